Background: an optimization exercise with open tools, aiming at small area. Do not read the settings as production practice.
At most, simulation tests tie the RTL to the original design; equivalence was not proved.
Runs are listed by start time; runs that overlapped did not see each other's results, and the first one shown may already differ from the original design.
Some runs may be left out. An edit can pass the tests and still lose a function that they never use.
Only the layout flow was run in runs 2, 3, 8, 11, 12, 18, 20, 21, 23 and 24; the RTL was not checked for function there.
The flow treats the clock pin as an ideal source, which a real chip does not have.
Power and IR drop assume default switching activity.

--- flow/config.mk ---
export PLATFORM = sky130hd
export DESIGN_NAME = main
export DESIGN_NICKNAME = main
export VERILOG_FILES = /design/flow/design.v
export SDC_FILE = /design/flow/constraint.sdc
export NUM_CORES = 4
export LEC_CHECK = 0
export CAP_MARGIN = 20
export CORE_MARGIN = 2
export CORE_UTILIZATION = 40
export SLEW_MARGIN = 20
--- flow/constraint.sdc ---
create_clock -name core_clock -period 10.0 [get_ports {clk}]
set_input_delay 2.0000 -clock core_clock [delete_from_list [all_inputs] [get_ports {clk}]]
set_output_delay 2.0000 -clock core_clock [all_outputs]
set_load 0.01 [all_outputs]
--- flow/run.sh ---
#!/bin/bash
# synth_recipe.tcl (not shown) runs the flow's synth.tcl, then flattens the netlist and writes it again
# the make line also repeats each setting of config.mk as NAME=value (left out here)
make -C /OpenROAD-flow-scripts/flow DESIGN_CONFIG=/design/flow/config.mk WORK_HOME=/design/flow/orfs CLKGATE_MAP_FILE= SYNTH_SCRIPT=/design/flow/synth_recipe.tcl finish
--- flow/design.v ---
`timescale 1ns / 1ps
module DigitToSeg(clk, Digit, Segments );
input clk;
input [3:0] Digit;
output [6:0] Segments;
reg [6:0] Segments;
always @(posedge clk) begin
	if (Digit == 0) begin
	Segments <= 7'b1000000;
	end if (Digit == 1) begin
	Segments <= 7'b1111001;
	end if (Digit == 2) begin
	Segments <= 7'b0100100;
	end if (Digit == 3) begin
	Segments <= 7'b0110000;
	end if (Digit == 4) begin
	Segments <= 7'b0011001;
	end if (Digit == 5) begin
	Segments <= 7'b0010010;
	end if (Digit == 6) begin
	Segments <= 7'b0000010;
	end if (Digit == 7) begin
	Segments <= 7'b1111000;
	end if (Digit == 8) begin
	Segments <= 7'b0000000;
	end if (Digit == 9) begin
	Segments <= 7'b0011000;
	end
end
endmodule
`timescale 1ns / 1ps
module SevenSegment2digit(clk, number, ten, one );
input [6:0] number;
input clk;
output [6:0] ten;
output [6:0] one;
wire [6:0] ten;
wire [6:0] one;
reg [3:0] tens;
reg [3:0] ones;
reg [3:0] t;
reg [3:0] o;
DigitToSeg left(clk, tens, ten);
DigitToSeg right(clk, ones, one);
	always @(posedge clk) begin
	t = tens;
	if (number < 10) begin
	t = 0;
	end if ((number > 9) && (number < 20)) begin
	t = 1;
	end if ((number > 19) && (number < 30)) begin
	t = 2;
	end if ((number > 29) && (number < 40)) begin
	t = 3;
	end if ((number > 39) && (number < 50)) begin
	t = 4;
	end if ((number > 49) && (number < 60)) begin
	t = 5;
	end if ((number > 59) && (number < 70)) begin
	t = 6;
	end if ((number > 69) && (number < 80)) begin
	t = 7;
	end if ((number > 79) && (number < 90)) begin
	t = 8;
	end if ((number > 89) && (number < 100)) begin
	t = 9;
	end
	o = (number - (t * 10));
	tens <= t;
	ones <= o;
	end
endmodule
`timescale 1ns / 1ps
module Countdown(clk, reset, stop, from, current, win, lose );
parameter CLOCK = 50000000;
input clk;
input reset;
input stop;
input [6:0] from;
output [6:0] current;
output win;
output lose;
reg [25:0] counter;
reg [6:0] current;
reg [6:0] cur;
reg win;
reg lose;
reg pause;
wire clk;
always @ (posedge clk) begin
cur = current;
if (reset) begin
cur = from;
counter = 0;
pause <= 0;
lose <= 0;
win <= 0;
end
if ((stop) && (pause == 0)) begin
pause <= 1;
	if (cur == 0) begin
	win <= 1;
	lose <= 0;
	end
	if (cur != 0) begin
	lose <= 1;
	win <= 0;
	end
end
	if ((counter < CLOCK) && (pause == 0)) begin
	counter = counter + 1;
	end
	if ((counter >= CLOCK) && (pause == 0)) begin
		if (cur == 0) begin
		lose <= 1;
		pause <= 1;
		end
		if (cur > 0) begin
		cur = cur - 1;
		end
	counter = 0;
	end
current <= cur;
end 
endmodule
`timescale 1ns / 1ps
module main(clk, reset, multiply, stop, Led, seg, an, sw, dp );    
parameter CLOCK = 5000;
parameter DISP_BITS = 10;
input reset;
input multiply;
input stop;	
input clk;
input [7:0] sw;
output [7:0] Led;
output [6:0] seg;
output [3:0] an;
output dp;
reg [DISP_BITS-1:0] counter;
reg [6:0] From;
reg pause;
reg dp;
reg [7:0] Led;
reg [3:0] an;
reg [6:0] seg;
wire [6:0] tens;
wire [6:0] ones;
wire [6:0] Number;
wire win;
wire lose;
wire clk;
localparam [DISP_BITS-1:0] DISP_ONE = 1;
localparam [DISP_BITS-1:0] DISP_HALF = 1 << (DISP_BITS-1);
SevenSegment2digit A1(clk, Number, tens, ones);
Countdown #(.CLOCK(CLOCK)) C1(clk, reset, stop, From, Number, win, lose);
always @(posedge clk) begin
Led = 0;
counter = counter + 1;
	if (stop) begin
	pause <= 1;
	end
	if (reset) begin
	From <= 10;
	pause <= 0;
	dp <= 1;
	counter = 0;
	an <= 4'b1111;
	seg <= 7'b1111111;
	end
	if ((8'b10000000 & sw) == 8'b10000000) begin
	Led = Led + 1;
	end if ((8'b01000000 & sw) == 8'b01000000) begin
	Led = Led + 1;
	end if ((8'b00100000 & sw) == 8'b00100000) begin
	Led = Led + 1;
	end if ((8'b00010000 & sw) == 8'b00010000) begin
	Led = Led + 1;
	end if ((8'b00001000 & sw) == 8'b00001000) begin
	Led = Led + 1;
	end if ((8'b00000100 & sw) == 8'b00000100) begin
	Led = Led + 1;
	end if ((8'b00000010 & sw) == 8'b00000010) begin
	Led = Led + 1;
	end if ((8'b00000001 & sw) == 8'b00000001) begin
	Led = Led + 1;
	end
	if (multiply) begin
	Led = Led * 2;
	end
	if ((counter == DISP_ONE) && (tens != 7'b1000000) && (!pause)) begin
	an <= 4'b0111;
	seg <= tens;
	end
	if ((counter == DISP_HALF) && (!pause)) begin
	an <= 4'b1011;
	seg <= ones;
	end
	if (pause || lose) begin
		if (win) begin
		an <= 4'b1100;
		seg <= 7'b1000001;
		end
		if (lose) begin
		an <= 4'b1101;
		seg <= 7'b1000111;
		end
	end
end
endmodule
==> flow_summary.html, run 1 <==
<table>
<tr><th>Metric</th><th>Value</th></tr>
<tr><th colspan="2">Status</th></tr>
<tr><td>Outcome</td><td>timing/DRC/antenna clean</td></tr>
<tr><th colspan="2">Timing</th></tr>
<tr><td>Final worst-path cycle share</td><td>60.9%</td></tr>
<tr><td>Upper clock frequency limit</td><td>0.164 GHz</td></tr>
<tr><td>Number of max-slew violations in the final report</td><td>0</td></tr>
<tr><td>Final min period</td><td>6.09 ns</td></tr>
<tr><td>Final hold violation count</td><td>0</td></tr>
<tr><td>Tightest Pin Transition</td><td>0.713 ns</td></tr>
<tr><td>Largest clock skew in the final design</td><td>0.00596 ns</td></tr>
<tr><td>Post-Route Setup TNS</td><td>0 ns</td></tr>
<tr><td>RSZ-0062 raised after global routing</td><td>no</td></tr>
<tr><td>Worst setup slack after layout</td><td>around 4 ns</td></tr>
<tr><td>Finish-stage setup viols</td><td>0</td></tr>
<tr><td>Worst max-slew margin expressed relative to the limit</td><td>52.5%</td></tr>
<tr><th colspan="2">Global routing</th></tr>
<tr><td>Via count of the first global-routing pass</td><td>3,670</td></tr>
<tr><td>Number of antenna violations at the first check in global routing</td><td>0</td></tr>
<tr><td>Maximum number of pins on one net before global-route repair</td><td>50</td></tr>
<tr><td>Total routing resource utilization after global routing</td><td>16.4%</td></tr>
<tr><td>Wire length of the first global-routing pass</td><td>17.0 mm</td></tr>
<tr><td>Total congestion overflow</td><td>0</td></tr>
<tr><th colspan="2">Logic synthesis</th></tr>
<tr><td>Average size of a mapped cell</td><td>8.59 µm²</td></tr>
<tr><td>Top post-synthesis cells by area</td><td>dfxtp_1 38%, xnor2_1 4.6%, nor2_1 4.4%</td></tr>
<tr><td>Total of warnings raised by yosys</td><td>4</td></tr>
<tr><td>Part of the Yosys area used for sequential elements</td><td>38.1%</td></tr>
<tr><td>Number of unique standard cell types used by synthesis</td><td>76</td></tr>
<tr><td>Combined area of all synthesized cells</td><td>0.00462 mm²</td></tr>
<tr><td>Number of flops mapped to enable cells by yosys</td><td>0</td></tr>
<tr><td>Async SR Flop Fraction</td><td>0%</td></tr>
<tr><td>Cell count after synthesis</td><td>538</td></tr>
<tr><td>Share of the synthesized area in the top cell type</td><td>38.1%</td></tr>
<tr><td>Dominant cell type by area after synthesis</td><td>dfxtp_1</td></tr>
<tr><td>Main synth FF type</td><td>dfxtp_1</td></tr>
<tr><td>Total of flip-flops plus latches after synthesis</td><td>88</td></tr>
<tr><th colspan="2">Power</th></tr>
<tr><td>Leakage</td><td>2.04 nW</td></tr>
<tr><td>Sequential Power Share</td><td>around 45%</td></tr>
<tr><td>Combinational power share</td><td>around 17%</td></tr>
<tr><td>Switching part of the total</td><td>~28%</td></tr>
<tr><td>Total chip power</td><td>0.000842 W</td></tr>
<tr><td>Pwr dens</td><td>160 mW/mm²</td></tr>
<tr><td>Sw power</td><td>0.000232 W</td></tr>
<tr><td>Clk network pwr share</td><td>38.1%</td></tr>
<tr><td>Worst vdd ir</td><td>0.121 mV</td></tr>
<tr><td>Internal Power</td><td>0.000609 W</td></tr>
<tr><th colspan="2">Setup path</th></tr>
<tr><td>Source of the critical timing path</td><td>sw[6]</td></tr>
<tr><td>Crit Path Category</td><td>input port to flop</td></tr>
<tr><td>Number of logic stages on the critical path including buffering</td><td>20</td></tr>
<tr><td>WP data required</td><td>between 10 and 15 ns</td></tr>
<tr><td>Crit. End Element</td><td>flop</td></tr>
<tr><td>Standard cell with the maximum stage delay on the critical path</td><td>clkdlybuf4s50_1</td></tr>
<tr><td>FF-to-FF setup slack</td><td>around 6.7 ns</td></tr>
<tr><td>Largest fanout on the critical path</td><td>6</td></tr>
<tr><td>Ordered list of cells on the worst path</td><td>clkdlybuf4s50_1, inv_1, ha_1, xor2_1, ha_1, nor2b_1, a31oi_1, ha_1, and2_1, or2_2, ha_1, nand2b_1, o31a_1, ha_1, nand2_1, xnor2_1, nand3_1, nor2_1, mux2_2, a21oi_1</td></tr>
<tr><td>Cell family with the largest share of critical-path delay</td><td>adder cells</td></tr>
<tr><td>CP max stage delay</td><td>0.48 ns</td></tr>
<tr><td>Last element of the critical path</td><td>Led[4]$_DFF_P_</td></tr>
<tr><td>Worst flop-to-flop path endpoint</td><td>A1.ones[3]$_DFF_P_</td></tr>
<tr><td>Number of buffer and inverter instances along the worst setup path</td><td>2</td></tr>
<tr><td>Worst flop-to-flop path startpoint</td><td>C1.current[4]$_DFF_P_</td></tr>
<tr><td>CP startpoint kind</td><td>input port</td></tr>
<tr><td>Most prevalent standard cell on the critical path</td><td>ha_1</td></tr>
<tr><td>CP Data Arrival Time</td><td>6.37 ns</td></tr>
<tr><td>R2r worst-path depth</td><td>12</td></tr>
<tr><th colspan="2">Finish</th></tr>
<tr><td>Final core area utilization</td><td>between 40% and 50%</td></tr>
<tr><td>Final instance area</td><td>0.00525 mm²</td></tr>
<tr><td>Fill cells</td><td>between 1,000 and 1,500</td></tr>
<tr><td>Multi-input gate area in the final layout</td><td>0.00262 mm²</td></tr>
<tr><td>Area Growth Syn to Fin</td><td>13.7%</td></tr>
<tr><td>Share of post-route cells with drive strength above 1</td><td>8.06%</td></tr>
<tr><td>Number of nets in the final layout</td><td>577</td></tr>
<tr><td>Number of diodes added for antenna fixing</td><td>0</td></tr>
<tr><td>Area used by sequential logic in the layout</td><td>roughly 0.0018 mm²</td></tr>
<tr><th colspan="2">Drt</th></tr>
<tr><td>Drt pass-1 iters</td><td>4</td></tr>
<tr><td>Wire per inst</td><td>around 14 µm</td></tr>
<tr><td>Post-detailed-route via-to-cell ratio</td><td>5.42</td></tr>
<tr><td>Wire length reported by the detailed router</td><td>about 9.7 mm</td></tr>
<tr><td>M1 wire length</td><td>4.64 mm</td></tr>
<tr><td>Antenna Violating Nets Remaining</td><td>0</td></tr>
<tr><td>Via count</td><td>between 3,000 and 4,000</td></tr>
<tr><td>DR WL met3</td><td>348 µm</td></tr>
<tr><td>DRC violations left</td><td>0</td></tr>
<tr><td>First-iteration detailed-routing DRC count</td><td>between 200 and 300</td></tr>
<tr><td>Top sig layer</td><td>met4</td></tr>
<tr><td>Detail Route met2 WL</td><td>4.55 mm</td></tr>
<tr><th colspan="2">Clock tree</th></tr>
<tr><td>Later-pin clock latency in the skew report</td><td>0.35 ns</td></tr>
<tr><td>CTS tree</td><td>yes</td></tr>
<tr><td>Clock sinks</td><td>a little under 90</td></tr>
<tr><td>Clock slew seen by the registers of the worst setup and hold paths</td><td>approximately 0.070 ns</td></tr>
<tr><td># resized after CTS</td><td>0</td></tr>
<tr><td>Number of hold buffers added after cts</td><td>0</td></tr>
<tr><td>Root buffer cell</td><td>clkbuf_16</td></tr>
<tr><td>Number of buffers inserted during clock tree synthesis</td><td>9</td></tr>
<tr><td>Largest buffer count on any clock path</td><td>2</td></tr>
<tr><td>Buffers inserted by post-CTS timing repair</td><td>0</td></tr>
<tr><td>Number of levels the H-tree was split into</td><td>3</td></tr>
<tr><th colspan="2">Placed design</th></tr>
<tr><td>Placed wire-length estimate</td><td>6.85 mm</td></tr>
<tr><td>Placer's final routability congestion estimate</td><td>~0.85</td></tr>
<tr><td>Area post-placement</td><td>0.00497 mm²</td></tr>
<tr><td>Post-Place Setup Slack</td><td>3.59 ns</td></tr>
<tr><td>Total of buffers placed on input and output ports</td><td>30</td></tr>
<tr><th colspan="2">Floorplan</th></tr>
<tr><td>Initial core utilization</td><td>40.8%</td></tr>
<tr><td>Die footprint</td><td>~0.012 mm²</td></tr>
<tr><td>Die Wd</td><td>approximately 110 µm</td></tr>
<tr><td>Placeable core region</td><td>around 0.011 mm²</td></tr>
<tr><td>Row cnt</td><td>39</td></tr>
<tr><td>Top-level I/O count</td><td>32</td></tr>
<tr><td>Vertical die dimension</td><td>111 µm</td></tr>
<tr><th colspan="2">Min path</th></tr>
<tr><td>Min-Delay Path Class</td><td>flop to flop</td></tr>
<tr><td>Startpoint of the most critical hold path</td><td>C1.current[0]$_DFF_P_</td></tr>
<tr><th colspan="2">Job</th></tr>
<tr><td>Count of maximum capacitance violations</td><td>0</td></tr>
</table>
## power groups by stage
stage / combinational (W) / sequential (W) / clock [W]
after floorplan: 0.0000881 / 0.000390 / 0
after global placement: 0.000136 / 0.000387 / 0
after detailed placement: 0.000141 / 0.000387 / 0
after CTS: 0.000142 / 0.000379 / 0.000330
after global routing: 0.000158 / 0.000380 / 0.000345
final: 0.000142 / 0.000379 / 0.000320
## layout make-up
class,instances,share of cell area [%]
tap,143,3.41
sequential,88,33.6
multi-input combinational,394,49.9
inverter,29,2.07
clock buffer,9,4.29
timing repair buffer,31,5.77
clock inverter,7,1.05
## cells in the mapped netlist (9+ instances only)
library cell  number
inv_1             28
clkbuf_1          16
a21oi_1           20
xnor2_1           24
xor2_1            12
o21ai_0           30
mux2i_1           11
dfxtp_1           88
nand3_1           21
nor2b_1            9
ha_1              11
nor2_1            54
nand4_1           10
and2_1            17
nor3_1            10
nand2_1           44
## flip-flops by register name (all words and copies together), names as in the netlist
signal             count
C1.counter            26
counter               10
Led                    8
A1.left.Segments       7
A1.right.Segments      7
C1.current             7
seg                    7
A1.ones                4
A1.tens                4
an                     4
C1.lose                1
C1.pause               1
C1.win                 1
pause                  1
## layout by cell type, fill, tap and decap left out, types with 6 or more instances in the layout
master           count
and2_1              17
o21ai_0             30
xor2_1              12
nor4_1               7
clkdlybuf4s50_1     29
mux2i_1             11
clkbuf_16            9
nand2_1             44
nor2_2               7
nand3_1             21
nor3_1              10
nor2b_1              9
ha_1                11
xnor2_1             24
nand4_1             10
a21oi_1             20
or3_1                6
inv_1               28
dfxtp_1             88
nor2_1              54
## how the worst min path moves through the flow
stage | endpoint | slack [ns] | cells past startpoint
finish | A1.ones[0]$_DFF_P_ | 0.42 | 0
global route | A1.ones[0]$_DFF_P_ | 0.44 | 0
CTS | A1.ones[0]$_DFF_P_ | 0.43 | 0
detailed placement | A1.ones[0]$_DFF_P_ | 0.42 | 0
global placement | A1.ones[0]$_DFF_P_ | 0.42 | 0
floorplan | A1.ones[0]$_DFF_P_ | 0.37 | 0
## logic make-up after synthesis
kind of cell	Yosys count	synth area share, %
multiplexers	15	3.60
XOR/XNOR	38	7.85
AO/OA/AOI/OAI	113	17.6
flip-flops	88	38.1
adder cells (fa/ha/maj)	12	3.41
other	2	0.163
AND/OR/NAND/NOR	213	24.0
buffers and inverters	57	5.28
## per-layer routing
metal	vias to the layer above	track usage (%)
li1	1930	-
met1	1794	20.2
met2	57	27.0
met3	15	4.46
met4	0	7.00
met5	-	0
## metrics by stage
stage,hold slack (ns),cells
global placement,0.423,685
detailed placement,0.420,685
floorplan,0.375,539
finish,0.425,701
global route,0.436,701
CTS,0.427,701
==> inputs of run 2 (changes only) <==
==> flow/design.v (replaced) <==
module DigitToSeg(D, seg, an);
input [3:0] D;
output reg [6:0] seg;
output reg [3:0] an;
always @(*) begin
	an = 4'b1011;
	case (D)
	4'd0: seg = 7'b1000000;
	4'd1: seg = 7'b1111001;
	4'd2: seg = 7'b0100100;
	4'd3: seg = 7'b0110000;
	4'd4: seg = 7'b0011001;
	4'd5: seg = 7'b0010010;
	4'd6: seg = 7'b0000010;
	4'd7: seg = 7'b1111000;
	4'd8: seg = 7'b0000000;
	4'd9: seg = 7'b0011000;
	4'd10: begin seg = 7'b1111001; an = 4'b0111; end
	4'd12: begin seg = 7'b1000001; an = 4'b1100; end
	4'd13: begin seg = 7'b1000111; an = 4'b1101; end
	default: begin seg = 7'b1111111; an = 4'b1111; end
	endcase
end
endmodule
module SevenSegment2digit(sw, count);
input [7:0] sw;
output [3:0] count;
assign count = sw[0] + sw[1] + sw[2] + sw[3] + sw[4] + sw[5] + sw[6] + sw[7];
endmodule
module Countdown(m, digit);
input [5:0] m;
output reg [3:0] digit;
always @(*) begin
	if (m < 6'd5)       digit = 4'd0;
	else if (m < 6'd10) digit = 4'd9;
	else if (m < 6'd15) digit = 4'd8;
	else if (m < 6'd20) digit = 4'd7;
	else if (m < 6'd24) digit = 4'd6;
	else if (m < 6'd29) digit = 4'd5;
	else if (m < 6'd34) digit = 4'd4;
	else if (m < 6'd39) digit = 4'd3;
	else if (m < 6'd44) digit = 4'd2;
	else if (m < 6'd49) digit = 4'd1;
	else                digit = 4'd0;
end
endmodule
module main(clk, reset, multiply, stop, Led, seg, an, sw, dp );
input reset;
input multiply;
input stop;
input clk;
input [7:0] sw;
output [7:0] Led;
output [6:0] seg;
output [3:0] an;
output dp;
reg [15:0] K;
reg        c0;
reg        win;
reg        lose;
reg        t1, t2;       
reg  [3:0] D;            
reg  [4:0] L;            
wire run = ~win & ~lose;
wire [5:0] m = K[15:10];
wire is10 = K < 16'd5000;
wire cur0 = K >= 16'd50000;
wire timeout = K == 16'd54999;
wire ten_ev = (K[9:0] == {9'd0, c0}) & t2;
wire one_ev = K[9:0] == (10'd511 + {9'd0, c0});
wire [3:0] pc;
wire [3:0] digit;
Countdown CD(.m(m), .digit(digit));
SevenSegment2digit P(.sw(sw), .count(pc));
DigitToSeg S(.D(D), .seg(seg), .an(an));
always @(posedge clk) begin
	t1 <= is10;
	t2 <= t1;
	L <= multiply ? {pc, 1'b0} : {1'b0, pc};
	if (reset) begin
		K <= {15'd0, run};
		c0 <= run;
		win <= 1'b0;
		lose <= stop & run;
	end else if (run) begin
		K <= K + 16'd1;
		if (timeout | (stop & ~cur0))
			lose <= 1'b1;
		else if (stop)
			win <= 1'b1;
	end
	if (lose)
		D <= 4'd13;
	else if (win)
		D <= 4'd12;
	else if (reset)
		D <= 4'd15;
	else if (ten_ev)
		D <= 4'd10;
	else if (one_ev)
		D <= digit;
end
assign Led = {3'b000, L};
assign dp = 1'b1;
endmodule
==> flow_summary.html, run 2 <==
<table>
<tr><th>Metric</th><th>Value</th></tr>
<tr><th colspan="2">Status</th></tr>
<tr><td>Outcome</td><td>timing/DRC/antenna clean</td></tr>
<tr><th colspan="2">Setup path</th></tr>
<tr><td>CP Data Arrival Time</td><td>4.75 ns</td></tr>
<tr><td>Number of buffer and inverter instances along the worst setup path</td><td>4</td></tr>
<tr><td>CP max stage delay</td><td>0.50 ns</td></tr>
<tr><td>Worst flop-to-flop path endpoint</td><td>K[12]$_SDFFE_PP0P_</td></tr>
<tr><td>Most prevalent standard cell on the critical path</td><td>fa_1</td></tr>
<tr><td>Cell family with the largest share of critical-path delay</td><td>adder cells</td></tr>
<tr><td>WP data required</td><td>roughly 10 ns</td></tr>
<tr><td>FF-to-FF setup slack</td><td>8.08 ns</td></tr>
<tr><td>Standard cell with the maximum stage delay on the critical path</td><td>fa_1</td></tr>
<tr><td>CP startpoint kind</td><td>input port</td></tr>
<tr><td>R2r worst-path depth</td><td>5</td></tr>
<tr><td>Ordered list of cells on the worst path</td><td>clkdlybuf4s50_1, ha_1, inv_1, fa_1, fa_1, inv_1, fa_1, inv_1, fa_1, o21ai_0</td></tr>
<tr><td>Crit Path Category</td><td>input port to flop</td></tr>
<tr><td>Largest fanout on the critical path</td><td>2</td></tr>
<tr><td>Worst flop-to-flop path startpoint</td><td>lose$_SDFFCE_PN1P_</td></tr>
<tr><td>Crit. End Element</td><td>flop</td></tr>
<tr><th colspan="2">Power</th></tr>
<tr><td>Clk network pwr share</td><td>32.8%</td></tr>
<tr><td>Worst vdd ir</td><td>between 0.1 and 0.15 mV</td></tr>
<tr><td>Combinational power share</td><td>22.8%</td></tr>
<tr><td>Leakage</td><td>roughly 0.96 nW</td></tr>
<tr><td>Switching part of the total</td><td>27.6%</td></tr>
<tr><td>Internal Power</td><td>0.000224 W</td></tr>
<tr><td>Sequential Power Share</td><td>44.3%</td></tr>
<tr><td>Pwr dens</td><td>132 mW/mm²</td></tr>
<tr><td>Sw power</td><td>0.0000854 W</td></tr>
<tr><th colspan="2">Clock tree</th></tr>
<tr><td>Root buffer cell</td><td>clkbuf_8</td></tr>
<tr><td>Clock sinks</td><td>30</td></tr>
<tr><td># resized after CTS</td><td>0</td></tr>
<tr><td>Later-pin clock latency in the skew report</td><td>~0.28 ns</td></tr>
<tr><td>Clock slew seen by the registers of the worst setup and hold paths</td><td>0.06 ns</td></tr>
<tr><td>Number of buffers inserted during clock tree synthesis</td><td>5</td></tr>
<tr><td>Number of levels the H-tree was split into</td><td>2</td></tr>
<tr><td>Buffers inserted by post-CTS timing repair</td><td>0</td></tr>
<tr><td>CTS tree</td><td>yes</td></tr>
<tr><td>Number of hold buffers added after cts</td><td>0</td></tr>
<tr><td>Largest buffer count on any clock path</td><td>2</td></tr>
<tr><th colspan="2">Timing</th></tr>
<tr><td>Final hold violation count</td><td>0</td></tr>
<tr><td>Finish-stage setup viols</td><td>0</td></tr>
<tr><td>Worst setup slack after layout</td><td>about 5.5 ns</td></tr>
<tr><td>RSZ-0062 raised after global routing</td><td>no</td></tr>
<tr><td>Final worst-path cycle share</td><td>45.4%</td></tr>
<tr><td>Post-Route Setup TNS</td><td>0 ns</td></tr>
<tr><td>Final min period</td><td>4.54 ns</td></tr>
<tr><td>Worst max-slew margin expressed relative to the limit</td><td>around 44%</td></tr>
<tr><td>Tightest Pin Transition</td><td>around 0.83 ns</td></tr>
<tr><td>Number of max-slew violations in the final report</td><td>0</td></tr>
<tr><td>Largest clock skew in the final design</td><td>0.00453 ns</td></tr>
<tr><td>Upper clock frequency limit</td><td>approximately 0.22 GHz</td></tr>
<tr><th colspan="2">Logic synthesis</th></tr>
<tr><td>Part of the Yosys area used for sequential elements</td><td>31.6%</td></tr>
<tr><td>Top post-synthesis cells by area</td><td>dfxtp_1 27%, ha_1 5.6%, nand2_1 4.9%</td></tr>
<tr><td>Average size of a mapped cell</td><td>slightly above 8 µm²</td></tr>
<tr><td>Total of warnings raised by yosys</td><td>3</td></tr>
<tr><td>Most frequently used cell type in the post-synthesis netlist</td><td>dfxtp_1</td></tr>
<tr><td>Number of unique standard cell types used by synthesis</td><td>52</td></tr>
<tr><td>Async SR Flop Fraction</td><td>0%</td></tr>
<tr><td>Total of flip-flops plus latches after synthesis</td><td>30</td></tr>
<tr><td>Number of flops mapped to enable cells by yosys</td><td>3</td></tr>
<tr><td>Commonest cells post-synth</td><td>27 x dfxtp_1, 26 x nand2_1, 19 x inv_1, 19 x o21ai_0, 18 x nor2_1</td></tr>
<tr><td>Dominant cell type by area after synthesis</td><td>dfxtp_1</td></tr>
<tr><td>Share of the synthesized area in the top cell type</td><td>27.1%</td></tr>
<tr><td>Main synth FF type</td><td>dfxtp_1</td></tr>
<tr><td>Cell count after synthesis</td><td>241</td></tr>
<tr><td>Combined area of all synthesized cells</td><td>0.00199 mm²</td></tr>
<tr><th colspan="2">Global routing</th></tr>
<tr><td>Number of antenna violations at the first check in global routing</td><td>0</td></tr>
<tr><td>Via count of the first global-routing pass</td><td>1,473</td></tr>
<tr><td>Total congestion overflow</td><td>0</td></tr>
<tr><td>Maximum number of pins on one net before global-route repair</td><td>24</td></tr>
<tr><td>Wire length of the first global-routing pass</td><td>6.62 mm</td></tr>
<tr><td>Total routing resource utilization after global routing</td><td>between 10% and 20%</td></tr>
<tr><th colspan="2">Drt</th></tr>
<tr><td>Antenna Violating Nets Remaining</td><td>0</td></tr>
<tr><td>DRC violations left</td><td>0</td></tr>
<tr><td>Wire per inst</td><td>about 12 µm</td></tr>
<tr><td>Via count</td><td>1,654</td></tr>
<tr><td>First-iteration detailed-routing DRC count</td><td>slightly above 70</td></tr>
<tr><td>Wire length reported by the detailed router</td><td>3.89 mm</td></tr>
<tr><td>Post-detailed-route via-to-cell ratio</td><td>5.09</td></tr>
<tr><td>Drt pass-1 iters</td><td>4</td></tr>
<tr><th colspan="2">Finish</th></tr>
<tr><td>Final instance area</td><td>0.00236 mm²</td></tr>
<tr><td>Number of flip-flops under the largest register name</td><td>16</td></tr>
<tr><td>Share of post-route cells with drive strength above 1</td><td>5.43%</td></tr>
<tr><td>Number of diodes added for antenna fixing</td><td>0</td></tr>
<tr><td>Commonest non-fill, non-tap cells in the layout</td><td>27 x dfxtp_1, 27 x clkdlybuf4s50_1, 26 x nand2_1, 19 x inv_1, 19 x o21ai_0</td></tr>
<tr><td>Number of nets in the final layout</td><td>282</td></tr>
<tr><td>Area Growth Syn to Fin</td><td>18.1%</td></tr>
<tr><th colspan="2">Floorplan</th></tr>
<tr><td>Die footprint</td><td>around 0.0056 mm²</td></tr>
<tr><td>Initial core utilization</td><td>41.9%</td></tr>
<tr><td>Row cnt</td><td>25</td></tr>
<tr><td>Vertical die dimension</td><td>74.6 µm</td></tr>
<tr><td>Die Wd</td><td>74.6 µm</td></tr>
<tr><td>Top-level I/O count</td><td>32</td></tr>
<tr><td>Placeable core region</td><td>0.00475 mm²</td></tr>
<tr><th colspan="2">Min path</th></tr>
<tr><td>Worst-case hold path end point</td><td>t2$_DFF_P_</td></tr>
<tr><td>Min-Delay Path Class</td><td>flop to flop</td></tr>
<tr><td>Startpoint of the most critical hold path</td><td>t1$_DFF_P_</td></tr>
<tr><td>Instance count along the most critical hold path</td><td>0</td></tr>
<tr><th colspan="2">Job</th></tr>
<tr><td>Count of maximum capacitance violations</td><td>0</td></tr>
<tr><th colspan="2">Placed design</th></tr>
<tr><td>Placed wire-length estimate</td><td>roughly 2.9 mm</td></tr>
<tr><td>Post-Place Setup Slack</td><td>5.15 ns</td></tr>
<tr><td>Area post-placement</td><td>0.00226 mm²</td></tr>
<tr><td>Total of buffers placed on input and output ports</td><td>27</td></tr>
<tr><td>Placer's final routability congestion estimate</td><td>roughly 0.78</td></tr>
</table>
## run 2: cell count changes after synthesis, sizes merged, moves of 6 or more
| cell | change |
|---|---|
| nand2 | -18 |
| a211oi | -6 |
| nand3 | -13 |
| nor2 | -43 |
| nor3 | -9 |
| dfxtp | -61 |
| a21oi | -15 |
| inv | -9 |
| o21ai | -11 |
| or3 | -6 |
| xnor2 | -18 |
| mux2i | -8 |
| and2 | -18 |
## run 2: area by class of cell
type	count	area [µm²]
Timing Repair Buffer	27	270
Fill cell	504	2400
Sequential cell	30	631
Clock buffer	6	82.6
Inverter	19	71.3
Multi-Input combinational cell	174	1200
Clock inverter	2	12.5
Tap cell	67	83.8
## run 2: kinds of logic after synthesis
group	count (synthesis)	share of synthesized area, %
buffers and inverters	39	8.34
XOR/XNOR	17	7.47
AND/OR/NAND/NOR	92	26.3
multiplexers	3	1.51
other	2	0.377
adder cells (fa/ha/maj)	13	9.66
flip-flops	30	31.6
AO/OA/AOI/OAI	45	14.7
## run 2: through the flow
step	cells	hold WS, ns	total power (W)	util, %
CTS	325	0.329	0.000314	49.6
floorplan	243	0.310	0.000180	-
finish	325	0.328	0.000310	49.6
global placement	317	0.311	0.000211	47.6
detailed placement	317	0.314	0.000212	47.6
global route	325	0.333	0.000330	49.6
## run 2: worst max path at each step
stage / startpoint / to / slack (ns) / cells past startpoint
finish: sw[0] / L[1]$_DFF_P_ / 5.46 / 10
global route: sw[0] / L[2]$_DFF_P_ / 5.37 / 10
CTS: sw[0] / L[1]$_DFF_P_ / 5.45 / 10
detailed placement: sw[0] / L[1]$_DFF_P_ / 5.15 / 10
global placement: sw[0] / L[1]$_DFF_P_ / 5.20 / 10
floorplan: sw[0] / L[1]$_DFF_P_ / 5.68 / 9
## run 2: power groups by stage
| stage | clock [W] | combinational, W | sequential, W |
|---|---|---|---|
| floorplan | 0 | 0.0000401 | 0.000140 |
| global placement | 0 | 0.0000705 | 0.000140 |
| detailed placement | 0 | 0.0000719 | 0.000140 |
| CTS | 0.000104 | 0.0000721 | 0.000138 |
| global route | 0.000111 | 0.0000799 | 0.000139 |
| finish | 0.000102 | 0.0000708 | 0.000137 |
## run 2: per-layer routing
metal	routed length, µm	up-vias	share of wire, %	track usage (%)
met5	0	-	0	0
met4	57	0	1.5	5.36
met3	139	5	3.6	4.42
met2	1770	31	46	23.8
met1	1910	760	49	21.0
li1	-	858	-	-
==> inputs of run 3 (changes only) <==
--- a/flow/config.mk
+++ b/flow/config.mk
@@ -5,6 +5,7 @@
 export SDC_FILE = /design/flow/constraint.sdc
 export NUM_CORES = 4
 export LEC_CHECK = 0
+export ABC_AREA = 1
 export CAP_MARGIN = 20
 export CORE_MARGIN = 2
 export CORE_UTILIZATION = 40
==> flow_summary.html, run 3 <==
<table>
<tr><th>Metric</th><th>Value</th></tr>
<tr><th colspan="2">Global routing</th></tr>
<tr><td>Via count of the first global-routing pass</td><td>approximately 1,700</td></tr>
<tr><td>Number of antenna violations at the first check in global routing</td><td>0</td></tr>
<tr><td>Maximum number of pins on one net before global-route repair</td><td>15</td></tr>
<tr><td>Met2 Use GR</td><td>27.6%</td></tr>
<tr><td>Met1 layer usage reported by global route</td><td>23.8%</td></tr>
<tr><td>Global route hottest layer</td><td>met2</td></tr>
<tr><td>Total congestion overflow</td><td>0</td></tr>
<tr><td>Wire length of the first global-routing pass</td><td>between 7 and 8 mm</td></tr>
<tr><td>M3 GR Usage</td><td>between 4 and 5%</td></tr>
<tr><td>Total routing resource utilization after global routing</td><td>between 10% and 20%</td></tr>
<tr><th colspan="2">Power</th></tr>
<tr><td>Sequential Power Share</td><td>44.2%</td></tr>
<tr><td>Internal Power</td><td>0.000219 W</td></tr>
<tr><td>Sw power</td><td>0.0000909 W</td></tr>
<tr><td>Clk network pwr share</td><td>29.3%</td></tr>
<tr><td>Pwr dens</td><td>roughly 130 mW/mm²</td></tr>
<tr><td>Switching part of the total</td><td>29.3%</td></tr>
<tr><td>Combinational power share</td><td>26.5%</td></tr>
<tr><td>Worst vdd ir</td><td>between 0.07 and 0.08 mV</td></tr>
<tr><td>Leakage</td><td>0.959 nW</td></tr>
<tr><th colspan="2">Logic synthesis</th></tr>
<tr><td>Share of the synthesized area in the top cell type</td><td>27.3%</td></tr>
<tr><td>Number of unique standard cell types used by synthesis</td><td>35</td></tr>
<tr><td>Top post-synthesis cells by area</td><td>dfxtp_1 27%, nand2_1 9.3%, inv_1 8.2%</td></tr>
<tr><td>Commonest cells post-synth</td><td>49 x nand2_1, 43 x inv_1, 27 x dfxtp_1, 27 x nor2_1, 25 x o21ai_0</td></tr>
<tr><td>Total of flip-flops plus latches after synthesis</td><td>30</td></tr>
<tr><td>Part of the Yosys area used for sequential elements</td><td>a little under a third</td></tr>
<tr><td>Dominant cell type by area after synthesis</td><td>dfxtp_1</td></tr>
<tr><td>Main synth FF type</td><td>dfxtp_1</td></tr>
<tr><td>Cell count after synthesis</td><td>281</td></tr>
<tr><td>Total of warnings raised by yosys</td><td>3</td></tr>
<tr><td>Async SR Flop Fraction</td><td>0%</td></tr>
<tr><td>Average size of a mapped cell</td><td>7.04 µm²</td></tr>
<tr><td>Number of flops mapped to enable cells by yosys</td><td>3</td></tr>
<tr><td>Combined area of all synthesized cells</td><td>between 0.0015 and 0.002 mm²</td></tr>
<tr><td>Most frequently used cell type in the post-synthesis netlist</td><td>nand2_1</td></tr>
<tr><th colspan="2">Setup path</th></tr>
<tr><td>CP startpoint kind</td><td>input port</td></tr>
<tr><td>Worst flop-to-flop path startpoint</td><td>K[0]$_DFFE_PP_</td></tr>
<tr><td>Largest fanout on the critical path</td><td>2</td></tr>
<tr><td>CP Data Arrival Time</td><td>~4.8 ns</td></tr>
<tr><td>Source of the critical timing path</td><td>sw[0]</td></tr>
<tr><td>WP data required</td><td>about 10 ns</td></tr>
<tr><td>R2r worst-path depth</td><td>8</td></tr>
<tr><td>Last element of the critical path</td><td>L[2]$_DFF_P_</td></tr>
<tr><td>Worst flop-to-flop path endpoint</td><td>K[14]$_SDFFE_PP0P_</td></tr>
<tr><td>CP max stage delay</td><td>0.49 ns</td></tr>
<tr><td>Most prevalent standard cell on the critical path</td><td>fa_1</td></tr>
<tr><td>Crit Path Category</td><td>input port to flop</td></tr>
<tr><td>Ordered list of cells on the worst path</td><td>clkdlybuf4s50_1, ha_1, inv_1, fa_1, fa_1, inv_1, fa_1, inv_1, fa_1, o21ai_0</td></tr>
<tr><td>Standard cell with the maximum stage delay on the critical path</td><td>fa_1</td></tr>
<tr><td>FF-to-FF setup slack</td><td>8.21 ns</td></tr>
<tr><td>Crit. End Element</td><td>flop</td></tr>
<tr><th colspan="2">Clock tree</th></tr>
<tr><td>CTS tree</td><td>yes</td></tr>
<tr><td>Clock sinks</td><td>30</td></tr>
<tr><td>Buffers inserted by post-CTS timing repair</td><td>0</td></tr>
<tr><td>Largest buffer count on any clock path</td><td>2</td></tr>
<tr><td>Number of hold buffers added after cts</td><td>0</td></tr>
<tr><td># resized after CTS</td><td>0</td></tr>
<tr><td>Number of buffers inserted during clock tree synthesis</td><td>5</td></tr>
<tr><td>Clock slew seen by the registers of the worst setup and hold paths</td><td>0.06 ns</td></tr>
<tr><td>Number of levels the H-tree was split into</td><td>2</td></tr>
<tr><td>Later-pin clock latency in the skew report</td><td>0.28 ns</td></tr>
<tr><td>Root buffer cell</td><td>clkbuf_8</td></tr>
<tr><th colspan="2">Finish</th></tr>
<tr><td>Area Growth Syn to Fin</td><td>19.2%</td></tr>
<tr><td>Share of post-route cells with drive strength above 1</td><td>7.82%</td></tr>
<tr><td>Number of diodes added for antenna fixing</td><td>0</td></tr>
<tr><td>Leading cell type in the layout, fill and taps excluded</td><td>nand2_1</td></tr>
<tr><td>Fill cells</td><td>489</td></tr>
<tr><td>Final instance area</td><td>0.00236 mm²</td></tr>
<tr><td>Commonest non-fill, non-tap cells in the layout</td><td>49 x nand2_1, 43 x inv_1, 27 x dfxtp_1, 27 x nor2_1, 27 x clkdlybuf4s50_1</td></tr>
<tr><td>Number of nets in the final layout</td><td>between 300 and 400</td></tr>
<tr><td>Number of flip-flops under the largest register name</td><td>16</td></tr>
<tr><th colspan="2">Floorplan</th></tr>
<tr><td>Initial core utilization</td><td>41.6%</td></tr>
<tr><td>Vertical die dimension</td><td>74.3 µm</td></tr>
<tr><td>Die Wd</td><td>74.3 µm</td></tr>
<tr><td>Row cnt</td><td>25</td></tr>
<tr><td>Placeable core region</td><td>0.00475 mm²</td></tr>
<tr><td>Die footprint</td><td>0.00552 mm²</td></tr>
<tr><td>Top-level I/O count</td><td>32</td></tr>
<tr><th colspan="2">Timing</th></tr>
<tr><td>Largest clock skew in the final design</td><td>0.00526 ns</td></tr>
<tr><td>RSZ-0062 raised after global routing</td><td>no</td></tr>
<tr><td>Finish-stage setup viols</td><td>0</td></tr>
<tr><td>Number of max-slew violations in the final report</td><td>0</td></tr>
<tr><td>Final min period</td><td>approximately 4.6 ns</td></tr>
<tr><td>Final hold violation count</td><td>0</td></tr>
<tr><td>Upper clock frequency limit</td><td>0.220 GHz</td></tr>
<tr><td>Post-Route Setup TNS</td><td>0 ns</td></tr>
<tr><td>Final worst-path cycle share</td><td>45.5%</td></tr>
<tr><th colspan="2">Drt</th></tr>
<tr><td>First-iteration detailed-routing DRC count</td><td>83</td></tr>
<tr><td>Post-detailed-route via-to-cell ratio</td><td>a little under 5</td></tr>
<tr><td>DRC violations left</td><td>0</td></tr>
<tr><td>Wire length reported by the detailed router</td><td>4.42 mm</td></tr>
<tr><td>Drt pass-1 iters</td><td>4</td></tr>
<tr><td>Antenna Violating Nets Remaining</td><td>0</td></tr>
<tr><td>Wire per inst</td><td>11.8 µm</td></tr>
<tr><td>Via count</td><td>1,835</td></tr>
<tr><th colspan="2">Placed design</th></tr>
<tr><td>Total of buffers placed on input and output ports</td><td>27</td></tr>
<tr><td>Placed wire-length estimate</td><td>3.36 mm</td></tr>
<tr><td>Area post-placement</td><td>~0.0023 mm²</td></tr>
<tr><td>Placer's final routability congestion estimate</td><td>between 0.8 and 0.9</td></tr>
<tr><th colspan="2">Min path</th></tr>
<tr><td>Startpoint of the most critical hold path</td><td>t1$_DFF_P_</td></tr>
<tr><td>Min-Delay Path Class</td><td>flop to flop</td></tr>
<tr><th colspan="2">Status</th></tr>
<tr><td>Outcome</td><td>timing/DRC/antenna clean</td></tr>
<tr><th colspan="2">Job</th></tr>
<tr><td>Count of maximum capacitance violations</td><td>0</td></tr>
</table>
run 3: changes by cell type after synthesis, moves of 9 or more:
cell      change
inv_1        +24
nand2_1      +23
nand3_1      +11
xor2_1       -10
clkbuf_1      -9
nor2_1        +9
run 3: worst min path at each step:
stage	to	slack (ns)	cells after the start
4_1_cts	t2$_DFF_P_	0.33	0
3_3_place_gp	t2$_DFF_P_	0.31	0
6_report	t2$_DFF_P_	0.33	0
2_1_floorplan	t2$_DFF_P_	0.31	0
3_5_place_dp	t2$_DFF_P_	0.31	0
5_1_grt	t2$_DFF_P_	0.35	0
run 3: layout make-up:
| cell class | instances | area [µm²] | area share [%] |
|---|---|---|---|
| clock inverter | 2 | 8.76 | 0.371 |
| sequential | 30 | 631 | 26.7 |
| multi-input combinational | 196 | 1120 | 47.5 |
| tap | 67 | 83.8 | 3.55 |
| inverter | 46 | 173 | 7.32 |
| clock buffer | 6 | 72.6 | 3.08 |
| timing repair buffer | 27 | 270 | 11.5 |
run 3: power by group through the flow:
| stage | Combinational (W) | Sequential, W | Clock, W |
|---|---|---|---|
| 5_1_grt | 0.0000945 | 0.000138 | 0.000100 |
| 2_1_floorplan | 0.0000471 | 0.000140 | 0 |
| 6_report | 0.0000821 | 0.000137 | 0.0000910 |
| 3_5_place_dp | 0.0000824 | 0.000140 | 0 |
| 3_3_place_gp | 0.0000821 | 0.000140 | 0 |
| 4_1_cts | 0.0000830 | 0.000137 | 0.0000944 |
run 3: logic make-up (layout without fill, tap and decap cells):
kind of cell | count (synthesis) | after routing | synth area share [%]
adder cells (fa/ha/maj) | 13 | 13 | 9.74
other | 2 | 4 | 0.380
buffers and inverters | 57 | 81 | 11.9
AO/OA/AOI/OAI | 52 | 52 | 14.7
AND/OR/NAND/NOR | 125 | 125 | 30.6
XOR/XNOR | 2 | 2 | 0.886
flip-flops | 30 | 30 | 31.9
run 3: stage by stage:
step	std cells	utilization, %	total power (W)	hold WS, ns	setup slack (ns)
floorplan	283	-	0.000187	0.310	5.68
global placement	366	47.9	0.000222	0.311	5.21
detailed placement	366	47.9	0.000222	0.314	5.15
CTS	374	49.6	0.000315	0.329	5.44
global route	374	49.6	0.000333	0.351	5.27
finish	374	49.6	0.000310	0.329	5.45
run 3: critical path: cells and delay by family:
family | cells | cell delay, ns
fa+ha+maj | 5 | 2.00
compound gates | 1 | 0.16
buf+inv | 4 | 0.61
run 3: per-layer routing:
metal  share of wire [%]  vias up
li1                    -      965
met1                  49      818
met4                 2.0        0
met5                   0        -
met3                 5.5        8
met2                  44       44
==> inputs of run 4 (changes only) <==
--- a/flow/design.v
+++ b/flow/design.v
@@ -54,37 +54,49 @@
 output [6:0] seg;
 output [3:0] an;
 output dp;
-reg [15:0] K;
+reg [15:0] k;
 reg        c0;
+reg        f10;
 reg        win;
 reg        lose;
 reg        t1, t2;       
 reg  [3:0] D;            
 reg  [4:0] L;            
 wire run = ~win & ~lose;
-wire [5:0] m = K[15:10];
-wire is10 = K < 16'd5000;
-wire cur0 = K >= 16'd50000;
-wire timeout = K == 16'd54999;
-wire ten_ev = (K[9:0] == {9'd0, c0}) & t2;
-wire one_ev = K[9:0] == (10'd511 + {9'd0, c0});
+wire [5:0] m = k[15:10];
+wire odd_ok = k[0] ^ c0;
+wire at4999  = odd_ok & (k[15:1] == 15'd2499);
+wire at54999 = odd_ok & (k[15:1] == 15'd27499);
+wire cur0 = (k >= 16'd50000) | (c0 & (k == 16'd49999));
+wire ten_ev = (k[9:0] == 10'd0) & t2;
+wire one_ev = k[9:0] == 10'd511;
+wire [16:0] cy;
+wire [15:0] kn;
+assign cy[0] = 1'b1;
+genvar i;
+generate for (i = 0; i < 16; i = i + 1) begin : inc
+	assign cy[i+1] = cy[i] & k[i];
+	assign kn[i] = ~reset & (k[i] ^ cy[i]);
+end endgenerate
 wire [3:0] pc;
 wire [3:0] digit;
 Countdown CD(.m(m), .digit(digit));
 SevenSegment2digit P(.sw(sw), .count(pc));
 DigitToSeg S(.D(D), .seg(seg), .an(an));
 always @(posedge clk) begin
-	t1 <= is10;
+	k <= kn;
+	t1 <= f10;
 	t2 <= t1;
 	L <= multiply ? {pc, 1'b0} : {1'b0, pc};
 	if (reset) begin
-		K <= {15'd0, run};
 		c0 <= run;
+		f10 <= 1'b1;
 		win <= 1'b0;
 		lose <= stop & run;
 	end else if (run) begin
-		K <= K + 16'd1;
-		if (timeout | (stop & ~cur0))
+		if (at4999)
+			f10 <= 1'b0;
+		if (at54999 | (stop & ~cur0))
 			lose <= 1'b1;
 		else if (stop)
 			win <= 1'b1;
==> flow/flow/run.sh (new file) <==
#!/bin/bash
# Own layout flow: the standard ORFS flow with
#  - synthesis that maps the logic with a stronger area-oriented ABC script and
#    without the half/full-adder cell mapping (registers are mapped exactly as in
#    the standard synthesis: only the abc call and the adder mapping differ),
#  - the smallest buffer for the port buffers.
# Each step's output goes to a log file in the work folder.
set -euo pipefail
W=$PWD
F=$W/flow

# synthesis script: synth_recipe.tcl, sourcing a copy of ORFS's synth.tcl whose
# abc call uses flow/area.abc
sed 's#log_cmd abc {\*}$abc_args#set abc_args [lreplace $abc_args 1 1 '"$F"'/area.abc]; log_cmd abc {*}$abc_args#' \
  "$FLOW_HOME/scripts/synth.tcl" > "$W/own_synth_body.tcl"
grep -q "$F/area.abc" "$W/own_synth_body.tcl"
sed "s#source \$::env(SCRIPTS_DIR)/synth.tcl#source $W/own_synth_body.tcl#" "$W/synth_recipe.tcl" > "$W/own_synth.tcl"
grep -q own_synth_body "$W/own_synth.tcl"

bash standard.sh SYNTH_SCRIPT="$W/own_synth.tcl" ADDER_MAP_FILE= synth > "$W/synth.log" 2>&1
bash standard.sh BUFFER_PORTS_ARGS="-buffer_cell sky130_fd_sc_hd__buf_1" finish > "$W/layout.log" 2>&1
test -s out/final.def
==> flow/flow/area.abc (new file) <==
strash;balance -l;resub -K 6 -l;rewrite -l;resub -K 6 -N 2 -l;refactor -l;resub -K 8 -l;balance -l;resub -K 8 -N 2 -l;rewrite -l;resub -K 10 -l;rewrite -z -l;resub -K 10 -N 2 -l;balance -l;resub -K 12 -l;refactor -z -l;resub -K 12 -N 2 -l;rewrite -z -l;balance -l;dch -f;amap;mfs2;strash;balance -l;resub -K 6 -l;rewrite -l;resub -K 6 -N 2 -l;refactor -l;resub -K 8 -l;balance -l;resub -K 8 -N 2 -l;rewrite -l;resub -K 10 -l;rewrite -z -l;resub -K 10 -N 2 -l;balance -l;resub -K 12 -l;refactor -z -l;resub -K 12 -N 2 -l;rewrite -z -l;balance -l;dch -f;amap;mfs2;strash;dch -f;amap
==> flow/standard.sh (new file) <==
#!/bin/bash
# synth_recipe.tcl (not shown) runs the flow's synth.tcl, then flattens the netlist and writes it again
# the make line also repeats each setting of config.mk as NAME=value (left out here)
make -C /OpenROAD-flow-scripts/flow DESIGN_CONFIG=/design/flow/config.mk WORK_HOME=/design/flow/orfs CLKGATE_MAP_FILE= SYNTH_SCRIPT=/design/flow/synth_recipe.tcl "${@:-finish}"
--- a/flow/config.mk
+++ b/flow/config.mk
@@ -5,7 +5,6 @@
 export SDC_FILE = /design/flow/constraint.sdc
 export NUM_CORES = 4
 export LEC_CHECK = 0
-export ABC_AREA = 1
 export CAP_MARGIN = 20
 export CORE_MARGIN = 2
 export CORE_UTILIZATION = 40
removed: flow/run.sh
==> flow_summary.html, run 4 <==
<table>
<tr><th>Metric</th><th>Value</th></tr>
<tr><th colspan="2">Floorplan</th></tr>
<tr><td>Die footprint</td><td>0.00447 mm²</td></tr>
<tr><td>Die Wd</td><td>between 60 and 70 µm</td></tr>
<tr><td>Vertical die dimension</td><td>about 67 µm</td></tr>
<tr><td>Row cnt</td><td>22</td></tr>
<tr><td>Placeable core region</td><td>0.00374 mm²</td></tr>
<tr><td>Initial core utilization</td><td>42.2%</td></tr>
<tr><td>Top-level I/O count</td><td>32</td></tr>
<tr><th colspan="2">Global routing</th></tr>
<tr><td>Number of antenna violations at the first check in global routing</td><td>0</td></tr>
<tr><td>Wire length of the first global-routing pass</td><td>5.69 mm</td></tr>
<tr><td>Via count of the first global-routing pass</td><td>1,339</td></tr>
<tr><td>Total congestion overflow</td><td>0</td></tr>
<tr><td>Total routing resource utilization after global routing</td><td>16.6%</td></tr>
<tr><td>Maximum number of pins on one net before global-route repair</td><td>21</td></tr>
<tr><th colspan="2">Finish</th></tr>
<tr><td>Area Growth Syn to Fin</td><td>14.4%</td></tr>
<tr><td>Number of diodes added for antenna fixing</td><td>0</td></tr>
<tr><td>Number of nets in the final layout</td><td>268</td></tr>
<tr><td>Final instance area</td><td>0.00181 mm²</td></tr>
<tr><td>Area used by sequential logic in the layout</td><td>641 µm²</td></tr>
<tr><td>Fill cells</td><td>392</td></tr>
<tr><td>Leading cell type in the layout, fill and taps excluded</td><td>nor2_1</td></tr>
<tr><td>Commonest non-fill, non-tap cells in the layout</td><td>48 x nor2_1, 32 x clkinv_1, 29 x dfxtp_1, 27 x buf_1, 20 x a21oi_1</td></tr>
<tr><td>Final core area utilization</td><td>48.3%</td></tr>
<tr><td>Post-route insts no fill</td><td>between 300 and 400</td></tr>
<tr><td>Number of flip-flops under the largest register name</td><td>16</td></tr>
<tr><td>Share of post-route cells with drive strength above 1</td><td>2.72%</td></tr>
<tr><td>Multi-input gate area in the final layout</td><td>about 800 µm²</td></tr>
<tr><th colspan="2">Drt</th></tr>
<tr><td>Via count</td><td>1,530</td></tr>
<tr><td>Top sig layer</td><td>met4</td></tr>
<tr><td>Detail Route met2 WL</td><td>1.37 mm</td></tr>
<tr><td>DR WL met3</td><td>137 µm</td></tr>
<tr><td>Wire length reported by the detailed router</td><td>3.29 mm</td></tr>
<tr><td>M1 wire length</td><td>1.73 mm</td></tr>
<tr><td>DRC violations left</td><td>0</td></tr>
<tr><td>Wire per inst</td><td>10.8 µm</td></tr>
<tr><td>First-iteration detailed-routing DRC count</td><td>61</td></tr>
<tr><td>Drt pass-1 iters</td><td>6</td></tr>
<tr><td>Post-detailed-route via-to-cell ratio</td><td>5.02</td></tr>
<tr><td>Antenna Violating Nets Remaining</td><td>0</td></tr>
<tr><th colspan="2">Job</th></tr>
<tr><td>Count of maximum capacitance violations</td><td>0</td></tr>
<tr><th colspan="2">Logic synthesis</th></tr>
<tr><td>Average size of a mapped cell</td><td>7.09 µm²</td></tr>
<tr><td>Combined area of all synthesized cells</td><td>between 0.0015 and 0.002 mm²</td></tr>
<tr><td>Total of flip-flops plus latches after synthesis</td><td>31</td></tr>
<tr><td>Cell count after synthesis</td><td>between 200 and 250</td></tr>
<tr><td>Total of warnings raised by yosys</td><td>3</td></tr>
<tr><td>Most frequently used cell type in the post-synthesis netlist</td><td>nor2_1</td></tr>
<tr><td>Share of the synthesized area in the top cell type</td><td>36.7%</td></tr>
<tr><td>Top post-synthesis cells by area</td><td>dfxtp_1 37%, nor2_1 11%, clkinv_1 7.6%</td></tr>
<tr><td>Number of unique standard cell types used by synthesis</td><td>32</td></tr>
<tr><td>Number of flops mapped to enable cells by yosys</td><td>2</td></tr>
<tr><td>Dominant cell type by area after synthesis</td><td>dfxtp_1</td></tr>
<tr><td>Part of the Yosys area used for sequential elements</td><td>around two fifths</td></tr>
<tr><td>Main synth FF type</td><td>dfxtp_1</td></tr>
<tr><td>Async SR Flop Fraction</td><td>0%</td></tr>
<tr><td>Commonest cells post-synth</td><td>48 x nor2_1, 32 x clkinv_1, 29 x dfxtp_1, 20 x a21oi_1, 18 x nand2_1</td></tr>
<tr><th colspan="2">Timing</th></tr>
<tr><td>Tightest Pin Transition</td><td>0.623 ns</td></tr>
<tr><td>Final min period</td><td>4.05 ns</td></tr>
<tr><td>Finish-stage setup viols</td><td>0</td></tr>
<tr><td>Post-Route Setup TNS</td><td>0 ns</td></tr>
<tr><td>Upper clock frequency limit</td><td>0.247 GHz</td></tr>
<tr><td>Final worst-path cycle share</td><td>40.5%</td></tr>
<tr><td>Worst max-slew margin expressed relative to the limit</td><td>57.9%</td></tr>
<tr><td>RSZ-0062 raised after global routing</td><td>no</td></tr>
<tr><td>Largest clock skew in the final design</td><td>0.00451 ns</td></tr>
<tr><td>Number of max-slew violations in the final report</td><td>0</td></tr>
<tr><td>Final hold violation count</td><td>0</td></tr>
<tr><th colspan="2">Clock tree</th></tr>
<tr><td>Largest buffer count on any clock path</td><td>2</td></tr>
<tr><td># resized after CTS</td><td>0</td></tr>
<tr><td>Number of levels the H-tree was split into</td><td>2</td></tr>
<tr><td>Clock sinks</td><td>31</td></tr>
<tr><td>CTS tree</td><td>yes</td></tr>
<tr><td>Buffers inserted by post-CTS timing repair</td><td>0</td></tr>
<tr><td>Later-pin clock latency in the skew report</td><td>~0.28 ns</td></tr>
<tr><td>Clock slew seen by the registers of the worst setup and hold paths</td><td>0.06 ns</td></tr>
<tr><td>Number of hold buffers added after cts</td><td>0</td></tr>
<tr><td>Root buffer cell</td><td>clkbuf_8</td></tr>
<tr><td>Number of buffers inserted during clock tree synthesis</td><td>5</td></tr>
<tr><th colspan="2">Placed design</th></tr>
<tr><td>Area post-placement</td><td>between 0.0015 and 0.002 mm²</td></tr>
<tr><td>Placer's final routability congestion estimate</td><td>0.916</td></tr>
<tr><td>Total of buffers placed on input and output ports</td><td>27</td></tr>
<tr><td>Number of placed instances with taps included</td><td>297</td></tr>
<tr><td>Placed wire-length estimate</td><td>2.55 mm</td></tr>
<tr><th colspan="2">Setup path</th></tr>
<tr><td>Ordered list of cells on the worst path</td><td>buf_1, o21ai_0, nor2_1, a21oi_1, nand2_1, o21a_1, a21oi_1, nor2_1, a21oi_1, nor2_1, a21oi_1, a21oi_1, a21oi_1, a21oi_1, o32a_1</td></tr>
<tr><td>Most prevalent standard cell on the critical path</td><td>a21oi_1</td></tr>
<tr><td>CP startpoint kind</td><td>input port</td></tr>
<tr><td>Largest fanout on the critical path</td><td>4</td></tr>
<tr><td>FF-to-FF setup slack</td><td>around 7.2 ns</td></tr>
<tr><td>Crit. End Element</td><td>flop</td></tr>
<tr><td>Standard cell with the maximum stage delay on the critical path</td><td>o21ai_0</td></tr>
<tr><td>CP Data Arrival Time</td><td>4.21 ns</td></tr>
<tr><td>Crit Path Category</td><td>input port to flop</td></tr>
<tr><td>WP data required</td><td>10.16 ns</td></tr>
<tr><td>CP max stage delay</td><td>between 0.2 and 0.3 ns</td></tr>
<tr><th colspan="2">Status</th></tr>
<tr><td>Outcome</td><td>timing/DRC/antenna clean</td></tr>
<tr><th colspan="2">Power</th></tr>
<tr><td>Pwr dens</td><td>~150 mW/mm²</td></tr>
<tr><td>Worst vdd ir</td><td>0.0725 mV</td></tr>
<tr><td>Leakage</td><td>roughly 0.64 nW</td></tr>
<tr><th colspan="2">Min path</th></tr>
<tr><td>Min-Delay Path Class</td><td>flop to flop</td></tr>
</table>
-- run 4: worst max-delay path: cells and delay by family --
family	cells	cell delay, ns
compound gates	10	1.82
simple gates	4	0.30
buf+inv	1	0.08
-- run 4: kinds of logic (layout without fill, tap and decap cells) --
| family | Yosys count | after routing | synth area share (%) |
|---|---|---|---|
| DFF | 31 | 31 | 40.5 |
| and+or+nand+nor | 94 | 94 | 25.8 |
| other | 2 | 4 | 0.475 |
| buffers and inverters | 36 | 68 | 9.49 |
| AOI/OAI and AO/OA | 60 | 60 | 23.7 |
-- run 4: layout make-up --
type | instances | share of cell area (%)
repair buffers | 28 | 6.02
clock inverters | 1 | 0.277
multi-input cells | 158 | 44.1
well taps | 48 | 3.32
clock buffers | 7 | 4.22
flip-flops and latches | 31 | 35.4
inverters | 32 | 6.64
-- run 4: where the power goes --
part           internal, W  leakage (nW)  switching, W  total [W]
clock network    0.0000486        0.0422     0.0000410  0.0000896
registers         0.000131         0.256    0.00000344   0.000134
logic            0.0000145         0.341     0.0000257  0.0000402
-- run 4: metal layers --
metal	vias to the layer above	global-route usage, %
li1	841	-
met1	656	22.0
met2	26	25.1
met3	7	4.56
met4	0	6.89
met5	-	0
-- run 4: stage by stage --
| step | worst slack, ns | total power [W] | hold WS (ns) |
|---|---|---|---|
| final | 5.95 | 0.000264 | 0.331 |
| after global routing | 5.50 | 0.000279 | 0.344 |
| after CTS | 5.95 | 0.000267 | 0.336 |
| after detailed placement | 5.66 | 0.000177 | 0.322 |
| after global placement | 5.77 | 0.000177 | 0.313 |
| after floorplan | 6.00 | 0.000165 | 0.310 |
-- run 4: worst paths after layout --
path	startpoint	endpoint	cells past startpoint
setup / recovery	sw[1]	L[2]$_DFF_P_	15
hold / removal	t1$_DFF_P_	t2$_DFF_P_	0
setup reg to reg	k[0]$_DFF_P_	D[1]$_SDFFE_PN0P_	13
hold reg to reg	t1$_DFF_P_	t2$_DFF_P_	0
==> inputs of run 5 (changes only) <==
==> flow/flow/run.sh (replaced) <==
#!/bin/bash
# Own layout flow: the standard ORFS flow (standard.sh) with three changes.
#  1. Synthesis maps the logic with a stronger area-oriented ABC script
#     (flow/area.abc) and without the half/full-adder cell mapping. Everything
#     else in synthesis, registers included, is the standard synthesis.
#  2. Port buffers use the smallest buffer, sky130_fd_sc_hd__buf_1.
#  3. Clock tree: before CTS, flow/pre_cts.tcl buffers the clock with one
#     clock buffer per group of registers (OWN_CLK_GROUPS groups by position,
#     OWN_CLKBUF cells); CTS then leaves the buffered net as it is, and ORFS's
#     CTS step goes on as usual (placement legalisation, timing repair).
# Each step's full output goes to a log file of its own in the work folder.
set -euo pipefail
W=$PWD
F=$W/flow
export OWN_CLKBUF=${OWN_CLKBUF:-sky130_fd_sc_hd__clkbuf_16}
export OWN_CLK_GROUPS=${OWN_CLK_GROUPS:-1}

sed 's#log_cmd abc {\*}$abc_args#set abc_args [lreplace $abc_args 1 1 '"$F"'/area.abc]; log_cmd abc {*}$abc_args#' \
  "$FLOW_HOME/scripts/synth.tcl" > "$W/own_synth_body.tcl"
grep -q "$F/area.abc" "$W/own_synth_body.tcl"
sed "s#source \$::env(SCRIPTS_DIR)/synth.tcl#source $W/own_synth_body.tcl#" "$W/synth_recipe.tcl" > "$W/own_synth.tcl"
grep -q own_synth_body "$W/own_synth.tcl"

bash standard.sh SYNTH_SCRIPT="$W/own_synth.tcl" ADDER_MAP_FILE= synth > "$W/synth.log" 2>&1
bash standard.sh BUFFER_PORTS_ARGS="-buffer_cell sky130_fd_sc_hd__buf_1" PRE_CTS_TCL="$F/pre_cts.tcl" finish > "$W/layout.log" 2>&1
test -s out/final.def
==> flow/flow/pre_cts.tcl (new file) <==
# Clock buffering: the registers are split into OWN_CLK_GROUPS groups by
# position (sorted by x, equal counts); one clock buffer per group, placed at
# the group's centre, drives that group's clock pins.
set block [ord::get_db_block]
set dbu [[ord::get_db_tech] getDbUnitsPerMicron]
set regs {}
foreach inst [$block getInsts] {
  if { [[$inst getMaster] isSequential] } {
    set bb [$inst getBBox]
    lappend regs [list [expr {([$bb xMin] + [$bb xMax]) / 2}] [expr {([$bb yMin] + [$bb yMax]) / 2}] [$inst getName]]
  }
}
set regs [lsort -integer -index 0 $regs]
set n [llength $regs]
set g $::env(OWN_CLK_GROUPS)
for {set i 0} {$i < $g} {incr i} {
  set lo [expr {$i * $n / $g}]
  set hi [expr {($i + 1) * $n / $g - 1}]
  set xs 0; set ys 0; set pins {}
  foreach r [lrange $regs $lo $hi] {
    set xs [expr {$xs + [lindex $r 0]}]
    set ys [expr {$ys + [lindex $r 1]}]
    lappend pins [get_pins [lindex $r 2]/CLK]
  }
  set k [expr {$hi - $lo + 1}]
  set cx [expr {double($xs) / $k / $dbu}]
  set cy [expr {double($ys) / $k / $dbu}]
  puts "clock buffer $i at $cx $cy for $k registers"
  insert_buffer -buffer_cell $::env(OWN_CLKBUF) -net clk -load_pins $pins -location [list $cx $cy] -buffer_name clkbuf_$i -net_name clknet_$i
}
==> flow_summary.html, run 5 <==
<table>
<tr><th>Metric</th><th>Value</th></tr>
<tr><th colspan="2">Drt</th></tr>
<tr><td>Drt pass-1 iters</td><td>4</td></tr>
<tr><td>Wire per inst</td><td>around 11 µm</td></tr>
<tr><td>Antenna Violating Nets Remaining</td><td>0</td></tr>
<tr><td>Wire length reported by the detailed router</td><td>about 3.3 mm</td></tr>
<tr><td>Post-detailed-route via-to-cell ratio</td><td>5.01</td></tr>
<tr><td>Via count</td><td>~1,500</td></tr>
<tr><td>First-iteration detailed-routing DRC count</td><td>61</td></tr>
<tr><td>DRC violations left</td><td>0</td></tr>
<tr><th colspan="2">Logic synthesis</th></tr>
<tr><td>Most frequently used cell type in the post-synthesis netlist</td><td>nor2_1</td></tr>
<tr><td>Share of the synthesized area in the top cell type</td><td>36.7%</td></tr>
<tr><td>Average size of a mapped cell</td><td>7.09 µm²</td></tr>
<tr><td>Total of flip-flops plus latches after synthesis</td><td>31</td></tr>
<tr><td>Total of warnings raised by yosys</td><td>3</td></tr>
<tr><td>Cell count after synthesis</td><td>223</td></tr>
<tr><td>Main synth FF type</td><td>dfxtp_1</td></tr>
<tr><td>Part of the Yosys area used for sequential elements</td><td>40.5%</td></tr>
<tr><td>Number of unique standard cell types used by synthesis</td><td>32</td></tr>
<tr><td>Top post-synthesis cells by area</td><td>dfxtp_1 37%, nor2_1 11%, clkinv_1 7.6%</td></tr>
<tr><td>Combined area of all synthesized cells</td><td>0.00158 mm²</td></tr>
<tr><td>Async SR Flop Fraction</td><td>0%</td></tr>
<tr><td>Number of flops mapped to enable cells by yosys</td><td>2</td></tr>
<tr><td>Commonest cells post-synth</td><td>48 x nor2_1, 32 x clkinv_1, 29 x dfxtp_1, 20 x a21oi_1, 18 x nand2_1</td></tr>
<tr><td>Dominant cell type by area after synthesis</td><td>dfxtp_1</td></tr>
<tr><th colspan="2">Global routing</th></tr>
<tr><td>Maximum number of pins on one net before global-route repair</td><td>32</td></tr>
<tr><td>Total routing resource utilization after global routing</td><td>15.2%</td></tr>
<tr><td>Via count of the first global-routing pass</td><td>between 1,000 and 1,500</td></tr>
<tr><td>Number of antenna violations at the first check in global routing</td><td>0</td></tr>
<tr><td>Wire length of the first global-routing pass</td><td>5.62 mm</td></tr>
<tr><td>Total congestion overflow</td><td>0</td></tr>
<tr><th colspan="2">Setup path</th></tr>
<tr><td>WP data required</td><td>roughly 10 ns</td></tr>
<tr><td>Standard cell with the maximum stage delay on the critical path</td><td>o21ai_0</td></tr>
<tr><td>FF-to-FF setup slack</td><td>between 7 and 8 ns</td></tr>
<tr><td>Largest fanout on the critical path</td><td>4</td></tr>
<tr><td>Source of the critical timing path</td><td>sw[1]</td></tr>
<tr><td>CP startpoint kind</td><td>input port</td></tr>
<tr><td>Most prevalent standard cell on the critical path</td><td>a21oi_1</td></tr>
<tr><td>CP Data Arrival Time</td><td>roughly 4.2 ns</td></tr>
<tr><td>R2r worst-path depth</td><td>13</td></tr>
<tr><td>Number of buffer and inverter instances along the worst setup path</td><td>1</td></tr>
<tr><td>Cell family with the largest share of critical-path delay</td><td>compound AO/OA/AOI/OAI gates</td></tr>
<tr><td>Worst flop-to-flop path endpoint</td><td>D[1]$_SDFFE_PN0P_</td></tr>
<tr><td>Crit Path Category</td><td>input port to flop</td></tr>
<tr><td>Crit. End Element</td><td>flop</td></tr>
<tr><td>Worst flop-to-flop path startpoint</td><td>k[0]$_DFF_P_</td></tr>
<tr><td>Ordered list of cells on the worst path</td><td>buf_1, o21ai_0, nor2_1, a21oi_1, nand2_1, o21a_1, a21oi_1, nor2_1, a21oi_1, nor2_1, a21oi_1, a21oi_1, a21oi_1, a21oi_1, o32a_1</td></tr>
<tr><td>CP max stage delay</td><td>0.27 ns</td></tr>
<tr><th colspan="2">Power</th></tr>
<tr><td>Clk network pwr share</td><td>between 20% and 30%</td></tr>
<tr><td>Internal Power</td><td>0.000164 W</td></tr>
<tr><td>Leakage</td><td>0.610 nW</td></tr>
<tr><td>Pwr dens</td><td>between 100 and 150 mW/mm²</td></tr>
<tr><td>Worst vdd ir</td><td>0.0768 mV</td></tr>
<tr><td>Combinational power share</td><td>between 15 and 20%</td></tr>
<tr><td>Switching part of the total</td><td>26.5%</td></tr>
<tr><td>Sequential Power Share</td><td>60.1%</td></tr>
<tr><td>Sw power</td><td>slightly below 0.00006 W</td></tr>
<tr><th colspan="2">Timing</th></tr>
<tr><td>RSZ-0062 raised after global routing</td><td>no</td></tr>
<tr><td>Largest clock skew in the final design</td><td>0.00146 ns</td></tr>
<tr><td>Tightest Pin Transition</td><td>approximately 0.63 ns</td></tr>
<tr><td>Post-Route Setup TNS</td><td>0 ns</td></tr>
<tr><td>Hold WS</td><td>0.343 ns</td></tr>
<tr><td>Upper clock frequency limit</td><td>0.241 GHz</td></tr>
<tr><td>Final hold violation count</td><td>0</td></tr>
<tr><td>Final min period</td><td>4.14 ns</td></tr>
<tr><td>Final worst-path cycle share</td><td>between 40% and 50%</td></tr>
<tr><td>Number of max-slew violations in the final report</td><td>0</td></tr>
<tr><td>Worst max-slew margin expressed relative to the limit</td><td>57.4%</td></tr>
<tr><td>Finish-stage setup viols</td><td>0</td></tr>
<tr><th colspan="2">Placed design</th></tr>
<tr><td>Placed wire-length estimate</td><td>2.55 mm</td></tr>
<tr><td>Total of buffers placed on input and output ports</td><td>27</td></tr>
<tr><td>Placer's final routability congestion estimate</td><td>0.916</td></tr>
<tr><th colspan="2">Floorplan</th></tr>
<tr><td>Vertical die dimension</td><td>66.9 µm</td></tr>
<tr><td>Die footprint</td><td>approximately 0.0045 mm²</td></tr>
<tr><td>Top-level I/O count</td><td>32</td></tr>
<tr><td>Initial core utilization</td><td>between 40% and 50%</td></tr>
<tr><td>Placeable core region</td><td>around 0.0037 mm²</td></tr>
<tr><td>Row cnt</td><td>22</td></tr>
<tr><td>Die Wd</td><td>between 60 and 70 µm</td></tr>
<tr><th colspan="2">Status</th></tr>
<tr><td>Outcome</td><td>timing/DRC/antenna clean</td></tr>
<tr><th colspan="2">Clock tree</th></tr>
<tr><td>Buffers inserted by post-CTS timing repair</td><td>0</td></tr>
<tr><td># resized after CTS</td><td>0</td></tr>
<tr><td>Number of hold buffers added after cts</td><td>0</td></tr>
<tr><td>Clock slew seen by the registers of the worst setup and hold paths</td><td>0.11 ns</td></tr>
<tr><td>Later-pin clock latency in the skew report</td><td>approximately 0.17 ns</td></tr>
<tr><th colspan="2">Finish</th></tr>
<tr><td>Share of post-route cells with drive strength above 1</td><td>0.800%</td></tr>
<tr><td>Final core area utilization</td><td>46.8%</td></tr>
<tr><td>Commonest non-fill, non-tap cells in the layout</td><td>48 x nor2_1, 32 x clkinv_1, 29 x dfxtp_1, 27 x buf_1, 20 x a21oi_1</td></tr>
<tr><td>Number of nets in the final layout</td><td>about 260</td></tr>
<tr><td>Number of diodes added for antenna fixing</td><td>0</td></tr>
<tr><td>Leading cell type in the layout, fill and taps excluded</td><td>nor2_1</td></tr>
<tr><td>Number of flip-flops under the largest register name</td><td>16</td></tr>
<tr><td>Area Growth Syn to Fin</td><td>10.8%</td></tr>
<tr><th colspan="2">Min path</th></tr>
<tr><td>Worst-case hold path end point</td><td>t2$_DFF_P_</td></tr>
<tr><td>Startpoint of the most critical hold path</td><td>t1$_DFF_P_</td></tr>
<tr><td>Min-Delay Path Class</td><td>flop to flop</td></tr>
<tr><td>Instance count along the most critical hold path</td><td>0</td></tr>
<tr><th colspan="2">Job</th></tr>
<tr><td>Count of maximum capacitance violations</td><td>0</td></tr>
</table>
==> run 5: worst register-to-register path: stages, from the launching register on <==
cell       delay (ns)
dfxtp_1          0.37
clkinv_1         0.12
nor2_1           0.19
nand2_1          0.12
nor2_1           0.21
nand2_1          0.10
nor2_1           0.19
nand2_1          0.13
nor2_1           0.20
clkinv_1         0.15
nor2_1           0.26
clkinv_1         0.16
a2111oi_0        0.45
nor2_1           0.07
==> run 5: per-stage QoR <==
step / area, µm² / power, W / cells / setup slack [ns]
final: 1750 / 0.000223 / 298 / 5.86
after global routing: 1750 / 0.000237 / 298 / 5.41
after CTS: 1750 / 0.000215 / 298 / 5.65
after detailed placement: 1730 / 0.000177 / 297 / 5.66
after global placement: 1730 / 0.000177 / 297 / 5.77
after floorplan: 1590 / 0.000165 / 225 / 6.00
==> run 5: cell families after synthesis <==
| logic type | Yosys count | share of synthesized area [%] |
|---|---|---|
| AO/OA/AOI/OAI | 60 | 23.7 |
| buffers and inverters | 36 | 9.49 |
| flip-flops | 31 | 40.5 |
| other | 2 | 0.475 |
| AND/OR/NAND/NOR | 94 | 25.8 |
==> run 5: area by class of cell, without the clock buffers <==
| type | instances | area (µm²) |
|---|---|---|
| well taps | 48 | 60.1 |
| repair buffers | 28 | 109 |
| flip-flops and latches | 31 | 641 |
| inverters | 32 | 120 |
| fillers | 395 | 1990 |
| multi-input cells | 158 | 798 |
==> run 5: worst max-delay path by stage <==
stage | to | slack [ns] | cells past startpoint
after floorplan | L[2]$_DFF_P_ | 6.00 | 14
after global placement | L[2]$_DFF_P_ | 5.77 | 15
after detailed placement | L[2]$_DFF_P_ | 5.66 | 15
after CTS | L[2]$_DFF_P_ | 5.65 | 15
after global routing | L[2]$_DFF_P_ | 5.41 | 15
final | L[2]$_DFF_P_ | 5.86 | 15
==> run 5: power groups by stage <==
stage	logic, W	clock network, W	registers, W
after floorplan	0.0000277	0	0.000138
after global placement	0.0000403	0	0.000137
after global routing	0.0000465	0.0000559	0.000135
final	0.0000402	0.0000487	0.000134
after CTS	0.0000405	0.0000370	0.000137
after detailed placement	0.0000403	0	0.000137
==> run 5: routing by layer <==
layer / share of wire (%) / vias up / track usage (%)
met2: 41 / 25 / 25.6
met4: 0.71 / 0 / 1.02
li1: - / 827 / -
met3: 3.3 / 2 / 0.676
met5: 0 / - / 0
met1: 55 / 640 / 22.3
==> inputs of run 6 (changes only) <==
==> flow/flow/run.sh (replaced) <==
#!/bin/bash
# Own layout flow: the standard ORFS flow (standard.sh) with these changes.
#  1. Synthesis: ORFS's synthesis with the abc call's script replaced and without
#     the half/full-adder cell mapping. It is run once for each flow/abc_*.abc and
#     the netlist with the smallest cell area (buffers aside) is kept. Registers are
#     mapped before abc, exactly as in the standard synthesis; the flow checks that
#     the kept netlist has the standard synthesis's registers (names and cell
#     types) and falls back to the standard synthesis if not.
#  2. Port buffers use the smallest buffer, sky130_fd_sc_hd__buf_1.
#  3. Tie cells are not duplicated per load (SKIP_REPAIR_TIE_FANOUT).
#  4. Clock: before CTS, flow/pre_cts.tcl buffers the clock with one clock buffer
#     per group of registers (OWN_CLK_GROUPS groups by position, OWN_CLKBUF
#     cells); CTS then leaves the buffered net as it is and ORFS's CTS step goes
#     on as usual (legalisation, timing repair).
# Each tool run's full output goes to a log file of its own in the work folder.
set -euo pipefail
W=$PWD
F=$W/flow
export OWN_CLKBUF=${OWN_CLKBUF:-sky130_fd_sc_hd__clkbuf_16}
export OWN_CLK_GROUPS=${OWN_CLK_GROUPS:-1}
R=orfs/results/sky130hd/main/base

regs() {  # register cell types (drive strength dropped) and names of a netlist
  grep -oE 'sky130_fd_sc_hd__[a-z0-9]*df[a-z0-9]*_[0-9]+ +[^ ]+' "$1" | sed -E 's/_[0-9]+ +/ /' | sort
}
area() {  # cell area without buffers from a synth_stat.txt
  awk '/sky130_fd_sc_hd__/ && $3 !~ /__(buf|clkbuf)_/ {s += $2} END {printf "%.3f\n", s}' "$1"
}

# standard synthesis, for its registers
bash standard.sh WORK_HOME="$W/try_std" synth > "$W/synth_std.log" 2>&1
regs "$W/try_std/results/sky130hd/main/base/1_2_yosys.v" > "$W/regs_std.txt"

best=""
best_area=""
for s in "$F"/abc_*.abc; do
  n=$(basename "$s" .abc)
  sed 's#log_cmd abc {\*}$abc_args#set abc_args [lreplace $abc_args 1 1 '"$s"']; log_cmd abc {*}$abc_args#' \
    "$FLOW_HOME/scripts/synth.tcl" > "$W/synth_body_$n.tcl"
  grep -q "$s" "$W/synth_body_$n.tcl" || continue
  sed "s#source \$::env(SCRIPTS_DIR)/synth.tcl#source $W/synth_body_$n.tcl#" "$W/synth_recipe.tcl" > "$W/synth_$n.tcl"
  grep -q "synth_body_$n" "$W/synth_$n.tcl" || continue
  if bash standard.sh WORK_HOME="$W/try_$n" SYNTH_SCRIPT="$W/synth_$n.tcl" ADDER_MAP_FILE= synth > "$W/synth_$n.log" 2>&1; then
    regs "$W/try_$n/results/sky130hd/main/base/1_2_yosys.v" > "$W/regs_$n.txt"
    if cmp -s "$W/regs_std.txt" "$W/regs_$n.txt"; then
      a=$(area "$W/try_$n/reports/sky130hd/main/base/synth_stat.txt")
      echo "$n $a" >> "$W/synth_areas.txt"
      if [[ -z "$best" ]] || awk -v a="$a" -v b="$best_area" 'BEGIN {exit !(a < b)}'; then
        best=$n
        best_area=$a
      fi
    fi
  fi
done
echo "chosen: ${best:-standard}" >> "$W/synth_areas.txt"

if [[ -n "$best" ]]; then
  bash standard.sh SYNTH_SCRIPT="$W/synth_$best.tcl" ADDER_MAP_FILE= synth > "$W/synth.log" 2>&1
else
  bash standard.sh synth > "$W/synth.log" 2>&1
fi
regs "$R/1_2_yosys.v" > "$W/regs_final.txt"
cmp "$W/regs_std.txt" "$W/regs_final.txt"

bash standard.sh BUFFER_PORTS_ARGS="-buffer_cell sky130_fd_sc_hd__buf_1" SKIP_REPAIR_TIE_FANOUT=1 \
  PRE_CTS_TCL="$F/pre_cts.tcl" finish > "$W/layout.log" 2>&1
test -s out/final.def
==> flow/flow/abc_a2.abc (new file) <==
strash;ifraig;dc2;dch -f;amap;mfs2;strash;dch -f;amap
==> flow/flow/abc_a7.abc (new file) <==
strash;balance -l;resub -K 6 -l;rewrite -l;resub -K 6 -N 2 -l;refactor -l;resub -K 8 -l;balance -l;resub -K 8 -N 2 -l;rewrite -l;resub -K 10 -l;rewrite -z -l;resub -K 10 -N 2 -l;balance -l;resub -K 12 -l;refactor -z -l;resub -K 12 -N 2 -l;rewrite -z -l;balance -l;dch -f;amap;mfs2;strash;balance -l;resub -K 6 -l;rewrite -l;resub -K 6 -N 2 -l;refactor -l;resub -K 8 -l;balance -l;resub -K 8 -N 2 -l;rewrite -l;resub -K 10 -l;rewrite -z -l;resub -K 10 -N 2 -l;balance -l;resub -K 12 -l;refactor -z -l;resub -K 12 -N 2 -l;rewrite -z -l;balance -l;dch -f;amap;mfs2;strash;dch -f;amap
==> flow/flow/abc_b1.abc (new file) <==
strash;&get -n;&deepsyn -T 15;&put;dch -f;amap;mfs2;strash;dch -f;amap
==> flow/flow/abc_b2.abc (new file) <==
strash;balance -l;resub -K 6 -l;rewrite -l;resub -K 6 -N 2 -l;refactor -l;resub -K 8 -l;balance -l;resub -K 8 -N 2 -l;rewrite -l;resub -K 10 -l;rewrite -z -l;resub -K 10 -N 2 -l;balance -l;resub -K 12 -l;refactor -z -l;resub -K 12 -N 2 -l;rewrite -z -l;balance -l;balance -l;resub -K 6 -l;rewrite -l;resub -K 6 -N 2 -l;refactor -l;resub -K 8 -l;balance -l;resub -K 8 -N 2 -l;rewrite -l;resub -K 10 -l;rewrite -z -l;resub -K 10 -N 2 -l;balance -l;resub -K 12 -l;refactor -z -l;resub -K 12 -N 2 -l;rewrite -z -l;balance -l;dch -f;amap;mfs2;strash;balance -l;resub -K 6 -l;rewrite -l;resub -K 6 -N 2 -l;refactor -l;resub -K 8 -l;balance -l;resub -K 8 -N 2 -l;rewrite -l;resub -K 10 -l;rewrite -z -l;resub -K 10 -N 2 -l;balance -l;resub -K 12 -l;refactor -z -l;resub -K 12 -N 2 -l;rewrite -z -l;balance -l;dch -f;amap;mfs2;strash;dch -f;amap
==> flow/flow/abc_s3.abc (new file) <==
strash;ifraig;dc2;dch -f;map -a;mfs2;strash;dch -f;map -a;mfs2;strash;dch -f;map -a
--- a/flow/config.mk
+++ b/flow/config.mk
@@ -8,4 +8,5 @@
 export CAP_MARGIN = 20
 export CORE_MARGIN = 2
 export CORE_UTILIZATION = 40
+export GPL_TIMING_DRIVEN = 0
 export SLEW_MARGIN = 20
removed: flow/flow/area.abc
==> flow_summary.html, run 6 <==
<table>
<tr><th>Metric</th><th>Value</th></tr>
<tr><th colspan="2">Placed design</th></tr>
<tr><td>Total of buffers placed on input and output ports</td><td>27</td></tr>
<tr><td>Placed wire-length estimate</td><td>approximately 2.5 mm</td></tr>
<tr><td>Number of placed instances with taps included</td><td>295</td></tr>
<tr><td>Placer's final routability congestion estimate</td><td>0.798</td></tr>
<tr><th colspan="2">Logic synthesis</th></tr>
<tr><td>Combined area of all synthesized cells</td><td>0.00157 mm²</td></tr>
<tr><td>Total of flip-flops plus latches after synthesis</td><td>31</td></tr>
<tr><td>Cell count after synthesis</td><td>220</td></tr>
<tr><td>Average size of a mapped cell</td><td>7.13 µm²</td></tr>
<tr><td>Dominant cell type by area after synthesis</td><td>dfxtp_1</td></tr>
<tr><td>Commonest cells post-synth</td><td>43 x nor2_1, 29 x dfxtp_1, 28 x clkinv_1, 22 x nand2_1, 19 x a21oi_1</td></tr>
<tr><td>Main combinational cell family by area after synthesis</td><td>simple AND/OR/NAND/NOR gates</td></tr>
<tr><td>Main synth FF type</td><td>dfxtp_1</td></tr>
<tr><td>Number of unique standard cell types used by synthesis</td><td>31</td></tr>
<tr><td>Most frequently used cell type in the post-synthesis netlist</td><td>nor2_1</td></tr>
<tr><td>Share of the synthesized area in the top cell type</td><td>37.0%</td></tr>
<tr><td>Synthesized-area fraction occupied by and/or/nand/nor cells</td><td>approximately 27%</td></tr>
<tr><td>Multiplexer share of the synthesized area</td><td>0%</td></tr>
<tr><td>Parity-gate share of the synthesized area counting xor and xnor cells</td><td>0%</td></tr>
<tr><td>Compound-cell area share of the yosys netlist</td><td>23.1%</td></tr>
<tr><td>Number of flops mapped to enable cells by yosys</td><td>2</td></tr>
<tr><td>Async SR Flop Fraction</td><td>0%</td></tr>
<tr><td>Top post-synthesis cells by area</td><td>dfxtp_1 37%, nor2_1 10%, clkinv_1 6.7%</td></tr>
<tr><td>Total of warnings raised by yosys</td><td>3</td></tr>
<tr><td>Part of the Yosys area used for sequential elements</td><td>40.8%</td></tr>
<tr><td>Synthesized-area fraction occupied by adder cells</td><td>0%</td></tr>
<tr><th colspan="2">Clock tree</th></tr>
<tr><td>Number of hold buffers added after cts</td><td>0</td></tr>
<tr><td>Clock slew seen by the registers of the worst setup and hold paths</td><td>~0.11 ns</td></tr>
<tr><td>Later-pin clock latency in the skew report</td><td>approximately 0.17 ns</td></tr>
<tr><td># resized after CTS</td><td>0</td></tr>
<tr><td>Buffers inserted by post-CTS timing repair</td><td>0</td></tr>
<tr><th colspan="2">Finish</th></tr>
<tr><td>Fill cells</td><td>412</td></tr>
<tr><td>Number of nets in the final layout</td><td>roughly 260</td></tr>
<tr><td>Share of post-route cells with drive strength above 1</td><td>under 10%</td></tr>
<tr><td>Area Growth Syn to Fin</td><td>11.9%</td></tr>
<tr><td>Number of flip-flops under the largest register name</td><td>16</td></tr>
<tr><td>Commonest non-fill, non-tap cells in the layout</td><td>43 x nor2_1, 29 x dfxtp_1, 28 x clkinv_1, 27 x buf_1, 22 x nand2_1</td></tr>
<tr><td>Number of diodes added for antenna fixing</td><td>0</td></tr>
<tr><td>Leading cell type in the layout, fill and taps excluded</td><td>nor2_1</td></tr>
<tr><td>Post-route insts no fill</td><td>just under 300</td></tr>
<tr><th colspan="2">Global routing</th></tr>
<tr><td>Maximum number of pins on one net before global-route repair</td><td>32</td></tr>
<tr><td>Number of antenna violations at the first check in global routing</td><td>0</td></tr>
<tr><td>Total routing resource utilization after global routing</td><td>15.5%</td></tr>
<tr><td>Total congestion overflow</td><td>0</td></tr>
<tr><td>Via count of the first global-routing pass</td><td>1,325</td></tr>
<tr><td>Wire length of the first global-routing pass</td><td>5.64 mm</td></tr>
<tr><th colspan="2">Setup path</th></tr>
<tr><td>CP Data Arrival Time</td><td>4.23 ns</td></tr>
<tr><td>Most prevalent standard cell on the critical path</td><td>a21oi_1</td></tr>
<tr><td>Standard cell with the maximum stage delay on the critical path</td><td>a21oi_1</td></tr>
<tr><td>Worst flop-to-flop path endpoint</td><td>D[0]$_SDFFE_PP1P_</td></tr>
<tr><td>Largest fanout on the critical path</td><td>4</td></tr>
<tr><td>Crit Path Category</td><td>input port to flop</td></tr>
<tr><td>Worst flop-to-flop path startpoint</td><td>k[0]$_DFF_P_</td></tr>
<tr><td>WP data required</td><td>10.07 ns</td></tr>
<tr><td>Ordered list of cells on the worst path</td><td>buf_1, o21ai_0, nor2_1, a21oi_1, nand2_1, o21a_1, a21oi_1, nor2_1, a21oi_1, nor2_1, a21oi_1, a21oi_1, a21oi_1, a21oi_1, o32a_1</td></tr>
<tr><td>CP startpoint kind</td><td>input port</td></tr>
<tr><td>FF-to-FF setup slack</td><td>7.31 ns</td></tr>
<tr><td>CP max stage delay</td><td>0.27 ns</td></tr>
<tr><td>R2r worst-path depth</td><td>13</td></tr>
<tr><td>Crit. End Element</td><td>flop</td></tr>
<tr><th colspan="2">Drt</th></tr>
<tr><td>Wire per inst</td><td>10.8 µm</td></tr>
<tr><td>Wire length reported by the detailed router</td><td>3.19 mm</td></tr>
<tr><td>Antenna Violating Nets Remaining</td><td>0</td></tr>
<tr><td>Via count</td><td>1,487</td></tr>
<tr><td>Post-detailed-route via-to-cell ratio</td><td>between 5 and 6</td></tr>
<tr><td>First-iteration detailed-routing DRC count</td><td>73</td></tr>
<tr><td>DRC violations left</td><td>0</td></tr>
<tr><td>Drt pass-1 iters</td><td>4</td></tr>
<tr><th colspan="2">Min path</th></tr>
<tr><td>Startpoint of the most critical hold path</td><td>t1$_DFF_P_</td></tr>
<tr><td>Worst-case hold path end point</td><td>t2$_DFF_P_</td></tr>
<tr><td>Instance count along the most critical hold path</td><td>0</td></tr>
<tr><td>Min-Delay Path Class</td><td>flop to flop</td></tr>
<tr><th colspan="2">Status</th></tr>
<tr><td>Outcome</td><td>timing/DRC/antenna clean</td></tr>
<tr><th colspan="2">Floorplan</th></tr>
<tr><td>Row cnt</td><td>22</td></tr>
<tr><td>Die Wd</td><td>between 60 and 70 µm</td></tr>
<tr><td>Vertical die dimension</td><td>66.6 µm</td></tr>
<tr><td>Top-level I/O count</td><td>32</td></tr>
<tr><td>Die footprint</td><td>0.00444 mm²</td></tr>
<tr><td>Initial core utilization</td><td>between 40% and 50%</td></tr>
<tr><td>Placeable core region</td><td>about 0.0037 mm²</td></tr>
<tr><th colspan="2">Timing</th></tr>
<tr><td>Upper clock frequency limit</td><td>0.240 GHz</td></tr>
<tr><td>Final worst-path cycle share</td><td>about two fifths</td></tr>
<tr><td>Number of max-slew violations in the final report</td><td>0</td></tr>
<tr><td>Largest clock skew in the final design</td><td>0.00380 ns</td></tr>
<tr><td>Finish-stage setup viols</td><td>0</td></tr>
<tr><td>Post-Route Setup TNS</td><td>0 ns</td></tr>
<tr><td>Tightest Pin Transition</td><td>0.939 ns</td></tr>
<tr><td>Final min period</td><td>4.16 ns</td></tr>
<tr><td>Worst max-slew margin expressed relative to the limit</td><td>37.4%</td></tr>
<tr><td>RSZ-0062 raised after global routing</td><td>no</td></tr>
<tr><td>Final hold violation count</td><td>0</td></tr>
<tr><th colspan="2">Power</th></tr>
<tr><td>Pwr dens</td><td>128 mW/mm²</td></tr>
<tr><td>Leakage</td><td>slightly above 0.6 nW</td></tr>
<tr><td>Worst vdd ir</td><td>0.0779 mV</td></tr>
<tr><th colspan="2">Job</th></tr>
<tr><td>Count of maximum capacitance violations</td><td>0</td></tr>
</table>
-- run 6: changes by cell type in the layout (fill, tap and decap cells not counted), sizes merged, moves of 2 or more --
cell / change
a31oi: +3
buf: +3
clkinv: -4
conb: -2
nand2: +4
nand3: +5
nor2: -5
o21ai: -2
-- run 6: routing by layer --
layer	GRT usage, %	wire (µm)
met4	1.53	36
met2	27.3	1420
met5	0	0
met3	0.676	97
met1	21.8	1630
-- run 6: logic make-up after synthesis --
kind of cell    after synthesis
flops                        31
other cells                   2
compound gates               58
simple gates                 97
buf+inv                      32
-- run 6: area by class of cell, without the clock buffers --
| cell class | count | area [µm²] | share of cell area [%] |
|---|---|---|---|
| repair buffers | 27 | 101 | 5.77 |
| multi-input cells | 157 | 793 | 45.2 |
| flip-flops and latches | 31 | 641 | 36.5 |
| well taps | 48 | 60.1 | 3.42 |
| inverters | 28 | 105 | 5.99 |
| plain buffers | 4 | 30.0 | 1.71 |
-- run 6: worst max-delay path by stage --
stage	from	endpoint	slack, ns	cells past startpoint
after global routing	sw[1]	L[2]$_DFF_P_	5.41	15
after floorplan	sw[1]	L[2]$_DFF_P_	6.00	14
after global placement	sw[1]	L[2]$_DFF_P_	5.68	15
after detailed placement	sw[1]	L[2]$_DFF_P_	5.64	15
after CTS	sw[1]	L[2]$_DFF_P_	5.63	15
final	sw[1]	L[2]$_DFF_P_	5.84	15
-- run 6: critical path, delay by kind of cell --
kind | cells | cell delay, ns
AND/OR/NAND/NOR | 4 | 0.31
AO/OA/AOI/OAI | 10 | 1.84
buffers and inverters | 1 | 0.08
-- run 6: stage by stage --
stage	hold slack, ns	total power [W]	instance area [µm²]	worst slack (ns)	util (%)
finish	0.346	0.000224	1760	5.84	47.2
global route	0.362	0.000239	1760	5.41	47.2
CTS	0.322	0.000216	1760	5.63	47.2
detailed placement	0.316	0.000178	1730	5.64	46.6
global placement	0.312	0.000178	1730	5.68	46.6
floorplan	0.310	0.000166	1570	6.00	-
-- run 6: power by group --
part           switching (W)  total (W)  internal [W]
clock network      0.0000301  0.0000487     0.0000186
logic              0.0000254  0.0000405     0.0000151
registers         0.00000394   0.000135      0.000131
total              0.0000594   0.000224      0.000165
==> inputs of run 7 (changes only) <==
--- a/flow/config.mk
+++ b/flow/config.mk
@@ -8,5 +8,4 @@
 export CAP_MARGIN = 20
 export CORE_MARGIN = 2
 export CORE_UTILIZATION = 40
-export GPL_TIMING_DRIVEN = 0
 export SLEW_MARGIN = 20
==> flow_summary.html, run 7 <==
<table>
<tr><th>Metric</th><th>Value</th></tr>
<tr><th colspan="2">Drt</th></tr>
<tr><td>Wire length reported by the detailed router</td><td>3.18 mm</td></tr>
<tr><td>DRC violations left</td><td>0</td></tr>
<tr><td>Wire per inst</td><td>10.8 µm</td></tr>
<tr><td>Post-detailed-route via-to-cell ratio</td><td>5.06</td></tr>
<tr><td>Antenna Violating Nets Remaining</td><td>0</td></tr>
<tr><td>First-iteration detailed-routing DRC count</td><td>108</td></tr>
<tr><td>Drt pass-1 iters</td><td>4</td></tr>
<tr><td>Via count</td><td>around 1,500</td></tr>
<tr><th colspan="2">Logic synthesis</th></tr>
<tr><td>Part of the Yosys area used for sequential elements</td><td>40.8%</td></tr>
<tr><td>Number of flops mapped to enable cells by yosys</td><td>2</td></tr>
<tr><td>Dominant cell type by area after synthesis</td><td>dfxtp_1</td></tr>
<tr><td>Main synth FF type</td><td>dfxtp_1</td></tr>
<tr><td>Average size of a mapped cell</td><td>7.13 µm²</td></tr>
<tr><td>Total of flip-flops plus latches after synthesis</td><td>31</td></tr>
<tr><td>Top post-synthesis cells by area</td><td>dfxtp_1 37%, nor2_1 10%, clkinv_1 6.7%</td></tr>
<tr><td>Total of warnings raised by yosys</td><td>3</td></tr>
<tr><td>Number of unique standard cell types used by synthesis</td><td>31</td></tr>
<tr><td>Cell count after synthesis</td><td>between 200 and 250</td></tr>
<tr><td>Async SR Flop Fraction</td><td>0%</td></tr>
<tr><td>Most frequently used cell type in the post-synthesis netlist</td><td>nor2_1</td></tr>
<tr><td>Commonest cells post-synth</td><td>43 x nor2_1, 29 x dfxtp_1, 28 x clkinv_1, 22 x nand2_1, 19 x a21oi_1</td></tr>
<tr><td>Share of the synthesized area in the top cell type</td><td>37.0%</td></tr>
<tr><td>Combined area of all synthesized cells</td><td>0.00157 mm²</td></tr>
<tr><th colspan="2">Min path</th></tr>
<tr><td>Min-Delay Path Class</td><td>flop to flop</td></tr>
<tr><td>Instance count along the most critical hold path</td><td>0</td></tr>
<tr><td>Worst-case hold path end point</td><td>t2$_DFF_P_</td></tr>
<tr><td>Startpoint of the most critical hold path</td><td>t1$_DFF_P_</td></tr>
<tr><th colspan="2">Timing</th></tr>
<tr><td>Post-Route Setup TNS</td><td>0 ns</td></tr>
<tr><td>Worst max-slew margin expressed relative to the limit</td><td>roughly 61%</td></tr>
<tr><td>Finish-stage setup viols</td><td>0</td></tr>
<tr><td>Final min period</td><td>4.14 ns</td></tr>
<tr><td>Largest clock skew in the final design</td><td>roughly 0.0086 ns</td></tr>
<tr><td>Final worst-path cycle share</td><td>41.4%</td></tr>
<tr><td>RSZ-0062 raised after global routing</td><td>no</td></tr>
<tr><td>Number of max-slew violations in the final report</td><td>0</td></tr>
<tr><td>Final hold violation count</td><td>0</td></tr>
<tr><td>Tightest Pin Transition</td><td>0.572 ns</td></tr>
<tr><td>Upper clock frequency limit</td><td>~0.24 GHz</td></tr>
<tr><th colspan="2">Finish</th></tr>
<tr><td>Fill cells</td><td>386</td></tr>
<tr><td>Leading cell type in the layout, fill and taps excluded</td><td>nor2_1</td></tr>
<tr><td>Commonest non-fill, non-tap cells in the layout</td><td>43 x nor2_1, 29 x dfxtp_1, 28 x clkinv_1, 27 x buf_1, 22 x nand2_1</td></tr>
<tr><td>Number of nets in the final layout</td><td>259</td></tr>
<tr><td>Number of flip-flops under the largest register name</td><td>16</td></tr>
<tr><td>Area Growth Syn to Fin</td><td>10.4%</td></tr>
<tr><td>Number of diodes added for antenna fixing</td><td>0</td></tr>
<tr><td>Final core area utilization</td><td>between 40% and 50%</td></tr>
<tr><td>Share of post-route cells with drive strength above 1</td><td>0.816%</td></tr>
<tr><th colspan="2">Floorplan</th></tr>
<tr><td>Placeable core region</td><td>0.00372 mm²</td></tr>
<tr><td>Row cnt</td><td>22</td></tr>
<tr><td>Die Wd</td><td>66.6 µm</td></tr>
<tr><td>Top-level I/O count</td><td>32</td></tr>
<tr><td>Vertical die dimension</td><td>roughly 67 µm</td></tr>
<tr><td>Initial core utilization</td><td>42.2%</td></tr>
<tr><td>Die footprint</td><td>between 0.004 and 0.005 mm²</td></tr>
<tr><th colspan="2">Status</th></tr>
<tr><td>Outcome</td><td>timing/DRC/antenna clean</td></tr>
<tr><th colspan="2">Setup path</th></tr>
<tr><td>R2r worst-path depth</td><td>13</td></tr>
<tr><td>WP data required</td><td>10.08 ns</td></tr>
<tr><td>Worst flop-to-flop path startpoint</td><td>k[0]$_DFF_P_</td></tr>
<tr><td>CP Data Arrival Time</td><td>4.21 ns</td></tr>
<tr><td>Largest fanout on the critical path</td><td>4</td></tr>
<tr><td>Source of the critical timing path</td><td>sw[1]</td></tr>
<tr><td>Worst flop-to-flop path endpoint</td><td>D[0]$_SDFFE_PP1P_</td></tr>
<tr><td>FF-to-FF setup slack</td><td>approximately 7.4 ns</td></tr>
<tr><td>Crit Path Category</td><td>input port to flop</td></tr>
<tr><td>Crit. End Element</td><td>flop</td></tr>
<tr><td>CP startpoint kind</td><td>input port</td></tr>
<tr><th colspan="2">Placed design</th></tr>
<tr><td>Placer's final routability congestion estimate</td><td>0.786</td></tr>
<tr><td>Total of buffers placed on input and output ports</td><td>27</td></tr>
<tr><td>Placed wire-length estimate</td><td>about 2.5 mm</td></tr>
<tr><th colspan="2">Global routing</th></tr>
<tr><td>Maximum number of pins on one net before global-route repair</td><td>32</td></tr>
<tr><td>Via count of the first global-routing pass</td><td>about 1,300</td></tr>
<tr><td>Number of antenna violations at the first check in global routing</td><td>0</td></tr>
<tr><td>Total routing resource utilization after global routing</td><td>14.7%</td></tr>
<tr><td>Total congestion overflow</td><td>0</td></tr>
<tr><td>Wire length of the first global-routing pass</td><td>5.39 mm</td></tr>
<tr><th colspan="2">Power</th></tr>
<tr><td>Leakage</td><td>between 0.6 and 0.7 nW</td></tr>
<tr><td>Worst vdd ir</td><td>0.0799 mV</td></tr>
<tr><td>Pwr dens</td><td>129 mW/mm²</td></tr>
<tr><th colspan="2">Clock tree</th></tr>
<tr><td>Number of hold buffers added after cts</td><td>0</td></tr>
<tr><td>Buffers inserted by post-CTS timing repair</td><td>0</td></tr>
<tr><td>Clock slew seen by the registers of the worst setup and hold paths</td><td>0.11 ns</td></tr>
<tr><td>Later-pin clock latency in the skew report</td><td>0.18 ns</td></tr>
<tr><td># resized after CTS</td><td>0</td></tr>
<tr><th colspan="2">Job</th></tr>
<tr><td>Count of maximum capacitance violations</td><td>0</td></tr>
</table>
run 7: through the flow:
step                      cells  total power, W  instance area (µm²)  worst slack [ns]  hold slack, ns
after detailed placement    292        0.000178                 1710              5.69           0.327
after global placement      292        0.000178                 1710              5.73           0.312
final                       293        0.000224                 1730              5.86           0.347
after CTS                   293        0.000215                 1730              5.67           0.324
after global routing        293        0.000237                 1730              5.47           0.356
after floorplan             220        0.000166                 1570              6.00           0.310
run 7: worst max-delay path by stage:
| stage | cells after the start | to | slack [ns] |
|---|---|---|---|
| after floorplan | 14 | L[2]$_DFF_P_ | 6.00 |
| after global placement | 15 | L[2]$_DFF_P_ | 5.73 |
| after detailed placement | 15 | L[2]$_DFF_P_ | 5.69 |
| after CTS | 15 | L[2]$_DFF_P_ | 5.67 |
| after global routing | 15 | L[2]$_DFF_P_ | 5.47 |
| final | 15 | L[2]$_DFF_P_ | 5.86 |
run 7: per-layer routing:
| layer | vias up | track usage, % | share of wire [%] |
|---|---|---|---|
| met3 | 2 | 0.845 | 2.9 |
| met4 | 0 | 1.28 | 1.1 |
| met5 | - | 0 | 0 |
| li1 | 822 | - | - |
| met1 | 637 | 20.1 | 52 |
| met2 | 23 | 26.1 | 44 |
run 7: final cells by class, without the clock buffers:
type	count	area (µm²)	share of cell area, %
Sequential cell	31	641	37.0
Timing Repair Buffer	28	109	6.28
Tap cell	48	60.1	3.47
Inverter	28	105	6.07
Multi-Input combinational cell	157	793	45.8
run 7: cells by family (layout without fill, tap and decap cells):
| logic type | after synthesis | after routing | synth area share (%) |
|---|---|---|---|
| AOI/OAI and AO/OA | 58 | 58 | 23.1 |
| buffers and inverters | 32 | 57 | 8.61 |
| DFF | 31 | 31 | 40.8 |
| other | 2 | 2 | 0.479 |
| and+or+nand+nor | 97 | 97 | 27.0 |
run 7: critical path: stages:
cell and delay [ns]:
buf_1 0.08, o21ai_0 0.26, nor2_1 0.07, a21oi_1 0.16, nand2_1 0.11, o21a_1 0.12
a21oi_1 0.22, nor2_1 0.06, a21oi_1 0.15, nor2_1 0.07, a21oi_1 0.19, a21oi_1 0.13
a21oi_1 0.27, a21oi_1 0.13, o32a_1 0.18
run 7: where the power goes:
part | internal [W] | total [W] | switching, W
combinational | 0.0000144 | 0.0000399 | 0.0000255
sequential | 0.000131 | 0.000135 | 0.00000383
clock | 0.0000187 | 0.0000497 | 0.0000311
total | 0.000164 | 0.000224 | 0.0000603
==> inputs of run 8 (changes only) <==
==> flow/design.v (replaced) <==
module DigitToSeg(k, gdl, gdw, rh, tf, seg, an);
input [15:0] k;
input gdl, gdw;
input [1:0] rh;
input tf;
output reg [6:0] seg;
output reg [3:0] an;
wire [6:0] h = k[15:9];
wire z = k[9:0] == 10'd0;
wire [5:0] j = (h - 7'd1) >> 1;
wire [3:0] d;
Countdown CD(.m(j), .digit(d));
always @(*) begin
	if (gdl | (h == 7'd0 & ~z & ~tf & rh[1])) begin
		seg = 7'b1000111; an = 4'b1101;
	end else if (gdw | (h == 7'd0 & ~z & ~tf & rh[0])) begin
		seg = 7'b1000001; an = 4'b1100;
	end else if (h == 7'd0 & (z | ~tf)) begin
		seg = 7'b1111111; an = 4'b1111;
	end else if (h == 7'd0 | (~k[9] & ~z & (k[15:10] <= 6'd4))) begin
		seg = 7'b1111001; an = 4'b0111;
	end else begin
		an = 4'b1011;
		case (d)
		4'd0: seg = 7'b1000000;
		4'd1: seg = 7'b1111001;
		4'd2: seg = 7'b0100100;
		4'd3: seg = 7'b0110000;
		4'd4: seg = 7'b0011001;
		4'd5: seg = 7'b0010010;
		4'd6: seg = 7'b0000010;
		4'd7: seg = 7'b1111000;
		4'd8: seg = 7'b0000000;
		default: seg = 7'b0011000;
		endcase
	end
end
endmodule
module SevenSegment2digit(sw, count);
input [7:0] sw;
output [3:0] count;
assign count = sw[0] + sw[1] + sw[2] + sw[3] + sw[4] + sw[5] + sw[6] + sw[7];
endmodule
module Countdown(m, digit);
input [5:0] m;
output reg [3:0] digit;
always @(*) begin
	if (m < 6'd5)       digit = 4'd0;
	else if (m < 6'd10) digit = 4'd9;
	else if (m < 6'd15) digit = 4'd8;
	else if (m < 6'd20) digit = 4'd7;
	else if (m < 6'd24) digit = 4'd6;
	else if (m < 6'd29) digit = 4'd5;
	else if (m < 6'd34) digit = 4'd4;
	else if (m < 6'd39) digit = 4'd3;
	else if (m < 6'd44) digit = 4'd2;
	else if (m < 6'd49) digit = 4'd1;
	else                digit = 4'd0;
end
endmodule
module main(clk, reset, multiply, stop, Led, seg, an, sw, dp );
input reset;
input multiply;
input stop;
input clk;
input [7:0] sw;
output [7:0] Led;
output [6:0] seg;
output [3:0] an;
output dp;
reg [15:0] k;
reg        c0;
reg        f10;
reg        t1;           
reg        tf;           
reg        win;
reg        lose;
reg        gdl, gdw;     
reg  [1:0] rh;           
reg  [4:0] L;
wire run = ~win & ~lose;
wire odd_ok = k[0] ^ c0;
wire at4999  = odd_ok & (k[15:1] == 15'd2499);
wire at54999 = odd_ok & (k[15:1] == 15'd27499);
wire cur0 = (k >= 16'd50000) | (c0 & (k == 16'd49999));
wire [16:0] cy;
wire [15:0] kn;
assign cy[0] = 1'b1;
genvar i;
generate for (i = 0; i < 16; i = i + 1) begin : inc
	assign cy[i+1] = cy[i] & k[i];
	assign kn[i] = ~reset & (k[i] ^ cy[i]);
end endgenerate
wire [3:0] pc;
SevenSegment2digit P(.sw(sw), .count(pc));
DigitToSeg S(.k(k), .gdl(gdl), .gdw(gdw), .rh(rh), .tf(tf), .seg(seg), .an(an));
always @(posedge clk) begin
	k <= kn;
	t1 <= f10;
	gdl <= lose;
	gdw <= win;
	L <= multiply ? {pc, 1'b0} : {1'b0, pc};
	if (reset) begin
		tf <= t1;
		rh <= {lose, win};
		c0 <= run;
		f10 <= 1'b1;
		win <= 1'b0;
		lose <= stop & run;
	end else if (run) begin
		if (at4999)
			f10 <= 1'b0;
		if (at54999 | (stop & ~cur0))
			lose <= 1'b1;
		else if (stop)
			win <= 1'b1;
	end
end
assign Led = {3'b000, L};
assign dp = 1'b1;
endmodule
==> flow/flow/run.sh (replaced) <==
#!/bin/bash
# Own layout flow: the standard ORFS flow (standard.sh) with these changes.
#  1. Synthesis: ORFS's synthesis with the script of its abc call replaced, in
#     three adder variants: no half/full-adder cell mapping, full adders only,
#     and ORFS's default. Each variant runs with each flow/abc_*.abc and the
#     netlist with the smallest cell area (buffers aside) is kept. Registers are
#     mapped before abc, as in the standard synthesis; the flow checks that the
#     kept netlist has the standard synthesis's registers (names and cell types)
#     and falls back to the standard synthesis if none does.
#  2. Port buffers use the smallest buffer, sky130_fd_sc_hd__buf_1.
#  3. Tie cells are not duplicated per load (SKIP_REPAIR_TIE_FANOUT).
#  4. Clock: before CTS, flow/pre_cts.tcl buffers the clock with one clock buffer
#     per group of registers (OWN_CLK_GROUPS groups by position, OWN_CLKBUF
#     cells); CTS then leaves the buffered net as it is and ORFS's CTS step goes
#     on as usual (legalisation, timing repair).
# Each tool run's full output goes to a log file of its own in the work folder.
set -euo pipefail
W=$PWD
F=$W/flow
export OWN_CLKBUF=${OWN_CLKBUF:-sky130_fd_sc_hd__clkbuf_16}
export OWN_CLK_GROUPS=${OWN_CLK_GROUPS:-1}
R=orfs/results/sky130hd/main/base
TR=results/sky130hd/main/base

regs() {  # register cell types (drive strength dropped) and names of a netlist
  grep -oE 'sky130_fd_sc_hd__[a-z0-9]*df[a-z0-9]*_[0-9]+ +[^ ]+' "$1" | sed -E 's/_[0-9]+ +/ /' | sort
}
area() {  # cell area without buffers from a synth_stat.txt
  awk '/sky130_fd_sc_hd__/ && $3 !~ /__(buf|clkbuf)_/ {s += $2} END {printf "%.3f\n", s}' "$1"
}

# standard synthesis, for its registers
bash standard.sh WORK_HOME="$W/try_std" synth > "$W/synth_std.log" 2>&1
regs "$W/try_std/$TR/1_2_yosys.v" > "$W/regs_std.txt"
test -s "$W/regs_std.txt"

# synthesis scripts: variant x abc script
names=()
for v in noadd fa both; do
  for s in "$F"/abc_*.abc; do
    n=${v}_$(basename "$s" .abc)
    sed 's#log_cmd abc {\*}$abc_args#set abc_args [lreplace $abc_args 1 1 '"$s"']; log_cmd abc {*}$abc_args#' \
      "$FLOW_HOME/scripts/synth.tcl" > "$W/synth_body_$n.tcl"
    grep -q "$s" "$W/synth_body_$n.tcl" || continue
    if [[ $v == fa ]]; then
      sed -i 's#extract_fa {\*}\[dont_use_extract_fa_args\]#extract_fa -fa#' "$W/synth_body_$n.tcl"
      grep -q "extract_fa -fa" "$W/synth_body_$n.tcl" || continue
    fi
    sed "s#source \$::env(SCRIPTS_DIR)/synth.tcl#source $W/synth_body_$n.tcl#" "$W/synth_recipe.tcl" > "$W/synth_$n.tcl"
    grep -q "synth_body_$n" "$W/synth_$n.tcl" || continue
    names+=("$n")
  done
done
adder_arg() { if [[ $1 == noadd_* ]]; then echo "ADDER_MAP_FILE="; else echo "OWN_VARIANT=$1"; fi; }

run_try() {
  local n=$1
  bash standard.sh WORK_HOME="$W/try_$n" SYNTH_SCRIPT="$W/synth_$n.tcl" "$(adder_arg "$n")" synth \
    > "$W/synth_$n.log" 2>&1 || return 0
  regs "$W/try_$n/$TR/1_2_yosys.v" > "$W/regs_$n.txt"
  if cmp -s "$W/regs_std.txt" "$W/regs_$n.txt"; then
    echo "$n $(area "$W/try_$n/reports/sky130hd/main/base/synth_stat.txt")" > "$W/area_$n.txt"
  fi
}
i=0
for n in "${names[@]}"; do
  run_try "$n" &
  i=$((i + 1))
  if (( i % ${NUM_CORES:-4} == 0 )); then wait; fi
done
wait

best=""
best_area=""
for n in "${names[@]}"; do
  [[ -s "$W/area_$n.txt" ]] || continue
  a=$(awk '{print $2}' "$W/area_$n.txt")
  echo "$n $a" >> "$W/synth_areas.txt"
  if [[ -z "$best" ]] || awk -v a="$a" -v b="$best_area" 'BEGIN {exit !(a < b)}'; then
    best=$n
    best_area=$a
  fi
done
echo "chosen: ${best:-standard}" >> "$W/synth_areas.txt"

if [[ -n "$best" ]]; then
  bash standard.sh SYNTH_SCRIPT="$W/synth_$best.tcl" "$(adder_arg "$best")" synth > "$W/synth.log" 2>&1
else
  bash standard.sh synth > "$W/synth.log" 2>&1
fi
regs "$R/1_2_yosys.v" > "$W/regs_final.txt"
cmp "$W/regs_std.txt" "$W/regs_final.txt"

bash standard.sh BUFFER_PORTS_ARGS="-buffer_cell sky130_fd_sc_hd__buf_1" SKIP_REPAIR_TIE_FANOUT=1 \
  PRE_CTS_TCL="$F/pre_cts.tcl" finish > "$W/layout.log" 2>&1
test -s out/final.def
==> flow/flow/abc_n3.abc (new file) <==
strash;balance -l;resub -K 6 -l;rewrite -l;resub -K 6 -N 2 -l;refactor -l;resub -K 8 -l;balance -l;resub -K 8 -N 2 -l;rewrite -l;resub -K 10 -l;rewrite -z -l;resub -K 10 -N 2 -l;balance -l;resub -K 12 -l;refactor -z -l;resub -K 12 -N 2 -l;rewrite -z -l;balance -l;dch -f;amap;mfs2;strash;balance -l;resub -K 6 -l;rewrite -l;resub -K 6 -N 2 -l;refactor -l;resub -K 8 -l;balance -l;resub -K 8 -N 2 -l;rewrite -l;resub -K 10 -l;rewrite -z -l;resub -K 10 -N 2 -l;balance -l;resub -K 12 -l;refactor -z -l;resub -K 12 -N 2 -l;rewrite -z -l;balance -l;&get -n;&dch -f;&nf -R 1000 -p;&put
==> flow_summary.html, run 8 <==
<table>
<tr><th>Metric</th><th>Value</th></tr>
<tr><th colspan="2">Clock tree</th></tr>
<tr><td>Later-pin clock latency in the skew report</td><td>0.17 ns</td></tr>
<tr><td>Number of hold buffers added after cts</td><td>0</td></tr>
<tr><td>Buffers inserted by post-CTS timing repair</td><td>0</td></tr>
<tr><td>Clock slew seen by the registers of the worst setup and hold paths</td><td>0.11 ns</td></tr>
<tr><td># resized after CTS</td><td>0</td></tr>
<tr><th colspan="2">Setup path</th></tr>
<tr><td>CP Data Arrival Time</td><td>2.86 ns</td></tr>
<tr><td>Worst flop-to-flop path endpoint</td><td>k[15]$_DFF_P_</td></tr>
<tr><td>R2r worst-path depth</td><td>18</td></tr>
<tr><td>Largest fanout on the critical path</td><td>6</td></tr>
<tr><td>Crit. End Element</td><td>primary output</td></tr>
<tr><td>CP startpoint kind</td><td>flop</td></tr>
<tr><td>Standard cell with the maximum stage delay on the critical path</td><td>dfxtp_1</td></tr>
<tr><td>Crit Path Category</td><td>flop to primary output</td></tr>
<tr><td>WP data required</td><td>8.00 ns</td></tr>
<tr><td>CP max stage delay</td><td>between 0.4 and 0.5 ns</td></tr>
<tr><td>FF-to-FF setup slack</td><td>6.89 ns</td></tr>
<tr><td>Worst flop-to-flop path startpoint</td><td>k[0]$_DFF_P_</td></tr>
<tr><td>Ordered list of cells on the worst path</td><td>clkinv_1, nor2_1, clkinv_1, nand2_1, a21oi_1, o21ai_0, nor3_1, o22a_1, a31oi_1, clkinv_1, o211ai_1, o21ai_0, nor2_1, buf_1</td></tr>
<tr><td>Number of buffer and inverter instances along the worst setup path</td><td>4</td></tr>
<tr><td>Number of logic stages on the critical path including buffering</td><td>14</td></tr>
<tr><td>Last element of the critical path</td><td>seg[3]</td></tr>
<tr><td>Most prevalent standard cell on the critical path</td><td>clkinv_1</td></tr>
<tr><td>Source of the critical timing path</td><td>k[9]$_DFF_P_</td></tr>
<tr><td>Cell family with the largest share of critical-path delay</td><td>compound AO/OA/AOI/OAI gates</td></tr>
<tr><th colspan="2">Floorplan</th></tr>
<tr><td>Die footprint</td><td>0.00441 mm²</td></tr>
<tr><td>Initial core utilization</td><td>42.2%</td></tr>
<tr><td>Row cnt</td><td>22</td></tr>
<tr><td>Vertical die dimension</td><td>between 60 and 70 µm</td></tr>
<tr><td>Top-level I/O count</td><td>32</td></tr>
<tr><td>Die Wd</td><td>66.4 µm</td></tr>
<tr><td>Placeable core region</td><td>0.00369 mm²</td></tr>
<tr><th colspan="2">Logic synthesis</th></tr>
<tr><td>Total of warnings raised by yosys</td><td>3</td></tr>
<tr><td>Total of flip-flops plus latches after synthesis</td><td>31</td></tr>
<tr><td>Top post-synthesis cells by area</td><td>dfxtp_1 33%, edfxtp_1 9.6%, nor2_1 9.4%</td></tr>
<tr><td>Main synth FF type</td><td>dfxtp_1</td></tr>
<tr><td>Share of the synthesized area in the top cell type</td><td>33.4%</td></tr>
<tr><td>Commonest cells post-synth</td><td>39 x nor2_1, 28 x clkinv_1, 26 x dfxtp_1, 22 x nand2_1, 20 x a21oi_1</td></tr>
<tr><td>Number of flops mapped to enable cells by yosys</td><td>5</td></tr>
<tr><td>Average size of a mapped cell</td><td>around 7.4 µm²</td></tr>
<tr><td>Dominant cell type by area after synthesis</td><td>dfxtp_1</td></tr>
<tr><td>Cell count after synthesis</td><td>211</td></tr>
<tr><td>Most frequently used cell type in the post-synthesis netlist</td><td>nor2_1</td></tr>
<tr><td>Part of the Yosys area used for sequential elements</td><td>43.1%</td></tr>
<tr><td>Async SR Flop Fraction</td><td>0%</td></tr>
<tr><td>Number of unique standard cell types used by synthesis</td><td>29</td></tr>
<tr><td>Combined area of all synthesized cells</td><td>0.00156 mm²</td></tr>
<tr><th colspan="2">Drt</th></tr>
<tr><td>Wire per inst</td><td>10.7 µm</td></tr>
<tr><td>Wire length reported by the detailed router</td><td>3.05 mm</td></tr>
<tr><td>Drt pass-1 iters</td><td>4</td></tr>
<tr><td>First-iteration detailed-routing DRC count</td><td>55</td></tr>
<tr><td>Antenna Violating Nets Remaining</td><td>0</td></tr>
<tr><td>Post-detailed-route via-to-cell ratio</td><td>4.99</td></tr>
<tr><td>Detail Route met2 WL</td><td>1.42 mm</td></tr>
<tr><td>DRC violations left</td><td>0</td></tr>
<tr><td>M1 wire length</td><td>1.51 mm</td></tr>
<tr><td>Top sig layer</td><td>met4</td></tr>
<tr><td>DR WL met3</td><td>89 µm</td></tr>
<tr><td>Via count</td><td>1,416</td></tr>
<tr><th colspan="2">Timing</th></tr>
<tr><td>Largest clock skew in the final design</td><td>0.00790 ns</td></tr>
<tr><td>Final hold violation count</td><td>0</td></tr>
<tr><td>Finish-stage setup viols</td><td>0</td></tr>
<tr><td>Upper clock frequency limit</td><td>just over 0.2 GHz</td></tr>
<tr><td>Post-Route Setup TNS</td><td>0 ns</td></tr>
<tr><td>Worst setup slack after layout</td><td>between 5 and 6 ns</td></tr>
<tr><td>Number of max-slew violations in the final report</td><td>0</td></tr>
<tr><td>RSZ-0062 raised after global routing</td><td>no</td></tr>
<tr><td>Final min period</td><td>4.86 ns</td></tr>
<tr><td>Final worst-path cycle share</td><td>48.6%</td></tr>
<tr><th colspan="2">Global routing</th></tr>
<tr><td>Wire length of the first global-routing pass</td><td>5.53 mm</td></tr>
<tr><td>Total routing resource utilization after global routing</td><td>15.3%</td></tr>
<tr><td>Total congestion overflow</td><td>0</td></tr>
<tr><td>Number of antenna violations at the first check in global routing</td><td>0</td></tr>
<tr><td>Via count of the first global-routing pass</td><td>1,258</td></tr>
<tr><td>Maximum number of pins on one net before global-route repair</td><td>32</td></tr>
<tr><th colspan="2">Finish</th></tr>
<tr><td>Final core area utilization</td><td>46.6%</td></tr>
<tr><td>Commonest non-fill, non-tap cells in the layout</td><td>39 x nor2_1, 28 x clkinv_1, 27 x buf_1, 26 x dfxtp_1, 22 x nand2_1</td></tr>
<tr><td>Number of nets in the final layout</td><td>250</td></tr>
<tr><td>Area used by sequential logic in the layout</td><td>around 670 µm²</td></tr>
<tr><td>Area Growth Syn to Fin</td><td>10.5%</td></tr>
<tr><td>Multi-input gate area in the final layout</td><td>751 µm²</td></tr>
<tr><td>Fill cells</td><td>405</td></tr>
<tr><td>Share of post-route cells with drive strength above 1</td><td>less than 1%</td></tr>
<tr><td>Number of flip-flops under the largest register name</td><td>16</td></tr>
<tr><td>Leading cell type in the layout, fill and taps excluded</td><td>nor2_1</td></tr>
<tr><td>Number of diodes added for antenna fixing</td><td>0</td></tr>
<tr><th colspan="2">Job</th></tr>
<tr><td>Count of maximum capacitance violations</td><td>0</td></tr>
<tr><th colspan="2">Power</th></tr>
<tr><td>Total chip power</td><td>0.000219 W</td></tr>
<tr><td>Worst vdd ir</td><td>0.0700 mV</td></tr>
<tr><td>Pwr dens</td><td>~130 mW/mm²</td></tr>
<tr><td>Leakage</td><td>0.577 nW</td></tr>
<tr><th colspan="2">Status</th></tr>
<tr><td>Outcome</td><td>timing/DRC/antenna clean</td></tr>
<tr><th colspan="2">Placed design</th></tr>
<tr><td>Placer's final routability congestion estimate</td><td>about 0.86</td></tr>
<tr><td>Placed wire-length estimate</td><td>2.45 mm</td></tr>
<tr><td>Post-Place Setup Slack</td><td>5.37 ns</td></tr>
<tr><td>Total of buffers placed on input and output ports</td><td>27</td></tr>
<tr><th colspan="2">Min path</th></tr>
<tr><td>Instance count along the most critical hold path</td><td>0</td></tr>
<tr><td>Min-Delay Path Class</td><td>flop to flop</td></tr>
</table>
==> run 8: cell types whose count changed after synthesis, sizes merged, moves of 3 or more <==
cell | previous run | this run
a211oi | 6 | 9
dfxtp | 29 | 26
edfxtp | 2 | 5
nor2 | 43 | 39
nor3 | 14 | 8
==> run 8: logic make-up after synthesis <==
group	count (synthesis)	synth area share [%]
flip-flops	31	43.1
other	2	0.482
AO/OA/AOI/OAI	60	24.0
buffers and inverters	32	8.68
AND/OR/NAND/NOR	86	23.8
==> run 8: metrics by stage <==
stage | cell area [µm²] | hold WS (ns) | cells
after global placement | 1700 | 0.350 | 283
after detailed placement | 1700 | 0.350 | 283
after CTS | 1720 | 0.351 | 284
after floorplan | 1560 | 0.338 | 211
final | 1720 | 0.363 | 284
after global routing | 1720 | 0.382 | 284
==> run 8: worst min path at each step <==
stage                     startpoint    endpoint  slack [ns]
finish              f10$_SDFFE_PP1P_  t1$_DFF_P_        0.36
global route        f10$_SDFFE_PP1P_  t1$_DFF_P_        0.38
CTS                 f10$_SDFFE_PP1P_  t1$_DFF_P_        0.35
detailed placement  f10$_SDFFE_PP1P_  t1$_DFF_P_        0.35
global placement    f10$_SDFFE_PP1P_  t1$_DFF_P_        0.35
floorplan           f10$_SDFFE_PP1P_  t1$_DFF_P_        0.34
==> run 8: per-layer routing <==
metal  GRT usage (%)  vias to the layer above
met4            1.79                        0
met3           0.681                        2
met1            20.7                      611
li1                -                      781
met2            27.5                       22
met5               0                        -
==> run 8: layout make-up, without the clock buffers <==
cell class	instances	share of cell area (%)
sequential	31	39.0
inverter	28	6.11
tap	48	3.49
timing repair buffer	28	6.33
multi-input combinational	148	43.6
==> run 8: worst reg2reg max path, cell delays in order (launching register included) <==
cell and delay (ns):
dfxtp_1 0.41, and2_0 0.23, nand2_1 0.10, nor2_1 0.19
clkinv_1 0.11, nor2_1 0.20, nand2_1 0.10, nor2_1 0.21
nand2_1 0.11, nor2_1 0.24, clkinv_1 0.13, nor2_1 0.19
nand2_1 0.12, nor2_1 0.17, nand2_1 0.12, nor2_1 0.17
nor2_1 0.06, a21oi_1 0.11, nor2_1 0.04
==> run 8: report_power, final <==
| part | total (W) | switching [W] | internal, W |
|---|---|---|---|
| clock network | 0.0000492 | 0.0000306 | 0.0000187 |
| logic | 0.0000344 | 0.0000224 | 0.0000121 |
| registers | 0.000135 | 0.00000257 | 0.000133 |
==> inputs of run 9 (changes only) <==
==> flow/design.v (replaced) <==
module DigitToSeg(D, seg, an);
input [3:0] D;
output reg [6:0] seg;
output reg [3:0] an;
always @(*) begin
	case (D)
	4'd0: begin seg = 7'b1000000; an = 4'b1011; end
	4'd1: begin seg = 7'b1111001; an = 4'b1011; end
	4'd2: begin seg = 7'b0010010; an = 4'b1011; end
	4'd3: begin seg = 7'b0110000; an = 4'b1011; end
	4'd4: begin seg = 7'b1000111; an = 4'b1101; end
	4'd5: begin seg = 7'b1111000; an = 4'b1011; end
	4'd6: begin seg = 7'b0000010; an = 4'b1011; end
	4'd7: begin seg = 7'b0100100; an = 4'b1011; end
	4'd8: begin seg = 7'b0000000; an = 4'b1011; end
	4'd9: begin seg = 7'b0011000; an = 4'b1011; end
	4'd10: begin seg = 7'b1111001; an = 4'b0111; end
	4'd11: begin seg = 7'b1111111; an = 4'b1111; end
	4'd12: begin seg = 7'b1000001; an = 4'b1100; end
	4'd13: begin seg = 7'b0011001; an = 4'b1011; end
	4'd14: begin seg = 7'b1111111; an = 4'b1111; end
	4'd15: begin seg = 7'b1111111; an = 4'b1111; end
	endcase
end
endmodule
module SevenSegment2digit(sw, count);
input [7:0] sw;
output [3:0] count;
assign count = sw[0] + sw[1] + sw[2] + sw[3] + sw[4] + sw[5] + sw[6] + sw[7];
endmodule
module Countdown(m, digit);
input [5:0] m;
output reg [3:0] digit;
always @(*) begin
	if (m < 6'd5) digit = 4'd0;
	else if (m < 6'd10) digit = 4'd9;
	else if (m < 6'd15) digit = 4'd8;
	else if (m < 6'd20) digit = 4'd5;
	else if (m < 6'd24) digit = 4'd6;
	else if (m < 6'd29) digit = 4'd2;
	else if (m < 6'd34) digit = 4'd13;
	else if (m < 6'd39) digit = 4'd3;
	else if (m < 6'd44) digit = 4'd7;
	else if (m < 6'd49) digit = 4'd1;
	else digit = 4'd0;
end
endmodule
module main(clk, reset, multiply, stop, Led, seg, an, sw, dp );
input reset;
input multiply;
input stop;
input clk;
input [7:0] sw;
output [7:0] Led;
output [6:0] seg;
output [3:0] an;
output dp;
reg [15:0] k;
reg        c0;
reg        f10;
reg        win;
reg        lose;
reg        t1, t2;       
reg  [3:0] D;            
reg  [4:0] L;            
wire run = ~win & ~lose;
wire [5:0] m = k[15:10];
wire odd_ok = k[0] ^ c0;
wire at4999  = odd_ok & (k[15:1] == 15'd2499);
wire at54999 = odd_ok & (k[15:1] == 15'd27499);
wire cur0 = (k >= 16'd50000) | (c0 & (k == 16'd49999));
wire ten_ev = (k[9:0] == 10'd0) & t2;
wire one_ev = k[9:0] == 10'd511;
wire [16:0] cy;
wire [15:0] kn;
assign cy[0] = 1'b1;
genvar i;
generate for (i = 0; i < 16; i = i + 1) begin : inc
	assign cy[i+1] = cy[i] & k[i];
	assign kn[i] = ~reset & (k[i] ^ cy[i]);
end endgenerate
wire [3:0] pc;
wire [3:0] digit;
Countdown CD(.m(m), .digit(digit));
SevenSegment2digit P(.sw(sw), .count(pc));
DigitToSeg S(.D(D), .seg(seg), .an(an));
always @(posedge clk) begin
	k <= kn;
	t1 <= f10;
	t2 <= t1;
	L <= multiply ? {pc, 1'b0} : {1'b0, pc};
	if (reset) begin
		c0 <= run;
		f10 <= 1'b1;
		win <= 1'b0;
		lose <= stop & run;
	end else if (run) begin
		if (at4999)
			f10 <= 1'b0;
		if (at54999 | (stop & ~cur0))
			lose <= 1'b1;
		else if (stop)
			win <= 1'b1;
	end
	if (lose)
		D <= 4'd4;
	else if (win)
		D <= 4'd12;
	else if (reset)
		D <= 4'd14;
	else if (ten_ev)
		D <= 4'd10;
	else if (one_ev)
		D <= digit;
end
assign Led = {3'b000, L};
assign dp = 1'b1;
endmodule
==> flow_summary.html, run 9 <==
<table>
<tr><th>Metric</th><th>Value</th></tr>
<tr><th colspan="2">Status</th></tr>
<tr><td>Outcome</td><td>timing/DRC/antenna clean</td></tr>
<tr><th colspan="2">Global routing</th></tr>
<tr><td>Via count of the first global-routing pass</td><td>1,268</td></tr>
<tr><td>Wire length of the first global-routing pass</td><td>5.33 mm</td></tr>
<tr><td>Number of antenna violations at the first check in global routing</td><td>0</td></tr>
<tr><td>Total congestion overflow</td><td>0</td></tr>
<tr><td>Total routing resource utilization after global routing</td><td>around 15%</td></tr>
<tr><td>Maximum number of pins on one net before global-route repair</td><td>32</td></tr>
<tr><th colspan="2">Logic synthesis</th></tr>
<tr><td>Main synth FF type</td><td>dfxtp_1</td></tr>
<tr><td>Part of the Yosys area used for sequential elements</td><td>41.2%</td></tr>
<tr><td>Cell count after synthesis</td><td>210</td></tr>
<tr><td>Most frequently used cell type in the post-synthesis netlist</td><td>nor2_1</td></tr>
<tr><td>Share of the synthesized area in the top cell type</td><td>37.4%</td></tr>
<tr><td>Total of warnings raised by yosys</td><td>3</td></tr>
<tr><td>Total of flip-flops plus latches after synthesis</td><td>31</td></tr>
<tr><td>Commonest cells post-synth</td><td>44 x nor2_1, 34 x clkinv_1, 29 x dfxtp_1, 18 x nand2_1</td></tr>
<tr><td>Number of flops mapped to enable cells by yosys</td><td>2</td></tr>
<tr><td>Async SR Flop Fraction</td><td>0%</td></tr>
<tr><td>Combined area of all synthesized cells</td><td>between 0.0015 and 0.002 mm²</td></tr>
<tr><td>Dominant cell type by area after synthesis</td><td>dfxtp_1</td></tr>
<tr><td>Average size of a mapped cell</td><td>7.40 µm²</td></tr>
<tr><td>Top post-synthesis cells by area</td><td>dfxtp_1 37%, nor2_1 11%, clkinv_1 8.2%</td></tr>
<tr><td>Number of unique standard cell types used by synthesis</td><td>29</td></tr>
<tr><th colspan="2">Drt</th></tr>
<tr><td>Drt pass-1 iters</td><td>4</td></tr>
<tr><td>Via count</td><td>1,419</td></tr>
<tr><td>Wire per inst</td><td>10.7 µm</td></tr>
<tr><td>First-iteration detailed-routing DRC count</td><td>34</td></tr>
<tr><td>Antenna Violating Nets Remaining</td><td>0</td></tr>
<tr><td>Post-detailed-route via-to-cell ratio</td><td>~5</td></tr>
<tr><td>Wire length reported by the detailed router</td><td>3.00 mm</td></tr>
<tr><td>DRC violations left</td><td>0</td></tr>
<tr><th colspan="2">Setup path</th></tr>
<tr><td>WP data required</td><td>around 10 ns</td></tr>
<tr><td>Crit. End Element</td><td>flop</td></tr>
<tr><td>Largest fanout on the critical path</td><td>2</td></tr>
<tr><td>CP Data Arrival Time</td><td>4.37 ns</td></tr>
<tr><td>CP startpoint kind</td><td>input port</td></tr>
<tr><td>Crit Path Category</td><td>input port to flop</td></tr>
<tr><th colspan="2">Timing</th></tr>
<tr><td>Number of max-slew violations in the final report</td><td>0</td></tr>
<tr><td>Worst max-slew margin expressed relative to the limit</td><td>between 40 and 50%</td></tr>
<tr><td>Upper clock frequency limit</td><td>0.235 GHz</td></tr>
<tr><td>Final min period</td><td>4.26 ns</td></tr>
<tr><td>Final hold violation count</td><td>0</td></tr>
<tr><td>RSZ-0062 raised after global routing</td><td>no</td></tr>
<tr><td>Tightest Pin Transition</td><td>approximately 0.75 ns</td></tr>
<tr><td>Finish-stage setup viols</td><td>0</td></tr>
<tr><td>Largest clock skew in the final design</td><td>0.00580 ns</td></tr>
<tr><td>Final worst-path cycle share</td><td>42.6%</td></tr>
<tr><td>Post-Route Setup TNS</td><td>0 ns</td></tr>
<tr><th colspan="2">Finish</th></tr>
<tr><td>Multi-input gate area in the final layout</td><td>756 µm²</td></tr>
<tr><td>Fill cells</td><td>around 390</td></tr>
<tr><td>Area Growth Syn to Fin</td><td>10.1%</td></tr>
<tr><td>Leading cell type in the layout, fill and taps excluded</td><td>nor2_1</td></tr>
<tr><td>Share of post-route cells with drive strength above 1</td><td>0.427%</td></tr>
<tr><td>Number of flip-flops under the largest register name</td><td>16</td></tr>
<tr><td>Commonest non-fill, non-tap cells in the layout</td><td>44 x nor2_1, 34 x clkinv_1, 29 x dfxtp_1, 27 x buf_1, 18 x nand2_1</td></tr>
<tr><td>Number of diodes added for antenna fixing</td><td>0</td></tr>
<tr><td>Number of nets in the final layout</td><td>252</td></tr>
<tr><td>Area used by sequential logic in the layout</td><td>641 µm²</td></tr>
<tr><th colspan="2">Floorplan</th></tr>
<tr><td>Top-level I/O count</td><td>32</td></tr>
<tr><td>Initial core utilization</td><td>42.1%</td></tr>
<tr><td>Placeable core region</td><td>0.00369 mm²</td></tr>
<tr><td>Vertical die dimension</td><td>about 66 µm</td></tr>
<tr><td>Row cnt</td><td>22</td></tr>
<tr><td>Die footprint</td><td>0.00440 mm²</td></tr>
<tr><td>Die Wd</td><td>66.3 µm</td></tr>
<tr><th colspan="2">Clock tree</th></tr>
<tr><td>Number of hold buffers added after cts</td><td>0</td></tr>
<tr><td># resized after CTS</td><td>0</td></tr>
<tr><td>Later-pin clock latency in the skew report</td><td>0.17 ns</td></tr>
<tr><td>Clock slew seen by the registers of the worst setup and hold paths</td><td>0.11 ns</td></tr>
<tr><td>Buffers inserted by post-CTS timing repair</td><td>0</td></tr>
<tr><th colspan="2">Power</th></tr>
<tr><td>Worst vdd ir</td><td>0.0829 mV</td></tr>
<tr><td>Leakage</td><td>0.572 nW</td></tr>
<tr><td>Pwr dens</td><td>136 mW/mm²</td></tr>
<tr><td>Total chip power</td><td>0.000232 W</td></tr>
<tr><th colspan="2">Placed design</th></tr>
<tr><td>Total of buffers placed on input and output ports</td><td>27</td></tr>
<tr><td>Placed wire-length estimate</td><td>approximately 2.4 mm</td></tr>
<tr><td>Placer's final routability congestion estimate</td><td>approximately 0.76</td></tr>
<tr><th colspan="2">Job</th></tr>
<tr><td>Count of maximum capacitance violations</td><td>0</td></tr>
<tr><th colspan="2">Min path</th></tr>
<tr><td>Min-Delay Path Class</td><td>flop to flop</td></tr>
</table>
[run 9: report_power, final]
part           leakage (nW)  internal [W]  switching, W
registers             0.256      0.000132    0.00000418
clock network        0.0123     0.0000186     0.0000304
logic                 0.304     0.0000170     0.0000295
total                 0.572      0.000168     0.0000641
[run 9: layout make-up, without the clock buffers]
type,count,area share [%]
tap,48,3.51
timing repair buffer,27,5.93
inverter,34,7.46
sequential,31,37.5
multi-input combinational,141,44.2
[run 9: cell families after synthesis]
| family | synth area share [%] |
|---|---|
| simple gates | 25.1 |
| compound gates | 17.9 |
| buf+inv | 10.1 |
| flops | 41.2 |
| fa+ha+maj | 5.15 |
| other cells | 0.483 |
[run 9: critical path: stages]
cell and delay, ns:
buf_1 0.08, o21ai_0 0.21, fa_1 0.47, fa_1 0.50, clkinv_1 0.07, fa_1 0.36
clkinv_1 0.07, fa_1 0.43, o22ai_1 0.17
[run 9: through the flow]
step / std cells / hold slack (ns) / worst slack (ns) / cell area, µm² / utilization (%)
finish: 282 / 0.344 / 5.74 / 1710 / 46.4
global route: 282 / 0.352 / 5.59 / 1710 / 46.4
CTS: 282 / 0.322 / 5.55 / 1710 / 46.4
detailed placement: 281 / 0.322 / 5.55 / 1690 / 45.7
global placement: 281 / 0.311 / 5.63 / 1690 / 45.7
floorplan: 210 / 0.310 / 5.76 / 1550 / -
[run 9: per-layer routing]
| layer | global-route usage (%) | up-vias | share of wire, % |
|---|---|---|---|
| li1 | - | 757 | - |
| met1 | 19.7 | 640 | 49 |
| met2 | 26.8 | 20 | 48 |
| met3 | 0.681 | 2 | 2.7 |
| met4 | 1.28 | 0 | 0.70 |
| met5 | 0 | - | 0 |
[run 9: path summary, 6_finish.rpt]
kind | from | end | slack [ns] | depth (start not counted)
worst max-delay path | sw[1] | L[1]$_DFF_P_ | 5.74 | 9
worst min-delay path | t1$_DFF_P_ | t2$_DFF_P_ | 0.34 | 0
worst max register to register | k[0]$_DFF_P_ | k[15]$_DFF_P_ | 7.30 | 14
worst min register to register | t1$_DFF_P_ | t2$_DFF_P_ | 0.34 | 0
==> inputs of run 10 (changes only) <==
--- a/flow/flow/run.sh
+++ b/flow/flow/run.sh
@@ -17,8 +17,8 @@
 set -euo pipefail
 W=$PWD
 F=$W/flow
-export OWN_CLKBUF=${OWN_CLKBUF:-sky130_fd_sc_hd__clkbuf_16}
-export OWN_CLK_GROUPS=${OWN_CLK_GROUPS:-1}
+export OWN_CLKBUF=${OWN_CLKBUF:-sky130_fd_sc_hd__clkbuf_4}
+export OWN_CLK_GROUPS=${OWN_CLK_GROUPS:-3}
 R=orfs/results/sky130hd/main/base
 TR=results/sky130hd/main/base
 
==> flow_summary.html, run 10 <==
<table>
<tr><th>Metric</th><th>Value</th></tr>
<tr><th colspan="2">Setup path</th></tr>
<tr><td>Last element of the critical path</td><td>L[1]$_DFF_P_</td></tr>
<tr><td>WP data required</td><td>around 10 ns</td></tr>
<tr><td>CP max stage delay</td><td>0.50 ns</td></tr>
<tr><td>Source of the critical timing path</td><td>sw[1]</td></tr>
<tr><td>Standard cell with the maximum stage delay on the critical path</td><td>fa_1</td></tr>
<tr><td>Ordered list of cells on the worst path</td><td>buf_1, o21ai_0, fa_1, fa_1, clkinv_1, fa_1, clkinv_1, fa_1, o22ai_1</td></tr>
<tr><td>CP Data Arrival Time</td><td>4.36 ns</td></tr>
<tr><td>Worst flop-to-flop path startpoint</td><td>k[0]$_DFF_P_</td></tr>
<tr><td>FF-to-FF setup slack</td><td>roughly 7.3 ns</td></tr>
<tr><td>Crit. End Element</td><td>flop</td></tr>
<tr><td>CP startpoint kind</td><td>input port</td></tr>
<tr><td>Crit Path Category</td><td>input port to flop</td></tr>
<tr><td>Largest fanout on the critical path</td><td>2</td></tr>
<tr><td>R2r worst-path depth</td><td>14</td></tr>
<tr><td>Worst flop-to-flop path endpoint</td><td>k[15]$_DFF_P_</td></tr>
<tr><td>Most prevalent standard cell on the critical path</td><td>fa_1</td></tr>
<tr><th colspan="2">Placed design</th></tr>
<tr><td>Post-Place Setup Slack</td><td>5.55 ns</td></tr>
<tr><td>Total of buffers placed on input and output ports</td><td>27</td></tr>
<tr><td>Placer's final routability congestion estimate</td><td>0.764</td></tr>
<tr><td>Placed wire-length estimate</td><td>2.40 mm</td></tr>
<tr><td>Area post-placement</td><td>0.00169 mm²</td></tr>
<tr><th colspan="2">Logic synthesis</th></tr>
<tr><td>Average size of a mapped cell</td><td>7.40 µm²</td></tr>
<tr><td>Share of the synthesized area in the top cell type</td><td>37.4%</td></tr>
<tr><td>Number of flops mapped to enable cells by yosys</td><td>2</td></tr>
<tr><td>Cell count after synthesis</td><td>210</td></tr>
<tr><td>Number of unique standard cell types used by synthesis</td><td>29</td></tr>
<tr><td>Total of flip-flops plus latches after synthesis</td><td>31</td></tr>
<tr><td>Top post-synthesis cells by area</td><td>dfxtp_1 37%, nor2_1 11%, clkinv_1 8.2%</td></tr>
<tr><td>Dominant cell type by area after synthesis</td><td>dfxtp_1</td></tr>
<tr><td>Part of the Yosys area used for sequential elements</td><td>41.2%</td></tr>
<tr><td>Async SR Flop Fraction</td><td>0%</td></tr>
<tr><td>Main synth FF type</td><td>dfxtp_1</td></tr>
<tr><td>Combined area of all synthesized cells</td><td>0.00155 mm²</td></tr>
<tr><td>Commonest cells post-synth</td><td>44 x nor2_1, 34 x clkinv_1, 29 x dfxtp_1, 18 x nand2_1</td></tr>
<tr><td>Total of warnings raised by yosys</td><td>3</td></tr>
<tr><td>Most frequently used cell type in the post-synthesis netlist</td><td>nor2_1</td></tr>
<tr><th colspan="2">Timing</th></tr>
<tr><td>Post-Route Setup TNS</td><td>0 ns</td></tr>
<tr><td>Worst max-slew margin expressed relative to the limit</td><td>47.8%</td></tr>
<tr><td>RSZ-0062 raised after global routing</td><td>no</td></tr>
<tr><td>Upper clock frequency limit</td><td>0.235 GHz</td></tr>
<tr><td>Final min period</td><td>4.26 ns</td></tr>
<tr><td>Largest clock skew in the final design</td><td>0.0125 ns</td></tr>
<tr><td>Hold WS</td><td>0.341 ns</td></tr>
<tr><td>Number of max-slew violations in the final report</td><td>0</td></tr>
<tr><td>Worst setup slack after layout</td><td>5.74 ns</td></tr>
<tr><td>Final worst-path cycle share</td><td>~43%</td></tr>
<tr><td>Final hold violation count</td><td>0</td></tr>
<tr><td>Finish-stage setup viols</td><td>0</td></tr>
<tr><td>Tightest Pin Transition</td><td>0.783 ns</td></tr>
<tr><th colspan="2">Drt</th></tr>
<tr><td>Post-detailed-route via-to-cell ratio</td><td>5.01</td></tr>
<tr><td>First-iteration detailed-routing DRC count</td><td>41</td></tr>
<tr><td>Via count</td><td>approximately 1,400</td></tr>
<tr><td>Wire length reported by the detailed router</td><td>3.01 mm</td></tr>
<tr><td>Drt pass-1 iters</td><td>4</td></tr>
<tr><td>Antenna Violating Nets Remaining</td><td>0</td></tr>
<tr><td>Wire per inst</td><td>about 11 µm</td></tr>
<tr><td>DRC violations left</td><td>0</td></tr>
<tr><th colspan="2">Finish</th></tr>
<tr><td>Number of flip-flops under the largest register name</td><td>16</td></tr>
<tr><td>Commonest non-fill, non-tap cells in the layout</td><td>44 x nor2_1, 34 x clkinv_1, 29 x dfxtp_1, 27 x buf_1, 18 x nand2_1</td></tr>
<tr><td>Number of nets in the final layout</td><td>254</td></tr>
<tr><td>Multi-input gate area in the final layout</td><td>~760 µm²</td></tr>
<tr><td>Final instance area</td><td>0.00171 mm²</td></tr>
<tr><td>Leading cell type in the layout, fill and taps excluded</td><td>nor2_1</td></tr>
<tr><td>Number of diodes added for antenna fixing</td><td>0</td></tr>
<tr><td>Fill cells</td><td>398</td></tr>
<tr><td>Area used by sequential logic in the layout</td><td>641 µm²</td></tr>
<tr><td>Share of post-route cells with drive strength above 1</td><td>1.27%</td></tr>
<tr><td>Area Growth Syn to Fin</td><td>9.90%</td></tr>
<tr><th colspan="2">Floorplan</th></tr>
<tr><td>Die Wd</td><td>66.3 µm</td></tr>
<tr><td>Top-level I/O count</td><td>32</td></tr>
<tr><td>Row cnt</td><td>22</td></tr>
<tr><td>Vertical die dimension</td><td>66.3 µm</td></tr>
<tr><td>Initial core utilization</td><td>42.1%</td></tr>
<tr><td>Placeable core region</td><td>between 0.003 and 0.004 mm²</td></tr>
<tr><td>Die footprint</td><td>0.00440 mm²</td></tr>
<tr><th colspan="2">Clock tree</th></tr>
<tr><td>Clock slew seen by the registers of the worst setup and hold paths</td><td>roughly 0.1 ns</td></tr>
<tr><td>Buffers inserted by post-CTS timing repair</td><td>0</td></tr>
<tr><td>Number of hold buffers added after cts</td><td>0</td></tr>
<tr><td>Later-pin clock latency in the skew report</td><td>0.17 ns</td></tr>
<tr><td># resized after CTS</td><td>0</td></tr>
<tr><th colspan="2">Global routing</th></tr>
<tr><td>Total congestion overflow</td><td>0</td></tr>
<tr><td>Maximum number of pins on one net before global-route repair</td><td>17</td></tr>
<tr><td>Total routing resource utilization after global routing</td><td>14.7%</td></tr>
<tr><td>Number of antenna violations at the first check in global routing</td><td>0</td></tr>
<tr><td>Via count of the first global-routing pass</td><td>1,277</td></tr>
<tr><td>Wire length of the first global-routing pass</td><td>5.38 mm</td></tr>
<tr><th colspan="2">Power</th></tr>
<tr><td>Worst vdd ir</td><td>0.0671 mV</td></tr>
<tr><td>Pwr dens</td><td>about 130 mW/mm²</td></tr>
<tr><td>Leakage</td><td>~0.57 nW</td></tr>
<tr><th colspan="2">Min path</th></tr>
<tr><td>Instance count along the most critical hold path</td><td>0</td></tr>
<tr><td>Min-Delay Path Class</td><td>flop to flop</td></tr>
<tr><th colspan="2">Job</th></tr>
<tr><td>Count of maximum capacitance violations</td><td>0</td></tr>
<tr><th colspan="2">Status</th></tr>
<tr><td>Outcome</td><td>timing/DRC/antenna clean</td></tr>
</table>
==> run 10: changes by cell type in the layout (fill, tap and decap cells not counted), sizes merged <==
cell,previous run,this run
clkbuf,1,3
==> run 10: cells by family after synthesis <==
group / after synthesis / share of synthesized area (%)
AND/OR/NAND/NOR: 90 / 25.1
AO/OA/AOI/OAI: 45 / 17.9
buffers and inverters: 38 / 10.1
flip-flops: 31 / 41.2
adder cells (fa/ha/maj): 4 / 5.15
other: 2 / 0.483
==> run 10: worst min-delay path by stage <==
stage                    start         end  slack, ns
floorplan           t1$_DFF_P_  t2$_DFF_P_       0.31
global placement    t1$_DFF_P_  t2$_DFF_P_       0.31
detailed placement  t1$_DFF_P_  t2$_DFF_P_       0.32
CTS                 t1$_DFF_P_  t2$_DFF_P_       0.32
global route        t1$_DFF_P_  t2$_DFF_P_       0.35
finish              t1$_DFF_P_  t2$_DFF_P_       0.34
==> run 10: where the power goes <==
| group | switching [W] | leakage, nW | internal (W) |
|---|---|---|---|
| logic | 0.0000295 | 0.304 | 0.0000170 |
| registers | 0.00000417 | 0.256 | 0.000132 |
| clock network | 0.0000312 | 0.0138 | 0.0000144 |
==> run 10: critical path: cells and delay by family <==
kind	cells	cell delay, ns
compound gates	2	0.38
fa+ha+maj	4	1.76
buf+inv	3	0.22
==> run 10: final cells by class, without the clock buffers <==
type / instances / area share [%]
Sequential cell: 31 / 37.5
Timing Repair Buffer: 27 / 5.93
Inverter: 34 / 7.47
Multi-Input combinational cell: 141 / 44.2
Tap cell: 48 / 3.52
==> run 10: stage by stage <==
step / util [%] / cells / power (W)
after floorplan: - / 210 / 0.000172
after global placement: 45.7 / 281 / 0.000185
after detailed placement: 45.7 / 281 / 0.000186
after CTS: 46.3 / 284 / 0.000219
after global routing: 46.3 / 284 / 0.000243
final: 46.3 / 284 / 0.000228
==> run 10: routing by layer <==
metal	share of wire, %	track usage [%]
met1	48	19.4
met2	48	27.0
met3	4.1	1.02
met4	0.66	1.28
met5	0	0
==> inputs of run 11 (changes only) <==
--- a/flow/design.v
+++ b/flow/design.v
@@ -26,7 +26,19 @@
 module SevenSegment2digit(sw, count);
 input [7:0] sw;
 output [3:0] count;
-assign count = sw[0] + sw[1] + sw[2] + sw[3] + sw[4] + sw[5] + sw[6] + sw[7];
+wire s1 = sw[0] ^ sw[1] ^ sw[2];
+wire c1 = (sw[0] & sw[1]) | (sw[2] & (sw[0] ^ sw[1]));
+wire s2 = sw[3] ^ sw[4] ^ sw[5];
+wire c2 = (sw[3] & sw[4]) | (sw[5] & (sw[3] ^ sw[4]));
+wire s3 = sw[6] ^ sw[7];
+wire c3 = sw[6] & sw[7];
+wire s4 = s1 ^ s2 ^ s3;
+wire c4 = (s1 & s2) | (s3 & (s1 ^ s2));
+wire s5 = c1 ^ c2 ^ c3;
+wire c5 = (c1 & c2) | (c3 & (c1 ^ c2));
+wire s6 = s5 ^ c4;
+wire c6 = s5 & c4;
+assign count = {c5 & c6, c5 ^ c6, s6, s4};
 endmodule
 module Countdown(m, digit);
 input [5:0] m;
--- a/flow/flow/run.sh
+++ b/flow/flow/run.sh
@@ -17,8 +17,8 @@
 set -euo pipefail
 W=$PWD
 F=$W/flow
-export OWN_CLKBUF=${OWN_CLKBUF:-sky130_fd_sc_hd__clkbuf_4}
-export OWN_CLK_GROUPS=${OWN_CLK_GROUPS:-3}
+export OWN_CLKBUF=${OWN_CLKBUF:-sky130_fd_sc_hd__clkbuf_16}
+export OWN_CLK_GROUPS=${OWN_CLK_GROUPS:-1}
 R=orfs/results/sky130hd/main/base
 TR=results/sky130hd/main/base
 
==> flow_summary.html, run 11 <==
<table>
<tr><th>Metric</th><th>Value</th></tr>
<tr><th colspan="2">Status</th></tr>
<tr><td>Outcome</td><td>timing/DRC/antenna clean</td></tr>
<tr><th colspan="2">Placed design</th></tr>
<tr><td>Area post-placement</td><td>0.00168 mm²</td></tr>
<tr><td>Placer's final routability congestion estimate</td><td>0.801</td></tr>
<tr><td>Placed wire-length estimate</td><td>around 2.4 mm</td></tr>
<tr><td>Total of buffers placed on input and output ports</td><td>27</td></tr>
<tr><th colspan="2">Logic synthesis</th></tr>
<tr><td>Total of warnings raised by yosys</td><td>3</td></tr>
<tr><td>Async SR Flop Fraction</td><td>0%</td></tr>
<tr><td>Dominant cell type by area after synthesis</td><td>dfxtp_1</td></tr>
<tr><td>Main synth FF type</td><td>dfxtp_1</td></tr>
<tr><td>Share of the synthesized area in the top cell type</td><td>between 30% and 40%</td></tr>
<tr><td>Cell count after synthesis</td><td>202</td></tr>
<tr><td>Top post-synthesis cells by area</td><td>dfxtp_1 37%, nor2_1 10%, clkinv_1 7.0%</td></tr>
<tr><td>Commonest cells post-synth</td><td>42 x nor2_1, 29 x clkinv_1, 29 x dfxtp_1, 12 x a21oi_1, 12 x nand2_1</td></tr>
<tr><td>Average size of a mapped cell</td><td>7.68 µm²</td></tr>
<tr><td>Number of flops mapped to enable cells by yosys</td><td>2</td></tr>
<tr><td>Most frequently used cell type in the post-synthesis netlist</td><td>nor2_1</td></tr>
<tr><td>Total of flip-flops plus latches after synthesis</td><td>31</td></tr>
<tr><td>Combined area of all synthesized cells</td><td>about 0.0016 mm²</td></tr>
<tr><td>Number of unique standard cell types used by synthesis</td><td>33</td></tr>
<tr><td>Part of the Yosys area used for sequential elements</td><td>41.3%</td></tr>
<tr><th colspan="2">Setup path</th></tr>
<tr><td>CP Data Arrival Time</td><td>~3.8 ns</td></tr>
<tr><td>Largest fanout on the critical path</td><td>5</td></tr>
<tr><td>Worst flop-to-flop path startpoint</td><td>k[0]$_DFF_P_</td></tr>
<tr><td>Worst flop-to-flop path endpoint</td><td>D[2]$_SDFFE_PP1P_</td></tr>
<tr><td>CP max stage delay</td><td>0.54 ns</td></tr>
<tr><td>FF-to-FF setup slack</td><td>7.48 ns</td></tr>
<tr><td>Ordered list of cells on the worst path</td><td>buf_1, clkinv_1, fa_1, clkinv_1, fa_1, and2_0, o32a_1</td></tr>
<tr><td>R2r worst-path depth</td><td>11</td></tr>
<tr><td>CP startpoint kind</td><td>input port</td></tr>
<tr><td>Standard cell with the maximum stage delay on the critical path</td><td>fa_1</td></tr>
<tr><td>WP data required</td><td>10.08 ns</td></tr>
<tr><td>Crit. End Element</td><td>flop</td></tr>
<tr><td>Crit Path Category</td><td>input port to flop</td></tr>
<tr><th colspan="2">Finish</th></tr>
<tr><td>Final core area utilization</td><td>46.3%</td></tr>
<tr><td>Leading cell type in the layout, fill and taps excluded</td><td>nor2_1</td></tr>
<tr><td>Area used by sequential logic in the layout</td><td>641 µm²</td></tr>
<tr><td>Final instance area</td><td>~0.0017 mm²</td></tr>
<tr><td>Fill cells</td><td>391</td></tr>
<tr><td>Number of nets in the final layout</td><td>between 200 and 250</td></tr>
<tr><td>Number of diodes added for antenna fixing</td><td>0</td></tr>
<tr><td>Commonest non-fill, non-tap cells in the layout</td><td>42 x nor2_1, 29 x dfxtp_1, 29 x clkinv_1, 27 x buf_1</td></tr>
<tr><td>Multi-input gate area in the final layout</td><td>772 µm²</td></tr>
<tr><td>Share of post-route cells with drive strength above 1</td><td>0.442%</td></tr>
<tr><td>Area Growth Syn to Fin</td><td>10.1%</td></tr>
<tr><td>Number of flip-flops under the largest register name</td><td>16</td></tr>
<tr><th colspan="2">Min path</th></tr>
<tr><td>Worst-case hold path end point</td><td>t2$_DFF_P_</td></tr>
<tr><td>Instance count along the most critical hold path</td><td>0</td></tr>
<tr><td>Startpoint of the most critical hold path</td><td>t1$_DFF_P_</td></tr>
<tr><td>Min-Delay Path Class</td><td>flop to flop</td></tr>
<tr><th colspan="2">Drt</th></tr>
<tr><td>Post-detailed-route via-to-cell ratio</td><td>5.01</td></tr>
<tr><td>Via count</td><td>between 1,000 and 1,500</td></tr>
<tr><td>DRC violations left</td><td>0</td></tr>
<tr><td>Drt pass-1 iters</td><td>4</td></tr>
<tr><td>Wire per inst</td><td>10.9 µm</td></tr>
<tr><td>Antenna Violating Nets Remaining</td><td>0</td></tr>
<tr><td>Wire length reported by the detailed router</td><td>2.98 mm</td></tr>
<tr><td>First-iteration detailed-routing DRC count</td><td>76</td></tr>
<tr><th colspan="2">Power</th></tr>
<tr><td>Pwr dens</td><td>136 mW/mm²</td></tr>
<tr><td>Clk network pwr share</td><td>22.2%</td></tr>
<tr><td>Sequential Power Share</td><td>approximately three fifths</td></tr>
<tr><td>Leakage</td><td>0.574 nW</td></tr>
<tr><td>Internal Power</td><td>roughly 0.00017 W</td></tr>
<tr><td>Sw power</td><td>0.0000645 W</td></tr>
<tr><td>Combinational power share</td><td>18.8%</td></tr>
<tr><td>Switching part of the total</td><td>27.8%</td></tr>
<tr><td>Worst vdd ir</td><td>0.0814 mV</td></tr>
<tr><th colspan="2">Timing</th></tr>
<tr><td>Finish-stage setup viols</td><td>0</td></tr>
<tr><td>Final worst-path cycle share</td><td>36.8%</td></tr>
<tr><td>Tightest Pin Transition</td><td>approximately 0.80 ns</td></tr>
<tr><td>Hold WS</td><td>0.340 ns</td></tr>
<tr><td>Largest clock skew in the final design</td><td>0.00208 ns</td></tr>
<tr><td>Upper clock frequency limit</td><td>0.272 GHz</td></tr>
<tr><td>Worst max-slew margin expressed relative to the limit</td><td>approximately 47%</td></tr>
<tr><td>RSZ-0062 raised after global routing</td><td>no</td></tr>
<tr><td>Final hold violation count</td><td>0</td></tr>
<tr><td>Post-Route Setup TNS</td><td>0 ns</td></tr>
<tr><td>Number of max-slew violations in the final report</td><td>0</td></tr>
<tr><td>Final min period</td><td>3.68 ns</td></tr>
<tr><th colspan="2">Job</th></tr>
<tr><td>Count of maximum capacitance violations</td><td>0</td></tr>
<tr><th colspan="2">Global routing</th></tr>
<tr><td>Total routing resource utilization after global routing</td><td>between 10% and 20%</td></tr>
<tr><td>Number of antenna violations at the first check in global routing</td><td>0</td></tr>
<tr><td>Via count of the first global-routing pass</td><td>between 1,000 and 1,500</td></tr>
<tr><td>Total congestion overflow</td><td>0</td></tr>
<tr><td>Wire length of the first global-routing pass</td><td>5.00 mm</td></tr>
<tr><td>Maximum number of pins on one net before global-route repair</td><td>32</td></tr>
<tr><th colspan="2">Floorplan</th></tr>
<tr><td>Placeable core region</td><td>0.00369 mm²</td></tr>
<tr><td>Initial core utilization</td><td>between 40% and 50%</td></tr>
<tr><td>Vertical die dimension</td><td>66.3 µm</td></tr>
<tr><td>Top-level I/O count</td><td>32</td></tr>
<tr><td>Row cnt</td><td>22</td></tr>
<tr><td>Die footprint</td><td>roughly 0.0044 mm²</td></tr>
<tr><td>Die Wd</td><td>66.3 µm</td></tr>
<tr><th colspan="2">Clock tree</th></tr>
<tr><td>Buffers inserted by post-CTS timing repair</td><td>0</td></tr>
<tr><td>Number of hold buffers added after cts</td><td>0</td></tr>
<tr><td>Later-pin clock latency in the skew report</td><td>0.17 ns</td></tr>
<tr><td># resized after CTS</td><td>0</td></tr>
<tr><td>Clock slew seen by the registers of the worst setup and hold paths</td><td>0.12 ns</td></tr>
</table>
[run 11: cell count changes in the layout (fill, tap and decap cells not counted), moves of 3 or more]
cell,delta
clkbuf_4,-3
clkinv_1,-5
nand2_1,-6
nor3_1,-3
[run 11: power groups by stage]
| stage | sequential [W] | combinational, W | clock [W] |
|---|---|---|---|
| finish | 0.000137 | 0.0000435 | 0.0000514 |
| global route | 0.000138 | 0.0000497 | 0.0000565 |
| CTS | 0.000140 | 0.0000440 | 0.0000370 |
| detailed placement | 0.000140 | 0.0000438 | 0 |
| global placement | 0.000140 | 0.0000437 | 0 |
| floorplan | 0.000141 | 0.0000291 | 0 |
[run 11: how the worst max path moves through the flow]
stage	startpoint	endpoint	slack, ns	cells after the start
after floorplan	sw[0]	L[2]$_DFF_P_	6.27	6
after global placement	sw[0]	L[2]$_DFF_P_	6.13	7
after detailed placement	sw[0]	L[2]$_DFF_P_	6.10	7
after CTS	sw[0]	L[2]$_DFF_P_	6.10	7
after global routing	sw[0]	L[2]$_DFF_P_	6.21	8
final	sw[0]	L[2]$_DFF_P_	6.32	7
[run 11: kinds of logic (layout without fill, tap and decap cells)]
| group | count (synthesis) | in the layout | synth area share [%] |
|---|---|---|---|
| and+or+nand+nor | 87 | 87 | 25.3 |
| AOI/OAI and AO/OA | 45 | 45 | 18.8 |
| buffers and inverters | 33 | 57 | 8.95 |
| DFF | 31 | 31 | 41.3 |
| adders and majority gates | 4 | 4 | 5.16 |
| other | 2 | 2 | 0.484 |
[run 11: critical path: cells and delay by family]
family	cells	cell delay (ns)
adders and majority gates	2	0.97
AOI/OAI and AO/OA	1	0.35
buffers and inverters	3	0.23
and+or+nand+nor	1	0.21
[run 11: through the flow]
step / total power (W) / worst slack (ns) / cells
5_1_grt: 0.000244 / 6.21 / 274
3_5_place_dp: 0.000184 / 6.10 / 273
3_3_place_gp: 0.000184 / 6.13 / 273
2_1_floorplan: 0.000170 / 6.27 / 202
4_1_cts: 0.000221 / 6.10 / 274
6_report: 0.000232 / 6.32 / 274
[run 11: area by class of cell, without the clock buffers]
| cell class | instances | share of cell area [%] |
|---|---|---|
| flip-flops and latches | 31 | 37.5 |
| repair buffers | 27 | 5.93 |
| multi-input cells | 138 | 45.2 |
| inverters | 29 | 6.37 |
| well taps | 48 | 3.52 |
[run 11: routing by layer]
layer	GRT usage, %	share of wire (%)	wire [µm]
met5	0	0	0
met3	1.02	3.6	107
met1	18.0	50	1500
met4	1.79	0.54	16
met2	25.3	45	1350
==> inputs of run 12 (changes only) <==
--- a/flow/flow/run.sh
+++ b/flow/flow/run.sh
@@ -1,9 +1,10 @@
 #!/bin/bash
 # Own layout flow: the standard ORFS flow (standard.sh) with these changes.
 #  1. Synthesis: ORFS's synthesis with the script of its abc call replaced, in
-#     three adder variants: no half/full-adder cell mapping, full adders only,
-#     and ORFS's default. Each variant runs with each flow/abc_*.abc and the
-#     netlist with the smallest cell area (buffers aside) is kept. Registers are
+#     two adder variants: no half/full-adder cell mapping, and full adders
+#     only. Each variant runs with each flow/abc_*.abc and the run whose netlist
+#     has the smallest cell area (buffers aside) is kept as the layout's
+#     synthesis (its results are copied, not re-run). Registers are
 #     mapped before abc, as in the standard synthesis; the flow checks that the
 #     kept netlist has the standard synthesis's registers (names and cell types)
 #     and falls back to the standard synthesis if none does.
@@ -17,8 +18,8 @@
 set -euo pipefail
 W=$PWD
 F=$W/flow
-export OWN_CLKBUF=${OWN_CLKBUF:-sky130_fd_sc_hd__clkbuf_16}
-export OWN_CLK_GROUPS=${OWN_CLK_GROUPS:-1}
+export OWN_CLKBUF=${OWN_CLKBUF:-sky130_fd_sc_hd__clkbuf_4}
+export OWN_CLK_GROUPS=${OWN_CLK_GROUPS:-3}
 R=orfs/results/sky130hd/main/base
 TR=results/sky130hd/main/base
 
@@ -36,7 +37,7 @@
 
 # synthesis scripts: variant x abc script
 names=()
-for v in noadd fa both; do
+for v in noadd fa; do
   for s in "$F"/abc_*.abc; do
     n=${v}_$(basename "$s" .abc)
     sed 's#log_cmd abc {\*}$abc_args#set abc_args [lreplace $abc_args 1 1 '"$s"']; log_cmd abc {*}$abc_args#' \
@@ -83,11 +84,15 @@
 done
 echo "chosen: ${best:-standard}" >> "$W/synth_areas.txt"
 
+mkdir -p orfs
 if [[ -n "$best" ]]; then
-  bash standard.sh SYNTH_SCRIPT="$W/synth_$best.tcl" "$(adder_arg "$best")" synth > "$W/synth.log" 2>&1
+  cp -a "$W/try_$best/." orfs/
 else
-  bash standard.sh synth > "$W/synth.log" 2>&1
+  cp -a "$W/try_std/." orfs/
 fi
+md5sum "$R/1_2_yosys.v" > "$W/synth_netlist.md5"
+bash standard.sh synth > "$W/synth.log" 2>&1
+md5sum -c "$W/synth_netlist.md5" >> "$W/synth.log" 2>&1
 regs "$R/1_2_yosys.v" > "$W/regs_final.txt"
 cmp "$W/regs_std.txt" "$W/regs_final.txt"
 
removed: flow/flow/abc_a2.abc
removed: flow/flow/abc_s3.abc
==> flow_summary.html, run 12 <==
<table>
<tr><th>Metric</th><th>Value</th></tr>
<tr><th colspan="2">Power</th></tr>
<tr><td>Sw power</td><td>roughly 0.000064 W</td></tr>
<tr><td>Switching part of the total</td><td>28.1%</td></tr>
<tr><td>Internal Power</td><td>0.000163 W</td></tr>
<tr><td>Leakage</td><td>0.576 nW</td></tr>
<tr><td>Sequential Power Share</td><td>60.3%</td></tr>
<tr><td>Worst vdd ir</td><td>0.110 mV</td></tr>
<tr><td>Clk network pwr share</td><td>20.4%</td></tr>
<tr><td>Pwr dens</td><td>about 130 mW/mm²</td></tr>
<tr><td>Combinational power share</td><td>between 10% and 20%</td></tr>
<tr><th colspan="2">Placed design</th></tr>
<tr><td>Placed wire-length estimate</td><td>2.39 mm</td></tr>
<tr><td>Total of buffers placed on input and output ports</td><td>27</td></tr>
<tr><td>Placer's final routability congestion estimate</td><td>0.801</td></tr>
<tr><td>Area post-placement</td><td>0.00168 mm²</td></tr>
<tr><td>Post-Place Setup Slack</td><td>6.10 ns</td></tr>
<tr><th colspan="2">Global routing</th></tr>
<tr><td>Number of antenna violations at the first check in global routing</td><td>0</td></tr>
<tr><td>Total congestion overflow</td><td>0</td></tr>
<tr><td>Via count of the first global-routing pass</td><td>1,163</td></tr>
<tr><td>Wire length of the first global-routing pass</td><td>5.04 mm</td></tr>
<tr><td>Maximum number of pins on one net before global-route repair</td><td>18</td></tr>
<tr><td>Total routing resource utilization after global routing</td><td>14.0%</td></tr>
<tr><th colspan="2">Logic synthesis</th></tr>
<tr><td>Most frequently used cell type in the post-synthesis netlist</td><td>nor2_1</td></tr>
<tr><td>Share of the synthesized area in the top cell type</td><td>37.4%</td></tr>
<tr><td>Cell count after synthesis</td><td>202</td></tr>
<tr><td>Top post-synthesis cells by area</td><td>dfxtp_1 37%, nor2_1 10%, clkinv_1 7.0%</td></tr>
<tr><td>Commonest cells post-synth</td><td>42 x nor2_1, 29 x clkinv_1, 29 x dfxtp_1, 12 x a21oi_1, 12 x nand2_1</td></tr>
<tr><td>Number of flops mapped to enable cells by yosys</td><td>2</td></tr>
<tr><td>Dominant cell type by area after synthesis</td><td>dfxtp_1</td></tr>
<tr><td>Synthesized-area fraction occupied by and/or/nand/nor cells</td><td>25.3%</td></tr>
<tr><td>Part of the Yosys area used for sequential elements</td><td>41.3%</td></tr>
<tr><td>Synthesized-area fraction occupied by adder cells</td><td>5.16%</td></tr>
<tr><td>Parity-gate share of the synthesized area counting xor and xnor cells</td><td>0%</td></tr>
<tr><td>Total of warnings raised by yosys</td><td>3</td></tr>
<tr><td>Main synth FF type</td><td>dfxtp_1</td></tr>
<tr><td>Average size of a mapped cell</td><td>7.68 µm²</td></tr>
<tr><td>Combined area of all synthesized cells</td><td>0.00155 mm²</td></tr>
<tr><td>Number of unique standard cell types used by synthesis</td><td>33</td></tr>
<tr><td>Compound-cell area share of the yosys netlist</td><td>about a fifth</td></tr>
<tr><td>Total of flip-flops plus latches after synthesis</td><td>31</td></tr>
<tr><td>Async SR Flop Fraction</td><td>0%</td></tr>
<tr><td>Multiplexer share of the synthesized area</td><td>0%</td></tr>
<tr><td>Main combinational cell family by area after synthesis</td><td>simple AND/OR/NAND/NOR gates</td></tr>
<tr><th colspan="2">Setup path</th></tr>
<tr><td>CP startpoint kind</td><td>input port</td></tr>
<tr><td>WP data required</td><td>~10 ns</td></tr>
<tr><td>FF-to-FF setup slack</td><td>7.49 ns</td></tr>
<tr><td>Largest fanout on the critical path</td><td>5</td></tr>
<tr><td>CP Data Arrival Time</td><td>3.76 ns</td></tr>
<tr><td>Crit Path Category</td><td>input port to flop</td></tr>
<tr><td>Crit. End Element</td><td>flop</td></tr>
<tr><th colspan="2">Clock tree</th></tr>
<tr><td>Later-pin clock latency in the skew report</td><td>0.17 ns</td></tr>
<tr><td>Buffers inserted by post-CTS timing repair</td><td>0</td></tr>
<tr><td>Clock slew seen by the registers of the worst setup and hold paths</td><td>0.10 ns</td></tr>
<tr><td># resized after CTS</td><td>0</td></tr>
<tr><td>Number of hold buffers added after cts</td><td>0</td></tr>
<tr><th colspan="2">Timing</th></tr>
<tr><td>Largest clock skew in the final design</td><td>0.0106 ns</td></tr>
<tr><td>Final hold violation count</td><td>0</td></tr>
<tr><td>Worst setup slack after layout</td><td>6.31 ns</td></tr>
<tr><td>Final min period</td><td>3.69 ns</td></tr>
<tr><td>Upper clock frequency limit</td><td>0.271 GHz</td></tr>
<tr><td>Post-Route Setup TNS</td><td>0 ns</td></tr>
<tr><td>Final worst-path cycle share</td><td>36.9%</td></tr>
<tr><td>Finish-stage setup viols</td><td>0</td></tr>
<tr><td>RSZ-0062 raised after global routing</td><td>no</td></tr>
<tr><td>Number of max-slew violations in the final report</td><td>0</td></tr>
<tr><td>Tightest Pin Transition</td><td>0.820 ns</td></tr>
<tr><td>Worst max-slew margin expressed relative to the limit</td><td>roughly 45%</td></tr>
<tr><th colspan="2">Drt</th></tr>
<tr><td>Detail Route met2 WL</td><td>1.43 mm</td></tr>
<tr><td>First-iteration detailed-routing DRC count</td><td>82</td></tr>
<tr><td>DRC violations left</td><td>0</td></tr>
<tr><td>Top sig layer</td><td>met4</td></tr>
<tr><td>Wire per inst</td><td>11.0 µm</td></tr>
<tr><td>M1 wire length</td><td>roughly 1.4 mm</td></tr>
<tr><td>Antenna Violating Nets Remaining</td><td>0</td></tr>
<tr><td>Post-detailed-route via-to-cell ratio</td><td>5.03</td></tr>
<tr><td>Wire length reported by the detailed router</td><td>3.03 mm</td></tr>
<tr><td>DR WL met3</td><td>126 µm</td></tr>
<tr><td>Via count</td><td>1,389</td></tr>
<tr><td>Drt pass-1 iters</td><td>4</td></tr>
<tr><th colspan="2">Finish</th></tr>
<tr><td>Number of diodes added for antenna fixing</td><td>0</td></tr>
<tr><td>Area Growth Syn to Fin</td><td>9.92%</td></tr>
<tr><td>Final instance area</td><td>0.00171 mm²</td></tr>
<tr><td>Number of flip-flops under the largest register name</td><td>16</td></tr>
<tr><td>Commonest non-fill, non-tap cells in the layout</td><td>42 x nor2_1, 29 x dfxtp_1, 29 x clkinv_1, 27 x buf_1</td></tr>
<tr><td>Share of post-route cells with drive strength above 1</td><td>roughly 1.3%</td></tr>
<tr><td>Leading cell type in the layout, fill and taps excluded</td><td>nor2_1</td></tr>
<tr><td>Number of nets in the final layout</td><td>246</td></tr>
<tr><th colspan="2">Floorplan</th></tr>
<tr><td>Die Wd</td><td>~66 µm</td></tr>
<tr><td>Initial core utilization</td><td>42.1%</td></tr>
<tr><td>Die footprint</td><td>roughly 0.0044 mm²</td></tr>
<tr><td>Vertical die dimension</td><td>66.3 µm</td></tr>
<tr><td>Row cnt</td><td>22</td></tr>
<tr><td>Top-level I/O count</td><td>32</td></tr>
<tr><td>Placeable core region</td><td>between 0.003 and 0.004 mm²</td></tr>
<tr><th colspan="2">Min path</th></tr>
<tr><td>Min-Delay Path Class</td><td>flop to flop</td></tr>
<tr><th colspan="2">Status</th></tr>
<tr><td>Outcome</td><td>timing/DRC/antenna clean</td></tr>
<tr><th colspan="2">Job</th></tr>
<tr><td>Count of maximum capacitance violations</td><td>0</td></tr>
</table>
-- run 12: final cells by class, without the clock buffers --
class	instances	area (µm²)
tap	48	60.1
inverter	29	109
timing repair buffer	27	101
fill	394	1980
multi-input combinational	138	772
sequential	31	641
-- run 12: layer usage --
layer | up-vias | track usage (%)
li1 | 744 | -
met1 | 621 | 17.6
met2 | 22 | 25.9
met5 | - | 0
met3 | 2 | 1.53
met4 | 0 | 2.04
-- run 12: power by group through the flow --
| stage | Clock (W) | Combinational, W | Sequential (W) |
|---|---|---|---|
| 6_report | 0.0000463 | 0.0000437 | 0.000137 |
| 2_1_floorplan | 0 | 0.0000291 | 0.000141 |
| 3_3_place_gp | 0 | 0.0000437 | 0.000140 |
| 5_1_grt | 0.0000524 | 0.0000497 | 0.000138 |
| 3_5_place_dp | 0 | 0.0000438 | 0.000140 |
| 4_1_cts | 0.0000331 | 0.0000440 | 0.000140 |
-- run 12: per-stage QoR --
stage / power (W) / utilization [%] / hold WS [ns] / cells
3_3_place_gp: 0.000184 / 45.6 / 0.310 / 273
2_1_floorplan: 0.000170 / - / 0.310 / 202
5_1_grt: 0.000240 / 46.2 / 0.360 / 276
4_1_cts: 0.000217 / 46.2 / 0.312 / 276
3_5_place_dp: 0.000184 / 45.6 / 0.312 / 273
6_report: 0.000227 / 46.2 / 0.337 / 276
-- run 12: cells by family (layout without fill, tap and decap cells) --
kind of cell               count (synthesis)  count (layout)
and+or+nand+nor                           87              87
AOI/OAI and AO/OA                         45              45
buffers and inverters                     33              59
DFF                                       31              31
adders and majority gates                  4               4
other                                      2               2
-- run 12: worst max-delay path: stages --
cell and delay (ns):
buf_1 0.07, clkinv_1 0.08, fa_1 0.54, clkinv_1 0.08
fa_1 0.43, and2_0 0.21, o32a_1 0.35
-- run 12: final timing paths --
check / from / end / cells after the start
setup / recovery: sw[0] / L[2]$_DFF_P_ / 7
hold / removal: t1$_DFF_P_ / t2$_DFF_P_ / 0
setup reg to reg: k[0]$_DFF_P_ / D[2]$_SDFFE_PP1P_ / 11
hold reg to reg: t1$_DFF_P_ / t2$_DFF_P_ / 0
==> inputs of run 13 (changes only) <==
--- a/flow/design.v
+++ b/flow/design.v
@@ -4,20 +4,20 @@
 output reg [3:0] an;
 always @(*) begin
 	case (D)
-	4'd0: begin seg = 7'b1000000; an = 4'b1011; end
+	4'd0: begin seg = 7'b1000001; an = 4'b1100; end
 	4'd1: begin seg = 7'b1111001; an = 4'b1011; end
-	4'd2: begin seg = 7'b0010010; an = 4'b1011; end
+	4'd2: begin seg = 7'b0011001; an = 4'b1011; end
 	4'd3: begin seg = 7'b0110000; an = 4'b1011; end
-	4'd4: begin seg = 7'b1000111; an = 4'b1101; end
+	4'd4: begin seg = 7'b1000000; an = 4'b1011; end
 	4'd5: begin seg = 7'b1111000; an = 4'b1011; end
 	4'd6: begin seg = 7'b0000010; an = 4'b1011; end
 	4'd7: begin seg = 7'b0100100; an = 4'b1011; end
 	4'd8: begin seg = 7'b0000000; an = 4'b1011; end
-	4'd9: begin seg = 7'b0011000; an = 4'b1011; end
+	4'd9: begin seg = 7'b1000111; an = 4'b1101; end
 	4'd10: begin seg = 7'b1111001; an = 4'b0111; end
-	4'd11: begin seg = 7'b1111111; an = 4'b1111; end
-	4'd12: begin seg = 7'b1000001; an = 4'b1100; end
-	4'd13: begin seg = 7'b0011001; an = 4'b1011; end
+	4'd11: begin seg = 7'b0010010; an = 4'b1011; end
+	4'd12: begin seg = 7'b0011000; an = 4'b1011; end
+	4'd13: begin seg = 7'b1111111; an = 4'b1111; end
 	4'd14: begin seg = 7'b1111111; an = 4'b1111; end
 	4'd15: begin seg = 7'b1111111; an = 4'b1111; end
 	endcase
@@ -44,17 +44,17 @@
 input [5:0] m;
 output reg [3:0] digit;
 always @(*) begin
-	if (m < 6'd5) digit = 4'd0;
-	else if (m < 6'd10) digit = 4'd9;
+	if (m < 6'd5) digit = 4'd4;
+	else if (m < 6'd10) digit = 4'd12;
 	else if (m < 6'd15) digit = 4'd8;
 	else if (m < 6'd20) digit = 4'd5;
 	else if (m < 6'd24) digit = 4'd6;
-	else if (m < 6'd29) digit = 4'd2;
-	else if (m < 6'd34) digit = 4'd13;
+	else if (m < 6'd29) digit = 4'd11;
+	else if (m < 6'd34) digit = 4'd2;
 	else if (m < 6'd39) digit = 4'd3;
 	else if (m < 6'd44) digit = 4'd7;
 	else if (m < 6'd49) digit = 4'd1;
-	else digit = 4'd0;
+	else digit = 4'd4;
 end
 endmodule
 module main(clk, reset, multiply, stop, Led, seg, an, sw, dp );
@@ -115,9 +115,9 @@
 			win <= 1'b1;
 	end
 	if (lose)
-		D <= 4'd4;
+		D <= 4'd9;
 	else if (win)
-		D <= 4'd12;
+		D <= 4'd0;
 	else if (reset)
 		D <= 4'd14;
 	else if (ten_ev)
--- a/flow/flow/run.sh
+++ b/flow/flow/run.sh
@@ -92,7 +92,7 @@
 fi
 md5sum "$R/1_2_yosys.v" > "$W/synth_netlist.md5"
 bash standard.sh synth > "$W/synth.log" 2>&1
-md5sum -c "$W/synth_netlist.md5" >> "$W/synth.log" 2>&1
+md5sum -c "$W/synth_netlist.md5" >> "$W/synth.log" 2>&1 || true
 regs "$R/1_2_yosys.v" > "$W/regs_final.txt"
 cmp "$W/regs_std.txt" "$W/regs_final.txt"
 
==> flow/flow/abc_p1.abc (new file) <==
strash;&get -n;&deepsyn -T 15;&put;dch -f;amap;mfs2;strash;dch -f;&get -n;&nf -R 1000 -p -F 10 -A 10;&put
==> flow/flow/abc_p5.abc (new file) <==
strash;&get -n;&deepsyn -T 15 -S 7;&put;dch -f;amap;mfs2;strash;dch -f;amap
==> flow_summary.html, run 13 <==
<table>
<tr><th>Metric</th><th>Value</th></tr>
<tr><th colspan="2">Logic synthesis</th></tr>
<tr><td>Share of the synthesized area in the top cell type</td><td>38.3%</td></tr>
<tr><td>Total of warnings raised by yosys</td><td>3</td></tr>
<tr><td>Cell count after synthesis</td><td>193</td></tr>
<tr><td>Main synth FF type</td><td>dfxtp_1</td></tr>
<tr><td>Combined area of all synthesized cells</td><td>0.00152 mm²</td></tr>
<tr><td>Dominant cell type by area after synthesis</td><td>dfxtp_1</td></tr>
<tr><td>Total of flip-flops plus latches after synthesis</td><td>31</td></tr>
<tr><td>Async SR Flop Fraction</td><td>0%</td></tr>
<tr><td>Average size of a mapped cell</td><td>around 7.9 µm²</td></tr>
<tr><td>Commonest cells post-synth</td><td>29 x dfxtp_1, 29 x nor2_1, 28 x clkinv_1, 16 x nor3_1, 15 x o21ai_0</td></tr>
<tr><td>Number of flops mapped to enable cells by yosys</td><td>2</td></tr>
<tr><td>Top post-synthesis cells by area</td><td>dfxtp_1 38%, nor2_1 7.2%, clkinv_1 6.9%</td></tr>
<tr><td>Number of unique standard cell types used by synthesis</td><td>31</td></tr>
<tr><td>Part of the Yosys area used for sequential elements</td><td>42.2%</td></tr>
<tr><th colspan="2">Global routing</th></tr>
<tr><td>Wire length of the first global-routing pass</td><td>around 5.6 mm</td></tr>
<tr><td>Total routing resource utilization after global routing</td><td>between 10% and 20%</td></tr>
<tr><td>Maximum number of pins on one net before global-route repair</td><td>19</td></tr>
<tr><td>Number of antenna violations at the first check in global routing</td><td>0</td></tr>
<tr><td>Via count of the first global-routing pass</td><td>1,275</td></tr>
<tr><td>Total congestion overflow</td><td>0</td></tr>
<tr><th colspan="2">Placed design</th></tr>
<tr><td>Placer's final routability congestion estimate</td><td>0.841</td></tr>
<tr><td>Placed wire-length estimate</td><td>2.41 mm</td></tr>
<tr><td>Total of buffers placed on input and output ports</td><td>27</td></tr>
<tr><th colspan="2">Floorplan</th></tr>
<tr><td>Initial core utilization</td><td>41.5%</td></tr>
<tr><td>Placeable core region</td><td>0.00366 mm²</td></tr>
<tr><td>Vertical die dimension</td><td>about 66 µm</td></tr>
<tr><td>Die footprint</td><td>0.00430 mm²</td></tr>
<tr><td>Die Wd</td><td>65.6 µm</td></tr>
<tr><td>Top-level I/O count</td><td>32</td></tr>
<tr><td>Row cnt</td><td>22</td></tr>
<tr><th colspan="2">Drt</th></tr>
<tr><td>First-iteration detailed-routing DRC count</td><td>33</td></tr>
<tr><td>Drt pass-1 iters</td><td>4</td></tr>
<tr><td>Wire per inst</td><td>approximately 11 µm</td></tr>
<tr><td>Wire length reported by the detailed router</td><td>around 3.1 mm</td></tr>
<tr><td>DRC violations left</td><td>0</td></tr>
<tr><td>Antenna Violating Nets Remaining</td><td>0</td></tr>
<tr><td>Via count</td><td>1,354</td></tr>
<tr><td>Post-detailed-route via-to-cell ratio</td><td>5.07</td></tr>
<tr><th colspan="2">Power</th></tr>
<tr><td>Total chip power</td><td>0.000230 W</td></tr>
<tr><td>Combinational power share</td><td>20.8%</td></tr>
<tr><td>Sequential Power Share</td><td>59.6%</td></tr>
<tr><td>Worst vdd ir</td><td>0.0621 mV</td></tr>
<tr><td>Switching part of the total</td><td>around 28%</td></tr>
<tr><td>Internal Power</td><td>between 0.00015 and 0.0002 W</td></tr>
<tr><td>Leakage</td><td>0.540 nW</td></tr>
<tr><td>Sw power</td><td>~0.000065 W</td></tr>
<tr><td>Pwr dens</td><td>138 mW/mm²</td></tr>
<tr><td>Clk network pwr share</td><td>19.6%</td></tr>
<tr><th colspan="2">Timing</th></tr>
<tr><td>Tightest Pin Transition</td><td>roughly 0.88 ns</td></tr>
<tr><td>Upper clock frequency limit</td><td>0.244 GHz</td></tr>
<tr><td>Post-Route Setup TNS</td><td>0 ns</td></tr>
<tr><td>Number of max-slew violations in the final report</td><td>0</td></tr>
<tr><td>Final hold violation count</td><td>0</td></tr>
<tr><td>Largest clock skew in the final design</td><td>a little over 0.009 ns</td></tr>
<tr><td>Worst max-slew margin expressed relative to the limit</td><td>40.6%</td></tr>
<tr><td>RSZ-0062 raised after global routing</td><td>no</td></tr>
<tr><td>Final worst-path cycle share</td><td>41.0%</td></tr>
<tr><td>Finish-stage setup viols</td><td>0</td></tr>
<tr><td>Final min period</td><td>between 4 and 5 ns</td></tr>
<tr><th colspan="2">Finish</th></tr>
<tr><td>Number of nets in the final layout</td><td>237</td></tr>
<tr><td>Number of flip-flops under the largest register name</td><td>16</td></tr>
<tr><td>Number of diodes added for antenna fixing</td><td>0</td></tr>
<tr><td>Area Growth Syn to Fin</td><td>10.1%</td></tr>
<tr><td>Commonest non-fill, non-tap cells in the layout</td><td>29 x dfxtp_1, 29 x nor2_1, 28 x clkinv_1, 27 x buf_1, 16 x nor3_1</td></tr>
<tr><td>Fill cells</td><td>398</td></tr>
<tr><td>Share of post-route cells with drive strength above 1</td><td>under 10%</td></tr>
<tr><td>Multi-input gate area in the final layout</td><td>742 µm²</td></tr>
<tr><td>Area used by sequential logic in the layout</td><td>641 µm²</td></tr>
<tr><th colspan="2">Setup path</th></tr>
<tr><td>WP data required</td><td>8.00 ns</td></tr>
<tr><td>CP Data Arrival Time</td><td>2.10 ns</td></tr>
<tr><td>Crit. End Element</td><td>primary output</td></tr>
<tr><td>Largest fanout on the critical path</td><td>7</td></tr>
<tr><td>CP startpoint kind</td><td>flop</td></tr>
<tr><td>Crit Path Category</td><td>flop to primary output</td></tr>
<tr><th colspan="2">Clock tree</th></tr>
<tr><td>Clock slew seen by the registers of the worst setup and hold paths</td><td>about 0.11 ns</td></tr>
<tr><td>Buffers inserted by post-CTS timing repair</td><td>0</td></tr>
<tr><td># resized after CTS</td><td>0</td></tr>
<tr><td>Later-pin clock latency in the skew report</td><td>0.17 ns</td></tr>
<tr><td>Number of hold buffers added after cts</td><td>0</td></tr>
<tr><th colspan="2">Min path</th></tr>
<tr><td>Min-Delay Path Class</td><td>flop to flop</td></tr>
<tr><th colspan="2">Status</th></tr>
<tr><td>Outcome</td><td>timing/DRC/antenna clean</td></tr>
<tr><th colspan="2">Job</th></tr>
<tr><td>Count of maximum capacitance violations</td><td>0</td></tr>
</table>
[run 13: changes by cell type after synthesis, sizes merged, moves of 2 or more]
| cell | before | now |
|---|---|---|
| o21ai | 11 | 15 |
| a21oi | 12 | 7 |
| a22oi | 0 | 2 |
| nor3 | 10 | 16 |
| nor4 | 3 | 0 |
| and2 | 1 | 3 |
| a211oi | 8 | 4 |
| nor2 | 42 | 29 |
| nand3 | 5 | 7 |
| o22ai | 1 | 4 |
| nor2b | 3 | 0 |
[run 13: area by class of cell, without the clock buffers]
| cell class | count | area share (%) |
|---|---|---|
| inverters | 28 | 6.29 |
| multi-input cells | 130 | 44.4 |
| flip-flops and latches | 31 | 38.3 |
| well taps | 48 | 3.59 |
| repair buffers | 27 | 6.06 |
[run 13: final timing paths]
kind	slack [ns]	cells past startpoint	endpoint	start
min reg2reg	0.34	0	t2$_DFF_P_	t1$_DFF_P_
max	5.90	9	seg[6]	D[3]$_SDFFE_PP1P_
max reg2reg	7.69	13	k[15]$_DFF_P_	k[0]$_DFF_P_
min	0.34	0	t2$_DFF_P_	t1$_DFF_P_
[run 13: power groups by stage]
stage / combinational, W / sequential, W / clock (W)
final: 0.0000478 / 0.000137 / 0.0000451
after global routing: 0.0000558 / 0.000138 / 0.0000526
after CTS: 0.0000485 / 0.000140 / 0.0000331
after detailed placement: 0.0000484 / 0.000140 / 0
after global placement: 0.0000478 / 0.000140 / 0
after floorplan: 0.0000312 / 0.000141 / 0
[run 13: worst max-delay path, cell delays in order, from the launching register on]
cell      delay [ns]
dfxtp_1         0.46
clkinv_1        0.18
o21ai_0         0.27
o22ai_1         0.13
a21oi_1         0.18
nand3_1         0.11
or2_0           0.23
o21ai_0         0.10
or2_0           0.13
buf_1           0.15
[run 13: per-stage QoR]
| stage | instances | utilization [%] | worst slack [ns] | hold WS [ns] | cell area, µm² |
|---|---|---|---|---|---|
| after floorplan | 193 | - | 5.98 | 0.310 | 1520 |
| after global placement | 264 | 45.0 | 6.19 | 0.315 | 1650 |
| after detailed placement | 264 | 45.0 | 6.13 | 0.313 | 1650 |
| after CTS | 267 | 45.7 | 6.13 | 0.313 | 1670 |
| after global routing | 267 | 45.7 | 5.63 | 0.357 | 1670 |
| final | 267 | 45.7 | 5.90 | 0.338 | 1670 |
[run 13: per-layer routing]
layer,share of wire (%),global-route usage [%],wire length (µm)
met5,0,0,0
met4,0.79,1.30,24
met3,4.6,1.37,141
met2,46,28.3,1410
met1,49,20.0,1480
[run 13: cell families (layout without fill, tap and decap cells)]
logic type               Yosys count  after routing  share of synthesized area (%)
buffers and inverters             32             58                           8.90
adder cells (fa/ha/maj)            4              4                           5.28
AND/OR/NAND/NOR                   80             80                           24.5
flip-flops                        31             31                           42.2
other                              2              2                          0.495
AO/OA/AOI/OAI                     44             44                           18.6
==> inputs of run 14 (changes only) <==
==> flow/flow/abc_ds2.abc (new file) <==
strash;&get -n;&deepsyn -T 15 -S 2;&put;dch -f;amap;mfs2;strash;dch -f;amap
==> flow/flow/abc_ds3.abc (new file) <==
strash;&get -n;&deepsyn -T 15 -S 3;&put;dch -f;amap;mfs2;strash;dch -f;amap
==> flow_summary.html, run 14 <==
<table>
<tr><th>Metric</th><th>Value</th></tr>
<tr><th colspan="2">Placed design</th></tr>
<tr><td>Placed wire-length estimate</td><td>2.41 mm</td></tr>
<tr><td>Total of buffers placed on input and output ports</td><td>27</td></tr>
<tr><td>Number of placed instances with taps included</td><td>around 260</td></tr>
<tr><td>Placer's final routability congestion estimate</td><td>0.841</td></tr>
<tr><th colspan="2">Drt</th></tr>
<tr><td>Drt pass-1 iters</td><td>4</td></tr>
<tr><td>Wire length reported by the detailed router</td><td>a little over 3 mm</td></tr>
<tr><td>Post-detailed-route via-to-cell ratio</td><td>5.07</td></tr>
<tr><td>Via count</td><td>1,354</td></tr>
<tr><td>Wire per inst</td><td>roughly 11 µm</td></tr>
<tr><td>DRC violations left</td><td>0</td></tr>
<tr><td>First-iteration detailed-routing DRC count</td><td>33</td></tr>
<tr><td>Antenna Violating Nets Remaining</td><td>0</td></tr>
<tr><th colspan="2">Setup path</th></tr>
<tr><td>Standard cell with the maximum stage delay on the critical path</td><td>dfxtp_1</td></tr>
<tr><td>Number of buffer and inverter instances along the worst setup path</td><td>2</td></tr>
<tr><td>WP data required</td><td>8.00 ns</td></tr>
<tr><td>Crit. End Element</td><td>primary output</td></tr>
<tr><td>CP max stage delay</td><td>0.46 ns</td></tr>
<tr><td>Worst flop-to-flop path startpoint</td><td>k[0]$_DFF_P_</td></tr>
<tr><td>Source of the critical timing path</td><td>D[3]$_SDFFE_PP1P_</td></tr>
<tr><td>Crit Path Category</td><td>flop to primary output</td></tr>
<tr><td>Largest fanout on the critical path</td><td>7</td></tr>
<tr><td>Ordered list of cells on the worst path</td><td>clkinv_1, o21ai_0, o22ai_1, a21oi_1, nand3_1, or2_0, o21ai_0, or2_0, buf_1</td></tr>
<tr><td>CP startpoint kind</td><td>flop</td></tr>
<tr><td>CP Data Arrival Time</td><td>about 2.1 ns</td></tr>
<tr><td>Cell family with the largest share of critical-path delay</td><td>compound AO/OA/AOI/OAI gates</td></tr>
<tr><th colspan="2">Logic synthesis</th></tr>
<tr><td>Number of flops mapped to enable cells by yosys</td><td>2</td></tr>
<tr><td>Total of flip-flops plus latches after synthesis</td><td>31</td></tr>
<tr><td>Combined area of all synthesized cells</td><td>0.00152 mm²</td></tr>
<tr><td>Number of unique standard cell types used by synthesis</td><td>31</td></tr>
<tr><td>Async SR Flop Fraction</td><td>0%</td></tr>
<tr><td>Commonest cells post-synth</td><td>29 x dfxtp_1, 29 x nor2_1, 28 x clkinv_1, 16 x nor3_1, 15 x o21ai_0</td></tr>
<tr><td>Dominant cell type by area after synthesis</td><td>dfxtp_1</td></tr>
<tr><td>Average size of a mapped cell</td><td>7.86 µm²</td></tr>
<tr><td>Part of the Yosys area used for sequential elements</td><td>42.2%</td></tr>
<tr><td>Share of the synthesized area in the top cell type</td><td>38.3%</td></tr>
<tr><td>Total of warnings raised by yosys</td><td>3</td></tr>
<tr><td>Main synth FF type</td><td>dfxtp_1</td></tr>
<tr><td>Top post-synthesis cells by area</td><td>dfxtp_1 38%, nor2_1 7.2%, clkinv_1 6.9%</td></tr>
<tr><td>Cell count after synthesis</td><td>193</td></tr>
<tr><th colspan="2">Clock tree</th></tr>
<tr><td>Later-pin clock latency in the skew report</td><td>0.17 ns</td></tr>
<tr><td># resized after CTS</td><td>0</td></tr>
<tr><td>Number of hold buffers added after cts</td><td>0</td></tr>
<tr><td>Buffers inserted by post-CTS timing repair</td><td>0</td></tr>
<tr><td>Clock slew seen by the registers of the worst setup and hold paths</td><td>0.11 ns</td></tr>
<tr><th colspan="2">Timing</th></tr>
<tr><td>Post-Route Setup TNS</td><td>0 ns</td></tr>
<tr><td>Finish-stage setup viols</td><td>0</td></tr>
<tr><td>Number of max-slew violations in the final report</td><td>0</td></tr>
<tr><td>Worst max-slew margin expressed relative to the limit</td><td>approximately two fifths</td></tr>
<tr><td>Largest clock skew in the final design</td><td>roughly 0.009 ns</td></tr>
<tr><td>Final hold violation count</td><td>0</td></tr>
<tr><td>Tightest Pin Transition</td><td>0.880 ns</td></tr>
<tr><td>Upper clock frequency limit</td><td>0.244 GHz</td></tr>
<tr><td>Final worst-path cycle share</td><td>41.0%</td></tr>
<tr><td>Final min period</td><td>between 4 and 5 ns</td></tr>
<tr><td>RSZ-0062 raised after global routing</td><td>no</td></tr>
<tr><td>Hold WS</td><td>0.338 ns</td></tr>
<tr><th colspan="2">Global routing</th></tr>
<tr><td>Total routing resource utilization after global routing</td><td>between 10% and 20%</td></tr>
<tr><td>Number of antenna violations at the first check in global routing</td><td>0</td></tr>
<tr><td>Wire length of the first global-routing pass</td><td>roughly 5.6 mm</td></tr>
<tr><td>Maximum number of pins on one net before global-route repair</td><td>19</td></tr>
<tr><td>Total congestion overflow</td><td>0</td></tr>
<tr><td>Via count of the first global-routing pass</td><td>1,275</td></tr>
<tr><th colspan="2">Floorplan</th></tr>
<tr><td>Die Wd</td><td>65.6 µm</td></tr>
<tr><td>Top-level I/O count</td><td>32</td></tr>
<tr><td>Vertical die dimension</td><td>65.6 µm</td></tr>
<tr><td>Die footprint</td><td>0.00430 mm²</td></tr>
<tr><td>Row cnt</td><td>22</td></tr>
<tr><td>Placeable core region</td><td>0.00366 mm²</td></tr>
<tr><td>Initial core utilization</td><td>41.5%</td></tr>
<tr><th colspan="2">Power</th></tr>
<tr><td>Total chip power</td><td>0.000230 W</td></tr>
<tr><td>Worst vdd ir</td><td>0.0621 mV</td></tr>
<tr><td>Pwr dens</td><td>138 mW/mm²</td></tr>
<tr><td>Leakage</td><td>about 0.54 nW</td></tr>
<tr><th colspan="2">Finish</th></tr>
<tr><td>Number of flip-flops under the largest register name</td><td>16</td></tr>
<tr><td>Commonest non-fill, non-tap cells in the layout</td><td>29 x dfxtp_1, 29 x nor2_1, 28 x clkinv_1, 27 x buf_1, 16 x nor3_1</td></tr>
<tr><td>Area Growth Syn to Fin</td><td>10.1%</td></tr>
<tr><td>Number of nets in the final layout</td><td>237</td></tr>
<tr><td>Share of post-route cells with drive strength above 1</td><td>about 1.4%</td></tr>
<tr><td>Number of diodes added for antenna fixing</td><td>0</td></tr>
<tr><td>Post-route insts no fill</td><td>267</td></tr>
<tr><th colspan="2">Status</th></tr>
<tr><td>Outcome</td><td>timing/DRC/antenna clean</td></tr>
<tr><th colspan="2">Min path</th></tr>
<tr><td>Min-Delay Path Class</td><td>flop to flop</td></tr>
<tr><td>Startpoint of the most critical hold path</td><td>t1$_DFF_P_</td></tr>
<tr><th colspan="2">Job</th></tr>
<tr><td>Count of maximum capacitance violations</td><td>0</td></tr>
</table>
[run 14: kinds of logic (layout without fill, tap and decap cells)]
logic type,count (synthesis),count (layout),synth area share (%)
AOI/OAI and AO/OA,44,44,18.6
adders and majority gates,4,4,5.28
other,2,2,0.495
and+or+nand+nor,80,80,24.5
DFF,31,31,42.2
buffers and inverters,32,58,8.90
[run 14: layer usage]
layer	share of wire (%)	GRT usage, %
met3	4.6	1.37
met4	0.79	1.30
met5	0	0
met1	49	20.0
met2	46	28.3
[run 14: final timing paths]
path | to | depth (start not counted) | slack (ns)
max | seg[6] | 9 | 5.90
min | t2$_DFF_P_ | 0 | 0.34
max reg2reg | k[15]$_DFF_P_ | 13 | 7.69
min reg2reg | t2$_DFF_P_ | 0 | 0.34
[run 14: layout make-up, without the clock buffers]
type	instances	area [µm²]
Fill cell	398	1990
Inverter	28	105
Multi-Input combinational cell	130	742
Sequential cell	31	641
Tap cell	48	60.1
Timing Repair Buffer	27	101
[run 14: per-stage QoR]
stage               utilization (%)  instance area (µm²)  setup slack (ns)
global placement               45.0                 1650              6.19
floorplan                         -                 1520              5.98
global route                   45.7                 1670              5.63
finish                         45.7                 1670              5.90
CTS                            45.7                 1670              6.13
detailed placement             45.0                 1650              6.13
[run 14: where the power goes]
| group | internal, W | total [W] | switching [W] |
|---|---|---|---|
| Clock | 0.0000144 | 0.0000451 | 0.0000307 |
| Sequential | 0.000133 | 0.000137 | 0.00000453 |
| Combinational | 0.0000176 | 0.0000478 | 0.0000302 |
| Total | 0.000165 | 0.000230 | 0.0000654 |
[run 14: worst register-to-register path: cells and delay by family, from the launching register on]
| kind | cells | cell delay [ns] |
|---|---|---|
| AOI/OAI and AO/OA | 1 | 0.20 |
| and+or+nand+nor | 10 | 1.43 |
| buffers and inverters | 2 | 0.20 |
| DFF | 1 | 0.42 |
==> inputs of run 15 (changes only) <==
--- a/flow/design.v
+++ b/flow/design.v
@@ -1,27 +1,18 @@
 module DigitToSeg(D, seg, an);
 input [3:0] D;
-output reg [6:0] seg;
-output reg [3:0] an;
-always @(*) begin
-	case (D)
-	4'd0: begin seg = 7'b1000001; an = 4'b1100; end
-	4'd1: begin seg = 7'b1111001; an = 4'b1011; end
-	4'd2: begin seg = 7'b0011001; an = 4'b1011; end
-	4'd3: begin seg = 7'b0110000; an = 4'b1011; end
-	4'd4: begin seg = 7'b1000000; an = 4'b1011; end
-	4'd5: begin seg = 7'b1111000; an = 4'b1011; end
-	4'd6: begin seg = 7'b0000010; an = 4'b1011; end
-	4'd7: begin seg = 7'b0100100; an = 4'b1011; end
-	4'd8: begin seg = 7'b0000000; an = 4'b1011; end
-	4'd9: begin seg = 7'b1000111; an = 4'b1101; end
-	4'd10: begin seg = 7'b1111001; an = 4'b0111; end
-	4'd11: begin seg = 7'b0010010; an = 4'b1011; end
-	4'd12: begin seg = 7'b0011000; an = 4'b1011; end
-	4'd13: begin seg = 7'b1111111; an = 4'b1111; end
-	4'd14: begin seg = 7'b1111111; an = 4'b1111; end
-	4'd15: begin seg = 7'b1111111; an = 4'b1111; end
-	endcase
-end
+output [6:0] seg;
+output [3:0] an;
+assign seg[0] = (D == 4'd0) | (D == 4'd1) | (D == 4'd2) | (D == 4'd9) | (D == 4'd10) | (D == 4'd13) | (D == 4'd14) | (D == 4'd15);
+assign seg[1] = (D == 4'd6) | (D == 4'd9) | (D == 4'd11) | (D == 4'd13) | (D == 4'd14) | (D == 4'd15);
+assign seg[2] = (D == 4'd7) | (D == 4'd9) | (D == 4'd13) | (D == 4'd14) | (D == 4'd15);
+assign seg[3] = (D == 4'd1) | (D == 4'd2) | (D == 4'd5) | (D == 4'd10) | (D == 4'd12) | (D == 4'd13) | (D == 4'd14) | (D == 4'd15);
+assign seg[4] = (D == 4'd1) | (D == 4'd2) | (D == 4'd3) | (D == 4'd5) | (D == 4'd10) | (D == 4'd11) | (D == 4'd12) | (D == 4'd13) | (D == 4'd14) | (D == 4'd15);
+assign seg[5] = (D == 4'd1) | (D == 4'd3) | (D == 4'd5) | (D == 4'd7) | (D == 4'd10) | (D == 4'd13) | (D == 4'd14) | (D == 4'd15);
+assign seg[6] = (D == 4'd0) | (D == 4'd1) | (D == 4'd4) | (D == 4'd5) | (D == 4'd9) | (D == 4'd10) | (D == 4'd13) | (D == 4'd14) | (D == 4'd15);
+assign an[0] = (D == 4'd1) | (D == 4'd2) | (D == 4'd3) | (D == 4'd4) | (D == 4'd5) | (D == 4'd6) | (D == 4'd7) | (D == 4'd8) | (D == 4'd9) | (D == 4'd10) | (D == 4'd11) | (D == 4'd12) | (D == 4'd13) | (D == 4'd14) | (D == 4'd15);
+assign an[1] = (D == 4'd1) | (D == 4'd2) | (D == 4'd3) | (D == 4'd4) | (D == 4'd5) | (D == 4'd6) | (D == 4'd7) | (D == 4'd8) | (D == 4'd10) | (D == 4'd11) | (D == 4'd12) | (D == 4'd13) | (D == 4'd14) | (D == 4'd15);
+assign an[2] = (D == 4'd0) | (D == 4'd9) | (D == 4'd10) | (D == 4'd13) | (D == 4'd14) | (D == 4'd15);
+assign an[3] = (D == 4'd0) | (D == 4'd1) | (D == 4'd2) | (D == 4'd3) | (D == 4'd4) | (D == 4'd5) | (D == 4'd6) | (D == 4'd7) | (D == 4'd8) | (D == 4'd9) | (D == 4'd11) | (D == 4'd12) | (D == 4'd13) | (D == 4'd14) | (D == 4'd15);
 endmodule
 module SevenSegment2digit(sw, count);
 input [7:0] sw;
==> flow_summary.html, run 15 <==
<table>
<tr><th>Metric</th><th>Value</th></tr>
<tr><th colspan="2">Logic synthesis</th></tr>
<tr><td>Async SR Flop Fraction</td><td>0%</td></tr>
<tr><td>Most frequently used cell type in the post-synthesis netlist</td><td>nor2_1</td></tr>
<tr><td>Dominant cell type by area after synthesis</td><td>dfxtp_1</td></tr>
<tr><td>Share of the synthesized area in the top cell type</td><td>37.9%</td></tr>
<tr><td>Commonest cells post-synth</td><td>32 x nor2_1, 29 x dfxtp_1, 28 x clkinv_1, 17 x o21ai_0, 16 x nand2_1</td></tr>
<tr><td>Top post-synthesis cells by area</td><td>dfxtp_1 38%, nor2_1 7.8%, clkinv_1 6.9%</td></tr>
<tr><td>Total of flip-flops plus latches after synthesis</td><td>31</td></tr>
<tr><td>Number of unique standard cell types used by synthesis</td><td>31</td></tr>
<tr><td>Average size of a mapped cell</td><td>7.74 µm²</td></tr>
<tr><td>Combined area of all synthesized cells</td><td>about 0.0015 mm²</td></tr>
<tr><td>Cell count after synthesis</td><td>198</td></tr>
<tr><td>Number of flops mapped to enable cells by yosys</td><td>2</td></tr>
<tr><td>Total of warnings raised by yosys</td><td>2</td></tr>
<tr><td>Main synth FF type</td><td>dfxtp_1</td></tr>
<tr><td>Part of the Yosys area used for sequential elements</td><td>41.8%</td></tr>
<tr><th colspan="2">Timing</th></tr>
<tr><td>Worst max-slew margin expressed relative to the limit</td><td>59.0%</td></tr>
<tr><td>Final hold violation count</td><td>0</td></tr>
<tr><td>Final worst-path cycle share</td><td>37.4%</td></tr>
<tr><td>Tightest Pin Transition</td><td>0.616 ns</td></tr>
<tr><td>Largest clock skew in the final design</td><td>between 0.01 and 0.015 ns</td></tr>
<tr><td>Post-Route Setup TNS</td><td>0 ns</td></tr>
<tr><td>RSZ-0062 raised after global routing</td><td>no</td></tr>
<tr><td>Upper clock frequency limit</td><td>0.268 GHz</td></tr>
<tr><td>Number of max-slew violations in the final report</td><td>0</td></tr>
<tr><td>Final min period</td><td>3.74 ns</td></tr>
<tr><td>Finish-stage setup viols</td><td>0</td></tr>
<tr><th colspan="2">Finish</th></tr>
<tr><td>Area Growth Syn to Fin</td><td>10.0%</td></tr>
<tr><td>Final core area utilization</td><td>46.1%</td></tr>
<tr><td>Share of post-route cells with drive strength above 1</td><td>about 1.3%</td></tr>
<tr><td>Number of nets in the final layout</td><td>242</td></tr>
<tr><td>Number of flip-flops under the largest register name</td><td>16</td></tr>
<tr><td>Number of diodes added for antenna fixing</td><td>0</td></tr>
<tr><td>Post-route insts no fill</td><td>roughly 270</td></tr>
<tr><td>Leading cell type in the layout, fill and taps excluded</td><td>nor2_1</td></tr>
<tr><td>Commonest non-fill, non-tap cells in the layout</td><td>32 x nor2_1, 29 x dfxtp_1, 28 x clkinv_1, 27 x buf_1, 17 x o21ai_0</td></tr>
<tr><th colspan="2">Drt</th></tr>
<tr><td>Antenna Violating Nets Remaining</td><td>0</td></tr>
<tr><td>Wire length reported by the detailed router</td><td>3.10 mm</td></tr>
<tr><td>Via count</td><td>1,381</td></tr>
<tr><td>First-iteration detailed-routing DRC count</td><td>62</td></tr>
<tr><td>Post-detailed-route via-to-cell ratio</td><td>5.08</td></tr>
<tr><td>DRC violations left</td><td>0</td></tr>
<tr><td>Wire per inst</td><td>11.4 µm</td></tr>
<tr><td>Drt pass-1 iters</td><td>4</td></tr>
<tr><th colspan="2">Job</th></tr>
<tr><td>Count of maximum capacitance violations</td><td>0</td></tr>
<tr><th colspan="2">Floorplan</th></tr>
<tr><td>Top-level I/O count</td><td>32</td></tr>
<tr><td>Die footprint</td><td>between 0.004 and 0.005 mm²</td></tr>
<tr><td>Vertical die dimension</td><td>about 66 µm</td></tr>
<tr><td>Initial core utilization</td><td>between 40% and 50%</td></tr>
<tr><td>Row cnt</td><td>22</td></tr>
<tr><td>Die Wd</td><td>65.9 µm</td></tr>
<tr><td>Placeable core region</td><td>0.00366 mm²</td></tr>
<tr><th colspan="2">Placed design</th></tr>
<tr><td>Placer's final routability congestion estimate</td><td>0.851</td></tr>
<tr><td>Placed wire-length estimate</td><td>2.46 mm</td></tr>
<tr><td>Total of buffers placed on input and output ports</td><td>27</td></tr>
<tr><td>Number of placed instances with taps included</td><td>269</td></tr>
<tr><th colspan="2">Setup path</th></tr>
<tr><td>Ordered list of cells on the worst path</td><td>clkinv_1, nor2_1, a21o_1, nor2_1, o21ai_0, clkinv_1, nand2_1, buf_1</td></tr>
<tr><td>WP data required</td><td>8.00 ns</td></tr>
<tr><td>Crit Path Category</td><td>flop to primary output</td></tr>
<tr><td>CP max stage delay</td><td>0.49 ns</td></tr>
<tr><td>CP startpoint kind</td><td>flop</td></tr>
<tr><td>Largest fanout on the critical path</td><td>8</td></tr>
<tr><td>CP Data Arrival Time</td><td>1.74 ns</td></tr>
<tr><td>Crit. End Element</td><td>primary output</td></tr>
<tr><td>Standard cell with the maximum stage delay on the critical path</td><td>dfxtp_1</td></tr>
<tr><th colspan="2">Global routing</th></tr>
<tr><td>Total congestion overflow</td><td>0</td></tr>
<tr><td>Via count of the first global-routing pass</td><td>1,283</td></tr>
<tr><td>Wire length of the first global-routing pass</td><td>5.58 mm</td></tr>
<tr><td>Total routing resource utilization after global routing</td><td>between 10% and 20%</td></tr>
<tr><td>Number of antenna violations at the first check in global routing</td><td>0</td></tr>
<tr><td>Maximum number of pins on one net before global-route repair</td><td>14</td></tr>
<tr><th colspan="2">Min path</th></tr>
<tr><td>Min-Delay Path Class</td><td>flop to flop</td></tr>
<tr><th colspan="2">Power</th></tr>
<tr><td>Leakage</td><td>0.568 nW</td></tr>
<tr><td>Worst vdd ir</td><td>0.0735 mV</td></tr>
<tr><td>Pwr dens</td><td>about 140 mW/mm²</td></tr>
<tr><th colspan="2">Clock tree</th></tr>
<tr><td>Clock slew seen by the registers of the worst setup and hold paths</td><td>0.11 ns</td></tr>
<tr><td># resized after CTS</td><td>0</td></tr>
<tr><td>Later-pin clock latency in the skew report</td><td>roughly 0.17 ns</td></tr>
<tr><td>Buffers inserted by post-CTS timing repair</td><td>0</td></tr>
<tr><td>Number of hold buffers added after cts</td><td>0</td></tr>
<tr><th colspan="2">Status</th></tr>
<tr><td>Outcome</td><td>timing/DRC/antenna clean</td></tr>
</table>
[run 15: cell count changes in the layout (fill, tap and decap cells not counted), moves of 2 or more]
cell / previous run / this run
a21oi_1: 7 / 10
a211oi_1: 4 / 9
o22ai_1: 4 / 2
a31oi_1: 2 / 4
a22oi_1: 2 / 0
nor2b_1: 0 / 2
or2_0: 5 / 3
nor2_1: 29 / 32
nor3_1: 16 / 10
nand2_1: 12 / 16
nand3_1: 7 / 5
o21ai_0: 15 / 17
[run 15: metrics by stage]
| step | setup WS, ns | hold slack [ns] | area (µm²) | total power [W] |
|---|---|---|---|---|
| after CTS | 6.40 | 0.314 | 1690 | 0.000224 |
| after floorplan | 6.60 | 0.310 | 1530 | 0.000174 |
| after global routing | 5.99 | 0.357 | 1690 | 0.000249 |
| final | 6.26 | 0.334 | 1690 | 0.000232 |
| after global placement | 6.43 | 0.311 | 1660 | 0.000190 |
| after detailed placement | 6.40 | 0.314 | 1660 | 0.000191 |
[run 15: final cells by class, without the clock buffers]
class                   count  area, µm²
fillers                   379       1970
multi-input cells         135        757
flip-flops and latches     31        641
inverters                  28        105
repair buffers             27        101
well taps                  48       60.1
[run 15: cells by family after synthesis]
group | Yosys count | share of synthesized area [%]
compound gates | 52 | 21.1
fa+ha+maj | 4 | 5.22
buf+inv | 32 | 8.82
flops | 31 | 41.8
other cells | 2 | 0.490
simple gates | 77 | 22.6
[run 15: final timing paths]
check | to | cells after the start | start | slack, ns
max | an[1] | 8 | D[3]$_SDFFE_PP1P_ | 6.26
min | t2$_DFF_P_ | 0 | t1$_DFF_P_ | 0.33
max reg2reg | k[15]$_DFF_P_ | 13 | k[0]$_DFF_P_ | 7.32
min reg2reg | t2$_DFF_P_ | 0 | t1$_DFF_P_ | 0.33
[run 15: power by group]
group | switching, W | internal, W | total (W)
Clock | 0.0000300 | 0.0000144 | 0.0000444
Sequential | 0.00000461 | 0.000132 | 0.000137
Combinational | 0.0000318 | 0.0000188 | 0.0000506
Total | 0.0000664 | 0.000166 | 0.000232
[run 15: metal layers]
| layer | track usage, % | wire length [µm] | vias up |
|---|---|---|---|
| met3 | 1.02 | 124 | 5 |
| met5 | 0 | 0 | - |
| met2 | 27.9 | 1460 | 26 |
| met1 | 20.9 | 1490 | 613 |
| met4 | 1.56 | 29 | 0 |
| li1 | - | - | 737 |
[run 15: worst max-delay path, delay by kind of cell, from the launching register on]
| kind | cells | cell delay, ns |
|---|---|---|
| AO/OA/AOI/OAI | 2 | 0.35 |
| buffers and inverters | 3 | 0.44 |
| flip-flops | 1 | 0.49 |
| AND/OR/NAND/NOR | 3 | 0.29 |
==> inputs of run 16 (changes only) <==
--- a/flow/flow/run.sh
+++ b/flow/flow/run.sh
@@ -9,7 +9,9 @@
 #     kept netlist has the standard synthesis's registers (names and cell types)
 #     and falls back to the standard synthesis if none does.
 #  2. Port buffers use the smallest buffer, sky130_fd_sc_hd__buf_1.
-#  3. Tie cells are not duplicated per load (SKIP_REPAIR_TIE_FANOUT).
+#  3. Tie cells: synthesis's two tie cells (constant 1 and constant 0) are merged
+#     into one sky130_fd_sc_hd__conb_1 (flow/merge_ties.py), and they are not
+#     duplicated per load (SKIP_REPAIR_TIE_FANOUT).
 #  4. Clock: before CTS, flow/pre_cts.tcl buffers the clock with one clock buffer
 #     per group of registers (OWN_CLK_GROUPS groups by position, OWN_CLKBUF
 #     cells); CTS then leaves the buffered net as it is and ORFS's CTS step goes
@@ -90,6 +92,8 @@
 else
   cp -a "$W/try_std/." orfs/
 fi
+# one tie cell for both constants (its netlist change makes make rebuild 1_synth.odb)
+python3 "$F/merge_ties.py" "$R/1_2_yosys.v" > "$W/merge_ties.log" 2>&1 || true
 md5sum "$R/1_2_yosys.v" > "$W/synth_netlist.md5"
 bash standard.sh synth > "$W/synth.log" 2>&1
 md5sum -c "$W/synth_netlist.md5" >> "$W/synth.log" 2>&1 || true
==> flow/flow/merge_ties.py (new file) <==
#!/usr/bin/env python3
"""Merge the synthesis netlist's two tie cells (one driving constant 1 from HI,
one driving constant 0 from LO) into one sky130_fd_sc_hd__conb_1, which has
both outputs. Leaves the netlist as it is unless it has exactly one of each."""
import re, sys
path = sys.argv[1]
text = open(path).read()
cell = r"  sky130_fd_sc_hd__conb_1 (\S+) \(\n    \.%s\(([^()]*)\)\n  \);\n"
hi = list(re.finditer(cell % 'HI', text))
lo = list(re.finditer(cell % 'LO', text))
if len(hi) != 1 or len(lo) != 1:
    print("tie merge: %d HI-only and %d LO-only tie cells, netlist unchanged" % (len(hi), len(lo)))
    sys.exit(0)
h, l = hi[0], lo[0]
merged = "  sky130_fd_sc_hd__conb_1 %s (\n    .HI(%s),\n    .LO(%s)\n  );\n" % (h.group(1), h.group(2), l.group(2))
spans = sorted([(h.start(), h.end(), merged), (l.start(), l.end(), "")], reverse=True)
for a, b, rep in spans:
    text = text[:a] + rep + text[b:]
open(path, 'w').write(text)
print("tie merge: %s and %s merged into %s" % (h.group(1), l.group(1), h.group(1)))
==> flow_summary.html, run 16 <==
<table>
<tr><th>Metric</th><th>Value</th></tr>
<tr><th colspan="2">Setup path</th></tr>
<tr><td>Worst flop-to-flop path endpoint</td><td>k[15]$_DFF_P_</td></tr>
<tr><td>R2r worst-path depth</td><td>13</td></tr>
<tr><td>FF-to-FF setup slack</td><td>7.41 ns</td></tr>
<tr><td>Worst flop-to-flop path startpoint</td><td>k[0]$_DFF_P_</td></tr>
<tr><td>CP Data Arrival Time</td><td>1.72 ns</td></tr>
<tr><td>Crit. End Element</td><td>primary output</td></tr>
<tr><td>CP startpoint kind</td><td>flop</td></tr>
<tr><td>Crit Path Category</td><td>flop to primary output</td></tr>
<tr><td>Largest fanout on the critical path</td><td>8</td></tr>
<tr><td>WP data required</td><td>8.00 ns</td></tr>
<tr><th colspan="2">Power</th></tr>
<tr><td>Sequential Power Share</td><td>58.8%</td></tr>
<tr><td>Combinational power share</td><td>21.5%</td></tr>
<tr><td>Clk network pwr share</td><td>19.7%</td></tr>
<tr><td>Leakage</td><td>0.564 nW</td></tr>
<tr><td>Internal Power</td><td>0.000165 W</td></tr>
<tr><td>Switching part of the total</td><td>between 20% and 30%</td></tr>
<tr><td>Worst vdd ir</td><td>0.0651 mV</td></tr>
<tr><td>Sw power</td><td>0.0000676 W</td></tr>
<tr><td>Pwr dens</td><td>138 mW/mm²</td></tr>
<tr><th colspan="2">Placed design</th></tr>
<tr><td>Placed wire-length estimate</td><td>2.43 mm</td></tr>
<tr><td>Total of buffers placed on input and output ports</td><td>27</td></tr>
<tr><td>Post-Place Setup Slack</td><td>between 6 and 7 ns</td></tr>
<tr><td>Number of placed instances with taps included</td><td>approximately 270</td></tr>
<tr><td>Area post-placement</td><td>0.00166 mm²</td></tr>
<tr><td>Placer's final routability congestion estimate</td><td>about 0.88</td></tr>
<tr><th colspan="2">Min path</th></tr>
<tr><td>Instance count along the most critical hold path</td><td>0</td></tr>
<tr><td>Worst-case hold path end point</td><td>t2$_DFF_P_</td></tr>
<tr><td>Startpoint of the most critical hold path</td><td>t1$_DFF_P_</td></tr>
<tr><td>Min-Delay Path Class</td><td>flop to flop</td></tr>
<tr><th colspan="2">Floorplan</th></tr>
<tr><td>Top-level I/O count</td><td>32</td></tr>
<tr><td>Placeable core region</td><td>0.00366 mm²</td></tr>
<tr><td>Die footprint</td><td>roughly 0.0043 mm²</td></tr>
<tr><td>Initial core utilization</td><td>a little over two fifths</td></tr>
<tr><td>Row cnt</td><td>22</td></tr>
<tr><td>Vertical die dimension</td><td>about 66 µm</td></tr>
<tr><td>Die Wd</td><td>65.8 µm</td></tr>
<tr><th colspan="2">Clock tree</th></tr>
<tr><td>Number of hold buffers added after cts</td><td>0</td></tr>
<tr><td>Later-pin clock latency in the skew report</td><td>0.17 ns</td></tr>
<tr><td>Clock slew seen by the registers of the worst setup and hold paths</td><td>between 0.1 and 0.15 ns</td></tr>
<tr><td>Buffers inserted by post-CTS timing repair</td><td>0</td></tr>
<tr><td># resized after CTS</td><td>0</td></tr>
<tr><th colspan="2">Drt</th></tr>
<tr><td>DR WL met3</td><td>132 µm</td></tr>
<tr><td>M1 wire length</td><td>1.46 mm</td></tr>
<tr><td>Detail Route met2 WL</td><td>1.51 mm</td></tr>
<tr><td>Via count</td><td>~1,400</td></tr>
<tr><td>First-iteration detailed-routing DRC count</td><td>46</td></tr>
<tr><td>Wire per inst</td><td>11.5 µm</td></tr>
<tr><td>Antenna Violating Nets Remaining</td><td>0</td></tr>
<tr><td>Top sig layer</td><td>met4</td></tr>
<tr><td>Post-detailed-route via-to-cell ratio</td><td>between 5 and 6</td></tr>
<tr><td>Wire length reported by the detailed router</td><td>around 3.1 mm</td></tr>
<tr><td>DRC violations left</td><td>0</td></tr>
<tr><td>Drt pass-1 iters</td><td>4</td></tr>
<tr><th colspan="2">Global routing</th></tr>
<tr><td>Total congestion overflow</td><td>0</td></tr>
<tr><td>Wire length of the first global-routing pass</td><td>5.23 mm</td></tr>
<tr><td>Total routing resource utilization after global routing</td><td>14.6%</td></tr>
<tr><td>Maximum number of pins on one net before global-route repair</td><td>14</td></tr>
<tr><td>Number of antenna violations at the first check in global routing</td><td>0</td></tr>
<tr><td>Via count of the first global-routing pass</td><td>between 1,000 and 1,500</td></tr>
<tr><th colspan="2">Timing</th></tr>
<tr><td>Worst max-slew margin expressed relative to the limit</td><td>58.1%</td></tr>
<tr><td>Worst setup slack after layout</td><td>6.28 ns</td></tr>
<tr><td>RSZ-0062 raised after global routing</td><td>no</td></tr>
<tr><td>Upper clock frequency limit</td><td>around 0.27 GHz</td></tr>
<tr><td>Final hold violation count</td><td>0</td></tr>
<tr><td>Largest clock skew in the final design</td><td>0.0143 ns</td></tr>
<tr><td>Tightest Pin Transition</td><td>0.628 ns</td></tr>
<tr><td>Final min period</td><td>3.72 ns</td></tr>
<tr><td>Final worst-path cycle share</td><td>37.2%</td></tr>
<tr><td>Number of max-slew violations in the final report</td><td>0</td></tr>
<tr><td>Finish-stage setup viols</td><td>0</td></tr>
<tr><td>Post-Route Setup TNS</td><td>0 ns</td></tr>
<tr><th colspan="2">Finish</th></tr>
<tr><td>Fill cells</td><td>between 300 and 400</td></tr>
<tr><td>Final core area utilization</td><td>between 40% and 50%</td></tr>
<tr><td>Number of flip-flops under the largest register name</td><td>16</td></tr>
<tr><td>Commonest non-fill, non-tap cells in the layout</td><td>32 x nor2_1, 29 x dfxtp_1, 28 x clkinv_1, 27 x buf_1, 17 x o21ai_0</td></tr>
<tr><td>Number of diodes added for antenna fixing</td><td>0</td></tr>
<tr><td>Share of post-route cells with drive strength above 1</td><td>1.35%</td></tr>
<tr><td>Area Growth Syn to Fin</td><td>10.1%</td></tr>
<tr><td>Post-route insts no fill</td><td>271</td></tr>
<tr><td>Number of nets in the final layout</td><td>242</td></tr>
<tr><td>Final instance area</td><td>0.00168 mm²</td></tr>
<tr><td>Leading cell type in the layout, fill and taps excluded</td><td>nor2_1</td></tr>
<tr><th colspan="2">Logic synthesis</th></tr>
<tr><td>Combined area of all synthesized cells</td><td>0.00153 mm²</td></tr>
<tr><td>Cell count after synthesis</td><td>197</td></tr>
<tr><td>Average size of a mapped cell</td><td>7.76 µm²</td></tr>
<tr><td>Total of warnings raised by yosys</td><td>2</td></tr>
<tr><th colspan="2">Job</th></tr>
<tr><td>Count of maximum capacitance violations</td><td>0</td></tr>
<tr><th colspan="2">Status</th></tr>
<tr><td>Outcome</td><td>timing/DRC/antenna clean</td></tr>
</table>
==> run 16: final cells by class, without the clock buffers <==
type	instances	area [µm²]	share of cell area [%]
Tap cell	48	60.1	3.57
Inverter	28	105	6.25
Sequential cell	31	641	38.1
Multi-Input combinational cell	134	753	44.8
Timing Repair Buffer	27	101	6.02
==> run 16: power by group through the flow <==
stage               combinational, W  clock (W)  sequential (W)
floorplan                  0.0000329          0        0.000141
detailed placement         0.0000503          0        0.000140
finish                     0.0000501  0.0000459        0.000137
global placement           0.0000500          0        0.000140
global route               0.0000569  0.0000524        0.000138
CTS                        0.0000507  0.0000331        0.000140
==> run 16: worst max-delay path by stage <==
stage / depth (start not counted) / slack (ns) / end / from
after floorplan: 7 / 6.60 / L[3]$_DFF_P_ / sw[3]
after global placement: 8 / 6.43 / L[3]$_DFF_P_ / sw[3]
after detailed placement: 3 / 6.39 / lose$_SDFFCE_PN1P_ / reset
after CTS: 8 / 6.38 / L[2]$_DFF_P_ / sw[0]
after global routing: 8 / 6.03 / an[1] / D[3]$_SDFFE_PP1P_
final: 8 / 6.28 / an[1] / D[3]$_SDFFE_PP1P_
==> run 16: per-layer routing <==
layer  track usage [%]  vias to the layer above
li1                  -                      732
met1              19.0                      613
met2              27.5                       29
met3              1.02                        2
met4              1.04                        0
met5                 0                        -
==> run 16: stage by stage <==
stage / hold slack [ns] / total power (W)
CTS: 0.314 / 0.000224
global route: 0.342 / 0.000248
floorplan: 0.310 / 0.000174
detailed placement: 0.314 / 0.000190
finish: 0.336 / 0.000233
global placement: 0.311 / 0.000190
==> run 16: worst max-delay path: stages, from the launching register on <==
cell and delay [ns]:
dfxtp_1 0.48, clkinv_1 0.18, nor2_1 0.16, a21o_1 0.12, nor2_1 0.05, o21ai_0 0.22
clkinv_1 0.11, nand2_1 0.07, buf_1 0.14
==> inputs of run 17 (changes only) <==
==> flow/design.v: back to that of run 13 <==
==> flow_summary.html, run 17 <==
<table>
<tr><th>Metric</th><th>Value</th></tr>
<tr><th colspan="2">Status</th></tr>
<tr><td>Outcome</td><td>timing/DRC/antenna clean</td></tr>
<tr><th colspan="2">Drt</th></tr>
<tr><td>Detail Route met2 WL</td><td>1.33 mm</td></tr>
<tr><td>Antenna Violating Nets Remaining</td><td>0</td></tr>
<tr><td>Post-detailed-route via-to-cell ratio</td><td>5.18</td></tr>
<tr><td>Drt pass-1 iters</td><td>4</td></tr>
<tr><td>DRC violations left</td><td>0</td></tr>
<tr><td>Wire per inst</td><td>11.3 µm</td></tr>
<tr><td>First-iteration detailed-routing DRC count</td><td>48</td></tr>
<tr><td>Wire length reported by the detailed router</td><td>approximately 3 mm</td></tr>
<tr><td>M1 wire length</td><td>1.46 mm</td></tr>
<tr><td>Via count</td><td>1,379</td></tr>
<tr><td>DR WL met3</td><td>170 µm</td></tr>
<tr><td>Top sig layer</td><td>met4</td></tr>
<tr><th colspan="2">Min path</th></tr>
<tr><td>Min-Delay Path Class</td><td>flop to flop</td></tr>
<tr><th colspan="2">Global routing</th></tr>
<tr><td>Total congestion overflow</td><td>0</td></tr>
<tr><td>Number of antenna violations at the first check in global routing</td><td>0</td></tr>
<tr><td>Wire length of the first global-routing pass</td><td>5.31 mm</td></tr>
<tr><td>Maximum number of pins on one net before global-route repair</td><td>19</td></tr>
<tr><td>Via count of the first global-routing pass</td><td>roughly 1,300</td></tr>
<tr><td>Total routing resource utilization after global routing</td><td>14.9%</td></tr>
<tr><th colspan="2">Floorplan</th></tr>
<tr><td>Initial core utilization</td><td>41.4%</td></tr>
<tr><td>Vertical die dimension</td><td>65.5 µm</td></tr>
<tr><td>Die footprint</td><td>0.00429 mm²</td></tr>
<tr><td>Row cnt</td><td>22</td></tr>
<tr><td>Placeable core region</td><td>0.00366 mm²</td></tr>
<tr><td>Top-level I/O count</td><td>32</td></tr>
<tr><td>Die Wd</td><td>about 66 µm</td></tr>
<tr><th colspan="2">Setup path</th></tr>
<tr><td>CP startpoint kind</td><td>flop</td></tr>
<tr><td>Cell family with the largest share of critical-path delay</td><td>compound AO/OA/AOI/OAI gates</td></tr>
<tr><td>Number of buffer and inverter instances along the worst setup path</td><td>2</td></tr>
<tr><td>CP Data Arrival Time</td><td>2.14 ns</td></tr>
<tr><td>CP max stage delay</td><td>0.46 ns</td></tr>
<tr><td>Ordered list of cells on the worst path</td><td>clkinv_1, o21ai_0, o22ai_1, a21oi_1, nand3_1, or2_0, o21ai_0, or2_0, buf_1</td></tr>
<tr><td>Standard cell with the maximum stage delay on the critical path</td><td>dfxtp_1</td></tr>
<tr><td>Crit. End Element</td><td>primary output</td></tr>
<tr><td>Largest fanout on the critical path</td><td>7</td></tr>
<tr><td>WP data required</td><td>8.00 ns</td></tr>
<tr><td>Crit Path Category</td><td>flop to primary output</td></tr>
<tr><th colspan="2">Finish</th></tr>
<tr><td>Commonest non-fill, non-tap cells in the layout</td><td>29 x dfxtp_1, 29 x nor2_1, 28 x clkinv_1, 27 x buf_1, 16 x nor3_1</td></tr>
<tr><td>Number of diodes added for antenna fixing</td><td>0</td></tr>
<tr><td>Share of post-route cells with drive strength above 1</td><td>1.38%</td></tr>
<tr><td>Fill cells</td><td>392</td></tr>
<tr><td>Number of flip-flops under the largest register name</td><td>16</td></tr>
<tr><td>Number of nets in the final layout</td><td>237</td></tr>
<tr><td>Area Growth Syn to Fin</td><td>10.2%</td></tr>
<tr><td>Multi-input gate area in the final layout</td><td>about 740 µm²</td></tr>
<tr><td>Area used by sequential logic in the layout</td><td>641 µm²</td></tr>
<tr><td>Final core area utilization</td><td>between 40 and 50%</td></tr>
<tr><th colspan="2">Logic synthesis</th></tr>
<tr><td>Cell count after synthesis</td><td>around 190</td></tr>
<tr><td>Average size of a mapped cell</td><td>a little under 8 µm²</td></tr>
<tr><td>Total of warnings raised by yosys</td><td>3</td></tr>
<tr><td>Combined area of all synthesized cells</td><td>roughly 0.0015 mm²</td></tr>
<tr><th colspan="2">Job</th></tr>
<tr><td>Count of maximum capacitance violations</td><td>0</td></tr>
<tr><th colspan="2">Timing</th></tr>
<tr><td>Final hold violation count</td><td>0</td></tr>
<tr><td>RSZ-0062 raised after global routing</td><td>no</td></tr>
<tr><td>Finish-stage setup viols</td><td>0</td></tr>
<tr><td>Largest clock skew in the final design</td><td>0.00553 ns</td></tr>
<tr><td>Worst max-slew margin expressed relative to the limit</td><td>~43%</td></tr>
<tr><td>Tightest Pin Transition</td><td>0.848 ns</td></tr>
<tr><td>Final min period</td><td>approximately 4.1 ns</td></tr>
<tr><td>Upper clock frequency limit</td><td>0.242 GHz</td></tr>
<tr><td>Final worst-path cycle share</td><td>41.4%</td></tr>
<tr><td>Post-Route Setup TNS</td><td>0 ns</td></tr>
<tr><td>Number of max-slew violations in the final report</td><td>0</td></tr>
<tr><th colspan="2">Clock tree</th></tr>
<tr><td>Number of hold buffers added after cts</td><td>0</td></tr>
<tr><td># resized after CTS</td><td>0</td></tr>
<tr><td>Buffers inserted by post-CTS timing repair</td><td>0</td></tr>
<tr><td>Clock slew seen by the registers of the worst setup and hold paths</td><td>around 0.11 ns</td></tr>
<tr><td>Later-pin clock latency in the skew report</td><td>approximately 0.17 ns</td></tr>
<tr><th colspan="2">Placed design</th></tr>
<tr><td>Total of buffers placed on input and output ports</td><td>27</td></tr>
<tr><td>Placed wire-length estimate</td><td>around 2.4 mm</td></tr>
<tr><td>Placer's final routability congestion estimate</td><td>0.865</td></tr>
<tr><th colspan="2">Power</th></tr>
<tr><td>Leakage</td><td>0.537 nW</td></tr>
<tr><td>Worst vdd ir</td><td>0.0689 mV</td></tr>
<tr><td>Pwr dens</td><td>~140 mW/mm²</td></tr>
</table>
==> run 17: changes by cell type in the layout (fill, tap and decap cells not counted), moves of 2 or more <==
cell	before	now
a22oi_1	0	2
nor2_1	32	29
nor2b_1	2	0
nor3_1	10	16
a21oi_1	10	7
o21ai_0	17	15
nand3_1	5	7
a31oi_1	4	2
or2_0	3	5
nand2_1	16	12
o22ai_1	2	4
a211oi_1	9	4
==> run 17: routing by layer <==
layer,vias up,track usage [%]
li1,725,-
met1,603,19.3
met2,44,27.4
met3,7,1.37
met4,0,1.82
met5,-,0
==> run 17: through the flow <==
stage                     setup WS, ns  area, µm²  instances  hold WS (ns)  power, W
after floorplan                   5.98       1510        192         0.310  0.000172
after global placement            6.20       1650        263         0.310  0.000188
after detailed placement          6.10       1650        263         0.312  0.000189
after CTS                         6.09       1670        266         0.312  0.000222
after global routing              5.64       1670        266         0.379  0.000247
final                             5.86       1670        266         0.332  0.000230
==> run 17: final timing paths <==
kind / depth (start not counted) / end / start / slack [ns]
hold / removal: 0 / t2$_DFF_P_ / t1$_DFF_P_ / 0.33
setup / recovery: 9 / seg[6] / D[3]$_SDFFE_PP1P_ / 5.86
hold reg to reg: 0 / t2$_DFF_P_ / t1$_DFF_P_ / 0.33
setup reg to reg: 13 / k[15]$_DFF_P_ / k[0]$_DFF_P_ / 7.70
==> run 17: area by class of cell, without the clock buffers <==
type / instances / share of cell area (%)
tap: 48 / 3.60
multi-input combinational: 129 / 44.3
inverter: 28 / 6.30
timing repair buffer: 27 / 6.08
sequential: 31 / 38.4
==> run 17: report_power, final <==
| group | internal (W) | leakage (nW) | switching, W |
|---|---|---|---|
| combinational | 0.0000178 | 0.266 | 0.0000306 |
| sequential | 0.000132 | 0.257 | 0.00000426 |
| clock | 0.0000144 | 0.0138 | 0.0000307 |
==> inputs of run 18 (changes only) <==
--- a/flow/design.v
+++ b/flow/design.v
@@ -9,12 +9,12 @@
 	4'd2: begin seg = 7'b0011001; an = 4'b1011; end
 	4'd3: begin seg = 7'b0110000; an = 4'b1011; end
 	4'd4: begin seg = 7'b1000000; an = 4'b1011; end
-	4'd5: begin seg = 7'b1111000; an = 4'b1011; end
+	4'd5: begin seg = 7'b1111001; an = 4'b0111; end
 	4'd6: begin seg = 7'b0000010; an = 4'b1011; end
 	4'd7: begin seg = 7'b0100100; an = 4'b1011; end
 	4'd8: begin seg = 7'b0000000; an = 4'b1011; end
 	4'd9: begin seg = 7'b1000111; an = 4'b1101; end
-	4'd10: begin seg = 7'b1111001; an = 4'b0111; end
+	4'd10: begin seg = 7'b1111000; an = 4'b1011; end
 	4'd11: begin seg = 7'b0010010; an = 4'b1011; end
 	4'd12: begin seg = 7'b0011000; an = 4'b1011; end
 	4'd13: begin seg = 7'b1111111; an = 4'b1111; end
@@ -47,7 +47,7 @@
 	if (m < 6'd5) digit = 4'd4;
 	else if (m < 6'd10) digit = 4'd12;
 	else if (m < 6'd15) digit = 4'd8;
-	else if (m < 6'd20) digit = 4'd5;
+	else if (m < 6'd20) digit = 4'd10;
 	else if (m < 6'd24) digit = 4'd6;
 	else if (m < 6'd29) digit = 4'd11;
 	else if (m < 6'd34) digit = 4'd2;
@@ -121,7 +121,7 @@
 	else if (reset)
 		D <= 4'd14;
 	else if (ten_ev)
-		D <= 4'd10;
+		D <= 4'd5;
 	else if (one_ev)
 		D <= digit;
 end
==> flow_summary.html, run 18 <==
<table>
<tr><th>Metric</th><th>Value</th></tr>
<tr><th colspan="2">Status</th></tr>
<tr><td>Outcome</td><td>timing/DRC/antenna clean</td></tr>
<tr><th colspan="2">Drt</th></tr>
<tr><td>Wire per inst</td><td>10.9 µm</td></tr>
<tr><td>Wire length reported by the detailed router</td><td>3.16 mm</td></tr>
<tr><td>Post-detailed-route via-to-cell ratio</td><td>slightly above 5</td></tr>
<tr><td>Drt pass-1 iters</td><td>4</td></tr>
<tr><td>Via count</td><td>1,487</td></tr>
<tr><td>First-iteration detailed-routing DRC count</td><td>37</td></tr>
<tr><td>DRC violations left</td><td>0</td></tr>
<tr><td>Antenna Violating Nets Remaining</td><td>0</td></tr>
<tr><th colspan="2">Floorplan</th></tr>
<tr><td>Vertical die dimension</td><td>66.1 µm</td></tr>
<tr><td>Placeable core region</td><td>~0.0037 mm²</td></tr>
<tr><td>Row cnt</td><td>22</td></tr>
<tr><td>Top-level I/O count</td><td>32</td></tr>
<tr><td>Die Wd</td><td>66.1 µm</td></tr>
<tr><td>Initial core utilization</td><td>41.8%</td></tr>
<tr><td>Die footprint</td><td>0.00437 mm²</td></tr>
<tr><th colspan="2">Global routing</th></tr>
<tr><td>Number of antenna violations at the first check in global routing</td><td>0</td></tr>
<tr><td>Maximum number of pins on one net before global-route repair</td><td>21</td></tr>
<tr><td>Via count of the first global-routing pass</td><td>1,376</td></tr>
<tr><td>Met1 layer usage reported by global route</td><td>a little over a fifth</td></tr>
<tr><td>Total congestion overflow</td><td>0</td></tr>
<tr><td>Total routing resource utilization after global routing</td><td>15.5%</td></tr>
<tr><td>Global route hottest layer</td><td>met2</td></tr>
<tr><td>M3 GR Usage</td><td>1.36%</td></tr>
<tr><td>Wire length of the first global-routing pass</td><td>5.75 mm</td></tr>
<tr><td>Met2 Use GR</td><td>27.8%</td></tr>
<tr><th colspan="2">Min path</th></tr>
<tr><td>Min-Delay Path Class</td><td>flop to flop</td></tr>
<tr><th colspan="2">Timing</th></tr>
<tr><td>RSZ-0062 raised after global routing</td><td>no</td></tr>
<tr><td>Number of max-slew violations in the final report</td><td>0</td></tr>
<tr><td>Finish-stage setup viols</td><td>0</td></tr>
<tr><td>Upper clock frequency limit</td><td>0.270 GHz</td></tr>
<tr><td>Worst setup slack after layout</td><td>between 6 and 7 ns</td></tr>
<tr><td>Post-Route Setup TNS</td><td>0 ns</td></tr>
<tr><td>Tightest Pin Transition</td><td>0.473 ns</td></tr>
<tr><td>Worst max-slew margin expressed relative to the limit</td><td>67.7%</td></tr>
<tr><td>Final min period</td><td>3.71 ns</td></tr>
<tr><td>Largest clock skew in the final design</td><td>0.00618 ns</td></tr>
<tr><td>Final worst-path cycle share</td><td>37.1%</td></tr>
<tr><td>Final hold violation count</td><td>0</td></tr>
<tr><th colspan="2">Setup path</th></tr>
<tr><td>Crit. End Element</td><td>primary output</td></tr>
<tr><td>Last element of the critical path</td><td>an[1]</td></tr>
<tr><td>Largest fanout on the critical path</td><td>7</td></tr>
<tr><td>Cell family with the largest share of critical-path delay</td><td>compound AO/OA/AOI/OAI gates</td></tr>
<tr><td>Worst flop-to-flop path endpoint</td><td>D[3]$_SDFFE_PP1P_</td></tr>
<tr><td>Standard cell with the maximum stage delay on the critical path</td><td>dfxtp_1</td></tr>
<tr><td>Most prevalent standard cell on the critical path</td><td>nand2_1</td></tr>
<tr><td>Crit Path Category</td><td>flop to primary output</td></tr>
<tr><td>FF-to-FF setup slack</td><td>about 7.2 ns</td></tr>
<tr><td>Ordered list of cells on the worst path</td><td>clkinv_1, o21ai_0, nand2_1, o32ai_1, o21a_1, nand2_1, buf_1</td></tr>
<tr><td>Number of logic stages on the critical path including buffering</td><td>7</td></tr>
<tr><td>R2r worst-path depth</td><td>13</td></tr>
<tr><td>CP Data Arrival Time</td><td>1.71 ns</td></tr>
<tr><td>CP startpoint kind</td><td>flop</td></tr>
<tr><td>Worst flop-to-flop path startpoint</td><td>k[0]$_DFF_P_</td></tr>
<tr><td>WP data required</td><td>8.00 ns</td></tr>
<tr><td>Source of the critical timing path</td><td>D[3]$_SDFFE_PP1P_</td></tr>
<tr><td>CP max stage delay</td><td>0.37 ns</td></tr>
<tr><td>Number of buffer and inverter instances along the worst setup path</td><td>2</td></tr>
<tr><th colspan="2">Clock tree</th></tr>
<tr><td>Clock slew seen by the registers of the worst setup and hold paths</td><td>0.11 ns</td></tr>
<tr><td>Later-pin clock latency in the skew report</td><td>0.17 ns</td></tr>
<tr><td># resized after CTS</td><td>0</td></tr>
<tr><td>Number of hold buffers added after cts</td><td>0</td></tr>
<tr><td>Buffers inserted by post-CTS timing repair</td><td>0</td></tr>
<tr><th colspan="2">Power</th></tr>
<tr><td>Combinational power share</td><td>20.5%</td></tr>
<tr><td>Pwr dens</td><td>134 mW/mm²</td></tr>
<tr><td>Total chip power</td><td>0.000228 W</td></tr>
<tr><td>Leakage</td><td>0.572 nW</td></tr>
<tr><td>Switching part of the total</td><td>28.5%</td></tr>
<tr><td>Sequential Power Share</td><td>59.5%</td></tr>
<tr><td>Worst vdd ir</td><td>0.0843 mV</td></tr>
<tr><td>Internal Power</td><td>0.000163 W</td></tr>
<tr><td>Sw power</td><td>0.0000649 W</td></tr>
<tr><td>Clk network pwr share</td><td>20.0%</td></tr>
<tr><th colspan="2">Logic synthesis</th></tr>
<tr><td>Total of warnings raised by yosys</td><td>3</td></tr>
<tr><td>Cell count after synthesis</td><td>between 200 and 250</td></tr>
<tr><td>Combined area of all synthesized cells</td><td>0.00154 mm²</td></tr>
<tr><td>Average size of a mapped cell</td><td>slightly above 7 µm²</td></tr>
<tr><th colspan="2">Finish</th></tr>
<tr><td>Share of post-route cells with drive strength above 1</td><td>1.65%</td></tr>
<tr><td>Number of nets in the final layout</td><td>258</td></tr>
<tr><td>Final instance area</td><td>0.00170 mm²</td></tr>
<tr><td>Multi-input gate area in the final layout</td><td>766 µm²</td></tr>
<tr><td>Leading cell type in the layout, fill and taps excluded</td><td>nor2_1</td></tr>
<tr><td>Number of flip-flops under the largest register name</td><td>16</td></tr>
<tr><td>Fill cells</td><td>about 400</td></tr>
<tr><td>Commonest non-fill, non-tap cells in the layout</td><td>52 x nor2_1, 29 x dfxtp_1, 28 x clkinv_1, 27 x buf_1, 21 x nand2_1</td></tr>
<tr><td>Area Growth Syn to Fin</td><td>10.5%</td></tr>
<tr><td>Number of diodes added for antenna fixing</td><td>0</td></tr>
<tr><td>Area used by sequential logic in the layout</td><td>roughly 640 µm²</td></tr>
<tr><th colspan="2">Job</th></tr>
<tr><td>Count of maximum capacitance violations</td><td>0</td></tr>
<tr><th colspan="2">Placed design</th></tr>
<tr><td>Post-Place Setup Slack</td><td>6.36 ns</td></tr>
<tr><td>Placer's final routability congestion estimate</td><td>0.912</td></tr>
<tr><td>Area post-placement</td><td>0.00168 mm²</td></tr>
<tr><td>Total of buffers placed on input and output ports</td><td>27</td></tr>
<tr><td>Placed wire-length estimate</td><td>2.43 mm</td></tr>
</table>
==> run 18: cell types whose count changed in the layout (fill, tap and decap cells not counted), moves of 3 or more <==
| cell | delta |
|---|---|
| nand3_1 | -3 |
| nor3_1 | -3 |
| nand2_1 | +9 |
| o21a_1 | +3 |
| nor2b_1 | +3 |
| a21o_1 | +3 |
| or2_0 | -4 |
| fa_1 | -4 |
| nor4_1 | +4 |
| nor2_1 | +23 |
==> run 18: worst register-to-register path: stages, from the launching register on <==
cell	delay [ns]
dfxtp_1	0.43
clkinv_1	0.12
nor2_1	0.19
nand2_1	0.12
nor2_1	0.21
nand2_1	0.11
nor2_1	0.20
nand2_1	0.14
nor3_1	0.44
clkinv_1	0.17
nand2_1	0.16
nor2_1	0.06
a311oi_1	0.22
o21ai_0	0.11
==> run 18: metal layers <==
metal / vias to the layer above / part of all wire, %
met5: - / 0
met2: 26 / 44
met3: 2 / 4.4
met4: 0 / 0.73
li1: 787 / -
met1: 672 / 51
==> run 18: final cells by class, without the clock buffers <==
| class | instances | share of cell area, % |
|---|---|---|
| Inverter | 28 | 6.17 |
| Multi-Input combinational cell | 153 | 45.0 |
| Sequential cell | 31 | 37.6 |
| Tap cell | 48 | 3.53 |
| Timing Repair Buffer | 28 | 6.39 |
==> run 18: worst min path at each step <==
| stage | startpoint | endpoint | slack (ns) | depth (start not counted) |
|---|---|---|---|---|
| 3_5_place_dp | t1$_DFF_P_ | t2$_DFF_P_ | 0.31 | 0 |
| 2_1_floorplan | t1$_DFF_P_ | t2$_DFF_P_ | 0.31 | 0 |
| 4_1_cts | t1$_DFF_P_ | t2$_DFF_P_ | 0.31 | 0 |
| 5_1_grt | t1$_DFF_P_ | t2$_DFF_P_ | 0.35 | 0 |
| 3_3_place_gp | t1$_DFF_P_ | t2$_DFF_P_ | 0.31 | 0 |
| 6_report | t1$_DFF_P_ | t2$_DFF_P_ | 0.34 | 0 |
==> run 18: per-stage QoR <==
step	hold slack (ns)	utilization [%]	instances
2_1_floorplan	0.310	-	216
3_5_place_dp	0.314	45.6	288
6_report	0.339	46.2	291
4_1_cts	0.314	46.2	291
3_3_place_gp	0.312	45.6	288
5_1_grt	0.346	46.2	291
==> run 18: power groups by stage <==
stage	Sequential (W)	Combinational (W)	Clock (W)
floorplan	0.000139	0.0000319	0
global placement	0.000139	0.0000466	0
detailed placement	0.000138	0.0000470	0
CTS	0.000138	0.0000471	0.0000331
global route	0.000136	0.0000534	0.0000513
finish	0.000135	0.0000467	0.0000454
==> inputs of run 19 (changes only) <==
--- a/flow/design.v
+++ b/flow/design.v
@@ -9,14 +9,14 @@
 	4'd2: begin seg = 7'b0011001; an = 4'b1011; end
 	4'd3: begin seg = 7'b0110000; an = 4'b1011; end
 	4'd4: begin seg = 7'b1000000; an = 4'b1011; end
-	4'd5: begin seg = 7'b1111001; an = 4'b0111; end
+	4'd5: begin seg = 7'b1111000; an = 4'b1011; end
 	4'd6: begin seg = 7'b0000010; an = 4'b1011; end
 	4'd7: begin seg = 7'b0100100; an = 4'b1011; end
 	4'd8: begin seg = 7'b0000000; an = 4'b1011; end
-	4'd9: begin seg = 7'b1000111; an = 4'b1101; end
-	4'd10: begin seg = 7'b1111000; an = 4'b1011; end
+	4'd9: begin seg = 7'b0011000; an = 4'b1011; end
+	4'd10: begin seg = 7'b1111001; an = 4'b0111; end
 	4'd11: begin seg = 7'b0010010; an = 4'b1011; end
-	4'd12: begin seg = 7'b0011000; an = 4'b1011; end
+	4'd12: begin seg = 7'b1000111; an = 4'b1101; end
 	4'd13: begin seg = 7'b1111111; an = 4'b1111; end
 	4'd14: begin seg = 7'b1111111; an = 4'b1111; end
 	4'd15: begin seg = 7'b1111111; an = 4'b1111; end
@@ -45,9 +45,9 @@
 output reg [3:0] digit;
 always @(*) begin
 	if (m < 6'd5) digit = 4'd4;
-	else if (m < 6'd10) digit = 4'd12;
+	else if (m < 6'd10) digit = 4'd9;
 	else if (m < 6'd15) digit = 4'd8;
-	else if (m < 6'd20) digit = 4'd10;
+	else if (m < 6'd20) digit = 4'd5;
 	else if (m < 6'd24) digit = 4'd6;
 	else if (m < 6'd29) digit = 4'd11;
 	else if (m < 6'd34) digit = 4'd2;
@@ -115,13 +115,13 @@
 			win <= 1'b1;
 	end
 	if (lose)
-		D <= 4'd9;
+		D <= 4'd12;
 	else if (win)
 		D <= 4'd0;
 	else if (reset)
 		D <= 4'd14;
 	else if (ten_ev)
-		D <= 4'd5;
+		D <= 4'd10;
 	else if (one_ev)
 		D <= digit;
 end
==> flow_summary.html, run 19 <==
<table>
<tr><th>Metric</th><th>Value</th></tr>
<tr><th colspan="2">Setup path</th></tr>
<tr><td>CP startpoint kind</td><td>flop</td></tr>
<tr><td>Largest fanout on the critical path</td><td>3</td></tr>
<tr><td>Standard cell with the maximum stage delay on the critical path</td><td>dfxtp_1</td></tr>
<tr><td>Crit. End Element</td><td>primary output</td></tr>
<tr><td>Crit Path Category</td><td>flop to primary output</td></tr>
<tr><td>WP data required</td><td>around 8 ns</td></tr>
<tr><td>CP max stage delay</td><td>0.37 ns</td></tr>
<tr><td>Ordered list of cells on the worst path</td><td>clkinv_1, nand2_1, clkinv_1, nor3_1, o21bai_1, nand2_1, buf_1</td></tr>
<tr><td>CP Data Arrival Time</td><td>roughly 1.5 ns</td></tr>
<tr><th colspan="2">Power</th></tr>
<tr><td>Clk network pwr share</td><td>20.3%</td></tr>
<tr><td>Worst vdd ir</td><td>0.0665 mV</td></tr>
<tr><td>Combinational power share</td><td>18.6%</td></tr>
<tr><td>Internal Power</td><td>~0.00016 W</td></tr>
<tr><td>Switching part of the total</td><td>27.1%</td></tr>
<tr><td>Pwr dens</td><td>133 mW/mm²</td></tr>
<tr><td>Sequential Power Share</td><td>61.1%</td></tr>
<tr><td>Leakage</td><td>0.562 nW</td></tr>
<tr><td>Sw power</td><td>approximately 0.000060 W</td></tr>
<tr><th colspan="2">Clock tree</th></tr>
<tr><td>Number of hold buffers added after cts</td><td>0</td></tr>
<tr><td>Later-pin clock latency in the skew report</td><td>0.17 ns</td></tr>
<tr><td># resized after CTS</td><td>0</td></tr>
<tr><td>Buffers inserted by post-CTS timing repair</td><td>0</td></tr>
<tr><td>Clock slew seen by the registers of the worst setup and hold paths</td><td>0.11 ns</td></tr>
<tr><th colspan="2">Logic synthesis</th></tr>
<tr><td>Combined area of all synthesized cells</td><td>0.00151 mm²</td></tr>
<tr><td>Average size of a mapped cell</td><td>roughly 7.7 µm²</td></tr>
<tr><td>Cell count after synthesis</td><td>197</td></tr>
<tr><td>Total of warnings raised by yosys</td><td>3</td></tr>
<tr><th colspan="2">Finish</th></tr>
<tr><td>Share of post-route cells with drive strength above 1</td><td>1.35%</td></tr>
<tr><td>Number of nets in the final layout</td><td>~240</td></tr>
<tr><td>Post-route insts no fill</td><td>271</td></tr>
<tr><td>Area Growth Syn to Fin</td><td>10.2%</td></tr>
<tr><td>Commonest non-fill, non-tap cells in the layout</td><td>34 x nor2_1, 29 x dfxtp_1, 28 x clkinv_1, 27 x buf_1, 20 x nand2_1</td></tr>
<tr><td>Final instance area</td><td>0.00167 mm²</td></tr>
<tr><td>Leading cell type in the layout, fill and taps excluded</td><td>nor2_1</td></tr>
<tr><td>Number of flip-flops under the largest register name</td><td>16</td></tr>
<tr><td>Final core area utilization</td><td>45.8%</td></tr>
<tr><td>Number of diodes added for antenna fixing</td><td>0</td></tr>
<tr><th colspan="2">Placed design</th></tr>
<tr><td>Number of placed instances with taps included</td><td>about 270</td></tr>
<tr><td>Placed wire-length estimate</td><td>2.34 mm</td></tr>
<tr><td>Total of buffers placed on input and output ports</td><td>27</td></tr>
<tr><td>Area post-placement</td><td>roughly 0.0016 mm²</td></tr>
<tr><td>Post-Place Setup Slack</td><td>6.41 ns</td></tr>
<tr><td>Placer's final routability congestion estimate</td><td>0.787</td></tr>
<tr><th colspan="2">Drt</th></tr>
<tr><td>DRC violations left</td><td>0</td></tr>
<tr><td>First-iteration detailed-routing DRC count</td><td>65</td></tr>
<tr><td>Wire length reported by the detailed router</td><td>2.96 mm</td></tr>
<tr><td>Via count</td><td>1,383</td></tr>
<tr><td>Drt pass-1 iters</td><td>4</td></tr>
<tr><td>Post-detailed-route via-to-cell ratio</td><td>roughly 5.1</td></tr>
<tr><td>Antenna Violating Nets Remaining</td><td>0</td></tr>
<tr><td>Wire per inst</td><td>10.9 µm</td></tr>
<tr><th colspan="2">Floorplan</th></tr>
<tr><td>Row cnt</td><td>22</td></tr>
<tr><td>Initial core utilization</td><td>41.6%</td></tr>
<tr><td>Vertical die dimension</td><td>65.5 µm</td></tr>
<tr><td>Placeable core region</td><td>0.00363 mm²</td></tr>
<tr><td>Top-level I/O count</td><td>32</td></tr>
<tr><td>Die footprint</td><td>0.00429 mm²</td></tr>
<tr><td>Die Wd</td><td>65.5 µm</td></tr>
<tr><th colspan="2">Global routing</th></tr>
<tr><td>Number of antenna violations at the first check in global routing</td><td>0</td></tr>
<tr><td>Via count of the first global-routing pass</td><td>1,295</td></tr>
<tr><td>Wire length of the first global-routing pass</td><td>5.60 mm</td></tr>
<tr><td>Maximum number of pins on one net before global-route repair</td><td>17</td></tr>
<tr><td>Total routing resource utilization after global routing</td><td>15.6%</td></tr>
<tr><td>Total congestion overflow</td><td>0</td></tr>
<tr><th colspan="2">Timing</th></tr>
<tr><td>Final hold violation count</td><td>0</td></tr>
<tr><td>Finish-stage setup viols</td><td>0</td></tr>
<tr><td>Worst setup slack after layout</td><td>6.49 ns</td></tr>
<tr><td>Final min period</td><td>3.51 ns</td></tr>
<tr><td>RSZ-0062 raised after global routing</td><td>no</td></tr>
<tr><td>Final worst-path cycle share</td><td>around a third</td></tr>
<tr><td>Largest clock skew in the final design</td><td>0.0117 ns</td></tr>
<tr><td>Upper clock frequency limit</td><td>0.285 GHz</td></tr>
<tr><td>Number of max-slew violations in the final report</td><td>0</td></tr>
<tr><td>Post-Route Setup TNS</td><td>0 ns</td></tr>
<tr><td>Tightest Pin Transition</td><td>0.691 ns</td></tr>
<tr><td>Worst max-slew margin expressed relative to the limit</td><td>53.9%</td></tr>
<tr><th colspan="2">Status</th></tr>
<tr><td>Outcome</td><td>timing/DRC/antenna clean</td></tr>
<tr><th colspan="2">Job</th></tr>
<tr><td>Count of maximum capacitance violations</td><td>0</td></tr>
<tr><th colspan="2">Min path</th></tr>
<tr><td>Min-Delay Path Class</td><td>flop to flop</td></tr>
</table>
==> run 19: path summary, 6_finish.rpt <==
| path | start | to | slack (ns) | depth (start not counted) |
|---|---|---|---|---|
| max | D[0]$_SDFFE_PP0P_ | an[1] | 6.49 | 7 |
| min | t1$_DFF_P_ | t2$_DFF_P_ | 0.34 | 0 |
| max reg2reg | k[0]$_DFF_P_ | D[0]$_SDFFE_PP0P_ | 7.47 | 13 |
| min reg2reg | t1$_DFF_P_ | t2$_DFF_P_ | 0.34 | 0 |
==> run 19: area by class of cell, without the clock buffers <==
| class | count | area [µm²] |
|---|---|---|
| tap | 48 | 60.1 |
| multi-input combinational | 134 | 736 |
| sequential | 31 | 641 |
| inverter | 28 | 105 |
| timing repair buffer | 27 | 101 |
| fill | 387 | 1970 |
==> run 19: power by group through the flow <==
stage               combinational (W)  clock (W)  sequential, W
floorplan                   0.0000272          0       0.000140
global placement            0.0000419          0       0.000139
detailed placement          0.0000419          0       0.000139
CTS                         0.0000419  0.0000331       0.000139
global route                0.0000489  0.0000521       0.000137
finish                      0.0000414  0.0000450       0.000136
==> run 19: stage by stage <==
| stage | power, W | hold slack (ns) |
|---|---|---|
| after floorplan | 0.000167 | 0.310 |
| after global placement | 0.000180 | 0.310 |
| after CTS | 0.000214 | 0.317 |
| final | 0.000222 | 0.337 |
| after detailed placement | 0.000180 | 0.317 |
| after global routing | 0.000238 | 0.345 |
==> run 19: critical path, delay by kind of cell (launching register included) <==
| family | cells | cell delay [ns] |
|---|---|---|
| simple gates | 3 | 0.49 |
| flops | 1 | 0.37 |
| buf+inv | 3 | 0.34 |
| compound gates | 1 | 0.13 |
==> run 19: metal layers <==
layer | part of all wire, % | vias to the layer above | global-route usage (%)
met1 | 48 | 609 | 21.2
li1 | - | 730 | -
met5 | 0 | - | 0
met3 | 6.1 | 2 | 1.71
met4 | 0.71 | 0 | 1.30
met2 | 46 | 42 | 27.8
==> inputs of run 20 (changes only) <==
--- a/flow/design.v
+++ b/flow/design.v
@@ -67,12 +67,17 @@
 output [6:0] seg;
 output [3:0] an;
 output dp;
-reg [15:0] k;
+reg [15:0] kq;             
+wire [15:0] k = ~kq;
 reg        c0;
 reg        f10;
 reg        win;
-reg        lose;
-reg        t1, t2;       
+reg        loseq;
+wire       lose = ~loseq;
+reg        t1q;           
+wire       t1 = ~t1q;
+reg        t2q;           
+wire       t2 = ~t2q;
 reg  [3:0] D;            
 reg  [4:0] L;            
 wire run = ~win & ~lose;
@@ -97,20 +102,20 @@
 SevenSegment2digit P(.sw(sw), .count(pc));
 DigitToSeg S(.D(D), .seg(seg), .an(an));
 always @(posedge clk) begin
-	k <= kn;
-	t1 <= f10;
-	t2 <= t1;
+	kq <= ~kn;
+	t1q <= ~(f10);
+	t2q <= ~(t1);
 	L <= multiply ? {pc, 1'b0} : {1'b0, pc};
 	if (reset) begin
 		c0 <= run;
 		f10 <= 1'b1;
 		win <= 1'b0;
-		lose <= stop & run;
+		loseq <= ~(stop & run);
 	end else if (run) begin
 		if (at4999)
 			f10 <= 1'b0;
 		if (at54999 | (stop & ~cur0))
-			lose <= 1'b1;
+			loseq <= ~(1'b1);
 		else if (stop)
 			win <= 1'b1;
 	end
==> flow_summary.html, run 20 <==
<table>
<tr><th>Metric</th><th>Value</th></tr>
<tr><th colspan="2">Timing</th></tr>
<tr><td>Final worst-path cycle share</td><td>38.5%</td></tr>
<tr><td>Upper clock frequency limit</td><td>0.260 GHz</td></tr>
<tr><td>Finish-stage setup viols</td><td>0</td></tr>
<tr><td>Post-Route Setup TNS</td><td>0 ns</td></tr>
<tr><td>RSZ-0062 raised after global routing</td><td>no</td></tr>
<tr><td>Number of max-slew violations in the final report</td><td>0</td></tr>
<tr><td>Largest clock skew in the final design</td><td>0.00449 ns</td></tr>
<tr><td>Worst setup slack after layout</td><td>6.15 ns</td></tr>
<tr><td>Worst max-slew margin expressed relative to the limit</td><td>60.5%</td></tr>
<tr><td>Final min period</td><td>approximately 3.8 ns</td></tr>
<tr><td>Final hold violation count</td><td>0</td></tr>
<tr><td>Tightest Pin Transition</td><td>0.593 ns</td></tr>
<tr><th colspan="2">Clock tree</th></tr>
<tr><td>Later-pin clock latency in the skew report</td><td>0.16 ns</td></tr>
<tr><td>Buffers inserted by post-CTS timing repair</td><td>0</td></tr>
<tr><td># resized after CTS</td><td>0</td></tr>
<tr><td>Clock slew seen by the registers of the worst setup and hold paths</td><td>0.10 ns</td></tr>
<tr><td>Number of hold buffers added after cts</td><td>0</td></tr>
<tr><th colspan="2">Setup path</th></tr>
<tr><td>Largest fanout on the critical path</td><td>4</td></tr>
<tr><td>CP startpoint kind</td><td>input port</td></tr>
<tr><td>FF-to-FF setup slack</td><td>7.05 ns</td></tr>
<tr><td>Crit. End Element</td><td>flop</td></tr>
<tr><td>Worst flop-to-flop path startpoint</td><td>kq[1]$_DFF_P_</td></tr>
<tr><td>Source of the critical timing path</td><td>sw[0]</td></tr>
<tr><td>Crit Path Category</td><td>input port to flop</td></tr>
<tr><td>WP data required</td><td>between 10 and 15 ns</td></tr>
<tr><td>CP Data Arrival Time</td><td>3.92 ns</td></tr>
<tr><th colspan="2">Finish</th></tr>
<tr><td>Post-route insts no fill</td><td>278</td></tr>
<tr><td>Number of flip-flops under the largest register name</td><td>16</td></tr>
<tr><td>Fill cells</td><td>375</td></tr>
<tr><td>Final instance area</td><td>between 0.0015 and 0.002 mm²</td></tr>
<tr><td>Area Growth Syn to Fin</td><td>10.1%</td></tr>
<tr><td>Share of post-route cells with drive strength above 1</td><td>1.30%</td></tr>
<tr><td>Leading cell type in the layout, fill and taps excluded</td><td>nor2_1</td></tr>
<tr><td>Number of diodes added for antenna fixing</td><td>0</td></tr>
<tr><td>Commonest non-fill, non-tap cells in the layout</td><td>38 x nor2_1, 29 x dfxtp_1, 27 x buf_1, 25 x clkinv_1, 25 x nand2_1</td></tr>
<tr><td>Number of nets in the final layout</td><td>approximately 250</td></tr>
<tr><td>Final core area utilization</td><td>45.8%</td></tr>
<tr><th colspan="2">Placed design</th></tr>
<tr><td>Post-Place Setup Slack</td><td>between 5 and 6 ns</td></tr>
<tr><td>Placed wire-length estimate</td><td>between 2 and 2.5 mm</td></tr>
<tr><td>Total of buffers placed on input and output ports</td><td>27</td></tr>
<tr><td>Placer's final routability congestion estimate</td><td>0.791</td></tr>
<tr><td>Area post-placement</td><td>0.00165 mm²</td></tr>
<tr><td>Number of placed instances with taps included</td><td>275</td></tr>
<tr><th colspan="2">Drt</th></tr>
<tr><td>Antenna Violating Nets Remaining</td><td>0</td></tr>
<tr><td>Detail Route met2 WL</td><td>1.45 mm</td></tr>
<tr><td>First-iteration detailed-routing DRC count</td><td>about 100</td></tr>
<tr><td>Top sig layer</td><td>met4</td></tr>
<tr><td>Wire per inst</td><td>11.4 µm</td></tr>
<tr><td>DRC violations left</td><td>0</td></tr>
<tr><td>M1 wire length</td><td>1.55 mm</td></tr>
<tr><td>Wire length reported by the detailed router</td><td>between 3 and 4 mm</td></tr>
<tr><td>Via count</td><td>approximately 1,500</td></tr>
<tr><td>Post-detailed-route via-to-cell ratio</td><td>5.33</td></tr>
<tr><td>Drt pass-1 iters</td><td>5</td></tr>
<tr><td>DR WL met3</td><td>119 µm</td></tr>
<tr><th colspan="2">Power</th></tr>
<tr><td>Leakage</td><td>0.565 nW</td></tr>
<tr><td>Worst vdd ir</td><td>0.103 mV</td></tr>
<tr><td>Pwr dens</td><td>roughly 130 mW/mm²</td></tr>
<tr><th colspan="2">Global routing</th></tr>
<tr><td>Number of antenna violations at the first check in global routing</td><td>0</td></tr>
<tr><td>Total routing resource utilization after global routing</td><td>15.5%</td></tr>
<tr><td>Maximum number of pins on one net before global-route repair</td><td>13</td></tr>
<tr><td>Via count of the first global-routing pass</td><td>1,303</td></tr>
<tr><td>Wire length of the first global-routing pass</td><td>5.55 mm</td></tr>
<tr><td>Total congestion overflow</td><td>0</td></tr>
<tr><th colspan="2">Job</th></tr>
<tr><td>Count of maximum capacitance violations</td><td>0</td></tr>
<tr><th colspan="2">Floorplan</th></tr>
<tr><td>Vertical die dimension</td><td>approximately 66 µm</td></tr>
<tr><td>Top-level I/O count</td><td>32</td></tr>
<tr><td>Placeable core region</td><td>between 0.003 and 0.004 mm²</td></tr>
<tr><td>Die Wd</td><td>65.7 µm</td></tr>
<tr><td>Row cnt</td><td>22</td></tr>
<tr><td>Initial core utilization</td><td>41.6%</td></tr>
<tr><td>Die footprint</td><td>0.00431 mm²</td></tr>
<tr><th colspan="2">Logic synthesis</th></tr>
<tr><td>Average size of a mapped cell</td><td>approximately 7.5 µm²</td></tr>
<tr><td>Total of warnings raised by yosys</td><td>3</td></tr>
<tr><td>Combined area of all synthesized cells</td><td>0.00152 mm²</td></tr>
<tr><td>Cell count after synthesis</td><td>approximately 200</td></tr>
<tr><th colspan="2">Status</th></tr>
<tr><td>Outcome</td><td>timing/DRC/antenna clean</td></tr>
<tr><th colspan="2">Min path</th></tr>
<tr><td>Startpoint of the most critical hold path</td><td>t1q$_DFF_P_</td></tr>
<tr><td>Min-Delay Path Class</td><td>flop to flop</td></tr>
</table>
-- run 20: cell types whose count changed in the layout (fill, tap and decap cells not counted), sizes merged, moves of 3 or more --
| cell | previous run | this run |
|---|---|---|
| a211o | 0 | 4 |
| a211oi | 5 | 0 |
| a21oi | 12 | 8 |
| clkinv | 28 | 25 |
| fa | 4 | 0 |
| nand2 | 20 | 25 |
| nor2 | 34 | 38 |
| nor3 | 13 | 9 |
| o211ai | 0 | 6 |
| o21ai | 13 | 10 |
| o221ai | 0 | 4 |
| o32ai | 0 | 3 |
-- run 20: final timing paths --
check                        end  cells past startpoint
setup / recovery    L[2]$_DFF_P_                     14
hold reg to reg      t2q$_DFF_P_                      0
hold / removal       t2q$_DFF_P_                      0
setup reg to reg  kq[14]$_DFF_P_                     17
-- run 20: area by class of cell, without the clock buffers --
cell class	count	area (µm²)	share of cell area (%)
Multi-Input combinational cell	144	757	45.2
Timing Repair Buffer	27	101	6.05
Sequential cell	31	641	38.2
Inverter	25	93.8	5.60
Tap cell	48	60.1	3.58
-- run 20: critical path, stage by stage --
cell	delay, ns
buf_1	0.09
and2_0	0.17
o22a_1	0.19
nor2_1	0.11
a21oi_1	0.06
nor2_1	0.17
nand2_1	0.12
o21ai_0	0.09
nand2_1	0.08
nand2_1	0.07
o21ai_0	0.09
or2_0	0.26
and3_1	0.21
o32ai_1	0.21
-- run 20: metrics by stage --
| stage | total power (W) | hold WS (ns) |
|---|---|---|
| after floorplan | 0.000166 | 0.310 |
| after global placement | 0.000179 | 0.311 |
| after detailed placement | 0.000179 | 0.314 |
| after CTS | 0.000212 | 0.314 |
| after global routing | 0.000234 | 0.333 |
| final | 0.000220 | 0.337 |
-- run 20: power breakdown --
part / switching, W / internal, W
Clock: 0.0000298 / 0.0000144
Combinational: 0.0000266 / 0.0000141
Sequential: 0.00000404 / 0.000131
-- run 20: metal layers --
layer  vias up  global-route usage [%]
met1       658                    20.7
met3         4                    1.37
li1        791                       -
met5         -                       0
met4         0                    2.08
met2        29                    27.5
==> inputs of run 21 (changes only) <==
--- a/flow/design.v
+++ b/flow/design.v
@@ -69,15 +69,13 @@
 output dp;
 reg [15:0] kq;             
 wire [15:0] k = ~kq;
-reg        c0;
+reg        c0q;
+wire       c0 = ~c0q;
 reg        f10;
 reg        win;
-reg        loseq;
-wire       lose = ~loseq;
-reg        t1q;           
-wire       t1 = ~t1q;
-reg        t2q;           
-wire       t2 = ~t2q;
+reg        lose;
+reg        t1;           
+reg        t2;           
 reg  [3:0] D;            
 reg  [4:0] L;            
 wire run = ~win & ~lose;
@@ -103,19 +101,19 @@
 DigitToSeg S(.D(D), .seg(seg), .an(an));
 always @(posedge clk) begin
 	kq <= ~kn;
-	t1q <= ~(f10);
-	t2q <= ~(t1);
+	t1 <= f10;
+	t2 <= t1;
 	L <= multiply ? {pc, 1'b0} : {1'b0, pc};
 	if (reset) begin
-		c0 <= run;
+		c0q <= ~(run);
 		f10 <= 1'b1;
 		win <= 1'b0;
-		loseq <= ~(stop & run);
+		lose <= stop & run;
 	end else if (run) begin
 		if (at4999)
 			f10 <= 1'b0;
 		if (at54999 | (stop & ~cur0))
-			loseq <= ~(1'b1);
+			lose <= 1'b1;
 		else if (stop)
 			win <= 1'b1;
 	end
==> flow_summary.html, run 21 <==
<table>
<tr><th>Metric</th><th>Value</th></tr>
<tr><th colspan="2">Status</th></tr>
<tr><td>Outcome</td><td>timing/DRC/antenna clean</td></tr>
<tr><th colspan="2">Setup path</th></tr>
<tr><td>R2r worst-path depth</td><td>15</td></tr>
<tr><td>Crit. End Element</td><td>primary output</td></tr>
<tr><td>CP max stage delay</td><td>0.40 ns</td></tr>
<tr><td>FF-to-FF setup slack</td><td>7.22 ns</td></tr>
<tr><td>Ordered list of cells on the worst path</td><td>clkinv_1, nor2_1, o21ai_0, nand2b_1, o22ai_1, o21ai_0, buf_1</td></tr>
<tr><td>CP Data Arrival Time</td><td>roughly 1.7 ns</td></tr>
<tr><td>Most prevalent standard cell on the critical path</td><td>o21ai_0</td></tr>
<tr><td>Worst flop-to-flop path endpoint</td><td>kq[15]$_DFF_P_</td></tr>
<tr><td>CP startpoint kind</td><td>flop</td></tr>
<tr><td>Standard cell with the maximum stage delay on the critical path</td><td>dfxtp_1</td></tr>
<tr><td>WP data required</td><td>8.00 ns</td></tr>
<tr><td>Crit Path Category</td><td>flop to primary output</td></tr>
<tr><td>Worst flop-to-flop path startpoint</td><td>kq[0]$_DFF_P_</td></tr>
<tr><td>Largest fanout on the critical path</td><td>5</td></tr>
<tr><th colspan="2">Global routing</th></tr>
<tr><td>Total congestion overflow</td><td>0</td></tr>
<tr><td>Total routing resource utilization after global routing</td><td>15.8%</td></tr>
<tr><td>Maximum number of pins on one net before global-route repair</td><td>13</td></tr>
<tr><td>Met2 Use GR</td><td>30.5%</td></tr>
<tr><td>Via count of the first global-routing pass</td><td>roughly 1,300</td></tr>
<tr><td>Wire length of the first global-routing pass</td><td>about 5.6 mm</td></tr>
<tr><td>Met1 layer usage reported by global route</td><td>19.7%</td></tr>
<tr><td>M3 GR Usage</td><td>1.54%</td></tr>
<tr><td>Number of antenna violations at the first check in global routing</td><td>0</td></tr>
<tr><td>Global route hottest layer</td><td>met2</td></tr>
<tr><th colspan="2">Timing</th></tr>
<tr><td>Finish-stage setup viols</td><td>0</td></tr>
<tr><td>Final worst-path cycle share</td><td>36.5%</td></tr>
<tr><td>Upper clock frequency limit</td><td>0.274 GHz</td></tr>
<tr><td>Post-Route Setup TNS</td><td>0 ns</td></tr>
<tr><td>Number of max-slew violations in the final report</td><td>0</td></tr>
<tr><td>Worst max-slew margin expressed relative to the limit</td><td>approximately 50%</td></tr>
<tr><td>Largest clock skew in the final design</td><td>approximately 0.013 ns</td></tr>
<tr><td>Final min period</td><td>3.65 ns</td></tr>
<tr><td>Final hold violation count</td><td>0</td></tr>
<tr><td>Tightest Pin Transition</td><td>0.727 ns</td></tr>
<tr><td>RSZ-0062 raised after global routing</td><td>no</td></tr>
<tr><th colspan="2">Power</th></tr>
<tr><td>Pwr dens</td><td>~130 mW/mm²</td></tr>
<tr><td>Clk network pwr share</td><td>21.1%</td></tr>
<tr><td>Sequential Power Share</td><td>between 60% and 70%</td></tr>
<tr><td>Internal Power</td><td>0.000157 W</td></tr>
<tr><td>Total chip power</td><td>0.000214 W</td></tr>
<tr><td>Leakage</td><td>0.595 nW</td></tr>
<tr><td>Combinational power share</td><td>16.3%</td></tr>
<tr><td>Sw power</td><td>0.0000566 W</td></tr>
<tr><td>Worst vdd ir</td><td>between 0.07 and 0.08 mV</td></tr>
<tr><td>Switching part of the total</td><td>26.5%</td></tr>
<tr><th colspan="2">Floorplan</th></tr>
<tr><td>Initial core utilization</td><td>41.3%</td></tr>
<tr><td>Die Wd</td><td>about 65 µm</td></tr>
<tr><td>Vertical die dimension</td><td>between 60 and 70 µm</td></tr>
<tr><td>Row cnt</td><td>22</td></tr>
<tr><td>Placeable core region</td><td>0.00366 mm²</td></tr>
<tr><td>Die footprint</td><td>between 0.004 and 0.005 mm²</td></tr>
<tr><td>Top-level I/O count</td><td>32</td></tr>
<tr><th colspan="2">Logic synthesis</th></tr>
<tr><td>Total of warnings raised by yosys</td><td>3</td></tr>
<tr><td>Combined area of all synthesized cells</td><td>0.00151 mm²</td></tr>
<tr><td>Average size of a mapped cell</td><td>7.34 µm²</td></tr>
<tr><td>Cell count after synthesis</td><td>206</td></tr>
<tr><th colspan="2">Job</th></tr>
<tr><td>Count of maximum capacitance violations</td><td>0</td></tr>
<tr><th colspan="2">Finish</th></tr>
<tr><td>Area Growth Syn to Fin</td><td>10.2%</td></tr>
<tr><td>Commonest non-fill, non-tap cells in the layout</td><td>39 x nor2_1, 29 x dfxtp_1, 27 x clkinv_1, 27 x buf_1, 21 x nand2_1</td></tr>
<tr><td>Number of nets in the final layout</td><td>247</td></tr>
<tr><td>Number of flip-flops under the largest register name</td><td>16</td></tr>
<tr><td>Leading cell type in the layout, fill and taps excluded</td><td>nor2_1</td></tr>
<tr><td>Share of post-route cells with drive strength above 1</td><td>around 1.3%</td></tr>
<tr><td>Final core area utilization</td><td>45.5%</td></tr>
<tr><td>Number of diodes added for antenna fixing</td><td>0</td></tr>
<tr><th colspan="2">Placed design</th></tr>
<tr><td>Placer's final routability congestion estimate</td><td>~0.8</td></tr>
<tr><td>Total of buffers placed on input and output ports</td><td>27</td></tr>
<tr><td>Placed wire-length estimate</td><td>2.47 mm</td></tr>
<tr><th colspan="2">Drt</th></tr>
<tr><td>Wire per inst</td><td>11.3 µm</td></tr>
<tr><td>Post-detailed-route via-to-cell ratio</td><td>5.16</td></tr>
<tr><td>Via count</td><td>1,446</td></tr>
<tr><td>DRC violations left</td><td>0</td></tr>
<tr><td>Drt pass-1 iters</td><td>4</td></tr>
<tr><td>First-iteration detailed-routing DRC count</td><td>52</td></tr>
<tr><td>Wire length reported by the detailed router</td><td>3.15 mm</td></tr>
<tr><td>Antenna Violating Nets Remaining</td><td>0</td></tr>
<tr><th colspan="2">Min path</th></tr>
<tr><td>Instance count along the most critical hold path</td><td>0</td></tr>
<tr><td>Min-Delay Path Class</td><td>flop to flop</td></tr>
<tr><td>Startpoint of the most critical hold path</td><td>t1$_DFF_P_</td></tr>
<tr><td>Worst-case hold path end point</td><td>t2$_DFF_P_</td></tr>
<tr><th colspan="2">Clock tree</th></tr>
<tr><td>Clock slew seen by the registers of the worst setup and hold paths</td><td>0.11 ns</td></tr>
<tr><td># resized after CTS</td><td>0</td></tr>
<tr><td>Buffers inserted by post-CTS timing repair</td><td>0</td></tr>
<tr><td>Number of hold buffers added after cts</td><td>0</td></tr>
<tr><td>Later-pin clock latency in the skew report</td><td>0.17 ns</td></tr>
</table>
run 21: stage by stage:
step,std cells,setup slack [ns],cell area [µm²],hold WS [ns]
4_1_cts,280,6.29,1670,0.317
3_3_place_gp,277,6.33,1640,0.311
5_1_grt,280,6.23,1670,0.344
2_1_floorplan,206,6.63,1510,0.310
6_report,280,6.35,1670,0.334
3_5_place_dp,277,6.29,1640,0.317
run 21: power by group through the flow:
stage | registers [W] | clock network [W] | logic [W]
floorplan | 0.000137 | 0 | 0.0000237
global placement | 0.000136 | 0 | 0.0000351
detailed placement | 0.000136 | 0 | 0.0000351
CTS | 0.000137 | 0.0000331 | 0.0000352
global route | 0.000135 | 0.0000519 | 0.0000399
finish | 0.000134 | 0.0000451 | 0.0000349
run 21: layout make-up, without the clock buffers:
class / instances / area (µm²)
fill: 378 / 1990
multi-input combinational: 144 / 741
sequential: 31 / 641
timing repair buffer: 27 / 101
inverter: 27 / 101
tap: 48 / 60.1
run 21: worst max path at each step:
stage | cells past startpoint | slack [ns] | start | end
final | 7 | 6.35 | D[1]$_SDFFE_PN0P_ | seg[4]
after global routing | 7 | 6.23 | D[1]$_SDFFE_PN0P_ | seg[4]
after CTS | 6 | 6.29 | reset | D[2]$_SDFFE_PP1P_
after detailed placement | 6 | 6.29 | reset | D[2]$_SDFFE_PP1P_
after global placement | 6 | 6.33 | reset | D[2]$_SDFFE_PP1P_
after floorplan | 11 | 6.63 | sw[4] | L[3]$_DFF_P_
run 21: worst max-delay path: cells and delay by family (launching register included):
family	cells	cell delay, ns
flops	1	0.40
simple gates	2	0.39
compound gates	3	0.37
buf+inv	2	0.33
run 21: per-layer routing:
layer	wire length, µm	share of wire [%]
met3	141	4.5
met1	1470	47
met4	26	0.83
met5	0	0
met2	1520	48
==> inputs of run 22 (changes only) <==
--- a/flow/design.v
+++ b/flow/design.v
@@ -69,13 +69,11 @@
 output dp;
 reg [15:0] kq;             
 wire [15:0] k = ~kq;
-reg        c0q;
-wire       c0 = ~c0q;
+reg        c0;
 reg        f10;
 reg        win;
 reg        lose;
-reg        t1;           
-reg        t2;           
+reg        t1, t2;       
 reg  [3:0] D;            
 reg  [4:0] L;            
 wire run = ~win & ~lose;
@@ -105,7 +103,7 @@
 	t2 <= t1;
 	L <= multiply ? {pc, 1'b0} : {1'b0, pc};
 	if (reset) begin
-		c0q <= ~(run);
+		c0 <= run;
 		f10 <= 1'b1;
 		win <= 1'b0;
 		lose <= stop & run;
==> flow_summary.html, run 22 <==
<table>
<tr><th>Metric</th><th>Value</th></tr>
<tr><th colspan="2">Logic synthesis</th></tr>
<tr><td>Total of warnings raised by yosys</td><td>3</td></tr>
<tr><td>Combined area of all synthesized cells</td><td>between 0.0015 and 0.002 mm²</td></tr>
<tr><td>Cell count after synthesis</td><td>188</td></tr>
<tr><td>Average size of a mapped cell</td><td>8.02 µm²</td></tr>
<tr><th colspan="2">Setup path</th></tr>
<tr><td>Standard cell with the maximum stage delay on the critical path</td><td>clkinv_1</td></tr>
<tr><td>Cell family with the largest share of critical-path delay</td><td>buffers and inverters</td></tr>
<tr><td>CP Data Arrival Time</td><td>3.81 ns</td></tr>
<tr><td>Largest fanout on the critical path</td><td>13</td></tr>
<tr><td>Crit Path Category</td><td>input port to flop</td></tr>
<tr><td>WP data required</td><td>a little over 10 ns</td></tr>
<tr><td>CP startpoint kind</td><td>input port</td></tr>
<tr><td>Crit. End Element</td><td>flop</td></tr>
<tr><td>Ordered list of cells on the worst path</td><td>buf_1, clkinv_1, o21ai_0, a31oi_1, or3_1, a31o_1</td></tr>
<tr><td>R2r worst-path depth</td><td>14</td></tr>
<tr><td>Number of logic stages on the critical path including buffering</td><td>6</td></tr>
<tr><td>Number of buffer and inverter instances along the worst setup path</td><td>2</td></tr>
<tr><td>CP max stage delay</td><td>0.44 ns</td></tr>
<tr><th colspan="2">Drt</th></tr>
<tr><td>Via count</td><td>~1,400</td></tr>
<tr><td>Wire length reported by the detailed router</td><td>between 3 and 4 mm</td></tr>
<tr><td>First-iteration detailed-routing DRC count</td><td>39</td></tr>
<tr><td>DRC violations left</td><td>0</td></tr>
<tr><td>Drt pass-1 iters</td><td>4</td></tr>
<tr><td>Post-detailed-route via-to-cell ratio</td><td>5.17</td></tr>
<tr><td>Wire per inst</td><td>around 11 µm</td></tr>
<tr><td>Antenna Violating Nets Remaining</td><td>0</td></tr>
<tr><th colspan="2">Placed design</th></tr>
<tr><td>Total of buffers placed on input and output ports</td><td>27</td></tr>
<tr><td>Post-Place Setup Slack</td><td>6.05 ns</td></tr>
<tr><td>Placer's final routability congestion estimate</td><td>0.873</td></tr>
<tr><td>Placed wire-length estimate</td><td>between 2 and 2.5 mm</td></tr>
<tr><th colspan="2">Global routing</th></tr>
<tr><td>Global route hottest layer</td><td>met2</td></tr>
<tr><td>Number of antenna violations at the first check in global routing</td><td>0</td></tr>
<tr><td>M3 GR Usage</td><td>1.20%</td></tr>
<tr><td>Via count of the first global-routing pass</td><td>1,257</td></tr>
<tr><td>Met2 Use GR</td><td>29.5%</td></tr>
<tr><td>Total congestion overflow</td><td>0</td></tr>
<tr><td>Total routing resource utilization after global routing</td><td>15.6%</td></tr>
<tr><td>Maximum number of pins on one net before global-route repair</td><td>14</td></tr>
<tr><td>Met1 layer usage reported by global route</td><td>20.1%</td></tr>
<tr><td>Wire length of the first global-routing pass</td><td>5.48 mm</td></tr>
<tr><th colspan="2">Finish</th></tr>
<tr><td>Area Growth Syn to Fin</td><td>10.2%</td></tr>
<tr><td>Number of flip-flops under the largest register name</td><td>16</td></tr>
<tr><td>Number of nets in the final layout</td><td>233</td></tr>
<tr><td>Commonest non-fill, non-tap cells in the layout</td><td>29 x dfxtp_1, 28 x clkinv_1, 28 x nor2_1, 27 x buf_1, 21 x nand2_1</td></tr>
<tr><td>Number of diodes added for antenna fixing</td><td>0</td></tr>
<tr><td>Leading cell type in the layout, fill and taps excluded</td><td>dfxtp_1</td></tr>
<tr><td>Share of post-route cells with drive strength above 1</td><td>between 1 and 1.5%</td></tr>
<tr><th colspan="2">Clock tree</th></tr>
<tr><td>Clock slew seen by the registers of the worst setup and hold paths</td><td>0.11 ns</td></tr>
<tr><td>Number of hold buffers added after cts</td><td>0</td></tr>
<tr><td>Buffers inserted by post-CTS timing repair</td><td>0</td></tr>
<tr><td># resized after CTS</td><td>0</td></tr>
<tr><td>Later-pin clock latency in the skew report</td><td>~0.17 ns</td></tr>
<tr><th colspan="2">Floorplan</th></tr>
<tr><td>Vertical die dimension</td><td>between 60 and 70 µm</td></tr>
<tr><td>Die Wd</td><td>65.4 µm</td></tr>
<tr><td>Placeable core region</td><td>0.00363 mm²</td></tr>
<tr><td>Initial core utilization</td><td>41.5%</td></tr>
<tr><td>Row cnt</td><td>22</td></tr>
<tr><td>Top-level I/O count</td><td>32</td></tr>
<tr><td>Die footprint</td><td>~0.0043 mm²</td></tr>
<tr><th colspan="2">Min path</th></tr>
<tr><td>Instance count along the most critical hold path</td><td>0</td></tr>
<tr><td>Min-Delay Path Class</td><td>flop to flop</td></tr>
<tr><th colspan="2">Timing</th></tr>
<tr><td>Final hold violation count</td><td>0</td></tr>
<tr><td>Final worst-path cycle share</td><td>37.3%</td></tr>
<tr><td>Worst setup slack after layout</td><td>roughly 6.3 ns</td></tr>
<tr><td>Largest clock skew in the final design</td><td>0.00809 ns</td></tr>
<tr><td>Finish-stage setup viols</td><td>0</td></tr>
<tr><td>RSZ-0062 raised after global routing</td><td>no</td></tr>
<tr><td>Final min period</td><td>3.73 ns</td></tr>
<tr><td>Number of max-slew violations in the final report</td><td>0</td></tr>
<tr><td>Upper clock frequency limit</td><td>0.268 GHz</td></tr>
<tr><td>Post-Route Setup TNS</td><td>0 ns</td></tr>
<tr><th colspan="2">Status</th></tr>
<tr><td>Outcome</td><td>timing/DRC/antenna clean</td></tr>
<tr><th colspan="2">Power</th></tr>
<tr><td>Leakage</td><td>0.561 nW</td></tr>
<tr><td>Worst vdd ir</td><td>0.0702 mV</td></tr>
<tr><td>Pwr dens</td><td>133 mW/mm²</td></tr>
<tr><th colspan="2">Job</th></tr>
<tr><td>Count of maximum capacitance violations</td><td>0</td></tr>
</table>
run 22: final timing paths:
path	from	endpoint	slack (ns)
worst min register to register	t1$_DFF_P_	t2$_DFF_P_	0.34
worst min-delay path	t1$_DFF_P_	t2$_DFF_P_	0.34
worst max-delay path	reset	D[2]$_SDFFE_PP1P_	6.27
worst max register to register	kq[0]$_DFF_P_	kq[15]$_DFF_P_	7.14
run 22: layout make-up, without the clock buffers:
class | instances | area, µm²
inverter | 28 | 105
sequential | 31 | 641
tap | 48 | 60.1
timing repair buffer | 27 | 101
fill | 399 | 1970
multi-input combinational | 125 | 732
run 22: where the power goes:
part / switching (W) / total [W] / internal [W]
registers: 0.00000370 / 0.000136 / 0.000132
logic: 0.0000260 / 0.0000409 / 0.0000148
clock network: 0.0000309 / 0.0000453 / 0.0000144
run 22: stage by stage:
| step | instances | utilization (%) | hold slack (ns) | power (W) | instance area (µm²) |
|---|---|---|---|---|---|
| final | 262 | 45.7 | 0.336 | 0.000222 | 1660 |
| after floorplan | 188 | - | 0.310 | 0.000167 | 1510 |
| after global placement | 259 | 45.1 | 0.311 | 0.000180 | 1640 |
| after global routing | 262 | 45.7 | 0.341 | 0.000237 | 1660 |
| after CTS | 262 | 45.7 | 0.312 | 0.000213 | 1660 |
| after detailed placement | 259 | 45.1 | 0.312 | 0.000180 | 1640 |
run 22: routing by layer:
| metal | wire length, µm | vias to the layer above |
|---|---|---|
| li1 | - | 721 |
| met1 | 1370 | 597 |
| met2 | 1470 | 31 |
| met3 | 126 | 5 |
| met4 | 35 | 0 |
| met5 | 0 | - |
==> inputs of run 23 (changes only) <==
--- a/flow/design.v
+++ b/flow/design.v
@@ -13,10 +13,10 @@
 	4'd6: begin seg = 7'b0000010; an = 4'b1011; end
 	4'd7: begin seg = 7'b0100100; an = 4'b1011; end
 	4'd8: begin seg = 7'b0000000; an = 4'b1011; end
-	4'd9: begin seg = 7'b0011000; an = 4'b1011; end
+	4'd9: begin seg = 7'b1000111; an = 4'b1101; end
 	4'd10: begin seg = 7'b1111001; an = 4'b0111; end
 	4'd11: begin seg = 7'b0010010; an = 4'b1011; end
-	4'd12: begin seg = 7'b1000111; an = 4'b1101; end
+	4'd12: begin seg = 7'b0011000; an = 4'b1011; end
 	4'd13: begin seg = 7'b1111111; an = 4'b1111; end
 	4'd14: begin seg = 7'b1111111; an = 4'b1111; end
 	4'd15: begin seg = 7'b1111111; an = 4'b1111; end
@@ -45,7 +45,7 @@
 output reg [3:0] digit;
 always @(*) begin
 	if (m < 6'd5) digit = 4'd4;
-	else if (m < 6'd10) digit = 4'd9;
+	else if (m < 6'd10) digit = 4'd12;
 	else if (m < 6'd15) digit = 4'd8;
 	else if (m < 6'd20) digit = 4'd5;
 	else if (m < 6'd24) digit = 4'd6;
@@ -116,7 +116,7 @@
 			win <= 1'b1;
 	end
 	if (lose)
-		D <= 4'd12;
+		D <= 4'd9;
 	else if (win)
 		D <= 4'd0;
 	else if (reset)
==> flow_summary.html, run 23 <==
<table>
<tr><th>Metric</th><th>Value</th></tr>
<tr><th colspan="2">Finish</th></tr>
<tr><td>Share of post-route cells with drive strength above 1</td><td>roughly 1.3%</td></tr>
<tr><td>Number of diodes added for antenna fixing</td><td>0</td></tr>
<tr><td>Number of flip-flops under the largest register name</td><td>16</td></tr>
<tr><td>Leading cell type in the layout, fill and taps excluded</td><td>nor2_1</td></tr>
<tr><td>Commonest non-fill, non-tap cells in the layout</td><td>41 x nor2_1, 29 x dfxtp_1, 27 x buf_1, 23 x clkinv_1, 21 x nand2_1</td></tr>
<tr><td>Fill cells</td><td>382</td></tr>
<tr><td>Final instance area</td><td>0.00166 mm²</td></tr>
<tr><td>Number of nets in the final layout</td><td>245</td></tr>
<tr><td>Area Growth Syn to Fin</td><td>10.2%</td></tr>
<tr><th colspan="2">Global routing</th></tr>
<tr><td>Number of antenna violations at the first check in global routing</td><td>0</td></tr>
<tr><td>Global route hottest layer</td><td>met2</td></tr>
<tr><td>Via count of the first global-routing pass</td><td>1,174</td></tr>
<tr><td>Maximum number of pins on one net before global-route repair</td><td>16</td></tr>
<tr><td>M3 GR Usage</td><td>1.20%</td></tr>
<tr><td>Met2 Use GR</td><td>24.4%</td></tr>
<tr><td>Total congestion overflow</td><td>0</td></tr>
<tr><td>Met1 layer usage reported by global route</td><td>between 20% and 30%</td></tr>
<tr><td>Wire length of the first global-routing pass</td><td>between 5 and 6 mm</td></tr>
<tr><td>Total routing resource utilization after global routing</td><td>14.2%</td></tr>
<tr><th colspan="2">Placed design</th></tr>
<tr><td>Area post-placement</td><td>0.00164 mm²</td></tr>
<tr><td>Placed wire-length estimate</td><td>about 2.4 mm</td></tr>
<tr><td>Placer's final routability congestion estimate</td><td>0.751</td></tr>
<tr><td>Total of buffers placed on input and output ports</td><td>27</td></tr>
<tr><th colspan="2">Clock tree</th></tr>
<tr><td># resized after CTS</td><td>0</td></tr>
<tr><td>Buffers inserted by post-CTS timing repair</td><td>0</td></tr>
<tr><td>Later-pin clock latency in the skew report</td><td>0.17 ns</td></tr>
<tr><td>Clock slew seen by the registers of the worst setup and hold paths</td><td>0.12 ns</td></tr>
<tr><td>Number of hold buffers added after cts</td><td>0</td></tr>
<tr><th colspan="2">Timing</th></tr>
<tr><td>Final min period</td><td>3.87 ns</td></tr>
<tr><td>Finish-stage setup viols</td><td>0</td></tr>
<tr><td>Largest clock skew in the final design</td><td>0.0128 ns</td></tr>
<tr><td>RSZ-0062 raised after global routing</td><td>no</td></tr>
<tr><td>Worst max-slew margin expressed relative to the limit</td><td>65.7%</td></tr>
<tr><td>Number of max-slew violations in the final report</td><td>0</td></tr>
<tr><td>Tightest Pin Transition</td><td>0.508 ns</td></tr>
<tr><td>Final worst-path cycle share</td><td>38.7%</td></tr>
<tr><td>Upper clock frequency limit</td><td>0.258 GHz</td></tr>
<tr><td>Post-Route Setup TNS</td><td>0 ns</td></tr>
<tr><td>Hold WS</td><td>0.332 ns</td></tr>
<tr><td>Final hold violation count</td><td>0</td></tr>
<tr><th colspan="2">Drt</th></tr>
<tr><td>DRC violations left</td><td>0</td></tr>
<tr><td>Drt pass-1 iters</td><td>5</td></tr>
<tr><td>Wire per inst</td><td>10.8 µm</td></tr>
<tr><td>First-iteration detailed-routing DRC count</td><td>75</td></tr>
<tr><td>Wire length reported by the detailed router</td><td>2.99 mm</td></tr>
<tr><td>Via count</td><td>1,431</td></tr>
<tr><td>Post-detailed-route via-to-cell ratio</td><td>5.15</td></tr>
<tr><td>Antenna Violating Nets Remaining</td><td>0</td></tr>
<tr><th colspan="2">Setup path</th></tr>
<tr><td>CP max stage delay</td><td>roughly 0.48 ns</td></tr>
<tr><td>CP startpoint kind</td><td>flop</td></tr>
<tr><td>R2r worst-path depth</td><td>15</td></tr>
<tr><td>Largest fanout on the critical path</td><td>8</td></tr>
<tr><td>Crit. End Element</td><td>primary output</td></tr>
<tr><td>Standard cell with the maximum stage delay on the critical path</td><td>dfxtp_1</td></tr>
<tr><td>FF-to-FF setup slack</td><td>slightly below 7 ns</td></tr>
<tr><td>Most prevalent standard cell on the critical path</td><td>a21oi_1</td></tr>
<tr><td>CP Data Arrival Time</td><td>1.87 ns</td></tr>
<tr><td>Crit Path Category</td><td>flop to primary output</td></tr>
<tr><td>Ordered list of cells on the worst path</td><td>a21oi_1, nor3_1, nor2_1, a21oi_1, o21ai_0, or2_0, buf_1</td></tr>
<tr><td>WP data required</td><td>8.00 ns</td></tr>
<tr><th colspan="2">Min path</th></tr>
<tr><td>Instance count along the most critical hold path</td><td>0</td></tr>
<tr><td>Min-Delay Path Class</td><td>flop to flop</td></tr>
<tr><th colspan="2">Power</th></tr>
<tr><td>Worst vdd ir</td><td>around 0.075 mV</td></tr>
<tr><td>Total chip power</td><td>0.000230 W</td></tr>
<tr><td>Pwr dens</td><td>138 mW/mm²</td></tr>
<tr><td>Leakage</td><td>0.588 nW</td></tr>
<tr><th colspan="2">Floorplan</th></tr>
<tr><td>Die Wd</td><td>65.4 µm</td></tr>
<tr><td>Top-level I/O count</td><td>32</td></tr>
<tr><td>Placeable core region</td><td>0.00363 mm²</td></tr>
<tr><td>Die footprint</td><td>0.00428 mm²</td></tr>
<tr><td>Row cnt</td><td>22</td></tr>
<tr><td>Initial core utilization</td><td>41.6%</td></tr>
<tr><td>Vertical die dimension</td><td>65.4 µm</td></tr>
<tr><th colspan="2">Logic synthesis</th></tr>
<tr><td>Average size of a mapped cell</td><td>between 7 and 8 µm²</td></tr>
<tr><td>Combined area of all synthesized cells</td><td>0.00151 mm²</td></tr>
<tr><td>Cell count after synthesis</td><td>204</td></tr>
<tr><td>Total of warnings raised by yosys</td><td>3</td></tr>
<tr><th colspan="2">Status</th></tr>
<tr><td>Outcome</td><td>timing/DRC/antenna clean</td></tr>
<tr><th colspan="2">Job</th></tr>
<tr><td>Count of maximum capacitance violations</td><td>0</td></tr>
</table>
==> run 23: worst max-delay path: cells and delay by family (launching register included) <==
| family | cells | cell delay [ns] |
|---|---|---|
| AO/OA/AOI/OAI | 3 | 0.51 |
| buffers and inverters | 1 | 0.13 |
| flip-flops | 1 | 0.48 |
| AND/OR/NAND/NOR | 3 | 0.58 |
==> run 23: final timing paths <==
| check | from | endpoint |
|---|---|---|
| setup / recovery | D[3]$_SDFFE_PP1P_ | an[1] |
| setup reg to reg | kq[0]$_DFF_P_ | kq[15]$_DFF_P_ |
| hold reg to reg | t1$_DFF_P_ | t2$_DFF_P_ |
| hold / removal | t1$_DFF_P_ | t2$_DFF_P_ |
==> run 23: per-layer routing <==
layer / part of all wire (%) / vias up
met1: 48 / 631
li1: - / 763
met5: 0 / -
met4: 0.63 / 0
met3: 5.2 / 2
met2: 46 / 35
==> run 23: final cells by class, without the clock buffers <==
type                       instances  area (µm²)  area share [%]
multi-input combinational        146         753            45.3
tap                               48        60.1            3.61
timing repair buffer              27         101            6.09
sequential                        31         641            38.5
inverter                          23        86.3            5.19
==> run 23: through the flow <==
stage | utilization [%] | setup slack [ns] | std cells
floorplan | - | 6.30 | 204
global placement | 45.2 | 6.25 | 275
detailed placement | 45.2 | 6.20 | 275
CTS | 45.8 | 6.19 | 278
global route | 45.8 | 5.95 | 278
finish | 45.8 | 6.13 | 278
==> run 23: where the power goes <==
group	internal, W	switching [W]
sequential	0.000131	0.00000493
combinational	0.0000173	0.0000300
clock	0.0000144	0.0000324
==> inputs of run 24 (changes only) <==
--- a/flow/design.v
+++ b/flow/design.v
@@ -1,27 +1,18 @@
 module DigitToSeg(D, seg, an);
 input [3:0] D;
-output reg [6:0] seg;
-output reg [3:0] an;
-always @(*) begin
-	case (D)
-	4'd0: begin seg = 7'b1000001; an = 4'b1100; end
-	4'd1: begin seg = 7'b1111001; an = 4'b1011; end
-	4'd2: begin seg = 7'b0011001; an = 4'b1011; end
-	4'd3: begin seg = 7'b0110000; an = 4'b1011; end
-	4'd4: begin seg = 7'b1000000; an = 4'b1011; end
-	4'd5: begin seg = 7'b1111000; an = 4'b1011; end
-	4'd6: begin seg = 7'b0000010; an = 4'b1011; end
-	4'd7: begin seg = 7'b0100100; an = 4'b1011; end
-	4'd8: begin seg = 7'b0000000; an = 4'b1011; end
-	4'd9: begin seg = 7'b1000111; an = 4'b1101; end
-	4'd10: begin seg = 7'b1111001; an = 4'b0111; end
-	4'd11: begin seg = 7'b0010010; an = 4'b1011; end
-	4'd12: begin seg = 7'b0011000; an = 4'b1011; end
-	4'd13: begin seg = 7'b1111111; an = 4'b1111; end
-	4'd14: begin seg = 7'b1111111; an = 4'b1111; end
-	4'd15: begin seg = 7'b1111111; an = 4'b1111; end
-	endcase
-end
+output [6:0] seg;
+output [3:0] an;
+assign seg[0] = (D == 4'd0) | (D == 4'd1) | (D == 4'd2) | (D == 4'd10) | (D == 4'd12) | (D == 4'd13) | (D == 4'd14) | (D == 4'd15);
+assign seg[1] = (D == 4'd6) | (D == 4'd11) | (D == 4'd12) | (D == 4'd13) | (D == 4'd14) | (D == 4'd15);
+assign seg[2] = (D == 4'd7) | (D == 4'd12) | (D == 4'd13) | (D == 4'd14) | (D == 4'd15);
+assign seg[3] = (D == 4'd1) | (D == 4'd2) | (D == 4'd5) | (D == 4'd9) | (D == 4'd10) | (D == 4'd13) | (D == 4'd14) | (D == 4'd15);
+assign seg[4] = (D == 4'd1) | (D == 4'd2) | (D == 4'd3) | (D == 4'd5) | (D == 4'd9) | (D == 4'd10) | (D == 4'd11) | (D == 4'd13) | (D == 4'd14) | (D == 4'd15);
+assign seg[5] = (D == 4'd1) | (D == 4'd3) | (D == 4'd5) | (D == 4'd7) | (D == 4'd10) | (D == 4'd13) | (D == 4'd14) | (D == 4'd15);
+assign seg[6] = (D == 4'd0) | (D == 4'd1) | (D == 4'd4) | (D == 4'd5) | (D == 4'd10) | (D == 4'd12) | (D == 4'd13) | (D == 4'd14) | (D == 4'd15);
+assign an[0] = (D == 4'd1) | (D == 4'd2) | (D == 4'd3) | (D == 4'd4) | (D == 4'd5) | (D == 4'd6) | (D == 4'd7) | (D == 4'd8) | (D == 4'd9) | (D == 4'd10) | (D == 4'd11) | (D == 4'd12) | (D == 4'd13) | (D == 4'd14) | (D == 4'd15);
+assign an[1] = (D == 4'd1) | (D == 4'd2) | (D == 4'd3) | (D == 4'd4) | (D == 4'd5) | (D == 4'd6) | (D == 4'd7) | (D == 4'd8) | (D == 4'd9) | (D == 4'd10) | (D == 4'd11) | (D == 4'd13) | (D == 4'd14) | (D == 4'd15);
+assign an[2] = (D == 4'd0) | (D == 4'd10) | (D == 4'd12) | (D == 4'd13) | (D == 4'd14) | (D == 4'd15);
+assign an[3] = (D == 4'd0) | (D == 4'd1) | (D == 4'd2) | (D == 4'd3) | (D == 4'd4) | (D == 4'd5) | (D == 4'd6) | (D == 4'd7) | (D == 4'd8) | (D == 4'd9) | (D == 4'd11) | (D == 4'd12) | (D == 4'd13) | (D == 4'd14) | (D == 4'd15);
 endmodule
 module SevenSegment2digit(sw, count);
 input [7:0] sw;
@@ -45,7 +36,7 @@
 output reg [3:0] digit;
 always @(*) begin
 	if (m < 6'd5) digit = 4'd4;
-	else if (m < 6'd10) digit = 4'd12;
+	else if (m < 6'd10) digit = 4'd9;
 	else if (m < 6'd15) digit = 4'd8;
 	else if (m < 6'd20) digit = 4'd5;
 	else if (m < 6'd24) digit = 4'd6;
@@ -116,7 +107,7 @@
 			win <= 1'b1;
 	end
 	if (lose)
-		D <= 4'd9;
+		D <= 4'd12;
 	else if (win)
 		D <= 4'd0;
 	else if (reset)
==> flow_summary.html, run 24 <==
<table>
<tr><th>Metric</th><th>Value</th></tr>
<tr><th colspan="2">Timing</th></tr>
<tr><td>Upper clock frequency limit</td><td>0.261 GHz</td></tr>
<tr><td>Post-Route Setup TNS</td><td>0 ns</td></tr>
<tr><td>Finish-stage setup viols</td><td>0</td></tr>
<tr><td>Final hold violation count</td><td>0</td></tr>
<tr><td>Final min period</td><td>around 3.8 ns</td></tr>
<tr><td>Number of max-slew violations in the final report</td><td>0</td></tr>
<tr><td>Tightest Pin Transition</td><td>0.669 ns</td></tr>
<tr><td>Largest clock skew in the final design</td><td>0.00863 ns</td></tr>
<tr><td>RSZ-0062 raised after global routing</td><td>no</td></tr>
<tr><td>Final worst-path cycle share</td><td>38.3%</td></tr>
<tr><td>Worst max-slew margin expressed relative to the limit</td><td>55.4%</td></tr>
<tr><td>Hold WS</td><td>around 0.34 ns</td></tr>
<tr><th colspan="2">Global routing</th></tr>
<tr><td>Number of antenna violations at the first check in global routing</td><td>0</td></tr>
<tr><td>Total routing resource utilization after global routing</td><td>15.1%</td></tr>
<tr><td>Via count of the first global-routing pass</td><td>approximately 1,300</td></tr>
<tr><td>Maximum number of pins on one net before global-route repair</td><td>15</td></tr>
<tr><td>Total congestion overflow</td><td>0</td></tr>
<tr><td>Wire length of the first global-routing pass</td><td>5.44 mm</td></tr>
<tr><th colspan="2">Logic synthesis</th></tr>
<tr><td>Average size of a mapped cell</td><td>7.30 µm²</td></tr>
<tr><td>Total of warnings raised by yosys</td><td>2</td></tr>
<tr><td>Combined area of all synthesized cells</td><td>0.00152 mm²</td></tr>
<tr><td>Cell count after synthesis</td><td>208</td></tr>
<tr><th colspan="2">Finish</th></tr>
<tr><td>Multi-input gate area in the final layout</td><td>751 µm²</td></tr>
<tr><td>Final instance area</td><td>approximately 0.0017 mm²</td></tr>
<tr><td>Fill cells</td><td>around 380</td></tr>
<tr><td>Area used by sequential logic in the layout</td><td>~640 µm²</td></tr>
<tr><td>Area Growth Syn to Fin</td><td>10.1%</td></tr>
<tr><td>Share of post-route cells with drive strength above 1</td><td>~1.3%</td></tr>
<tr><td>Number of diodes added for antenna fixing</td><td>0</td></tr>
<tr><td>Commonest non-fill, non-tap cells in the layout</td><td>40 x nor2_1, 29 x dfxtp_1, 27 x buf_1, 26 x clkinv_1, 25 x nand2_1</td></tr>
<tr><td>Leading cell type in the layout, fill and taps excluded</td><td>nor2_1</td></tr>
<tr><td>Number of nets in the final layout</td><td>249</td></tr>
<tr><td>Number of flip-flops under the largest register name</td><td>16</td></tr>
<tr><th colspan="2">Power</th></tr>
<tr><td>Sw power</td><td>about 0.000060 W</td></tr>
<tr><td>Leakage</td><td>around 0.59 nW</td></tr>
<tr><td>Clk network pwr share</td><td>between 20% and 30%</td></tr>
<tr><td>Switching part of the total</td><td>about 27%</td></tr>
<tr><td>Internal Power</td><td>0.000159 W</td></tr>
<tr><td>Pwr dens</td><td>131 mW/mm²</td></tr>
<tr><td>Sequential Power Share</td><td>a little over 60%</td></tr>
<tr><td>Combinational power share</td><td>between 15 and 20%</td></tr>
<tr><td>Worst vdd ir</td><td>0.0540 mV</td></tr>
<tr><td>Total chip power</td><td>0.000219 W</td></tr>
<tr><th colspan="2">Floorplan</th></tr>
<tr><td>Placeable core region</td><td>0.00366 mm²</td></tr>
<tr><td>Die footprint</td><td>0.00431 mm²</td></tr>
<tr><td>Top-level I/O count</td><td>32</td></tr>
<tr><td>Row cnt</td><td>22</td></tr>
<tr><td>Die Wd</td><td>65.6 µm</td></tr>
<tr><td>Initial core utilization</td><td>41.5%</td></tr>
<tr><td>Vertical die dimension</td><td>65.6 µm</td></tr>
<tr><th colspan="2">Drt</th></tr>
<tr><td>Wire per inst</td><td>11.1 µm</td></tr>
<tr><td>Via count</td><td>1,432</td></tr>
<tr><td>Wire length reported by the detailed router</td><td>3.13 mm</td></tr>
<tr><td>Antenna Violating Nets Remaining</td><td>0</td></tr>
<tr><td>First-iteration detailed-routing DRC count</td><td>61</td></tr>
<tr><td>Drt pass-1 iters</td><td>4</td></tr>
<tr><td>Post-detailed-route via-to-cell ratio</td><td>~5.1</td></tr>
<tr><td>DRC violations left</td><td>0</td></tr>
<tr><th colspan="2">Placed design</th></tr>
<tr><td>Placed wire-length estimate</td><td>~2.4 mm</td></tr>
<tr><td>Area post-placement</td><td>0.00165 mm²</td></tr>
<tr><td>Total of buffers placed on input and output ports</td><td>27</td></tr>
<tr><td>Placer's final routability congestion estimate</td><td>0.746</td></tr>
<tr><th colspan="2">Setup path</th></tr>
<tr><td>R2r worst-path depth</td><td>13</td></tr>
<tr><td>Worst flop-to-flop path startpoint</td><td>kq[0]$_DFF_P_</td></tr>
<tr><td>WP data required</td><td>8.00 ns</td></tr>
<tr><td>Source of the critical timing path</td><td>D[3]$_SDFFE_PP1P_</td></tr>
<tr><td>Crit Path Category</td><td>flop to primary output</td></tr>
<tr><td>FF-to-FF setup slack</td><td>7.18 ns</td></tr>
<tr><td>CP startpoint kind</td><td>flop</td></tr>
<tr><td>Crit. End Element</td><td>primary output</td></tr>
<tr><td>Worst flop-to-flop path endpoint</td><td>kq[14]$_DFF_P_</td></tr>
<tr><td>CP Data Arrival Time</td><td>between 1.5 and 2 ns</td></tr>
<tr><td>Largest fanout on the critical path</td><td>7</td></tr>
<tr><td>Last element of the critical path</td><td>seg[4]</td></tr>
<tr><th colspan="2">Status</th></tr>
<tr><td>Outcome</td><td>timing/DRC/antenna clean</td></tr>
<tr><th colspan="2">Clock tree</th></tr>
<tr><td>Number of hold buffers added after cts</td><td>0</td></tr>
<tr><td>Buffers inserted by post-CTS timing repair</td><td>0</td></tr>
<tr><td>Later-pin clock latency in the skew report</td><td>between 0.15 and 0.2 ns</td></tr>
<tr><td>Clock slew seen by the registers of the worst setup and hold paths</td><td>0.11 ns</td></tr>
<tr><td># resized after CTS</td><td>0</td></tr>
<tr><th colspan="2">Job</th></tr>
<tr><td>Count of maximum capacitance violations</td><td>0</td></tr>
<tr><th colspan="2">Min path</th></tr>
<tr><td>Min-Delay Path Class</td><td>flop to flop</td></tr>
</table>
-- run 24: metrics by stage --
stage / std cells / utilization [%] / setup slack, ns
floorplan: 208 / - / 6.53
global placement: 279 / 45.1 / 6.33
detailed placement: 279 / 45.1 / 6.22
CTS: 282 / 45.7 / 6.22
global route: 282 / 45.7 / 6.00
finish: 282 / 45.7 / 6.17
-- run 24: final cells by class, without the clock buffers --
type,count,share of cell area (%)
multi-input combinational,147,44.9
tap,48,3.59
inverter,26,5.83
sequential,31,38.3
timing repair buffer,27,6.06
-- run 24: power by group through the flow --
stage | clock (W) | sequential, W | combinational (W)
6_report | 0.0000463 | 0.000135 | 0.0000378
4_1_cts | 0.0000331 | 0.000138 | 0.0000381
3_3_place_gp | 0 | 0.000138 | 0.0000377
3_5_place_dp | 0 | 0.000138 | 0.0000379
2_1_floorplan | 0 | 0.000138 | 0.0000255
5_1_grt | 0.0000507 | 0.000135 | 0.0000437
-- run 24: critical path, cell delays in order, from the launching register on --
cell and delay, ns:
dfxtp_1 0.46, clkinv_1 0.14, nor3_1 0.33, a21oi_1 0.12
o31ai_1 0.16, o22ai_1 0.16, o21ai_0 0.11, buf_1 0.17
-- run 24: how the worst min path moves through the flow --
| stage | cells past startpoint | endpoint | start |
|---|---|---|---|
| after CTS | 0 | t2$_DFF_P_ | t1$_DFF_P_ |
| after global placement | 0 | t2$_DFF_P_ | t1$_DFF_P_ |
| after detailed placement | 0 | t2$_DFF_P_ | t1$_DFF_P_ |
| after floorplan | 0 | t2$_DFF_P_ | t1$_DFF_P_ |
| after global routing | 0 | t2$_DFF_P_ | t1$_DFF_P_ |
| final | 0 | t2$_DFF_P_ | t1$_DFF_P_ |
-- run 24: metal layers --
metal  vias up  track usage [%]  wire, µm
met1       631             20.5      1540
met4         0             1.56        27
met3         2             1.54       118
met5         -                0         0
met2        25             26.5      1440
li1        774                -         -

[what the ideal ports hide]
The flow's constraints put no driver on any port. The routed layouts listed below were extracted and timed again, unchanged, in two steps.
Step 1 (the two cells are an assumption about what drives the block):
set clk [get_ports {clk}]
set_driving_cell -lib_cell sky130_fd_sc_hd__clkbuf_16 $clk
set_driving_cell -lib_cell sky130_fd_sc_hd__buf_2 [delete_from_list [all_inputs] $clk]
Step 2 also shifts input and output timing later by t, the mid clock arrival at the registers, as if the neighbouring blocks saw the same clock.
Three values: ideal, step 1, step 2; two values: the first two.
| run | t, ns | setup WS [ns] | hold slack, ns | latest minus earliest clock arrival (ns) |
|---|---|---|---|---|
| run 1 | 0.382 | 3.909 / 3.914 / 3.532 | 0.425 / 0.425 / 0.425 | 0.006 / 0.006 |
| run 2 | 0.308 | 5.463 / 5.467 / 5.159 | 0.328 / 0.328 / 0.328 | 0.005 / 0.004 |
| run 3 | 0.310 | 5.447 / 5.456 / 5.146 | 0.329 / 0.329 / 0.329 | 0.005 / 0.006 |
| run 4 | 0.300 | 5.950 / 5.956 / 5.656 | 0.331 / 0.331 / 0.331 | 0.005 / 0.004 |
| run 5 | 0.197 | 5.855 / 5.865 / 5.669 | 0.343 / 0.343 / 0.343 | 0.002 / 0.001 |
| run 6 | 0.201 | 5.837 / 5.850 / 5.649 | 0.346 / 0.346 / 0.346 | 0.004 / 0.004 |
| run 7 | 0.204 | 5.864 / 5.877 / 5.674 | 0.347 / 0.347 / 0.347 | 0.008 / 0.009 |
| run 8 | 0.200 | 5.142 / 5.112 / 5.312 | 0.363 / 0.363 / 0.363 | 0.008 / 0.008 |
| run 9 | 0.200 | 5.743 / 5.755 / 5.555 | 0.344 / 0.344 / 0.344 | 0.006 / 0.006 |
| run 10 | 0.201 | 5.736 / 5.751 / 5.550 | 0.341 / 0.341 / 0.341 | 0.013 / 0.013 |
| run 11 | 0.200 | 6.322 / 6.326 / 6.126 | 0.340 / 0.340 / 0.340 | 0.002 / 0.002 |
| run 12 | 0.203 | 6.307 / 6.318 / 6.115 | 0.337 / 0.337 / 0.337 | 0.011 / 0.011 |
| run 13 | 0.199 | 5.895 / 5.862 / 6.060 | 0.338 / 0.338 / 0.338 | 0.009 / 0.009 |
| run 14 | 0.199 | 5.895 / 5.862 / 6.060 | 0.338 / 0.338 / 0.338 | 0.009 / 0.009 |
| run 15 | 0.198 | 6.263 / 6.227 / 6.407 | 0.334 / 0.334 / 0.334 | 0.012 / 0.011 |
| run 16 | 0.201 | 6.280 / 6.246 / 6.383 | 0.336 / 0.336 / 0.336 | 0.014 / 0.014 |
| run 17 | 0.199 | 5.862 / 5.826 / 6.025 | 0.332 / 0.332 / 0.332 | 0.006 / 0.005 |
| run 18 | 0.200 | 6.291 / 6.255 / 6.369 | 0.339 / 0.339 / 0.339 | 0.006 / 0.007 |
| run 19 | 0.196 | 6.492 / 6.458 / 6.432 | 0.337 / 0.337 / 0.337 | 0.012 / 0.012 |
| run 20 | 0.198 | 6.153 / 6.168 / 5.970 | 0.337 / 0.337 / 0.337 | 0.005 / 0.004 |
| run 21 | 0.201 | 6.345 / 6.310 / 6.337 | 0.334 / 0.334 / 0.334 | 0.013 / 0.013 |
| run 22 | 0.201 | 6.266 / 6.281 / 6.080 | 0.336 / 0.336 / 0.336 | 0.008 / 0.008 |
| run 23 | 0.200 | 6.127 / 6.095 / 6.215 | 0.332 / 0.332 / 0.332 | 0.013 / 0.012 |
| run 24 | 0.206 | 6.175 / 6.137 / 6.227 | 0.338 / 0.338 / 0.338 | 0.009 / 0.009 |
After both steps every run listed still meets setup and hold. For run 1, which loses most, drivers alone change the setup slack by +0.005 ns; drivers and shift together by -0.377 ns.
